This design comes from an exercise in tuning for small area, a short achievable clock period and few clock cycles per item on the open sky130 flow, not from production work. At most, simulation tests tie the RTL to the original design; equivalence was not proved. The runs stand in the order in which they began. Some may have run side by side, so a run need not build on the results above it, and the first need not be the original design. The series may have gaps, and a smaller design here may also do less where the tests do not look. Function not checked in runs 3 to 8, 13, 25, 27, 33, 39 to 43, 50 and 53: the RTL went through the layout flow alone. Power figures rest on the tool's default switching activity, not on a simulated workload.

`design/flow/run.sh`:
```
#!/bin/bash
# synth_recipe.tcl (not shown) runs the flow's synth.tcl, then flattens the netlist and writes it again
# the make line also repeats each setting of config.mk as NAME=value (left out here)
make -C /OpenROAD-flow-scripts/flow DESIGN_CONFIG=/design/flow/config.mk WORK_HOME=/design/flow/orfs CLKGATE_MAP_FILE= SYNTH_SCRIPT=/design/flow/synth_recipe.tcl finish
```
`design/flow/config.mk`:
```
export PLATFORM = sky130hd
export DESIGN_NAME = unsigned_nonrestoring
export DESIGN_NICKNAME = unsigned_nonrestoring
export VERILOG_FILES = /design/flow/design.v
export SDC_FILE = /design/flow/constraint.sdc
export NUM_CORES = 4
export LEC_CHECK = 0
export CAP_MARGIN = 20
export CORE_MARGIN = 2
export CORE_UTILIZATION = 40
export SLEW_MARGIN = 20
```
`design/flow/constraint.sdc`:
```
create_clock -name core_clock -period 6.0 [get_ports {clk}]
set_input_delay 1.2000 -clock core_clock [delete_from_list [all_inputs] [get_ports {clk}]]
set_output_delay 1.2000 -clock core_clock [all_outputs]
set_load 0.01 [all_outputs]
```
`design/flow/design.v`:
```
module unsigned_nonrestoring #(
    parameter int WIDTH = 32
) (
    input logic go,
    input logic[WIDTH-1:0] divisor,
    input logic[WIDTH-1:0] dividend,
    input logic clk, rst,
    output logic done,
    output logic[WIDTH-1:0] quotient,
    output logic[WIDTH-1:0] remainder,
    output logic divide_by_zero
);
typedef enum logic [1:0] {
    WAIT,
    COMPUTE,
    DONE
} state_t;
state_t next_state, state_R;
logic[WIDTH-1:0] Q_R, next_Q, quotient_R, next_quotient, remainder_R, next_remainder;
logic[WIDTH:0] A_R, next_A, B_R, next_B, B_twos_comp_R, next_B_twos_comp;
logic[$clog2(WIDTH):0] Count_R, next_Count;
logic done_R, next_done;
logic divide_by_zero_R, next_divide_by_zero;
assign done = done_R;
assign divide_by_zero = divide_by_zero_R;
assign quotient = quotient_R;
assign remainder = remainder_R;
always_ff @(posedge clk or posedge rst) begin
    if(rst) begin
        state_R <= WAIT;
        Q_R <= '0;
        A_R <= '0;
        B_R <= '0;
        B_twos_comp_R <= '0;
        Count_R <= '0;
        quotient_R <= '0;
        remainder_R <= '0;
        done_R <= 1'b0;
        divide_by_zero_R <= 1'b0;
    end
    else begin
        state_R <= next_state;
        Q_R <= next_Q;
        A_R <= next_A;
        B_R <= next_B;
        B_twos_comp_R <= next_B_twos_comp;
        Count_R <= next_Count;
        quotient_R <= next_quotient;
        remainder_R <= next_remainder;
        done_R <= next_done;
        divide_by_zero_R <= next_divide_by_zero;
    end
end 
logic[WIDTH:0] A_temp;
always_comb begin
    logic[WIDTH:0] one;
    one = 1;
    A_temp = '0;
    next_Q = Q_R;
    next_A = A_R;
    next_B = B_R;
    next_B_twos_comp = B_twos_comp_R;
    next_Count = Count_R;
    next_remainder = remainder_R;
    next_quotient = quotient_R;
    next_state = state_R;
    next_divide_by_zero = divide_by_zero_R;
    next_done = done_R;
    case(state_R)
        WAIT: begin
            if (go) begin
                if(divisor == 0) begin
                    next_state = DONE;
                    next_done = 1'b1;
                    next_divide_by_zero = 1'b1;
                end
                else begin
                    next_A = '0;
                    next_B = {1'b0,divisor};
                    next_B_twos_comp = ~next_B + one;
                    next_Q = dividend;
                    next_Count = WIDTH;
                    next_state = COMPUTE;
                end
            end
        end
        COMPUTE: begin
            if(A_R[WIDTH]) begin
                A_temp = {A_R[WIDTH-1:0], Q_R[WIDTH-1]};
                next_A = A_temp + B_R;
            end else begin
                A_temp = {A_R[WIDTH-1:0], Q_R[WIDTH-1]};
                next_A = A_temp + B_twos_comp_R;
            end
            next_Q = {Q_R[WIDTH-2:0],~next_A[WIDTH]};
            next_Count = Count_R - 1;
            if(next_Count == 0) begin 
                next_state = DONE;
                if(next_A[WIDTH]) next_remainder = next_A[WIDTH-1:0] + B_R;
                else next_remainder = next_A[WIDTH-1:0];
                next_quotient = next_Q[WIDTH-1:0];
                next_done = 1;
            end
        end
        DONE: begin
            next_done = 0;
            next_divide_by_zero = 1'b0;
            next_state = WAIT;
        end
    endcase
end
endmodule
```
==> reports/summary.md, run 1 <==
### Outcome
* timing/DRC/antenna clean — status

### Clocking
* 0 — Post CTS Setup Buffer Count
* 0.55 ns — clock latency reported for the late side of the worst-skew pair
* 3 — Longest Clk Path Bufs
* 0 — quantity of hold-fixing buffers added after cts
* 1 — number of levels in the clock H-tree
* built — TritonCTS clock tree
* 203 — clock net sink count
* 25 — number of CTS-inserted buffers
* 0.06 ns — register clock-pin slew on the reported worst setup and hold paths
* clkbuf_16 — CTS Root Buffer Type
* 0 — # resized after CTS

### STA
* 0.928 — share of the clock period used by the worst path
* 0 ns — aggregate negative setup slack
* 0 — total setup violations reported at the end of the flow
* 5.57 ns — crit path time final
* 0.435 ns — worst setup slack after layout
* 0.471 ns — hold slack
* 0.0181 ns — setup clock skew after layout
* 180 MHz — achievable frequency
* 0 — number of pins with negative max-slew slack in the final report
* 1.13 ns — measured slew at the worst slew-check pin
* 0.244 — slew margin rel.
* 0 — Hold Violations, Final
* no — unrepaired setup endpoints after global routing

### Setup path
* 20 — crit path max fanout
* register to register — critical setup path kind
* 6.40 ns — data required time of the worst path
* register — Worst Setup End Kind
* register — startpoint types
* 5.97 ns — Worst EP arrival

### Finish
* 0.0954 — proportion of layout cells with a drive suffix above 1
* 1926 — final standard cell count with taps included and fillers excluded
* 20.6% — layout overhead on the synthesized area
* 1656 — fin nets
* 0 — antenna diode instance count

### GRT
* met2 — routing layer with the top usage in global route
* 0.331 — met2 layer usage reported by global route
* 0 — GR Overflow Total
* 0.0507 — GR Layer Usage met3
* 0.279 — met1 track demand over resource
* 10278 — vias in the first global route
* 0.207 — GRT Overall Usage
* 55.4 mm — global-route wire length before repair
* 0 — number of antenna violations at the first check in global routing
* 93 — maximum number of pins on one net before global-route repair

### Floorplan
* 0.0329 mm^2 — DIE AREA
* 0.409 — initial core utilization
* 182 um — height of the chip
* 133 — number of top-level pins
* 64 — Core Rows
* 182 um — die boundary width
* 0.0308 mm^2 — Std-Cell Core Area

### Route
* 0 — number of routed nets with antenna violations
* 5 — 1st-pass router iterations
* 5.36 — vias per cell
* 10322 — total vias in the final route
* 17.6 um — per-cell routed wire length
* 0 — post-route DRC violation count
* 478 — DRC marker count from the first detailed-route iteration
* 33.9 mm — detailed-route wire length

### Place
* 132 — count of input and output buffers
* 24.8 mm — final HPWL from detailed placement
* 1881 — cell count after placement
* 0.490 ns — Placement Setup Slack
* 0.883 — routability cong.

### Synthesis
* 1.00 — Synth async-reset ratio
* 64 — distinct cell type count of the synthesized netlist
* dfrtp_1, nand2_1, ha_1 — largest cells by area after synthesis
* dfrtp_1 — biggest area consumer among synthesized cells
* 1539 — synthesized net count
* 0 — number of synthesized flops with an enable pin
* dfrtp_1 — dominant synthesized flop cell
* 1 — synth warn
* nand2_1 — library cell with the highest instance count after synthesis
* 0.403 — area share of the largest cell type after synthesis
* 1395 — Post-Syn Instances
* 203 — number of synthesized register bits
* nand2_1, dfrtp_1, o21ai_0, ha_1, a21oi_1 — most frequent cells after synthesis
* 9.03 um^2 — mean post-synth cell area
* 0.0126 mm^2 — cell area after technology mapping
* 0.403 — proportion of synthesized chip area in sequential cells

### Hold path
* register to register — kind of path behind the tightest hold check

### Flow run
* 0 — Max-cap violations

[area by class of cell]
class	count	area, um^2
fillers	2916	15600
inverters	35	135
multi-input cells	1093	7140
repair buffers	154	1540
well taps	396	495
flip-flops and latches	203	5080
clock buffers	35	713
clock inverters	10	106
[worst max-delay path, stage by stage, from the launching register on]
cell and delay (ns):
dfrtp_1 0.47, buf_4 0.34, mux2_2 0.38, ha_1 0.36
a211oi_1 0.25, nor2_1 0.08, nor3_1 0.38, a21oi_1 0.13
nor2b_1 0.26, o21bai_1 0.14, a21o_1 0.19, a21oi_1 0.17
xor2_1 0.24, inv_1 0.08, ha_1 0.39, a21o_1 0.20
a21o_1 0.17, a21oi_1 0.22, nor4_1 0.07, a21oi_1 0.14
o211ai_1 0.15, o21ba_2 0.24, mux2i_1 0.11, o21ai_0 0.18
a31oi_1 0.10
[routing by layer]
metal  share of wire  routed length [um]
met3           0.067                2280
met1            0.46               15600
met5               0                   0
met2            0.44               15000
met4           0.030                1010
[final timing paths]
path | slack, ns | to | cells after the start | from
max in group asynchronous | 4.07 | B_R[24]$_DFFE_PP0P_ | 3 | rst
worst min-delay path | 0.47 | quotient_R[9]$_DFFE_PP0P_ | 2 | quotient_R[9]$_DFFE_PP0P_
worst max-delay path | 0.43 | remainder_R[29]$_DFFE_PP0P_ | 24 | A_R[32]$_DFFE_PP0P_
worst min register to register | 0.47 | quotient_R[9]$_DFFE_PP0P_ | 2 | quotient_R[9]$_DFFE_PP0P_
min in group asynchronous | 1.06 | quotient_R[8]$_DFFE_PP0P_ | 2 | rst
worst max register to register | 0.43 | remainder_R[29]$_DFFE_PP0P_ | 24 | A_R[32]$_DFFE_PP0P_
[registers in the layout, summed over array words and instances (netlist names)]
signal,count
A_R,33
B_R,31
B_twos_comp_R,33
Count_R,6
Q_R,32
divide_by_zero_R,1
done_R,1
quotient_R,32
remainder_R,32
state_R,2
[per-stage QoR]
stage / cell area, um^2 / utilization
after floorplan: 12600 / -
after global placement: 14400 / 0.467
after detailed placement: 14400 / 0.467
after CTS: 15200 / 0.493
after global routing: 15200 / 0.493
final: 15200 / 0.493
[layout by cell type (no fill, tap or decap), types with 25 or more instances in the layout]
cell | synthesis | routed
mux2_2 | 61 | 61
clkbuf_16 | 0 | 25
nand3_1 | 42 | 42
inv_1 | 35 | 34
a21oi_1 | 69 | 69
ha_1 | 75 | 74
o21ai_0 | 129 | 129
dfrtp_1 | 203 | 203
xor2_1 | 35 | 35
clkdlybuf4s50_1 | 0 | 132
nor2_1 | 53 | 53
nand2_1 | 306 | 305
xnor2_1 | 42 | 42
mux2i_1 | 57 | 57
a21o_1 | 28 | 28
[kinds of logic after synthesis]
| logic type | synth area share |
|---|---|
| xor+xnor | 0.0535 |
| fa+ha+maj | 0.0776 |
| flops | 0.403 |
| buf+inv | 0.0344 |
| mux | 0.0998 |
| compound gates | 0.157 |
| simple gates | 0.175 |
Testbench counts, summed over its fixed seeds: cycles 108,792, divisions 3,200.
Power of run 1 is not shown: the default activity estimate is doubtful for this run.
==> run 2: changes to the inputs <==
==> design/flow/design.v (replaced) <==
module unsigned_nonrestoring #(
    parameter int WIDTH = 32
) (
    input logic go,
    input logic[WIDTH-1:0] divisor,
    input logic[WIDTH-1:0] dividend,
    input logic clk, rst,
    output logic done,
    output logic[WIDTH-1:0] quotient,
    output logic[WIDTH-1:0] remainder,
    output logic divide_by_zero
);
logic align_R, iter_R, done_R, dbz_R;
logic [3:0] cnt_R;
logic [31:0] Q_R, A_R, B_R;
logic [33:0] B3_R;
assign done = done_R;
assign divide_by_zero = dbz_R;
assign quotient = Q_R;
assign remainder = A_R;
function automatic logic [5:0] lzc32(input logic [31:0] x);
    lzc32 = 6'd32;
    for (int i = 0; i < 32; i++)
        if (x[i]) lzc32 = 6'(31 - i);
endfunction
logic [5:0] lza, lzb;
logic [6:0] kdiff;       
logic [4:0] ndig;        
logic [5:0] sh;          
logic [63:0] shifted;
logic bzero;
always_comb begin
    lza = lzc32(Q_R);
    lzb = lzc32(B_R);
    bzero = (B_R == 32'd0);
    kdiff = {1'b0, lzb} - {1'b0, lza} + 7'd1;
    if (kdiff[6] || kdiff == 7'd0) ndig = 5'd0;
    else ndig = 5'((kdiff + 7'd1) >> 1);
    sh = 6'd32 - {ndig, 1'b0};
    shifted = {32'd0, Q_R} << sh;
end
logic [33:0] W;
logic [34:0] d1, d3;
logic [33:0] d2;
logic [1:0] qd;
logic [31:0] A_next;
always_comb begin
    W = {A_R, Q_R[31:30]};
    d1 = {1'b0, W} - {3'b0, B_R};
    d2 = {W[33:1] - {1'b0, B_R}, W[0]};
    d3 = {1'b0, W} - {1'b0, B3_R};
    if (!d3[34]) begin
        qd = 2'd3; A_next = d3[31:0];
    end else if (!d2[33]) begin
        qd = 2'd2; A_next = d2[31:0];
    end else if (!d1[34]) begin
        qd = 2'd1; A_next = d1[31:0];
    end else begin
        qd = 2'd0; A_next = W[31:0];
    end
end
always_ff @(posedge clk or posedge rst) begin
    if (rst) begin
        align_R <= 1'b0;
        iter_R <= 1'b0;
        done_R <= 1'b0;
        dbz_R <= 1'b0;
    end else begin
        done_R <= 1'b0;
        if (align_R) begin
            align_R <= 1'b0;
            dbz_R <= bzero;
            if (bzero || ndig == 5'd0) done_R <= 1'b1;
            else iter_R <= 1'b1;
        end else if (iter_R) begin
            if (cnt_R == 4'd0) begin
                iter_R <= 1'b0;
                done_R <= 1'b1;
            end
        end else if (go) begin
            align_R <= 1'b1;
        end
    end
end
always_ff @(posedge clk) begin
    if (align_R) begin
        {A_R, Q_R} <= shifted;
        B3_R <= {2'b0, B_R} + {1'b0, B_R, 1'b0};
        cnt_R <= 4'(ndig - 5'd1);
    end else if (iter_R) begin
        A_R <= A_next;
        Q_R <= {Q_R[29:0], qd};
        cnt_R <= cnt_R - 4'd1;
    end else begin
        Q_R <= dividend;
        B_R <= divisor;
    end
end
endmodule
==> reports/summary.md, run 2 <==
### Place
* 0.990 — routability cong.
* -0.660 ns — Placement Setup Slack
* 50.4 mm — final HPWL from detailed placement
* 0.0189 mm^2 — cell area reported after detailed placement
* 132 — count of input and output buffers
* 2659 — cell count after placement

### Synthesis
* edfxtp_1 — dominant synthesized flop cell
* 1853 — Post-Syn Instances
* a21oi_1, nand2_1, ha_1, nor2_1, inv_1 — most frequent cells after synthesis
* a21oi_1 — library cell with the highest instance count after synthesis
* 0.0290 — Synth async-reset ratio
* 8.36 um^2 — mean post-synth cell area
* 0.0155 mm^2 — cell area after technology mapping
* 2089 — synthesized net count
* 102 — number of synthesized flops with an enable pin
* 86 — distinct cell type count of the synthesized netlist
* edfxtp_1, ha_1, a21oi_1 — largest cells by area after synthesis
* 0.198 — area share of the largest cell type after synthesis
* 138 — number of synthesized register bits
* edfxtp_1 — biggest area consumer among synthesized cells
* 1 — synth warn
* 0.246 — proportion of synthesized chip area in sequential cells

### Setup path
* B_R[1]$_DFFE_PP_ — origin of the worst setup path
* register — startpoint types
* register to register — critical setup path kind
* fa_2 — Critical-path top delay cell
* register — Worst Setup End Kind
* -0.02 ns — minimum setup slack among reg-to-reg paths
* 0.38 ns — crit-path max cell delay
* 31 — worst reg2reg path depth
* 6 — crit path max fanout
* 6.21 ns — data required time of the worst path
* B_R[1]$_DFFE_PP_ — worst reg2reg startpoint
* A_R[27]$_DFFE_PN_ — terminus of the critical flop-to-flop path
* 6.23 ns — Worst EP arrival

### Floorplan
* 0.0385 mm^2 — Std-Cell Core Area
* 0.402 — initial core utilization
* 133 — number of top-level pins
* 72 — Core Rows
* 201 um — die boundary width
* 0.0403 mm^2 — DIE AREA
* 201 um — height of the chip

### STA
* 1.00 — share of the clock period used by the worst path
* 0 — Hold Violations, Final
* 166 MHz — achievable frequency
* yes — unrepaired setup endpoints after global routing
* 0.305 — slew margin rel.
* 0 — number of pins with negative max-slew slack in the final report
* 3 — total setup violations reported at the end of the flow
* 6.02 ns — crit path time final
* 1.04 ns — measured slew at the worst slew-check pin
* -0.0359 ns — aggregate negative setup slack
* 0.511 ns — hold slack
* 0.0109 ns — setup clock skew after layout
* -0.0186 ns — worst setup slack after layout

### Clocking
* 2 — Longest Clk Path Bufs
* 4 — number of levels in the clock H-tree
* 0 — quantity of hold-fixing buffers added after cts
* built — TritonCTS clock tree
* 0.06 ns — register clock-pin slew on the reported worst setup and hold paths
* 17 — number of CTS-inserted buffers
* 138 — clock net sink count
* clkbuf_16 — CTS Root Buffer Type
* 0.46 ns — clock latency reported for the late side of the worst-skew pair

### Route
* 5 — 1st-pass router iterations
* 1237 — DRC marker count from the first detailed-route iteration
* 16388 — total vias in the final route
* 0 — post-route DRC violation count
* 23.2 um — per-cell routed wire length
* 63.2 mm — detailed-route wire length
* 0 — number of routed nets with antenna violations
* 6.03 — vias per cell

### Finish
* 2720 — final standard cell count with taps included and fillers excluded
* B3_R — largest register by flop count
* 0.00381 mm^2 — area occupied by registers
* 0.541 — Final Util
* 0.0208 mm^2 — Layout Cell Area excl Fill
* 0.218 — proportion of layout cells with a drive suffix above 1
* 34 — number of flip-flops in the largest register
* buf_4, ha_1, nand2_1 — most frequent cells in the layout
* buf_4 — most frequent standard cell in the layout excluding fill and tap cells
* 0.0119 mm^2 — area used by multi-input combinational logic
* 3621 — number of fill cells in the layout
* 0 — antenna diode instance count
* 2425 — fin nets
* 34.4% — layout overhead on the synthesized area

### GRT
* 94.5 mm — global-route wire length before repair
* 54 — maximum number of pins on one net before global-route repair
* 0 — GR Overflow Total
* 0.306 — GRT Overall Usage
* 15880 — vias in the first global route
* 0 — number of antenna violations at the first check in global routing

### Flow run
* 0 — Max-cap violations

### Outcome
* negative setup slack — Layout Check Fail Reasons
* finished with violations — status

### Hold path
* 1 — count of cells along the worst hold path
* register to register — kind of path behind the tightest hold check
* dbz_R$_DFFE_PP0P_ — hold path startpoint
* dbz_R$_DFFE_PP0P_ — sink of the worst hold path

## run 2: cell count changes after synthesis, moves of 26 or more
cell      delta
nor2_1      +90
edfxtp_1   +102
nand2_1    -141
a21oi_1    +101
o21ai_0     -26
o22ai_1     +31
inv_1       +78
mux2_2      -56
xnor2_1     +32
dfrtp_1    -199
ha_1        +89
dfxtp_1     +32
## run 2: per-layer routing
| metal | global-route usage | up-vias | wire length [um] |
|---|---|---|---|
| met1 | 0.383 | 7961 | 27100 |
| met3 | 0.0378 | 133 | 3040 |
| met5 | 0 | - | 0 |
| met2 | 0.528 | 599 | 30300 |
| li1 | - | 7695 | - |
| met4 | 0.137 | 0 | 2760 |
## run 2: cell families (layout without fill, tap and decap cells)
| family | after synthesis | after routing | synth area share |
|---|---|---|---|
| AO/OA/AOI/OAI | 626 | 626 | 0.267 |
| flip-flops | 138 | 138 | 0.246 |
| multiplexers | 92 | 92 | 0.0765 |
| XOR/XNOR | 111 | 111 | 0.0628 |
| adder cells (fa/ha/maj) | 169 | 169 | 0.139 |
| AND/OR/NAND/NOR | 533 | 533 | 0.161 |
| buffers and inverters | 184 | 533 | 0.0487 |
## run 2: timing repair
action                     4_1_cts  5_1_grt
setup endpoints to repair       64       64
setup buffers                   19       19
resized for setup               91      149
pin swaps                       38       51
## run 2: area by class of cell
cell class / count / area share
clock buffers: 21 / 0.0247
repair buffers: 386 / 0.164
well taps: 518 / 0.0311
clock inverters: 11 / 0.00379
flip-flops and latches: 138 / 0.183
inverters: 115 / 0.0215
multi-input cells: 1531 / 0.572
## run 2: worst max-delay path by stage
stage | to | slack (ns)
after CTS | A_R[27]$_DFFE_PN_ | -0.14
final | A_R[27]$_DFFE_PN_ | -0.02
after global routing | A_R[29]$_DFFE_PN_ | -0.35
after floorplan | A_R[22]$_DFFE_PN_ | 0.01
after detailed placement | A_R[16]$_DFFE_PN_ | -0.66
after global placement | A_R[16]$_DFFE_PN_ | -0.66
## run 2: worst max-delay path, delay by kind of cell, from the launching register on
kind                     cells  cell delay, ns
buffers and inverters        8            0.89
adder cells (fa/ha/maj)      5            1.19
XOR/XNOR                     1            0.17
AO/OA/AOI/OAI                8            1.71
flip-flops                   1            0.37
multiplexers                 1            0.36
AND/OR/NAND/NOR              8            1.05
Testbench counts for the RTL of run 2, summed over its fixed seeds: cycles 20,152, divisions 3,200.
Power of run 2 is left out: the tool's default activity adds up to more than one toggle a clock period on the data nets, which glitch-free logic cannot reach.
==> run 3: changes to the inputs <==
--- a/design/flow/design.v
+++ b/design/flow/design.v
@@ -16,2 +16,3 @@
 logic [33:0] B3_R;
+logic [5:0] lza_R, lzb_R;
 assign done = done_R;
@@ -21,21 +22,41 @@
 function automatic logic [5:0] lzc32(input logic [31:0] x);
-    lzc32 = 6'd32;
-    for (int i = 0; i < 32; i++)
-        if (x[i]) lzc32 = 6'(31 - i);
+    logic [15:0] v1; logic [15:0] c1;
+    logic [7:0] v2; logic [1:0] c2 [8];
+    logic [3:0] v3; logic [2:0] c3 [4];
+    logic [1:0] v4; logic [3:0] c4 [2];
+    for (int i = 0; i < 16; i++) begin
+        v1[i] = x[2*i+1] | x[2*i];
+        c1[i] = ~x[2*i+1];
+    end
+    for (int i = 0; i < 8; i++) begin
+        v2[i] = v1[2*i+1] | v1[2*i];
+        c2[i] = v1[2*i+1] ? {1'b0, c1[2*i+1]} : {1'b1, c1[2*i]};
+    end
+    for (int i = 0; i < 4; i++) begin
+        v3[i] = v2[2*i+1] | v2[2*i];
+        c3[i] = v2[2*i+1] ? {1'b0, c2[2*i+1]} : {1'b1, c2[2*i]};
+    end
+    for (int i = 0; i < 2; i++) begin
+        v4[i] = v3[2*i+1] | v3[2*i];
+        c4[i] = v3[2*i+1] ? {1'b0, c3[2*i+1]} : {1'b1, c3[2*i]};
+    end
+    if (v4[1]) lzc32 = {2'b00, c4[1]};
+    else if (v4[0]) lzc32 = {2'b01, c4[0]};
+    else lzc32 = 6'd32;
 endfunction
-logic [5:0] lza, lzb;
-logic [6:0] kdiff;       
-logic [4:0] ndig;        
-logic [5:0] sh;          
-logic [63:0] shifted;
+logic [6:0] t;
+logic [4:0] ndig;
+logic [31:0] rot, amask;
 logic bzero;
 always_comb begin
-    lza = lzc32(Q_R);
-    lzb = lzc32(B_R);
-    bzero = (B_R == 32'd0);
-    kdiff = {1'b0, lzb} - {1'b0, lza} + 7'd1;
-    if (kdiff[6] || kdiff == 7'd0) ndig = 5'd0;
-    else ndig = 5'((kdiff + 7'd1) >> 1);
-    sh = 6'd32 - {ndig, 1'b0};
-    shifted = {32'd0, Q_R} << sh;
+    t = {1'b0, lzb_R} - {1'b0, lza_R} + 7'd2;
+    if (t[6] || t[5:1] == 5'd0) ndig = 5'd0;
+    else ndig = t[5:1];
+    bzero = lzb_R[5];
+    rot = Q_R;
+    if (ndig[0]) rot = {rot[1:0], rot[31:2]};
+    if (ndig[1]) rot = {rot[3:0], rot[31:4]};
+    if (ndig[2]) rot = {rot[7:0], rot[31:8]};
+    if (ndig[3]) rot = {rot[15:0], rot[31:16]};
+    for (int i = 0; i < 32; i++) amask[i] = (6'(i) < 6'd32 - {ndig, 1'b0});
 end
@@ -86,13 +107,16 @@
     if (align_R) begin
-        {A_R, Q_R} <= shifted;
-        B3_R <= {2'b0, B_R} + {1'b0, B_R, 1'b0};
+        A_R <= rot & amask;
+        Q_R <= rot & ~amask;
         cnt_R <= 4'(ndig - 5'd1);
-    end else if (iter_R) begin
+    end else begin
         A_R <= A_next;
-        Q_R <= {Q_R[29:0], qd};
+        Q_R <= iter_R ? {Q_R[29:0], qd} : dividend;
         cnt_R <= cnt_R - 4'd1;
-    end else begin
-        Q_R <= dividend;
+    end
+    if (!align_R && !iter_R) begin
         B_R <= divisor;
+        lza_R <= lzc32(dividend);
+        lzb_R <= lzc32(divisor);
     end
+    if (!iter_R) B3_R <= {2'b0, B_R} + {1'b0, B_R, 1'b0};
 end
==> reports/summary.md, run 3 <==
### Synthesis
* 1765 — Post-Syn Instances
* mux2i_1 — library cell with the highest instance count after synthesis
* 8.47 um^2 — mean post-synth cell area
* mux2i_1, ha_1, nand2_1, nor2_1, a21oi_1 — most frequent cells after synthesis
* 0.0149 mm^2 — cell area after technology mapping
* 0.254 — proportion of synthesized chip area in sequential cells
* 0.157 — area share of the largest cell type after synthesis
* edfxtp_1 — dominant synthesized flop cell
* 1981 — synthesized net count
* edfxtp_1 — biggest area consumer among synthesized cells
* edfxtp_1, ha_1, mux2i_1 — largest cells by area after synthesis
* 150 — number of synthesized register bits
* 78 — number of synthesized flops with an enable pin
* 7 — synth warn
* 0.0267 — Synth async-reset ratio
* 92 — distinct cell type count of the synthesized netlist

### Finish
* 0.0475 — proportion of layout cells with a drive suffix above 1
* mux2i_1 — most frequent standard cell in the layout excluding fill and tap cells
* 34 — number of flip-flops in the largest register
* mux2i_1, ha_1, nand2_1 — most frequent cells in the layout
* B3_R — largest register by flop count
* 0 — antenna diode instance count
* 15.8% — layout overhead on the synthesized area
* 2099 — fin nets

### STA
* 214 MHz — achievable frequency
* 0.523 ns — hold slack
* 0 — Hold Violations, Final
* 4.66 ns — crit path time final
* 0 ns — aggregate negative setup slack
* no — unrepaired setup endpoints after global routing
* 1.08 ns — measured slew at the worst slew-check pin
* 0.277 — slew margin rel.
* 0 — total setup violations reported at the end of the flow
* 0.0127 ns — setup clock skew after layout
* 0 — number of pins with negative max-slew slack in the final report
* 0.777 — share of the clock period used by the worst path

### Setup path
* lzb_R[1]$_DFFE_PP_ — origin of the worst setup path
* register to register — critical setup path kind
* 5.02 ns — Worst EP arrival
* 31 — crit path max fanout
* register — startpoint types
* lzb_R[1]$_DFFE_PP_ — worst reg2reg startpoint
* 6.35 ns — data required time of the worst path
* register — Worst Setup End Kind

### Floorplan
* 0.407 — initial core utilization
* 0.0389 mm^2 — DIE AREA
* 0.0367 mm^2 — Std-Cell Core Area
* 133 — number of top-level pins
* 197 um — die boundary width
* 70 — Core Rows
* 197 um — height of the chip

### Clocking
* 17 — number of CTS-inserted buffers
* 150 — clock net sink count
* built — TritonCTS clock tree
* 0 — Post CTS Setup Buffer Count
* 0 — # resized after CTS
* 0.46 ns — clock latency reported for the late side of the worst-skew pair
* clkbuf_16 — CTS Root Buffer Type
* 0 — quantity of hold-fixing buffers added after cts
* 4 — number of levels in the clock H-tree
* 0.08 ns — register clock-pin slew on the reported worst setup and hold paths
* 2 — Longest Clk Path Bufs

### Outcome
* timing/DRC/antenna clean — status

### Route
* 51.2 mm — detailed-route wire length
* 21.6 um — per-cell routed wire length
* 5 — 1st-pass router iterations
* 0 — number of routed nets with antenna violations
* 13975 — total vias in the final route
* 5.91 — vias per cell
* 900 — DRC marker count from the first detailed-route iteration
* 0 — post-route DRC violation count

### GRT
* 53 — maximum number of pins on one net before global-route repair
* 0 — GR Overflow Total
* 13706 — vias in the first global route
* 0.264 — GRT Overall Usage
* 78.3 mm — global-route wire length before repair
* 2 — number of antenna violations at the first check in global routing

### Place
* 42.3 mm — final HPWL from detailed placement
* 132 — count of input and output buffers
* 0.920 — routability cong.

### Hold path
* cnt_R[0]$_DFF_P_ — hold path startpoint
* register to register — kind of path behind the tightest hold check

### Flow run
* 0 — Max-cap violations

-- run 3: worst max-delay path, cell delays in order (launching register included) --
cell	delay, ns
edfxtp_1	0.46
inv_1	0.17
ha_1	0.31
inv_1	0.04
ha_1	0.23
a211oi_1	0.45
or4b_4	0.25
nand3_2	0.09
and2_1	0.23
inv_4	0.38
ha_1	0.35
nand2_1	0.07
nor2_1	0.10
ha_1	0.45
and2_1	0.26
nand2_1	0.11
a21oi_1	0.26
nor3_1	0.09
a221o_1	0.26
-- run 3: layout make-up --
| class | instances | area, um^2 |
|---|---|---|
| Multi-Input combinational cell | 1445 | 10400 |
| Sequential cell | 150 | 3810 |
| Inverter | 118 | 445 |
| Clock inverter | 15 | 131 |
| Clock buffer | 17 | 425 |
| Tap cell | 468 | 586 |
| Fill cell | 3594 | 19400 |
| Timing Repair Buffer | 151 | 1460 |
-- run 3: path summary, 6_finish.rpt --
kind / cells after the start / slack [ns] / to
worst min-delay path: 1 / 0.52 / cnt_R[0]$_DFF_P_
min in group asynchronous: 2 / 0.94 / dbz_R$_DFFE_PP0P_
worst max-delay path: 18 / 1.34 / A_R[5]$_DFF_P_
max in group asynchronous: 2 / 4.89 / iter_R$_DFFE_PP0P_
worst max register to register: 18 / 1.34 / A_R[5]$_DFF_P_
worst min register to register: 1 / 0.52 / cnt_R[0]$_DFF_P_
-- run 3: cells by family (layout without fill, tap and decap cells) --
logic type,count (synthesis),count (layout),share of synthesized area
flip-flops,150,150,0.254
AO/OA/AOI/OAI,551,551,0.248
buffers and inverters,170,301,0.0486
AND/OR/NAND/NOR,475,475,0.149
adder cells (fa/ha/maj),149,149,0.127
XOR/XNOR,119,119,0.0712
multiplexers,151,151,0.102
-- run 3: layer usage --
layer | GRT usage | wire [um] | vias to the layer above
met4 | 0.0916 | 1630 | 0
met2 | 0.450 | 24100 | 473
met3 | 0.0374 | 2740 | 74
li1 | - | - | 6804
met5 | 0 | 0 | -
met1 | 0.340 | 22700 | 6624
-- run 3: stage by stage --
| stage | setup WS, ns | utilization | cells | cell area [um^2] |
|---|---|---|---|---|
| floorplan | 2.20 | - | 1765 | 14900 |
| global placement | 1.39 | 0.456 | 2332 | 16700 |
| detailed placement | 1.32 | 0.456 | 2332 | 16700 |
| CTS | 1.33 | 0.472 | 2364 | 17300 |
| global route | 0.995 | 0.472 | 2364 | 17300 |
| finish | 1.34 | 0.472 | 2364 | 17300 |
Power of run 3 is left out for the same reason.
==> run 4: changes to the inputs <==
==> design/flow/design.v (replaced) <==
module unsigned_nonrestoring #(
    parameter int WIDTH = 32
) (
    input logic go,
    input logic[WIDTH-1:0] divisor,
    input logic[WIDTH-1:0] dividend,
    input logic clk, rst,
    output logic done,
    output logic[WIDTH-1:0] quotient,
    output logic[WIDTH-1:0] remainder,
    output logic divide_by_zero
);
logic align_R, iter_R, done_R, dbz_R;
logic [4:0] cnt_R;
logic [31:0] Q_R, R_R, B_R;
logic [5:0] lza_R, lzb_R;
assign done = done_R;
assign divide_by_zero = dbz_R;
assign quotient = Q_R;
assign remainder = R_R;
function automatic logic [5:0] lzc32(input logic [31:0] x);
    logic [15:0] v1; logic [15:0] c1;
    logic [7:0] v2; logic [1:0] c2 [8];
    logic [3:0] v3; logic [2:0] c3 [4];
    logic [1:0] v4; logic [3:0] c4 [2];
    for (int i = 0; i < 16; i++) begin
        v1[i] = x[2*i+1] | x[2*i];
        c1[i] = ~x[2*i+1];
    end
    for (int i = 0; i < 8; i++) begin
        v2[i] = v1[2*i+1] | v1[2*i];
        c2[i] = v1[2*i+1] ? {1'b0, c1[2*i+1]} : {1'b1, c1[2*i]};
    end
    for (int i = 0; i < 4; i++) begin
        v3[i] = v2[2*i+1] | v2[2*i];
        c3[i] = v2[2*i+1] ? {1'b0, c2[2*i+1]} : {1'b1, c2[2*i]};
    end
    for (int i = 0; i < 2; i++) begin
        v4[i] = v3[2*i+1] | v3[2*i];
        c4[i] = v3[2*i+1] ? {1'b0, c3[2*i+1]} : {1'b1, c3[2*i]};
    end
    if (v4[1]) lzc32 = {2'b00, c4[1]};
    else if (v4[0]) lzc32 = {2'b01, c4[0]};
    else lzc32 = 6'd32;
endfunction
logic [6:0] d;
logic [31:0] bsh;
logic bzero, qzero;
always_comb begin
    d = {1'b0, lzb_R} - {1'b0, lza_R};
    bzero = lzb_R[5];
    qzero = d[6];
    bsh = B_R << d[4:0];
end
logic [32:0] diff;
logic qd;
always_comb begin
    diff = {1'b0, R_R} - {1'b0, B_R};
    qd = !diff[32];
end
always_ff @(posedge clk or posedge rst) begin
    if (rst) begin
        align_R <= 1'b0;
        iter_R <= 1'b0;
        done_R <= 1'b0;
        dbz_R <= 1'b0;
    end else begin
        done_R <= 1'b0;
        if (align_R) begin
            align_R <= 1'b0;
            dbz_R <= bzero;
            if (bzero || qzero) done_R <= 1'b1;
            else iter_R <= 1'b1;
        end else if (iter_R) begin
            if (cnt_R == 5'd0) begin
                iter_R <= 1'b0;
                done_R <= 1'b1;
            end
        end else if (go) begin
            align_R <= 1'b1;
        end
    end
end
always_ff @(posedge clk) begin
    if (align_R) begin
        B_R <= bsh;
        Q_R <= '0;
        cnt_R <= d[4:0];
    end else if (iter_R) begin
        if (qd) R_R <= diff[31:0];
        B_R <= {1'b0, B_R[31:1]};
        Q_R <= {Q_R[30:0], qd};
        cnt_R <= cnt_R - 5'd1;
    end else begin
        R_R <= dividend;
        B_R <= divisor;
        lza_R <= lzc32(dividend);
        lzb_R <= lzc32(divisor);
    end
end
endmodule
==> reports/summary.md, run 4 <==
### Outcome
* timing/DRC/antenna clean — status

### Synthesis
* 0.334 — proportion of synthesized chip area in sequential cells
* 7 — synth warn
* 980 — Post-Syn Instances
* 0.00860 mm^2 — cell area after technology mapping
* 0.178 — area share of the largest cell type after synthesis
* nor2_1 — library cell with the highest instance count after synthesis
* 51 — number of synthesized flops with an enable pin
* 71 — distinct cell type count of the synthesized netlist
* edfxtp_1, dfxtp_1, mux2i_1 — largest cells by area after synthesis
* 0.0342 — Synth async-reset ratio
* 1089 — synthesized net count
* 8.77 um^2 — mean post-synth cell area
* 117 — number of synthesized register bits
* dfxtp_1 — dominant synthesized flop cell
* nor2_1, nand2_1, mux2i_1, a21oi_1, inv_1 — most frequent cells after synthesis
* edfxtp_1 — biggest area consumer among synthesized cells

### Setup path
* 3.61 ns — Worst EP arrival
* R_R[0]$_DFFE_PP_ — worst reg2reg startpoint
* 6.07 ns — data required time of the worst path
* 33 — crit path max fanout
* register — Worst Setup End Kind
* R_R[0]$_DFFE_PP_ — origin of the worst setup path
* register to register — critical setup path kind
* register — startpoint types

### Hold path
* register to register — kind of path behind the tightest hold check
* Q_R[0]$_SDFFE_PP0P_ — hold path startpoint

### Clocking
* 0.06 ns — register clock-pin slew on the reported worst setup and hold paths
* 2 — Longest Clk Path Bufs
* 117 — clock net sink count
* 0 — # resized after CTS
* clkbuf_16 — CTS Root Buffer Type
* 0 — quantity of hold-fixing buffers added after cts
* 0 — Post CTS Setup Buffer Count
* 4 — number of levels in the clock H-tree
* 0.43 ns — clock latency reported for the late side of the worst-skew pair
* built — TritonCTS clock tree
* 17 — number of CTS-inserted buffers

### Place
* 132 — count of input and output buffers
* 20.6 mm — final HPWL from detailed placement
* 0.906 — routability cong.

### Flow run
* 0 — Max-cap violations

### STA
* 282 MHz — achievable frequency
* 0 ns — aggregate negative setup slack
* 0 — Hold Violations, Final
* 0.0125 ns — setup clock skew after layout
* 0 — total setup violations reported at the end of the flow
* 0 — number of pins with negative max-slew slack in the final report
* 1.05 ns — measured slew at the worst slew-check pin
* 3.54 ns — crit path time final
* 0.591 — share of the clock period used by the worst path
* 0.293 — slew margin rel.
* no — unrepaired setup endpoints after global routing

### GRT
* 74 — maximum number of pins on one net before global-route repair
* 0.244 — GRT Overall Usage
* 0 — number of antenna violations at the first check in global routing
* 42.1 mm — global-route wire length before repair
* 0 — GR Overflow Total
* 7552 — vias in the first global route

### Route
* 27.4 mm — detailed-route wire length
* 0 — number of routed nets with antenna violations
* 5.75 — vias per cell
* 0 — post-route DRC violation count
* 7938 — total vias in the final route
* 5 — 1st-pass router iterations
* 19.8 um — per-cell routed wire length
* 937 — DRC marker count from the first detailed-route iteration

### Floorplan
* 0.0211 mm^2 — Std-Cell Core Area
* 133 — number of top-level pins
* 0.408 — initial core utilization
* 0.0227 mm^2 — DIE AREA
* 53 — Core Rows
* 151 um — height of the chip
* 151 um — die boundary width

### Finish
* clkdlybuf4s50_1, nor2_1, nand2_1 — most frequent cells in the layout
* clkdlybuf4s50_1 — most frequent standard cell in the layout excluding fill and tap cells
* 1994 — number of fill cells in the layout
* 0 — antenna diode instance count
* 0.0904 — proportion of layout cells with a drive suffix above 1
* 1202 — fin nets
* B_R (32), Q_R (32), R_R (32) — registers with the most flip-flops
* 25.5% — layout overhead on the synthesized area

==> run 4: worst paths after layout <==
| kind | endpoint | slack [ns] | cells past startpoint |
|---|---|---|---|
| worst max-delay path | R_R[0]$_DFFE_PP_ | 2.46 | 11 |
| worst min-delay path | Q_R[0]$_SDFFE_PP0P_ | 0.48 | 1 |
| worst max register to register | R_R[0]$_DFFE_PP_ | 2.46 | 11 |
| worst min register to register | Q_R[0]$_SDFFE_PP0P_ | 0.48 | 1 |
| max in group asynchronous | iter_R$_DFFE_PP0P_ | 4.88 | 2 |
| min in group asynchronous | iter_R$_DFFE_PP0P_ | 0.95 | 2 |
==> run 4: logic make-up after synthesis <==
logic type                 after synthesis  synth area share
AOI/OAI and AO/OA                      241             0.183
DFF                                    117             0.334
muxes                                  127             0.173
buffers and inverters                  118            0.0530
xor gates and xnor gates                32            0.0326
and+or+nand+nor                        303             0.161
adders and majority gates               42            0.0629
==> run 4: worst max-delay path, stage by stage, from the launching register on <==
cell	delay, ns
edfxtp_1	0.34
inv_1	0.05
ha_1	0.23
fa_1	0.38
nand2b_1	0.20
a21oi_1	0.24
o21ai_0	0.19
o21ai_0	0.42
a21oi_1	0.22
a21bo_2	0.28
o22ai_4	0.16
buf_4	0.43
==> run 4: per-layer routing <==
layer | share of wire | GRT usage | vias to the layer above
met5 | 0 | 0 | -
met4 | 0.017 | 0.0640 | 0
met3 | 0.077 | 0.0503 | 40
met2 | 0.45 | 0.375 | 338
met1 | 0.46 | 0.350 | 3735
li1 | - | - | 3825
==> run 4: metrics by stage <==
stage / area, um^2 / hold WS, ns / std cells / util / worst slack (ns)
2_1_floorplan: 8600 / 0.511 / 980 / - / 1.91
3_3_place_gp: 10200 / 0.472 / 1349 / 0.483 / 2.46
3_5_place_dp: 10200 / 0.472 / 1349 / 0.483 / 2.40
4_1_cts: 10800 / 0.486 / 1381 / 0.512 / 2.50
5_1_grt: 10800 / 0.507 / 1381 / 0.512 / 2.29
6_report: 10800 / 0.483 / 1381 / 0.512 / 2.46
==> run 4: layout make-up <==
| cell class | instances | area, um^2 | area share |
|---|---|---|---|
| well taps | 275 | 344 | 0.0319 |
| inverters | 68 | 255 | 0.0237 |
| flip-flops and latches | 117 | 2880 | 0.267 |
| multi-input cells | 745 | 5300 | 0.491 |
| repair buffers | 144 | 1410 | 0.131 |
| clock inverters | 12 | 101 | 0.00939 |
| clock buffers | 20 | 500 | 0.0464 |
Power of run 4 is not shown: the default activity estimate is doubtful for this run.
==> run 5: changes to the inputs <==
--- a/design/flow/config.mk
+++ b/design/flow/config.mk
@@ -10,2 +10,3 @@
 export CORE_UTILIZATION = 40
+export SETUP_SLACK_MARGIN = 2.5
 export SLEW_MARGIN = 20
==> reports/summary.md, run 5 <==
### Place
* 0.887 — routability cong.
* 2.34 ns — Placement Setup Slack
* 132 — count of input and output buffers
* 1350 — cell count after placement
* 21.0 mm — final HPWL from detailed placement

### Finish
* clkdlybuf4s50_1, nor2_1, nand2_1 — most frequent cells in the layout
* B_R (32), Q_R (32), R_R (32) — registers with the most flip-flops
* 0.511 — Final Util
* clkdlybuf4s50_1 — most frequent standard cell in the layout excluding fill and tap cells
* 25.4% — layout overhead on the synthesized area
* 1204 — fin nets
* 0 — antenna diode instance count
* 1383 — final standard cell count with taps included and fillers excluded
* 1985 — number of fill cells in the layout
* 0.0921 — proportion of layout cells with a drive suffix above 1

### STA
* 300 MHz — achievable frequency
* 0 ns — aggregate negative setup slack
* no — unrepaired setup endpoints after global routing
* 3.33 ns — crit path time final
* 0.0111 ns — setup clock skew after layout
* 0 — Hold Violations, Final
* 0.328 — slew margin rel.
* 2.67 ns — worst setup slack after layout
* 0 — number of pins with negative max-slew slack in the final report
* 0 — total setup violations reported at the end of the flow
* 0.556 — share of the clock period used by the worst path
* 1.01 ns — measured slew at the worst slew-check pin

### Synthesis
* 0.173 — post-synthesis mux area share
* 1089 — synthesized net count
* 71 — distinct cell type count of the synthesized netlist
* 51 — number of synthesized flops with an enable pin
* 0.0326 — XOR/XNOR Fraction of Synth Area
* compound AO/OA/AOI/OAI gates — largest family of logic cells by synthesized area
* 0.00860 mm^2 — cell area after technology mapping
* 8.77 um^2 — mean post-synth cell area
* edfxtp_1 — biggest area consumer among synthesized cells
* 0.0342 — Synth async-reset ratio
* 7 — synth warn
* 0.178 — area share of the largest cell type after synthesis
* dfxtp_1 — dominant synthesized flop cell
* 0.334 — proportion of synthesized chip area in sequential cells
* 117 — number of synthesized register bits
* 0.0629 — adder-cell share of the synthesized area
* 0.161 — post-synthesis simple-gate area fraction
* 980 — Post-Syn Instances
* nor2_1 — library cell with the highest instance count after synthesis
* edfxtp_1, dfxtp_1, mux2i_1 — largest cells by area after synthesis
* nor2_1, nand2_1, mux2i_1, a21oi_1, inv_1 — most frequent cells after synthesis
* 0.183 — post-synthesis compound-gate area fraction

### Route
* 5.71 — vias per cell
* 0 — post-route DRC violation count
* 0 — number of routed nets with antenna violations
* 729 — DRC marker count from the first detailed-route iteration
* 7892 — total vias in the final route
* 5 — 1st-pass router iterations
* 27.7 mm — detailed-route wire length
* 20.0 um — per-cell routed wire length

### Clocking
* 117 — clock net sink count
* 2 — Longest Clk Path Bufs
* 4 — number of levels in the clock H-tree
* 0.42 ns — clock latency reported for the late side of the worst-skew pair
* built — TritonCTS clock tree
* 17 — number of CTS-inserted buffers
* 0.06 ns — register clock-pin slew on the reported worst setup and hold paths
* clkbuf_16 — CTS Root Buffer Type
* 0 — quantity of hold-fixing buffers added after cts

### Setup path
* 3.48 ns — Worst EP arrival
* 13 — cell count along the critical path
* register to register — critical setup path kind
* 3 — Buffers & Inverters on Critical Path
* B_R[30]$_DFFE_PP_ — terminus of the critical flop-to-flop path
* lzb_R[0]$_DFFE_PP_ — worst reg2reg startpoint
* 0.56 ns — crit-path max cell delay
* register — startpoint types
* compound AO/OA/AOI/OAI gates — cell type group with the largest total delay on the critical path
* fa_2 — Critical-path top delay cell
* inv_1, ha_1, inv_1, fa_2, buf_12, mux2_2, a22oi_1, nand2_1, o21ai_1, nand2_1, o21ai_0, a21bo_2, a21oi_1 — CP cell instances
* 6.14 ns — data required time of the worst path
* 2.67 ns — minimum setup slack among reg-to-reg paths
* register — Worst Setup End Kind
* 37 — crit path max fanout
* 13 — worst reg2reg path depth

### GRT
* 0 — number of antenna violations at the first check in global routing
* 42.8 mm — global-route wire length before repair
* 74 — maximum number of pins on one net before global-route repair
* 0 — GR Overflow Total
* 0.248 — GRT Overall Usage
* 7775 — vias in the first global route

### Hold path
* Q_R[31]$_SDFFE_PP0P_ — hold path startpoint
* Q_R[31]$_SDFFE_PP0P_ — sink of the worst hold path
* 2 — count of cells along the worst hold path
* register to register — kind of path behind the tightest hold check

### Floorplan
* 151 um — die boundary width
* 53 — Core Rows
* 0.408 — initial core utilization
* 151 um — height of the chip
* 133 — number of top-level pins
* 0.0227 mm^2 — DIE AREA
* 0.0211 mm^2 — Std-Cell Core Area

### Flow run
* 0 — Max-cap violations

### Outcome
* timing/DRC/antenna clean — status

## run 5: cell counts after synthesis
No cell type changed its count.
## run 5: layout make-up
class                           count  area, um^2  area share
Clock buffer                       18         439      0.0407
Clock inverter                     14         126      0.0117
Inverter                           68         255      0.0237
Multi-Input combinational cell    745        5300       0.492
Sequential cell                   117        2880       0.267
Tap cell                          275         344      0.0319
Timing Repair Buffer              146        1440       0.133
## run 5: worst max-delay path by stage
stage / from / endpoint / slack [ns]
after floorplan: R_R[0]$_DFFE_PP_ / R_R[0]$_DFFE_PP_ / 2.59
after global placement: R_R[0]$_DFFE_PP_ / R_R[26]$_DFFE_PP_ / 2.46
after detailed placement: R_R[0]$_DFFE_PP_ / R_R[26]$_DFFE_PP_ / 2.34
after CTS: lzb_R[0]$_DFFE_PP_ / B_R[30]$_DFFE_PP_ / 2.59
after global routing: lzb_R[0]$_DFFE_PP_ / B_R[30]$_DFFE_PP_ / 2.53
final: lzb_R[0]$_DFFE_PP_ / B_R[30]$_DFFE_PP_ / 2.67
## run 5: cells by family (layout without fill, tap and decap cells)
logic type | Yosys count | after routing
and+or+nand+nor | 303 | 303
DFF | 117 | 117
muxes | 127 | 127
AOI/OAI and AO/OA | 241 | 241
adders and majority gates | 42 | 42
xor gates and xnor gates | 32 | 32
buffers and inverters | 118 | 246
## run 5: worst reg2reg max path, cell delays in order, from the launching register on
cell	delay, ns
edfxtp_1	0.36
inv_1	0.09
ha_1	0.15
inv_1	0.07
fa_2	0.56
buf_12	0.24
mux2_2	0.42
a22oi_1	0.32
nand2_1	0.09
o21ai_1	0.33
nand2_1	0.09
o21ai_0	0.13
a21bo_2	0.17
a21oi_1	0.05
## run 5: repair_timing
item,CTS,global route
endpoints found under the setup margin,21,2
resized for setup,1,4
buffers inserted,1,0
hold endpoints to repair,0,0
pin swaps,1,0
gates cloned,0,0
## run 5: layer usage
metal  GRT usage  vias to the layer above  share of wire
met1       0.348                     3745           0.45
met4      0.0790                        0          0.022
met5           0                        -              0
li1            -                     3816              -
met2       0.389                      284           0.46
met3      0.0403                       47          0.065
## run 5: per-stage QoR
step	instance area, um^2	hold WS (ns)
after global routing	10800	0.520
after CTS	10800	0.498
after global placement	10200	0.478
after detailed placement	10200	0.483
final	10800	0.497
after floorplan	8600	0.511
Power of run 5 is not shown: the default activity estimate is doubtful for this run.
==> run 6: changes to the inputs <==
--- a/design/flow/config.mk
+++ b/design/flow/config.mk
@@ -10,3 +10,3 @@
 export CORE_UTILIZATION = 40
-export SETUP_SLACK_MARGIN = 2.5
+export SETUP_SLACK_MARGIN = 3.5
 export SLEW_MARGIN = 20
==> reports/summary.md, run 6 <==
### Finish
* 0.00291 mm^2 — area occupied by registers
* 46.6% — layout overhead on the synthesized area
* dlygate4sd2_1, nor2_1, nand2_1 — most frequent cells in the layout
* 1793 — number of fill cells in the layout
* B_R (32), Q_R (32), R_R (32) — registers with the most flip-flops
* dlygate4sd2_1 — most frequent standard cell in the layout excluding fill and tap cells
* 0.294 — proportion of layout cells with a drive suffix above 1
* 1282 — fin nets
* 0.00634 mm^2 — area used by multi-input combinational logic

### Floorplan
* 133 — number of top-level pins
* 151 um — height of the chip
* 0.0227 mm^2 — DIE AREA
* 0.408 — initial core utilization
* 53 — Core Rows
* 0.0211 mm^2 — Std-Cell Core Area
* 151 um — die boundary width

### GRT
* 7788 — vias in the first global route
* 1 — number of antenna violations at the first check in global routing
* 0 — GR Overflow Total
* 43.8 mm — global-route wire length before repair
* 0.254 — GRT Overall Usage
* 74 — maximum number of pins on one net before global-route repair

### Synthesis
* 980 — Post-Syn Instances
* 8.77 um^2 — mean post-synth cell area
* edfxtp_1, dfxtp_1, mux2i_1 — largest cells by area after synthesis
* 117 — number of synthesized register bits
* 0.183 — post-synthesis compound-gate area fraction
* 0.161 — post-synthesis simple-gate area fraction
* edfxtp_1 — biggest area consumer among synthesized cells
* 0.00860 mm^2 — cell area after technology mapping
* 1089 — synthesized net count
* compound AO/OA/AOI/OAI gates — largest family of logic cells by synthesized area
* dfxtp_1 — dominant synthesized flop cell
* 7 — synth warn
* 71 — distinct cell type count of the synthesized netlist
* 0.0342 — Synth async-reset ratio
* 0.0326 — XOR/XNOR Fraction of Synth Area
* nor2_1 — library cell with the highest instance count after synthesis
* 0.0629 — adder-cell share of the synthesized area
* 0.178 — area share of the largest cell type after synthesis
* 0.334 — proportion of synthesized chip area in sequential cells
* nor2_1, nand2_1, mux2i_1, a21oi_1, inv_1 — most frequent cells after synthesis
* 51 — number of synthesized flops with an enable pin
* 0.173 — post-synthesis mux area share

### Setup path
* lzb_R[0]$_DFFE_PP_ — worst reg2reg startpoint
* B_R[24]$_DFF_P_ — terminus of the critical flop-to-flop path
* 3.29 ns — Worst EP arrival
* inv_1, ha_2, inv_2, fa_2, buf_12, buf_8, mux4_2, nand2_2, nand2_2, mux2i_2, nor2_1, a31oi_1, a21oi_1 — CP cell instances
* fa_2 — Critical-path top delay cell
* 4 — Buffers & Inverters on Critical Path
* 2.97 ns — minimum setup slack among reg-to-reg paths
* adder cells — cell type group with the largest total delay on the critical path
* 0.60 ns — crit-path max cell delay
* 5 — crit path max fanout
* register to register — critical setup path kind
* register — Worst Setup End Kind
* nand2_2 — most frequent cell on the critical path
* 13 — worst reg2reg path depth
* 6.27 ns — data required time of the worst path
* register — startpoint types

### Outcome
* timing/DRC/antenna clean — status

### Hold path
* Q_R[31]$_SDFFE_PP0P_ — hold path startpoint
* register to register — kind of path behind the tightest hold check
* Q_R[31]$_SDFFE_PP0P_ — sink of the worst hold path
* 2 — count of cells along the worst hold path

### Clocking
* 17 — number of CTS-inserted buffers
* 4 — number of levels in the clock H-tree
* 117 — clock net sink count
* built — TritonCTS clock tree
* 0.06 ns — register clock-pin slew on the reported worst setup and hold paths
* clkbuf_16 — CTS Root Buffer Type
* 0.44 ns — clock latency reported for the late side of the worst-skew pair
* 2 — Longest Clk Path Bufs
* 0 — quantity of hold-fixing buffers added after cts

### Route
* 0 — post-route DRC violation count
* 0 — number of routed nets with antenna violations
* 797 — DRC marker count from the first detailed-route iteration
* 8587 — total vias in the final route
* 6 — 1st-pass router iterations
* 5.87 — vias per cell
* 20.9 um — per-cell routed wire length
* 30.5 mm — detailed-route wire length

### Place
* 132 — count of input and output buffers
* 20.8 mm — final HPWL from detailed placement
* 0.959 — routability cong.

### STA
* yes — unrepaired setup endpoints after global routing
* 330 MHz — achievable frequency
* 0 — Hold Violations, Final
* 0.0139 ns — setup clock skew after layout
* 0.504 — share of the clock period used by the worst path
* 1.01 ns — measured slew at the worst slew-check pin
* 0.330 — slew margin rel.
* 0 — number of pins with negative max-slew slack in the final report
* 3.03 ns — crit path time final
* 0 ns — aggregate negative setup slack
* 0 — total setup violations reported at the end of the flow

### Flow run
* 0 — Max-cap violations

==> run 6: worst max-delay path by stage <==
stage,to,startpoint,cells after the start,slack (ns)
finish,B_R[24]$_DFF_P_,lzb_R[0]$_DFFE_PP_,13,2.97
global route,B_R[24]$_DFF_P_,lzb_R[0]$_DFFE_PP_,13,2.94
CTS,B_R[24]$_DFF_P_,lzb_R[0]$_DFFE_PP_,13,2.99
detailed placement,lzb_R[1]$_DFFE_PP_,divisor[15],8,2.48
global placement,lzb_R[1]$_DFFE_PP_,divisor[15],8,2.53
floorplan,lzb_R[1]$_DFFE_PP_,divisor[15],7,3.08
==> run 6: per-stage QoR <==
stage           util  hold slack [ns]  cell area, um^2  cells  setup WS (ns)
5_1_grt        0.598            0.517            12600   1461           2.94
3_3_place_gp   0.489            0.475            10300   1348           2.53
4_1_cts        0.546            0.497            11500   1412           2.99
2_1_floorplan      -            0.511             8780    980           3.08
6_report       0.598            0.490            12600   1462           2.97
3_5_place_dp   0.489            0.487            10300   1348           2.48
==> run 6: logic make-up (layout without fill, tap and decap cells) <==
kind of cell / Yosys count / count (layout)
adder cells (fa/ha/maj): 42 / 42
AND/OR/NAND/NOR: 303 / 303
AO/OA/AOI/OAI: 241 / 241
flip-flops: 117 / 117
buffers and inverters: 118 / 324
XOR/XNOR: 32 / 32
other: 0 / 1
multiplexers: 127 / 127
==> run 6: per-layer routing <==
layer | vias to the layer above | GRT usage | part of all wire
li1 | 3973 | - | -
met1 | 4137 | 0.357 | 0.44
met2 | 393 | 0.384 | 0.46
met3 | 84 | 0.0521 | 0.067
met4 | 0 | 0.0953 | 0.033
met5 | - | 0 | 0
==> run 6: area by class of cell <==
| cell class | count | share of cell area |
|---|---|---|
| multi-input cells | 745 | 0.503 |
| flip-flops and latches | 117 | 0.231 |
| repair buffers | 224 | 0.172 |
| clock buffers | 19 | 0.0377 |
| well taps | 275 | 0.0273 |
| inverters | 68 | 0.0209 |
| clock inverters | 13 | 0.00854 |
| diodes | 1 | 0.000199 |
==> run 6: repair_timing <==
action | CTS | global route
endpoints found under the hold margin | 0 | 0
setup buffers | 32 | 43
pin swaps | 27 | 76
setup endpoints to repair | 167 | 97
gates resized for setup | 227 | 146
gates cloned | 0 | 6
Power of run 6 is not shown: default switching activity piles up to over one toggle a cycle in this logic, so the estimate is an artifact.
==> run 7: changes to the inputs <==
--- a/design/flow/config.mk
+++ b/design/flow/config.mk
@@ -9,4 +9,4 @@
 export CORE_MARGIN = 2
-export CORE_UTILIZATION = 40
-export SETUP_SLACK_MARGIN = 3.5
+export CORE_UTILIZATION = 60
+export SETUP_SLACK_MARGIN = 3.0
 export SLEW_MARGIN = 20
==> reports/summary.md, run 7 <==
### Outcome
* timing/DRC/antenna clean — status

### Synthesis
* compound AO/OA/AOI/OAI gates — largest family of logic cells by synthesized area
* 0.173 — post-synthesis mux area share
* 0.0326 — XOR/XNOR Fraction of Synth Area
* edfxtp_1, dfxtp_1, mux2i_1 — largest cells by area after synthesis
* 980 — Post-Syn Instances
* edfxtp_1 — biggest area consumer among synthesized cells
* 117 — number of synthesized register bits
* 0.183 — post-synthesis compound-gate area fraction
* 0.178 — area share of the largest cell type after synthesis
* nor2_1, nand2_1, mux2i_1, a21oi_1, inv_1 — most frequent cells after synthesis
* 8.77 um^2 — mean post-synth cell area
* 51 — number of synthesized flops with an enable pin
* 7 — synth warn
* 71 — distinct cell type count of the synthesized netlist
* 1089 — synthesized net count
* 0.161 — post-synthesis simple-gate area fraction
* 0.00860 mm^2 — cell area after technology mapping
* 0.0629 — adder-cell share of the synthesized area
* nor2_1 — library cell with the highest instance count after synthesis
* 0.334 — proportion of synthesized chip area in sequential cells
* dfxtp_1 — dominant synthesized flop cell
* 0.0342 — Synth async-reset ratio

### Setup path
* 2.78 ns — minimum setup slack among reg-to-reg paths
* 11 — worst reg2reg path depth
* 8 — crit path max fanout
* register to register — critical setup path kind
* 6.32 ns — data required time of the worst path
* B_R[11]$_DFF_P_ — terminus of the critical flop-to-flop path
* lzb_R[0]$_DFFE_PP_ — worst reg2reg startpoint
* register — Worst Setup End Kind
* register — startpoint types
* 3.54 ns — Worst EP arrival

### Finish
* clkdlybuf4s50_1 — most frequent standard cell in the layout excluding fill and tap cells
* 0.187 — proportion of layout cells with a drive suffix above 1
* clkdlybuf4s50_1, nor2_1, nand2_1 — most frequent cells in the layout
* 1238 — fin nets
* 33.6% — layout overhead on the synthesized area
* 0.00571 mm^2 — area used by multi-input combinational logic
* 0.824 — Final Util
* B_R (32), Q_R (32), R_R (32) — registers with the most flip-flops
* 875 — number of fill cells in the layout
* 0.00289 mm^2 — area occupied by registers
* 0 — antenna diode instance count

### GRT
* 0 — GR Overflow Total
* 0 — number of antenna violations at the first check in global routing
* 0.372 — GRT Overall Usage
* 43.2 mm — global-route wire length before repair
* 8027 — vias in the first global route
* 73 — maximum number of pins on one net before global-route repair

### Floorplan
* 124 um — height of the chip
* 124 um — die boundary width
* 43 — Core Rows
* 0.617 — initial core utilization
* 133 — number of top-level pins
* 0.0153 mm^2 — DIE AREA
* 0.0139 mm^2 — Std-Cell Core Area

### Clocking
* 17 — number of CTS-inserted buffers
* 2 — Longest Clk Path Bufs
* 0.07 ns — register clock-pin slew on the reported worst setup and hold paths
* 0.44 ns — clock latency reported for the late side of the worst-skew pair
* built — TritonCTS clock tree
* 117 — clock net sink count
* clkbuf_16 — CTS Root Buffer Type
* 4 — number of levels in the clock H-tree

### STA
* 3.22 ns — crit path time final
* 0 — Hold Violations, Final
* 0.933 ns — measured slew at the worst slew-check pin
* 0 — number of pins with negative max-slew slack in the final report
* 0 ns — aggregate negative setup slack
* 0 — total setup violations reported at the end of the flow
* 0.0174 ns — setup clock skew after layout
* 0.378 — slew margin rel.
* yes — unrepaired setup endpoints after global routing
* 311 MHz — achievable frequency
* 0.536 — share of the clock period used by the worst path

### Place
* 0.959 — routability cong.
* 19.6 mm — final HPWL from detailed placement
* 132 — count of input and output buffers

### Route
* 29.9 mm — detailed-route wire length
* met4 — top layer in use
* 13.4 mm — met2 wire length
* 22.6 um — per-cell routed wire length
* 11.2 mm — sum of routed wire segments on met1
* 0 — number of routed nets with antenna violations
* 1196 — DRC marker count from the first detailed-route iteration
* 8 — 1st-pass router iterations
* 8963 — total vias in the final route
* 0 — post-route DRC violation count
* 3.63 mm — detailed-routed wire length on met3
* 6.78 — vias per cell

### Flow run
* 0 — Max-cap violations

### Hold path
* Q_R[31]$_SDFFE_PP0P_ — sink of the worst hold path
* Q_R[31]$_SDFFE_PP0P_ — hold path startpoint
* 2 — count of cells along the worst hold path
* register to register — kind of path behind the tightest hold check

-- run 7: critical path, stage by stage (launching register included) --
cell       delay [ns]
edfxtp_1         0.38
inv_2            0.08
ha_4             0.12
inv_2            0.04
fa_4             0.87
bufbuf_16        0.32
mux4_2           0.34
nor2_1           0.17
a21oi_1          0.12
a21oi_2          0.34
nand2_1          0.13
o21ai_0          0.17
-- run 7: logic make-up after synthesis --
| group | count (synthesis) |
|---|---|
| AND/OR/NAND/NOR | 303 |
| XOR/XNOR | 32 |
| buffers and inverters | 118 |
| AO/OA/AOI/OAI | 241 |
| adder cells (fa/ha/maj) | 42 |
| multiplexers | 127 |
| flip-flops | 117 |
-- run 7: worst max-delay path by stage --
| stage | from | end | slack, ns |
|---|---|---|---|
| after floorplan | R_R[0]$_DFFE_PP_ | R_R[0]$_DFFE_PP_ | 3.03 |
| after global placement | lzb_R[0]$_DFFE_PP_ | B_R[30]$_DFFE_PP_ | 2.44 |
| after detailed placement | divisor[15] | lzb_R[1]$_DFFE_PP_ | 2.33 |
| after CTS | lzb_R[0]$_DFFE_PP_ | B_R[30]$_DFFE_PP_ | 2.82 |
| after global routing | lzb_R[0]$_DFFE_PP_ | B_R[30]$_DFFE_PP_ | 2.74 |
| final | lzb_R[0]$_DFFE_PP_ | B_R[11]$_DFF_P_ | 2.78 |
-- run 7: metal layers --
layer / global-route usage / vias up
li1: - / 3900
met1: 0.473 / 4177
met2: 0.589 / 712
met3: 0.0897 / 174
met4: 0.189 / 0
met5: 0 / -
-- run 7: final cells by class --
class | count | area share
Multi-Input combinational cell | 745 | 0.497
Sequential cell | 117 | 0.252
Timing Repair Buffer | 180 | 0.158
Clock buffer | 22 | 0.0441
Inverter | 68 | 0.0225
Tap cell | 180 | 0.0196
Clock inverter | 10 | 0.00741
-- run 7: what timing repair did --
item,CTS,global route
pin swaps,17,21
setup buffers,21,13
setup endpoints to repair,73,75
cloned,2,2
resized for setup,59,62
hold buffers,0,0
hold endpoints to repair,0,0
-- run 7: metrics by stage --
stage	hold WS, ns	instances	cell area, um^2	setup WS [ns]
after floorplan	0.511	980	8610	3.03
after global placement	0.481	1251	10000	2.44
after detailed placement	0.497	1252	10100	2.33
after CTS	0.513	1307	11100	2.82
after global routing	0.554	1322	11500	2.74
final	0.510	1322	11500	2.78
Power of run 7 is left out for the same reason.
==> run 8: changes to the inputs <==
--- a/design/flow/design.v
+++ b/design/flow/design.v
@@ -13,4 +13,5 @@
 logic align_R, iter_R, done_R, dbz_R;
-logic [4:0] cnt_R;
-logic [31:0] Q_R, R_R, B_R;
+logic [3:0] cnt_R;
+logic [31:0] Q_R, A_R, B_R;
+logic [33:0] B3_R;
 logic [5:0] lza_R, lzb_R;
@@ -19,3 +20,3 @@
 assign quotient = Q_R;
-assign remainder = R_R;
+assign remainder = A_R;
 function automatic logic [5:0] lzc32(input logic [31:0] x);
@@ -45,16 +46,35 @@
 endfunction
-logic [6:0] d;
-logic [31:0] bsh;
+logic [6:0] t;
+logic [31:0] rot, amask;
 logic bzero, qzero;
 always_comb begin
-    d = {1'b0, lzb_R} - {1'b0, lza_R};
+    t = {1'b0, lzb_R} - {1'b0, lza_R} + 7'd2;
+    qzero = t[6] || t[5:1] == 5'd0;
     bzero = lzb_R[5];
-    qzero = d[6];
-    bsh = B_R << d[4:0];
+    rot = Q_R;
+    if (t[1]) rot = {rot[1:0], rot[31:2]};
+    if (t[2]) rot = {rot[3:0], rot[31:4]};
+    if (t[3]) rot = {rot[7:0], rot[31:8]};
+    if (t[4]) rot = {rot[15:0], rot[31:16]};
+    for (int i = 0; i < 32; i++) amask[i] = (6'(i) < 6'd32 - {t[5:1], 1'b0});
 end
-logic [32:0] diff;
-logic qd;
+logic [33:0] W;
+logic [34:0] d1, d3;
+logic [33:0] d2;
+logic [1:0] qd;
+logic [31:0] A_next;
 always_comb begin
-    diff = {1'b0, R_R} - {1'b0, B_R};
-    qd = !diff[32];
+    W = {A_R, Q_R[31:30]};
+    d1 = {1'b0, W} - {3'b0, B_R};
+    d2 = {W[33:1] - {1'b0, B_R}, W[0]};
+    d3 = {1'b0, W} - {1'b0, B3_R};
+    if (!d3[34]) begin
+        qd = 2'd3; A_next = d3[31:0];
+    end else if (!d2[33]) begin
+        qd = 2'd2; A_next = d2[31:0];
+    end else if (!d1[34]) begin
+        qd = 2'd1; A_next = d1[31:0];
+    end else begin
+        qd = 2'd0; A_next = W[31:0];
+    end
 end
@@ -74,3 +94,3 @@
         end else if (iter_R) begin
-            if (cnt_R == 5'd0) begin
+            if (cnt_R == 4'd0) begin
                 iter_R <= 1'b0;
@@ -85,12 +105,11 @@
     if (align_R) begin
-        B_R <= bsh;
-        Q_R <= '0;
-        cnt_R <= d[4:0];
-    end else if (iter_R) begin
-        if (qd) R_R <= diff[31:0];
-        B_R <= {1'b0, B_R[31:1]};
-        Q_R <= {Q_R[30:0], qd};
-        cnt_R <= cnt_R - 5'd1;
+        A_R <= qzero ? Q_R : rot & amask;
+        Q_R <= qzero ? 32'd0 : rot & ~amask;
+        cnt_R <= 4'(t[5:1] - 5'd1);
     end else begin
-        R_R <= dividend;
+        A_R <= A_next;
+        Q_R <= iter_R ? {Q_R[29:0], qd} : dividend;
+        cnt_R <= cnt_R - 4'd1;
+    end
+    if (!align_R && !iter_R) begin
         B_R <= divisor;
@@ -99,2 +118,3 @@
     end
+    if (!iter_R) B3_R <= {2'b0, B_R} + {1'b0, B_R, 1'b0};
 end
--- a/design/flow/config.mk
+++ b/design/flow/config.mk
@@ -9,4 +9,4 @@
 export CORE_MARGIN = 2
-export CORE_UTILIZATION = 60
-export SETUP_SLACK_MARGIN = 3.0
+export CORE_UTILIZATION = 40
+export SETUP_SLACK_MARGIN = 2.5
 export SLEW_MARGIN = 20
==> reports/summary.md, run 8 <==
### Outcome
* timing/DRC/antenna clean — status

### STA
* 281 MHz — achievable frequency
* 1.11 ns — measured slew at the worst slew-check pin
* 0 — Hold Violations, Final
* 0.504 ns — hold slack
* 0.594 — share of the clock period used by the worst path
* 0 ns — aggregate negative setup slack
* 0.0171 ns — setup clock skew after layout
* 3.56 ns — crit path time final
* 0 — total setup violations reported at the end of the flow
* 0.257 — slew margin rel.
* 0 — number of pins with negative max-slew slack in the final report
* yes — unrepaired setup endpoints after global routing

### Synthesis
* 2159 — synthesized net count
* edfxtp_1 — biggest area consumer among synthesized cells
* 0.243 — proportion of synthesized chip area in sequential cells
* 0.0267 — Synth async-reset ratio
* 0.149 — area share of the largest cell type after synthesis
* edfxtp_1, ha_1, dfxtp_1 — largest cells by area after synthesis
* nand2_1 — library cell with the highest instance count after synthesis
* edfxtp_1 — dominant synthesized flop cell
* 78 — number of synthesized flops with an enable pin
* 1943 — Post-Syn Instances
* 0.0157 mm^2 — cell area after technology mapping
* 7 — synth warn
* nand2_1, a21oi_1, nor2_1, ha_1, o21ai_0 — most frequent cells after synthesis
* 150 — number of synthesized register bits
* 8.06 um^2 — mean post-synth cell area
* 90 — distinct cell type count of the synthesized netlist

### Floorplan
* 133 — number of top-level pins
* 72 — Core Rows
* 202 um — height of the chip
* 0.405 — initial core utilization
* 202 um — die boundary width
* 0.0386 mm^2 — Std-Cell Core Area
* 0.0408 mm^2 — DIE AREA

### Route
* 0 — number of routed nets with antenna violations
* 27.1 mm — sum of routed wire segments on met1
* met4 — top layer in use
* 4.27 mm — detailed-routed wire length on met3
* 0 — post-route DRC violation count
* 5 — 1st-pass router iterations
* 62.1 mm — detailed-route wire length
* 6.07 — vias per cell
* 28.3 mm — met2 wire length
* 16087 — total vias in the final route
* 1596 — DRC marker count from the first detailed-route iteration
* 23.4 um — per-cell routed wire length

### Setup path
* Q_R[30]$_DFF_P_ — worst reg2reg startpoint
* 6.31 ns — data required time of the worst path
* 2.44 ns — minimum setup slack among reg-to-reg paths
* 7 — crit path max fanout
* A_R[3]$_DFF_P_ — terminus of the critical flop-to-flop path
* 14 — worst reg2reg path depth
* Q_R[30]$_DFF_P_ — origin of the worst setup path
* 3.87 ns — Worst EP arrival
* register — Worst Setup End Kind
* register — startpoint types
* register to register — critical setup path kind

### Place
* 132 — count of input and output buffers
* 0.0175 mm^2 — cell area reported after detailed placement
* 0.973 — routability cong.
* 45.6 mm — final HPWL from detailed placement

### Clocking
* built — TritonCTS clock tree
* 2 — Longest Clk Path Bufs
* 17 — number of CTS-inserted buffers
* 150 — clock net sink count
* 4 — number of levels in the clock H-tree
* 0.07 ns — register clock-pin slew on the reported worst setup and hold paths
* 0.46 ns — clock latency reported for the late side of the worst-skew pair
* clkbuf_16 — CTS Root Buffer Type

### Flow run
* 0 — Max-cap violations

### GRT
* 0.0392 — GR Layer Usage met3
* 0.462 — met2 layer usage reported by global route
* 0.394 — met1 track demand over resource
* 0 — GR Overflow Total
* 14849 — vias in the first global route
* 0.287 — GRT Overall Usage
* met2 — routing layer with the top usage in global route
* 59 — maximum number of pins on one net before global-route repair
* 1 — number of antenna violations at the first check in global routing
* 89.2 mm — global-route wire length before repair

### Hold path
* register to register — kind of path behind the tightest hold check
* cnt_R[0]$_DFF_P_ — sink of the worst hold path
* cnt_R[0]$_DFF_P_ — hold path startpoint
* 1 — count of cells along the worst hold path

### Finish
* 34 — number of flip-flops in the largest register
* nand2_1, a21oi_1, nor2_1 — most frequent cells in the layout
* 0.0198 mm^2 — Layout Cell Area excl Fill
* 0.156 — proportion of layout cells with a drive suffix above 1
* B3_R — largest register by flop count
* 2334 — fin nets
* nand2_1 — most frequent standard cell in the layout excluding fill and tap cells
* 26.1% — layout overhead on the synthesized area

[run 8: cell types whose count changed after synthesis, sizes merged, moves of 59 or more]
cell,delta
o21ai,+108
a21oi,+107
ha,+104
nand2,+95
inv,+61
nor2,+59
[run 8: kinds of logic (layout without fill, tap and decap cells)]
| group | Yosys count | in the layout | synth area share |
|---|---|---|---|
| other | 0 | 1 | 0 |
| AOI/OAI and AO/OA | 658 | 658 | 0.277 |
| adders and majority gates | 149 | 149 | 0.121 |
| xor gates and xnor gates | 106 | 107 | 0.0597 |
| buffers and inverters | 214 | 397 | 0.0558 |
| and+or+nand+nor | 581 | 585 | 0.175 |
| DFF | 150 | 150 | 0.243 |
| muxes | 85 | 85 | 0.0684 |
[run 8: stage by stage]
stage | util | setup slack [ns] | instances
detailed placement | 0.452 | 1.31 | 2528
finish | 0.511 | 2.44 | 2650
global route | 0.511 | 2.37 | 2649
global placement | 0.452 | 1.31 | 2528
floorplan | - | 2.51 | 1943
CTS | 0.481 | 2.44 | 2592
[run 8: area by class of cell]
cell class | instances | area, um^2
Clock buffer | 22 | 477
Inverter | 128 | 498
Clock inverter | 10 | 92.6
Timing Repair Buffer | 237 | 2370
Antenna cell | 1 | 2.50
Fill cell | 3656 | 18900
Tap cell | 518 | 648
Multi-Input combinational cell | 1584 | 11800
Sequential cell | 150 | 3840
[run 8: critical path, stage by stage (launching register included)]
cell	delay, ns
dfxtp_4	0.41
clkinvlp_4	0.18
ha_4	0.21
fa_2	0.35
nand2b_4	0.16
a21o_1	0.23
a211oi_4	0.34
a2111oi_4	0.18
nor3_4	0.27
nor3_4	0.13
buf_6	0.16
clkbuf_16	0.16
a211o_1	0.31
a311oi_2	0.24
a21oi_1	0.07
[run 8: how the worst max path moves through the flow]
| stage | endpoint | slack [ns] | cells past startpoint |
|---|---|---|---|
| final | A_R[3]$_DFF_P_ | 2.44 | 14 |
| after global routing | A_R[8]$_DFF_P_ | 2.37 | 13 |
| after CTS | Q_R[0]$_DFF_P_ | 2.44 | 14 |
| after detailed placement | A_R[12]$_DFF_P_ | 1.31 | 15 |
| after global placement | A_R[12]$_DFF_P_ | 1.31 | 15 |
| after floorplan | Q_R[0]$_DFF_P_ | 2.51 | 17 |
[run 8: timing repair]
| action | CTS | global route |
|---|---|---|
| gates resized for setup | 77 | 174 |
| cloned | 3 | 8 |
| buffers inserted | 29 | 49 |
| pin swaps | 20 | 56 |
| hold buffers | 0 | 0 |
| setup endpoints to repair | 69 | 48 |
Power of run 8 is left out for the same reason.
==> run 9: changes to the inputs <==
--- a/design/flow/design.v
+++ b/design/flow/design.v
@@ -13,5 +13,4 @@
 logic align_R, iter_R, done_R, dbz_R;
-logic [3:0] cnt_R;
-logic [31:0] Q_R, A_R, B_R;
-logic [33:0] B3_R;
+logic [4:0] cnt_R;
+logic [31:0] Q_R, R_R, B_R;
 logic [5:0] lza_R, lzb_R;
@@ -20,3 +19,3 @@
 assign quotient = Q_R;
-assign remainder = A_R;
+assign remainder = R_R;
 function automatic logic [5:0] lzc32(input logic [31:0] x);
@@ -46,35 +45,16 @@
 endfunction
-logic [6:0] t;
-logic [31:0] rot, amask;
+logic [6:0] d;
+logic [31:0] bsh;
 logic bzero, qzero;
 always_comb begin
-    t = {1'b0, lzb_R} - {1'b0, lza_R} + 7'd2;
-    qzero = t[6] || t[5:1] == 5'd0;
+    d = {1'b0, lzb_R} - {1'b0, lza_R};
     bzero = lzb_R[5];
-    rot = Q_R;
-    if (t[1]) rot = {rot[1:0], rot[31:2]};
-    if (t[2]) rot = {rot[3:0], rot[31:4]};
-    if (t[3]) rot = {rot[7:0], rot[31:8]};
-    if (t[4]) rot = {rot[15:0], rot[31:16]};
-    for (int i = 0; i < 32; i++) amask[i] = (6'(i) < 6'd32 - {t[5:1], 1'b0});
+    qzero = d[6];
+    bsh = divisor << d[4:0];
 end
-logic [33:0] W;
-logic [34:0] d1, d3;
-logic [33:0] d2;
-logic [1:0] qd;
-logic [31:0] A_next;
+logic [32:0] diff;
+logic qd;
 always_comb begin
-    W = {A_R, Q_R[31:30]};
-    d1 = {1'b0, W} - {3'b0, B_R};
-    d2 = {W[33:1] - {1'b0, B_R}, W[0]};
-    d3 = {1'b0, W} - {1'b0, B3_R};
-    if (!d3[34]) begin
-        qd = 2'd3; A_next = d3[31:0];
-    end else if (!d2[33]) begin
-        qd = 2'd2; A_next = d2[31:0];
-    end else if (!d1[34]) begin
-        qd = 2'd1; A_next = d1[31:0];
-    end else begin
-        qd = 2'd0; A_next = W[31:0];
-    end
+    diff = {1'b0, R_R} - {1'b0, B_R};
+    qd = !diff[32];
 end
@@ -94,3 +74,3 @@
         end else if (iter_R) begin
-            if (cnt_R == 4'd0) begin
+            if (cnt_R == 5'd0) begin
                 iter_R <= 1'b0;
@@ -104,17 +84,15 @@
 always_ff @(posedge clk) begin
+    lza_R <= lzc32(dividend);
+    lzb_R <= lzc32(divisor);
     if (align_R) begin
-        A_R <= qzero ? Q_R : rot & amask;
-        Q_R <= qzero ? 32'd0 : rot & ~amask;
-        cnt_R <= 4'(t[5:1] - 5'd1);
+        B_R <= bsh;
+        Q_R <= '0;
+        cnt_R <= d[4:0];
     end else begin
-        A_R <= A_next;
-        Q_R <= iter_R ? {Q_R[29:0], qd} : dividend;
-        cnt_R <= cnt_R - 4'd1;
+        B_R <= {1'b0, B_R[31:1]};
+        Q_R <= {Q_R[30:0], qd};
+        cnt_R <= cnt_R - 5'd1;
     end
-    if (!align_R && !iter_R) begin
-        B_R <= divisor;
-        lza_R <= lzc32(dividend);
-        lzb_R <= lzc32(divisor);
-    end
-    if (!iter_R) B3_R <= {2'b0, B_R} + {1'b0, B_R, 1'b0};
+    if (!align_R && !iter_R) R_R <= dividend;
+    else if (iter_R && qd) R_R <= diff[31:0];
 end
==> reports/summary.md, run 9 <==
### Finish
* 27.9% — layout overhead on the synthesized area
* clkdlybuf4s50_1 — most frequent standard cell in the layout excluding fill and tap cells
* 0.0733 — proportion of layout cells with a drive suffix above 1
* B_R (32), Q_R (32), R_R (32) — registers with the most flip-flops
* 0.00996 mm^2 — Layout Cell Area excl Fill
* 1188 — fin nets
* clkdlybuf4s50_1, a21oi_1, nor2_1 — most frequent cells in the layout
* 1357 — final standard cell count with taps included and fillers excluded
* 0.00268 mm^2 — area occupied by registers
* 1900 — number of fill cells in the layout
* 0.517 — Final Util
* 0 — antenna diode instance count
* 0.00470 mm^2 — area used by multi-input combinational logic

### Place
* 132 — count of input and output buffers
* 1324 — cell count after placement
* 0.00935 mm^2 — cell area reported after detailed placement
* 17.2 mm — final HPWL from detailed placement
* 2.14 ns — Placement Setup Slack
* 0.924 — routability cong.

### Clocking
* 0.06 ns — register clock-pin slew on the reported worst setup and hold paths
* 17 — number of CTS-inserted buffers
* 2 — Longest Clk Path Bufs
* 4 — number of levels in the clock H-tree
* 0 — quantity of hold-fixing buffers added after cts
* 117 — clock net sink count
* built — TritonCTS clock tree
* clkbuf_16 — CTS Root Buffer Type
* 0.42 ns — clock latency reported for the late side of the worst-skew pair

### Power and ir drop
* 3.99 nW — leakage power summed over all cells
* 0.000224 V — Max rail drop VDD
* 0.00623 W — overall power after layout
* 625 mW/mm^2 — pwr dens

### GRT
* 34.9 mm — global-route wire length before repair
* 0.218 — GRT Overall Usage
* 6638 — vias in the first global route
* 0 — GR Overflow Total
* 95 — maximum number of pins on one net before global-route repair
* 0 — number of antenna violations at the first check in global routing

### STA
* 0.546 — share of the clock period used by the worst path
* 0.887 ns — measured slew at the worst slew-check pin
* 0 — number of pins with negative max-slew slack in the final report
* 0 — total setup violations reported at the end of the flow
* 2.72 ns — worst setup slack after layout
* 0.456 ns — hold slack
* 0.0118 ns — setup clock skew after layout
* 3.28 ns — crit path time final
* 0 ns — aggregate negative setup slack
* 305 MHz — achievable frequency
* no — unrepaired setup endpoints after global routing
* 0.409 — slew margin rel.
* 0 — Hold Violations, Final

### Synthesis
* dfxtp_1, edfxtp_1, a21oi_1 — largest cells by area after synthesis
* 0.208 — area share of the largest cell type after synthesis
* 0.00779 mm^2 — cell area after technology mapping
* 0.344 — proportion of synthesized chip area in sequential cells
* 967 — Post-Syn Instances
* dfxtp_1 — dominant synthesized flop cell
* 8.06 um^2 — mean post-synth cell area
* 117 — number of synthesized register bits
* 32 — number of synthesized flops with an enable pin
* a21oi_1, nor2_1, nand2_1, dfxtp_1, inv_1 — most frequent cells after synthesis
* a21oi_1 — library cell with the highest instance count after synthesis
* 67 — distinct cell type count of the synthesized netlist
* 0.0342 — Synth async-reset ratio
* 7 — synth warn
* dfxtp_1 — biggest area consumer among synthesized cells
* 1076 — synthesized net count

### Floorplan
* 51 — Core Rows
* 133 — number of top-level pins
* 0.404 — initial core utilization
* 0.0206 mm^2 — DIE AREA
* 0.0193 mm^2 — Std-Cell Core Area
* 144 um — die boundary width
* 144 um — height of the chip

### Setup path
* 0.46 ns — crit-path max cell delay
* register to register — critical setup path kind
* inv_1, ha_2, fa_2, and2b_1, o2111ai_2, a21oi_2, nor2_2, a2111oi_2, nor3b_2, and3_4, o31ai_4, buf_6 — CP cell instances
* 21 — crit path max fanout
* register — Worst Setup End Kind
* 3.38 ns — Worst EP arrival
* 2 — Buffers & Inverters on Critical Path
* 6.10 ns — data required time of the worst path
* register — startpoint types
* compound AO/OA/AOI/OAI gates — cell type group with the largest total delay on the critical path
* 2.72 ns — minimum setup slack among reg-to-reg paths
* a2111oi_2 — Critical-path top delay cell

### Route
* 0 — number of routed nets with antenna violations
* 22.2 mm — detailed-route wire length
* 16.4 um — per-cell routed wire length
* 530 — DRC marker count from the first detailed-route iteration
* 0 — post-route DRC violation count
* 5.31 — vias per cell
* 7210 — total vias in the final route
* 5 — 1st-pass router iterations

### Hold path
* register to register — kind of path behind the tightest hold check

### Flow run
* 0 — Max-cap violations

### Outcome
* timing/DRC/antenna clean — status

-- run 9: changes by cell type after synthesis, sizes merged, moves of 42 or more --
cell	before	now
a21o	51	9
a21oi	183	112
edfxtp	78	32
ha	144	40
inv	128	64
nand2	189	83
nor2	158	103
o21ai	146	69
xnor2	61	19
-- run 9: kinds of logic (layout without fill, tap and decap cells) --
| kind of cell | count (synthesis) | in the layout | synth area share |
|---|---|---|---|
| and+or+nand+nor | 320 | 320 | 0.194 |
| AOI/OAI and AO/OA | 296 | 296 | 0.234 |
| DFF | 117 | 117 | 0.344 |
| buffers and inverters | 114 | 239 | 0.0588 |
| adders and majority gates | 42 | 42 | 0.0694 |
| muxes | 42 | 42 | 0.0585 |
| xor gates and xnor gates | 36 | 36 | 0.0414 |
-- run 9: repair_timing --
item,in CTS,in global routing
resized for setup,0,1
pin swaps,1,0
setup buffers,1,0
endpoints found under the hold margin,0,0
endpoints found under the setup margin,21,21
-- run 9: final timing paths --
path                                    start                  to  cells after the start
max                          R_R[0]$_DFFE_PP_   R_R[12]$_DFFE_PP_                     12
min                        Q_R[30]$_SDFF_PP0_  Q_R[31]$_SDFF_PP0_                      1
max reg2reg                  R_R[0]$_DFFE_PP_   R_R[12]$_DFFE_PP_                     12
min reg2reg                Q_R[30]$_SDFF_PP0_  Q_R[31]$_SDFF_PP0_                      1
max in group asynchronous                 rst   align_R$_DFF_PP0_                      2
min in group asynchronous                 rst   dbz_R$_DFFE_PP0P_                      2
-- run 9: power by group --
group	switching [W]	leakage [nW]	internal, W
Combinational	0.00210	2.66	0.00159
Clock	0.000411	0.293	0.000635
Sequential	0.000168	1.03	0.00133
-- run 9: routing by layer --
| metal | wire [um] | part of all wire | global-route usage |
|---|---|---|---|
| met1 | 10900 | 0.49 | 0.310 |
| met5 | 0 | 0 | 0 |
| met2 | 9930 | 0.45 | 0.341 |
| met3 | 1110 | 0.050 | 0.0360 |
| met4 | 236 | 0.011 | 0.0619 |
-- run 9: cell type report --
| type | count | share of cell area |
|---|---|---|
| tap | 265 | 0.0333 |
| clock buffer | 18 | 0.0441 |
| inverter | 64 | 0.0241 |
| timing repair buffer | 143 | 0.141 |
| multi-input combinational | 736 | 0.472 |
| clock inverter | 14 | 0.0163 |
| sequential | 117 | 0.269 |
Testbench counts for the RTL of run 9, summed over its fixed seeds: cycles 32,890, divisions 3,200.
==> run 10: changes to the inputs <==
--- a/design/flow/config.mk
+++ b/design/flow/config.mk
@@ -10,3 +10,3 @@
 export CORE_UTILIZATION = 40
-export SETUP_SLACK_MARGIN = 2.5
+export SETUP_SLACK_MARGIN = 3.0
 export SLEW_MARGIN = 20
==> reports/summary.md, run 10 <==
### Outcome
* timing/DRC/antenna clean — status

### Route
* 10.2 mm — met2 wire length
* 22.5 mm — detailed-route wire length
* 16.4 um — per-cell routed wire length
* 7291 — total vias in the final route
* 7 — 1st-pass router iterations
* 5.33 — vias per cell
* 0 — post-route DRC violation count
* 533 — DRC marker count from the first detailed-route iteration
* met4 — top layer in use
* 11.0 mm — sum of routed wire segments on met1
* 944 um — detailed-routed wire length on met3
* 0 — number of routed nets with antenna violations

### Clocking
* 0 — quantity of hold-fixing buffers added after cts
* 117 — clock net sink count
* built — TritonCTS clock tree
* clkbuf_16 — CTS Root Buffer Type
* 4 — number of levels in the clock H-tree
* 17 — number of CTS-inserted buffers
* 2 — Longest Clk Path Bufs
* 0.06 ns — register clock-pin slew on the reported worst setup and hold paths
* 0.42 ns — clock latency reported for the late side of the worst-skew pair

### Finish
* 1883 — number of fill cells in the layout
* 1200 — fin nets
* B_R (32), Q_R (32), R_R (32) — registers with the most flip-flops
* 0.0915 — proportion of layout cells with a drive suffix above 1
* 31.0% — layout overhead on the synthesized area
* clkdlybuf4s50_1, a21oi_1, nor2_1 — most frequent cells in the layout
* clkdlybuf4s50_1 — most frequent standard cell in the layout excluding fill and tap cells
* 0 — antenna diode instance count

### Floorplan
* 144 um — die boundary width
* 144 um — height of the chip
* 133 — number of top-level pins
* 0.0206 mm^2 — DIE AREA
* 0.404 — initial core utilization
* 0.0193 mm^2 — Std-Cell Core Area
* 51 — Core Rows

### STA
* 0 ns — aggregate negative setup slack
* 3.13 ns — crit path time final
* 0.457 ns — hold slack
* 0.402 — slew margin rel.
* yes — unrepaired setup endpoints after global routing
* 0 — Hold Violations, Final
* 0 — total setup violations reported at the end of the flow
* 319 MHz — achievable frequency
* 0.896 ns — measured slew at the worst slew-check pin
* 0.0114 ns — setup clock skew after layout
* 0 — number of pins with negative max-slew slack in the final report
* 0.522 — share of the clock period used by the worst path

### Synthesis
* 1076 — synthesized net count
* 8.06 um^2 — mean post-synth cell area
* 117 — number of synthesized register bits
* dfxtp_1 — biggest area consumer among synthesized cells
* dfxtp_1 — dominant synthesized flop cell
* 0.208 — area share of the largest cell type after synthesis
* 32 — number of synthesized flops with an enable pin
* 967 — Post-Syn Instances
* 67 — distinct cell type count of the synthesized netlist
* 0.00779 mm^2 — cell area after technology mapping
* 0.0342 — Synth async-reset ratio
* a21oi_1 — library cell with the highest instance count after synthesis
* a21oi_1, nor2_1, nand2_1, dfxtp_1, inv_1 — most frequent cells after synthesis
* 7 — synth warn
* 0.344 — proportion of synthesized chip area in sequential cells
* dfxtp_1, edfxtp_1, a21oi_1 — largest cells by area after synthesis

### Place
* 132 — count of input and output buffers
* 17.2 mm — final HPWL from detailed placement
* 0.924 — routability cong.

### GRT
* 0.220 — GRT Overall Usage
* 95 — maximum number of pins on one net before global-route repair
* 0 — GR Overflow Total
* 35.2 mm — global-route wire length before repair
* 0 — number of antenna violations at the first check in global routing
* 6679 — vias in the first global route

### Setup path
* 5 — crit path max fanout
* 0.37 ns — crit-path max cell delay
* compound AO/OA/AOI/OAI gates — cell type group with the largest total delay on the critical path
* register — Worst Setup End Kind
* 6.15 ns — data required time of the worst path
* 13 — cell count along the critical path
* 3.28 ns — Worst EP arrival
* inv_2, ha_4, fa_2, and2b_1, o2111ai_2, a21oi_2, nor2_4, a2111oi_4, nor3b_2, and3_4, o31ai_4, buf_6, clkbuf_16 — CP cell instances
* 3 — Buffers & Inverters on Critical Path
* 13 — worst reg2reg path depth
* register — startpoint types
* edfxtp_1 — Critical-path top delay cell
* register to register — critical setup path kind

### Flow run
* 0 — Max-cap violations

### Power and ir drop
* 4.08 nW — leakage power summed over all cells
* 0.000245 V — Max rail drop VDD
* 640 mW/mm^2 — pwr dens

### Hold path
* register to register — kind of path behind the tightest hold check
* 1 — count of cells along the worst hold path

## run 10: per-stage QoR
step	instances	total power (W)	util	instance area (um^2)	setup WS, ns
6_report	1369	0.00653	0.529	10200	2.87
5_1_grt	1369	0.00701	0.529	10200	2.73
4_1_cts	1362	0.00639	0.522	10100	2.90
3_5_place_dp	1324	0.00516	0.485	9350	2.14
3_3_place_gp	1324	0.00513	0.485	9350	2.17
2_1_floorplan	967	0.00404	-	7820	2.45
## run 10: cells by family (layout without fill, tap and decap cells)
| kind of cell | Yosys count | count (layout) | share of synthesized area |
|---|---|---|---|
| adders and majority gates | 42 | 42 | 0.0694 |
| xor gates and xnor gates | 36 | 36 | 0.0414 |
| DFF | 117 | 117 | 0.344 |
| and+or+nand+nor | 320 | 320 | 0.194 |
| buffers and inverters | 114 | 251 | 0.0588 |
| muxes | 42 | 42 | 0.0585 |
| AOI/OAI and AO/OA | 296 | 296 | 0.234 |
## run 10: layout make-up
class | count | area (um^2) | share of cell area
Sequential cell | 117 | 2680 | 0.263
Tap cell | 265 | 332 | 0.0325
Inverter | 64 | 243 | 0.0238
Timing Repair Buffer | 155 | 1560 | 0.153
Multi-Input combinational cell | 736 | 4780 | 0.469
Clock buffer | 18 | 439 | 0.0430
Clock inverter | 14 | 163 | 0.0159
## run 10: repair_timing
action                     4_1_cts  5_1_grt
gates resized for setup         10       15
pin swaps                        4        5
cloned                           1        1
setup endpoints to repair       46       56
buffers inserted                 5        6
## run 10: per-layer routing
layer  track usage  up-vias
met4        0.0660        0
met1         0.313     3337
met2         0.343      219
met3        0.0340       28
met5             0        -
li1              -     3707
## run 10: final timing paths
path / startpoint / to / slack (ns)
setup / recovery: R_R[0]$_DFFE_PP_ / R_R[30]$_DFFE_PP_ / 2.87
min in group asynchronous: rst / dbz_R$_DFFE_PP0P_ / 0.99
hold reg to reg: Q_R[30]$_SDFF_PP0_ / Q_R[31]$_SDFF_PP0_ / 0.46
hold / removal: Q_R[30]$_SDFF_PP0_ / Q_R[31]$_SDFF_PP0_ / 0.46
max in group asynchronous: rst / align_R$_DFF_PP0_ / 4.82
setup reg to reg: R_R[0]$_DFFE_PP_ / R_R[30]$_DFFE_PP_ / 2.87
## run 10: power by group
group	total, W	switching, W	internal (W)	leakage (nW)
Sequential	0.00150	0.000173	0.00133	1.03
Combinational	0.00398	0.00219	0.00179	2.76
Clock	0.00105	0.000412	0.000635	0.293
==> run 11: changes to the inputs <==
--- a/design/flow/config.mk
+++ b/design/flow/config.mk
@@ -10,3 +10,3 @@
 export CORE_UTILIZATION = 40
-export SETUP_SLACK_MARGIN = 3.0
+export SETUP_SLACK_MARGIN = 3.5
 export SLEW_MARGIN = 20
==> reports/summary.md, run 11 <==
### Outcome
* timing/DRC/antenna clean — status

### GRT
* 7023 — vias in the first global route
* met2 — routing layer with the top usage in global route
* 95 — maximum number of pins on one net before global-route repair
* 0 — GR Overflow Total
* 0.318 — met1 track demand over resource
* 0.0383 — GR Layer Usage met3
* 0.370 — met2 layer usage reported by global route
* 36.9 mm — global-route wire length before repair
* 0 — number of antenna violations at the first check in global routing
* 0.230 — GRT Overall Usage

### Finish
* 45.3% — layout overhead on the synthesized area
* 1750 — number of fill cells in the layout
* 0 — antenna diode instance count
* 0.244 — proportion of layout cells with a drive suffix above 1
* nor2_1 — most frequent standard cell in the layout excluding fill and tap cells
* B_R (32), Q_R (32), R_R (32) — registers with the most flip-flops
* nor2_1, a21oi_1, dfxtp_1, dlygate4sd2_1, nand2_1 — most frequent cells in the layout
* 1235 — fin nets

### STA
* 0 — Hold Violations, Final
* 0.507 — share of the clock period used by the worst path
* 0.00961 ns — setup clock skew after layout
* 0.358 — slew margin rel.
* yes — unrepaired setup endpoints after global routing
* 0 ns — aggregate negative setup slack
* 329 MHz — achievable frequency
* 0.963 ns — measured slew at the worst slew-check pin
* 0 — number of pins with negative max-slew slack in the final report
* 0 — total setup violations reported at the end of the flow
* 3.04 ns — crit path time final

### Route
* 0 — number of routed nets with antenna violations
* met4 — top layer in use
* 11.4 mm — sum of routed wire segments on met1
* 6 — 1st-pass router iterations
* 11.9 mm — met2 wire length
* 7668 — total vias in the final route
* 0 — post-route DRC violation count
* 1.04 mm — detailed-routed wire length on met3
* 17.6 um — per-cell routed wire length
* 24.7 mm — detailed-route wire length
* 5.46 — vias per cell
* 486 — DRC marker count from the first detailed-route iteration

### Power and ir drop
* 0.00377 W — Internal
* 0.00301 W — reported net switching power
* 0.000994 W — P_clk
* 0.222 — part of the total power dissipated in sequential elements
* 0.000298 V — Max rail drop VDD
* 599 mW/mm^2 — pwr dens
* 0.147 — proportion of power drawn by the clock network
* 0.632 — part of the power in combinational logic
* 0.00678 W — overall power after layout
* 0.00150 W — Sequential Power
* 4.97 nW — leakage power summed over all cells
* 0.444 — share of total power consumed by net switching
* combinational cells — dominant power group
* 0.00428 W — combinational group power

### Clocking
* clkbuf_16 — CTS Root Buffer Type
* 117 — clock net sink count
* 17 — number of CTS-inserted buffers
* 2 — Longest Clk Path Bufs
* 31 — Post CTS Setup Buffer Count
* 0.06 ns — register clock-pin slew on the reported worst setup and hold paths
* 0 — quantity of hold-fixing buffers added after cts
* 194 — # resized after CTS
* built — TritonCTS clock tree
* 0.43 ns — clock latency reported for the late side of the worst-skew pair
* 4 — number of levels in the clock H-tree

### Synthesis
* a21oi_1 — library cell with the highest instance count after synthesis
* 0.208 — area share of the largest cell type after synthesis
* 8.06 um^2 — mean post-synth cell area
* dfxtp_1, edfxtp_1, a21oi_1 — largest cells by area after synthesis
* a21oi_1, nor2_1, nand2_1, dfxtp_1, inv_1 — most frequent cells after synthesis
* 117 — number of synthesized register bits
* 32 — number of synthesized flops with an enable pin
* 67 — distinct cell type count of the synthesized netlist
* dfxtp_1 — biggest area consumer among synthesized cells
* 7 — synth warn
* 967 — Post-Syn Instances
* 0.0342 — Synth async-reset ratio
* 0.344 — proportion of synthesized chip area in sequential cells
* 1076 — synthesized net count
* dfxtp_1 — dominant synthesized flop cell
* 0.00779 mm^2 — cell area after technology mapping

### Setup path
* R_R[12]$_DFFE_PP_ — terminus of the critical flop-to-flop path
* register to register — critical setup path kind
* 16 — crit path max fanout
* R_R[0]$_DFFE_PP_ — worst reg2reg startpoint
* 2.96 ns — minimum setup slack among reg-to-reg paths
* 6.13 ns — data required time of the worst path
* register — Worst Setup End Kind
* 13 — worst reg2reg path depth
* register — startpoint types
* 3.17 ns — Worst EP arrival

### Floorplan
* 0.0193 mm^2 — Std-Cell Core Area
* 0.404 — initial core utilization
* 51 — Core Rows
* 0.0206 mm^2 — DIE AREA
* 144 um — height of the chip
* 144 um — die boundary width
* 133 — number of top-level pins

### Hold path
* register to register — kind of path behind the tightest hold check
* 1 — count of cells along the worst hold path
* Q_R[29]$_SDFF_PP0_ — hold path startpoint
* Q_R[30]$_SDFF_PP0_ — sink of the worst hold path

### Place
* 132 — count of input and output buffers
* 0.918 — routability cong.
* 17.2 mm — final HPWL from detailed placement

### Flow run
* 0 — Max-cap violations

## run 11: worst max-delay path, cell delays in order (launching register included)
cell and delay, ns:
edfxtp_1 0.34, inv_1 0.05, ha_2 0.19, fa_2 0.34, and2b_2 0.25, o2111ai_4 0.13
a21oi_4 0.21, nor2_4 0.06, a2111oi_4 0.34, nor3b_2 0.10, and3_4 0.17, o31ai_4 0.22
buf_4 0.16, buf_12 0.16
## run 11: area by class of cell
| type | instances | area, um^2 | share of cell area |
|---|---|---|---|
| clock buffers | 17 | 425 | 0.0376 |
| clock inverters | 15 | 141 | 0.0125 |
| repair buffers | 188 | 1850 | 0.164 |
| well taps | 265 | 332 | 0.0293 |
| multi-input cells | 736 | 5590 | 0.494 |
| repair inverters | 2 | 22.5 | 0.00199 |
| inverters | 64 | 269 | 0.0238 |
| flip-flops and latches | 117 | 2690 | 0.237 |
## run 11: stage by stage
| step | instances | worst slack [ns] | utilization | instance area, um^2 | hold slack (ns) |
|---|---|---|---|---|---|
| after floorplan | 967 | 2.45 | - | 7830 | 0.435 |
| after global placement | 1323 | 1.87 | 0.485 | 9350 | 0.442 |
| after detailed placement | 1323 | 2.01 | 0.485 | 9350 | 0.449 |
| after CTS | 1388 | 2.92 | 0.548 | 10600 | 0.462 |
| after global routing | 1404 | 2.83 | 0.587 | 11300 | 0.470 |
| final | 1404 | 2.96 | 0.587 | 11300 | 0.454 |
## run 11: logic make-up (layout without fill, tap and decap cells)
family | after synthesis | after routing | share of synthesized area
and+or+nand+nor | 320 | 320 | 0.194
AOI/OAI and AO/OA | 296 | 296 | 0.234
DFF | 117 | 117 | 0.344
buffers and inverters | 114 | 286 | 0.0588
adders and majority gates | 42 | 42 | 0.0694
muxes | 42 | 42 | 0.0585
xor gates and xnor gates | 36 | 36 | 0.0414
## run 11: worst max path at each step
stage | end | start | slack, ns
final | R_R[12]$_DFFE_PP_ | R_R[0]$_DFFE_PP_ | 2.96
after detailed placement | lza_R[5]$_SDFF_PN0_ | dividend[27] | 2.01
after global placement | lza_R[5]$_SDFF_PN0_ | dividend[27] | 1.87
after CTS | R_R[13]$_DFFE_PP_ | R_R[0]$_DFFE_PP_ | 2.92
after global routing | R_R[14]$_DFFE_PP_ | R_R[0]$_DFFE_PP_ | 2.83
after floorplan | R_R[0]$_DFFE_PP_ | R_R[0]$_DFFE_PP_ | 2.45
==> run 12: changes to the inputs <==
==> design/flow/flow/run.sh (new file) <==
#!/bin/bash
# The standard layout, with the port buffers made from the smallest plain buffer
# (buf_1) instead of the cell buffer_ports picks by itself.
set -euo pipefail
bash standard.sh 'BUFFER_PORTS_ARGS=-buffer_cell sky130_fd_sc_hd__buf_1' finish > make.log 2>&1
==> design/flow/standard.sh (new file) <==
#!/bin/bash
# synth_recipe.tcl (not shown) runs the flow's synth.tcl, then flattens the netlist and writes it again
# the make line also repeats each setting of config.mk as NAME=value (left out here)
make -C /OpenROAD-flow-scripts/flow DESIGN_CONFIG=/design/flow/config.mk WORK_HOME=/design/flow/orfs CLKGATE_MAP_FILE= SYNTH_SCRIPT=/design/flow/synth_recipe.tcl "${@:-finish}"
--- a/design/flow/config.mk
+++ b/design/flow/config.mk
@@ -10,3 +10,3 @@
 export CORE_UTILIZATION = 40
-export SETUP_SLACK_MARGIN = 3.5
+export SETUP_SLACK_MARGIN = 3.0
 export SLEW_MARGIN = 20
removed: design/flow/run.sh
==> reports/summary.md, run 12 <==
### Outcome
* timing/DRC/antenna clean — status

### Route
* 11.0 mm — sum of routed wire segments on met1
* 16.3 um — per-cell routed wire length
* 22.4 mm — detailed-route wire length
* met4 — top layer in use
* 1.02 mm — detailed-routed wire length on met3
* 461 — DRC marker count from the first detailed-route iteration
* 7327 — total vias in the final route
* 5 — 1st-pass router iterations
* 5.35 — vias per cell
* 10.0 mm — met2 wire length
* 0 — post-route DRC violation count
* 0 — number of routed nets with antenna violations

### Floorplan
* 0.0193 mm^2 — Std-Cell Core Area
* 144 um — die boundary width
* 51 — Core Rows
* 133 — number of top-level pins
* 144 um — height of the chip
* 0.0206 mm^2 — DIE AREA
* 0.404 — initial core utilization

### Synthesis
* 0.0342 — Synth async-reset ratio
* 8.06 um^2 — mean post-synth cell area
* 0.208 — area share of the largest cell type after synthesis
* 0.00779 mm^2 — cell area after technology mapping
* 117 — number of synthesized register bits
* 7 — synth warn
* a21oi_1 — library cell with the highest instance count after synthesis
* 32 — number of synthesized flops with an enable pin
* 967 — Post-Syn Instances
* 0.344 — proportion of synthesized chip area in sequential cells
* 67 — distinct cell type count of the synthesized netlist
* dfxtp_1, edfxtp_1, a21oi_1 — largest cells by area after synthesis
* dfxtp_1 — dominant synthesized flop cell
* 1076 — synthesized net count
* dfxtp_1 — biggest area consumer among synthesized cells
* a21oi_1, nor2_1, nand2_1, dfxtp_1, inv_1 — most frequent cells after synthesis

### Finish
* buf_1, a21oi_1, nor2_1 — most frequent cells in the layout
* 0.487 — Final Util
* 1921 — number of fill cells in the layout
* B_R (32), Q_R (32), R_R (32) — registers with the most flip-flops
* buf_1 — most frequent standard cell in the layout excluding fill and tap cells
* 20.4% — layout overhead on the synthesized area
* 1201 — fin nets
* 0 — antenna diode instance count
* 1370 — final standard cell count with taps included and fillers excluded
* 0.0878 — proportion of layout cells with a drive suffix above 1

### STA
* 0.00795 ns — setup clock skew after layout
* 3.19 ns — crit path time final
* 0 ns — aggregate negative setup slack
* 313 MHz — achievable frequency
* yes — unrepaired setup endpoints after global routing
* 0.404 — slew margin rel.
* 0 — number of pins with negative max-slew slack in the final report
* 0.532 — share of the clock period used by the worst path
* 0.894 ns — measured slew at the worst slew-check pin
* 0 — total setup violations reported at the end of the flow
* 0 — Hold Violations, Final

### Setup path
* compound AO/OA/AOI/OAI gates — cell type group with the largest total delay on the critical path
* a2111oi_4 — Critical-path top delay cell
* 2.81 ns — minimum setup slack among reg-to-reg paths
* R_R[0]$_DFFE_PP_ — worst reg2reg startpoint
* register — Worst Setup End Kind
* 4 — Buffers & Inverters on Critical Path
* R_R[3]$_DFFE_PP_ — terminus of the critical flop-to-flop path
* register to register — critical setup path kind
* inv_1, ha_2, fa_2, and2b_1, o2111ai_2, a21oi_2, nor2_4, a2111oi_4, nor3b_2, and3_4, o31ai_4, buf_6, buf_12, buf_16 — CP cell instances
* register — startpoint types
* 14 — worst reg2reg path depth
* 6.14 ns — data required time of the worst path
* 3.33 ns — Worst EP arrival
* 0.35 ns — crit-path max cell delay
* 8 — crit path max fanout

### Hold path
* Q_R[20]$_SDFF_PP0_ — sink of the worst hold path
* register to register — kind of path behind the tightest hold check
* 1 — count of cells along the worst hold path
* Q_R[19]$_SDFF_PP0_ — hold path startpoint

### GRT
* 0 — number of antenna violations at the first check in global routing
* 6691 — vias in the first global route
* 0.218 — GRT Overall Usage
* 35.2 mm — global-route wire length before repair
* 57 — maximum number of pins on one net before global-route repair
* 0 — GR Overflow Total

### Clocking
* 17 — number of CTS-inserted buffers
* clkbuf_16 — CTS Root Buffer Type
* 2 — Longest Clk Path Bufs
* 0.06 ns — register clock-pin slew on the reported worst setup and hold paths
* 4 — number of levels in the clock H-tree
* 117 — clock net sink count
* 0 — quantity of hold-fixing buffers added after cts
* 0.42 ns — clock latency reported for the late side of the worst-skew pair
* built — TritonCTS clock tree

### Flow run
* 0 — Max-cap violations

### Place
* 0.888 — routability cong.
* 1323 — cell count after placement
* 132 — count of input and output buffers
* 16.9 mm — final HPWL from detailed placement

[run 12: cell counts after synthesis]
Identical to the previous run, type by type.
[run 12: per-stage QoR]
step                      hold slack, ns  setup WS [ns]  area, um^2
after detailed placement           0.451           2.58        8520
final                              0.461           2.81        9380
after global placement             0.440           2.59        8520
after floorplan                    0.435           2.45        7820
after CTS                          0.461           2.85        9340
after global routing               0.471           2.69        9380
[run 12: final cells by class]
| cell class | count | area (um^2) | area share |
|---|---|---|---|
| multi-input combinational | 736 | 4730 | 0.504 |
| sequential | 117 | 2680 | 0.286 |
| timing repair buffer | 156 | 788 | 0.0840 |
| clock buffer | 20 | 489 | 0.0521 |
| tap | 265 | 332 | 0.0353 |
| inverter | 64 | 243 | 0.0259 |
| clock inverter | 12 | 114 | 0.0121 |
[run 12: worst max path at each step]
| stage | start | end | slack (ns) | cells past startpoint |
|---|---|---|---|---|
| 3_5_place_dp | R_R[0]$_DFFE_PP_ | R_R[4]$_DFFE_PP_ | 2.58 | 12 |
| 2_1_floorplan | R_R[0]$_DFFE_PP_ | R_R[0]$_DFFE_PP_ | 2.45 | 11 |
| 6_report | R_R[0]$_DFFE_PP_ | R_R[3]$_DFFE_PP_ | 2.81 | 14 |
| 3_3_place_gp | R_R[0]$_DFFE_PP_ | R_R[4]$_DFFE_PP_ | 2.59 | 12 |
| 5_1_grt | R_R[0]$_DFFE_PP_ | R_R[19]$_DFFE_PP_ | 2.69 | 14 |
| 4_1_cts | R_R[0]$_DFFE_PP_ | R_R[19]$_DFFE_PP_ | 2.85 | 14 |
[run 12: timing repair]
| action | 4_1_cts | 5_1_grt |
|---|---|---|
| buffers inserted | 9 | 3 |
| gates cloned | 3 | 0 |
| pin swaps | 4 | 2 |
| resized for setup | 13 | 5 |
| setup endpoints to repair | 35 | 36 |
[run 12: logic make-up after synthesis]
family	synth area share
AO/OA/AOI/OAI	0.234
XOR/XNOR	0.0414
adder cells (fa/ha/maj)	0.0694
buffers and inverters	0.0588
flip-flops	0.344
multiplexers	0.0585
AND/OR/NAND/NOR	0.194
[run 12: metal layers]
metal  global-route usage  vias to the layer above
met5                    0                        -
met2                0.340                      187
met1                0.307                     3403
met4               0.0676                        0
li1                     -                     3705
met3               0.0380                       32
Power of run 12 is not shown: the default activity estimate is doubtful for this run.
==> run 13: changes to the inputs <==
--- a/design/flow/design.v
+++ b/design/flow/design.v
@@ -12,5 +12,6 @@
 );
-logic align_R, iter_R, done_R, dbz_R;
+logic align_R, iter_R, fix_R, done_R, dbz_R;
 logic [4:0] cnt_R;
-logic [31:0] Q_R, R_R, B_R;
+logic [31:0] Q_R, B_R;
+logic [32:0] R_R;
 logic [5:0] lza_R, lzb_R;
@@ -19,3 +20,3 @@
 assign quotient = Q_R;
-assign remainder = R_R;
+assign remainder = R_R[31:0];
 function automatic logic [5:0] lzc32(input logic [31:0] x);
@@ -54,7 +55,7 @@
 end
-logic [32:0] diff;
-logic qd;
+logic [32:0] sum;
+logic last;
 always_comb begin
-    diff = {1'b0, R_R} - {1'b0, B_R};
-    qd = !diff[32];
+    sum = R_R[32] ? R_R + {1'b0, B_R} : R_R - {1'b0, B_R};
+    last = (cnt_R == 5'd0);
 end
@@ -64,2 +65,3 @@
         iter_R <= 1'b0;
+        fix_R <= 1'b0;
         done_R <= 1'b0;
@@ -74,6 +76,10 @@
         end else if (iter_R) begin
-            if (cnt_R == 5'd0) begin
+            if (last) begin
                 iter_R <= 1'b0;
-                done_R <= 1'b1;
+                if (sum[32]) fix_R <= 1'b1;
+                else done_R <= 1'b1;
             end
+        end else if (fix_R) begin
+            fix_R <= 1'b0;
+            done_R <= 1'b1;
         end else if (go) begin
@@ -91,8 +97,8 @@
     end else begin
-        B_R <= {1'b0, B_R[31:1]};
-        Q_R <= {Q_R[30:0], qd};
+        if (!last) B_R <= {1'b0, B_R[31:1]};
+        if (!fix_R) Q_R <= {Q_R[30:0], !sum[32]};
         cnt_R <= cnt_R - 5'd1;
     end
-    if (!align_R && !iter_R) R_R <= dividend;
-    else if (iter_R && qd) R_R <= diff[31:0];
+    if (!align_R && !iter_R && !fix_R) R_R <= {1'b0, dividend};
+    else if (!align_R) R_R <= sum;
 end
==> reports/summary.md, run 13 <==
### Place
* 132 — count of input and output buffers
* 0.874 — routability cong.
* 20.4 mm — final HPWL from detailed placement

### Setup path
* register — Worst Setup End Kind
* 3.97 ns — Worst EP arrival
* register to register — critical setup path kind
* 6.16 ns — data required time of the worst path
* 4 — crit path max fanout
* register — startpoint types

### STA
* 0.315 — slew margin rel.
* 1.03 ns — measured slew at the worst slew-check pin
* 0 ns — aggregate negative setup slack
* 0.00898 ns — setup clock skew after layout
* 3.81 ns — crit path time final
* 0.635 — share of the clock period used by the worst path
* 0 — number of pins with negative max-slew slack in the final report
* 0 — total setup violations reported at the end of the flow
* 0 — Hold Violations, Final
* 262 MHz — achievable frequency
* yes — unrepaired setup endpoints after global routing

### Hold path
* register to register — kind of path behind the tightest hold check

### Synthesis
* 7 — synth warn
* edfxtp_1, dfxtp_1, mux2i_1 — largest cells by area after synthesis
* edfxtp_1 — dominant synthesized flop cell
* nor2_1 — library cell with the highest instance count after synthesis
* 0.317 — proportion of synthesized chip area in sequential cells
* edfxtp_1 — biggest area consumer among synthesized cells
* 74 — distinct cell type count of the synthesized netlist
* 8.68 um^2 — mean post-synth cell area
* 0.0420 — Synth async-reset ratio
* 0.00961 mm^2 — cell area after technology mapping
* 1217 — synthesized net count
* 119 — number of synthesized register bits
* 1107 — Post-Syn Instances
* 0.200 — area share of the largest cell type after synthesis
* 64 — number of synthesized flops with an enable pin
* nor2_1, a21oi_1, nand2_1, edfxtp_1, mux2i_1 — most frequent cells after synthesis

### Route
* 18.4 um — per-cell routed wire length
* 0 — post-route DRC violation count
* 0 — number of routed nets with antenna violations
* 759 — DRC marker count from the first detailed-route iteration
* 9167 — total vias in the final route
* 29.7 mm — detailed-route wire length
* 5.67 — vias per cell
* 5 — 1st-pass router iterations

### Floorplan
* 56 — Core Rows
* 159 um — die boundary width
* 133 — number of top-level pins
* 0.0253 mm^2 — DIE AREA
* 159 um — height of the chip
* 0.0235 mm^2 — Std-Cell Core Area
* 0.408 — initial core utilization

### Finish
* R_R (33), B_R (32), Q_R (32) — registers with the most flip-flops
* 0 — antenna diode instance count
* buf_1 — most frequent standard cell in the layout excluding fill and tap cells
* R_R — largest register by flop count
* 0.00305 mm^2 — area occupied by registers
* 1395 — fin nets
* 0.307 — proportion of layout cells with a drive suffix above 1
* 0.00714 mm^2 — area used by multi-input combinational logic
* 33 — number of flip-flops in the largest register
* 35.0% — layout overhead on the synthesized area
* buf_1, nor2_1, buf_4 — most frequent cells in the layout
* 2136 — number of fill cells in the layout

### GRT
* 8758 — vias in the first global route
* 74 — maximum number of pins on one net before global-route repair
* 0 — GR Overflow Total
* 0.227 — GRT Overall Usage
* 46.6 mm — global-route wire length before repair
* 0 — number of antenna violations at the first check in global routing

### Clocking
* 0.42 ns — clock latency reported for the late side of the worst-skew pair
* clkbuf_16 — CTS Root Buffer Type
* 0 — quantity of hold-fixing buffers added after cts
* 0.06 ns — register clock-pin slew on the reported worst setup and hold paths
* built — TritonCTS clock tree
* 4 — number of levels in the clock H-tree
* 2 — Longest Clk Path Bufs
* 17 — number of CTS-inserted buffers
* 119 — clock net sink count

### Flow run
* 0 — Max-cap violations

### Outcome
* timing/DRC/antenna clean — status

## run 13: what timing repair did
item | in CTS | in global routing
cloned | 2 | 0
buffers inserted | 84 | 21
gates resized for setup | 185 | 94
pin swaps | 105 | 73
hold endpoints to repair | 0 | 0
setup endpoints to repair | 57 | 51
## run 13: routing by layer
metal	vias up	wire, um	GRT usage
met5	-	0	0
met4	0	517	0.0628
met3	35	1550	0.0302
met2	278	14300	0.375
met1	4436	13400	0.315
li1	4418	-	-
## run 13: through the flow
stage,hold slack (ns),instances,util,area [um^2],setup WS [ns]
2_1_floorplan,0.435,1107,-,9790,2.12
3_3_place_gp,0.457,1478,0.436,10300,1.89
3_5_place_dp,0.463,1478,0.436,10300,1.80
4_1_cts,0.477,1596,0.528,12400,2.19
5_1_grt,0.507,1617,0.551,13000,2.01
6_report,0.474,1617,0.551,13000,2.19
## run 13: critical path: stages (launching register included)
cell	delay, ns
edfxtp_1	0.39
or4_4	0.54
or4_4	0.47
nor3_4	0.23
a21oi_2	0.09
xor2_1	0.21
ha_2	0.34
buf_6	0.14
a21o_1	0.16
a21o_1	0.17
a21oi_2	0.20
o21ai_2	0.12
a211oi_2	0.21
xnor2_1	0.19
o21ai_1	0.10
## run 13: final timing paths
kind                                   startpoint                end  slack (ns)  cells past startpoint
worst min-delay path             cnt_R[0]$_DFF_P_   cnt_R[0]$_DFF_P_        0.47                      1
worst min register to register   cnt_R[0]$_DFF_P_   cnt_R[0]$_DFF_P_        0.47                      1
worst max-delay path            B_R[16]$_DFFE_PP_  R_R[28]$_DFFE_PP_        2.19                     14
max in group asynchronous                     rst  fix_R$_DFFE_PP0P_        5.15                      2
worst max register to register  B_R[16]$_DFFE_PP_  R_R[28]$_DFFE_PP_        2.19                     14
min in group asynchronous                     rst   done_R$_DFF_PP0_        0.65                      2
## run 13: cells by family (layout without fill, tap and decap cells)
family / count (synthesis) / after routing / share of synthesized area
AOI/OAI and AO/OA: 304 / 304 / 0.205
xor gates and xnor gates: 57 / 57 / 0.0519
adders and majority gates: 43 / 43 / 0.0575
buffers and inverters: 138 / 329 / 0.0690
DFF: 119 / 119 / 0.317
muxes: 91 / 91 / 0.126
and+or+nand+nor: 355 / 355 / 0.173
## run 13: area by class of cell
type	instances	area share
Clock inverter	13	0.0112
Tap cell	319	0.0308
Multi-Input combinational cell	850	0.550
Sequential cell	119	0.235
Inverter	48	0.0141
Clock buffer	19	0.0366
Timing Repair Buffer	249	0.122
Power of run 13 is not shown: the default activity estimate is doubtful for this run.
==> run 14: changes to the inputs <==
--- a/design/flow/design.v
+++ b/design/flow/design.v
@@ -12,6 +12,5 @@
 );
-logic align_R, iter_R, fix_R, done_R, dbz_R;
+logic align_R, iter_R, done_R, dbz_R;
 logic [4:0] cnt_R;
-logic [31:0] Q_R, B_R;
-logic [32:0] R_R;
+logic [31:0] Q_R, R_R, B_R;
 logic [5:0] lza_R, lzb_R;
@@ -20,3 +19,3 @@
 assign quotient = Q_R;
-assign remainder = R_R[31:0];
+assign remainder = R_R;
 function automatic logic [5:0] lzc32(input logic [31:0] x);
@@ -55,7 +54,7 @@
 end
-logic [32:0] sum;
-logic last;
+logic [32:0] diff;
+logic qd;
 always_comb begin
-    sum = R_R[32] ? R_R + {1'b0, B_R} : R_R - {1'b0, B_R};
-    last = (cnt_R == 5'd0);
+    diff = {1'b0, R_R} - {1'b0, B_R};
+    qd = R_R >= B_R;
 end
@@ -65,3 +64,2 @@
         iter_R <= 1'b0;
-        fix_R <= 1'b0;
         done_R <= 1'b0;
@@ -76,10 +74,6 @@
         end else if (iter_R) begin
-            if (last) begin
+            if (cnt_R == 5'd0) begin
                 iter_R <= 1'b0;
-                if (sum[32]) fix_R <= 1'b1;
-                else done_R <= 1'b1;
+                done_R <= 1'b1;
             end
-        end else if (fix_R) begin
-            fix_R <= 1'b0;
-            done_R <= 1'b1;
         end else if (go) begin
@@ -97,8 +91,8 @@
     end else begin
-        if (!last) B_R <= {1'b0, B_R[31:1]};
-        if (!fix_R) Q_R <= {Q_R[30:0], !sum[32]};
+        B_R <= {1'b0, B_R[31:1]};
+        Q_R <= {Q_R[30:0], qd};
         cnt_R <= cnt_R - 5'd1;
     end
-    if (!align_R && !iter_R && !fix_R) R_R <= {1'b0, dividend};
-    else if (!align_R) R_R <= sum;
+    if (!align_R && !iter_R) R_R <= dividend;
+    else if (iter_R && qd) R_R <= diff[31:0];
 end
--- a/design/flow/config.mk
+++ b/design/flow/config.mk
@@ -10,3 +10,3 @@
 export CORE_UTILIZATION = 40
-export SETUP_SLACK_MARGIN = 3.0
+export SETUP_SLACK_MARGIN = 3.25
 export SLEW_MARGIN = 20
==> reports/summary.md, run 14 <==
### GRT
* 0 — GR Overflow Total
* 36.6 mm — global-route wire length before repair
* 0 — number of antenna violations at the first check in global routing
* 62 — maximum number of pins on one net before global-route repair
* 0.231 — GRT Overall Usage
* 6824 — vias in the first global route

### Synthesis
* 1063 — synthesized net count
* 0.346 — proportion of synthesized chip area in sequential cells
* 32 — number of synthesized flops with an enable pin
* dfxtp_1 — dominant synthesized flop cell
* 117 — number of synthesized register bits
* 954 — Post-Syn Instances
* 8.12 um^2 — mean post-synth cell area
* 62 — distinct cell type count of the synthesized netlist
* 0.209 — area share of the largest cell type after synthesis
* dfxtp_1, edfxtp_1, a21oi_1 — largest cells by area after synthesis
* a21oi_1, nor2_1, nand2_1, dfxtp_1, inv_1 — most frequent cells after synthesis
* dfxtp_1 — biggest area consumer among synthesized cells
* 0.00775 mm^2 — cell area after technology mapping
* 7 — synth warn
* 0.0342 — Synth async-reset ratio

### Clocking
* built — TritonCTS clock tree
* 0 — quantity of hold-fixing buffers added after cts
* 0.43 ns — clock latency reported for the late side of the worst-skew pair
* 17 — number of CTS-inserted buffers
* 0.06 ns — register clock-pin slew on the reported worst setup and hold paths
* 117 — clock net sink count
* 2 — Longest Clk Path Bufs
* clkbuf_16 — CTS Root Buffer Type
* 4 — number of levels in the clock H-tree

### STA
* 0 ns — aggregate negative setup slack
* 0.517 — slew margin rel.
* 0 — number of pins with negative max-slew slack in the final report
* 0.722 ns — measured slew at the worst slew-check pin
* 0.482 — share of the clock period used by the worst path
* 2.89 ns — crit path time final
* 0 — Hold Violations, Final
* 0.0133 ns — setup clock skew after layout
* 0 — total setup violations reported at the end of the flow
* 346 MHz — achievable frequency
* yes — unrepaired setup endpoints after global routing

### Route
* 5.45 — vias per cell
* 7459 — total vias in the final route
* 5 — 1st-pass router iterations
* 534 — DRC marker count from the first detailed-route iteration
* 0 — number of routed nets with antenna violations
* 24.1 mm — detailed-route wire length
* 0 — post-route DRC violation count
* 17.6 um — per-cell routed wire length

### Floorplan
* 50 — Core Rows
* 143 um — die boundary width
* 133 — number of top-level pins
* 0.0205 mm^2 — DIE AREA
* 143 um — height of the chip
* 0.0188 mm^2 — Std-Cell Core Area
* 0.412 — initial core utilization

### Finish
* 27.0% — layout overhead on the synthesized area
* 0.00514 mm^2 — area used by multi-input combinational logic
* buf_1, nor2_1, a21oi_1 — most frequent cells in the layout
* 1873 — number of fill cells in the layout
* 0.00269 mm^2 — area occupied by registers
* B_R (32), Q_R (32), R_R (32) — registers with the most flip-flops
* 1205 — fin nets
* 0 — antenna diode instance count
* buf_1 — most frequent standard cell in the layout excluding fill and tap cells
* 0.156 — proportion of layout cells with a drive suffix above 1

### Place
* 132 — count of input and output buffers
* 0.901 — routability cong.
* 17.5 mm — final HPWL from detailed placement

### Setup path
* register — startpoint types
* register — Worst Setup End Kind
* 3.08 ns — Worst EP arrival
* register to register — critical setup path kind
* 12 — crit path max fanout
* 6.19 ns — data required time of the worst path
* 10 — worst reg2reg path depth

### Hold path
* 1 — count of cells along the worst hold path
* register to register — kind of path behind the tightest hold check

### Flow run
* 0 — Max-cap violations

### Outcome
* timing/DRC/antenna clean — status

==> run 14: kinds of logic after synthesis <==
logic type | Yosys count | synth area share
muxes | 42 | 0.0589
and+or+nand+nor | 317 | 0.194
AOI/OAI and AO/OA | 293 | 0.239
xor gates and xnor gates | 33 | 0.0373
buffers and inverters | 110 | 0.0550
adders and majority gates | 42 | 0.0697
DFF | 117 | 0.346
==> run 14: timing repair <==
item | 4_1_cts | 5_1_grt
buffers inserted | 17 | 8
endpoints found under the setup margin | 75 | 71
resized for setup | 49 | 62
gates cloned | 2 | 2
pin swaps | 16 | 25
==> run 14: area by class of cell <==
type	count	share of cell area
well taps	260	0.0330
repair inverters	2	0.00152
multi-input cells	727	0.522
flip-flops and latches	117	0.273
repair buffers	167	0.0868
inverters	64	0.0248
clock buffers	17	0.0432
clock inverters	15	0.0156
==> run 14: through the flow <==
stage / hold WS, ns / cells / instance area, um^2 / setup slack [ns] / utilization
floorplan: 0.435 / 954 / 7780 / 2.93 / -
finish: 0.460 / 1369 / 9850 / 3.11 / 0.523
detailed placement: 0.450 / 1308 / 8500 / 2.29 / 0.451
global placement: 0.441 / 1308 / 8500 / 2.32 / 0.451
global route: 0.472 / 1369 / 9850 / 3.01 / 0.523
CTS: 0.462 / 1359 / 9480 / 3.10 / 0.503
==> run 14: layer usage <==
layer	up-vias	routed length [um]	track usage
met5	-	0	0
li1	3721	-	-
met3	26	1390	0.0392
met2	256	10900	0.359
met4	0	406	0.0662
met1	3456	11400	0.330
==> run 14: final timing paths <==
check	endpoint	slack [ns]	startpoint
min in group asynchronous	done_R$_DFF_PP0_	0.62	rst
max in group asynchronous	align_R$_DFF_PP0_	5.21	rst
hold reg to reg	Q_R[28]$_SDFF_PP0_	0.46	Q_R[27]$_SDFF_PP0_
setup reg to reg	R_R[5]$_DFFE_PP_	3.11	R_R[4]$_DFFE_PP_
setup / recovery	R_R[5]$_DFFE_PP_	3.11	R_R[4]$_DFFE_PP_
hold / removal	Q_R[28]$_SDFF_PP0_	0.46	Q_R[27]$_SDFF_PP0_
==> run 14: worst max-delay path, stage by stage (launching register included) <==
cell       delay (ns)
edfxtp_1         0.40
ha_1             0.40
a21o_1           0.20
a221o_2          0.44
a31oi_4          0.22
o221ai_4         0.15
o2111ai_2        0.22
and3_4           0.22
mux2i_4          0.08
buf_12           0.17
buf_12           0.15
Testbench counts for the RTL of run 14, summed over its fixed seeds: cycles 32,890, divisions 3,200.
Power of run 14 is not shown: the default activity estimate is doubtful for this run.
==> run 15: changes to the inputs <==
--- a/design/flow/config.mk
+++ b/design/flow/config.mk
@@ -10,3 +10,3 @@
 export CORE_UTILIZATION = 40
-export SETUP_SLACK_MARGIN = 3.25
+export SETUP_SLACK_MARGIN = 3.5
 export SLEW_MARGIN = 20
==> reports/summary.md, run 15 <==
### GRT
* 2 — number of antenna violations at the first check in global routing
* 0.245 — GRT Overall Usage
* 79 — maximum number of pins on one net before global-route repair
* 7336 — vias in the first global route
* 38.8 mm — global-route wire length before repair
* 0 — GR Overflow Total

### Outcome
* timing/DRC/antenna clean — status

### STA
* 0.414 — slew margin rel.
* 0.498 — share of the clock period used by the worst path
* 2.99 ns — crit path time final
* 0 — total setup violations reported at the end of the flow
* 0.456 ns — hold slack
* 0 ns — aggregate negative setup slack
* 335 MHz — achievable frequency
* 0.0121 ns — setup clock skew after layout
* yes — unrepaired setup endpoints after global routing
* 0 — Hold Violations, Final
* 0.879 ns — measured slew at the worst slew-check pin
* 0 — number of pins with negative max-slew slack in the final report

### Synthesis
* 0.00775 mm^2 — cell area after technology mapping
* 0.346 — proportion of synthesized chip area in sequential cells
* a21oi_1, nor2_1, nand2_1, dfxtp_1, inv_1 — most frequent cells after synthesis
* 8.12 um^2 — mean post-synth cell area
* dfxtp_1 — biggest area consumer among synthesized cells
* 117 — number of synthesized register bits
* 0.194 — post-synthesis simple-gate area fraction
* compound AO/OA/AOI/OAI gates — largest family of logic cells by synthesized area
* 1063 — synthesized net count
* 32 — number of synthesized flops with an enable pin
* dfxtp_1, edfxtp_1, a21oi_1 — largest cells by area after synthesis
* 0.0589 — post-synthesis mux area share
* 0.239 — post-synthesis compound-gate area fraction
* 0.0697 — adder-cell share of the synthesized area
* 0.0342 — Synth async-reset ratio
* 0.209 — area share of the largest cell type after synthesis
* 7 — synth warn
* 954 — Post-Syn Instances
* 62 — distinct cell type count of the synthesized netlist
* 0.0373 — XOR/XNOR Fraction of Synth Area
* dfxtp_1 — dominant synthesized flop cell

### Power and ir drop
* 0.211 — part of the total power dissipated in sequential elements
* 4.31 nW — leakage power summed over all cells
* 0.445 — share of total power consumed by net switching
* 0.000276 V — Max rail drop VDD
* 0.140 — proportion of power drawn by the clock network
* 0.00318 W — reported net switching power
* 647 mW/mm^2 — pwr dens
* 0.649 — part of the power in combinational logic
* 0.00397 W — Internal

### Clocking
* 2 — Longest Clk Path Bufs
* 0.42 ns — clock latency reported for the late side of the worst-skew pair
* 0.06 ns — register clock-pin slew on the reported worst setup and hold paths
* 4 — number of levels in the clock H-tree
* built — TritonCTS clock tree
* clkbuf_16 — CTS Root Buffer Type
* 17 — number of CTS-inserted buffers
* 117 — clock net sink count
* 0 — quantity of hold-fixing buffers added after cts

### Hold path
* register to register — kind of path behind the tightest hold check
* Q_R[2]$_SDFF_PP0_ — hold path startpoint
* 1 — count of cells along the worst hold path
* Q_R[3]$_SDFF_PP0_ — sink of the worst hold path

### Setup path
* R_R[0]$_DFFE_PP_ — worst reg2reg startpoint
* edfxtp_1 — Critical-path top delay cell
* inv_2 — most frequent cell on the critical path
* register — Worst Setup End Kind
* register — startpoint types
* R_R[0]$_DFFE_PP_ — origin of the worst setup path
* inv_2, ha_4, fa_2, inv_2, a21o_1, a221o_1, buf_6, a211oi_4, o211ai_1, a21oi_2, mux2_4, a211oi_2 — CP cell instances
* 3.24 ns — Worst EP arrival
* R_R[30]$_DFFE_PP_ — terminus of the critical flop-to-flop path
* 12 — worst reg2reg path depth
* R_R[30]$_DFFE_PP_ — worst setup path endpoint
* 2 — crit path max fanout
* 6.25 ns — data required time of the worst path
* 3.01 ns — minimum setup slack among reg-to-reg paths
* register to register — critical setup path kind
* 0.40 ns — crit-path max cell delay

### Flow run
* 0 — Max-cap violations

### Floorplan
* 0.0205 mm^2 — DIE AREA
* 50 — Core Rows
* 143 um — height of the chip
* 143 um — die boundary width
* 0.412 — initial core utilization
* 0.0188 mm^2 — Std-Cell Core Area
* 133 — number of top-level pins

### Place
* 132 — count of input and output buffers
* 0.892 — routability cong.
* 1310 — cell count after placement
* 17.2 mm — final HPWL from detailed placement
* 0.00858 mm^2 — cell area reported after detailed placement

### Route
* 26.0 mm — detailed-route wire length
* 7933 — total vias in the final route
* 665 — DRC marker count from the first detailed-route iteration
* 6 — 1st-pass router iterations
* 5.58 — vias per cell
* 0 — number of routed nets with antenna violations
* 18.3 um — per-cell routed wire length
* 0 — post-route DRC violation count

### Finish
* buf_1, nor2_1, dfxtp_1 — most frequent cells in the layout
* 1421 — final standard cell count with taps included and fillers excluded
* buf_1 — most frequent standard cell in the layout excluding fill and tap cells
* 0.280 — proportion of layout cells with a drive suffix above 1
* B_R (32), Q_R (32), R_R (32) — registers with the most flip-flops
* 1637 — number of fill cells in the layout
* 0.0111 mm^2 — Layout Cell Area excl Fill
* 0 — antenna diode instance count
* 1257 — fin nets
* 42.6% — layout overhead on the synthesized area

run 15: power by group through the flow:
| stage | sequential (W) | clock [W] | combinational, W |
|---|---|---|---|
| 2_1_floorplan | 0.00154 | 0 | 0.00242 |
| 3_3_place_gp | 0.00150 | 0 | 0.00330 |
| 3_5_place_dp | 0.00151 | 0 | 0.00329 |
| 4_1_cts | 0.00151 | 0.00101 | 0.00406 |
| 5_1_grt | 0.00155 | 0.00105 | 0.00500 |
| 6_report | 0.00151 | 0.000998 | 0.00464 |
run 15: cells by family (layout without fill, tap and decap cells):
| kind of cell | count (synthesis) | in the layout |
|---|---|---|
| mux | 42 | 42 |
| xor+xnor | 33 | 34 |
| flops | 117 | 117 |
| buf+inv | 110 | 316 |
| simple gates | 317 | 317 |
| compound gates | 293 | 293 |
| fa+ha+maj | 42 | 42 |
run 15: layout make-up:
class                           instances  area (um^2)  share of cell area
Clock buffer                           20          478              0.0432
Timing Repair inverter                  2         15.0             0.00136
Multi-Input combinational cell        728         5810               0.526
Sequential cell                       117         2690               0.243
Inverter                               64          246              0.0223
Timing Repair Buffer                  218         1390               0.125
Clock inverter                         12          105             0.00951
Tap cell                              260          325              0.0294
run 15: repair_timing:
item,4_1_cts,5_1_grt
gates resized for setup,171,113
gates cloned,6,0
setup buffers,47,26
endpoints found under the setup margin,85,86
pin swaps,49,64
run 15: through the flow:
stage | total power [W] | utilization | setup slack [ns]
finish | 0.00715 | 0.587 | 3.01
global route | 0.00760 | 0.587 | 2.91
CTS | 0.00657 | 0.549 | 3.07
detailed placement | 0.00480 | 0.456 | 2.59
global placement | 0.00480 | 0.456 | 2.62
floorplan | 0.00396 | - | 2.93
run 15: per-layer routing:
layer / routed length (um) / track usage / share of wire / up-vias
li1: - / - / - / 3828
met1: 11500 / 0.336 / 0.44 / 3765
met2: 12000 / 0.391 / 0.46 / 287
met3: 1770 / 0.0402 / 0.068 / 53
met4: 748 / 0.0886 / 0.029 / 0
met5: 0 / 0 / 0 / -
run 15: critical path: cells and delay by family, from the launching register on:
family / cells / cell delay, ns
flops: 1 / 0.40
mux: 1 / 0.33
fa+ha+maj: 2 / 0.34
buf+inv: 3 / 0.27
compound gates: 6 / 1.48
==> run 16: changes to the inputs <==
--- a/design/flow/config.mk
+++ b/design/flow/config.mk
@@ -10,3 +10,4 @@
 export CORE_UTILIZATION = 40
-export SETUP_SLACK_MARGIN = 3.5
+export CTS_BUF_LIST = sky130_fd_sc_hd__clkbuf_8
+export SETUP_SLACK_MARGIN = 3.0
 export SLEW_MARGIN = 20
==> reports/summary.md, run 16 <==
### Power and ir drop
* 0.00312 W — Internal
* combinational cells — dominant power group
* 0.000317 V — Max rail drop VDD
* 0.00274 W — reported net switching power
* 0.468 — share of total power consumed by net switching
* 0.00150 W — Sequential Power
* 0.135 — proportion of power drawn by the clock network
* 3.70 nW — leakage power summed over all cells
* 636 mW/mm^2 — pwr dens
* 0.00357 W — combinational group power
* 0.000790 W — P_clk
* 0.609 — part of the power in combinational logic
* 0.256 — part of the total power dissipated in sequential elements

### Flow run
* 0 — Max-cap violations

### Place
* 1308 — cell count after placement
* 0.00850 mm^2 — cell area reported after detailed placement
* 0.910 — routability cong.
* 132 — count of input and output buffers
* 17.6 mm — final HPWL from detailed placement

### Synthesis
* 0.346 — proportion of synthesized chip area in sequential cells
* 32 — number of synthesized flops with an enable pin
* 1063 — synthesized net count
* 0.0589 — post-synthesis mux area share
* 954 — Post-Syn Instances
* dfxtp_1 — biggest area consumer among synthesized cells
* 0.00775 mm^2 — cell area after technology mapping
* a21oi_1, nor2_1, nand2_1, dfxtp_1, inv_1 — most frequent cells after synthesis
* compound AO/OA/AOI/OAI gates — largest family of logic cells by synthesized area
* dfxtp_1 — dominant synthesized flop cell
* 0.0697 — adder-cell share of the synthesized area
* 0.0373 — XOR/XNOR Fraction of Synth Area
* 0.0342 — Synth async-reset ratio
* 0.194 — post-synthesis simple-gate area fraction
* 62 — distinct cell type count of the synthesized netlist
* 0.239 — post-synthesis compound-gate area fraction
* 7 — synth warn
* 117 — number of synthesized register bits
* dfxtp_1, edfxtp_1, a21oi_1 — largest cells by area after synthesis
* 8.12 um^2 — mean post-synth cell area
* 0.209 — area share of the largest cell type after synthesis

### Floorplan
* 133 — number of top-level pins
* 0.0205 mm^2 — DIE AREA
* 50 — Core Rows
* 143 um — die boundary width
* 0.412 — initial core utilization
* 0.0188 mm^2 — Std-Cell Core Area
* 143 um — height of the chip

### Finish
* 18.8% — layout overhead on the synthesized area
* 0.00921 mm^2 — Layout Cell Area excl Fill
* B_R (32), Q_R (32), R_R (32) — registers with the most flip-flops
* buf_1, nor2_1, a21oi_1 — most frequent cells in the layout
* 0 — antenna diode instance count
* 1354 — final standard cell count with taps included and fillers excluded
* buf_1 — most frequent standard cell in the layout excluding fill and tap cells
* 0.489 — Final Util
* 1190 — fin nets
* 0.101 — proportion of layout cells with a drive suffix above 1

### Route
* 502 — DRC marker count from the first detailed-route iteration
* 0 — number of routed nets with antenna violations
* 7372 — total vias in the final route
* 5 — 1st-pass router iterations
* 0 — post-route DRC violation count
* 23.1 mm — detailed-route wire length
* 17.1 um — per-cell routed wire length
* 5.44 — vias per cell

### GRT
* 0 — number of antenna violations at the first check in global routing
* 35.9 mm — global-route wire length before repair
* 0.226 — GRT Overall Usage
* 0 — GR Overflow Total
* 66 — maximum number of pins on one net before global-route repair
* 6852 — vias in the first global route

### Hold path
* register to register — kind of path behind the tightest hold check

### Setup path
* inv_1 — most frequent cell on the critical path
* register — startpoint types
* register to register — critical setup path kind
* 6.18 ns — data required time of the worst path
* inv_1, ha_2, fa_2, inv_1, a21o_1, a221o_2, a31oi_4, o221ai_4, o2111ai_2, and3_4, mux2i_4, buf_12 — CP cell instances
* 0.43 ns — crit-path max cell delay
* 3.12 ns — Worst EP arrival
* register — Worst Setup End Kind
* a221o_2 — Critical-path top delay cell
* 25 — crit path max fanout

### STA
* 0 — number of pins with negative max-slew slack in the final report
* 0 — Hold Violations, Final
* 0 — total setup violations reported at the end of the flow
* 0.490 — share of the clock period used by the worst path
* 2.94 ns — crit path time final
* 0.319 — slew margin rel.
* 0.0191 ns — setup clock skew after layout
* 0 ns — aggregate negative setup slack
* 340 MHz — achievable frequency
* 0.460 ns — hold slack
* yes — unrepaired setup endpoints after global routing
* 1.01 ns — measured slew at the worst slew-check pin

### Clocking
* clkbuf_8 — CTS Root Buffer Type
* 0.09 ns — register clock-pin slew on the reported worst setup and hold paths
* 2 — Longest Clk Path Bufs
* 117 — clock net sink count
* 17 — number of CTS-inserted buffers
* built — TritonCTS clock tree
* 0.44 ns — clock latency reported for the late side of the worst-skew pair
* 4 — number of levels in the clock H-tree

### Outcome
* timing/DRC/antenna clean — status

run 16: cell counts after synthesis:
No cell type changed its count.
run 16: critical path, delay by kind of cell (launching register included):
kind / cells / cell delay (ns)
AND/OR/NAND/NOR: 1 / 0.23
AO/OA/AOI/OAI: 5 / 1.25
flip-flops: 1 / 0.38
adder cells (fa/ha/maj): 2 / 0.40
buffers and inverters: 3 / 0.33
multiplexers: 1 / 0.08
run 16: routing by layer:
| metal | track usage | part of all wire |
|---|---|---|
| met2 | 0.353 | 0.44 |
| met5 | 0 | 0 |
| met3 | 0.0386 | 0.060 |
| met4 | 0.0631 | 0.018 |
| met1 | 0.321 | 0.48 |
run 16: layout make-up:
cell class	instances	area [um^2]
Multi-Input combinational cell	727	4850
Fill cell	1904	9620
Clock buffer	17	234
Timing Repair inverter	1	7.51
Inverter	64	244
Timing Repair Buffer	153	682
Clock inverter	15	184
Tap cell	260	325
Sequential cell	117	2680
run 16: final timing paths:
kind | startpoint | end | slack, ns | depth (start not counted)
min | Q_R[6]$_SDFF_PP0_ | Q_R[7]$_SDFF_PP0_ | 0.46 | 1
max in group asynchronous | rst | align_R$_DFF_PP0_ | 5.24 | 2
max | R_R[0]$_DFFE_PP_ | R_R[13]$_DFFE_PP_ | 3.06 | 12
max reg2reg | R_R[0]$_DFFE_PP_ | R_R[13]$_DFFE_PP_ | 3.06 | 12
min reg2reg | Q_R[6]$_SDFF_PP0_ | Q_R[7]$_SDFF_PP0_ | 0.46 | 1
min in group asynchronous | rst | dbz_R$_DFFE_PP0P_ | 0.59 | 2
run 16: timing repair:
item	CTS	global route
pin swaps	4	10
gates resized for setup	13	22
setup buffers	4	9
cloned	1	0
setup endpoints to repair	53	65
hold buffers	0	0
run 16: kinds of logic (layout without fill, tap and decap cells):
logic type                 Yosys count  in the layout
and+or+nand+nor                    317            317
adders and majority gates           42             42
xor gates and xnor gates            33             33
AOI/OAI and AO/OA                  293            293
DFF                                117            117
muxes                               42             42
buffers and inverters              110            250
run 16: stage by stage:
step                      worst slack [ns]  total power (W)
after floorplan                       2.93          0.00392
after CTS                             2.90          0.00572
after global routing                  2.96          0.00632
after detailed placement              2.30          0.00478
final                                 3.06          0.00586
after global placement                2.34          0.00478
==> run 17: changes to the inputs <==
--- a/design/flow/config.mk
+++ b/design/flow/config.mk
@@ -10,3 +10,2 @@
 export CORE_UTILIZATION = 40
-export CTS_BUF_LIST = sky130_fd_sc_hd__clkbuf_8
 export SETUP_SLACK_MARGIN = 3.0
==> reports/summary.md, run 17 <==
### Route
* 0 — number of routed nets with antenna violations
* 17.3 um — per-cell routed wire length
* 0 — post-route DRC violation count
* 23.4 mm — detailed-route wire length
* 5.49 — vias per cell
* 562 — DRC marker count from the first detailed-route iteration
* 5 — 1st-pass router iterations
* 7417 — total vias in the final route

### GRT
* 66 — maximum number of pins on one net before global-route repair
* 0 — number of antenna violations at the first check in global routing
* 36.5 mm — global-route wire length before repair
* 0 — GR Overflow Total
* 0.231 — GRT Overall Usage
* 6949 — vias in the first global route

### Finish
* B_R (32), Q_R (32), R_R (32) — registers with the most flip-flops
* 20.9% — layout overhead on the synthesized area
* 1886 — number of fill cells in the layout
* 0.498 — Final Util
* 1187 — fin nets
* 0 — antenna diode instance count
* buf_1 — most frequent standard cell in the layout excluding fill and tap cells
* 0.0962 — proportion of layout cells with a drive suffix above 1
* buf_1, nor2_1, a21oi_1 — most frequent cells in the layout

### Synthesis
* 0.209 — area share of the largest cell type after synthesis
* 32 — number of synthesized flops with an enable pin
* 8.12 um^2 — mean post-synth cell area
* dfxtp_1 — dominant synthesized flop cell
* 0.239 — post-synthesis compound-gate area fraction
* 1063 — synthesized net count
* 62 — distinct cell type count of the synthesized netlist
* 0.0697 — adder-cell share of the synthesized area
* compound AO/OA/AOI/OAI gates — largest family of logic cells by synthesized area
* 0.00775 mm^2 — cell area after technology mapping
* 0.0589 — post-synthesis mux area share
* 954 — Post-Syn Instances
* dfxtp_1, edfxtp_1, a21oi_1 — largest cells by area after synthesis
* 0.194 — post-synthesis simple-gate area fraction
* 0.0373 — XOR/XNOR Fraction of Synth Area
* 7 — synth warn
* 0.0342 — Synth async-reset ratio
* 0.346 — proportion of synthesized chip area in sequential cells
* 117 — number of synthesized register bits
* dfxtp_1 — biggest area consumer among synthesized cells
* a21oi_1, nor2_1, nand2_1, dfxtp_1, inv_1 — most frequent cells after synthesis

### Floorplan
* 133 — number of top-level pins
* 143 um — die boundary width
* 0.0205 mm^2 — DIE AREA
* 143 um — height of the chip
* 50 — Core Rows
* 0.0188 mm^2 — Std-Cell Core Area
* 0.412 — initial core utilization

### Power and ir drop
* 0.00613 W — overall power after layout
* 0.000329 V — Max rail drop VDD
* 654 mW/mm^2 — pwr dens
* 3.77 nW — leakage power summed over all cells

### Flow run
* 0 — Max-cap violations

### Setup path
* 25 — crit path max fanout
* register — startpoint types
* register to register — critical setup path kind
* 6.16 ns — data required time of the worst path
* 3 — Buffers & Inverters on Critical Path
* R_R[13]$_DFFE_PP_ — terminus of the critical flop-to-flop path
* inv_1, ha_2, fa_2, inv_1, a21o_1, a221o_2, a31oi_4, o221ai_4, o2111ai_2, and3_4, mux2i_4, buf_12 — CP cell instances
* 3.10 ns — Worst EP arrival
* 0.41 ns — crit-path max cell delay
* R_R[0]$_DFFE_PP_ — worst reg2reg startpoint
* a221o_2 — Critical-path top delay cell
* compound AO/OA/AOI/OAI gates — cell type group with the largest total delay on the critical path
* register — Worst Setup End Kind
* R_R[0]$_DFFE_PP_ — origin of the worst setup path
* 3.06 ns — minimum setup slack among reg-to-reg paths
* 12 — worst reg2reg path depth
* inv_1 — most frequent cell on the critical path

### Clocking
* clkbuf_16 — CTS Root Buffer Type
* 17 — number of CTS-inserted buffers
* 117 — clock net sink count
* 0.42 ns — clock latency reported for the late side of the worst-skew pair
* 2 — Longest Clk Path Bufs
* 0 — quantity of hold-fixing buffers added after cts
* built — TritonCTS clock tree
* 4 — number of levels in the clock H-tree
* 0.06 ns — register clock-pin slew on the reported worst setup and hold paths

### Place
* 2.30 ns — Placement Setup Slack
* 17.6 mm — final HPWL from detailed placement
* 132 — count of input and output buffers
* 0.910 — routability cong.

### STA
* 0.0141 ns — setup clock skew after layout
* 3.06 ns — worst setup slack after layout
* yes — unrepaired setup endpoints after global routing
* 0 — number of pins with negative max-slew slack in the final report
* 0 ns — aggregate negative setup slack
* 0.350 — slew margin rel.
* 340 MHz — achievable frequency
* 0.966 ns — measured slew at the worst slew-check pin
* 0.490 — share of the clock period used by the worst path
* 2.94 ns — crit path time final
* 0 — Hold Violations, Final
* 0 — total setup violations reported at the end of the flow

### Outcome
* timing/DRC/antenna clean — status

### Hold path
* register to register — kind of path behind the tightest hold check
* Q_R[0]$_SDFF_PP0_ — hold path startpoint
* Q_R[1]$_SDFF_PP0_ — sink of the worst hold path
* 1 — count of cells along the worst hold path

[run 17: how the worst max path moves through the flow]
stage / endpoint / cells past startpoint / slack [ns]
final: R_R[13]$_DFFE_PP_ / 12 / 3.06
after detailed placement: R_R[9]$_DFFE_PP_ / 9 / 2.30
after global placement: R_R[9]$_DFFE_PP_ / 9 / 2.34
after CTS: R_R[16]$_DFFE_PP_ / 9 / 2.91
after global routing: R_R[13]$_DFFE_PP_ / 12 / 2.96
after floorplan: R_R[0]$_DFFE_PP_ / 11 / 2.93
[run 17: metrics by stage]
stage / std cells / cell area (um^2) / hold WS [ns]
floorplan: 954 / 7780 / 0.435
global placement: 1308 / 8500 / 0.440
detailed placement: 1308 / 8500 / 0.450
CTS: 1345 / 9220 / 0.463
global route: 1351 / 9370 / 0.470
finish: 1351 / 9370 / 0.461
[run 17: kinds of logic (layout without fill, tap and decap cells)]
logic type	Yosys count	count (layout)
XOR/XNOR	33	33
adder cells (fa/ha/maj)	42	42
multiplexers	42	42
AND/OR/NAND/NOR	317	317
AO/OA/AOI/OAI	293	293
flip-flops	117	117
buffers and inverters	110	247
[run 17: area by class of cell]
cell class	instances	area, um^2	share of cell area
timing repair buffer	150	659	0.0704
inverter	64	244	0.0260
tap	260	325	0.0347
clock inverter	15	184	0.0196
multi-input combinational	727	4840	0.517
sequential	117	2680	0.286
timing repair inverter	1	7.51	0.000801
clock buffer	17	425	0.0454
[run 17: repair_timing]
item                                   4_1_cts  5_1_grt
cloned                                       1        0
gates resized for setup                     14       19
pin swaps                                    4        9
endpoints found under the hold margin        0        0
setup endpoints to repair                   55       64
setup buffers                                4        6
[run 17: power breakdown]
| part | switching, W | total, W | leakage, nW | internal (W) |
|---|---|---|---|---|
| Sequential | 0.000193 | 0.00149 | 1.04 | 0.00130 |
| Combinational | 0.00215 | 0.00357 | 2.43 | 0.00142 |
| Clock | 0.000440 | 0.00107 | 0.301 | 0.000632 |
| Total | 0.00278 | 0.00613 | 3.77 | 0.00335 |
[run 17: per-layer routing]
metal  GRT usage  vias to the layer above  wire length (um)  part of all wire
li1            -                     3685                 -                 -
met1       0.324                     3443             11200              0.48
met2       0.363                      259             10400              0.44
met3      0.0416                       30              1390             0.059
met4      0.0646                        0               476             0.020
met5           0                        -                 0                 0
==> run 18: changes to the inputs <==
--- a/design/flow/config.mk
+++ b/design/flow/config.mk
@@ -10,3 +10,4 @@
 export CORE_UTILIZATION = 40
-export SETUP_SLACK_MARGIN = 3.0
+export CTS_BUF_LIST = sky130_fd_sc_hd__clkbuf_8
+export SETUP_SLACK_MARGIN = 2.75
 export SLEW_MARGIN = 20
==> reports/summary.md, run 18 <==
### GRT
* 35.4 mm — global-route wire length before repair
* 91 — maximum number of pins on one net before global-route repair
* 0 — number of antenna violations at the first check in global routing
* 6772 — vias in the first global route
* 0.222 — GRT Overall Usage
* 0 — GR Overflow Total

### Setup path
* register to register — critical setup path kind
* register — startpoint types
* R_R[13]$_DFFE_PP_ — terminus of the critical flop-to-flop path
* 2.88 ns — minimum setup slack among reg-to-reg paths
* 7 — crit path max fanout
* 3.27 ns — Worst EP arrival
* 6.15 ns — data required time of the worst path
* R_R[0]$_DFFE_PP_ — worst reg2reg startpoint
* 12 — worst reg2reg path depth
* register — Worst Setup End Kind

### Finish
* 17 — clk_buf instances
* 17.4% — layout overhead on the synthesized area
* 0 — antenna diode instance count
* 0.523 — proportion of cell area occupied by multi-input gates
* 65 — Non-clock inverters
* buf_1 — most frequent standard cell in the layout excluding fill and tap cells
* 117 — sequential cell count of the final layout
* 1192 — fin nets
* 0.483 — Final Util
* 728 — count of multi-input gates
* 1356 — final standard cell count with taps included and fillers excluded
* 0.295 — share of the final layout cell area in sequential cells
* B_R (32), Q_R (32), R_R (32) — registers with the most flip-flops
* multi-input combinational cells — dominant kind of cell by area
* 0.00476 mm^2 — area used by multi-input combinational logic
* 0.0743 — final-layout non-clock buffer area share
* 154 — number of ordinary and repair buffers in the finished layout
* 0.0443 — ClkCell Share
* buf_1, nor2_1, a21oi_1 — most frequent cells in the layout
* 1887 — number of fill cells in the layout
* 0.0885 — proportion of layout cells with a drive suffix above 1
* 0.00268 mm^2 — area occupied by registers

### Clocking
* clkbuf_8 — CTS Root Buffer Type
* 0 — quantity of hold-fixing buffers added after cts
* built — TritonCTS clock tree
* 117 — clock net sink count
* 2 — Longest Clk Path Bufs
* 17 — number of CTS-inserted buffers
* 0.44 ns — clock latency reported for the late side of the worst-skew pair
* 0.08 ns — register clock-pin slew on the reported worst setup and hold paths
* 4 — number of levels in the clock H-tree

### STA
* 0.414 — slew margin rel.
* 0.879 ns — measured slew at the worst slew-check pin
* 2.88 ns — worst setup slack after layout
* 3.12 ns — crit path time final
* 0 — number of pins with negative max-slew slack in the final report
* 320 MHz — achievable frequency
* no — unrepaired setup endpoints after global routing
* 0.00967 ns — setup clock skew after layout
* 0 — total setup violations reported at the end of the flow
* 0 — Hold Violations, Final
* 0 ns — aggregate negative setup slack
* 0.520 — share of the clock period used by the worst path

### Route
* 5.47 — vias per cell
* 5 — 1st-pass router iterations
* 475 — DRC marker count from the first detailed-route iteration
* 0 — number of routed nets with antenna violations
* 22.8 mm — detailed-route wire length
* 7423 — total vias in the final route
* 0 — post-route DRC violation count
* 16.8 um — per-cell routed wire length

### Synthesis
* 7 — synth warn
* dfxtp_1 — biggest area consumer among synthesized cells
* 0.0342 — Synth async-reset ratio
* dfxtp_1 — dominant synthesized flop cell
* dfxtp_1, edfxtp_1, a21oi_1 — largest cells by area after synthesis
* 32 — number of synthesized flops with an enable pin
* 1063 — synthesized net count
* a21oi_1, nor2_1, nand2_1, dfxtp_1, inv_1 — most frequent cells after synthesis
* 117 — number of synthesized register bits
* 0.209 — area share of the largest cell type after synthesis
* 8.12 um^2 — mean post-synth cell area
* 0.346 — proportion of synthesized chip area in sequential cells
* 954 — Post-Syn Instances
* 62 — distinct cell type count of the synthesized netlist
* 0.00775 mm^2 — cell area after technology mapping

### Flow run
* 0 — Max-cap violations

### Hold path
* Q_R[2]$_SDFF_PP0_ — hold path startpoint
* Q_R[3]$_SDFF_PP0_ — sink of the worst hold path
* register to register — kind of path behind the tightest hold check
* 1 — count of cells along the worst hold path

### Floorplan
* 50 — Core Rows
* 0.0188 mm^2 — Std-Cell Core Area
* 143 um — height of the chip
* 0.0205 mm^2 — DIE AREA
* 143 um — die boundary width
* 0.412 — initial core utilization
* 260 — well tap count
* 133 — number of top-level pins

### Place
* 2.16 ns — Placement Setup Slack
* 0.957 — routability cong.
* 17.3 mm — final HPWL from detailed placement
* 132 — count of input and output buffers
* 1310 — cell count after placement

### Power and ir drop
* 0.000341 V — Max rail drop VDD
* 3.67 nW — leakage power summed over all cells
* 635 mW/mm^2 — pwr dens

### Outcome
* timing/DRC/antenna clean — status

==> run 18: cell counts after synthesis <==
No cell type changed its count.
==> run 18: worst max-delay path by stage <==
stage,start,endpoint,slack (ns),depth (start not counted)
floorplan,R_R[0]$_DFFE_PP_,R_R[0]$_DFFE_PP_,2.79,11
global placement,R_R[0]$_DFFE_PP_,R_R[0]$_DFFE_PP_,2.23,12
detailed placement,R_R[0]$_DFFE_PP_,R_R[8]$_DFFE_PP_,2.16,12
CTS,R_R[0]$_DFFE_PP_,R_R[13]$_DFFE_PP_,2.75,12
global route,R_R[14]$_DFFE_PP_,R_R[13]$_DFFE_PP_,2.74,9
finish,R_R[0]$_DFFE_PP_,R_R[13]$_DFFE_PP_,2.88,12
==> run 18: per-stage QoR <==
stage	area [um^2]	total power [W]	hold slack (ns)
6_report	9100	0.00578	0.462
5_1_grt	9100	0.00625	0.470
4_1_cts	8980	0.00562	0.465
3_5_place_dp	8500	0.00475	0.450
3_3_place_gp	8500	0.00477	0.441
2_1_floorplan	7770	0.00391	0.435
==> run 18: report_power, final <==
part	switching (W)	total (W)	internal [W]
logic	0.00213	0.00355	0.00142
clock network	0.000370	0.000750	0.000381
registers	0.000182	0.00148	0.00130
==> run 18: timing repair <==
action                     in CTS  in global routing
pin swaps                       1                  6
setup buffers                   6                  6
resized for setup               2                 16
gates cloned                    2                  0
setup endpoints to repair      35                 45
==> run 18: routing by layer <==
| metal | share of wire | wire, um | vias up | GRT usage |
|---|---|---|---|---|
| met3 | 0.061 | 1400 | 37 | 0.0476 |
| met5 | 0 | 0 | - | 0 |
| li1 | - | - | 3689 | - |
| met1 | 0.47 | 10700 | 3452 | 0.301 |
| met4 | 0.021 | 490 | 0 | 0.0714 |
| met2 | 0.45 | 10200 | 245 | 0.353 |
==> run 18: cells by family (layout without fill, tap and decap cells) <==
group	Yosys count	after routing	synth area share
buffers and inverters	110	251	0.0550
AO/OA/AOI/OAI	293	293	0.239
AND/OR/NAND/NOR	317	317	0.194
multiplexers	42	43	0.0589
flip-flops	117	117	0.346
adder cells (fa/ha/maj)	42	42	0.0697
XOR/XNOR	33	33	0.0373
==> run 18: critical path, cell delays in order, from the launching register on <==
cell and delay [ns]:
edfxtp_1 0.35, inv_1 0.05, ha_1 0.22, fa_2 0.35, inv_1 0.06, a21o_1 0.13
a221o_1 0.27, a31oi_2 0.20, o221ai_4 0.29, o2111ai_2 0.17, and3_4 0.27, mux2i_4 0.28
buf_6 0.20
==> run 19: changes to the inputs <==
--- a/design/flow/design.v
+++ b/design/flow/design.v
@@ -54,2 +54,28 @@
 end
+function automatic logic ge32(input logic [31:0] x, input logic [31:0] y);
+    logic [31:0] g0, e0;
+    logic [15:0] g1, e1;
+    logic [7:0] g2, e2;
+    logic [3:0] g3, e3;
+    logic [1:0] g4, e4;
+    g0 = x & ~y;
+    e0 = ~(x ^ y);
+    for (int i = 0; i < 16; i++) begin
+        g1[i] = g0[2*i+1] | (e0[2*i+1] & g0[2*i]);
+        e1[i] = e0[2*i+1] & e0[2*i];
+    end
+    for (int i = 0; i < 8; i++) begin
+        g2[i] = g1[2*i+1] | (e1[2*i+1] & g1[2*i]);
+        e2[i] = e1[2*i+1] & e1[2*i];
+    end
+    for (int i = 0; i < 4; i++) begin
+        g3[i] = g2[2*i+1] | (e2[2*i+1] & g2[2*i]);
+        e3[i] = e2[2*i+1] & e2[2*i];
+    end
+    for (int i = 0; i < 2; i++) begin
+        g4[i] = g3[2*i+1] | (e3[2*i+1] & g3[2*i]);
+        e4[i] = e3[2*i+1] & e3[2*i];
+    end
+    ge32 = g4[1] | (e4[1] & (g4[0] | e4[0]));
+endfunction
 logic [32:0] diff;
@@ -58,3 +84,3 @@
     diff = {1'b0, R_R} - {1'b0, B_R};
-    qd = R_R >= B_R;
+    qd = ge32(R_R, B_R);
 end
--- a/design/flow/config.mk
+++ b/design/flow/config.mk
@@ -11,3 +11,3 @@
 export CTS_BUF_LIST = sky130_fd_sc_hd__clkbuf_8
-export SETUP_SLACK_MARGIN = 2.75
+export SETUP_SLACK_MARGIN = 3.0
 export SLEW_MARGIN = 20
==> reports/summary.md, run 19 <==
### STA
* no — unrepaired setup endpoints after global routing
* 0.359 — slew margin rel.
* 2.89 ns — crit path time final
* 0.0127 ns — setup clock skew after layout
* 0 — Hold Violations, Final
* 0 — total setup violations reported at the end of the flow
* 0 — number of pins with negative max-slew slack in the final report
* 346 MHz — achievable frequency
* 0.482 — share of the clock period used by the worst path
* 0.962 ns — measured slew at the worst slew-check pin
* 0 ns — aggregate negative setup slack

### GRT
* 0 — GR Overflow Total
* 7053 — vias in the first global route
* 94 — maximum number of pins on one net before global-route repair
* 0 — number of antenna violations at the first check in global routing
* 0.222 — GRT Overall Usage
* 38.0 mm — global-route wire length before repair

### Finish
* 16.2% — layout overhead on the synthesized area
* buf_1, nor2_1, nand2_1 — most frequent cells in the layout
* buf_1 — most frequent standard cell in the layout excluding fill and tap cells
* B_R (32), Q_R (32), R_R (32) — registers with the most flip-flops
* 1229 — fin nets
* 0.101 — proportion of layout cells with a drive suffix above 1
* 0 — antenna diode instance count

### Synthesis
* 0.00817 mm^2 — cell area after technology mapping
* dfxtp_1, edfxtp_1, ha_1 — largest cells by area after synthesis
* 0.0279 — XOR/XNOR Fraction of Synth Area
* dfxtp_1 — dominant synthesized flop cell
* 117 — number of synthesized register bits
* nor2_1, nand2_1, a21oi_1, dfxtp_1, inv_1 — most frequent cells after synthesis
* 995 — Post-Syn Instances
* 1105 — synthesized net count
* dfxtp_1 — biggest area consumer among synthesized cells
* 74 — distinct cell type count of the synthesized netlist
* nor2_1 — library cell with the highest instance count after synthesis
* 32 — number of synthesized flops with an enable pin
* compound AO/OA/AOI/OAI gates — largest family of logic cells by synthesized area
* 0.0677 — adder-cell share of the synthesized area
* 7 — synth warn
* 0.0342 — Synth async-reset ratio
* 0.0926 — post-synthesis mux area share
* 0.223 — post-synthesis compound-gate area fraction
* 0.198 — area share of the largest cell type after synthesis
* 0.206 — post-synthesis simple-gate area fraction
* 8.21 um^2 — mean post-synth cell area
* 0.328 — proportion of synthesized chip area in sequential cells

### Setup path
* register — startpoint types
* 2 — Buffers & Inverters on Critical Path
* register to register — critical setup path kind
* 0.59 ns — crit-path max cell delay
* fa_2 — Critical-path top delay cell
* ha_4, inv_1, fa_2, buf_4, mux4_2, nand2_1, o21ai_0, mux2i_2, nand2_1, a31o_2 — CP cell instances
* 6.35 ns — data required time of the worst path
* register — Worst Setup End Kind
* 3.24 ns — Worst EP arrival
* 5 — crit path max fanout
* nand2_1 — most frequent cell on the critical path
* multiplexers — cell type group with the largest total delay on the critical path

### Place
* 0.968 — routability cong.
* 132 — count of input and output buffers
* 18.6 mm — final HPWL from detailed placement

### Clocking
* 0.46 ns — clock latency reported for the late side of the worst-skew pair
* 117 — clock net sink count
* clkbuf_8 — CTS Root Buffer Type
* 0.08 ns — register clock-pin slew on the reported worst setup and hold paths
* built — TritonCTS clock tree
* 2 — Longest Clk Path Bufs
* 17 — number of CTS-inserted buffers
* 4 — number of levels in the clock H-tree

### Power and ir drop
* 0.000246 V — Max rail drop VDD
* 636 mW/mm^2 — pwr dens
* 3.81 nW — leakage power summed over all cells
* 0.00604 W — overall power after layout

### Floorplan
* 0.0216 mm^2 — DIE AREA
* 147 um — die boundary width
* 52 — Core Rows
* 0.0202 mm^2 — Std-Cell Core Area
* 0.405 — initial core utilization
* 147 um — height of the chip
* 133 — number of top-level pins

### Hold path
* register to register — kind of path behind the tightest hold check

### Outcome
* timing/DRC/antenna clean — status

### Route
* 528 — DRC marker count from the first detailed-route iteration
* 0 — number of routed nets with antenna violations
* 7759 — total vias in the final route
* 17.3 um — per-cell routed wire length
* 5.53 — vias per cell
* 5 — 1st-pass router iterations
* 24.2 mm — detailed-route wire length
* 0 — post-route DRC violation count

### Flow run
* 0 — Max-cap violations

## run 19: area by class of cell
cell class / instances / area [um^2]
clock buffers: 17 / 234
clock inverters: 15 / 158
fillers: 2100 / 10700
inverters: 62 / 236
multi-input cells: 769 / 5160
flip-flops and latches: 117 / 2680
well taps: 270 / 338
repair buffers: 151 / 676
repair inverters: 1 / 7.51
## run 19: layer usage
| layer | track usage | part of all wire |
|---|---|---|
| met5 | 0 | 0 |
| met4 | 0.0611 | 0.012 |
| met3 | 0.0320 | 0.048 |
| met2 | 0.351 | 0.46 |
| met1 | 0.319 | 0.48 |
## run 19: through the flow
stage / instances / hold WS [ns] / util / worst slack (ns) / area (um^2)
2_1_floorplan: 995 / 0.431 / - / 3.05 / 8180
3_3_place_gp: 1357 / 0.442 / 0.440 / 2.30 / 8880
3_5_place_dp: 1359 / 0.451 / 0.443 / 2.25 / 8930
4_1_cts: 1398 / 0.461 / 0.466 / 3.00 / 9400
5_1_grt: 1402 / 0.477 / 0.471 / 2.97 / 9500
6_report: 1402 / 0.462 / 0.471 / 3.11 / 9500
## run 19: final timing paths
path / start / endpoint / slack (ns) / cells past startpoint
min: Q_R[1]$_SDFF_PP0_ / Q_R[2]$_SDFF_PP0_ / 0.46 / 1
max in group asynchronous: rst / align_R$_DFF_PP0_ / 5.25 / 2
max reg2reg: lza_R[0]$_DFF_P_ / B_R[28]$_DFF_P_ / 3.11 / 10
min reg2reg: Q_R[1]$_SDFF_PP0_ / Q_R[2]$_SDFF_PP0_ / 0.46 / 1
max: lza_R[0]$_DFF_P_ / B_R[28]$_DFF_P_ / 3.11 / 10
min in group asynchronous: rst / done_R$_DFF_PP0_ / 0.59 / 2
## run 19: cell families after synthesis
family                     count (synthesis)
muxes                                     62
AOI/OAI and AO/OA                        286
buffers and inverters                    109
DFF                                      117
adders and majority gates                 43
and+or+nand+nor                          352
xor gates and xnor gates                  26
## run 19: timing repair
action,4_1_cts,5_1_grt
resized for setup,5,16
hold buffers,0,0
cloned,1,0
setup buffers,6,4
pin swaps,2,1
setup endpoints to repair,56,45
## run 19: power by group
group / switching, W / internal (W)
sequential: 0.000173 / 0.00131
combinational: 0.00230 / 0.00152
clock: 0.000363 / 0.000371
total: 0.00283 / 0.00321
Testbench counts for the RTL of run 19, summed over its fixed seeds: cycles 32,890, divisions 3,200.
==> run 20: changes to the inputs <==
--- a/design/flow/config.mk
+++ b/design/flow/config.mk
@@ -11,3 +11,3 @@
 export CTS_BUF_LIST = sky130_fd_sc_hd__clkbuf_8
-export SETUP_SLACK_MARGIN = 3.0
+export SETUP_SLACK_MARGIN = 3.25
 export SLEW_MARGIN = 20
==> reports/summary.md, run 20 <==
### Outcome
* timing/DRC/antenna clean — status

### Route
* 17.2 um — per-cell routed wire length
* 5.49 — vias per cell
* 24.3 mm — detailed-route wire length
* 0 — post-route DRC violation count
* 7768 — total vias in the final route
* 0 — number of routed nets with antenna violations
* 5 — 1st-pass router iterations
* 521 — DRC marker count from the first detailed-route iteration

### Place
* 0.951 — routability cong.
* 18.3 mm — final HPWL from detailed placement
* 132 — count of input and output buffers

### Floorplan
* 147 um — die boundary width
* 0.0216 mm^2 — DIE AREA
* 52 — Core Rows
* 133 — number of top-level pins
* 0.0202 mm^2 — Std-Cell Core Area
* 147 um — height of the chip
* 0.405 — initial core utilization

### Finish
* 19.8% — layout overhead on the synthesized area
* buf_1, nor2_1, nand2_1 — most frequent cells in the layout
* B_R (32), Q_R (32), R_R (32) — registers with the most flip-flops
* 0.139 — proportion of layout cells with a drive suffix above 1
* 0 — antenna diode instance count
* buf_1 — most frequent standard cell in the layout excluding fill and tap cells
* 1242 — fin nets

### STA
* 0.397 — slew margin rel.
* 0.461 — share of the clock period used by the worst path
* 0 — number of pins with negative max-slew slack in the final report
* 0.458 ns — hold slack
* yes — unrepaired setup endpoints after global routing
* 0 — Hold Violations, Final
* 361 MHz — achievable frequency
* 0 ns — aggregate negative setup slack
* 0 — total setup violations reported at the end of the flow
* 0.00767 ns — setup clock skew after layout
* 2.77 ns — crit path time final
* 0.904 ns — measured slew at the worst slew-check pin

### Synthesis
* 0.0342 — Synth async-reset ratio
* dfxtp_1, edfxtp_1, ha_1 — largest cells by area after synthesis
* 74 — distinct cell type count of the synthesized netlist
* 0.00817 mm^2 — cell area after technology mapping
* 117 — number of synthesized register bits
* dfxtp_1 — biggest area consumer among synthesized cells
* 8.21 um^2 — mean post-synth cell area
* 32 — number of synthesized flops with an enable pin
* 0.328 — proportion of synthesized chip area in sequential cells
* 995 — Post-Syn Instances
* dfxtp_1 — dominant synthesized flop cell
* 7 — synth warn
* 1105 — synthesized net count
* nor2_1 — library cell with the highest instance count after synthesis
* 0.198 — area share of the largest cell type after synthesis
* nor2_1, nand2_1, a21oi_1, dfxtp_1, inv_1 — most frequent cells after synthesis

### Clocking
* 0.45 ns — clock latency reported for the late side of the worst-skew pair
* 0.08 ns — register clock-pin slew on the reported worst setup and hold paths
* built — TritonCTS clock tree
* 17 — number of CTS-inserted buffers
* 4 — number of levels in the clock H-tree
* 117 — clock net sink count
* 0 — quantity of hold-fixing buffers added after cts
* 2 — Longest Clk Path Bufs
* clkbuf_8 — CTS Root Buffer Type

### Setup path
* 3.23 ns — minimum setup slack among reg-to-reg paths
* 6.17 ns — data required time of the worst path
* register to register — critical setup path kind
* register — startpoint types
* 2.94 ns — Worst EP arrival
* 6 — crit path max fanout
* register — Worst Setup End Kind

### Flow run
* 0 — Max-cap violations

### GRT
* 0 — GR Overflow Total
* 7053 — vias in the first global route
* 37.5 mm — global-route wire length before repair
* 0 — number of antenna violations at the first check in global routing
* 95 — maximum number of pins on one net before global-route repair
* 0.220 — GRT Overall Usage

### Hold path
* register to register — kind of path behind the tightest hold check

-- run 20: cell counts after synthesis --
No cell type changed its count.
-- run 20: cell families after synthesis --
kind of cell / after synthesis / share of synthesized area
and+or+nand+nor: 352 / 0.206
AOI/OAI and AO/OA: 286 / 0.223
DFF: 117 / 0.328
buffers and inverters: 109 / 0.0542
muxes: 62 / 0.0926
adders and majority gates: 43 / 0.0677
xor gates and xnor gates: 26 / 0.0279
-- run 20: path summary, 6_finish.rpt --
path                                    start                  to  cells past startpoint
max                         R_R[12]$_DFFE_PP_   R_R[31]$_DFFE_PP_                      8
min                        Q_R[27]$_SDFF_PP0_  Q_R[28]$_SDFF_PP0_                      1
max reg2reg                 R_R[12]$_DFFE_PP_   R_R[31]$_DFFE_PP_                      8
min reg2reg                Q_R[27]$_SDFF_PP0_  Q_R[28]$_SDFF_PP0_                      1
max in group asynchronous                 rst   align_R$_DFF_PP0_                      2
min in group asynchronous                 rst   dbz_R$_DFFE_PP0P_                      2
-- run 20: through the flow --
| step | setup slack, ns | instance area, um^2 | utilization | std cells |
|---|---|---|---|---|
| floorplan | 3.25 | 8220 | - | 995 |
| finish | 3.23 | 9780 | 0.485 | 1415 |
| detailed placement | 2.24 | 8920 | 0.442 | 1358 |
| global placement | 2.30 | 8890 | 0.441 | 1357 |
| CTS | 3.21 | 9500 | 0.471 | 1402 |
| global route | 3.20 | 9780 | 0.485 | 1415 |
-- run 20: metal layers --
metal  track usage  vias to the layer above  wire (um)
li1              -                     3872          -
met1         0.309                     3596      11200
met2         0.341                      259      11000
met3        0.0410                       41       1520
met4        0.0740                        0        511
met5             0                        -          0
-- run 20: worst max-delay path, stage by stage (launching register included) --
cell      delay [ns]
edfxtp_1        0.42
ha_1            0.43
a21oi_1         0.33
nor2_1          0.11
o41ai_2         0.41
a311oi_1        0.20
a221oi_2        0.25
mux2i_1         0.20
o311ai_0        0.14
-- run 20: timing repair --
action                                  CTS  global route
resized for setup                        24            48
buffers inserted                         11            11
cloned                                    1             2
endpoints found under the setup margin   71            65
hold endpoints to repair                  0             0
pin swaps                                 3            20
-- run 20: final cells by class --
class                      instances  area, um^2
multi-input combinational        769        5330
sequential                       117        2690
clock inverter                    15         131
timing repair inverter             1        7.51
clock buffer                      17         234
tap                              270         338
timing repair buffer             164         813
fill                            2011       10400
inverter                          62         236
Power of run 20 is not shown: the default activity estimate is doubtful for this run.
==> run 21: changes to the inputs <==
--- a/design/flow/config.mk
+++ b/design/flow/config.mk
@@ -9,5 +9,5 @@
 export CORE_MARGIN = 2
-export CORE_UTILIZATION = 40
+export CORE_UTILIZATION = 55
 export CTS_BUF_LIST = sky130_fd_sc_hd__clkbuf_8
-export SETUP_SLACK_MARGIN = 3.25
+export SETUP_SLACK_MARGIN = 3.0
 export SLEW_MARGIN = 20
==> reports/summary.md, run 21 <==
### Route
* 18.4 um — per-cell routed wire length
* 7909 — total vias in the final route
* 6.00 — vias per cell
* 24.2 mm — detailed-route wire length
* 6 — 1st-pass router iterations
* 0 — number of routed nets with antenna violations
* 0 — post-route DRC violation count
* 780 — DRC marker count from the first detailed-route iteration

### Setup path
* 6.33 ns — data required time of the worst path
* buf_1, nor4_1, nand3_1, nand2b_1, nor2_1, nand3_1, o22ai_1 — CP cell instances
* 4 — crit path max fanout
* nor4_1 — Critical-path top delay cell
* R_R[1]$_DFFE_PP_ — worst reg2reg startpoint
* primary input to register — critical setup path kind
* 0.61 ns — crit-path max cell delay
* nand3_1 — most frequent cell on the critical path
* simple AND/OR/NAND/NOR gates — cell type group with the largest total delay on the critical path
* R_R[29]$_DFFE_PP_ — terminus of the critical flop-to-flop path
* primary input — startpoint types
* 3.07 ns — minimum setup slack among reg-to-reg paths
* 3.29 ns — Worst EP arrival
* register — Worst Setup End Kind
* 8 — worst reg2reg path depth
* 1 — Buffers & Inverters on Critical Path

### GRT
* 94 — maximum number of pins on one net before global-route repair
* 0.303 — GRT Overall Usage
* 7218 — vias in the first global route
* 0 — GR Overflow Total
* 1 — number of antenna violations at the first check in global routing
* 37.9 mm — global-route wire length before repair

### Clocking
* 4 — number of levels in the clock H-tree
* clkbuf_8 — CTS Root Buffer Type
* 117 — clock net sink count
* 0.46 ns — clock latency reported for the late side of the worst-skew pair
* built — TritonCTS clock tree
* 17 — number of CTS-inserted buffers
* 2 — Longest Clk Path Bufs
* 0.09 ns — register clock-pin slew on the reported worst setup and hold paths
* 0 — quantity of hold-fixing buffers added after cts

### STA
* 2.96 ns — crit path time final
* 0 — total setup violations reported at the end of the flow
* 0.362 — slew margin rel.
* 338 MHz — achievable frequency
* 0.0130 ns — setup clock skew after layout
* 0 — Hold Violations, Final
* yes — unrepaired setup endpoints after global routing
* 0 — number of pins with negative max-slew slack in the final report
* 0.957 ns — measured slew at the worst slew-check pin
* 0.494 — share of the clock period used by the worst path
* 0 ns — aggregate negative setup slack

### Place
* 0.945 — routability cong.
* 1270 — cell count after placement
* 132 — count of input and output buffers
* 18.0 mm — final HPWL from detailed placement

### Finish
* buf_1 — most frequent standard cell in the layout excluding fill and tap cells
* 0.0980 — proportion of layout cells with a drive suffix above 1
* 0.644 — Final Util
* 1318 — final standard cell count with taps included and fillers excluded
* 0.00268 mm^2 — area occupied by registers
* 1352 — number of fill cells in the layout
* 14.6% — layout overhead on the synthesized area
* 0.00516 mm^2 — area used by multi-input combinational logic
* 1230 — fin nets
* B_R (32), Q_R (32), R_R (32) — registers with the most flip-flops
* buf_1, nor2_1, nand2_1 — most frequent cells in the layout

### Synthesis
* 0.0677 — adder-cell share of the synthesized area
* 0.0342 — Synth async-reset ratio
* 74 — distinct cell type count of the synthesized netlist
* 0.0926 — post-synthesis mux area share
* dfxtp_1 — biggest area consumer among synthesized cells
* 32 — number of synthesized flops with an enable pin
* 0.206 — post-synthesis simple-gate area fraction
* 8.21 um^2 — mean post-synth cell area
* dfxtp_1 — dominant synthesized flop cell
* compound AO/OA/AOI/OAI gates — largest family of logic cells by synthesized area
* nor2_1 — library cell with the highest instance count after synthesis
* 0.198 — area share of the largest cell type after synthesis
* 117 — number of synthesized register bits
* 0.00817 mm^2 — cell area after technology mapping
* 995 — Post-Syn Instances
* dfxtp_1, edfxtp_1, ha_1 — largest cells by area after synthesis
* 0.0279 — XOR/XNOR Fraction of Synth Area
* 1105 — synthesized net count
* 0.223 — post-synthesis compound-gate area fraction
* nor2_1, nand2_1, a21oi_1, dfxtp_1, inv_1 — most frequent cells after synthesis
* 7 — synth warn
* 0.328 — proportion of synthesized chip area in sequential cells

### Floorplan
* 0.0158 mm^2 — DIE AREA
* 133 — number of top-level pins
* 126 um — height of the chip
* 0.562 — initial core utilization
* 0.0145 mm^2 — Std-Cell Core Area
* 126 um — die boundary width
* 44 — Core Rows

### Hold path
* register to register — kind of path behind the tightest hold check
* 1 — count of cells along the worst hold path
* Q_R[1]$_SDFF_PP0_ — sink of the worst hold path
* Q_R[0]$_SDFF_PP0_ — hold path startpoint

### Flow run
* 0 — Max-cap violations

### Outcome
* timing/DRC/antenna clean — status

run 21: cell types whose count changed in the layout (fill, tap and decap cells not counted), sizes merged:
cell,before,now
buf,163,151
o21ai,63,64
clkinv,4,2
bufinv,1,0
inv,67,72
diode,0,1
clkinvlp,6,4
clkbuf,18,17
run 21: repair_timing:
action	in CTS	in global routing
pin swaps	3	1
resized for setup	7	8
cloned	2	0
endpoints found under the setup margin	60	43
setup buffers	12	1
run 21: kinds of logic after synthesis:
family,count (synthesis)
AND/OR/NAND/NOR,352
AO/OA/AOI/OAI,286
flip-flops,117
buffers and inverters,109
multiplexers,62
adder cells (fa/ha/maj),43
XOR/XNOR,26
run 21: final cells by class:
type	count	area share
sequential	117	0.287
multi-input combinational	770	0.551
timing repair buffer	151	0.0708
tap	184	0.0246
clock buffer	17	0.0250
antenna	1	0.000267
inverter	62	0.0253
clock inverter	15	0.0159
timing repair inverter	1	0.000802
run 21: through the flow:
| step | cell area (um^2) | hold WS, ns | worst slack [ns] |
|---|---|---|---|
| 2_1_floorplan | 8180 | 0.431 | 3.05 |
| 3_3_place_gp | 8760 | 0.439 | 2.25 |
| 3_5_place_dp | 8760 | 0.450 | 2.19 |
| 4_1_cts | 9300 | 0.451 | 3.07 |
| 5_1_grt | 9360 | 0.468 | 2.99 |
| 6_report | 9360 | 0.453 | 3.04 |
run 21: worst max-delay path by stage:
stage	end	slack, ns	from	depth (start not counted)
2_1_floorplan	R_R[0]$_DFFE_PP_	3.05	R_R[18]$_DFFE_PP_	9
3_3_place_gp	B_R[21]$_DFF_P_	2.25	lzb_R[0]$_DFF_P_	11
3_5_place_dp	B_R[21]$_DFF_P_	2.19	lzb_R[0]$_DFF_P_	11
4_1_cts	B_R[21]$_DFF_P_	3.07	lzb_R[0]$_DFF_P_	12
5_1_grt	R_R[29]$_DFFE_PP_	2.99	R_R[1]$_DFFE_PP_	8
6_report	lza_R[0]$_DFF_P_	3.04	dividend[27]	7
run 21: routing by layer:
layer,vias up,global-route usage,share of wire
li1,3836,-,-
met1,3662,0.423,0.44
met2,350,0.453,0.45
met3,61,0.0616,0.076
met4,0,0.137,0.033
met5,-,0,0
Power of run 21 is not shown: the default activity estimate is doubtful for this run.
==> run 22: changes to the inputs <==
--- a/design/flow/config.mk
+++ b/design/flow/config.mk
@@ -9,4 +9,5 @@
 export CORE_MARGIN = 2
-export CORE_UTILIZATION = 55
+export CORE_UTILIZATION = 40
 export CTS_BUF_LIST = sky130_fd_sc_hd__clkbuf_8
+export PLACE_DENSITY = 0.75
 export SETUP_SLACK_MARGIN = 3.0
==> reports/summary.md, run 22 <==
### Finish
* buf_1, nor2_1, nand2_1 — most frequent cells in the layout
* 0 — antenna diode instance count
* 17.5% — layout overhead on the synthesized area
* 1233 — fin nets
* 1406 — final standard cell count with taps included and fillers excluded
* buf_1 — most frequent standard cell in the layout excluding fill and tap cells
* 0.100 — proportion of layout cells with a drive suffix above 1
* B_R (32), Q_R (32), R_R (32) — registers with the most flip-flops

### Place
* 2.26 ns — Placement Setup Slack
* 18.4 mm — final HPWL from detailed placement
* 1356 — cell count after placement
* 0.969 — routability cong.
* 132 — count of input and output buffers

### GRT
* 0.0373 — GR Layer Usage met3
* 0.350 — met2 layer usage reported by global route
* 0.311 — met1 track demand over resource
* met2 — routing layer with the top usage in global route
* 1 — number of antenna violations at the first check in global routing
* 7130 — vias in the first global route
* 95 — maximum number of pins on one net before global-route repair
* 0.222 — GRT Overall Usage
* 38.0 mm — global-route wire length before repair
* 0 — GR Overflow Total

### Route
* 5.66 — vias per cell
* 24.3 mm — detailed-route wire length
* 7958 — total vias in the final route
* 0 — post-route DRC violation count
* 675 — DRC marker count from the first detailed-route iteration
* 17.3 um — per-cell routed wire length
* 0 — number of routed nets with antenna violations
* 5 — 1st-pass router iterations

### Setup path
* 3.21 ns — Worst EP arrival
* o41ai_1 — Critical-path top delay cell
* ha_1, a21oi_1, nor2_1, o41ai_1, a311oi_1, a221oi_1, mux2i_1, o311ai_0 — CP cell instances
* 0.56 ns — crit-path max cell delay
* 6.18 ns — data required time of the worst path
* register to register — critical setup path kind
* register — Worst Setup End Kind
* 6 — crit path max fanout
* compound AO/OA/AOI/OAI gates — cell type group with the largest total delay on the critical path
* 2.97 ns — minimum setup slack among reg-to-reg paths
* R_R[31]$_DFFE_PP_ — terminus of the critical flop-to-flop path
* 8 — worst reg2reg path depth
* 0 — Buffers & Inverters on Critical Path
* R_R[12]$_DFFE_PP_ — worst reg2reg startpoint
* register — startpoint types

### Clocking
* 0 — quantity of hold-fixing buffers added after cts
* 0.46 ns — clock latency reported for the late side of the worst-skew pair
* clkbuf_8 — CTS Root Buffer Type
* built — TritonCTS clock tree
* 4 — number of levels in the clock H-tree
* 0.08 ns — register clock-pin slew on the reported worst setup and hold paths
* 117 — clock net sink count
* 2 — Longest Clk Path Bufs
* 17 — number of CTS-inserted buffers

### Hold path
* register to register — kind of path behind the tightest hold check
* Q_R[31]$_SDFF_PP0_ — sink of the worst hold path
* Q_R[30]$_SDFF_PP0_ — hold path startpoint
* 1 — count of cells along the worst hold path

### Floorplan
* 0.0216 mm^2 — DIE AREA
* 52 — Core Rows
* 147 um — height of the chip
* 133 — number of top-level pins
* 0.0202 mm^2 — Std-Cell Core Area
* 0.405 — initial core utilization
* 147 um — die boundary width

### STA
* 0.0158 ns — setup clock skew after layout
* yes — unrepaired setup endpoints after global routing
* 0 — total setup violations reported at the end of the flow
* 0 — number of pins with negative max-slew slack in the final report
* 0 — Hold Violations, Final
* 3.03 ns — crit path time final
* 0 ns — aggregate negative setup slack
* 0.954 ns — measured slew at the worst slew-check pin
* 0.505 — share of the clock period used by the worst path
* 330 MHz — achievable frequency
* 0.364 — slew margin rel.
* 2.97 ns — worst setup slack after layout

### Synthesis
* 995 — Post-Syn Instances
* 0.00817 mm^2 — cell area after technology mapping
* dfxtp_1, edfxtp_1, ha_1 — largest cells by area after synthesis
* nor2_1, nand2_1, a21oi_1, dfxtp_1, inv_1 — most frequent cells after synthesis
* dfxtp_1 — biggest area consumer among synthesized cells
* 32 — number of synthesized flops with an enable pin
* 0.198 — area share of the largest cell type after synthesis
* dfxtp_1 — dominant synthesized flop cell
* 0.0342 — Synth async-reset ratio
* 74 — distinct cell type count of the synthesized netlist
* nor2_1 — library cell with the highest instance count after synthesis
* 7 — synth warn
* 8.21 um^2 — mean post-synth cell area
* 117 — number of synthesized register bits
* 1105 — synthesized net count
* 0.328 — proportion of synthesized chip area in sequential cells

### Outcome
* timing/DRC/antenna clean — status

### Flow run
* 0 — Max-cap violations

[run 22: cell counts after synthesis]
Identical to the previous run, type by type.
[run 22: logic make-up after synthesis]
| family | Yosys count | synth area share |
|---|---|---|
| DFF | 117 | 0.328 |
| adders and majority gates | 43 | 0.0677 |
| buffers and inverters | 109 | 0.0542 |
| AOI/OAI and AO/OA | 286 | 0.223 |
| muxes | 62 | 0.0926 |
| and+or+nand+nor | 352 | 0.206 |
| xor gates and xnor gates | 26 | 0.0279 |
[run 22: worst max-delay path by stage]
stage                   endpoint               from  depth (start not counted)  slack, ns
2_1_floorplan   R_R[0]$_DFFE_PP_  R_R[18]$_DFFE_PP_                          9       3.05
3_3_place_gp     B_R[28]$_DFF_P_   lza_R[0]$_DFF_P_                          9       2.33
3_5_place_dp     B_R[30]$_DFF_P_   lza_R[0]$_DFF_P_                         10       2.26
4_1_cts          B_R[30]$_DFF_P_   lza_R[0]$_DFF_P_                          9       2.94
5_1_grt        R_R[31]$_DFFE_PP_  R_R[12]$_DFFE_PP_                          8       2.94
6_report       R_R[31]$_DFFE_PP_  R_R[12]$_DFFE_PP_                          8       2.97
[run 22: through the flow]
stage | hold slack (ns) | cell area [um^2] | util
final | 0.461 | 9600 | 0.476
after floorplan | 0.431 | 8180 | -
after CTS | 0.463 | 9500 | 0.471
after detailed placement | 0.449 | 8870 | 0.440
after global routing | 0.476 | 9600 | 0.476
after global placement | 0.445 | 8870 | 0.440
[run 22: final cells by class]
class,instances,area [um^2]
repair inverters,1,5.00
multi-input cells,770,5160
flip-flops and latches,117,2690
well taps,270,338
repair buffers,154,683
inverters,62,236
clock inverters,13,229
fillers,2036,10600
clock buffers,19,262
[run 22: worst reg2reg max path, cell delays in order (launching register included)]
cell,delay (ns)
edfxtp_1,0.43
ha_1,0.42
a21oi_1,0.33
nor2_1,0.10
o41ai_1,0.56
a311oi_1,0.19
a221oi_1,0.34
mux2i_1,0.24
o311ai_0,0.16
[run 22: what timing repair did]
action / CTS / global route
gates cloned: 2 / 0
endpoints found under the setup margin: 61 / 68
pin swaps: 3 / 1
setup buffers: 12 / 4
gates resized for setup: 4 / 12
[run 22: layer usage]
metal | part of all wire | up-vias
met5 | 0 | -
met4 | 0.026 | 0
met3 | 0.079 | 47
met2 | 0.45 | 327
met1 | 0.44 | 3734
li1 | - | 3850
Power of run 22 is not shown: the default activity estimate is doubtful for this run.
==> run 23: changes to the inputs <==
--- a/design/flow/config.mk
+++ b/design/flow/config.mk
@@ -7,2 +7,3 @@
 export LEC_CHECK = 0
+export ABC_AREA = 1
 export CAP_MARGIN = 20
@@ -11,3 +12,2 @@
 export CTS_BUF_LIST = sky130_fd_sc_hd__clkbuf_8
-export PLACE_DENSITY = 0.75
 export SETUP_SLACK_MARGIN = 3.0
==> reports/summary.md, run 23 <==
### Setup path
* B_R[13]$_DFF_P_ — worst setup path endpoint
* lzb_R[0]$_DFF_P_ — worst reg2reg startpoint
* 34 — crit path max fanout
* register — Worst Setup End Kind
* 3.10 ns — Worst EP arrival
* B_R[13]$_DFF_P_ — terminus of the critical flop-to-flop path
* 6.36 ns — data required time of the worst path
* lzb_R[0]$_DFF_P_ — origin of the worst setup path
* 11 — worst reg2reg path depth
* 3.26 ns — minimum setup slack among reg-to-reg paths
* register — startpoint types
* register to register — critical setup path kind

### Clocking
* 0.45 ns — clock latency reported for the late side of the worst-skew pair
* 0 — quantity of hold-fixing buffers added after cts
* 117 — clock net sink count
* 0 — Post CTS Setup Buffer Count
* 0.08 ns — register clock-pin slew on the reported worst setup and hold paths
* clkbuf_8 — CTS Root Buffer Type
* built — TritonCTS clock tree
* 17 — number of CTS-inserted buffers
* 4 — number of levels in the clock H-tree
* 0 — # resized after CTS
* 2 — Longest Clk Path Bufs

### Route
* 4.99 — vias per cell
* 0 — post-route DRC violation count
* 27.1 mm — detailed-route wire length
* 687 — DRC marker count from the first detailed-route iteration
* 9224 — total vias in the final route
* 14.6 um — per-cell routed wire length
* 6 — 1st-pass router iterations
* 0 — number of routed nets with antenna violations

### STA
* 2.74 ns — crit path time final
* 0.456 — share of the clock period used by the worst path
* 365 MHz — achievable frequency
* 0.0172 ns — setup clock skew after layout
* 0 — Hold Violations, Final
* 0 — number of pins with negative max-slew slack in the final report
* 0 — total setup violations reported at the end of the flow
* 1.06 ns — measured slew at the worst slew-check pin
* 0 ns — aggregate negative setup slack
* no — unrepaired setup endpoints after global routing
* 0.290 — slew margin rel.

### Finish
* 1667 — fin nets
* 0.00993 mm^2 — Layout Cell Area excl Fill
* 12.5% — layout overhead on the synthesized area
* 0.456 — Final Util
* 2411 — number of fill cells in the layout
* B_R (32), Q_R (32), R_R (32) — registers with the most flip-flops
* nand2_1 — most frequent standard cell in the layout excluding fill and tap cells
* nand2_1, inv_1, nand3_1 — most frequent cells in the layout
* 0 — antenna diode instance count
* 1850 — final standard cell count with taps included and fillers excluded
* 0.0427 — proportion of layout cells with a drive suffix above 1

### Synthesis
* nand2_1 — biggest area consumer among synthesized cells
* nand2_1 — library cell with the highest instance count after synthesis
* dfxtp_1 — dominant synthesized flop cell
* 0.196 — area share of the largest cell type after synthesis
* 117 — number of synthesized register bits
* nand2_1, dfxtp_1, inv_1 — largest cells by area after synthesis
* 32 — number of synthesized flops with an enable pin
* 0.00882 mm^2 — cell area after technology mapping
* nand2_1, inv_1, nand3_1, nor2_1, dfxtp_1 — most frequent cells after synthesis
* 1549 — synthesized net count
* 7 — synth warn
* 0.0342 — Synth async-reset ratio
* 41 — distinct cell type count of the synthesized netlist
* 0.304 — proportion of synthesized chip area in sequential cells
* 6.13 um^2 — mean post-synth cell area
* 1439 — Post-Syn Instances

### Power and ir drop
* 0.00374 W — combinational group power
* 0.000187 V — Max rail drop VDD
* 0.00284 W — Internal
* 595 mW/mm^2 — pwr dens
* combinational cells — dominant power group
* 0.00306 W — reported net switching power
* 0.518 — share of total power consumed by net switching
* 0.117 — proportion of power drawn by the clock network
* 0.250 — part of the total power dissipated in sequential elements
* 0.634 — part of the power in combinational logic
* 0.000690 W — P_clk
* 0.00147 W — Sequential Power
* 4.98 nW — leakage power summed over all cells

### Place
* 0.00954 mm^2 — cell area reported after detailed placement
* 1817 — cell count after placement
* 0.915 — routability cong.
* 21.9 mm — final HPWL from detailed placement
* 132 — count of input and output buffers

### GRT
* 8546 — vias in the first global route
* 62 — maximum number of pins on one net before global-route repair
* 0 — GR Overflow Total
* 43.1 mm — global-route wire length before repair
* 0.231 — GRT Overall Usage
* 0 — number of antenna violations at the first check in global routing

### Floorplan
* 153 um — height of the chip
* 153 um — die boundary width
* 0.0218 mm^2 — Std-Cell Core Area
* 133 — number of top-level pins
* 54 — Core Rows
* 0.0233 mm^2 — DIE AREA
* 0.406 — initial core utilization

### Outcome
* timing/DRC/antenna clean — status

### Hold path
* register to register — kind of path behind the tightest hold check

### Flow run
* 0 — Max-cap violations

==> run 23: changes by cell type after synthesis, sizes merged, moves of 20 or more <==
cell and delta:
inv +199, a21oi -46, nand2 +362, nor2b -42, mux2i -38, nand3 +143, o211ai +20
==> run 23: cells by family (layout without fill, tap and decap cells) <==
logic type                 count (synthesis)  after routing  share of synthesized area
buffers and inverters                    303            434                      0.132
adders and majority gates                 43             43                     0.0627
xor gates and xnor gates                  12             12                     0.0136
AOI/OAI and AO/OA                        175            175                      0.113
and+or+nand+nor                          784            784                      0.368
muxes                                      5              5                    0.00567
DFF                                      117            117                      0.304
==> run 23: layout make-up <==
class                           instances  area (um^2)  area share
Timing Repair inverter                  1         5.00    0.000504
Tap cell                              280          350      0.0353
Clock inverter                         15          133      0.0134
Inverter                              261          983      0.0991
Sequential cell                       117         2680       0.270
Clock buffer                           17          234      0.0236
Timing Repair Buffer                  140          559      0.0563
Multi-Input combinational cell       1019         4980       0.501
==> run 23: through the flow <==
stage	total power, W	setup slack (ns)	hold WS (ns)
6_report	0.00591	3.26	0.422
4_1_cts	0.00588	3.00	0.426
2_1_floorplan	0.00417	3.40	0.431
3_3_place_gp	0.00514	3.09	0.407
3_5_place_dp	0.00518	3.02	0.413
5_1_grt	0.00651	3.02	0.443
==> run 23: worst min-delay path by stage <==
stage / cells after the start / slack [ns] / from / endpoint
2_1_floorplan: 2 / 0.43 / B_R[22]$_DFF_P_ / B_R[21]$_DFF_P_
3_3_place_gp: 2 / 0.41 / Q_R[8]$_SDFF_PP0_ / Q_R[9]$_SDFF_PP0_
3_5_place_dp: 2 / 0.41 / Q_R[4]$_SDFF_PP0_ / Q_R[5]$_SDFF_PP0_
4_1_cts: 2 / 0.43 / Q_R[23]$_SDFF_PP0_ / Q_R[24]$_SDFF_PP0_
5_1_grt: 2 / 0.44 / Q_R[8]$_SDFF_PP0_ / Q_R[9]$_SDFF_PP0_
6_report: 2 / 0.42 / Q_R[10]$_SDFF_PP0_ / Q_R[11]$_SDFF_PP0_
==> run 23: worst max-delay path, stage by stage (launching register included) <==
cell and delay [ns]:
dfxtp_1 0.30, inv_1 0.05, ha_1 0.13, inv_1 0.06, fa_1 0.47, buf_4 0.33
clkinvlp_2 0.55, nand2_1 0.24, nand3_1 0.12, o211ai_1 0.19, nand3_1 0.11, o21ai_0 0.10
==> run 23: metal layers <==
layer,global-route usage,wire length (um)
met1,0.303,12400
met2,0.396,12800
met3,0.0321,1160
met4,0.0758,642
met5,0,0
==> run 24: changes to the inputs <==
--- a/design/flow/config.mk
+++ b/design/flow/config.mk
@@ -12,3 +12,3 @@
 export CTS_BUF_LIST = sky130_fd_sc_hd__clkbuf_8
-export SETUP_SLACK_MARGIN = 3.0
+export SETUP_SLACK_MARGIN = 3.25
 export SLEW_MARGIN = 20
==> reports/summary.md, run 24 <==
### Outcome
* timing/DRC/antenna clean — status

### Route
* 702 — DRC marker count from the first detailed-route iteration
* 14.6 um — per-cell routed wire length
* 9227 — total vias in the final route
* 0 — number of routed nets with antenna violations
* 0 — post-route DRC violation count
* 4.98 — vias per cell
* 27.0 mm — detailed-route wire length
* 5 — 1st-pass router iterations

### Finish
* 0.0445 — proportion of layout cells with a drive suffix above 1
* B_R (32), Q_R (32), R_R (32) — registers with the most flip-flops
* 0.00498 mm^2 — area used by multi-input combinational logic
* 12.9% — layout overhead on the synthesized area
* 1669 — fin nets
* 1852 — final standard cell count with taps included and fillers excluded
* 0.00269 mm^2 — area occupied by registers
* 2405 — number of fill cells in the layout
* nand2_1 — most frequent standard cell in the layout excluding fill and tap cells
* 0 — antenna diode instance count
* nand2_1, inv_1, nand3_1 — most frequent cells in the layout

### Setup path
* 34 — crit path max fanout
* 0.47 ns — crit-path max cell delay
* 2.89 ns — Worst EP arrival
* fa_1 — Critical-path top delay cell
* inv_1, ha_1, inv_1, fa_1, buf_4, clkinvlp_4, buf_4, or2_1, nand3_1, inv_1, nand2_1, nor2_1, a21oi_1, nand2_1 — CP cell instances
* register — startpoint types
* lzb_R[0]$_DFF_P_ — origin of the worst setup path
* register to register — critical setup path kind
* lzb_R[0]$_DFF_P_ — worst reg2reg startpoint
* 6.34 ns — data required time of the worst path
* buffers and inverters — cell type group with the largest total delay on the critical path
* register — Worst Setup End Kind
* 6 — Buffers & Inverters on Critical Path
* inv_1 — most frequent cell on the critical path
* 3.45 ns — minimum setup slack among reg-to-reg paths

### STA
* 0.0154 ns — setup clock skew after layout
* 0 — Hold Violations, Final
* 0 ns — aggregate negative setup slack
* no — unrepaired setup endpoints after global routing
* 3.45 ns — worst setup slack after layout
* 392 MHz — achievable frequency
* 0.554 — slew margin rel.
* 0.425 — share of the clock period used by the worst path
* 0 — number of pins with negative max-slew slack in the final report
* 0.661 ns — measured slew at the worst slew-check pin
* 2.55 ns — crit path time final
* 0 — total setup violations reported at the end of the flow

### Synthesis
* 0.00882 mm^2 — cell area after technology mapping
* 6.13 um^2 — mean post-synth cell area
* nand2_1 — library cell with the highest instance count after synthesis
* 0.304 — proportion of synthesized chip area in sequential cells
* 0.0342 — Synth async-reset ratio
* 1549 — synthesized net count
* dfxtp_1 — dominant synthesized flop cell
* nand2_1 — biggest area consumer among synthesized cells
* 0.196 — area share of the largest cell type after synthesis
* 1439 — Post-Syn Instances
* nand2_1, inv_1, nand3_1, nor2_1, dfxtp_1 — most frequent cells after synthesis
* 7 — synth warn
* 117 — number of synthesized register bits
* 32 — number of synthesized flops with an enable pin
* nand2_1, dfxtp_1, inv_1 — largest cells by area after synthesis
* 41 — distinct cell type count of the synthesized netlist

### Power and ir drop
* 0.000198 V — Max rail drop VDD
* 5.00 nW — leakage power summed over all cells
* 594 mW/mm^2 — pwr dens
* 0.00592 W — overall power after layout

### Clocking
* 0.08 ns — register clock-pin slew on the reported worst setup and hold paths
* 117 — clock net sink count
* 2 — Longest Clk Path Bufs
* built — TritonCTS clock tree
* clkbuf_8 — CTS Root Buffer Type
* 17 — number of CTS-inserted buffers
* 4 — number of levels in the clock H-tree
* 0.45 ns — clock latency reported for the late side of the worst-skew pair

### Place
* 0.915 — routability cong.
* 1817 — cell count after placement
* 132 — count of input and output buffers
* 3.02 ns — Placement Setup Slack
* 21.9 mm — final HPWL from detailed placement

### Hold path
* register to register — kind of path behind the tightest hold check
* Q_R[10]$_SDFF_PP0_ — hold path startpoint

### Floorplan
* 153 um — height of the chip
* 153 um — die boundary width
* 0.406 — initial core utilization
* 133 — number of top-level pins
* 0.0233 mm^2 — DIE AREA
* 54 — Core Rows
* 0.0218 mm^2 — Std-Cell Core Area

### GRT
* 62 — maximum number of pins on one net before global-route repair
* 8568 — vias in the first global route
* 0 — number of antenna violations at the first check in global routing
* 0.233 — GRT Overall Usage
* 43.3 mm — global-route wire length before repair
* 0 — GR Overflow Total

### Flow run
* 0 — Max-cap violations

==> run 24: worst paths after layout <==
path | endpoint | depth (start not counted)
worst max-delay path | B_R[19]$_DFF_P_ | 14
worst min-delay path | Q_R[11]$_SDFF_PP0_ | 2
worst max register to register | B_R[19]$_DFF_P_ | 14
worst min register to register | Q_R[11]$_SDFF_PP0_ | 2
max in group asynchronous | align_R$_DFF_PP0_ | 2
min in group asynchronous | done_R$_DFF_PP0_ | 2
==> run 24: tightest hold or removal path, stage by stage (launching register included) <==
cell and delay (ns):
dfxtp_1 0.31, inv_1 0.05, nor2_1 0.03
==> run 24: layout make-up <==
class | count | area share
clock buffers | 17 | 0.0235
clock inverters | 15 | 0.0133
inverters | 261 | 0.0990
multi-input cells | 1019 | 0.500
flip-flops and latches | 117 | 0.270
well taps | 280 | 0.0352
repair buffers | 142 | 0.0585
repair inverters | 1 | 0.000754
==> run 24: cells by family after synthesis <==
family,count (synthesis),synth area share
compound gates,175,0.113
fa+ha+maj,43,0.0627
mux,5,0.00567
simple gates,784,0.368
buf+inv,303,0.132
flops,117,0.304
xor+xnor,12,0.0136
==> run 24: power by group <==
group          switching [W]  internal [W]  total (W)
logic                0.00249       0.00127    0.00376
registers           0.000207       0.00127    0.00147
clock network       0.000357      0.000329   0.000686
total                0.00305       0.00286    0.00592
==> run 24: metrics by stage <==
step / cell area, um^2 / utilization / hold slack [ns]
2_1_floorplan: 8820 / - / 0.431
3_3_place_gp: 9540 / 0.439 / 0.407
3_5_place_dp: 9540 / 0.439 / 0.413
4_1_cts: 9930 / 0.456 / 0.426
5_1_grt: 9960 / 0.458 / 0.443
6_report: 9960 / 0.458 / 0.423
==> run 24: layer usage <==
| metal | wire length [um] | global-route usage |
|---|---|---|
| met5 | 0 | 0 |
| met3 | 1140 | 0.0321 |
| met2 | 12800 | 0.397 |
| met1 | 12400 | 0.304 |
| met4 | 703 | 0.0758 |
==> run 24: timing repair <==
item,4_1_cts,5_1_grt
gates resized for setup,3,7
cloned,1,0
setup buffers,0,2
hold endpoints to repair,0,0
hold buffers,0,0
endpoints found under the setup margin,25,53
==> run 25: changes to the inputs <==
--- a/design/flow/design.v
+++ b/design/flow/design.v
@@ -13,3 +13,3 @@
 logic align_R, iter_R, done_R, dbz_R;
-logic [4:0] cnt_R;
+logic [3:0] cnt_R;
 logic [31:0] Q_R, R_R, B_R;
@@ -52,35 +52,26 @@
     qzero = d[6];
-    bsh = divisor << d[4:0];
+    bsh = divisor << {d[4:1], 1'b0};
 end
-function automatic logic ge32(input logic [31:0] x, input logic [31:0] y);
-    logic [31:0] g0, e0;
-    logic [15:0] g1, e1;
-    logic [7:0] g2, e2;
-    logic [3:0] g3, e3;
-    logic [1:0] g4, e4;
-    g0 = x & ~y;
-    e0 = ~(x ^ y);
-    for (int i = 0; i < 16; i++) begin
-        g1[i] = g0[2*i+1] | (e0[2*i+1] & g0[2*i]);
-        e1[i] = e0[2*i+1] & e0[2*i];
+logic [32:0] d1;
+logic [33:0] d2;
+logic [34:0] d3;
+logic ge1, ge2, ge3;
+logic [1:0] qd;
+logic [31:0] R_next;
+always_comb begin
+    d1 = {1'b0, R_R} - {1'b0, B_R};
+    d2 = {2'b0, R_R} - {1'b0, B_R, 1'b0};
+    d3 = {3'b0, R_R} - {3'b0, B_R} - {2'b0, B_R, 1'b0};
+    ge1 = R_R >= B_R;
+    ge2 = {1'b0, R_R} >= {B_R, 1'b0};
+    ge3 = !d3[34];
+    if (ge3) begin
+        qd = 2'd3; R_next = d3[31:0];
+    end else if (ge2) begin
+        qd = 2'd2; R_next = d2[31:0];
+    end else if (ge1) begin
+        qd = 2'd1; R_next = d1[31:0];
+    end else begin
+        qd = 2'd0; R_next = R_R;
     end
-    for (int i = 0; i < 8; i++) begin
-        g2[i] = g1[2*i+1] | (e1[2*i+1] & g1[2*i]);
-        e2[i] = e1[2*i+1] & e1[2*i];
-    end
-    for (int i = 0; i < 4; i++) begin
-        g3[i] = g2[2*i+1] | (e2[2*i+1] & g2[2*i]);
-        e3[i] = e2[2*i+1] & e2[2*i];
-    end
-    for (int i = 0; i < 2; i++) begin
-        g4[i] = g3[2*i+1] | (e3[2*i+1] & g3[2*i]);
-        e4[i] = e3[2*i+1] & e3[2*i];
-    end
-    ge32 = g4[1] | (e4[1] & (g4[0] | e4[0]));
-endfunction
-logic [32:0] diff;
-logic qd;
-always_comb begin
-    diff = {1'b0, R_R} - {1'b0, B_R};
-    qd = ge32(R_R, B_R);
 end
@@ -100,3 +91,3 @@
         end else if (iter_R) begin
-            if (cnt_R == 5'd0) begin
+            if (cnt_R == 4'd0) begin
                 iter_R <= 1'b0;
@@ -115,10 +106,10 @@
         Q_R <= '0;
-        cnt_R <= d[4:0];
+        cnt_R <= d[4:1];
     end else begin
-        B_R <= {1'b0, B_R[31:1]};
-        Q_R <= {Q_R[30:0], qd};
-        cnt_R <= cnt_R - 5'd1;
+        B_R <= {2'b0, B_R[31:2]};
+        Q_R <= {Q_R[29:0], qd};
+        cnt_R <= cnt_R - 4'd1;
     end
     if (!align_R && !iter_R) R_R <= dividend;
-    else if (iter_R && qd) R_R <= diff[31:0];
+    else if (iter_R) R_R <= R_next;
 end
--- a/design/flow/config.mk
+++ b/design/flow/config.mk
@@ -12,3 +12,3 @@
 export CTS_BUF_LIST = sky130_fd_sc_hd__clkbuf_8
-export SETUP_SLACK_MARGIN = 3.25
+export SETUP_SLACK_MARGIN = 2.75
 export SLEW_MARGIN = 20
==> reports/summary.md, run 25 <==
### Outcome
* timing/DRC/antenna clean — status

### Route
* 20.0 um — per-cell routed wire length
* 5.33 — vias per cell
* 16693 — total vias in the final route
* 62.8 mm — detailed-route wire length
* 0 — post-route DRC violation count
* 1430 — DRC marker count from the first detailed-route iteration
* 6 — 1st-pass router iterations
* 0 — number of routed nets with antenna violations

### Finish
* nand2_1, inv_1, nor2_1 — most frequent cells in the layout
* 26.9% — layout overhead on the synthesized area
* 0.159 — proportion of layout cells with a drive suffix above 1
* B_R (32), Q_R (32), R_R (32) — registers with the most flip-flops
* 3134 — final standard cell count with taps included and fillers excluded
* 0 — antenna diode instance count
* nand2_1 — most frequent standard cell in the layout excluding fill and tap cells
* 2837 — fin nets

### STA
* 2.04 ns — worst setup slack after layout
* 0.660 — share of the clock period used by the worst path
* 0.412 ns — hold slack
* 0.780 ns — measured slew at the worst slew-check pin
* 0 — total setup violations reported at the end of the flow
* 0 ns — aggregate negative setup slack
* 0.0143 ns — setup clock skew after layout
* 0.479 — slew margin rel.
* 3.96 ns — crit path time final
* 252 MHz — achievable frequency
* 0 — Hold Violations, Final
* yes — unrepaired setup endpoints after global routing
* 0 — number of pins with negative max-slew slack in the final report

### Floorplan
* 133 — number of top-level pins
* 190 um — die boundary width
* 190 um — height of the chip
* 68 — Core Rows
* 0.0343 mm^2 — Std-Cell Core Area
* 0.404 — initial core utilization
* 0.0361 mm^2 — DIE AREA

### Synthesis
* 0.192 — proportion of synthesized chip area in sequential cells
* 7 — synth warn
* 49 — distinct cell type count of the synthesized netlist
* nand2_1 — library cell with the highest instance count after synthesis
* nand2_1, inv_1, nor2_1, nand3_1, ha_1 — most frequent cells after synthesis
* 2631 — synthesized net count
* 116 — number of synthesized register bits
* 2460 — Post-Syn Instances
* nand2_1, inv_1, dfxtp_1 — largest cells by area after synthesis
* 0.0345 — Synth async-reset ratio
* 5.62 um^2 — mean post-synth cell area
* 32 — number of synthesized flops with an enable pin
* 0.241 — area share of the largest cell type after synthesis
* 0.0138 mm^2 — cell area after technology mapping
* nand2_1 — biggest area consumer among synthesized cells
* dfxtp_1 — dominant synthesized flop cell

### Setup path
* 8 — Buffers & Inverters on Critical Path
* simple AND/OR/NAND/NOR gates — cell type group with the largest total delay on the critical path
* register — Worst Setup End Kind
* 4.19 ns — Worst EP arrival
* 6.23 ns — data required time of the worst path
* 5 — crit path max fanout
* 0.49 ns — crit-path max cell delay
* R_R[8]$_DFFE_PP_ — origin of the worst setup path
* register — startpoint types
* edfxtp_1 — Critical-path top delay cell
* R_R[8]$_DFFE_PP_ — worst reg2reg startpoint
* nand2_2 — most frequent cell on the critical path
* register to register — critical setup path kind

### Hold path
* register to register — kind of path behind the tightest hold check
* Q_R[11]$_SDFF_PP0_ — hold path startpoint

### GRT
* 76 — maximum number of pins on one net before global-route repair
* 0 — GR Overflow Total
* 0 — number of antenna violations at the first check in global routing
* 15509 — vias in the first global route
* 91.4 mm — global-route wire length before repair
* 0.340 — GRT Overall Usage

### Place
* 1.02 — routability cong.
* 3005 — cell count after placement
* 49.9 mm — final HPWL from detailed placement
* 132 — count of input and output buffers
* 1.32 ns — Placement Setup Slack

### Clocking
* clkbuf_8 — CTS Root Buffer Type
* built — TritonCTS clock tree
* 116 — clock net sink count
* 0 — quantity of hold-fixing buffers added after cts
* 2 — Longest Clk Path Bufs
* 17 — number of CTS-inserted buffers
* 0.08 ns — register clock-pin slew on the reported worst setup and hold paths
* 0.47 ns — clock latency reported for the late side of the worst-skew pair
* 4 — number of levels in the clock H-tree

### Flow run
* 0 — Max-cap violations

[run 25: cell types whose count changed after synthesis, sizes merged, moves of 16 or more]
cell	previous run	this run
nor2	120	208
nand3b	2	18
ha	41	100
and2	1	17
nand4	6	27
o211ai	26	7
nand3	164	195
inv	261	486
nand2	460	905
xnor2	6	28
a21oi	43	89
[run 25: kinds of logic (layout without fill, tap and decap cells)]
kind of cell	after synthesis	after routing	share of synthesized area
simple gates	1406	1407	0.424
buf+inv	537	755	0.152
compound gates	243	243	0.101
flops	116	116	0.192
fa+ha+maj	104	104	0.0962
xor+xnor	47	47	0.0298
mux	7	7	0.00506
[run 25: final timing paths]
| path | slack (ns) | end | depth (start not counted) |
|---|---|---|---|
| setup / recovery | 2.04 | R_R[19]$_DFFE_PP_ | 29 |
| hold / removal | 0.41 | Q_R[13]$_SDFF_PP0_ | 2 |
| setup reg to reg | 2.04 | R_R[19]$_DFFE_PP_ | 29 |
| hold reg to reg | 0.41 | Q_R[13]$_SDFF_PP0_ | 2 |
| max in group asynchronous | 5.26 | align_R$_DFF_PP0_ | 2 |
| min in group asynchronous | 0.58 | dbz_R$_DFFE_PP0P_ | 2 |
[run 25: layer usage]
layer / wire (um) / global-route usage / share of wire
met2: 28000 / 0.550 / 0.45
met3: 5110 / 0.0483 / 0.081
met1: 27000 / 0.458 / 0.43
met5: 0 / 0 / 0
met4: 2610 / 0.134 / 0.042
[run 25: final cells by class]
| type | instances | area [um^2] |
|---|---|---|
| fill | 3592 | 16700 |
| multi-input combinational | 1808 | 10500 |
| inverter | 486 | 1840 |
| clock inverter | 15 | 194 |
| clock buffer | 17 | 234 |
| tap | 455 | 569 |
| sequential | 116 | 2670 |
| timing repair buffer | 237 | 1590 |
[run 25: repair_timing]
item,in CTS,in global routing
gates resized for setup,212,86
cloned,8,3
endpoints found under the setup margin,66,74
buffers inserted,69,17
pin swaps,38,58
[run 25: through the flow]
stage | utilization | instance area (um^2)
after floorplan | - | 13900
after global placement | 0.431 | 14800
after detailed placement | 0.431 | 14800
after CTS | 0.496 | 17000
after global routing | 0.512 | 17600
final | 0.512 | 17600
[run 25: tightest hold or removal path: cells and delay by family, from the launching register on]
kind	cells	cell delay [ns]
DFF	1	0.31
and+or+nand+nor	1	0.03
buffers and inverters	1	0.05
Power of run 25 is left out: the tool's default activity adds up to more than one toggle a clock period on the data nets, which glitch-free logic cannot reach.
==> run 26: changes to the inputs <==
--- a/design/flow/design.v
+++ b/design/flow/design.v
@@ -13,3 +13,3 @@
 logic align_R, iter_R, done_R, dbz_R;
-logic [3:0] cnt_R;
+logic [4:0] cnt_R;
 logic [31:0] Q_R, R_R, B_R;
@@ -52,26 +52,35 @@
     qzero = d[6];
-    bsh = divisor << {d[4:1], 1'b0};
+    bsh = divisor << d[4:0];
 end
-logic [32:0] d1;
-logic [33:0] d2;
-logic [34:0] d3;
-logic ge1, ge2, ge3;
-logic [1:0] qd;
-logic [31:0] R_next;
+function automatic logic ge32(input logic [31:0] x, input logic [31:0] y);
+    logic [31:0] g0, e0;
+    logic [15:0] g1, e1;
+    logic [7:0] g2, e2;
+    logic [3:0] g3, e3;
+    logic [1:0] g4, e4;
+    g0 = x & ~y;
+    e0 = ~(x ^ y);
+    for (int i = 0; i < 16; i++) begin
+        g1[i] = g0[2*i+1] | (e0[2*i+1] & g0[2*i]);
+        e1[i] = e0[2*i+1] & e0[2*i];
+    end
+    for (int i = 0; i < 8; i++) begin
+        g2[i] = g1[2*i+1] | (e1[2*i+1] & g1[2*i]);
+        e2[i] = e1[2*i+1] & e1[2*i];
+    end
+    for (int i = 0; i < 4; i++) begin
+        g3[i] = g2[2*i+1] | (e2[2*i+1] & g2[2*i]);
+        e3[i] = e2[2*i+1] & e2[2*i];
+    end
+    for (int i = 0; i < 2; i++) begin
+        g4[i] = g3[2*i+1] | (e3[2*i+1] & g3[2*i]);
+        e4[i] = e3[2*i+1] & e3[2*i];
+    end
+    ge32 = g4[1] | (e4[1] & (g4[0] | e4[0]));
+endfunction
+logic [32:0] diff;
+logic qd;
 always_comb begin
-    d1 = {1'b0, R_R} - {1'b0, B_R};
-    d2 = {2'b0, R_R} - {1'b0, B_R, 1'b0};
-    d3 = {3'b0, R_R} - {3'b0, B_R} - {2'b0, B_R, 1'b0};
-    ge1 = R_R >= B_R;
-    ge2 = {1'b0, R_R} >= {B_R, 1'b0};
-    ge3 = !d3[34];
-    if (ge3) begin
-        qd = 2'd3; R_next = d3[31:0];
-    end else if (ge2) begin
-        qd = 2'd2; R_next = d2[31:0];
-    end else if (ge1) begin
-        qd = 2'd1; R_next = d1[31:0];
-    end else begin
-        qd = 2'd0; R_next = R_R;
-    end
+    diff = {1'b0, R_R} - {1'b0, B_R};
+    qd = ge32(R_R, B_R);
 end
@@ -91,3 +100,3 @@
         end else if (iter_R) begin
-            if (cnt_R == 4'd0) begin
+            if (cnt_R == 5'd0) begin
                 iter_R <= 1'b0;
@@ -106,10 +115,10 @@
         Q_R <= '0;
-        cnt_R <= d[4:1];
+        cnt_R <= d[4:0];
     end else begin
-        B_R <= {2'b0, B_R[31:2]};
-        Q_R <= {Q_R[29:0], qd};
-        cnt_R <= cnt_R - 4'd1;
+        B_R <= {1'b0, B_R[31:1]};
+        Q_R <= {Q_R[30:0], qd};
+        cnt_R <= cnt_R - 5'd1;
     end
     if (!align_R && !iter_R) R_R <= dividend;
-    else if (iter_R) R_R <= R_next;
+    else if (iter_R && qd) R_R <= diff[31:0];
 end
--- a/design/flow/config.mk
+++ b/design/flow/config.mk
@@ -12,3 +12,3 @@
 export CTS_BUF_LIST = sky130_fd_sc_hd__clkbuf_8
-export SETUP_SLACK_MARGIN = 2.75
+export SETUP_SLACK_MARGIN = 3.75
 export SLEW_MARGIN = 20
==> reports/summary.md, run 26 <==
### Synthesis
* 41 — distinct cell type count of the synthesized netlist
* 117 — number of synthesized register bits
* dfxtp_1 — dominant synthesized flop cell
* 0.304 — proportion of synthesized chip area in sequential cells
* 1439 — Post-Syn Instances
* 0.00882 mm^2 — cell area after technology mapping
* nand2_1, inv_1, nand3_1, nor2_1, dfxtp_1 — most frequent cells after synthesis
* nand2_1, dfxtp_1, inv_1 — largest cells by area after synthesis
* 7 — synth warn
* nand2_1 — library cell with the highest instance count after synthesis
* nand2_1 — biggest area consumer among synthesized cells
* 0.196 — area share of the largest cell type after synthesis
* 32 — number of synthesized flops with an enable pin
* 0.0342 — Synth async-reset ratio
* 1549 — synthesized net count
* 6.13 um^2 — mean post-synth cell area

### Finish
* 0.00269 mm^2 — area occupied by registers
* 0 — antenna diode instance count
* B_R (32), Q_R (32), R_R (32) — registers with the most flip-flops
* 17 — clk_buf instances
* 0.159 — proportion of layout cells with a drive suffix above 1
* 0.0381 — ClkCell Share
* nand2_1, inv_1, nand3_1 — most frequent cells in the layout
* 0.513 — proportion of cell area occupied by multi-input gates
* 0.238 — share of the final layout cell area in sequential cells
* 117 — sequential cell count of the final layout
* multi-input combinational cells — dominant kind of cell by area
* 0.0883 — final-layout non-clock buffer area share
* 1895 — final standard cell count with taps included and fillers excluded
* 263 — Non-clock inverters
* 0.520 — Final Util
* 179 — number of ordinary and repair buffers in the finished layout
* 28.1% — layout overhead on the synthesized area
* 0.0113 mm^2 — Layout Cell Area excl Fill
* 0.00580 mm^2 — area used by multi-input combinational logic
* 1024 — count of multi-input gates
* 2186 — number of fill cells in the layout
* nand2_1 — most frequent standard cell in the layout excluding fill and tap cells
* 1712 — fin nets

### Setup path
* register — startpoint types
* 1.14 ns — Worst EP arrival
* 4.80 ns — data required time of the worst path
* register to output pin — critical setup path kind
* 2 — crit path max fanout
* output pin — Worst Setup End Kind

### Hold path
* register to register — kind of path behind the tightest hold check

### GRT
* 0.247 — GRT Overall Usage
* 54 — maximum number of pins on one net before global-route repair
* 8825 — vias in the first global route
* 0 — GR Overflow Total
* 45.6 mm — global-route wire length before repair
* 0 — number of antenna violations at the first check in global routing

### STA
* 428 MHz — achievable frequency
* 0 — total setup violations reported at the end of the flow
* 0.0156 ns — setup clock skew after layout
* 2.34 ns — crit path time final
* 0.771 ns — measured slew at the worst slew-check pin
* 0 ns — aggregate negative setup slack
* 0.389 — share of the clock period used by the worst path
* yes — unrepaired setup endpoints after global routing
* 0.486 — slew margin rel.
* 0 — number of pins with negative max-slew slack in the final report
* 0 — Hold Violations, Final

### Route
* 793 — DRC marker count from the first detailed-route iteration
* 5.10 — vias per cell
* 0 — post-route DRC violation count
* 9667 — total vias in the final route
* 5 — 1st-pass router iterations
* 15.8 um — per-cell routed wire length
* 0 — number of routed nets with antenna violations
* 29.9 mm — detailed-route wire length

### Clocking
* built — TritonCTS clock tree
* 0.46 ns — clock latency reported for the late side of the worst-skew pair
* 0.09 ns — register clock-pin slew on the reported worst setup and hold paths
* 4 — number of levels in the clock H-tree
* 17 — number of CTS-inserted buffers
* 0 — quantity of hold-fixing buffers added after cts
* clkbuf_8 — CTS Root Buffer Type
* 2 — Longest Clk Path Bufs
* 117 — clock net sink count

### Place
* 1815 — cell count after placement
* 0.944 — routability cong.
* 22.2 mm — final HPWL from detailed placement
* 0.00956 mm^2 — cell area reported after detailed placement
* 132 — count of input and output buffers

### Floorplan
* 153 um — height of the chip
* 153 um — die boundary width
* 0.0233 mm^2 — DIE AREA
* 280 — well tap count
* 133 — number of top-level pins
* 0.406 — initial core utilization
* 0.0218 mm^2 — Std-Cell Core Area
* 54 — Core Rows

### Power and ir drop
* 5.43 nW — leakage power summed over all cells
* 615 mW/mm^2 — pwr dens
* 0.000206 V — Max rail drop VDD

### Flow run
* 0 — Max-cap violations

### Outcome
* timing/DRC/antenna clean — status

==> run 26: cell count changes after synthesis, sizes merged, moves of 16 or more <==
cell / previous run / this run
a21oi: 89 / 43
and2: 17 / 1
ha: 100 / 41
inv: 486 / 261
nand2: 905 / 460
nand3: 195 / 164
nand3b: 18 / 2
nand4: 27 / 6
nor2: 208 / 120
o211ai: 7 / 26
xnor2: 28 / 6
==> run 26: kinds of logic after synthesis <==
group	Yosys count	synth area share
simple gates	784	0.368
buf+inv	303	0.132
compound gates	175	0.113
flops	117	0.304
fa+ha+maj	43	0.0627
xor+xnor	12	0.0136
mux	5	0.00567
==> run 26: per-stage QoR <==
stage	worst slack, ns	hold WS, ns	power [W]
after CTS	3.64	0.418	0.00630
after floorplan	3.76	0.431	0.00417
after global routing	3.62	0.439	0.00756
after global placement	3.20	0.406	0.00516
after detailed placement	3.11	0.407	0.00518
final	3.66	0.418	0.00695
==> run 26: repair_timing <==
item / in CTS / in global routing
setup endpoints to repair: 108 / 108
hold endpoints to repair: 0 / 0
setup buffers: 14 / 25
gates cloned: 7 / 2
pin swaps: 11 / 52
resized for setup: 43 / 164
==> run 26: report_power, final <==
group / switching (W) / total [W] / leakage (nW) / internal (W)
clock: 0.000393 / 0.000816 / 0.218 / 0.000424
sequential: 0.000230 / 0.00150 / 1.04 / 0.00127
combinational: 0.00287 / 0.00463 / 4.17 / 0.00176
total: 0.00349 / 0.00695 / 5.43 / 0.00346
==> run 26: final timing paths <==
kind | from | depth (start not counted) | slack (ns) | endpoint
max in group asynchronous | rst | 2 | 5.25 | align_R$_DFF_PP0_
worst min register to register | Q_R[18]$_SDFF_PP0_ | 2 | 0.42 | Q_R[19]$_SDFF_PP0_
worst min-delay path | Q_R[18]$_SDFF_PP0_ | 2 | 0.42 | Q_R[19]$_SDFF_PP0_
min in group asynchronous | rst | 2 | 0.59 | align_R$_DFF_PP0_
worst max register to register | lzb_R[0]$_DFF_P_ | 14 | 3.72 | B_R[19]$_DFF_P_
worst max-delay path | R_R[14]$_DFFE_PP_ | 2 | 3.66 | remainder[14]
==> run 26: worst max-delay path, stage by stage (launching register included) <==
cell and delay [ns]:
edfxtp_1 0.43, buf_6 0.15, buf_6 0.11
==> run 26: layer usage <==
layer	wire length, um	track usage
met5	0	0
met4	739	0.0833
met3	1570	0.0338
met2	14500	0.425
met1	13100	0.320
Testbench counts for the RTL of run 26, summed over its fixed seeds: cycles 32,890, divisions 3,200.
==> run 27: changes to the inputs <==
--- a/design/flow/design.v
+++ b/design/flow/design.v
@@ -15,3 +15,5 @@
 logic [31:0] Q_R, R_R, B_R;
-logic [5:0] lza_R, lzb_R;
+logic [3:0] lzah_R, lzbh_R;    
+logic [1:0] dl_R;              
+logic bl_R;                    
 assign done = done_R;
@@ -45,2 +47,5 @@
 endfunction
+logic [5:0] lza, lzb;
+logic [2:0] dl;
+logic [4:0] dh;
 logic [6:0] d;
@@ -49,5 +54,9 @@
 always_comb begin
-    d = {1'b0, lzb_R} - {1'b0, lza_R};
-    bzero = lzb_R[5];
-    qzero = d[6];
+    lza = lzc32(dividend);
+    lzb = lzc32(divisor);
+    dl = {1'b0, lzb[1:0]} - {1'b0, lza[1:0]};
+    dh = {1'b0, lzbh_R} - {1'b0, lzah_R} - {4'b0, bl_R};
+    d = {dh, dl_R};
+    bzero = lzbh_R[3];
+    qzero = dh[4];
     bsh = divisor << d[4:0];
@@ -110,4 +119,6 @@
 always_ff @(posedge clk) begin
-    lza_R <= lzc32(dividend);
-    lzb_R <= lzc32(divisor);
+    lzah_R <= lza[5:2];
+    lzbh_R <= lzb[5:2];
+    dl_R <= dl[1:0];
+    bl_R <= dl[2];
     if (align_R) begin
--- a/design/flow/config.mk
+++ b/design/flow/config.mk
@@ -12,3 +12,3 @@
 export CTS_BUF_LIST = sky130_fd_sc_hd__clkbuf_8
-export SETUP_SLACK_MARGIN = 3.75
+export SETUP_SLACK_MARGIN = 3.5
 export SLEW_MARGIN = 20
==> reports/summary.md, run 27 <==
### Outcome
* timing/DRC/antenna clean — status

### Setup path
* 11 — worst reg2reg path depth
* 2.98 ns — Worst EP arrival
* B_R[24]$_DFF_P_ — worst setup path endpoint
* 7 — crit path max fanout
* 0.62 ns — crit-path max cell delay
* register to register — critical setup path kind
* adder cells — cell type group with the largest total delay on the critical path
* register — startpoint types
* fa_2 — Critical-path top delay cell
* B_R[24]$_DFF_P_ — terminus of the critical flop-to-flop path
* 11 — cell count along the critical path
* register — Worst Setup End Kind
* nand3_1 — most frequent cell on the critical path
* bl_R$_DFF_P_ — origin of the worst setup path
* inv_2, fa_1, inv_1, ha_2, nor2_4, fa_2, buf_12, buf_6, o211ai_1, nand3_1, nand3_1 — CP cell instances
* 4 — Buffers & Inverters on Critical Path
* bl_R$_DFF_P_ — worst reg2reg startpoint
* 3.38 ns — minimum setup slack among reg-to-reg paths
* 6.36 ns — data required time of the worst path

### Flow run
* 0 — Max-cap violations

### Route
* 13.3 mm — met2 wire length
* 30.3 mm — detailed-route wire length
* 16.5 um — per-cell routed wire length
* 9570 — total vias in the final route
* 5.20 — vias per cell
* 0 — post-route DRC violation count
* 0 — number of routed nets with antenna violations
* met4 — top layer in use
* 13.9 mm — sum of routed wire segments on met1
* 882 — DRC marker count from the first detailed-route iteration
* 7 — 1st-pass router iterations
* 2.52 mm — detailed-routed wire length on met3

### Power and ir drop
* 5.17 nW — leakage power summed over all cells
* 0.119 — proportion of power drawn by the clock network
* 0.00331 W — reported net switching power
* 0.00286 W — Internal
* 0.228 — part of the total power dissipated in sequential elements
* 0.654 — part of the power in combinational logic
* 0.537 — share of total power consumed by net switching
* 0.000281 V — Max rail drop VDD
* 571 mW/mm^2 — pwr dens

### Finish
* 0.124 — proportion of layout cells with a drive suffix above 1
* B_R (32), Q_R (32), R_R (32) — registers with the most flip-flops
* 0.495 — Final Util
* 0.00543 mm^2 — area used by multi-input combinational logic
* nand2_1, inv_1, buf_1 — most frequent cells in the layout
* 1659 — fin nets
* nand2_1 — most frequent standard cell in the layout excluding fill and tap cells
* 21.7% — layout overhead on the synthesized area
* 2264 — number of fill cells in the layout
* 0 — antenna diode instance count
* 0.00267 mm^2 — area occupied by registers

### GRT
* 0.0454 — GR Layer Usage met3
* 8379 — vias in the first global route
* 0.245 — GRT Overall Usage
* 0 — GR Overflow Total
* 62 — maximum number of pins on one net before global-route repair
* 0.348 — met1 track demand over resource
* 0.383 — met2 layer usage reported by global route
* met2 — routing layer with the top usage in global route
* 0 — number of antenna violations at the first check in global routing
* 45.2 mm — global-route wire length before repair

### Synthesis
* 0.300 — proportion of synthesized chip area in sequential cells
* 7 — synth warn
* 0.183 — area share of the largest cell type after synthesis
* nand2_1 — library cell with the highest instance count after synthesis
* nand2_1, inv_1, nand3_1, nor2_1, dfxtp_1 — most frequent cells after synthesis
* nand2_1 — biggest area consumer among synthesized cells
* 50 — distinct cell type count of the synthesized netlist
* 0.00889 mm^2 — cell area after technology mapping
* 1405 — Post-Syn Instances
* 0.0345 — Synth async-reset ratio
* nand2_1, dfxtp_1, edfxtp_1 — largest cells by area after synthesis
* 116 — number of synthesized register bits
* 32 — number of synthesized flops with an enable pin
* dfxtp_1 — dominant synthesized flop cell
* 1517 — synthesized net count
* 6.32 um^2 — mean post-synth cell area

### Floorplan
* 153 um — die boundary width
* 54 — Core Rows
* 0.407 — initial core utilization
* 0.0234 mm^2 — DIE AREA
* 153 um — height of the chip
* 0.0218 mm^2 — Std-Cell Core Area
* 133 — number of top-level pins

### STA
* 0.975 ns — measured slew at the worst slew-check pin
* 0 — Hold Violations, Final
* 0.350 — slew margin rel.
* 0 — total setup violations reported at the end of the flow
* yes — unrepaired setup endpoints after global routing
* 2.62 ns — crit path time final
* 382 MHz — achievable frequency
* 0.437 — share of the clock period used by the worst path
* 0 — number of pins with negative max-slew slack in the final report
* 0.0141 ns — setup clock skew after layout
* 0 ns — aggregate negative setup slack

### Clocking
* 17 — number of CTS-inserted buffers
* clkbuf_8 — CTS Root Buffer Type
* built — TritonCTS clock tree
* 0.09 ns — register clock-pin slew on the reported worst setup and hold paths
* 4 — number of levels in the clock H-tree
* 116 — clock net sink count
* 2 — Longest Clk Path Bufs
* 0.47 ns — clock latency reported for the late side of the worst-skew pair

### Hold path
* register to register — kind of path behind the tightest hold check

### Place
* 22.2 mm — final HPWL from detailed placement
* 0.945 — routability cong.
* 132 — count of input and output buffers

[run 27: worst min path at each step]
stage	start	end	slack [ns]	cells after the start
after floorplan	B_R[12]$_DFF_P_	B_R[11]$_DFF_P_	0.43	2
after global placement	Q_R[0]$_SDFF_PP0_	Q_R[1]$_SDFF_PP0_	0.41	2
after detailed placement	Q_R[5]$_SDFF_PP0_	Q_R[6]$_SDFF_PP0_	0.41	2
after CTS	Q_R[5]$_SDFF_PP0_	Q_R[6]$_SDFF_PP0_	0.42	2
after global routing	Q_R[12]$_SDFF_PP0_	Q_R[13]$_SDFF_PP0_	0.44	2
final	Q_R[1]$_SDFF_PP0_	Q_R[2]$_SDFF_PP0_	0.42	2
[run 27: kinds of logic (layout without fill, tap and decap cells)]
family                     after synthesis  count (layout)  share of synthesized area
muxes                                    5               5                    0.00563
xor gates and xnor gates                10              10                     0.0120
and+or+nand+nor                        765             766                      0.366
adders and majority gates               45              45                     0.0667
DFF                                    116             116                      0.300
buffers and inverters                  291             445                      0.133
AOI/OAI and AO/OA                      173             173                      0.116
[run 27: timing repair]
item	in CTS	in global routing
pin swaps	14	34
gates resized for setup	33	85
gates cloned	4	7
setup endpoints to repair	77	80
hold buffers	0	0
endpoints found under the hold margin	0	0
buffers inserted	9	9
[run 27: through the flow]
stage	cell area, um^2	total power [W]	worst slack, ns	hold slack [ns]	cells
6_report	10800	0.00618	3.38	0.420	1840
5_1_grt	10800	0.00675	3.31	0.443	1840
4_1_cts	10300	0.00598	3.48	0.424	1824
3_5_place_dp	9570	0.00515	2.63	0.410	1779
3_3_place_gp	9570	0.00511	2.68	0.408	1779
2_1_floorplan	8940	0.00412	3.36	0.431	1405
[run 27: cell type report]
class,count,share of cell area
Clock buffer,17,0.0216
Clock inverter,15,0.0139
Inverter,246,0.0892
Multi-Input combinational cell,999,0.502
Sequential cell,116,0.247
Tap cell,280,0.0324
Timing Repair Buffer,165,0.0914
Timing Repair inverter,2,0.00255
[run 27: power by group through the flow]
stage / clock network (W) / registers (W) / logic, W
after global placement: 0 / 0.00142 / 0.00369
final: 0.000733 / 0.00141 / 0.00404
after global routing: 0.000781 / 0.00143 / 0.00453
after detailed placement: 0 / 0.00141 / 0.00373
after CTS: 0.000744 / 0.00140 / 0.00384
after floorplan: 0 / 0.00142 / 0.00270
==> run 28: changes to the inputs <==
--- a/design/flow/design.v
+++ b/design/flow/design.v
@@ -15,5 +15,3 @@
 logic [31:0] Q_R, R_R, B_R;
-logic [3:0] lzah_R, lzbh_R;    
-logic [1:0] dl_R;              
-logic bl_R;                    
+logic [5:0] lza_R, lzb_R;
 assign done = done_R;
@@ -47,5 +45,2 @@
 endfunction
-logic [5:0] lza, lzb;
-logic [2:0] dl;
-logic [4:0] dh;
 logic [6:0] d;
@@ -54,9 +49,5 @@
 always_comb begin
-    lza = lzc32(dividend);
-    lzb = lzc32(divisor);
-    dl = {1'b0, lzb[1:0]} - {1'b0, lza[1:0]};
-    dh = {1'b0, lzbh_R} - {1'b0, lzah_R} - {4'b0, bl_R};
-    d = {dh, dl_R};
-    bzero = lzbh_R[3];
-    qzero = dh[4];
+    d = {1'b0, lzb_R} - {1'b0, lza_R};
+    bzero = lzb_R[5];
+    qzero = d[6];
     bsh = divisor << d[4:0];
@@ -119,6 +110,4 @@
 always_ff @(posedge clk) begin
-    lzah_R <= lza[5:2];
-    lzbh_R <= lzb[5:2];
-    dl_R <= dl[1:0];
-    bl_R <= dl[2];
+    lza_R <= lzc32(dividend);
+    lzb_R <= lzc32(divisor);
     if (align_R) begin
==> reports/summary.md, run 28 <==
### Clocking
* 0 — quantity of hold-fixing buffers added after cts
* clkbuf_8 — CTS Root Buffer Type
* 0.09 ns — register clock-pin slew on the reported worst setup and hold paths
* 0.46 ns — clock latency reported for the late side of the worst-skew pair
* 4 — number of levels in the clock H-tree
* 117 — clock net sink count
* 17 — number of CTS-inserted buffers
* 2 — Longest Clk Path Bufs
* built — TritonCTS clock tree

### STA
* 0.599 — slew margin rel.
* 0.600 ns — measured slew at the worst slew-check pin
* 0.393 — share of the clock period used by the worst path
* 3.64 ns — worst setup slack after layout
* yes — unrepaired setup endpoints after global routing
* 424 MHz — achievable frequency
* 0 — number of pins with negative max-slew slack in the final report
* 0 — total setup violations reported at the end of the flow
* 2.36 ns — crit path time final
* 0 ns — aggregate negative setup slack
* 0 — Hold Violations, Final
* 0.0161 ns — setup clock skew after layout

### Synthesis
* 1549 — synthesized net count
* 1439 — Post-Syn Instances
* 41 — distinct cell type count of the synthesized netlist
* 0.0342 — Synth async-reset ratio
* 32 — number of synthesized flops with an enable pin
* 7 — synth warn
* 0.00882 mm^2 — cell area after technology mapping
* 0.196 — area share of the largest cell type after synthesis
* nand2_1 — biggest area consumer among synthesized cells
* nand2_1, inv_1, nand3_1, nor2_1, dfxtp_1 — most frequent cells after synthesis
* 6.13 um^2 — mean post-synth cell area
* dfxtp_1 — dominant synthesized flop cell
* nand2_1, dfxtp_1, inv_1 — largest cells by area after synthesis
* 117 — number of synthesized register bits
* nand2_1 — library cell with the highest instance count after synthesis
* 0.304 — proportion of synthesized chip area in sequential cells

### Route
* 688 — DRC marker count from the first detailed-route iteration
* met4 — top layer in use
* 0 — post-route DRC violation count
* 1.75 mm — detailed-routed wire length on met3
* 0 — number of routed nets with antenna violations
* 15.2 um — per-cell routed wire length
* 5.05 — vias per cell
* 28.3 mm — detailed-route wire length
* 13.5 mm — met2 wire length
* 9419 — total vias in the final route
* 7 — 1st-pass router iterations
* 12.1 mm — sum of routed wire segments on met1

### Floorplan
* 0.0233 mm^2 — DIE AREA
* 153 um — height of the chip
* 54 — Core Rows
* 0.406 — initial core utilization
* 0.0218 mm^2 — Std-Cell Core Area
* 153 um — die boundary width
* 133 — number of top-level pins

### Power and ir drop
* 601 mW/mm^2 — pwr dens
* 0.000222 V — Max rail drop VDD
* 5.11 nW — leakage power summed over all cells

### GRT
* 43.2 mm — global-route wire length before repair
* 0 — number of antenna violations at the first check in global routing
* 0.234 — GRT Overall Usage
* 62 — maximum number of pins on one net before global-route repair
* 8574 — vias in the first global route
* 0 — GR Overflow Total

### Setup path
* 0.61 ns — crit-path max cell delay
* register — Worst Setup End Kind
* inv_1, ha_2, inv_2, fa_2, buf_12, clkinvlp_4, buf_12, nand2_2, nand2_2, o211ai_1, nand3_1, nand3_1 — CP cell instances
* register to register — critical setup path kind
* 2.75 ns — Worst EP arrival
* 8 — crit path max fanout
* 6.39 ns — data required time of the worst path
* fa_2 — Critical-path top delay cell
* 5 — Buffers & Inverters on Critical Path
* register — startpoint types
* adder cells — cell type group with the largest total delay on the critical path

### Flow run
* 0 — Max-cap violations

### Place
* 22.0 mm — final HPWL from detailed placement
* 0.925 — routability cong.
* 132 — count of input and output buffers
* 2.88 ns — Placement Setup Slack

### Finish
* nand2_1 — most frequent standard cell in the layout excluding fill and tap cells
* 0.0631 — proportion of layout cells with a drive suffix above 1
* 1683 — fin nets
* 0 — antenna diode instance count
* 16.1% — layout overhead on the synthesized area
* nand2_1, inv_1, nand3_1 — most frequent cells in the layout
* B_R (32), Q_R (32), R_R (32) — registers with the most flip-flops

### Hold path
* register to register — kind of path behind the tightest hold check

### Outcome
* timing/DRC/antenna clean — status

run 28: changes by cell type in the layout (fill, tap and decap cells not counted), sizes merged, moves of 5 or more:
cell / previous run / this run
inv: 254 / 268
o21ai: 85 / 80
nand2: 442 / 462
buf: 160 / 150
run 28: what timing repair did:
| action | in CTS | in global routing |
|---|---|---|
| setup buffers | 2 | 10 |
| gates resized for setup | 8 | 24 |
| gates cloned | 1 | 6 |
| endpoints found under the setup margin | 86 | 67 |
| pin swaps | 0 | 15 |
run 28: cell type report:
cell class / count / area [um^2]
Sequential cell: 117 / 2690
Timing Repair inverter: 2 / 12.5
Inverter: 261 / 993
Clock inverter: 15 / 160
Fill cell: 2352 / 11500
Multi-Input combinational cell: 1022 / 5080
Clock buffer: 17 / 234
Tap cell: 280 / 350
Timing Repair Buffer: 152 / 722
run 28: path summary, 6_finish.rpt:
path                                    startpoint            endpoint  slack, ns  cells after the start
worst max-delay path              lzb_R[0]$_DFF_P_     B_R[24]$_DFF_P_       3.64                     12
worst min-delay path            Q_R[24]$_SDFF_PP0_  Q_R[25]$_SDFF_PP0_       0.42                      2
worst max register to register    lzb_R[0]$_DFF_P_     B_R[24]$_DFF_P_       3.64                     12
worst min register to register  Q_R[24]$_SDFF_PP0_  Q_R[25]$_SDFF_PP0_       0.42                      2
max in group asynchronous                      rst   align_R$_DFF_PP0_       5.25                      2
min in group asynchronous                      rst    done_R$_DFF_PP0_       0.58                      2
run 28: report_power, final:
part	leakage, nW	total (W)	switching [W]	internal (W)
Clock	0.207	0.000748	0.000400	0.000348
Sequential	1.04	0.00147	0.000204	0.00127
Combinational	3.86	0.00393	0.00261	0.00132
run 28: kinds of logic after synthesis:
family,after synthesis,synth area share
AO/OA/AOI/OAI,175,0.113
AND/OR/NAND/NOR,784,0.368
multiplexers,5,0.00567
buffers and inverters,303,0.132
adder cells (fa/ha/maj),43,0.0627
flip-flops,117,0.304
XOR/XNOR,12,0.0136
run 28: per-stage QoR:
stage	std cells	util	area [um^2]	hold slack (ns)	power, W
6_report	1866	0.471	10200	0.418	0.00615
3_3_place_gp	1815	0.438	9530	0.406	0.00516
4_1_cts	1850	0.459	9990	0.421	0.00598
2_1_floorplan	1439	-	8830	0.431	0.00417
5_1_grt	1866	0.471	10200	0.443	0.00675
3_5_place_dp	1815	0.438	9530	0.410	0.00519
run 28: metal layers:
metal	vias up	GRT usage
li1	4820	-
met2	316	0.405
met4	0	0.0825
met1	4232	0.293
met3	51	0.0435
met5	-	0
Testbench counts for the RTL of run 28, summed over its fixed seeds: cycles 32,890, divisions 3,200.
==> run 29: changes to the inputs <==
--- a/design/flow/config.mk
+++ b/design/flow/config.mk
@@ -8,2 +8,3 @@
 export ABC_AREA = 1
+export ABC_CLOCK_PERIOD_IN_PS = 2000
 export CAP_MARGIN = 20
==> reports/summary.md, run 29 <==
### Outcome
* timing/DRC/antenna clean — status

### Setup path
* 2.75 ns — Worst EP arrival
* B_R[24]$_DFF_P_ — terminus of the critical flop-to-flop path
* 6.39 ns — data required time of the worst path
* lzb_R[0]$_DFF_P_ — origin of the worst setup path
* register — startpoint types
* 8 — crit path max fanout
* lzb_R[0]$_DFF_P_ — worst reg2reg startpoint
* register to register — critical setup path kind
* register — Worst Setup End Kind
* 12 — worst reg2reg path depth
* 3.64 ns — minimum setup slack among reg-to-reg paths

### Synthesis
* nand2_1 — library cell with the highest instance count after synthesis
* 0.0342 — Synth async-reset ratio
* 0.196 — area share of the largest cell type after synthesis
* 32 — number of synthesized flops with an enable pin
* 0.00567 — post-synthesis mux area share
* 1439 — Post-Syn Instances
* 0.00882 mm^2 — cell area after technology mapping
* 0.0627 — adder-cell share of the synthesized area
* dfxtp_1 — dominant synthesized flop cell
* nand2_1, dfxtp_1, inv_1 — largest cells by area after synthesis
* 0.368 — post-synthesis simple-gate area fraction
* 117 — number of synthesized register bits
* 41 — distinct cell type count of the synthesized netlist
* 0.0136 — XOR/XNOR Fraction of Synth Area
* nand2_1 — biggest area consumer among synthesized cells
* nand2_1, inv_1, nand3_1, nor2_1, dfxtp_1 — most frequent cells after synthesis
* 0.113 — post-synthesis compound-gate area fraction
* 6.13 um^2 — mean post-synth cell area
* 7 — synth warn
* 1549 — synthesized net count
* 0.304 — proportion of synthesized chip area in sequential cells
* simple AND/OR/NAND/NOR gates — largest family of logic cells by synthesized area

### Finish
* 2352 — number of fill cells in the layout
* 1683 — fin nets
* 0 — antenna diode instance count
* 16.1% — layout overhead on the synthesized area
* nand2_1 — most frequent standard cell in the layout excluding fill and tap cells
* B_R (32), Q_R (32), R_R (32) — registers with the most flip-flops
* 0.0631 — proportion of layout cells with a drive suffix above 1
* nand2_1, inv_1, nand3_1 — most frequent cells in the layout
* 1866 — final standard cell count with taps included and fillers excluded
* 0.471 — Final Util

### STA
* 2.36 ns — crit path time final
* yes — unrepaired setup endpoints after global routing
* 0.599 — slew margin rel.
* 0 — total setup violations reported at the end of the flow
* 0.393 — share of the clock period used by the worst path
* 424 MHz — achievable frequency
* 0 ns — aggregate negative setup slack
* 0.600 ns — measured slew at the worst slew-check pin
* 0.0161 ns — setup clock skew after layout
* 0 — number of pins with negative max-slew slack in the final report
* 0 — Hold Violations, Final
* 3.64 ns — worst setup slack after layout

### Clocking
* 117 — clock net sink count
* built — TritonCTS clock tree
* 17 — number of CTS-inserted buffers
* 0.09 ns — register clock-pin slew on the reported worst setup and hold paths
* 2 — Longest Clk Path Bufs
* 4 — number of levels in the clock H-tree
* clkbuf_8 — CTS Root Buffer Type
* 0.46 ns — clock latency reported for the late side of the worst-skew pair

### Floorplan
* 0.406 — initial core utilization
* 153 um — die boundary width
* 0.0233 mm^2 — DIE AREA
* 153 um — height of the chip
* 133 — number of top-level pins
* 0.0218 mm^2 — Std-Cell Core Area
* 54 — Core Rows

### Place
* 132 — count of input and output buffers
* 2.88 ns — Placement Setup Slack
* 0.925 — routability cong.
* 22.0 mm — final HPWL from detailed placement
* 1815 — cell count after placement

### Route
* 7 — 1st-pass router iterations
* 9419 — total vias in the final route
* 15.2 um — per-cell routed wire length
* 5.05 — vias per cell
* 0 — number of routed nets with antenna violations
* 688 — DRC marker count from the first detailed-route iteration
* 0 — post-route DRC violation count
* 28.3 mm — detailed-route wire length

### Hold path
* 2 — count of cells along the worst hold path
* Q_R[25]$_SDFF_PP0_ — sink of the worst hold path
* register to register — kind of path behind the tightest hold check
* Q_R[24]$_SDFF_PP0_ — hold path startpoint

### GRT
* 43.2 mm — global-route wire length before repair
* 0.234 — GRT Overall Usage
* 0 — GR Overflow Total
* 62 — maximum number of pins on one net before global-route repair
* 8574 — vias in the first global route
* 0 — number of antenna violations at the first check in global routing

### Power and ir drop
* 601 mW/mm^2 — pwr dens
* 5.11 nW — leakage power summed over all cells
* 0.000222 V — Max rail drop VDD

### Flow run
* 0 — Max-cap violations

## run 29: cell counts in the layout (fill, tap and decap cells not counted)
No cell type changed its count.
## run 29: how the worst max path moves through the flow
stage / endpoint / slack [ns] / cells after the start
floorplan: R_R[0]$_DFFE_PP_ / 3.70 / 11
global placement: R_R[5]$_DFFE_PP_ / 2.92 / 4
detailed placement: R_R[5]$_DFFE_PP_ / 2.88 / 4
CTS: B_R[5]$_DFF_P_ / 3.55 / 4
global route: R_R[12]$_DFFE_PP_ / 3.47 / 11
finish: B_R[24]$_DFF_P_ / 3.64 / 12
## run 29: critical path: stages (launching register included)
cell and delay [ns]:
dfxtp_1 0.31, inv_1 0.05, ha_2 0.16, inv_2 0.04
fa_2 0.61, buf_12 0.14, clkinvlp_4 0.15, buf_12 0.17
nand2_2 0.07, nand2_2 0.06, o211ai_1 0.23, nand3_1 0.17
nand3_1 0.11
## run 29: through the flow
step	total power (W)	hold slack (ns)	area, um^2
finish	0.00615	0.418	10200
global route	0.00675	0.443	10200
detailed placement	0.00519	0.410	9530
CTS	0.00598	0.421	9990
global placement	0.00516	0.406	9530
floorplan	0.00417	0.431	8830
## run 29: metal layers
layer / GRT usage / part of all wire / vias to the layer above
met4: 0.0825 / 0.032 / 0
met3: 0.0435 / 0.062 / 51
met1: 0.293 / 0.43 / 4232
met5: 0 / 0 / -
met2: 0.405 / 0.48 / 316
li1: - / - / 4820
## run 29: power by group
group,internal [W],switching (W),leakage [nW]
Clock,0.000348,0.000400,0.207
Sequential,0.00127,0.000204,1.04
Combinational,0.00132,0.00261,3.86
## run 29: repair_timing
item | in CTS | in global routing
hold buffers | 0 | 0
endpoints found under the hold margin | 0 | 0
gates cloned | 1 | 6
endpoints found under the setup margin | 86 | 67
resized for setup | 8 | 24
setup buffers | 2 | 10
pin swaps | 0 | 15
## run 29: area by class of cell
| type | count | area [um^2] | area share |
|---|---|---|---|
| Clock buffer | 17 | 234 | 0.0228 |
| Tap cell | 280 | 350 | 0.0342 |
| Sequential cell | 117 | 2690 | 0.262 |
| Inverter | 261 | 993 | 0.0970 |
| Multi-Input combinational cell | 1022 | 5080 | 0.496 |
| Timing Repair Buffer | 152 | 722 | 0.0705 |
| Clock inverter | 15 | 160 | 0.0156 |
| Timing Repair inverter | 2 | 12.5 | 0.00122 |
==> run 30: changes to the inputs <==
--- a/design/flow/config.mk
+++ b/design/flow/config.mk
@@ -8,3 +8,3 @@
 export ABC_AREA = 1
-export ABC_CLOCK_PERIOD_IN_PS = 2000
+export ABC_CLOCK_PERIOD_IN_PS = 3000
 export CAP_MARGIN = 20
==> reports/summary.md, run 30 <==
### Finish
* 0 — antenna diode instance count
* nand2_1 — most frequent standard cell in the layout excluding fill and tap cells
* 0.0102 mm^2 — Layout Cell Area excl Fill
* 0.0631 — proportion of layout cells with a drive suffix above 1
* 1683 — fin nets
* nand2_1, inv_1, nand3_1 — most frequent cells in the layout
* B_R (32), Q_R (32), R_R (32) — registers with the most flip-flops
* 16.1% — layout overhead on the synthesized area

### Power and ir drop
* 0.000222 V — Max rail drop VDD
* 0.00615 W — overall power after layout
* 5.11 nW — leakage power summed over all cells
* 601 mW/mm^2 — pwr dens

### Place
* 132 — count of input and output buffers
* 2.88 ns — Placement Setup Slack
* 22.0 mm — final HPWL from detailed placement
* 0.00953 mm^2 — cell area reported after detailed placement
* 0.925 — routability cong.

### GRT
* 8574 — vias in the first global route
* 0 — GR Overflow Total
* 0 — number of antenna violations at the first check in global routing
* 62 — maximum number of pins on one net before global-route repair
* 0.234 — GRT Overall Usage
* 43.2 mm — global-route wire length before repair

### STA
* 0.600 ns — measured slew at the worst slew-check pin
* 3.64 ns — worst setup slack after layout
* 0.599 — slew margin rel.
* 0.0161 ns — setup clock skew after layout
* 0 — total setup violations reported at the end of the flow
* 0 — number of pins with negative max-slew slack in the final report
* 0.418 ns — hold slack
* 0.393 — share of the clock period used by the worst path
* 0 — Hold Violations, Final
* 0 ns — aggregate negative setup slack
* 2.36 ns — crit path time final
* 424 MHz — achievable frequency
* yes — unrepaired setup endpoints after global routing

### Route
* 0 — number of routed nets with antenna violations
* 7 — 1st-pass router iterations
* 15.2 um — per-cell routed wire length
* 9419 — total vias in the final route
* 28.3 mm — detailed-route wire length
* 0 — post-route DRC violation count
* 688 — DRC marker count from the first detailed-route iteration
* 5.05 — vias per cell

### Synthesis
* nand2_1, dfxtp_1, inv_1 — largest cells by area after synthesis
* 0.196 — area share of the largest cell type after synthesis
* dfxtp_1 — dominant synthesized flop cell
* 1439 — Post-Syn Instances
* 41 — distinct cell type count of the synthesized netlist
* 117 — number of synthesized register bits
* 7 — synth warn
* nand2_1 — library cell with the highest instance count after synthesis
* 32 — number of synthesized flops with an enable pin
* 0.0342 — Synth async-reset ratio
* nand2_1 — biggest area consumer among synthesized cells
* 1549 — synthesized net count
* 0.304 — proportion of synthesized chip area in sequential cells
* nand2_1, inv_1, nand3_1, nor2_1, dfxtp_1 — most frequent cells after synthesis
* 6.13 um^2 — mean post-synth cell area
* 0.00882 mm^2 — cell area after technology mapping

### Floorplan
* 54 — Core Rows
* 0.406 — initial core utilization
* 0.0218 mm^2 — Std-Cell Core Area
* 153 um — die boundary width
* 133 — number of top-level pins
* 153 um — height of the chip
* 0.0233 mm^2 — DIE AREA

### Clocking
* 117 — clock net sink count
* 0.46 ns — clock latency reported for the late side of the worst-skew pair
* 0.09 ns — register clock-pin slew on the reported worst setup and hold paths
* 17 — number of CTS-inserted buffers
* clkbuf_8 — CTS Root Buffer Type
* built — TritonCTS clock tree
* 0 — quantity of hold-fixing buffers added after cts
* 2 — Longest Clk Path Bufs
* 4 — number of levels in the clock H-tree

### Setup path
* 5 — Buffers & Inverters on Critical Path
* inv_1, ha_2, inv_2, fa_2, buf_12, clkinvlp_4, buf_12, nand2_2, nand2_2, o211ai_1, nand3_1, nand3_1 — CP cell instances
* register — Worst Setup End Kind
* adder cells — cell type group with the largest total delay on the critical path
* 2.75 ns — Worst EP arrival
* 0.61 ns — crit-path max cell delay
* register — startpoint types
* 8 — crit path max fanout
* fa_2 — Critical-path top delay cell
* register to register — critical setup path kind
* 6.39 ns — data required time of the worst path

### Hold path
* register to register — kind of path behind the tightest hold check

### Outcome
* timing/DRC/antenna clean — status

### Flow run
* 0 — Max-cap violations

run 30: cell counts in the layout (fill, tap and decap cells not counted):
Identical to the previous run, type by type.
run 30: kinds of logic (layout without fill, tap and decap cells):
logic type | count (synthesis) | in the layout | synth area share
simple gates | 784 | 787 | 0.368
buf+inv | 303 | 447 | 0.132
xor+xnor | 12 | 12 | 0.0136
compound gates | 175 | 175 | 0.113
flops | 117 | 117 | 0.304
fa+ha+maj | 43 | 43 | 0.0627
mux | 5 | 5 | 0.00567
run 30: area by class of cell:
cell class	instances	area [um^2]
repair buffers	152	722
inverters	261	993
well taps	280	350
fillers	2352	11500
clock inverters	15	160
multi-input cells	1022	5080
clock buffers	17	234
repair inverters	2	12.5
flip-flops and latches	117	2690
run 30: worst min-delay path, cell delays in order, from the launching register on:
cell     delay, ns
dfxtp_1       0.31
inv_1         0.04
nor2_1        0.03
run 30: stage by stage:
stage               utilization  cells
floorplan                     -   1439
global placement          0.438   1815
detailed placement        0.438   1815
CTS                       0.459   1850
global route              0.471   1866
finish                    0.471   1866
run 30: path summary, 6_finish.rpt:
check	startpoint	slack, ns	endpoint	depth (start not counted)
min in group asynchronous	rst	0.58	done_R$_DFF_PP0_	2
hold reg to reg	Q_R[24]$_SDFF_PP0_	0.42	Q_R[25]$_SDFF_PP0_	2
setup reg to reg	lzb_R[0]$_DFF_P_	3.64	B_R[24]$_DFF_P_	12
hold / removal	Q_R[24]$_SDFF_PP0_	0.42	Q_R[25]$_SDFF_PP0_	2
max in group asynchronous	rst	5.25	align_R$_DFF_PP0_	2
setup / recovery	lzb_R[0]$_DFF_P_	3.64	B_R[24]$_DFF_P_	12
run 30: repair_timing:
item / 4_1_cts / 5_1_grt
endpoints found under the hold margin: 0 / 0
setup buffers: 2 / 10
cloned: 1 / 6
resized for setup: 8 / 24
pin swaps: 0 / 15
endpoints found under the setup margin: 86 / 67
run 30: metal layers:
layer / vias to the layer above / wire, um / GRT usage
met1: 4232 / 12100 / 0.293
met5: - / 0 / 0
met3: 51 / 1750 / 0.0435
met2: 316 / 13500 / 0.405
met4: 0 / 912 / 0.0825
li1: 4820 / - / -
run 30: power breakdown:
part / switching [W] / leakage [nW] / total [W] / internal, W
sequential: 0.000204 / 1.04 / 0.00147 / 0.00127
combinational: 0.00261 / 3.86 / 0.00393 / 0.00132
clock: 0.000400 / 0.207 / 0.000748 / 0.000348
total: 0.00322 / 5.11 / 0.00615 / 0.00293
==> run 31: changes to the inputs <==
--- a/design/flow/design.v
+++ b/design/flow/design.v
@@ -54,28 +54,2 @@
 end
-function automatic logic ge32(input logic [31:0] x, input logic [31:0] y);
-    logic [31:0] g0, e0;
-    logic [15:0] g1, e1;
-    logic [7:0] g2, e2;
-    logic [3:0] g3, e3;
-    logic [1:0] g4, e4;
-    g0 = x & ~y;
-    e0 = ~(x ^ y);
-    for (int i = 0; i < 16; i++) begin
-        g1[i] = g0[2*i+1] | (e0[2*i+1] & g0[2*i]);
-        e1[i] = e0[2*i+1] & e0[2*i];
-    end
-    for (int i = 0; i < 8; i++) begin
-        g2[i] = g1[2*i+1] | (e1[2*i+1] & g1[2*i]);
-        e2[i] = e1[2*i+1] & e1[2*i];
-    end
-    for (int i = 0; i < 4; i++) begin
-        g3[i] = g2[2*i+1] | (e2[2*i+1] & g2[2*i]);
-        e3[i] = e2[2*i+1] & e2[2*i];
-    end
-    for (int i = 0; i < 2; i++) begin
-        g4[i] = g3[2*i+1] | (e3[2*i+1] & g3[2*i]);
-        e4[i] = e3[2*i+1] & e3[2*i];
-    end
-    ge32 = g4[1] | (e4[1] & (g4[0] | e4[0]));
-endfunction
 logic [32:0] diff;
@@ -84,3 +58,3 @@
     diff = {1'b0, R_R} - {1'b0, B_R};
-    qd = ge32(R_R, B_R);
+    qd = !diff[32];
 end
--- a/design/flow/config.mk
+++ b/design/flow/config.mk
@@ -8,3 +8,2 @@
 export ABC_AREA = 1
-export ABC_CLOCK_PERIOD_IN_PS = 3000
 export CAP_MARGIN = 20
==> reports/summary.md, run 31 <==
### Setup path
* 6.16 ns — data required time of the worst path
* register to register — critical setup path kind
* register — startpoint types
* R_R[0]$_DFFE_PP_ — origin of the worst setup path
* 8 — crit path max fanout
* fa_1 — Critical-path top delay cell
* inv_1, ha_1, fa_1, inv_2, nand3_1, nand3_2, nand2_1, nand2_2, nand2_1, nand2_2, nand2_2, nand2_4, nand2_8, nand2_8 — CP cell instances
* 0.38 ns — crit-path max cell delay
* nand2_2 — most frequent cell on the critical path
* register — Worst Setup End Kind
* 2.57 ns — Worst EP arrival
* R_R[0]$_DFFE_PP_ — worst reg2reg startpoint

### Route
* 12.7 mm — sum of routed wire segments on met1
* 13.4 mm — met2 wire length
* 733 — DRC marker count from the first detailed-route iteration
* met4 — top layer in use
* 15.5 um — per-cell routed wire length
* 5 — 1st-pass router iterations
* 5.10 — vias per cell
* 0 — post-route DRC violation count
* 1.74 mm — detailed-routed wire length on met3
* 28.5 mm — detailed-route wire length
* 9402 — total vias in the final route
* 0 — number of routed nets with antenna violations

### Synthesis
* nand2_1 — library cell with the highest instance count after synthesis
* 0.0342 — Synth async-reset ratio
* 0.194 — area share of the largest cell type after synthesis
* 0.00574 — post-synthesis mux area share
* 32 — number of synthesized flops with an enable pin
* 6.15 um^2 — mean post-synth cell area
* 39 — distinct cell type count of the synthesized netlist
* 117 — number of synthesized register bits
* 0.364 — post-synthesis simple-gate area fraction
* 0.0620 — adder-cell share of the synthesized area
* 1417 — Post-Syn Instances
* 0.308 — proportion of synthesized chip area in sequential cells
* 1526 — synthesized net count
* 7 — synth warn
* 0.115 — post-synthesis compound-gate area fraction
* nand2_1 — biggest area consumer among synthesized cells
* nand2_1, dfxtp_1, edfxtp_1 — largest cells by area after synthesis
* 0.00871 mm^2 — cell area after technology mapping
* dfxtp_1 — dominant synthesized flop cell
* nand2_1, inv_1, nand3_1, nor2_1, dfxtp_1 — most frequent cells after synthesis
* simple AND/OR/NAND/NOR gates — largest family of logic cells by synthesized area
* 0.0128 — XOR/XNOR Fraction of Synth Area

### STA
* 0 — Hold Violations, Final
* 3.58 ns — worst setup slack after layout
* 0 ns — aggregate negative setup slack
* 0.403 — share of the clock period used by the worst path
* 0.505 — slew margin rel.
* 0 — number of pins with negative max-slew slack in the final report
* 0 — total setup violations reported at the end of the flow
* 0.0117 ns — setup clock skew after layout
* no — unrepaired setup endpoints after global routing
* 0.740 ns — measured slew at the worst slew-check pin
* 2.42 ns — crit path time final
* 414 MHz — achievable frequency

### Clocking
* built — TritonCTS clock tree
* 4 — number of levels in the clock H-tree
* 0.07 ns — register clock-pin slew on the reported worst setup and hold paths
* 17 — number of CTS-inserted buffers
* 117 — clock net sink count
* clkbuf_8 — CTS Root Buffer Type
* 0 — quantity of hold-fixing buffers added after cts
* 0.46 ns — clock latency reported for the late side of the worst-skew pair
* 2 — Longest Clk Path Bufs

### GRT
* 0.0386 — GR Layer Usage met3
* 0.250 — GRT Overall Usage
* met2 — routing layer with the top usage in global route
* 0 — GR Overflow Total
* 0.410 — met2 layer usage reported by global route
* 8397 — vias in the first global route
* 43.8 mm — global-route wire length before repair
* 0 — number of antenna violations at the first check in global routing
* 63 — maximum number of pins on one net before global-route repair
* 0.333 — met1 track demand over resource

### Power and ir drop
* 607 mW/mm^2 — pwr dens
* 0.00321 W — reported net switching power
* 0.239 — part of the total power dissipated in sequential elements
* 0.634 — part of the power in combinational logic
* 0.127 — proportion of power drawn by the clock network
* 5.01 nW — leakage power summed over all cells
* 0.516 — share of total power consumed by net switching
* 0.000209 V — Max rail drop VDD
* 0.00301 W — Internal

### Finish
* 0 — antenna diode instance count
* 0.0657 — proportion of layout cells with a drive suffix above 1
* B_R (32), Q_R (32), R_R (32) — registers with the most flip-flops
* 1664 — fin nets
* 17.6% — layout overhead on the synthesized area
* nand2_1 — most frequent standard cell in the layout excluding fill and tap cells
* 1843 — final standard cell count with taps included and fillers excluded
* nand2_1, inv_1, nand3_1 — most frequent cells in the layout

### Floorplan
* 53 — Core Rows
* 152 um — height of the chip
* 152 um — die boundary width
* 0.0230 mm^2 — DIE AREA
* 0.411 — initial core utilization
* 133 — number of top-level pins
* 0.0212 mm^2 — Std-Cell Core Area

### Place
* 21.5 mm — final HPWL from detailed placement
* 132 — count of input and output buffers
* 0.924 — routability cong.
* 1787 — cell count after placement
* 2.42 ns — Placement Setup Slack

### Flow run
* 0 — Max-cap violations

### Hold path
* register to register — kind of path behind the tightest hold check
* Q_R[2]$_SDFF_PP0_ — hold path startpoint

### Outcome
* timing/DRC/antenna clean — status

-- run 31: cell count changes in the layout (fill, tap and decap cells not counted), moves of 4 or more --
cell and delta:
or2_2 -4, nand2_1 -8, a21oi_1 +4, inv_8 -5
o21ai_0 -6, buf_4 +4
-- run 31: critical path: cells and delay by family (launching register included) --
kind                     cells  cell delay [ns]
adder cells (fa/ha/maj)      2             0.60
buffers and inverters        2             0.14
flip-flops                   1             0.34
AND/OR/NAND/NOR             10             1.03
-- run 31: path summary, 6_finish.rpt --
check	slack (ns)	cells past startpoint	end
hold / removal	0.42	2	Q_R[3]$_SDFF_PP0_
hold reg to reg	0.42	2	Q_R[3]$_SDFF_PP0_
setup / recovery	3.58	14	R_R[1]$_DFFE_PP_
max in group asynchronous	5.24	2	align_R$_DFF_PP0_
setup reg to reg	3.58	14	R_R[1]$_DFFE_PP_
min in group asynchronous	0.58	2	done_R$_DFF_PP0_
-- run 31: kinds of logic after synthesis --
group / Yosys count
buffers and inverters: 300
and+or+nand+nor: 767
AOI/OAI and AO/OA: 175
xor gates and xnor gates: 11
adders and majority gates: 42
muxes: 5
DFF: 117
-- run 31: cell type report --
type                            count  area [um^2]
Inverter                          258          985
Sequential cell                   117         2690
Fill cell                        2273        11000
Timing Repair Buffer              154          693
Clock inverter                     15          179
Tap cell                          275          344
Timing Repair inverter              1         7.51
Clock buffer                       17          234
Multi-Input combinational cell   1006         5110
-- run 31: power groups by stage --
stage | clock network (W) | registers, W | logic (W)
2_1_floorplan | 0 | 0.00150 | 0.00261
3_3_place_gp | 0 | 0.00151 | 0.00357
3_5_place_dp | 0 | 0.00152 | 0.00360
4_1_cts | 0.000798 | 0.00150 | 0.00379
5_1_grt | 0.000830 | 0.00152 | 0.00448
6_report | 0.000786 | 0.00149 | 0.00394
-- run 31: stage by stage --
| step | area [um^2] | utilization | hold WS [ns] | power (W) |
|---|---|---|---|---|
| after floorplan | 8720 | - | 0.431 | 0.00411 |
| after global placement | 9430 | 0.445 | 0.404 | 0.00508 |
| after detailed placement | 9430 | 0.445 | 0.408 | 0.00512 |
| after CTS | 10000 | 0.473 | 0.419 | 0.00609 |
| after global routing | 10200 | 0.483 | 0.431 | 0.00683 |
| final | 10200 | 0.483 | 0.418 | 0.00621 |
-- run 31: timing repair --
action	CTS	global route
resized for setup	20	20
endpoints found under the hold margin	0	0
pin swaps	7	6
cloned	6	1
setup buffers	6	11
endpoints found under the setup margin	64	79
Testbench counts for the RTL of run 31, summed over its fixed seeds: cycles 32,890, divisions 3,200.
==> run 32: changes to the inputs <==
--- a/design/flow/design.v
+++ b/design/flow/design.v
@@ -58,3 +58,3 @@
     diff = {1'b0, R_R} - {1'b0, B_R};
-    qd = !diff[32];
+    qd = R_R >= B_R;
 end
==> reports/summary.md, run 32 <==
### Outcome
* timing/DRC/antenna clean — status

### Synthesis
* 51 — distinct cell type count of the synthesized netlist
* 1529 — synthesized net count
* 0.0342 — Synth async-reset ratio
* nand2_1, dfxtp_1, edfxtp_1 — largest cells by area after synthesis
* 0.298 — proportion of synthesized chip area in sequential cells
* dfxtp_1 — dominant synthesized flop cell
* nand2_1 — library cell with the highest instance count after synthesis
* 6.34 um^2 — mean post-synth cell area
* 7 — synth warn
* nand2_1 — biggest area consumer among synthesized cells
* 32 — number of synthesized flops with an enable pin
* 117 — number of synthesized register bits
* 1420 — Post-Syn Instances
* nand2_1, inv_1, nand3_1, nor2_1, dfxtp_1 — most frequent cells after synthesis
* 0.187 — area share of the largest cell type after synthesis
* 0.00900 mm^2 — cell area after technology mapping

### Power and ir drop
* 5.14 nW — leakage power summed over all cells
* 593 mW/mm^2 — pwr dens
* 0.650 — part of the power in combinational logic
* 0.000199 V — Max rail drop VDD
* 0.00621 W — overall power after layout
* 0.227 — part of the total power dissipated in sequential elements
* 0.00292 W — Internal
* 0.124 — proportion of power drawn by the clock network
* 0.529 — share of total power consumed by net switching
* 0.00329 W — reported net switching power

### Route
* 5.06 — vias per cell
* 7 — 1st-pass router iterations
* 787 — DRC marker count from the first detailed-route iteration
* 15.6 um — per-cell routed wire length
* 0 — post-route DRC violation count
* 29.0 mm — detailed-route wire length
* 0 — number of routed nets with antenna violations
* 9379 — total vias in the final route

### Finish
* 0 — antenna diode instance count
* 0.0105 mm^2 — Layout Cell Area excl Fill
* nand2_1, inv_1, nand3_1 — most frequent cells in the layout
* nand2_1 — most frequent standard cell in the layout excluding fill and tap cells
* 0.0863 — proportion of layout cells with a drive suffix above 1
* 2316 — number of fill cells in the layout
* 16.4% — layout overhead on the synthesized area
* 1671 — fin nets
* B_R (32), Q_R (32), R_R (32) — registers with the most flip-flops
* 0.477 — Final Util

### Flow run
* 0 — Max-cap violations

### Hold path
* 2 — count of cells along the worst hold path
* Q_R[27]$_SDFF_PP0_ — sink of the worst hold path
* register to register — kind of path behind the tightest hold check
* Q_R[26]$_SDFF_PP0_ — hold path startpoint

### Setup path
* 3.59 ns — minimum setup slack among reg-to-reg paths
* R_R[28]$_DFFE_PP_ — worst setup path endpoint
* R_R[28]$_DFFE_PP_ — worst reg2reg startpoint
* register — Worst Setup End Kind
* R_R[28]$_DFFE_PP_ — terminus of the critical flop-to-flop path
* 6.16 ns — data required time of the worst path
* R_R[28]$_DFFE_PP_ — origin of the worst setup path
* 9 — worst reg2reg path depth
* 8 — crit path max fanout
* register — startpoint types
* register to register — critical setup path kind
* 2.56 ns — Worst EP arrival

### GRT
* 0.241 — GRT Overall Usage
* 0 — number of antenna violations at the first check in global routing
* 63 — maximum number of pins on one net before global-route repair
* 44.7 mm — global-route wire length before repair
* 8397 — vias in the first global route
* 0 — GR Overflow Total

### Clocking
* 2 — Longest Clk Path Bufs
* 0.09 ns — register clock-pin slew on the reported worst setup and hold paths
* 17 — number of CTS-inserted buffers
* 4 — number of levels in the clock H-tree
* 117 — clock net sink count
* clkbuf_8 — CTS Root Buffer Type
* built — TritonCTS clock tree
* 0.46 ns — clock latency reported for the late side of the worst-skew pair

### STA
* 0 — total setup violations reported at the end of the flow
* 415 MHz — achievable frequency
* 0 — number of pins with negative max-slew slack in the final report
* 0.402 — share of the clock period used by the worst path
* 0.959 ns — measured slew at the worst slew-check pin
* 0.353 — slew margin rel.
* no — unrepaired setup endpoints after global routing
* 0 — Hold Violations, Final
* 0 ns — aggregate negative setup slack
* 2.41 ns — crit path time final
* 0.0134 ns — setup clock skew after layout

### Place
* 0.924 — routability cong.
* 132 — count of input and output buffers
* 0.00965 mm^2 — cell area reported after detailed placement
* 22.1 mm — final HPWL from detailed placement

### Floorplan
* 0.0220 mm^2 — Std-Cell Core Area
* 133 — number of top-level pins
* 0.410 — initial core utilization
* 154 um — height of the chip
* 0.0237 mm^2 — DIE AREA
* 54 — Core Rows
* 154 um — die boundary width

==> run 32: cell count changes after synthesis, moves of 3 or more <==
| cell | delta |
|---|---|
| clkbuf_1 | -13 |
| a21oi_1 | -7 |
| nand2_2 | +3 |
| nand3_1 | -9 |
| nor2_1 | -7 |
| o311ai_0 | +3 |
| inv_1 | +3 |
| o21ai_2 | +7 |
| buf_6 | +5 |
| nand3_2 | +18 |
==> run 32: final cells by class <==
class	instances	area (um^2)	area share
Tap cell	280	350	0.0334
Inverter	260	1000	0.0958
Timing Repair Buffer	157	733	0.0700
Multi-Input combinational cell	1008	5280	0.504
Sequential cell	117	2680	0.256
Clock inverter	15	184	0.0176
Timing Repair inverter	1	7.51	0.000716
Clock buffer	17	234	0.0223
==> run 32: kinds of logic after synthesis <==
group | share of synthesized area
AOI/OAI and AO/OA | 0.117
xor gates and xnor gates | 0.0145
adders and majority gates | 0.0600
buffers and inverters | 0.138
DFF | 0.298
muxes | 0.00445
and+or+nand+nor | 0.368
==> run 32: routing by layer <==
metal	GRT usage	wire length (um)	up-vias
met2	0.411	13900	312
met5	0	0	-
met1	0.317	12900	4213
li1	-	-	4810
met4	0.0601	584	0
met3	0.0409	1630	44
==> run 32: what timing repair did <==
item | 4_1_cts | 5_1_grt
setup endpoints to repair | 64 | 64
hold buffers | 0 | 0
pin swaps | 5 | 7
gates resized for setup | 15 | 21
hold endpoints to repair | 0 | 0
buffers inserted | 3 | 15
gates cloned | 5 | 2
==> run 32: power by group through the flow <==
| stage | Clock [W] | Sequential (W) | Combinational [W] |
|---|---|---|---|
| 2_1_floorplan | 0 | 0.00143 | 0.00272 |
| 6_report | 0.000768 | 0.00141 | 0.00404 |
| 4_1_cts | 0.000781 | 0.00141 | 0.00388 |
| 3_5_place_dp | 0 | 0.00143 | 0.00372 |
| 3_3_place_gp | 0 | 0.00142 | 0.00368 |
| 5_1_grt | 0.000818 | 0.00144 | 0.00453 |
==> run 32: through the flow <==
stage	setup slack (ns)	hold slack, ns	instances
6_report	3.59	0.422	1855
5_1_grt	3.49	0.443	1855
4_1_cts	3.51	0.425	1838
3_5_place_dp	3.17	0.410	1798
3_3_place_gp	3.19	0.407	1798
2_1_floorplan	3.64	0.431	1420
==> run 32: worst max-delay path, stage by stage (launching register included) <==
cell      delay [ns]
edfxtp_1        0.43
ha_1            0.41
nand2_1         0.12
nor3_1          0.31
nand2_1         0.17
nor2_1          0.14
nand2_1         0.11
nand2_2         0.13
nand2_8         0.12
nand2_8         0.17
Testbench counts for the RTL of run 32, summed over its fixed seeds: cycles 32,890, divisions 3,200.
==> run 33: changes to the inputs <==
--- a/design/flow/design.v
+++ b/design/flow/design.v
@@ -15,3 +15,4 @@
 logic [31:0] Q_R, R_R, B_R;
-logic [5:0] lza_R, lzb_R;
+logic [4:0] lza_R;
+logic [5:0] lzb_R;
 assign done = done_R;
@@ -48,5 +49,7 @@
 logic bzero, qzero;
+logic [5:0] lza6;
 always_comb begin
-    d = {1'b0, lzb_R} - {1'b0, lza_R};
+    d = {1'b0, lzb_R} - {2'b0, lza_R};
     bzero = lzb_R[5];
+    lza6 = lzc32(dividend);
     qzero = d[6];
@@ -54,2 +57,28 @@
 end
+function automatic logic ge32(input logic [31:0] x, input logic [31:0] y);
+    logic [31:0] g0, e0;
+    logic [15:0] g1, e1;
+    logic [7:0] g2, e2;
+    logic [3:0] g3, e3;
+    logic [1:0] g4, e4;
+    g0 = x & ~y;
+    e0 = ~(x ^ y);
+    for (int i = 0; i < 16; i++) begin
+        g1[i] = g0[2*i+1] | (e0[2*i+1] & g0[2*i]);
+        e1[i] = e0[2*i+1] & e0[2*i];
+    end
+    for (int i = 0; i < 8; i++) begin
+        g2[i] = g1[2*i+1] | (e1[2*i+1] & g1[2*i]);
+        e2[i] = e1[2*i+1] & e1[2*i];
+    end
+    for (int i = 0; i < 4; i++) begin
+        g3[i] = g2[2*i+1] | (e2[2*i+1] & g2[2*i]);
+        e3[i] = e2[2*i+1] & e2[2*i];
+    end
+    for (int i = 0; i < 2; i++) begin
+        g4[i] = g3[2*i+1] | (e3[2*i+1] & g3[2*i]);
+        e4[i] = e3[2*i+1] & e3[2*i];
+    end
+    ge32 = g4[1] | (e4[1] & (g4[0] | e4[0]));
+endfunction
 logic [32:0] diff;
@@ -58,3 +87,3 @@
     diff = {1'b0, R_R} - {1'b0, B_R};
-    qd = R_R >= B_R;
+    qd = ge32(R_R, B_R);
 end
@@ -84,3 +113,3 @@
 always_ff @(posedge clk) begin
-    lza_R <= lzc32(dividend);
+    lza_R <= lza6[4:0] | {5{lza6[5]}};
     lzb_R <= lzc32(divisor);
==> reports/summary.md, run 33 <==
### Outcome
* timing/DRC/antenna clean — status

### GRT
* 0.238 — GRT Overall Usage
* 0 — GR Overflow Total
* 42.1 mm — global-route wire length before repair
* 0 — number of antenna violations at the first check in global routing
* 63 — maximum number of pins on one net before global-route repair
* 8264 — vias in the first global route

### Finish
* 0.00508 mm^2 — area used by multi-input combinational logic
* 0.469 — Final Util
* 0.0101 mm^2 — Layout Cell Area excl Fill
* nand2_1 — most frequent standard cell in the layout excluding fill and tap cells
* 2344 — number of fill cells in the layout
* 0.00267 mm^2 — area occupied by registers
* nand2_1, inv_1, nand3_1 — most frequent cells in the layout
* 16.0% — layout overhead on the synthesized area
* 0 — antenna diode instance count
* B_R (32), Q_R (32), R_R (32) — registers with the most flip-flops
* 1669 — fin nets
* 0.0655 — proportion of layout cells with a drive suffix above 1
* 1853 — final standard cell count with taps included and fillers excluded

### Synthesis
* dfxtp_1 — dominant synthesized flop cell
* 7 — synth warn
* 116 — number of synthesized register bits
* nand2_1 — library cell with the highest instance count after synthesis
* 37 — distinct cell type count of the synthesized netlist
* 32 — number of synthesized flops with an enable pin
* 0.00873 mm^2 — cell area after technology mapping
* 1535 — synthesized net count
* nand2_1, dfxtp_1, edfxtp_1 — largest cells by area after synthesis
* nand2_1, inv_1, nand3_1, nor2_1, dfxtp_1 — most frequent cells after synthesis
* 0.0345 — Synth async-reset ratio
* 0.198 — area share of the largest cell type after synthesis
* nand2_1 — biggest area consumer among synthesized cells
* 0.305 — proportion of synthesized chip area in sequential cells
* 1426 — Post-Syn Instances
* 6.12 um^2 — mean post-synth cell area

### Power and ir drop
* 591 mW/mm^2 — pwr dens
* 5.02 nW — leakage power summed over all cells
* 0.000182 V — Max rail drop VDD

### Route
* 28.2 mm — detailed-route wire length
* 5.04 — vias per cell
* 0 — number of routed nets with antenna violations
* 15.2 um — per-cell routed wire length
* 6 — 1st-pass router iterations
* 613 — DRC marker count from the first detailed-route iteration
* 9343 — total vias in the final route
* 0 — post-route DRC violation count

### Setup path
* 2.59 ns — Worst EP arrival
* 11 — worst reg2reg path depth
* register — Worst Setup End Kind
* nand2_1 — most frequent cell on the critical path
* ha_1, nand2_1, inv_1, nand2_1, nand2_1, a21oi_1, nor2_1, nor2_1, nand2_1, nand2_4, nand2_8 — CP cell instances
* 6.17 ns — data required time of the worst path
* register — startpoint types
* register to register — critical setup path kind
* 0.45 ns — crit-path max cell delay
* 16 — crit path max fanout
* edfxtp_1 — Critical-path top delay cell

### STA
* 0 — total setup violations reported at the end of the flow
* 2.42 ns — crit path time final
* 0 ns — aggregate negative setup slack
* 0 — Hold Violations, Final
* yes — unrepaired setup endpoints after global routing
* 413 MHz — achievable frequency
* 0.0157 ns — setup clock skew after layout
* 0.689 ns — measured slew at the worst slew-check pin
* 0.540 — slew margin rel.
* 0.403 — share of the clock period used by the worst path
* 0 — number of pins with negative max-slew slack in the final report

### Floorplan
* 152 um — height of the chip
* 133 — number of top-level pins
* 54 — Core Rows
* 152 um — die boundary width
* 0.404 — initial core utilization
* 0.0216 mm^2 — Std-Cell Core Area
* 0.0230 mm^2 — DIE AREA

### Flow run
* 0 — Max-cap violations

### Clocking
* 0.47 ns — clock latency reported for the late side of the worst-skew pair
* 2 — Longest Clk Path Bufs
* 17 — number of CTS-inserted buffers
* built — TritonCTS clock tree
* clkbuf_8 — CTS Root Buffer Type
* 0.08 ns — register clock-pin slew on the reported worst setup and hold paths
* 4 — number of levels in the clock H-tree
* 116 — clock net sink count

### Place
* 132 — count of input and output buffers
* 21.6 mm — final HPWL from detailed placement
* 1802 — cell count after placement
* 0.901 — routability cong.
* 0.00945 mm^2 — cell area reported after detailed placement

### Hold path
* 2 — count of cells along the worst hold path
* register to register — kind of path behind the tightest hold check

==> run 33: layout make-up <==
class | count | area share
well taps | 280 | 0.0346
repair inverters | 1 | 0.000741
clock buffers | 17 | 0.0231
clock inverters | 15 | 0.0102
multi-input cells | 1018 | 0.501
inverters | 253 | 0.0947
flip-flops and latches | 116 | 0.263
repair buffers | 153 | 0.0723
==> run 33: cell families after synthesis <==
group	Yosys count	synth area share
buffers and inverters	295	0.130
AO/OA/AOI/OAI	171	0.111
XOR/XNOR	13	0.0148
AND/OR/NAND/NOR	785	0.372
flip-flops	116	0.305
adder cells (fa/ha/maj)	42	0.0619
multiplexers	4	0.00458
==> run 33: per-stage QoR <==
stage	worst slack [ns]	power, W	hold slack [ns]
2_1_floorplan	3.70	0.00409	0.412
3_3_place_gp	3.10	0.00508	0.406
3_5_place_dp	3.08	0.00511	0.410
4_1_cts	3.51	0.00581	0.423
5_1_grt	3.44	0.00659	0.440
6_report	3.58	0.00599	0.422
==> run 33: power by group <==
group          switching, W  leakage (nW)  total [W]  internal (W)
sequential         0.000212          1.03    0.00143       0.00122
combinational       0.00260          3.81    0.00391       0.00131
clock              0.000371         0.179   0.000656      0.000286
total               0.00318          5.02    0.00599       0.00281
==> run 33: worst paths after layout <==
check | startpoint | to | slack (ns)
min in group asynchronous | rst | iter_R$_DFFE_PP0P_ | 0.58
min reg2reg | Q_R[7]$_SDFF_PP0_ | Q_R[8]$_SDFF_PP0_ | 0.42
min | Q_R[7]$_SDFF_PP0_ | Q_R[8]$_SDFF_PP0_ | 0.42
max in group asynchronous | rst | align_R$_DFF_PP0_ | 5.24
max reg2reg | R_R[23]$_DFFE_PP_ | R_R[8]$_DFFE_PP_ | 3.58
max | R_R[23]$_DFFE_PP_ | R_R[8]$_DFFE_PP_ | 3.58
==> run 33: layer usage <==
metal	GRT usage	routed length (um)
met1	0.316	12900
met2	0.397	13200
met3	0.0317	1380
met4	0.0852	670
met5	0	0
==> run 33: repair_timing <==
item | 4_1_cts | 5_1_grt
hold buffers | 0 | 0
cloned | 2 | 4
resized for setup | 10 | 21
pin swaps | 1 | 8
setup endpoints to repair | 65 | 63
setup buffers | 2 | 11
==> run 33: critical path: cells and delay by family, from the launching register on <==
family          cells  cell delay (ns)
fa+ha+maj           1             0.40
compound gates      1             0.26
buf+inv             1             0.05
flops               1             0.45
simple gates        8             0.96
==> run 34: changes to the inputs <==
--- a/design/flow/design.v
+++ b/design/flow/design.v
@@ -15,4 +15,3 @@
 logic [31:0] Q_R, R_R, B_R;
-logic [4:0] lza_R;
-logic [5:0] lzb_R;
+logic [5:0] lza_R, lzb_R;
 assign done = done_R;
@@ -49,7 +48,5 @@
 logic bzero, qzero;
-logic [5:0] lza6;
 always_comb begin
-    d = {1'b0, lzb_R} - {2'b0, lza_R};
+    d = {1'b0, lzb_R} - {1'b0, lza_R};
     bzero = lzb_R[5];
-    lza6 = lzc32(dividend);
     qzero = d[6];
@@ -113,3 +110,3 @@
 always_ff @(posedge clk) begin
-    lza_R <= lza6[4:0] | {5{lza6[5]}};
+    lza_R <= lzc32(dividend);
     lzb_R <= lzc32(divisor);
--- a/design/flow/config.mk
+++ b/design/flow/config.mk
@@ -12,3 +12,3 @@
 export CTS_BUF_LIST = sky130_fd_sc_hd__clkbuf_8
-export SETUP_SLACK_MARGIN = 3.5
+export SETUP_SLACK_MARGIN = 3.4
 export SLEW_MARGIN = 20
==> reports/summary.md, run 34 <==
### Outcome
* timing/DRC/antenna clean — status

### Clocking
* 0.08 ns — register clock-pin slew on the reported worst setup and hold paths
* clkbuf_8 — CTS Root Buffer Type
* 4 — number of levels in the clock H-tree
* 117 — clock net sink count
* 0 — quantity of hold-fixing buffers added after cts
* 0.46 ns — clock latency reported for the late side of the worst-skew pair
* 2 — Longest Clk Path Bufs
* 17 — number of CTS-inserted buffers
* built — TritonCTS clock tree

### Setup path
* 53 — crit path max fanout
* B_R[24]$_DFF_P_ — terminus of the critical flop-to-flop path
* nand3_1 — most frequent cell on the critical path
* fa_1 — Critical-path top delay cell
* 11 — worst reg2reg path depth
* buffers and inverters — cell type group with the largest total delay on the critical path
* register — Worst Setup End Kind
* 6.39 ns — data required time of the worst path
* B_R[24]$_DFF_P_ — worst setup path endpoint
* register to register — critical setup path kind
* 11 — cell count along the critical path
* 2.82 ns — Worst EP arrival
* 3.57 ns — minimum setup slack among reg-to-reg paths
* lzb_R[0]$_DFF_P_ — worst reg2reg startpoint
* lzb_R[0]$_DFF_P_ — origin of the worst setup path
* inv_1, ha_1, inv_1, fa_1, xor2_1, buf_4, inv_4, nand3_1, o211ai_1, nand3_1, nand3_1 — CP cell instances
* register — startpoint types
* 0.41 ns — crit-path max cell delay
* 4 — Buffers & Inverters on Critical Path

### Place
* 0.00954 mm^2 — cell area reported after detailed placement
* 3.02 ns — Placement Setup Slack
* 21.9 mm — final HPWL from detailed placement
* 132 — count of input and output buffers
* 0.915 — routability cong.
* 1817 — cell count after placement

### GRT
* 0 — GR Overflow Total
* 43.4 mm — global-route wire length before repair
* 62 — maximum number of pins on one net before global-route repair
* 0 — number of antenna violations at the first check in global routing
* 0.233 — GRT Overall Usage
* 8604 — vias in the first global route

### STA
* 0.423 ns — hold slack
* 412 MHz — achievable frequency
* 0.540 — slew margin rel.
* no — unrepaired setup endpoints after global routing
* 0 — number of pins with negative max-slew slack in the final report
* 0 ns — aggregate negative setup slack
* 0.681 ns — measured slew at the worst slew-check pin
* 0 — Hold Violations, Final
* 0 — total setup violations reported at the end of the flow
* 0.0167 ns — setup clock skew after layout
* 0.405 — share of the clock period used by the worst path
* 3.57 ns — worst setup slack after layout
* 2.43 ns — crit path time final

### Route
* 14.7 um — per-cell routed wire length
* 0 — number of routed nets with antenna violations
* 4.99 — vias per cell
* 5 — 1st-pass router iterations
* 0 — post-route DRC violation count
* 27.2 mm — detailed-route wire length
* 9250 — total vias in the final route
* 651 — DRC marker count from the first detailed-route iteration

### Synthesis
* simple AND/OR/NAND/NOR gates — largest family of logic cells by synthesized area
* 32 — number of synthesized flops with an enable pin
* 1549 — synthesized net count
* 0.0342 — Synth async-reset ratio
* 0.196 — area share of the largest cell type after synthesis
* 0.113 — post-synthesis compound-gate area fraction
* dfxtp_1 — dominant synthesized flop cell
* 1439 — Post-Syn Instances
* nand2_1, inv_1, nand3_1, nor2_1, dfxtp_1 — most frequent cells after synthesis
* 7 — synth warn
* 0.304 — proportion of synthesized chip area in sequential cells
* 117 — number of synthesized register bits
* nand2_1, dfxtp_1, inv_1 — largest cells by area after synthesis
* 0.00882 mm^2 — cell area after technology mapping
* 0.368 — post-synthesis simple-gate area fraction
* nand2_1 — library cell with the highest instance count after synthesis
* 0.0627 — adder-cell share of the synthesized area
* 0.00567 — post-synthesis mux area share
* 0.0136 — XOR/XNOR Fraction of Synth Area
* nand2_1 — biggest area consumer among synthesized cells
* 41 — distinct cell type count of the synthesized netlist
* 6.13 um^2 — mean post-synth cell area

### Finish
* 0.0100 mm^2 — Layout Cell Area excl Fill
* B_R (32), Q_R (32), R_R (32) — registers with the most flip-flops
* 1672 — fin nets
* 0.460 — Final Util
* 1855 — final standard cell count with taps included and fillers excluded
* 2407 — number of fill cells in the layout
* nand2_1, inv_1, nand3_1 — most frequent cells in the layout
* 0.0476 — proportion of layout cells with a drive suffix above 1
* nand2_1 — most frequent standard cell in the layout excluding fill and tap cells
* 0 — antenna diode instance count
* 13.4% — layout overhead on the synthesized area

### Floorplan
* 0.0233 mm^2 — DIE AREA
* 153 um — height of the chip
* 153 um — die boundary width
* 54 — Core Rows
* 0.0218 mm^2 — Std-Cell Core Area
* 133 — number of top-level pins
* 0.406 — initial core utilization

### Power and ir drop
* 0.00308 W — reported net switching power
* 5.01 nW — leakage power summed over all cells
* 0.00288 W — Internal
* 0.000200 V — Max rail drop VDD
* 0.116 — proportion of power drawn by the clock network
* 0.248 — part of the total power dissipated in sequential elements
* 596 mW/mm^2 — pwr dens
* 0.637 — part of the power in combinational logic
* 0.517 — share of total power consumed by net switching
* 0.00596 W — overall power after layout

### Hold path
* register to register — kind of path behind the tightest hold check

### Flow run
* 0 — Max-cap violations

[run 34: changes by cell type in the layout (fill, tap and decap cells not counted), sizes merged, moves of 2 or more]
cell and delta:
inv +7, o31ai +2, nand4 +2, buf -7
clkbuf -2, nand3 +3, a21boi +2, nand2 -4
nor2 -6
[run 34: worst min path at each step]
stage                            start            endpoint  slack (ns)  cells after the start
finish              Q_R[10]$_SDFF_PP0_  Q_R[11]$_SDFF_PP0_        0.42                      2
global route         Q_R[8]$_SDFF_PP0_   Q_R[9]$_SDFF_PP0_        0.44                      2
CTS                 Q_R[23]$_SDFF_PP0_  Q_R[24]$_SDFF_PP0_        0.43                      2
detailed placement   Q_R[4]$_SDFF_PP0_   Q_R[5]$_SDFF_PP0_        0.41                      2
global placement     Q_R[8]$_SDFF_PP0_   Q_R[9]$_SDFF_PP0_        0.41                      2
floorplan              B_R[22]$_DFF_P_     B_R[21]$_DFF_P_        0.43                      2
[run 34: worst min-delay path: cells and delay by family (launching register included)]
family                 cells  cell delay (ns)
and+or+nand+nor            1             0.03
DFF                        1             0.31
buffers and inverters      1             0.05
[run 34: logic make-up after synthesis]
kind of cell,Yosys count
mux,5
xor+xnor,12
flops,117
fa+ha+maj,43
simple gates,784
buf+inv,303
compound gates,175
[run 34: layout make-up]
type,instances,area (um^2),share of cell area
repair buffers,144,602,0.0602
inverters,261,986,0.0985
flip-flops and latches,117,2690,0.269
multi-input cells,1020,5010,0.500
clock buffers,17,234,0.0234
well taps,280,350,0.0350
repair inverters,1,7.51,0.000750
clock inverters,15,133,0.0133
[run 34: what timing repair did]
action / in CTS / in global routing
setup buffers: 4 / 0
pin swaps: 0 / 1
setup endpoints to repair: 72 / 46
gates cloned: 1 / 1
resized for setup: 6 / 7
endpoints found under the hold margin: 0 / 0
[run 34: per-layer routing]
layer  track usage  wire (um)  vias to the layer above  share of wire
li1              -          -                     4800              -
met1         0.303      12400                     4169           0.45
met2         0.400      13000                      242           0.48
met3        0.0321       1210                       39          0.044
met4        0.0758        672                        0          0.025
met5             0          0                        -              0
[run 34: power by group through the flow]
stage,combinational [W],sequential (W),clock (W)
2_1_floorplan,0.00267,0.00150,0
3_3_place_gp,0.00365,0.00148,0
3_5_place_dp,0.00369,0.00149,0
4_1_cts,0.00373,0.00148,0.000695
5_1_grt,0.00431,0.00151,0.000735
6_report,0.00380,0.00148,0.000690
Testbench counts for the RTL of run 34, summed over its fixed seeds: cycles 32,890, divisions 3,200.
==> run 35: changes to the inputs <==
--- a/design/flow/config.mk
+++ b/design/flow/config.mk
@@ -10,5 +10,5 @@
 export CORE_MARGIN = 2
-export CORE_UTILIZATION = 40
+export CORE_UTILIZATION = 50
 export CTS_BUF_LIST = sky130_fd_sc_hd__clkbuf_8
-export SETUP_SLACK_MARGIN = 3.4
+export SETUP_SLACK_MARGIN = 3.5
 export SLEW_MARGIN = 20
==> reports/summary.md, run 35 <==
### Setup path
* R_R[1]$_DFFE_PP_ — terminus of the critical flop-to-flop path
* register — Worst Setup End Kind
* 16 — crit path max fanout
* simple AND/OR/NAND/NOR gates — cell type group with the largest total delay on the critical path
* register — startpoint types
* B_R[31]$_SDFF_PN0_ — worst reg2reg startpoint
* 2 — Buffers & Inverters on Critical Path
* 3.50 ns — minimum setup slack among reg-to-reg paths
* inv_1 — most frequent cell on the critical path
* dfxtp_1 — Critical-path top delay cell
* 2.65 ns — Worst EP arrival
* register to register — critical setup path kind
* 6.15 ns — data required time of the worst path
* 0.39 ns — crit-path max cell delay
* 10 — worst reg2reg path depth
* inv_1, ha_1, inv_1, nor3_1, o21ai_0, nand3_1, nor2_1, nand2_1, nand2_2, nand2_4 — CP cell instances

### Synthesis
* 117 — number of synthesized register bits
* 41 — distinct cell type count of the synthesized netlist
* 0.304 — proportion of synthesized chip area in sequential cells
* dfxtp_1 — dominant synthesized flop cell
* 6.13 um^2 — mean post-synth cell area
* 0.196 — area share of the largest cell type after synthesis
* 0.0342 — Synth async-reset ratio
* 1439 — Post-Syn Instances
* 7 — synth warn
* nand2_1, dfxtp_1, inv_1 — largest cells by area after synthesis
* nand2_1, inv_1, nand3_1, nor2_1, dfxtp_1 — most frequent cells after synthesis
* nand2_1 — biggest area consumer among synthesized cells
* 0.00882 mm^2 — cell area after technology mapping
* nand2_1 — library cell with the highest instance count after synthesis
* 32 — number of synthesized flops with an enable pin
* 1549 — synthesized net count

### STA
* 0 — Hold Violations, Final
* 0.571 ns — measured slew at the worst slew-check pin
* 0 — number of pins with negative max-slew slack in the final report
* 0.619 — slew margin rel.
* 0.417 — share of the clock period used by the worst path
* 0 ns — aggregate negative setup slack
* 400 MHz — achievable frequency
* 0 — total setup violations reported at the end of the flow
* 0.0110 ns — setup clock skew after layout
* 2.50 ns — crit path time final
* yes — unrepaired setup endpoints after global routing

### Route
* 0 — post-route DRC violation count
* 726 — DRC marker count from the first detailed-route iteration
* 9459 — total vias in the final route
* 7 — 1st-pass router iterations
* 15.6 um — per-cell routed wire length
* 0 — number of routed nets with antenna violations
* 5.23 — vias per cell
* 28.2 mm — detailed-route wire length

### Clocking
* 0.09 ns — register clock-pin slew on the reported worst setup and hold paths
* 117 — clock net sink count
* built — TritonCTS clock tree
* 0.47 ns — clock latency reported for the late side of the worst-skew pair
* clkbuf_8 — CTS Root Buffer Type
* 4 — number of levels in the clock H-tree
* 2 — Longest Clk Path Bufs
* 0 — quantity of hold-fixing buffers added after cts
* 17 — number of CTS-inserted buffers

### GRT
* 8284 — vias in the first global route
* 41.9 mm — global-route wire length before repair
* 0.292 — GRT Overall Usage
* 0 — GR Overflow Total
* 62 — maximum number of pins on one net before global-route repair
* 0 — number of antenna violations at the first check in global routing

### Hold path
* register to register — kind of path behind the tightest hold check
* Q_R[22]$_SDFF_PP0_ — hold path startpoint
* Q_R[23]$_SDFF_PP0_ — sink of the worst hold path
* 2 — count of cells along the worst hold path

### Finish
* 1681 — fin nets
* 15.1% — layout overhead on the synthesized area
* 1808 — number of fill cells in the layout
* 0 — antenna diode instance count
* 0.00269 mm^2 — area occupied by registers
* 1809 — final standard cell count with taps included and fillers excluded
* 0.0102 mm^2 — Layout Cell Area excl Fill
* B_R (32), Q_R (32), R_R (32) — registers with the most flip-flops
* nand2_1, inv_1, nand3_1 — most frequent cells in the layout
* 0.0574 — proportion of layout cells with a drive suffix above 1
* 0.00510 mm^2 — area used by multi-input combinational logic
* nand2_1 — most frequent standard cell in the layout excluding fill and tap cells

### Floorplan
* 133 — number of top-level pins
* 137 um — die boundary width
* 0.0173 mm^2 — Std-Cell Core Area
* 0.510 — initial core utilization
* 137 um — height of the chip
* 0.0187 mm^2 — DIE AREA
* 48 — Core Rows

### Flow run
* 0 — Max-cap violations

### Place
* 0.950 — routability cong.
* 132 — count of input and output buffers
* 1760 — cell count after placement
* 0.00947 mm^2 — cell area reported after detailed placement
* 21.8 mm — final HPWL from detailed placement

### Power and ir drop
* 5.09 nW — leakage power summed over all cells
* 0.000277 V — Max rail drop VDD
* 606 mW/mm^2 — pwr dens

### Outcome
* timing/DRC/antenna clean — status

[run 35: cell counts after synthesis]
Identical to the previous run, type by type.
[run 35: cells by family after synthesis]
group,count (synthesis),synth area share
simple gates,784,0.368
compound gates,175,0.113
mux,5,0.00567
xor+xnor,12,0.0136
fa+ha+maj,43,0.0627
flops,117,0.304
buf+inv,303,0.132
[run 35: metal layers]
metal | global-route usage | share of wire
met1 | 0.384 | 0.44
met2 | 0.503 | 0.49
met3 | 0.0415 | 0.056
met4 | 0.0785 | 0.020
met5 | 0 | 0
[run 35: worst max path at each step]
stage                             startpoint               end  slack, ns  cells past startpoint
after detailed placement    lzb_R[0]$_DFF_P_   B_R[13]$_DFF_P_       3.11                     12
after CTS                   lzb_R[0]$_DFF_P_   B_R[19]$_DFF_P_       3.51                     13
after global placement      lzb_R[0]$_DFF_P_   B_R[29]$_DFF_P_       3.14                     12
after floorplan            R_R[14]$_DFFE_PP_  R_R[0]$_DFFE_PP_       3.70                     11
final                     B_R[31]$_SDFF_PN0_  R_R[1]$_DFFE_PP_       3.50                     10
after global routing       R_R[14]$_DFFE_PP_  R_R[1]$_DFFE_PP_       3.35                     11
[run 35: worst reg2reg max path: cells and delay by family (launching register included)]
kind / cells / cell delay, ns
AOI/OAI and AO/OA: 1 / 0.17
buffers and inverters: 2 / 0.18
and+or+nand+nor: 6 / 1.10
DFF: 1 / 0.39
adders and majority gates: 1 / 0.35
[run 35: report_power, final]
group	total [W]	internal, W	switching (W)
clock network	0.000752	0.000321	0.000431
logic	0.00392	0.00131	0.00261
registers	0.00148	0.00127	0.000215
total	0.00615	0.00290	0.00326
[run 35: final cells by class]
cell class	count	area share
flip-flops and latches	117	0.264
clock inverters	15	0.0179
repair inverters	3	0.00197
repair buffers	148	0.0652
well taps	225	0.0277
inverters	261	0.0977
multi-input cells	1023	0.502
clock buffers	17	0.0230
[run 35: what timing repair did]
| action | 4_1_cts | 5_1_grt |
|---|---|---|
| gates cloned | 1 | 7 |
| setup buffers | 2 | 7 |
| endpoints found under the setup margin | 65 | 68 |
| pin swaps | 0 | 4 |
| resized for setup | 9 | 17 |
[run 35: stage by stage]
step	power, W	worst slack [ns]	util	hold WS [ns]
after floorplan	0.00417	3.70	-	0.431
after global placement	0.00518	3.14	0.548	0.405
after detailed placement	0.00521	3.11	0.548	0.409
after CTS	0.00600	3.51	0.575	0.422
after global routing	0.00673	3.35	0.587	0.434
final	0.00615	3.50	0.587	0.421
==> run 36: changes to the inputs <==
--- a/design/flow/config.mk
+++ b/design/flow/config.mk
@@ -10,3 +10,3 @@
 export CORE_MARGIN = 2
-export CORE_UTILIZATION = 50
+export CORE_UTILIZATION = 30
 export CTS_BUF_LIST = sky130_fd_sc_hd__clkbuf_8
==> reports/summary.md, run 36 <==
### Synthesis
* 117 — number of synthesized register bits
* 0.0342 — Synth async-reset ratio
* 0.304 — proportion of synthesized chip area in sequential cells
* nand2_1 — biggest area consumer among synthesized cells
* 1439 — Post-Syn Instances
* nand2_1, dfxtp_1, inv_1 — largest cells by area after synthesis
* nand2_1 — library cell with the highest instance count after synthesis
* 32 — number of synthesized flops with an enable pin
* 0.196 — area share of the largest cell type after synthesis
* dfxtp_1 — dominant synthesized flop cell
* 6.13 um^2 — mean post-synth cell area
* 0.00882 mm^2 — cell area after technology mapping
* 7 — synth warn
* 1549 — synthesized net count
* 41 — distinct cell type count of the synthesized netlist
* nand2_1, inv_1, nand3_1, nor2_1, dfxtp_1 — most frequent cells after synthesis

### Clocking
* 17 — number of CTS-inserted buffers
* 0.46 ns — clock latency reported for the late side of the worst-skew pair
* 117 — clock net sink count
* 2 — Longest Clk Path Bufs
* built — TritonCTS clock tree
* clkbuf_8 — CTS Root Buffer Type
* 0.09 ns — register clock-pin slew on the reported worst setup and hold paths
* 4 — number of levels in the clock H-tree

### Setup path
* 0.38 ns — crit-path max cell delay
* 32 — crit path max fanout
* inv_1, ha_1, nand2_1, nor3_1, o21ai_0, nand3_1, nor2_1, nand2_1, nand2_1, nand2_8 — CP cell instances
* 1 — Buffers & Inverters on Critical Path
* 2.53 ns — Worst EP arrival
* register — Worst Setup End Kind
* register — startpoint types
* 6.13 ns — data required time of the worst path
* dfxtp_1 — Critical-path top delay cell
* simple AND/OR/NAND/NOR gates — cell type group with the largest total delay on the critical path
* register to register — critical setup path kind
* nand2_1 — most frequent cell on the critical path

### STA
* 0 — Hold Violations, Final
* 2.40 ns — crit path time final
* 416 MHz — achievable frequency
* yes — unrepaired setup endpoints after global routing
* 0.400 — share of the clock period used by the worst path
* 0 ns — aggregate negative setup slack
* 0 — number of pins with negative max-slew slack in the final report
* 0 — total setup violations reported at the end of the flow
* 0.0151 ns — setup clock skew after layout
* 0.505 — slew margin rel.
* 0.736 ns — measured slew at the worst slew-check pin
* 3.60 ns — worst setup slack after layout

### Floorplan
* 62 — Core Rows
* 133 — number of top-level pins
* 0.0289 mm^2 — Std-Cell Core Area
* 0.306 — initial core utilization
* 175 um — height of the chip
* 175 um — die boundary width
* 0.0308 mm^2 — DIE AREA

### Finish
* nand2_1 — most frequent standard cell in the layout excluding fill and tap cells
* 0.00508 mm^2 — area used by multi-input combinational logic
* nand2_1, inv_1, nand3_1 — most frequent cells in the layout
* 0.00269 mm^2 — area occupied by registers
* 17.0% — layout overhead on the synthesized area
* B_R (32), Q_R (32), R_R (32) — registers with the most flip-flops
* 3236 — number of fill cells in the layout
* 0.0544 — proportion of layout cells with a drive suffix above 1
* 0 — antenna diode instance count
* 1678 — fin nets
* 1965 — final standard cell count with taps included and fillers excluded

### Route
* 14.7 um — per-cell routed wire length
* 0 — number of routed nets with antenna violations
* 0 — post-route DRC violation count
* 4.77 — vias per cell
* 5 — 1st-pass router iterations
* 29.0 mm — detailed-route wire length
* 687 — DRC marker count from the first detailed-route iteration
* 9374 — total vias in the final route

### Place
* 1918 — cell count after placement
* 22.9 mm — final HPWL from detailed placement
* 3.15 ns — Placement Setup Slack
* 0.910 — routability cong.
* 132 — count of input and output buffers

### Power and ir drop
* 0.00610 W — overall power after layout
* 5.07 nW — leakage power summed over all cells
* 591 mW/mm^2 — pwr dens
* 0.000195 V — Max rail drop VDD

### Outcome
* timing/DRC/antenna clean — status

### GRT
* 0.185 — GRT Overall Usage
* 44.4 mm — global-route wire length before repair
* 8544 — vias in the first global route
* 0 — number of antenna violations at the first check in global routing
* 62 — maximum number of pins on one net before global-route repair
* 0 — GR Overflow Total

### Hold path
* register to register — kind of path behind the tightest hold check

### Flow run
* 0 — Max-cap violations

## run 36: cell counts after synthesis
No cell type changed its count.
## run 36: cell type report
type / instances / share of cell area
multi-input cells: 1022 / 0.492
well taps: 384 / 0.0466
clock buffers: 17 / 0.0227
inverters: 261 / 0.0965
repair inverters: 3 / 0.00194
repair buffers: 146 / 0.0643
clock inverters: 15 / 0.0153
flip-flops and latches: 117 / 0.260
## run 36: cell families after synthesis
family | synth area share
and+or+nand+nor | 0.368
buffers and inverters | 0.132
AOI/OAI and AO/OA | 0.113
DFF | 0.304
adders and majority gates | 0.0627
xor gates and xnor gates | 0.0136
muxes | 0.00567
## run 36: routing by layer
layer / global-route usage / wire, um / vias up
met5: 0 / 0 / -
met4: 0.0689 / 825 / 0
met2: 0.304 / 13600 / 254
li1: - / - / 4819
met1: 0.246 / 13200 / 4265
met3: 0.0258 / 1360 / 36
## run 36: final timing paths
path                                    from                 end  slack [ns]  cells after the start
max                          B_R[29]$_DFF_P_    R_R[2]$_DFFE_PP_        3.60                     10
min                        Q_R[7]$_SDFF_PP0_   Q_R[8]$_SDFF_PP0_        0.42                      2
max reg2reg                  B_R[29]$_DFF_P_    R_R[2]$_DFFE_PP_        3.60                     10
min reg2reg                Q_R[7]$_SDFF_PP0_   Q_R[8]$_SDFF_PP0_        0.42                      2
max in group asynchronous                rst   align_R$_DFF_PP0_        5.24                      2
min in group asynchronous                rst  iter_R$_DFFE_PP0P_        0.58                      2
## run 36: timing repair
action | 4_1_cts | 5_1_grt
endpoints found under the setup margin | 66 | 67
pin swaps | 0 | 4
hold buffers | 0 | 0
setup buffers | 2 | 6
resized for setup | 10 | 12
cloned | 1 | 6
## run 36: where the power goes
group	internal (W)	switching (W)
registers	0.00127	0.000207
clock network	0.000348	0.000410
logic	0.00128	0.00258
total	0.00290	0.00320
## run 36: stage by stage
stage / instance area (um^2) / hold WS (ns) / util
after floorplan: 8830 / 0.431 / -
after global routing: 10300 / 0.441 / 0.358
after CTS: 10100 / 0.419 / 0.351
final: 10300 / 0.422 / 0.358
after detailed placement: 9670 / 0.411 / 0.335
after global placement: 9670 / 0.405 / 0.335
## run 36: worst min-delay path, delay by kind of cell (launching register included)
family | cells | cell delay (ns)
buffers and inverters | 1 | 0.04
and+or+nand+nor | 1 | 0.03
DFF | 1 | 0.32
==> run 37: changes to the inputs <==
--- a/design/flow/config.mk
+++ b/design/flow/config.mk
@@ -10,3 +10,3 @@
 export CORE_MARGIN = 2
-export CORE_UTILIZATION = 30
+export CORE_UTILIZATION = 40
 export CTS_BUF_LIST = sky130_fd_sc_hd__clkbuf_8
@@ -14 +14,2 @@
 export SLEW_MARGIN = 20
+export TNS_END_PERCENT = 20
==> reports/summary.md, run 37 <==
### Setup path
* 2.59 ns — Worst EP arrival
* register — Worst Setup End Kind
* register — startpoint types
* 1 — Buffers & Inverters on Critical Path
* ha_1, nand2_1, nor2_1, inv_1, nor2_1, nand3_1, nand3_1, nand2_1, nand2_1, nand2_2, nand2_8 — CP cell instances
* edfxtp_1 — Critical-path top delay cell
* 0.43 ns — crit-path max cell delay
* nand2_1 — most frequent cell on the critical path
* 16 — crit path max fanout
* simple AND/OR/NAND/NOR gates — cell type group with the largest total delay on the critical path
* register to register — critical setup path kind
* 6.15 ns — data required time of the worst path

### Finish
* 15.9% — layout overhead on the synthesized area
* B_R (32), Q_R (32), R_R (32) — registers with the most flip-flops
* 2356 — number of fill cells in the layout
* nand2_1 — most frequent standard cell in the layout excluding fill and tap cells
* 1683 — fin nets
* 1866 — final standard cell count with taps included and fillers excluded
* nand2_1, inv_1, nand3_1 — most frequent cells in the layout
* 0.0624 — proportion of layout cells with a drive suffix above 1
* 0 — antenna diode instance count

### STA
* 0.0182 ns — setup clock skew after layout
* 410 MHz — achievable frequency
* 0 — number of pins with negative max-slew slack in the final report
* 0.407 — share of the clock period used by the worst path
* 0 — Hold Violations, Final
* 0 ns — aggregate negative setup slack
* yes — unrepaired setup endpoints after global routing
* 0.598 — slew margin rel.
* 0.602 ns — measured slew at the worst slew-check pin
* 2.44 ns — crit path time final
* 0 — total setup violations reported at the end of the flow

### Place
* 22.0 mm — final HPWL from detailed placement
* 132 — count of input and output buffers
* 1815 — cell count after placement
* 0.925 — routability cong.

### Synthesis
* dfxtp_1 — dominant synthesized flop cell
* 6.13 um^2 — mean post-synth cell area
* 7 — synth warn
* 0.0342 — Synth async-reset ratio
* 0.196 — area share of the largest cell type after synthesis
* nand2_1, inv_1, nand3_1, nor2_1, dfxtp_1 — most frequent cells after synthesis
* 1549 — synthesized net count
* nand2_1 — biggest area consumer among synthesized cells
* nand2_1, dfxtp_1, inv_1 — largest cells by area after synthesis
* 41 — distinct cell type count of the synthesized netlist
* 32 — number of synthesized flops with an enable pin
* nand2_1 — library cell with the highest instance count after synthesis
* 0.00882 mm^2 — cell area after technology mapping
* 0.304 — proportion of synthesized chip area in sequential cells
* 1439 — Post-Syn Instances
* 117 — number of synthesized register bits

### Clocking
* 2 — Post CTS Setup Buffer Count
* 117 — clock net sink count
* 0.08 ns — register clock-pin slew on the reported worst setup and hold paths
* 4 — number of levels in the clock H-tree
* built — TritonCTS clock tree
* 0.46 ns — clock latency reported for the late side of the worst-skew pair
* clkbuf_8 — CTS Root Buffer Type
* 8 — # resized after CTS
* 2 — Longest Clk Path Bufs
* 17 — number of CTS-inserted buffers
* 0 — quantity of hold-fixing buffers added after cts

### Route
* 5.04 — vias per cell
* 7 — 1st-pass router iterations
* 12.2 mm — sum of routed wire segments on met1
* 9399 — total vias in the final route
* 28.3 mm — detailed-route wire length
* 13.5 mm — met2 wire length
* 0 — post-route DRC violation count
* 15.2 um — per-cell routed wire length
* 1.62 mm — detailed-routed wire length on met3
* 644 — DRC marker count from the first detailed-route iteration
* met4 — top layer in use
* 0 — number of routed nets with antenna violations

### Floorplan
* 0.406 — initial core utilization
* 133 — number of top-level pins
* 0.0233 mm^2 — DIE AREA
* 0.0218 mm^2 — Std-Cell Core Area
* 153 um — height of the chip
* 54 — Core Rows
* 153 um — die boundary width

### Power and ir drop
* 601 mW/mm^2 — pwr dens
* 0.000222 V — Max rail drop VDD
* 5.10 nW — leakage power summed over all cells

### GRT
* 0 — GR Overflow Total
* met2 — routing layer with the top usage in global route
* 0.0435 — GR Layer Usage met3
* 0.293 — met1 track demand over resource
* 62 — maximum number of pins on one net before global-route repair
* 8574 — vias in the first global route
* 0.234 — GRT Overall Usage
* 43.2 mm — global-route wire length before repair
* 0.405 — met2 layer usage reported by global route
* 0 — number of antenna violations at the first check in global routing

### Outcome
* timing/DRC/antenna clean — status

### Flow run
* 0 — Max-cap violations

### Hold path
* register to register — kind of path behind the tightest hold check

## run 37: stage by stage
| stage | hold slack (ns) | utilization | power, W | worst slack, ns | instance area (um^2) |
|---|---|---|---|---|---|
| after floorplan | 0.431 | - | 0.00417 | 3.70 | 8830 |
| after global placement | 0.406 | 0.438 | 0.00516 | 2.92 | 9530 |
| final | 0.419 | 0.470 | 0.00614 | 3.56 | 10200 |
| after detailed placement | 0.410 | 0.438 | 0.00519 | 2.88 | 9530 |
| after CTS | 0.421 | 0.459 | 0.00598 | 3.55 | 9990 |
| after global routing | 0.443 | 0.470 | 0.00673 | 3.38 | 10200 |
## run 37: final cells by class
| cell class | instances | area [um^2] | area share |
|---|---|---|---|
| multi-input cells | 1022 | 5060 | 0.495 |
| flip-flops and latches | 117 | 2690 | 0.263 |
| inverters | 261 | 993 | 0.0972 |
| repair buffers | 152 | 722 | 0.0706 |
| well taps | 280 | 350 | 0.0343 |
| clock buffers | 17 | 234 | 0.0229 |
| clock inverters | 15 | 160 | 0.0157 |
| repair inverters | 2 | 12.5 | 0.00122 |
## run 37: power by group
part	internal [W]	switching (W)
Clock	0.000348	0.000400
Sequential	0.00127	0.000203
Combinational	0.00131	0.00261
Total	0.00292	0.00322
## run 37: logic make-up (layout without fill, tap and decap cells)
logic type,Yosys count,in the layout,synth area share
AND/OR/NAND/NOR,784,787,0.368
buffers and inverters,303,447,0.132
AO/OA/AOI/OAI,175,175,0.113
flip-flops,117,117,0.304
adder cells (fa/ha/maj),43,43,0.0627
XOR/XNOR,12,12,0.0136
multiplexers,5,5,0.00567
## run 37: path summary, 6_finish.rpt
path	from	to	slack [ns]	depth (start not counted)
max	R_R[13]$_DFFE_PP_	R_R[23]$_DFFE_PP_	3.56	11
min	Q_R[30]$_SDFF_PP0_	Q_R[31]$_SDFF_PP0_	0.42	2
max reg2reg	R_R[13]$_DFFE_PP_	R_R[23]$_DFFE_PP_	3.56	11
min reg2reg	Q_R[30]$_SDFF_PP0_	Q_R[31]$_SDFF_PP0_	0.42	2
max in group asynchronous	rst	align_R$_DFF_PP0_	5.25	2
min in group asynchronous	rst	done_R$_DFF_PP0_	0.59	2
## run 37: worst reg2reg max path, cell delays in order (launching register included)
cell and delay (ns):
edfxtp_1 0.43, ha_1 0.38, nand2_1 0.09, nor2_1 0.19, inv_1 0.11, nor2_1 0.16, nand3_1 0.09, nand3_1 0.09
nand2_1 0.10, nand2_1 0.09, nand2_2 0.18, nand2_8 0.24
==> run 38: changes to the inputs <==
--- a/design/flow/config.mk
+++ b/design/flow/config.mk
@@ -12,3 +12,3 @@
 export CTS_BUF_LIST = sky130_fd_sc_hd__clkbuf_8
-export SETUP_SLACK_MARGIN = 3.5
+export SETUP_SLACK_MARGIN = 3.75
 export SLEW_MARGIN = 20
==> reports/summary.md, run 38 <==
### Outcome
* timing/DRC/antenna clean — status

### STA
* 0.673 — slew margin rel.
* 0 — Hold Violations, Final
* 0 ns — aggregate negative setup slack
* 0.399 — share of the clock period used by the worst path
* 0 — number of pins with negative max-slew slack in the final report
* yes — unrepaired setup endpoints after global routing
* 0.485 ns — measured slew at the worst slew-check pin
* 418 MHz — achievable frequency
* 2.39 ns — crit path time final
* 0.0145 ns — setup clock skew after layout
* 0 — total setup violations reported at the end of the flow

### Clocking
* clkbuf_8 — CTS Root Buffer Type
* 2 — Longest Clk Path Bufs
* 17 — number of CTS-inserted buffers
* built — TritonCTS clock tree
* 0.08 ns — register clock-pin slew on the reported worst setup and hold paths
* 4 — number of levels in the clock H-tree
* 117 — clock net sink count
* 0.46 ns — clock latency reported for the late side of the worst-skew pair

### Synthesis
* nand2_1 — library cell with the highest instance count after synthesis
* 0.304 — proportion of synthesized chip area in sequential cells
* 7 — synth warn
* nand2_1 — biggest area consumer among synthesized cells
* 0.00882 mm^2 — cell area after technology mapping
* dfxtp_1 — dominant synthesized flop cell
* 32 — number of synthesized flops with an enable pin
* 0.0342 — Synth async-reset ratio
* 0.196 — area share of the largest cell type after synthesis
* 0.00567 — post-synthesis mux area share
* nand2_1, inv_1, nand3_1, nor2_1, dfxtp_1 — most frequent cells after synthesis
* 0.113 — post-synthesis compound-gate area fraction
* nand2_1, dfxtp_1, inv_1 — largest cells by area after synthesis
* 0.368 — post-synthesis simple-gate area fraction
* simple AND/OR/NAND/NOR gates — largest family of logic cells by synthesized area
* 0.0136 — XOR/XNOR Fraction of Synth Area
* 0.0627 — adder-cell share of the synthesized area
* 117 — number of synthesized register bits
* 41 — distinct cell type count of the synthesized netlist
* 1549 — synthesized net count
* 6.13 um^2 — mean post-synth cell area
* 1439 — Post-Syn Instances

### Route
* 0 — number of routed nets with antenna violations
* 15.5 um — per-cell routed wire length
* 9506 — total vias in the final route
* 713 — DRC marker count from the first detailed-route iteration
* 5.06 — vias per cell
* 29.2 mm — detailed-route wire length
* 8 — 1st-pass router iterations
* 0 — post-route DRC violation count

### Hold path
* Q_R[12]$_SDFF_PP0_ — hold path startpoint
* 2 — count of cells along the worst hold path
* register to register — kind of path behind the tightest hold check
* Q_R[13]$_SDFF_PP0_ — sink of the worst hold path

### GRT
* 0.249 — GRT Overall Usage
* 45.6 mm — global-route wire length before repair
* 1 — number of antenna violations at the first check in global routing
* 0 — GR Overflow Total
* 8873 — vias in the first global route
* 63 — maximum number of pins on one net before global-route repair

### Finish
* 1879 — final standard cell count with taps included and fillers excluded
* nand2_1 — most frequent standard cell in the layout excluding fill and tap cells
* 0.114 — proportion of layout cells with a drive suffix above 1
* 1695 — fin nets
* 22.6% — layout overhead on the synthesized area
* nand2_1, inv_1, nand3_1 — most frequent cells in the layout
* B_R (32), Q_R (32), R_R (32) — registers with the most flip-flops

### Setup path
* lzb_R[0]$_DFF_P_ — worst reg2reg startpoint
* register — startpoint types
* 3.73 ns — minimum setup slack among reg-to-reg paths
* B_R[15]$_DFF_P_ — terminus of the critical flop-to-flop path
* output pin — Worst Setup End Kind
* 1.19 ns — Worst EP arrival
* 4.80 ns — data required time of the worst path
* 13 — worst reg2reg path depth
* 2 — crit path max fanout
* register to output pin — critical setup path kind

### Floorplan
* 54 — Core Rows
* 153 um — die boundary width
* 0.0218 mm^2 — Std-Cell Core Area
* 0.406 — initial core utilization
* 133 — number of top-level pins
* 0.0233 mm^2 — DIE AREA
* 153 um — height of the chip

### Place
* 132 — count of input and output buffers
* 22.3 mm — final HPWL from detailed placement
* 1816 — cell count after placement
* 0.933 — routability cong.

### Flow run
* 0 — Max-cap violations

[run 38: changes by cell type in the layout (fill, tap and decap cells not counted), moves of 4 or more]
cell     previous run  this run
inv_8               6         0
nand2_2             7        11
ha_4                0        25
ha_2                1         5
nor2_1            116       104
buf_4              14        23
nor2_2              3        13
a21oi_1            43        38
nand2_1           451       446
inv_2               3         7
nand3_1           164       160
a21oi_2             0         5
ha_1               40        11
inv_1             254       250
[run 38: worst max-delay path, stage by stage, from the launching register on]
cell and delay [ns]:
edfxtp_1 0.44, buf_4 0.18, buf_1 0.12
[run 38: through the flow]
| step | hold WS (ns) | setup WS, ns | cell area [um^2] | utilization |
|---|---|---|---|---|
| after floorplan | 0.431 | 3.71 | 8830 | - |
| after global placement | 0.406 | 3.20 | 9540 | 0.439 |
| after detailed placement | 0.409 | 3.13 | 9540 | 0.439 |
| after CTS | 0.423 | 3.69 | 10300 | 0.473 |
| after global routing | 0.442 | 3.58 | 10800 | 0.497 |
| final | 0.421 | 3.61 | 10800 | 0.497 |
[run 38: routing by layer]
metal	GRT usage	wire, um
met4	0.0851	741
met2	0.423	13900
met1	0.319	12900
met3	0.0447	1630
met5	0	0
[run 38: how the worst max path moves through the flow]
stage / from / end / slack [ns] / cells after the start
6_report: R_R[14]$_DFFE_PP_ / remainder[14] / 3.61 / 2
5_1_grt: R_R[12]$_DFFE_PP_ / remainder[12] / 3.58 / 2
4_1_cts: R_R[14]$_DFFE_PP_ / remainder[14] / 3.69 / 1
3_5_place_dp: lzb_R[0]$_DFF_P_ / B_R[13]$_DFF_P_ / 3.13 / 12
3_3_place_gp: lzb_R[0]$_DFF_P_ / B_R[13]$_DFF_P_ / 3.20 / 12
2_1_floorplan: dividend[30] / lza_R[1]$_DFF_P_ / 3.71 / 8
[run 38: final cells by class]
type | count | area, um^2
fillers | 2299 | 10900
multi-input cells | 1023 | 5570
flip-flops and latches | 117 | 2690
inverters | 261 | 1000
repair buffers | 163 | 833
well taps | 280 | 350
clock buffers | 17 | 234
clock inverters | 15 | 129
repair inverters | 2 | 12.5
diodes | 1 | 2.50
[run 38: timing repair]
action,in CTS,in global routing
resized for setup,41,86
gates cloned,7,0
pin swaps,8,21
hold buffers,0,0
endpoints found under the setup margin,111,129
buffers inserted,10,13
hold endpoints to repair,0,0
Power of run 38 is not shown: the default activity estimate is doubtful for this run.
==> run 39: changes to the inputs <==
--- a/design/flow/design.v
+++ b/design/flow/design.v
@@ -82,4 +82,67 @@
 logic qd;
+logic [32:0] sx, sz, sg, sp, G, P;
 always_comb begin
-    diff = {1'b0, R_R} - {1'b0, B_R};
+    sx = {1'b0, R_R}; sz = ~{1'b0, B_R};
+    sg = sx & sz; sp = sx ^ sz;
+    G = {sg[32:1], sg[0] | sp[0]}; P = sp;
+    G[1] = G[1] | (P[1] & G[0]); P[1] = P[1] & P[0];
+    G[3] = G[3] | (P[3] & G[2]); P[3] = P[3] & P[2];
+    G[5] = G[5] | (P[5] & G[4]); P[5] = P[5] & P[4];
+    G[7] = G[7] | (P[7] & G[6]); P[7] = P[7] & P[6];
+    G[9] = G[9] | (P[9] & G[8]); P[9] = P[9] & P[8];
+    G[11] = G[11] | (P[11] & G[10]); P[11] = P[11] & P[10];
+    G[13] = G[13] | (P[13] & G[12]); P[13] = P[13] & P[12];
+    G[15] = G[15] | (P[15] & G[14]); P[15] = P[15] & P[14];
+    G[17] = G[17] | (P[17] & G[16]); P[17] = P[17] & P[16];
+    G[19] = G[19] | (P[19] & G[18]); P[19] = P[19] & P[18];
+    G[21] = G[21] | (P[21] & G[20]); P[21] = P[21] & P[20];
+    G[23] = G[23] | (P[23] & G[22]); P[23] = P[23] & P[22];
+    G[25] = G[25] | (P[25] & G[24]); P[25] = P[25] & P[24];
+    G[27] = G[27] | (P[27] & G[26]); P[27] = P[27] & P[26];
+    G[29] = G[29] | (P[29] & G[28]); P[29] = P[29] & P[28];
+    G[31] = G[31] | (P[31] & G[30]); P[31] = P[31] & P[30];
+    G[3] = G[3] | (P[3] & G[1]); P[3] = P[3] & P[1];
+    G[7] = G[7] | (P[7] & G[5]); P[7] = P[7] & P[5];
+    G[11] = G[11] | (P[11] & G[9]); P[11] = P[11] & P[9];
+    G[15] = G[15] | (P[15] & G[13]); P[15] = P[15] & P[13];
+    G[19] = G[19] | (P[19] & G[17]); P[19] = P[19] & P[17];
+    G[23] = G[23] | (P[23] & G[21]); P[23] = P[23] & P[21];
+    G[27] = G[27] | (P[27] & G[25]); P[27] = P[27] & P[25];
+    G[31] = G[31] | (P[31] & G[29]); P[31] = P[31] & P[29];
+    G[7] = G[7] | (P[7] & G[3]); P[7] = P[7] & P[3];
+    G[15] = G[15] | (P[15] & G[11]); P[15] = P[15] & P[11];
+    G[23] = G[23] | (P[23] & G[19]); P[23] = P[23] & P[19];
+    G[31] = G[31] | (P[31] & G[27]); P[31] = P[31] & P[27];
+    G[15] = G[15] | (P[15] & G[7]); P[15] = P[15] & P[7];
+    G[31] = G[31] | (P[31] & G[23]); P[31] = P[31] & P[23];
+    G[31] = G[31] | (P[31] & G[15]); P[31] = P[31] & P[15];
+    G[23] = G[23] | (P[23] & G[15]); P[23] = P[23] & P[15];
+    G[11] = G[11] | (P[11] & G[7]); P[11] = P[11] & P[7];
+    G[19] = G[19] | (P[19] & G[15]); P[19] = P[19] & P[15];
+    G[27] = G[27] | (P[27] & G[23]); P[27] = P[27] & P[23];
+    G[5] = G[5] | (P[5] & G[3]); P[5] = P[5] & P[3];
+    G[9] = G[9] | (P[9] & G[7]); P[9] = P[9] & P[7];
+    G[13] = G[13] | (P[13] & G[11]); P[13] = P[13] & P[11];
+    G[17] = G[17] | (P[17] & G[15]); P[17] = P[17] & P[15];
+    G[21] = G[21] | (P[21] & G[19]); P[21] = P[21] & P[19];
+    G[25] = G[25] | (P[25] & G[23]); P[25] = P[25] & P[23];
+    G[29] = G[29] | (P[29] & G[27]); P[29] = P[29] & P[27];
+    G[2] = G[2] | (P[2] & G[1]); P[2] = P[2] & P[1];
+    G[4] = G[4] | (P[4] & G[3]); P[4] = P[4] & P[3];
+    G[6] = G[6] | (P[6] & G[5]); P[6] = P[6] & P[5];
+    G[8] = G[8] | (P[8] & G[7]); P[8] = P[8] & P[7];
+    G[10] = G[10] | (P[10] & G[9]); P[10] = P[10] & P[9];
+    G[12] = G[12] | (P[12] & G[11]); P[12] = P[12] & P[11];
+    G[14] = G[14] | (P[14] & G[13]); P[14] = P[14] & P[13];
+    G[16] = G[16] | (P[16] & G[15]); P[16] = P[16] & P[15];
+    G[18] = G[18] | (P[18] & G[17]); P[18] = P[18] & P[17];
+    G[20] = G[20] | (P[20] & G[19]); P[20] = P[20] & P[19];
+    G[22] = G[22] | (P[22] & G[21]); P[22] = P[22] & P[21];
+    G[24] = G[24] | (P[24] & G[23]); P[24] = P[24] & P[23];
+    G[26] = G[26] | (P[26] & G[25]); P[26] = P[26] & P[25];
+    G[28] = G[28] | (P[28] & G[27]); P[28] = P[28] & P[27];
+    G[30] = G[30] | (P[30] & G[29]); P[30] = P[30] & P[29];
+    G[32] = G[32] | (P[32] & G[31]); P[32] = P[32] & P[31];
+    diff[0] = ~sp[0];
+    for (int i = 1; i < 33; i++) diff[i] = sp[i] ^ G[i-1];
     qd = ge32(R_R, B_R);
--- a/design/flow/config.mk
+++ b/design/flow/config.mk
@@ -12,4 +12,3 @@
 export CTS_BUF_LIST = sky130_fd_sc_hd__clkbuf_8
-export SETUP_SLACK_MARGIN = 3.75
+export SETUP_SLACK_MARGIN = 3.5
 export SLEW_MARGIN = 20
-export TNS_END_PERCENT = 20
==> reports/summary.md, run 39 <==
### Finish
* nand2_1 — most frequent standard cell in the layout excluding fill and tap cells
* 0.00269 mm^2 — area occupied by registers
* 0.00444 mm^2 — area used by multi-input combinational logic
* 1345 — fin nets
* nand2_1, inv_1, buf_1 — most frequent cells in the layout
* B_R (32), Q_R (32), R_R (32) — registers with the most flip-flops
* 1892 — number of fill cells in the layout
* 22.9% — layout overhead on the synthesized area
* 0 — antenna diode instance count
* 0.502 — Final Util
* 0.120 — proportion of layout cells with a drive suffix above 1
* 0.00939 mm^2 — Layout Cell Area excl Fill

### STA
* 0.570 ns — measured slew at the worst slew-check pin
* 2.56 ns — crit path time final
* 0 — total setup violations reported at the end of the flow
* 390 MHz — achievable frequency
* 0.427 — share of the clock period used by the worst path
* 0 ns — aggregate negative setup slack
* 0.620 — slew margin rel.
* 0 — Hold Violations, Final
* 0 — number of pins with negative max-slew slack in the final report
* 0.0124 ns — setup clock skew after layout
* yes — unrepaired setup endpoints after global routing

### Flow run
* 0 — Max-cap violations

### Setup path
* 6.19 ns — data required time of the worst path
* edfxtp_1 — Critical-path top delay cell
* register — Worst Setup End Kind
* 0.37 ns — crit-path max cell delay
* 4 — crit path max fanout
* inv_1, ha_2, fa_2, inv_2, nand3_2, nand2_2, nand2_2, nand2_2, nand2_2, nand2_4, nand2_2, nand2_4, nand2_2, nand2_2, inv_2, fa_2, xor2_1, o21ai_1 — CP cell instances
* register to register — critical setup path kind
* nand2_2 — most frequent cell on the critical path
* register — startpoint types
* 2.75 ns — Worst EP arrival

### Clocking
* 17 — number of CTS-inserted buffers
* 0 — quantity of hold-fixing buffers added after cts
* 0.45 ns — clock latency reported for the late side of the worst-skew pair
* 4 — number of levels in the clock H-tree
* built — TritonCTS clock tree
* 0.07 ns — register clock-pin slew on the reported worst setup and hold paths
* clkbuf_8 — CTS Root Buffer Type
* 2 — Longest Clk Path Bufs
* 117 — clock net sink count

### Synthesis
* nand2_1, inv_1, nand3_1, nor2_1, o21ai_0 — most frequent cells after synthesis
* 0.00763 mm^2 — cell area after technology mapping
* dfxtp_1 — dominant synthesized flop cell
* 0.0342 — Synth async-reset ratio
* nand2_1 — library cell with the highest instance count after synthesis
* 7 — synth warn
* 117 — number of synthesized register bits
* 7.16 um^2 — mean post-synth cell area
* dfxtp_1, edfxtp_1, nand2_1 — largest cells by area after synthesis
* 32 — number of synthesized flops with an enable pin
* 41 — distinct cell type count of the synthesized netlist
* 1067 — Post-Syn Instances
* 0.212 — area share of the largest cell type after synthesis
* 1192 — synthesized net count
* dfxtp_1 — biggest area consumer among synthesized cells
* 0.351 — proportion of synthesized chip area in sequential cells

### Route
* 5.03 — vias per cell
* 5 — 1st-pass router iterations
* 21.8 mm — detailed-route wire length
* 545 — DRC marker count from the first detailed-route iteration
* 0 — number of routed nets with antenna violations
* 14.8 um — per-cell routed wire length
* 0 — post-route DRC violation count
* 7386 — total vias in the final route

### Floorplan
* 50 — Core Rows
* 133 — number of top-level pins
* 0.408 — initial core utilization
* 142 um — height of the chip
* 142 um — die boundary width
* 0.0187 mm^2 — Std-Cell Core Area
* 0.0202 mm^2 — DIE AREA

### GRT
* 33.6 mm — global-route wire length before repair
* 0.0434 — GR Layer Usage met3
* met2 — routing layer with the top usage in global route
* 57 — maximum number of pins on one net before global-route repair
* 0 — GR Overflow Total
* 0 — number of antenna violations at the first check in global routing
* 6660 — vias in the first global route
* 0.305 — met1 track demand over resource
* 0.212 — GRT Overall Usage
* 0.323 — met2 layer usage reported by global route

### Place
* 15.8 mm — final HPWL from detailed placement
* 0.897 — routability cong.
* 132 — count of input and output buffers
* 0.00829 mm^2 — cell area reported after detailed placement

### Power and ir drop
* 0.00523 W — overall power after layout
* 0.000208 V — Max rail drop VDD
* 4.03 nW — leakage power summed over all cells
* 557 mW/mm^2 — pwr dens

### Hold path
* register to register — kind of path behind the tightest hold check

### Outcome
* timing/DRC/antenna clean — status

run 39: power breakdown:
group	leakage, nW	switching, W	internal (W)
sequential	1.04	0.000254	0.00123
clock	0.223	0.000342	0.000432
combinational	2.76	0.00174	0.00123
total	4.03	0.00233	0.00290
run 39: stage by stage:
| stage | hold WS, ns | std cells | worst slack [ns] |
|---|---|---|---|
| global placement | 0.405 | 1395 | 3.04 |
| detailed placement | 0.412 | 1395 | 3.03 |
| finish | 0.415 | 1467 | 3.44 |
| floorplan | 0.427 | 1067 | 3.40 |
| global route | 0.428 | 1467 | 3.32 |
| CTS | 0.416 | 1442 | 3.45 |
run 39: cells by family (layout without fill, tap and decap cells):
logic type | count (synthesis) | after routing | synth area share
DFF | 117 | 117 | 0.351
muxes | 1 | 1 | 0.00131
adders and majority gates | 58 | 58 | 0.112
AOI/OAI and AO/OA | 195 | 195 | 0.147
and+or+nand+nor | 474 | 474 | 0.259
buffers and inverters | 203 | 369 | 0.107
xor gates and xnor gates | 19 | 19 | 0.0228
run 39: worst paths after layout:
check	from	endpoint	slack, ns	depth (start not counted)
worst min-delay path	Q_R[1]$_SDFF_PP0_	Q_R[2]$_SDFF_PP0_	0.42	2
worst min register to register	Q_R[1]$_SDFF_PP0_	Q_R[2]$_SDFF_PP0_	0.42	2
worst max register to register	R_R[0]$_DFFE_PP_	R_R[29]$_DFFE_PP_	3.44	18
max in group asynchronous	rst	align_R$_DFF_PP0_	5.22	2
min in group asynchronous	rst	align_R$_DFF_PP0_	0.61	2
worst max-delay path	R_R[0]$_DFFE_PP_	R_R[29]$_DFFE_PP_	3.44	18
run 39: final cells by class:
class,instances,share of cell area
Clock buffer,19,0.0279
Clock inverter,13,0.0165
Inverter,159,0.0652
Multi-Input combinational cell,747,0.473
Sequential cell,117,0.286
Tap cell,234,0.0312
Timing Repair Buffer,170,0.0940
Timing Repair inverter,8,0.00613
run 39: critical path, delay by kind of cell, from the launching register on:
kind	cells	cell delay, ns
fa+ha+maj	3	0.87
flops	1	0.37
xor+xnor	1	0.16
compound gates	1	0.08
buf+inv	3	0.17
simple gates	10	0.66
run 39: layer usage:
layer | wire length (um) | vias up
li1 | - | 3792
met1 | 10500 | 3357
met2 | 9740 | 215
met3 | 1140 | 22
met4 | 361 | 0
met5 | 0 | -
run 39: timing repair:
item | CTS | global route
pin swaps | 3 | 13
cloned | 3 | 8
setup buffers | 12 | 17
endpoints found under the hold margin | 0 | 0
resized for setup | 29 | 42
setup endpoints to repair | 79 | 84
==> run 40: changes to the inputs <==
--- a/design/flow/design.v
+++ b/design/flow/design.v
@@ -54,28 +54,2 @@
 end
-function automatic logic ge32(input logic [31:0] x, input logic [31:0] y);
-    logic [31:0] g0, e0;
-    logic [15:0] g1, e1;
-    logic [7:0] g2, e2;
-    logic [3:0] g3, e3;
-    logic [1:0] g4, e4;
-    g0 = x & ~y;
-    e0 = ~(x ^ y);
-    for (int i = 0; i < 16; i++) begin
-        g1[i] = g0[2*i+1] | (e0[2*i+1] & g0[2*i]);
-        e1[i] = e0[2*i+1] & e0[2*i];
-    end
-    for (int i = 0; i < 8; i++) begin
-        g2[i] = g1[2*i+1] | (e1[2*i+1] & g1[2*i]);
-        e2[i] = e1[2*i+1] & e1[2*i];
-    end
-    for (int i = 0; i < 4; i++) begin
-        g3[i] = g2[2*i+1] | (e2[2*i+1] & g2[2*i]);
-        e3[i] = e2[2*i+1] & e2[2*i];
-    end
-    for (int i = 0; i < 2; i++) begin
-        g4[i] = g3[2*i+1] | (e3[2*i+1] & g3[2*i]);
-        e4[i] = e3[2*i+1] & e3[2*i];
-    end
-    ge32 = g4[1] | (e4[1] & (g4[0] | e4[0]));
-endfunction
 logic [32:0] diff;
@@ -147,3 +121,3 @@
     for (int i = 1; i < 33; i++) diff[i] = sp[i] ^ G[i-1];
-    qd = ge32(R_R, B_R);
+    qd = !diff[32];
 end
==> reports/summary.md, run 40 <==
### Clocking
* 0.08 ns — register clock-pin slew on the reported worst setup and hold paths
* 0.46 ns — clock latency reported for the late side of the worst-skew pair
* 117 — clock net sink count
* 2 — Longest Clk Path Bufs
* 4 — number of levels in the clock H-tree
* 17 — number of CTS-inserted buffers
* built — TritonCTS clock tree
* clkbuf_8 — CTS Root Buffer Type

### Setup path
* 6.20 ns — data required time of the worst path
* register — Worst Setup End Kind
* 2.83 ns — Worst EP arrival
* 4 — crit path max fanout
* register to register — critical setup path kind
* register — startpoint types

### GRT
* 0 — number of antenna violations at the first check in global routing
* 56 — maximum number of pins on one net before global-route repair
* 6436 — vias in the first global route
* 0.209 — GRT Overall Usage
* 0 — GR Overflow Total
* 32.9 mm — global-route wire length before repair

### Finish
* 0 — antenna diode instance count
* 19.5% — layout overhead on the synthesized area
* 0.00905 mm^2 — Layout Cell Area excl Fill
* nand2_1 — most frequent standard cell in the layout excluding fill and tap cells
* B_R (32), Q_R (32), R_R (32) — registers with the most flip-flops
* 1309 — fin nets
* nand2_1, inv_1, buf_1 — most frequent cells in the layout
* 0.0976 — proportion of layout cells with a drive suffix above 1
* 1433 — final standard cell count with taps included and fillers excluded
* 0.486 — Final Util

### STA
* 0 — number of pins with negative max-slew slack in the final report
* 0 — total setup violations reported at the end of the flow
* 1.05 ns — measured slew at the worst slew-check pin
* yes — unrepaired setup endpoints after global routing
* 0 ns — aggregate negative setup slack
* 3.38 ns — worst setup slack after layout
* 2.62 ns — crit path time final
* 381 MHz — achievable frequency
* 0.411 ns — hold slack
* 0.437 — share of the clock period used by the worst path
* 0.0175 ns — setup clock skew after layout
* 0.297 — slew margin rel.
* 0 — Hold Violations, Final

### Route
* 21.2 mm — detailed-route wire length
* 0 — number of routed nets with antenna violations
* 527 — DRC marker count from the first detailed-route iteration
* 5 — 1st-pass router iterations
* 0 — post-route DRC violation count
* 7318 — total vias in the final route
* 5.11 — vias per cell
* 14.8 um — per-cell routed wire length

### Synthesis
* dfxtp_1 — dominant synthesized flop cell
* 45 — distinct cell type count of the synthesized netlist
* 0.354 — proportion of synthesized chip area in sequential cells
* 1051 — Post-Syn Instances
* 0.0342 — Synth async-reset ratio
* 117 — number of synthesized register bits
* 32 — number of synthesized flops with an enable pin
* 7.20 um^2 — mean post-synth cell area
* 7 — synth warn
* 1174 — synthesized net count
* dfxtp_1, nand2_1, edfxtp_1 — largest cells by area after synthesis
* 0.214 — area share of the largest cell type after synthesis
* nand2_1, inv_1, nand3_1, dfxtp_1, nor2_1 — most frequent cells after synthesis
* nand2_1 — library cell with the highest instance count after synthesis
* dfxtp_1 — biggest area consumer among synthesized cells
* 0.00757 mm^2 — cell area after technology mapping

### Outcome
* timing/DRC/antenna clean — status

### Floorplan
* 50 — Core Rows
* 142 um — height of the chip
* 0.0186 mm^2 — Std-Cell Core Area
* 142 um — die boundary width
* 0.0200 mm^2 — DIE AREA
* 133 — number of top-level pins
* 0.406 — initial core utilization

### Power and ir drop
* 0.00144 W — Sequential Power
* 0.449 — share of total power consumed by net switching
* 0.00510 W — overall power after layout
* 0.00286 W — combinational group power
* 0.000231 V — Max rail drop VDD
* 0.283 — part of the total power dissipated in sequential elements
* 0.560 — part of the power in combinational logic
* 563 mW/mm^2 — pwr dens
* 0.00229 W — reported net switching power
* 3.94 nW — leakage power summed over all cells
* 0.157 — proportion of power drawn by the clock network
* combinational cells — dominant power group
* 0.000798 W — P_clk
* 0.00281 W — Internal

### Place
* 2.89 ns — Placement Setup Slack
* 132 — count of input and output buffers
* 0.00821 mm^2 — cell area reported after detailed placement
* 1380 — cell count after placement
* 0.880 — routability cong.
* 15.7 mm — final HPWL from detailed placement

### Hold path
* register to register — kind of path behind the tightest hold check

### Flow run
* 0 — Max-cap violations

==> run 40: changes by cell type after synthesis, sizes merged, moves of 3 or more <==
cell / delta
inv: -8
nor2: -7
nand3: -4
o21ai: -4
a31oi: -3
nand2: +11
a21oi: -3
==> run 40: critical path, cell delays in order (launching register included) <==
cell      delay [ns]
edfxtp_1        0.35
inv_1           0.06
ha_2            0.17
fa_2            0.33
inv_2           0.07
nand3_2         0.06
nand2_2         0.08
nand2_2         0.07
nand2_4         0.08
nand2_2         0.07
nand2_4         0.11
nand2_4         0.06
nand2_4         0.08
nand2_2         0.05
nand2_2         0.09
a21oi_2         0.07
fa_2            0.52
o21ai_2         0.06
==> run 40: path summary, 6_finish.rpt <==
kind                       slack, ns  depth (start not counted)            endpoint                from
max                             3.38                         17   R_R[30]$_DFFE_PP_    R_R[0]$_DFFE_PP_
min                             0.41                          2  Q_R[30]$_SDFF_PP0_  Q_R[29]$_SDFF_PP0_
max reg2reg                     3.38                         17   R_R[30]$_DFFE_PP_    R_R[0]$_DFFE_PP_
min reg2reg                     0.41                          2  Q_R[30]$_SDFF_PP0_  Q_R[29]$_SDFF_PP0_
max in group asynchronous       5.26                          2   dbz_R$_DFFE_PP0P_                 rst
min in group asynchronous       0.58                          2    done_R$_DFF_PP0_                 rst
==> run 40: cell families after synthesis <==
kind of cell,Yosys count,share of synthesized area
AO/OA/AOI/OAI,187,0.143
AND/OR/NAND/NOR,477,0.264
multiplexers,1,0.00132
adder cells (fa/ha/maj),56,0.109
flip-flops,117,0.354
buffers and inverters,194,0.106
XOR/XNOR,19,0.0230
==> run 40: cell type report <==
cell class,instances,area [um^2]
repair buffers,155,679
multi-input cells,743,4390
flip-flops and latches,117,2680
clock buffers,17,234
clock inverters,15,188
fillers,1897,9590
repair inverters,1,7.51
inverters,151,576
well taps,234,293
==> run 40: repair_timing <==
| item | in CTS | in global routing |
|---|---|---|
| hold buffers | 0 | 0 |
| pin swaps | 7 | 12 |
| cloned | 0 | 4 |
| resized for setup | 24 | 40 |
| buffers inserted | 6 | 11 |
| endpoints found under the setup margin | 77 | 82 |
==> run 40: layer usage <==
| metal | GRT usage | part of all wire |
|---|---|---|
| met2 | 0.318 | 0.44 |
| met5 | 0 | 0 |
| met4 | 0.0458 | 0.012 |
| met3 | 0.0391 | 0.064 |
| met1 | 0.307 | 0.48 |
==> run 41: changes to the inputs <==
--- a/design/flow/config.mk
+++ b/design/flow/config.mk
@@ -12,3 +12,3 @@
 export CTS_BUF_LIST = sky130_fd_sc_hd__clkbuf_8
-export SETUP_SLACK_MARGIN = 3.5
+export SETUP_SLACK_MARGIN = 3.75
 export SLEW_MARGIN = 20
==> reports/summary.md, run 41 <==
### Synthesis
* nand2_1, inv_1, nand3_1, dfxtp_1, nor2_1 — most frequent cells after synthesis
* dfxtp_1, nand2_1, edfxtp_1 — largest cells by area after synthesis
* 0.354 — proportion of synthesized chip area in sequential cells
* 0.00757 mm^2 — cell area after technology mapping
* 0.214 — area share of the largest cell type after synthesis
* 7.20 um^2 — mean post-synth cell area
* dfxtp_1 — dominant synthesized flop cell
* 117 — number of synthesized register bits
* 1174 — synthesized net count
* 1051 — Post-Syn Instances
* dfxtp_1 — biggest area consumer among synthesized cells
* 45 — distinct cell type count of the synthesized netlist
* 32 — number of synthesized flops with an enable pin
* nand2_1 — library cell with the highest instance count after synthesis
* 0.0342 — Synth async-reset ratio
* 7 — synth warn

### Finish
* 1335 — fin nets
* nand2_1 — most frequent standard cell in the layout excluding fill and tap cells
* B_R (32), Q_R (32), R_R (32) — registers with the most flip-flops
* 1459 — final standard cell count with taps included and fillers excluded
* 0.00955 mm^2 — Layout Cell Area excl Fill
* 0 — antenna diode instance count
* 26.1% — layout overhead on the synthesized area
* nand2_1, inv_1, buf_1 — most frequent cells in the layout
* 0.153 — proportion of layout cells with a drive suffix above 1

### Power and ir drop
* 0.000189 V — Max rail drop VDD
* 553 mW/mm^2 — pwr dens
* 4.19 nW — leakage power summed over all cells
* 0.00528 W — overall power after layout

### STA
* 2.60 ns — crit path time final
* 0.418 ns — hold slack
* 0 — total setup violations reported at the end of the flow
* 0.434 — share of the clock period used by the worst path
* 0.0126 ns — setup clock skew after layout
* yes — unrepaired setup endpoints after global routing
* 0 — Hold Violations, Final
* 1.16 ns — measured slew at the worst slew-check pin
* 0 — number of pins with negative max-slew slack in the final report
* 0 ns — aggregate negative setup slack
* 0.225 — slew margin rel.
* 384 MHz — achievable frequency

### Route
* 0 — number of routed nets with antenna violations
* 7583 — total vias in the final route
* 5.20 — vias per cell
* 22.3 mm — detailed-route wire length
* 15.3 um — per-cell routed wire length
* met4 — top layer in use
* 5 — 1st-pass router iterations
* 9.82 mm — met2 wire length
* 1.60 mm — detailed-routed wire length on met3
* 657 — DRC marker count from the first detailed-route iteration
* 0 — post-route DRC violation count
* 10.4 mm — sum of routed wire segments on met1

### GRT
* 0 — number of antenna violations at the first check in global routing
* 0.217 — GRT Overall Usage
* 0 — GR Overflow Total
* 6676 — vias in the first global route
* 56 — maximum number of pins on one net before global-route repair
* 34.2 mm — global-route wire length before repair

### Place
* 15.7 mm — final HPWL from detailed placement
* 0.00826 mm^2 — cell area reported after detailed placement
* 132 — count of input and output buffers
* 0.838 — routability cong.
* 1380 — cell count after placement

### Flow run
* 0 — Max-cap violations

### Setup path
* 0.51 ns — crit-path max cell delay
* adder cells — cell type group with the largest total delay on the critical path
* 2.80 ns — Worst EP arrival
* 6.20 ns — data required time of the worst path
* nand2_4 — most frequent cell on the critical path
* 3 — Buffers & Inverters on Critical Path
* register — startpoint types
* inv_1, ha_2, fa_2, inv_2, nand3_2, nand2_4, nand2_4, nand2_4, nand2_2, nand2_4, nand2_4, nand2_4, nand2_2, nand2_2, inv_1, fa_2, o21ai_1 — CP cell instances
* register — Worst Setup End Kind
* 4 — crit path max fanout
* register to register — critical setup path kind
* fa_2 — Critical-path top delay cell

### Floorplan
* 133 — number of top-level pins
* 142 um — die boundary width
* 50 — Core Rows
* 0.406 — initial core utilization
* 0.0186 mm^2 — Std-Cell Core Area
* 142 um — height of the chip
* 0.0200 mm^2 — DIE AREA

### Outcome
* timing/DRC/antenna clean — status

### Clocking
* 4 — number of levels in the clock H-tree
* 0 — quantity of hold-fixing buffers added after cts
* 17 — number of CTS-inserted buffers
* 0.46 ns — clock latency reported for the late side of the worst-skew pair
* clkbuf_8 — CTS Root Buffer Type
* built — TritonCTS clock tree
* 117 — clock net sink count
* 0.08 ns — register clock-pin slew on the reported worst setup and hold paths
* 2 — Longest Clk Path Bufs

### Hold path
* register to register — kind of path behind the tightest hold check

## run 41: cell counts after synthesis
Identical to the previous run, type by type.
## run 41: per-layer routing
layer,global-route usage,vias to the layer above
met2,0.325,280
met1,0.316,3472
met3,0.0415,44
met5,0,-
li1,-,3787
met4,0.0668,0
## run 41: layout make-up
| type | instances | area [um^2] |
|---|---|---|
| Fill cell | 1829 | 9090 |
| Clock inverter | 15 | 144 |
| Timing Repair Buffer | 178 | 1050 |
| Tap cell | 234 | 293 |
| Sequential cell | 117 | 2680 |
| Timing Repair inverter | 4 | 33.8 |
| Inverter | 151 | 588 |
| Multi-Input combinational cell | 743 | 4520 |
| Clock buffer | 17 | 234 |
## run 41: metrics by stage
stage                     setup slack [ns]   util
after floorplan                       3.44      -
after global placement                2.94  0.443
after detailed placement              2.90  0.443
after CTS                             3.43  0.484
after global routing                  3.31  0.512
final                                 3.40  0.512
## run 41: path summary, 6_finish.rpt
check                                        start  slack, ns  cells past startpoint                  to
worst max register to register    R_R[0]$_DFFE_PP_       3.40                     17   R_R[28]$_DFFE_PP_
worst max-delay path              R_R[0]$_DFFE_PP_       3.40                     17   R_R[28]$_DFFE_PP_
worst min-delay path            Q_R[11]$_SDFF_PP0_       0.42                      2  Q_R[12]$_SDFF_PP0_
min in group asynchronous                      rst       0.58                      2    done_R$_DFF_PP0_
max in group asynchronous                      rst       5.28                      2   align_R$_DFF_PP0_
worst min register to register  Q_R[11]$_SDFF_PP0_       0.42                      2  Q_R[12]$_SDFF_PP0_
## run 41: logic make-up (layout without fill, tap and decap cells)
group / Yosys count / count (layout) / share of synthesized area
simple gates: 477 / 480 / 0.264
buf+inv: 194 / 365 / 0.106
compound gates: 187 / 187 / 0.143
flops: 117 / 117 / 0.354
fa+ha+maj: 56 / 56 / 0.109
xor+xnor: 19 / 19 / 0.0230
mux: 1 / 1 / 0.00132
## run 41: timing repair
| action | in CTS | in global routing |
|---|---|---|
| pin swaps | 13 | 23 |
| gates resized for setup | 44 | 86 |
| setup buffers | 18 | 19 |
| cloned | 4 | 6 |
| setup endpoints to repair | 112 | 123 |
## run 41: where the power goes
| part | switching, W | total [W] | internal [W] |
|---|---|---|---|
| registers | 0.000211 | 0.00144 | 0.00123 |
| clock network | 0.000381 | 0.000718 | 0.000337 |
| logic | 0.00181 | 0.00312 | 0.00132 |
| total | 0.00240 | 0.00528 | 0.00288 |
==> run 42: changes to the inputs <==
--- a/design/flow/config.mk
+++ b/design/flow/config.mk
@@ -12,3 +12,3 @@
 export CTS_BUF_LIST = sky130_fd_sc_hd__clkbuf_8
-export SETUP_SLACK_MARGIN = 3.75
+export SETUP_SLACK_MARGIN = 3.25
 export SLEW_MARGIN = 20
==> reports/summary.md, run 42 <==
### Clocking
* 4 — number of levels in the clock H-tree
* 17 — number of CTS-inserted buffers
* 2 — Longest Clk Path Bufs
* built — TritonCTS clock tree
* 0.08 ns — register clock-pin slew on the reported worst setup and hold paths
* 117 — clock net sink count
* clkbuf_8 — CTS Root Buffer Type
* 0 — quantity of hold-fixing buffers added after cts
* 0.45 ns — clock latency reported for the late side of the worst-skew pair

### Synthesis
* 0.0342 — Synth async-reset ratio
* dfxtp_1, nand2_1, edfxtp_1 — largest cells by area after synthesis
* 117 — number of synthesized register bits
* 7 — synth warn
* 7.20 um^2 — mean post-synth cell area
* 32 — number of synthesized flops with an enable pin
* 0.214 — area share of the largest cell type after synthesis
* 0.00757 mm^2 — cell area after technology mapping
* 45 — distinct cell type count of the synthesized netlist
* nand2_1, inv_1, nand3_1, dfxtp_1, nor2_1 — most frequent cells after synthesis
* dfxtp_1 — biggest area consumer among synthesized cells
* nand2_1 — library cell with the highest instance count after synthesis
* dfxtp_1 — dominant synthesized flop cell
* 1051 — Post-Syn Instances
* 1174 — synthesized net count
* 0.354 — proportion of synthesized chip area in sequential cells

### STA
* 2.67 ns — crit path time final
* 0.446 — share of the clock period used by the worst path
* 0.980 ns — measured slew at the worst slew-check pin
* 0.344 — slew margin rel.
* 0.0122 ns — setup clock skew after layout
* 0 — Hold Violations, Final
* 374 MHz — achievable frequency
* 0 ns — aggregate negative setup slack
* 3.33 ns — worst setup slack after layout
* yes — unrepaired setup endpoints after global routing
* 0 — total setup violations reported at the end of the flow
* 0 — number of pins with negative max-slew slack in the final report

### Floorplan
* 142 um — height of the chip
* 0.406 — initial core utilization
* 0.0200 mm^2 — DIE AREA
* 50 — Core Rows
* 133 — number of top-level pins
* 142 um — die boundary width
* 0.0186 mm^2 — Std-Cell Core Area

### Finish
* 0.469 — Final Util
* 0.0673 — proportion of layout cells with a drive suffix above 1
* 0 — antenna diode instance count
* 1422 — final standard cell count with taps included and fillers excluded
* nand2_1, inv_1, buf_1 — most frequent cells in the layout
* 0.00269 mm^2 — area occupied by registers
* nand2_1 — most frequent standard cell in the layout excluding fill and tap cells
* 0.00420 mm^2 — area used by multi-input combinational logic
* B_R (32), Q_R (32), R_R (32) — registers with the most flip-flops
* 1985 — number of fill cells in the layout
* 15.6% — layout overhead on the synthesized area
* 1298 — fin nets

### Hold path
* 2 — count of cells along the worst hold path
* Q_R[28]$_SDFF_PP0_ — hold path startpoint
* register to register — kind of path behind the tightest hold check
* Q_R[29]$_SDFF_PP0_ — sink of the worst hold path

### Power and ir drop
* 3.85 nW — leakage power summed over all cells
* 0.00147 W — Sequential Power
* 0.306 — part of the total power dissipated in sequential elements
* 0.159 — proportion of power drawn by the clock network
* 0.459 — share of total power consumed by net switching
* 0.00259 W — Internal
* 0.000180 V — Max rail drop VDD
* 0.000760 W — P_clk
* 0.536 — part of the power in combinational logic
* 0.00220 W — reported net switching power
* combinational cells — dominant power group
* 0.00257 W — combinational group power
* 548 mW/mm^2 — pwr dens

### Flow run
* 0 — Max-cap violations

### Route
* 5 — 1st-pass router iterations
* 0 — post-route DRC violation count
* 5.14 — vias per cell
* 593 — DRC marker count from the first detailed-route iteration
* 14.8 um — per-cell routed wire length
* 0 — number of routed nets with antenna violations
* 7312 — total vias in the final route
* 21.1 mm — detailed-route wire length

### GRT
* 0.213 — GRT Overall Usage
* 33.5 mm — global-route wire length before repair
* 0 — GR Overflow Total
* 2 — number of antenna violations at the first check in global routing
* 57 — maximum number of pins on one net before global-route repair
* 6534 — vias in the first global route

### Place
* 132 — count of input and output buffers
* 2.88 ns — Placement Setup Slack
* 15.8 mm — final HPWL from detailed placement
* 1379 — cell count after placement
* 0.877 — routability cong.

### Setup path
* B_R[26]$_DFF_P_ — terminus of the critical flop-to-flop path
* 0.77 ns — crit-path max cell delay
* 6.37 ns — data required time of the worst path
* inv_1, ha_1, inv_1, fa_2, nand3_1, nand2_1, nand2_1, nand2_1, nor2_1, nand3_1, nand3_1 — CP cell instances
* 15 — crit path max fanout
* 11 — worst reg2reg path depth
* register to register — critical setup path kind
* 3.33 ns — minimum setup slack among reg-to-reg paths
* lzb_R[0]$_DFF_P_ — worst reg2reg startpoint
* register — Worst Setup End Kind
* nor2_1 — Critical-path top delay cell
* register — startpoint types
* 3.05 ns — Worst EP arrival

### Outcome
* timing/DRC/antenna clean — status

run 42: per-stage QoR:
step | total power (W) | hold WS (ns) | area [um^2]
final | 0.00479 | 0.414 | 8750
after global routing | 0.00524 | 0.427 | 8750
after CTS | 0.00474 | 0.416 | 8680
after detailed placement | 0.00383 | 0.410 | 8170
after global placement | 0.00380 | 0.405 | 8170
after floorplan | 0.00318 | 0.427 | 7570
run 42: worst max-delay path by stage:
stage	start	slack (ns)	to	cells past startpoint
6_report	lzb_R[0]$_DFF_P_	3.33	B_R[26]$_DFF_P_	11
5_1_grt	R_R[0]$_DFFE_PP_	3.22	R_R[30]$_DFFE_PP_	17
4_1_cts	R_R[0]$_DFFE_PP_	3.24	R_R[31]$_DFFE_PP_	18
3_5_place_dp	R_R[0]$_DFFE_PP_	2.88	R_R[8]$_DFFE_PP_	16
3_3_place_gp	R_R[0]$_DFFE_PP_	2.95	R_R[12]$_DFFE_PP_	16
2_1_floorplan	R_R[0]$_DFFE_PP_	3.29	R_R[31]$_DFFE_PP_	18
run 42: kinds of logic (layout without fill, tap and decap cells):
group                      Yosys count  count (layout)  share of synthesized area
and+or+nand+nor                    477             480                      0.264
adders and majority gates           56              56                      0.109
xor gates and xnor gates            19              19                     0.0230
buffers and inverters              194             328                      0.106
DFF                                117             117                      0.354
AOI/OAI and AO/OA                  187             187                      0.143
muxes                                1               1                    0.00132
run 42: timing repair:
action                                  CTS  global route
setup buffers                             3             5
pin swaps                                 1             2
resized for setup                        11            15
endpoints found under the setup margin   72            40
endpoints found under the hold margin     0             0
gates cloned                              3             0
run 42: per-layer routing:
metal	GRT usage	vias up	wire length, um
li1	-	3703	-
met3	0.0348	24	1490
met4	0.0600	0	293
met5	0	-	0
met1	0.312	3303	10000
met2	0.325	282	9290
run 42: critical path: cells and delay by family, from the launching register on:
| family | cells | cell delay (ns) |
|---|---|---|
| flops | 1 | 0.30 |
| simple gates | 7 | 1.65 |
| buf+inv | 2 | 0.11 |
| fa+ha+maj | 2 | 0.54 |
run 42: cell type report:
cell class / instances / share of cell area
Clock buffer: 17 / 0.0267
Clock inverter: 15 / 0.0194
Inverter: 151 / 0.0651
Multi-Input combinational cell: 743 / 0.480
Sequential cell: 117 / 0.307
Tap cell: 234 / 0.0335
Timing Repair Buffer: 145 / 0.0686
==> run 43: changes to the inputs <==
==> design/flow/design.v (replaced) <==
module unsigned_nonrestoring #(
    parameter int WIDTH = 32
) (
    input logic go,
    input logic[WIDTH-1:0] divisor,
    input logic[WIDTH-1:0] dividend,
    input logic clk, rst,
    output logic done,
    output logic[WIDTH-1:0] quotient,
    output logic[WIDTH-1:0] remainder,
    output logic divide_by_zero
);
logic align_R, iter_R, done_R, dbz_R;
logic [4:0] cnt_R;
logic [31:0] Q_R, R_R, B_R;
logic [5:0] lza_R, lzb_R;
assign done = done_R;
assign divide_by_zero = dbz_R;
assign quotient = Q_R;
assign remainder = R_R;
function automatic logic [5:0] lzc32(input logic [31:0] x);
    logic [15:0] v1; logic [15:0] c1;
    logic [7:0] v2; logic [1:0] c2 [8];
    logic [3:0] v3; logic [2:0] c3 [4];
    logic [1:0] v4; logic [3:0] c4 [2];
    for (int i = 0; i < 16; i++) begin
        v1[i] = x[2*i+1] | x[2*i];
        c1[i] = ~x[2*i+1];
    end
    for (int i = 0; i < 8; i++) begin
        v2[i] = v1[2*i+1] | v1[2*i];
        c2[i] = v1[2*i+1] ? {1'b0, c1[2*i+1]} : {1'b1, c1[2*i]};
    end
    for (int i = 0; i < 4; i++) begin
        v3[i] = v2[2*i+1] | v2[2*i];
        c3[i] = v2[2*i+1] ? {1'b0, c2[2*i+1]} : {1'b1, c2[2*i]};
    end
    for (int i = 0; i < 2; i++) begin
        v4[i] = v3[2*i+1] | v3[2*i];
        c4[i] = v3[2*i+1] ? {1'b0, c3[2*i+1]} : {1'b1, c3[2*i]};
    end
    if (v4[1]) lzc32 = {2'b00, c4[1]};
    else if (v4[0]) lzc32 = {2'b01, c4[0]};
    else lzc32 = 6'd32;
endfunction
logic [6:0] d;
logic [31:0] bsh;
logic bzero, qzero;
always_comb begin
    d = {1'b0, lzb_R} - {1'b0, lza_R};
    bzero = lzb_R[5];
    qzero = d[6];
    bsh = divisor << d[4:0];
end
logic [32:0] diff;
logic qd;
logic [32:0] sx, sz, sg, sp, G, P;
always_comb begin
    sx = {1'b0, R_R}; sz = ~{1'b0, B_R};
    sg = sx & sz; sp = sx ^ sz;
    G = {sg[32:1], sg[0] | sp[0]}; P = sp;
    G[31] = G[31] | (P[31] & G[30]); P[31] = P[31] & P[30];
    G[29] = G[29] | (P[29] & G[28]); P[29] = P[29] & P[28];
    G[27] = G[27] | (P[27] & G[26]); P[27] = P[27] & P[26];
    G[25] = G[25] | (P[25] & G[24]); P[25] = P[25] & P[24];
    G[23] = G[23] | (P[23] & G[22]); P[23] = P[23] & P[22];
    G[21] = G[21] | (P[21] & G[20]); P[21] = P[21] & P[20];
    G[19] = G[19] | (P[19] & G[18]); P[19] = P[19] & P[18];
    G[17] = G[17] | (P[17] & G[16]); P[17] = P[17] & P[16];
    G[15] = G[15] | (P[15] & G[14]); P[15] = P[15] & P[14];
    G[13] = G[13] | (P[13] & G[12]); P[13] = P[13] & P[12];
    G[11] = G[11] | (P[11] & G[10]); P[11] = P[11] & P[10];
    G[9] = G[9] | (P[9] & G[8]); P[9] = P[9] & P[8];
    G[7] = G[7] | (P[7] & G[6]); P[7] = P[7] & P[6];
    G[5] = G[5] | (P[5] & G[4]); P[5] = P[5] & P[4];
    G[3] = G[3] | (P[3] & G[2]); P[3] = P[3] & P[2];
    G[1] = G[1] | (P[1] & G[0]); P[1] = P[1] & P[0];
    G[31] = G[31] | (P[31] & G[29]); P[31] = P[31] & P[29];
    G[29] = G[29] | (P[29] & G[27]); P[29] = P[29] & P[27];
    G[27] = G[27] | (P[27] & G[25]); P[27] = P[27] & P[25];
    G[25] = G[25] | (P[25] & G[23]); P[25] = P[25] & P[23];
    G[23] = G[23] | (P[23] & G[21]); P[23] = P[23] & P[21];
    G[21] = G[21] | (P[21] & G[19]); P[21] = P[21] & P[19];
    G[19] = G[19] | (P[19] & G[17]); P[19] = P[19] & P[17];
    G[17] = G[17] | (P[17] & G[15]); P[17] = P[17] & P[15];
    G[15] = G[15] | (P[15] & G[13]); P[15] = P[15] & P[13];
    G[13] = G[13] | (P[13] & G[11]); P[13] = P[13] & P[11];
    G[11] = G[11] | (P[11] & G[9]); P[11] = P[11] & P[9];
    G[9] = G[9] | (P[9] & G[7]); P[9] = P[9] & P[7];
    G[7] = G[7] | (P[7] & G[5]); P[7] = P[7] & P[5];
    G[5] = G[5] | (P[5] & G[3]); P[5] = P[5] & P[3];
    G[3] = G[3] | (P[3] & G[1]); P[3] = P[3] & P[1];
    G[31] = G[31] | (P[31] & G[27]); P[31] = P[31] & P[27];
    G[29] = G[29] | (P[29] & G[25]); P[29] = P[29] & P[25];
    G[27] = G[27] | (P[27] & G[23]); P[27] = P[27] & P[23];
    G[25] = G[25] | (P[25] & G[21]); P[25] = P[25] & P[21];
    G[23] = G[23] | (P[23] & G[19]); P[23] = P[23] & P[19];
    G[21] = G[21] | (P[21] & G[17]); P[21] = P[21] & P[17];
    G[19] = G[19] | (P[19] & G[15]); P[19] = P[19] & P[15];
    G[17] = G[17] | (P[17] & G[13]); P[17] = P[17] & P[13];
    G[15] = G[15] | (P[15] & G[11]); P[15] = P[15] & P[11];
    G[13] = G[13] | (P[13] & G[9]); P[13] = P[13] & P[9];
    G[11] = G[11] | (P[11] & G[7]); P[11] = P[11] & P[7];
    G[9] = G[9] | (P[9] & G[5]); P[9] = P[9] & P[5];
    G[7] = G[7] | (P[7] & G[3]); P[7] = P[7] & P[3];
    G[5] = G[5] | (P[5] & G[1]); P[5] = P[5] & P[1];
    G[31] = G[31] | (P[31] & G[23]); P[31] = P[31] & P[23];
    G[29] = G[29] | (P[29] & G[21]); P[29] = P[29] & P[21];
    G[27] = G[27] | (P[27] & G[19]); P[27] = P[27] & P[19];
    G[25] = G[25] | (P[25] & G[17]); P[25] = P[25] & P[17];
    G[23] = G[23] | (P[23] & G[15]); P[23] = P[23] & P[15];
    G[21] = G[21] | (P[21] & G[13]); P[21] = P[21] & P[13];
    G[19] = G[19] | (P[19] & G[11]); P[19] = P[19] & P[11];
    G[17] = G[17] | (P[17] & G[9]); P[17] = P[17] & P[9];
    G[15] = G[15] | (P[15] & G[7]); P[15] = P[15] & P[7];
    G[13] = G[13] | (P[13] & G[5]); P[13] = P[13] & P[5];
    G[11] = G[11] | (P[11] & G[3]); P[11] = P[11] & P[3];
    G[9] = G[9] | (P[9] & G[1]); P[9] = P[9] & P[1];
    G[31] = G[31] | (P[31] & G[15]); P[31] = P[31] & P[15];
    G[29] = G[29] | (P[29] & G[13]); P[29] = P[29] & P[13];
    G[27] = G[27] | (P[27] & G[11]); P[27] = P[27] & P[11];
    G[25] = G[25] | (P[25] & G[9]); P[25] = P[25] & P[9];
    G[23] = G[23] | (P[23] & G[7]); P[23] = P[23] & P[7];
    G[21] = G[21] | (P[21] & G[5]); P[21] = P[21] & P[5];
    G[19] = G[19] | (P[19] & G[3]); P[19] = P[19] & P[3];
    G[17] = G[17] | (P[17] & G[1]); P[17] = P[17] & P[1];
    G[32] = G[32] | (P[32] & G[31]); P[32] = P[32] & P[31];
    G[30] = G[30] | (P[30] & G[29]); P[30] = P[30] & P[29];
    G[28] = G[28] | (P[28] & G[27]); P[28] = P[28] & P[27];
    G[26] = G[26] | (P[26] & G[25]); P[26] = P[26] & P[25];
    G[24] = G[24] | (P[24] & G[23]); P[24] = P[24] & P[23];
    G[22] = G[22] | (P[22] & G[21]); P[22] = P[22] & P[21];
    G[20] = G[20] | (P[20] & G[19]); P[20] = P[20] & P[19];
    G[18] = G[18] | (P[18] & G[17]); P[18] = P[18] & P[17];
    G[16] = G[16] | (P[16] & G[15]); P[16] = P[16] & P[15];
    G[14] = G[14] | (P[14] & G[13]); P[14] = P[14] & P[13];
    G[12] = G[12] | (P[12] & G[11]); P[12] = P[12] & P[11];
    G[10] = G[10] | (P[10] & G[9]); P[10] = P[10] & P[9];
    G[8] = G[8] | (P[8] & G[7]); P[8] = P[8] & P[7];
    G[6] = G[6] | (P[6] & G[5]); P[6] = P[6] & P[5];
    G[4] = G[4] | (P[4] & G[3]); P[4] = P[4] & P[3];
    G[2] = G[2] | (P[2] & G[1]); P[2] = P[2] & P[1];
    diff[0] = ~sp[0];
    for (int i = 1; i < 33; i++) diff[i] = sp[i] ^ G[i-1];
    qd = !diff[32];
end
always_ff @(posedge clk or posedge rst) begin
    if (rst) begin
        align_R <= 1'b0;
        iter_R <= 1'b0;
        done_R <= 1'b0;
        dbz_R <= 1'b0;
    end else begin
        done_R <= 1'b0;
        if (align_R) begin
            align_R <= 1'b0;
            dbz_R <= bzero;
            if (bzero || qzero) done_R <= 1'b1;
            else iter_R <= 1'b1;
        end else if (iter_R) begin
            if (cnt_R == 5'd0) begin
                iter_R <= 1'b0;
                done_R <= 1'b1;
            end
        end else if (go) begin
            align_R <= 1'b1;
        end
    end
end
always_ff @(posedge clk) begin
    lza_R <= lzc32(dividend);
    lzb_R <= lzc32(divisor);
    if (align_R) begin
        B_R <= bsh;
        Q_R <= '0;
        cnt_R <= d[4:0];
    end else begin
        B_R <= {1'b0, B_R[31:1]};
        Q_R <= {Q_R[30:0], qd};
        cnt_R <= cnt_R - 5'd1;
    end
    if (!align_R && !iter_R) R_R <= dividend;
    else if (iter_R && qd) R_R <= diff[31:0];
end
endmodule
--- a/design/flow/config.mk
+++ b/design/flow/config.mk
@@ -12,3 +12,3 @@
 export CTS_BUF_LIST = sky130_fd_sc_hd__clkbuf_8
-export SETUP_SLACK_MARGIN = 3.25
+export SETUP_SLACK_MARGIN = 3.5
 export SLEW_MARGIN = 20
==> reports/summary.md, run 43 <==
### Outcome
* timing/DRC/antenna clean — status

### Setup path
* 6.16 ns — data required time of the worst path
* R_R[31]$_DFFE_PP_ — terminus of the critical flop-to-flop path
* 0.47 ns — crit-path max cell delay
* register — startpoint types
* 3.43 ns — minimum setup slack among reg-to-reg paths
* edfxtp_1 — Critical-path top delay cell
* R_R[13]$_DFFE_PP_ — worst reg2reg startpoint
* 11 — worst reg2reg path depth
* 1 — Buffers & Inverters on Critical Path
* 2.73 ns — Worst EP arrival
* 3 — crit path max fanout
* ha_4, nand2_1, nor2_2, inv_1, nor2_1, nor2_1, o21ai_4, a21oi_2, fa_1, xor2_1, o21ai_0 — CP cell instances
* nor2_1 — most frequent cell on the critical path
* R_R[13]$_DFFE_PP_ — origin of the worst setup path
* register to register — critical setup path kind
* adder cells — cell type group with the largest total delay on the critical path
* register — Worst Setup End Kind

### Synthesis
* 0.00775 mm^2 — cell area after technology mapping
* 0.0342 — Synth async-reset ratio
* 0.209 — area share of the largest cell type after synthesis
* nand2_1 — library cell with the highest instance count after synthesis
* dfxtp_1, nand3_1, edfxtp_1 — largest cells by area after synthesis
* 0.346 — proportion of synthesized chip area in sequential cells
* 6.93 um^2 — mean post-synth cell area
* 39 — distinct cell type count of the synthesized netlist
* 7 — synth warn
* dfxtp_1 — dominant synthesized flop cell
* 32 — number of synthesized flops with an enable pin
* 1119 — Post-Syn Instances
* 117 — number of synthesized register bits
* nand2_1, nand3_1, inv_1, nor2_1, dfxtp_1 — most frequent cells after synthesis
* dfxtp_1 — biggest area consumer among synthesized cells
* 1242 — synthesized net count

### STA
* 0.428 — share of the clock period used by the worst path
* 0 — number of pins with negative max-slew slack in the final report
* 0.280 — slew margin rel.
* 2.57 ns — crit path time final
* 0 ns — aggregate negative setup slack
* 0.0144 ns — setup clock skew after layout
* 0 — Hold Violations, Final
* 1.08 ns — measured slew at the worst slew-check pin
* yes — unrepaired setup endpoints after global routing
* 0 — total setup violations reported at the end of the flow
* 389 MHz — achievable frequency

### Clocking
* built — TritonCTS clock tree
* 117 — clock net sink count
* 4 — number of levels in the clock H-tree
* 2 — Longest Clk Path Bufs
* 0.08 ns — register clock-pin slew on the reported worst setup and hold paths
* 17 — number of CTS-inserted buffers
* clkbuf_8 — CTS Root Buffer Type
* 0.43 ns — clock latency reported for the late side of the worst-skew pair
* 0 — quantity of hold-fixing buffers added after cts

### Power and ir drop
* 0.260 — part of the total power dissipated in sequential elements
* 0.136 — proportion of power drawn by the clock network
* 0.458 — share of total power consumed by net switching
* 0.000220 V — Max rail drop VDD
* 4.24 nW — leakage power summed over all cells
* 0.604 — part of the power in combinational logic
* 0.00270 W — reported net switching power
* 605 mW/mm^2 — pwr dens
* 0.00319 W — Internal
* 0.00588 W — overall power after layout

### Floorplan
* 0.0205 mm^2 — DIE AREA
* 0.0188 mm^2 — Std-Cell Core Area
* 50 — Core Rows
* 133 — number of top-level pins
* 143 um — height of the chip
* 0.412 — initial core utilization
* 143 um — die boundary width

### GRT
* 36.8 mm — global-route wire length before repair
* 7191 — vias in the first global route
* 63 — maximum number of pins on one net before global-route repair
* 1 — number of antenna violations at the first check in global routing
* 0 — GR Overflow Total
* 0.231 — GRT Overall Usage

### Place
* 0.00845 mm^2 — cell area reported after detailed placement
* 17.5 mm — final HPWL from detailed placement
* 0.898 — routability cong.
* 132 — count of input and output buffers

### Hold path
* Q_R[5]$_SDFF_PP0_ — sink of the worst hold path
* Q_R[4]$_SDFF_PP0_ — hold path startpoint
* register to register — kind of path behind the tightest hold check
* 2 — count of cells along the worst hold path

### Finish
* nand2_1, nand3_1, inv_1 — most frequent cells in the layout
* 1401 — fin nets
* B_R (32), Q_R (32), R_R (32) — registers with the most flip-flops
* 0.00973 mm^2 — Layout Cell Area excl Fill
* 0 — antenna diode instance count
* 0.129 — proportion of layout cells with a drive suffix above 1
* 25.5% — layout overhead on the synthesized area
* nand2_1 — most frequent standard cell in the layout excluding fill and tap cells
* 0.517 — Final Util

### Route
* 8055 — total vias in the final route
* 7 — 1st-pass router iterations
* 590 — DRC marker count from the first detailed-route iteration
* 15.7 um — per-cell routed wire length
* 0 — number of routed nets with antenna violations
* 24.3 mm — detailed-route wire length
* 0 — post-route DRC violation count
* 5.19 — vias per cell

### Flow run
* 0 — Max-cap violations

## run 43: cell count changes after synthesis, sizes merged, moves of 6 or more
cell,before,now
buf,34,14
clkbuf,9,27
nor2,82,116
o22ai,0,10
nand3,108,218
o21ai,102,61
a21oi,33,44
o211ai,23,7
or2,10,1
nor3,10,4
## run 43: how the worst max path moves through the flow
stage | end | cells after the start | slack, ns
finish | R_R[31]$_DFFE_PP_ | 11 | 3.43
global route | R_R[23]$_DFFE_PP_ | 14 | 3.26
CTS | R_R[23]$_DFFE_PP_ | 14 | 3.42
detailed placement | R_R[5]$_DFFE_PP_ | 4 | 2.73
global placement | R_R[5]$_DFFE_PP_ | 4 | 2.77
floorplan | R_R[23]$_DFFE_PP_ | 14 | 3.52
## run 43: worst min-delay path: stages, from the launching register on
cell and delay (ns):
dfxtp_1 0.31, inv_1 0.04, nor2_1 0.03
## run 43: power by group through the flow
stage / clock, W / sequential [W] / combinational (W)
global route: 0.000850 / 0.00157 / 0.00395
floorplan: 0 / 0.00155 / 0.00189
detailed placement: 0 / 0.00153 / 0.00269
finish: 0.000800 / 0.00153 / 0.00356
CTS: 0.000816 / 0.00152 / 0.00298
global placement: 0 / 0.00153 / 0.00265
## run 43: area by class of cell
type	count	area (um^2)
Clock buffer	17	234
Clock inverter	15	205
Fill cell	1897	9100
Inverter	147	566
Multi-Input combinational cell	819	4830
Sequential cell	117	2690
Tap cell	260	325
Timing Repair Buffer	174	870
Timing Repair inverter	2	15.0
## run 43: cells by family after synthesis
family,share of synthesized area
compound gates,0.0959
xor+xnor,0.0245
fa+ha+maj,0.107
buf+inv,0.0943
flops,0.346
simple gates,0.332
## run 43: repair_timing
item | 4_1_cts | 5_1_grt
endpoints found under the setup margin | 84 | 84
cloned | 5 | 3
pin swaps | 16 | 27
buffers inserted | 12 | 25
gates resized for setup | 41 | 62
## run 43: per-layer routing
layer  GRT usage  part of all wire  vias to the layer above
li1            -                 -                     3997
met1       0.320              0.44                     3728
met2       0.368              0.46                      295
met3      0.0419             0.069                       35
met4      0.0697             0.021                        0
met5           0                 0                        -
## run 43: stage by stage
| step | worst slack [ns] | hold WS (ns) | cells |
|---|---|---|---|
| after detailed placement | 2.73 | 0.412 | 1474 |
| after floorplan | 3.52 | 0.431 | 1119 |
| after global placement | 2.77 | 0.405 | 1474 |
| final | 3.43 | 0.421 | 1551 |
| after CTS | 3.42 | 0.419 | 1523 |
| after global routing | 3.26 | 0.433 | 1551 |
==> run 44: changes to the inputs <==
--- a/design/flow/design.v
+++ b/design/flow/design.v
@@ -78,66 +78,66 @@
     G[31] = G[31] | (P[31] & G[29]); P[31] = P[31] & P[29];
+    G[30] = G[30] | (P[30] & G[29]); P[30] = P[30] & P[29];
+    G[27] = G[27] | (P[27] & G[25]); P[27] = P[27] & P[25];
+    G[26] = G[26] | (P[26] & G[25]); P[26] = P[26] & P[25];
+    G[23] = G[23] | (P[23] & G[21]); P[23] = P[23] & P[21];
+    G[22] = G[22] | (P[22] & G[21]); P[22] = P[22] & P[21];
+    G[19] = G[19] | (P[19] & G[17]); P[19] = P[19] & P[17];
+    G[18] = G[18] | (P[18] & G[17]); P[18] = P[18] & P[17];
+    G[15] = G[15] | (P[15] & G[13]); P[15] = P[15] & P[13];
+    G[14] = G[14] | (P[14] & G[13]); P[14] = P[14] & P[13];
+    G[11] = G[11] | (P[11] & G[9]); P[11] = P[11] & P[9];
+    G[10] = G[10] | (P[10] & G[9]); P[10] = P[10] & P[9];
+    G[7] = G[7] | (P[7] & G[5]); P[7] = P[7] & P[5];
+    G[6] = G[6] | (P[6] & G[5]); P[6] = P[6] & P[5];
+    G[3] = G[3] | (P[3] & G[1]); P[3] = P[3] & P[1];
+    G[2] = G[2] | (P[2] & G[1]); P[2] = P[2] & P[1];
+    G[31] = G[31] | (P[31] & G[27]); P[31] = P[31] & P[27];
+    G[30] = G[30] | (P[30] & G[27]); P[30] = P[30] & P[27];
     G[29] = G[29] | (P[29] & G[27]); P[29] = P[29] & P[27];
-    G[27] = G[27] | (P[27] & G[25]); P[27] = P[27] & P[25];
+    G[28] = G[28] | (P[28] & G[27]); P[28] = P[28] & P[27];
+    G[23] = G[23] | (P[23] & G[19]); P[23] = P[23] & P[19];
+    G[22] = G[22] | (P[22] & G[19]); P[22] = P[22] & P[19];
+    G[21] = G[21] | (P[21] & G[19]); P[21] = P[21] & P[19];
+    G[20] = G[20] | (P[20] & G[19]); P[20] = P[20] & P[19];
+    G[15] = G[15] | (P[15] & G[11]); P[15] = P[15] & P[11];
+    G[14] = G[14] | (P[14] & G[11]); P[14] = P[14] & P[11];
+    G[13] = G[13] | (P[13] & G[11]); P[13] = P[13] & P[11];
+    G[12] = G[12] | (P[12] & G[11]); P[12] = P[12] & P[11];
+    G[7] = G[7] | (P[7] & G[3]); P[7] = P[7] & P[3];
+    G[6] = G[6] | (P[6] & G[3]); P[6] = P[6] & P[3];
+    G[5] = G[5] | (P[5] & G[3]); P[5] = P[5] & P[3];
+    G[4] = G[4] | (P[4] & G[3]); P[4] = P[4] & P[3];
+    G[31] = G[31] | (P[31] & G[23]); P[31] = P[31] & P[23];
+    G[30] = G[30] | (P[30] & G[23]); P[30] = P[30] & P[23];
+    G[29] = G[29] | (P[29] & G[23]); P[29] = P[29] & P[23];
+    G[28] = G[28] | (P[28] & G[23]); P[28] = P[28] & P[23];
+    G[27] = G[27] | (P[27] & G[23]); P[27] = P[27] & P[23];
+    G[26] = G[26] | (P[26] & G[23]); P[26] = P[26] & P[23];
     G[25] = G[25] | (P[25] & G[23]); P[25] = P[25] & P[23];
-    G[23] = G[23] | (P[23] & G[21]); P[23] = P[23] & P[21];
-    G[21] = G[21] | (P[21] & G[19]); P[21] = P[21] & P[19];
-    G[19] = G[19] | (P[19] & G[17]); P[19] = P[19] & P[17];
+    G[24] = G[24] | (P[24] & G[23]); P[24] = P[24] & P[23];
+    G[15] = G[15] | (P[15] & G[7]); P[15] = P[15] & P[7];
+    G[14] = G[14] | (P[14] & G[7]); P[14] = P[14] & P[7];
+    G[13] = G[13] | (P[13] & G[7]); P[13] = P[13] & P[7];
+    G[12] = G[12] | (P[12] & G[7]); P[12] = P[12] & P[7];
+    G[11] = G[11] | (P[11] & G[7]); P[11] = P[11] & P[7];
+    G[10] = G[10] | (P[10] & G[7]); P[10] = P[10] & P[7];
+    G[9] = G[9] | (P[9] & G[7]); P[9] = P[9] & P[7];
+    G[8] = G[8] | (P[8] & G[7]); P[8] = P[8] & P[7];
+    G[31] = G[31] | (P[31] & G[15]); P[31] = P[31] & P[15];
+    G[30] = G[30] | (P[30] & G[15]); P[30] = P[30] & P[15];
+    G[29] = G[29] | (P[29] & G[15]); P[29] = P[29] & P[15];
+    G[28] = G[28] | (P[28] & G[15]); P[28] = P[28] & P[15];
+    G[27] = G[27] | (P[27] & G[15]); P[27] = P[27] & P[15];
+    G[26] = G[26] | (P[26] & G[15]); P[26] = P[26] & P[15];
+    G[25] = G[25] | (P[25] & G[15]); P[25] = P[25] & P[15];
+    G[24] = G[24] | (P[24] & G[15]); P[24] = P[24] & P[15];
+    G[23] = G[23] | (P[23] & G[15]); P[23] = P[23] & P[15];
+    G[22] = G[22] | (P[22] & G[15]); P[22] = P[22] & P[15];
+    G[21] = G[21] | (P[21] & G[15]); P[21] = P[21] & P[15];
+    G[20] = G[20] | (P[20] & G[15]); P[20] = P[20] & P[15];
+    G[19] = G[19] | (P[19] & G[15]); P[19] = P[19] & P[15];
+    G[18] = G[18] | (P[18] & G[15]); P[18] = P[18] & P[15];
     G[17] = G[17] | (P[17] & G[15]); P[17] = P[17] & P[15];
-    G[15] = G[15] | (P[15] & G[13]); P[15] = P[15] & P[13];
-    G[13] = G[13] | (P[13] & G[11]); P[13] = P[13] & P[11];
-    G[11] = G[11] | (P[11] & G[9]); P[11] = P[11] & P[9];
-    G[9] = G[9] | (P[9] & G[7]); P[9] = P[9] & P[7];
-    G[7] = G[7] | (P[7] & G[5]); P[7] = P[7] & P[5];
-    G[5] = G[5] | (P[5] & G[3]); P[5] = P[5] & P[3];
-    G[3] = G[3] | (P[3] & G[1]); P[3] = P[3] & P[1];
-    G[31] = G[31] | (P[31] & G[27]); P[31] = P[31] & P[27];
-    G[29] = G[29] | (P[29] & G[25]); P[29] = P[29] & P[25];
-    G[27] = G[27] | (P[27] & G[23]); P[27] = P[27] & P[23];
-    G[25] = G[25] | (P[25] & G[21]); P[25] = P[25] & P[21];
-    G[23] = G[23] | (P[23] & G[19]); P[23] = P[23] & P[19];
-    G[21] = G[21] | (P[21] & G[17]); P[21] = P[21] & P[17];
-    G[19] = G[19] | (P[19] & G[15]); P[19] = P[19] & P[15];
-    G[17] = G[17] | (P[17] & G[13]); P[17] = P[17] & P[13];
-    G[15] = G[15] | (P[15] & G[11]); P[15] = P[15] & P[11];
-    G[13] = G[13] | (P[13] & G[9]); P[13] = P[13] & P[9];
-    G[11] = G[11] | (P[11] & G[7]); P[11] = P[11] & P[7];
-    G[9] = G[9] | (P[9] & G[5]); P[9] = P[9] & P[5];
-    G[7] = G[7] | (P[7] & G[3]); P[7] = P[7] & P[3];
-    G[5] = G[5] | (P[5] & G[1]); P[5] = P[5] & P[1];
-    G[31] = G[31] | (P[31] & G[23]); P[31] = P[31] & P[23];
-    G[29] = G[29] | (P[29] & G[21]); P[29] = P[29] & P[21];
-    G[27] = G[27] | (P[27] & G[19]); P[27] = P[27] & P[19];
-    G[25] = G[25] | (P[25] & G[17]); P[25] = P[25] & P[17];
-    G[23] = G[23] | (P[23] & G[15]); P[23] = P[23] & P[15];
-    G[21] = G[21] | (P[21] & G[13]); P[21] = P[21] & P[13];
-    G[19] = G[19] | (P[19] & G[11]); P[19] = P[19] & P[11];
-    G[17] = G[17] | (P[17] & G[9]); P[17] = P[17] & P[9];
-    G[15] = G[15] | (P[15] & G[7]); P[15] = P[15] & P[7];
-    G[13] = G[13] | (P[13] & G[5]); P[13] = P[13] & P[5];
-    G[11] = G[11] | (P[11] & G[3]); P[11] = P[11] & P[3];
-    G[9] = G[9] | (P[9] & G[1]); P[9] = P[9] & P[1];
-    G[31] = G[31] | (P[31] & G[15]); P[31] = P[31] & P[15];
-    G[29] = G[29] | (P[29] & G[13]); P[29] = P[29] & P[13];
-    G[27] = G[27] | (P[27] & G[11]); P[27] = P[27] & P[11];
-    G[25] = G[25] | (P[25] & G[9]); P[25] = P[25] & P[9];
-    G[23] = G[23] | (P[23] & G[7]); P[23] = P[23] & P[7];
-    G[21] = G[21] | (P[21] & G[5]); P[21] = P[21] & P[5];
-    G[19] = G[19] | (P[19] & G[3]); P[19] = P[19] & P[3];
-    G[17] = G[17] | (P[17] & G[1]); P[17] = P[17] & P[1];
+    G[16] = G[16] | (P[16] & G[15]); P[16] = P[16] & P[15];
     G[32] = G[32] | (P[32] & G[31]); P[32] = P[32] & P[31];
-    G[30] = G[30] | (P[30] & G[29]); P[30] = P[30] & P[29];
-    G[28] = G[28] | (P[28] & G[27]); P[28] = P[28] & P[27];
-    G[26] = G[26] | (P[26] & G[25]); P[26] = P[26] & P[25];
-    G[24] = G[24] | (P[24] & G[23]); P[24] = P[24] & P[23];
-    G[22] = G[22] | (P[22] & G[21]); P[22] = P[22] & P[21];
-    G[20] = G[20] | (P[20] & G[19]); P[20] = P[20] & P[19];
-    G[18] = G[18] | (P[18] & G[17]); P[18] = P[18] & P[17];
-    G[16] = G[16] | (P[16] & G[15]); P[16] = P[16] & P[15];
-    G[14] = G[14] | (P[14] & G[13]); P[14] = P[14] & P[13];
-    G[12] = G[12] | (P[12] & G[11]); P[12] = P[12] & P[11];
-    G[10] = G[10] | (P[10] & G[9]); P[10] = P[10] & P[9];
-    G[8] = G[8] | (P[8] & G[7]); P[8] = P[8] & P[7];
-    G[6] = G[6] | (P[6] & G[5]); P[6] = P[6] & P[5];
-    G[4] = G[4] | (P[4] & G[3]); P[4] = P[4] & P[3];
-    G[2] = G[2] | (P[2] & G[1]); P[2] = P[2] & P[1];
     diff[0] = ~sp[0];
--- a/design/flow/config.mk
+++ b/design/flow/config.mk
@@ -12,3 +12,3 @@
 export CTS_BUF_LIST = sky130_fd_sc_hd__clkbuf_8
-export SETUP_SLACK_MARGIN = 3.5
+export SETUP_SLACK_MARGIN = 3.75
 export SLEW_MARGIN = 20
==> reports/summary.md, run 44 <==
### Synthesis
* 7 — synth warn
* dfxtp_1, nand2_1, edfxtp_1 — largest cells by area after synthesis
* 0.321 — post-synthesis simple-gate area fraction
* 0.00380 — post-synthesis mux area share
* 0.0342 — Synth async-reset ratio
* 1317 — synthesized net count
* simple AND/OR/NAND/NOR gates — largest family of logic cells by synthesized area
* 0.130 — post-synthesis compound-gate area fraction
* 0.0152 — XOR/XNOR Fraction of Synth Area
* 6.57 um^2 — mean post-synth cell area
* dfxtp_1 — biggest area consumer among synthesized cells
* 117 — number of synthesized register bits
* nand2_1 — library cell with the highest instance count after synthesis
* nand2_1, inv_1, nand3_1, nor2_1, dfxtp_1 — most frequent cells after synthesis
* 0.00791 mm^2 — cell area after technology mapping
* dfxtp_1 — dominant synthesized flop cell
* 0.205 — area share of the largest cell type after synthesis
* 44 — distinct cell type count of the synthesized netlist
* 0.339 — proportion of synthesized chip area in sequential cells
* 0.0769 — adder-cell share of the synthesized area
* 1205 — Post-Syn Instances
* 32 — number of synthesized flops with an enable pin

### Finish
* 0.195 — proportion of layout cells with a drive suffix above 1
* 0.0104 mm^2 — Layout Cell Area excl Fill
* 31.2% — layout overhead on the synthesized area
* 0 — antenna diode instance count
* nand2_1, inv_1, nand3_1 — most frequent cells in the layout
* 1482 — fin nets
* B_R (32), Q_R (32), R_R (32) — registers with the most flip-flops
* nand2_1 — most frequent standard cell in the layout excluding fill and tap cells

### Route
* 14.6 um — per-cell routed wire length
* 24.1 mm — detailed-route wire length
* 0 — number of routed nets with antenna violations
* 0 — post-route DRC violation count
* 5 — 1st-pass router iterations
* 623 — DRC marker count from the first detailed-route iteration
* 8317 — total vias in the final route
* 5.05 — vias per cell

### Place
* 0.00866 mm^2 — cell area reported after detailed placement
* 0.878 — routability cong.
* 132 — count of input and output buffers
* 17.1 mm — final HPWL from detailed placement

### GRT
* 54 — maximum number of pins on one net before global-route repair
* 0.0397 — GR Layer Usage met3
* 0.365 — met2 layer usage reported by global route
* met2 — routing layer with the top usage in global route
* 0.315 — met1 track demand over resource
* 0.227 — GRT Overall Usage
* 0 — number of antenna violations at the first check in global routing
* 36.6 mm — global-route wire length before repair
* 7337 — vias in the first global route
* 0 — GR Overflow Total

### Power and ir drop
* 4.73 nW — leakage power summed over all cells
* 568 mW/mm^2 — pwr dens
* 0.244 — part of the total power dissipated in sequential elements
* 0.476 — share of total power consumed by net switching
* 0.00281 W — reported net switching power
* 0.000189 V — Max rail drop VDD
* 0.00309 W — Internal
* 0.116 — proportion of power drawn by the clock network
* 0.639 — part of the power in combinational logic

### STA
* 0 — Hold Violations, Final
* 0.397 — share of the clock period used by the worst path
* 0 — total setup violations reported at the end of the flow
* 2.38 ns — crit path time final
* 0 — number of pins with negative max-slew slack in the final report
* 0.722 ns — measured slew at the worst slew-check pin
* 0.0100 ns — setup clock skew after layout
* yes — unrepaired setup endpoints after global routing
* 420 MHz — achievable frequency
* 0.518 — slew margin rel.
* 0 ns — aggregate negative setup slack

### Setup path
* 2.76 ns — Worst EP arrival
* register — Worst Setup End Kind
* register to register — critical setup path kind
* fa_2 — Critical-path top delay cell
* 5 — Buffers & Inverters on Critical Path
* lzb_R[0]$_DFF_P_ — worst reg2reg startpoint
* 12 — cell count along the critical path
* lzb_R[0]$_DFF_P_ — origin of the worst setup path
* inv_2, ha_4, inv_2, fa_2, buf_12, clkinvlp_4, buf_12, nand2_4, nand2_2, o211ai_1, nand3_1, nand3_1 — CP cell instances
* 12 — worst reg2reg path depth
* 3.62 ns — minimum setup slack among reg-to-reg paths
* adder cells — cell type group with the largest total delay on the critical path
* 6.38 ns — data required time of the worst path
* 0.57 ns — crit-path max cell delay
* B_R[24]$_DFF_P_ — worst setup path endpoint
* 6 — crit path max fanout
* B_R[24]$_DFF_P_ — terminus of the critical flop-to-flop path
* register — startpoint types

### Clocking
* 17 — number of CTS-inserted buffers
* 2 — Longest Clk Path Bufs
* 0 — quantity of hold-fixing buffers added after cts
* clkbuf_8 — CTS Root Buffer Type
* 0.45 ns — clock latency reported for the late side of the worst-skew pair
* built — TritonCTS clock tree
* 4 — number of levels in the clock H-tree
* 0.08 ns — register clock-pin slew on the reported worst setup and hold paths
* 117 — clock net sink count

### Outcome
* timing/DRC/antenna clean — status

### Floorplan
* 145 um — die boundary width
* 145 um — height of the chip
* 133 — number of top-level pins
* 0.0195 mm^2 — Std-Cell Core Area
* 0.407 — initial core utilization
* 0.0209 mm^2 — DIE AREA
* 51 — Core Rows

### Hold path
* Q_R[4]$_SDFF_PP0_ — sink of the worst hold path
* 2 — count of cells along the worst hold path
* Q_R[3]$_SDFF_PP0_ — hold path startpoint
* register to register — kind of path behind the tightest hold check

### Flow run
* 0 — Max-cap violations

==> run 44: cell count changes after synthesis, moves of 12 or more <==
cell	change
nand2_1	+82
nand3_1	-76
inv_1	+41
o21ai_0	+25
o211ai_1	+19
a21oi_1	+12
==> run 44: worst register-to-register path, cell delays in order (launching register included) <==
cell and delay, ns:
dfxtp_2 0.32, inv_2 0.05, ha_4 0.12, inv_2 0.04, fa_2 0.57, buf_12 0.14, clkinvlp_4 0.19, buf_12 0.20
nand2_4 0.07, nand2_2 0.06, o211ai_1 0.32, nand3_1 0.15, nand3_1 0.09
==> run 44: through the flow <==
step / power (W) / worst slack (ns) / hold slack, ns / std cells / util
floorplan: 0.00349 / 3.63 / 0.431 / 1205 / -
global placement: 0.00416 / 3.19 / 0.405 / 1565 / 0.445
detailed placement: 0.00418 / 3.11 / 0.410 / 1565 / 0.445
CTS: 0.00530 / 3.66 / 0.414 / 1625 / 0.493
global route: 0.00641 / 3.53 / 0.432 / 1648 / 0.534
finish: 0.00590 / 3.62 / 0.414 / 1648 / 0.534
==> run 44: metal layers <==
layer  routed length (um)  up-vias
li1                     -     4233
met1                11400     3794
met2                11100      258
met3                 1210       32
met4                  334        0
met5                    0        -
==> run 44: repair_timing <==
action,in CTS,in global routing
setup endpoints to repair,104,113
pin swaps,23,62
resized for setup,55,173
cloned,7,4
setup buffers,21,19
==> run 44: cell families after synthesis <==
group / count (synthesis)
XOR/XNOR: 12
buffers and inverters: 233
multiplexers: 3
flip-flops: 117
AND/OR/NAND/NOR: 613
adder cells (fa/ha/maj): 45
AO/OA/AOI/OAI: 182
==> run 44: layout make-up <==
class	instances	area (um^2)
fill	1985	9080
clock buffer	19	262
clock inverter	13	106
sequential	117	2690
inverter	190	731
timing repair buffer	182	1090
multi-input combinational	860	5150
tap	265	332
timing repair inverter	2	15.0
==> run 44: power by group through the flow <==
stage	Clock (W)	Combinational, W	Sequential (W)
after global routing	0.000735	0.00420	0.00147
final	0.000685	0.00377	0.00144
after CTS	0.000699	0.00317	0.00144
after detailed placement	0	0.00272	0.00146
after floorplan	0	0.00206	0.00143
after global placement	0	0.00271	0.00145
Testbench counts for the RTL of run 44, summed over its fixed seeds: cycles 32,890, divisions 3,200.
==> run 45: changes to the inputs <==
--- a/design/flow/config.mk
+++ b/design/flow/config.mk
@@ -12,3 +12,3 @@
 export CTS_BUF_LIST = sky130_fd_sc_hd__clkbuf_8
-export SETUP_SLACK_MARGIN = 3.75
+export SETUP_SLACK_MARGIN = 3.5
 export SLEW_MARGIN = 20
==> reports/summary.md, run 45 <==
### Route
* 23.1 mm — detailed-route wire length
* 0 — post-route DRC violation count
* 14.3 um — per-cell routed wire length
* 591 — DRC marker count from the first detailed-route iteration
* 6 — 1st-pass router iterations
* 0 — number of routed nets with antenna violations
* 4.99 — vias per cell
* 8083 — total vias in the final route

### GRT
* 61 — maximum number of pins on one net before global-route repair
* 0.220 — GRT Overall Usage
* 0 — GR Overflow Total
* 36.0 mm — global-route wire length before repair
* 0 — number of antenna violations at the first check in global routing
* 7074 — vias in the first global route

### STA
* 0 — total setup violations reported at the end of the flow
* 419 MHz — achievable frequency
* 0.498 — slew margin rel.
* 0 ns — aggregate negative setup slack
* 0.411 ns — hold slack
* 0.752 ns — measured slew at the worst slew-check pin
* 0 — number of pins with negative max-slew slack in the final report
* yes — unrepaired setup endpoints after global routing
* 0.398 — share of the clock period used by the worst path
* 2.39 ns — crit path time final
* 3.61 ns — worst setup slack after layout
* 0 — Hold Violations, Final
* 0.0141 ns — setup clock skew after layout

### Synthesis
* 0.205 — area share of the largest cell type after synthesis
* 0.00791 mm^2 — cell area after technology mapping
* 1317 — synthesized net count
* nand2_1, inv_1, nand3_1, nor2_1, dfxtp_1 — most frequent cells after synthesis
* 0.0342 — Synth async-reset ratio
* 7 — synth warn
* dfxtp_1 — biggest area consumer among synthesized cells
* 1205 — Post-Syn Instances
* nand2_1 — library cell with the highest instance count after synthesis
* dfxtp_1 — dominant synthesized flop cell
* 44 — distinct cell type count of the synthesized netlist
* 6.57 um^2 — mean post-synth cell area
* 117 — number of synthesized register bits
* 32 — number of synthesized flops with an enable pin
* 0.339 — proportion of synthesized chip area in sequential cells
* dfxtp_1, nand2_1, edfxtp_1 — largest cells by area after synthesis

### Setup path
* 6.17 ns — data required time of the worst path
* inv_1, ha_2, fa_2, inv_2, nand3_2, nand2_2, nand2_2, nand2_4, nand2_4, nand2_4, buf_6, fa_1, nand2_1, o21ai_1 — CP cell instances
* register — startpoint types
* 2.56 ns — Worst EP arrival
* fa_1 — Critical-path top delay cell
* 5 — crit path max fanout
* nand2_4 — most frequent cell on the critical path
* register to register — critical setup path kind
* 0.41 ns — crit-path max cell delay
* register — Worst Setup End Kind
* 3 — Buffers & Inverters on Critical Path
* adder cells — cell type group with the largest total delay on the critical path

### Place
* 132 — count of input and output buffers
* 3.09 ns — Placement Setup Slack
* 0.911 — routability cong.
* 0.00862 mm^2 — cell area reported after detailed placement
* 17.2 mm — final HPWL from detailed placement

### Finish
* 2033 — number of fill cells in the layout
* 20.6% — layout overhead on the synthesized area
* 0.0783 — proportion of layout cells with a drive suffix above 1
* B_R (32), Q_R (32), R_R (32) — registers with the most flip-flops
* 0.00954 mm^2 — Layout Cell Area excl Fill
* 1453 — fin nets
* nand2_1, inv_1, nand3_1 — most frequent cells in the layout
* nand2_1 — most frequent standard cell in the layout excluding fill and tap cells
* 0 — antenna diode instance count

### Clocking
* 4 — number of levels in the clock H-tree
* 2 — Longest Clk Path Bufs
* 117 — clock net sink count
* clkbuf_8 — CTS Root Buffer Type
* 17 — number of CTS-inserted buffers
* 0.07 ns — register clock-pin slew on the reported worst setup and hold paths
* 0.44 ns — clock latency reported for the late side of the worst-skew pair
* built — TritonCTS clock tree

### Flow run
* 0 — Max-cap violations

### Floorplan
* 145 um — die boundary width
* 51 — Core Rows
* 0.0209 mm^2 — DIE AREA
* 133 — number of top-level pins
* 0.0195 mm^2 — Std-Cell Core Area
* 0.407 — initial core utilization
* 145 um — height of the chip

### Outcome
* timing/DRC/antenna clean — status

### Power and ir drop
* 0.000188 V — Max rail drop VDD
* 569 mW/mm^2 — pwr dens
* 4.36 nW — leakage power summed over all cells

### Hold path
* register to register — kind of path behind the tightest hold check

==> run 45: cell counts after synthesis <==
No cell type changed its count.
==> run 45: power breakdown <==
group	leakage [nW]	switching [W]	internal, W	total [W]
combinational	3.09	0.00202	0.00122	0.00324
clock	0.225	0.000330	0.000426	0.000756
sequential	1.04	0.000212	0.00122	0.00143
==> run 45: logic make-up (layout without fill, tap and decap cells) <==
kind of cell,count (synthesis),in the layout,synth area share
multiplexers,3,3,0.00380
AND/OR/NAND/NOR,613,617,0.321
AO/OA/AOI/OAI,182,182,0.130
XOR/XNOR,12,12,0.0152
buffers and inverters,233,378,0.115
flip-flops,117,117,0.339
adder cells (fa/ha/maj),45,45,0.0769
==> run 45: cell type report <==
type                       instances  area [um^2]  share of cell area
multi-input combinational        859         4630               0.485
sequential                       117         2690               0.281
timing repair buffer             155          758              0.0794
inverter                         190          727              0.0762
tap                              265          332              0.0347
clock buffer                      19          262              0.0274
clock inverter                    13          141              0.0148
timing repair inverter             1         7.51            0.000787
==> run 45: repair_timing <==
item	CTS	global route
pin swaps	2	13
hold buffers	0	0
gates cloned	3	3
resized for setup	16	41
buffers inserted	7	9
setup endpoints to repair	80	76
==> run 45: stage by stage <==
step / utilization / instances / total power [W]
floorplan: - / 1205 / 0.00346
global placement: 0.443 / 1565 / 0.00413
detailed placement: 0.443 / 1565 / 0.00416
CTS: 0.472 / 1607 / 0.00512
global route: 0.490 / 1619 / 0.00594
finish: 0.490 / 1619 / 0.00543
==> run 45: path summary, 6_finish.rpt <==
kind	start	end	slack (ns)	cells after the start
max	R_R[0]$_DFFE_PP_	R_R[16]$_DFFE_PP_	3.61	14
max in group asynchronous	rst	align_R$_DFF_PP0_	5.24	2
min reg2reg	Q_R[24]$_SDFF_PP0_	Q_R[25]$_SDFF_PP0_	0.41	2
min	Q_R[24]$_SDFF_PP0_	Q_R[25]$_SDFF_PP0_	0.41	2
min in group asynchronous	rst	align_R$_DFF_PP0_	0.60	2
max reg2reg	R_R[0]$_DFFE_PP_	R_R[16]$_DFFE_PP_	3.61	14
==> run 45: metal layers <==
layer,global-route usage,wire (um)
met3,0.0377,1380
met4,0.0731,436
met1,0.309,11100
met2,0.343,10200
met5,0,0
==> run 45: worst reg2reg max path: cells and delay by family, from the launching register on <==
kind                     cells  cell delay, ns
adder cells (fa/ha/maj)      3            0.97
buffers and inverters        3            0.26
flip-flops                   1            0.34
AO/OA/AOI/OAI                1            0.06
AND/OR/NAND/NOR              7            0.51
==> run 46: changes to the inputs <==
--- a/design/flow/config.mk
+++ b/design/flow/config.mk
@@ -11,3 +11,3 @@
 export CORE_UTILIZATION = 40
-export CTS_BUF_LIST = sky130_fd_sc_hd__clkbuf_8
+export CTS_BUF_LIST = sky130_fd_sc_hd__clkbuf_4 sky130_fd_sc_hd__clkbuf_8
 export SETUP_SLACK_MARGIN = 3.5
==> reports/summary.md, run 46 <==
### Synthesis
* dfxtp_1 — dominant synthesized flop cell
* 32 — number of synthesized flops with an enable pin
* 0.00791 mm^2 — cell area after technology mapping
* 0.205 — area share of the largest cell type after synthesis
* dfxtp_1, nand2_1, edfxtp_1 — largest cells by area after synthesis
* nand2_1 — library cell with the highest instance count after synthesis
* 0.00380 — post-synthesis mux area share
* 1205 — Post-Syn Instances
* dfxtp_1 — biggest area consumer among synthesized cells
* 0.130 — post-synthesis compound-gate area fraction
* 0.339 — proportion of synthesized chip area in sequential cells
* 44 — distinct cell type count of the synthesized netlist
* 7 — synth warn
* 0.0769 — adder-cell share of the synthesized area
* 0.0152 — XOR/XNOR Fraction of Synth Area
* 0.321 — post-synthesis simple-gate area fraction
* 117 — number of synthesized register bits
* simple AND/OR/NAND/NOR gates — largest family of logic cells by synthesized area
* 0.0342 — Synth async-reset ratio
* 1317 — synthesized net count
* nand2_1, inv_1, nand3_1, nor2_1, dfxtp_1 — most frequent cells after synthesis
* 6.57 um^2 — mean post-synth cell area

### Floorplan
* 0.0195 mm^2 — Std-Cell Core Area
* 133 — number of top-level pins
* 51 — Core Rows
* 145 um — die boundary width
* 145 um — height of the chip
* 0.407 — initial core utilization
* 0.0209 mm^2 — DIE AREA

### STA
* 3.61 ns — worst setup slack after layout
* 2.39 ns — crit path time final
* 0 ns — aggregate negative setup slack
* 0.734 ns — measured slew at the worst slew-check pin
* yes — unrepaired setup endpoints after global routing
* 0 — total setup violations reported at the end of the flow
* 418 MHz — achievable frequency
* 0 — number of pins with negative max-slew slack in the final report
* 0.399 — share of the clock period used by the worst path
* 0.510 — slew margin rel.
* 0.0141 ns — setup clock skew after layout
* 0.412 ns — hold slack
* 0 — Hold Violations, Final

### GRT
* 0 — GR Overflow Total
* 7093 — vias in the first global route
* 36.0 mm — global-route wire length before repair
* 0.220 — GRT Overall Usage
* 0 — number of antenna violations at the first check in global routing
* 61 — maximum number of pins on one net before global-route repair

### Route
* 6 — 1st-pass router iterations
* 14.3 um — per-cell routed wire length
* 563 — DRC marker count from the first detailed-route iteration
* 8089 — total vias in the final route
* 23.1 mm — detailed-route wire length
* 0 — number of routed nets with antenna violations
* 0 — post-route DRC violation count
* 5.00 — vias per cell

### Power and ir drop
* 4.35 nW — leakage power summed over all cells
* 571 mW/mm^2 — pwr dens
* 0.000189 V — Max rail drop VDD

### Setup path
* 6.38 ns — data required time of the worst path
* register to register — critical setup path kind
* 17 — crit path max fanout
* fa_2 — Critical-path top delay cell
* inv_1, fa_2, buf_12, clkinvlp_4, buf_4, nand2_1, nand2_1, o211ai_1, nand3_1, nand3_1 — CP cell instances
* 4 — Buffers & Inverters on Critical Path
* register — Worst Setup End Kind
* 0.65 ns — crit-path max cell delay
* adder cells — cell type group with the largest total delay on the critical path
* register — startpoint types
* 2.77 ns — Worst EP arrival

### Hold path
* register to register — kind of path behind the tightest hold check

### Finish
* nand2_1 — most frequent standard cell in the layout excluding fill and tap cells
* nand2_1, inv_1, nand3_1 — most frequent cells in the layout
* 1619 — final standard cell count with taps included and fillers excluded
* 0 — antenna diode instance count
* 20.8% — layout overhead on the synthesized area
* 1453 — fin nets
* B_R (32), Q_R (32), R_R (32) — registers with the most flip-flops
* 0.0812 — proportion of layout cells with a drive suffix above 1
* 0.00956 mm^2 — Layout Cell Area excl Fill

### Clocking
* built — TritonCTS clock tree
* 4 — number of levels in the clock H-tree
* 117 — clock net sink count
* 2 — Longest Clk Path Bufs
* 0.08 ns — register clock-pin slew on the reported worst setup and hold paths
* 17 — number of CTS-inserted buffers
* clkbuf_8 — CTS Root Buffer Type
* 0.44 ns — clock latency reported for the late side of the worst-skew pair

### Place
* 0.00862 mm^2 — cell area reported after detailed placement
* 3.09 ns — Placement Setup Slack
* 132 — count of input and output buffers
* 1565 — cell count after placement
* 17.2 mm — final HPWL from detailed placement
* 0.911 — routability cong.

### Flow run
* 0 — Max-cap violations

### Outcome
* timing/DRC/antenna clean — status

[run 46: worst min-delay path, stage by stage, from the launching register on]
cell,delay (ns)
dfxtp_1,0.31
inv_1,0.05
nor2_1,0.03
[run 46: cell type report]
class | count | area [um^2]
Clock buffer | 23 | 292
Clock inverter | 9 | 126
Fill cell | 2029 | 9900
Inverter | 190 | 727
Multi-Input combinational cell | 859 | 4630
Sequential cell | 117 | 2690
Tap cell | 265 | 332
Timing Repair Buffer | 155 | 758
Timing Repair inverter | 1 | 7.51
[run 46: worst paths after layout]
kind                                      end  depth (start not counted)  slack, ns          startpoint
setup / recovery              B_R[28]$_DFF_P_                         10       3.61    lza_R[1]$_DFF_P_
min in group asynchronous   align_R$_DFF_PP0_                          2       0.60                 rst
max in group asynchronous   align_R$_DFF_PP0_                          2       5.23                 rst
hold / removal             Q_R[25]$_SDFF_PP0_                          2       0.41  Q_R[24]$_SDFF_PP0_
hold reg to reg            Q_R[25]$_SDFF_PP0_                          2       0.41  Q_R[24]$_SDFF_PP0_
setup reg to reg              B_R[28]$_DFF_P_                         10       3.61    lza_R[1]$_DFF_P_
[run 46: metrics by stage]
stage	total power, W	utilization
final	0.00545	0.491
after global routing	0.00597	0.491
after CTS	0.00514	0.473
after detailed placement	0.00416	0.443
after global placement	0.00413	0.443
after floorplan	0.00346	-
[run 46: report_power, final]
part | switching, W | internal, W
clock | 0.000329 | 0.000451
sequential | 0.000213 | 0.00122
combinational | 0.00203 | 0.00122
total | 0.00257 | 0.00289
[run 46: repair_timing]
| item | in CTS | in global routing |
|---|---|---|
| buffers inserted | 7 | 9 |
| endpoints found under the setup margin | 80 | 76 |
| cloned | 3 | 3 |
| pin swaps | 2 | 14 |
| hold buffers | 0 | 0 |
| gates resized for setup | 16 | 41 |
[run 46: logic make-up after synthesis]
kind of cell / count (synthesis)
and+or+nand+nor: 613
buffers and inverters: 233
AOI/OAI and AO/OA: 182
DFF: 117
adders and majority gates: 45
xor gates and xnor gates: 12
muxes: 3
[run 46: per-layer routing]
| layer | wire [um] | vias up | track usage |
|---|---|---|---|
| met4 | 421 | 0 | 0.0731 |
| met3 | 1220 | 30 | 0.0377 |
| met2 | 10300 | 241 | 0.343 |
| met1 | 11200 | 3647 | 0.309 |
| met5 | 0 | - | 0 |
| li1 | - | 4171 | - |
==> run 47: changes to the inputs <==
--- a/design/flow/design.v
+++ b/design/flow/design.v
@@ -15,3 +15,4 @@
 logic [31:0] Q_R, R_R, B_R;
-logic [5:0] lza_R, lzb_R;
+logic [4:0] lza_R;
+logic [5:0] lzb_R;
 assign done = done_R;
@@ -48,5 +49,7 @@
 logic bzero, qzero;
+logic [5:0] lza6;
 always_comb begin
-    d = {1'b0, lzb_R} - {1'b0, lza_R};
+    d = {1'b0, lzb_R} - {2'b0, lza_R};
     bzero = lzb_R[5];
+    lza6 = lzc32(dividend);
     qzero = d[6];
@@ -170,3 +173,3 @@
 always_ff @(posedge clk) begin
-    lza_R <= lzc32(dividend);
+    lza_R <= lza6[4:0] | {5{lza6[5]}};
     lzb_R <= lzc32(divisor);
--- a/design/flow/config.mk
+++ b/design/flow/config.mk
@@ -11,3 +11,3 @@
 export CORE_UTILIZATION = 40
-export CTS_BUF_LIST = sky130_fd_sc_hd__clkbuf_4 sky130_fd_sc_hd__clkbuf_8
+export CTS_BUF_LIST = sky130_fd_sc_hd__clkbuf_8
 export SETUP_SLACK_MARGIN = 3.5
==> reports/summary.md, run 47 <==
### Synthesis
* 1291 — synthesized net count
* nand2_1 — library cell with the highest instance count after synthesis
* 32 — number of synthesized flops with an enable pin
* 0.0345 — Synth async-reset ratio
* dfxtp_1, nand2_1, edfxtp_1 — largest cells by area after synthesis
* dfxtp_1 — dominant synthesized flop cell
* 116 — number of synthesized register bits
* 41 — distinct cell type count of the synthesized netlist
* dfxtp_1 — biggest area consumer among synthesized cells
* 6.62 um^2 — mean post-synth cell area
* nand2_1, inv_1, nand3_1, nor2_1, dfxtp_1 — most frequent cells after synthesis
* 7 — synth warn
* 1180 — Post-Syn Instances
* 0.205 — area share of the largest cell type after synthesis
* 0.00781 mm^2 — cell area after technology mapping
* 0.341 — proportion of synthesized chip area in sequential cells

### Setup path
* register — startpoint types
* 2.56 ns — Worst EP arrival
* R_R[17]$_DFFE_PP_ — terminus of the critical flop-to-flop path
* register to register — critical setup path kind
* 5 — crit path max fanout
* 6.18 ns — data required time of the worst path
* R_R[10]$_DFFE_PP_ — worst reg2reg startpoint
* register — Worst Setup End Kind
* 11 — worst reg2reg path depth
* 3.62 ns — minimum setup slack among reg-to-reg paths
* R_R[17]$_DFFE_PP_ — worst setup path endpoint
* R_R[10]$_DFFE_PP_ — origin of the worst setup path

### Clocking
* 2 — Longest Clk Path Bufs
* clkbuf_8 — CTS Root Buffer Type
* 4 — number of levels in the clock H-tree
* built — TritonCTS clock tree
* 0.45 ns — clock latency reported for the late side of the worst-skew pair
* 17 — number of CTS-inserted buffers
* 0 — quantity of hold-fixing buffers added after cts
* 0.07 ns — register clock-pin slew on the reported worst setup and hold paths
* 116 — clock net sink count

### Finish
* 19.2% — layout overhead on the synthesized area
* nand2_1, inv_1, nand3_1 — most frequent cells in the layout
* 1592 — final standard cell count with taps included and fillers excluded
* B_R (32), Q_R (32), R_R (32) — registers with the most flip-flops
* 1425 — fin nets
* 0 — antenna diode instance count
* 0.0746 — proportion of layout cells with a drive suffix above 1
* 0.00267 mm^2 — area occupied by registers
* 0.00446 mm^2 — area used by multi-input combinational logic
* 2013 — number of fill cells in the layout
* nand2_1 — most frequent standard cell in the layout excluding fill and tap cells

### Route
* 0 — number of routed nets with antenna violations
* 4.96 — vias per cell
* 14.1 um — per-cell routed wire length
* 9.68 mm — met2 wire length
* 22.5 mm — detailed-route wire length
* 0 — post-route DRC violation count
* met4 — top layer in use
* 1.32 mm — detailed-routed wire length on met3
* 627 — DRC marker count from the first detailed-route iteration
* 7896 — total vias in the final route
* 6 — 1st-pass router iterations
* 11.0 mm — sum of routed wire segments on met1

### GRT
* 0 — GR Overflow Total
* 0.0403 — GR Layer Usage met3
* 6957 — vias in the first global route
* 0.324 — met2 layer usage reported by global route
* 0.314 — met1 track demand over resource
* 0 — number of antenna violations at the first check in global routing
* 60 — maximum number of pins on one net before global-route repair
* 0.217 — GRT Overall Usage
* 35.1 mm — global-route wire length before repair
* met2 — routing layer with the top usage in global route

### Power and ir drop
* 4.33 nW — leakage power summed over all cells
* 0.000190 V — Max rail drop VDD
* 565 mW/mm^2 — pwr dens

### Place
* 132 — count of input and output buffers
* 16.6 mm — final HPWL from detailed placement
* 1541 — cell count after placement
* 0.866 — routability cong.

### Floorplan
* 0.0207 mm^2 — DIE AREA
* 51 — Core Rows
* 133 — number of top-level pins
* 144 um — height of the chip
* 0.404 — initial core utilization
* 0.0193 mm^2 — Std-Cell Core Area
* 144 um — die boundary width

### STA
* yes — unrepaired setup endpoints after global routing
* 0.638 ns — measured slew at the worst slew-check pin
* 419 MHz — achievable frequency
* 0.574 — slew margin rel.
* 0 — Hold Violations, Final
* 0 — total setup violations reported at the end of the flow
* 0 — number of pins with negative max-slew slack in the final report
* 0 ns — aggregate negative setup slack
* 2.38 ns — crit path time final
* 0.397 — share of the clock period used by the worst path
* 0.0128 ns — setup clock skew after layout

### Hold path
* register to register — kind of path behind the tightest hold check

### Outcome
* timing/DRC/antenna clean — status

### Flow run
* 0 — Max-cap violations

## run 47: where the power goes
part	leakage [nW]	internal (W)	total (W)	switching, W
logic	3.07	0.00107	0.00304	0.00196
clock network	0.228	0.000474	0.000809	0.000335
registers	1.03	0.00121	0.00142	0.000202
## run 47: timing repair
action | in CTS | in global routing
endpoints found under the setup margin | 72 | 86
gates cloned | 4 | 3
pin swaps | 3 | 9
setup buffers | 7 | 5
gates resized for setup | 12 | 27
## run 47: worst min-delay path by stage
stage	startpoint	slack (ns)	endpoint	depth (start not counted)
global placement	Q_R[25]$_SDFF_PP0_	0.40	Q_R[26]$_SDFF_PP0_	2
global route	Q_R[22]$_SDFF_PP0_	0.43	Q_R[23]$_SDFF_PP0_	2
CTS	Q_R[30]$_SDFF_PP0_	0.41	Q_R[31]$_SDFF_PP0_	2
finish	Q_R[30]$_SDFF_PP0_	0.41	Q_R[31]$_SDFF_PP0_	2
floorplan	B_R[22]$_DFF_P_	0.43	B_R[21]$_DFF_P_	2
detailed placement	Q_R[13]$_SDFF_PP0_	0.41	Q_R[14]$_SDFF_PP0_	2
## run 47: worst max-delay path: stages (launching register included)
cell and delay, ns:
edfxtp_1 0.42, ha_1 0.36, nand2_1 0.09, inv_1 0.05
nand2_1 0.07, nand2_2 0.10, a21oi_2 0.20, nand2_4 0.10
buf_6 0.14, fa_1 0.37, xnor2_1 0.15, o21ai_0 0.08
## run 47: per-stage QoR
step | hold WS (ns) | total power [W] | util | cell area, um^2 | setup WS, ns
after global placement | 0.405 | 0.00411 | 0.441 | 8520 | 3.16
final | 0.413 | 0.00526 | 0.481 | 9310 | 3.62
after detailed placement | 0.410 | 0.00415 | 0.441 | 8520 | 3.12
after floorplan | 0.431 | 0.00346 | - | 7830 | 3.52
after global routing | 0.433 | 0.00578 | 0.481 | 9310 | 3.48
after CTS | 0.414 | 0.00514 | 0.471 | 9110 | 3.46
## run 47: final cells by class
class	count	area share
Sequential cell	116	0.287
Timing Repair Buffer	151	0.0748
Tap cell	265	0.0356
Timing Repair inverter	2	0.00134
Inverter	180	0.0750
Multi-Input combinational cell	846	0.479
Clock buffer	19	0.0281
Clock inverter	13	0.0194
## run 47: cell families after synthesis
group           after synthesis  synth area share
flops                       116             0.341
simple gates                601             0.320
xor+xnor                     12            0.0154
mux                           4           0.00513
fa+ha+maj                    44            0.0763
buf+inv                     222             0.111
compound gates              181             0.131
Testbench counts for the RTL of run 47, summed over its fixed seeds: cycles 32,895, divisions 3,200.
==> run 48: changes to the inputs <==
--- a/design/flow/config.mk
+++ b/design/flow/config.mk
@@ -12,3 +12,3 @@
 export CTS_BUF_LIST = sky130_fd_sc_hd__clkbuf_8
-export SETUP_SLACK_MARGIN = 3.5
+export SETUP_SLACK_MARGIN = 3.6
 export SLEW_MARGIN = 20
==> reports/summary.md, run 48 <==
### Place
* 0.00853 mm^2 — cell area reported after detailed placement
* 16.8 mm — final HPWL from detailed placement
* 0.854 — routability cong.
* 3.11 ns — Placement Setup Slack
* 1541 — cell count after placement
* 132 — count of input and output buffers

### Power and ir drop
* 0.00288 W — Internal
* 0.147 — proportion of power drawn by the clock network
* 0.00547 W — overall power after layout
* 572 mW/mm^2 — pwr dens
* 0.264 — part of the total power dissipated in sequential elements
* 0.00259 W — reported net switching power
* 0.589 — part of the power in combinational logic
* 0.473 — share of total power consumed by net switching
* 0.000199 V — Max rail drop VDD
* 4.40 nW — leakage power summed over all cells

### Floorplan
* 51 — Core Rows
* 133 — number of top-level pins
* 0.0193 mm^2 — Std-Cell Core Area
* 144 um — height of the chip
* 144 um — die boundary width
* 0.404 — initial core utilization
* 0.0207 mm^2 — DIE AREA

### Synthesis
* 1180 — Post-Syn Instances
* 7 — synth warn
* 41 — distinct cell type count of the synthesized netlist
* nand2_1, inv_1, nand3_1, nor2_1, dfxtp_1 — most frequent cells after synthesis
* 116 — number of synthesized register bits
* dfxtp_1 — biggest area consumer among synthesized cells
* nand2_1 — library cell with the highest instance count after synthesis
* 0.00781 mm^2 — cell area after technology mapping
* 6.62 um^2 — mean post-synth cell area
* 0.341 — proportion of synthesized chip area in sequential cells
* 0.0345 — Synth async-reset ratio
* 32 — number of synthesized flops with an enable pin
* 0.205 — area share of the largest cell type after synthesis
* 1291 — synthesized net count
* dfxtp_1, nand2_1, edfxtp_1 — largest cells by area after synthesis
* dfxtp_1 — dominant synthesized flop cell

### Finish
* 0.0914 — proportion of layout cells with a drive suffix above 1
* 0 — antenna diode instance count
* 1600 — final standard cell count with taps included and fillers excluded
* 0.00956 mm^2 — Layout Cell Area excl Fill
* nand2_1, inv_1, nand3_1 — most frequent cells in the layout
* 0.495 — Final Util
* nand2_1 — most frequent standard cell in the layout excluding fill and tap cells
* B_R (32), Q_R (32), R_R (32) — registers with the most flip-flops
* 22.5% — layout overhead on the synthesized area
* 1433 — fin nets

### STA
* 0 — Hold Violations, Final
* 3.64 ns — worst setup slack after layout
* 423 MHz — achievable frequency
* 0.584 — slew margin rel.
* 0.407 ns — hold slack
* 2.36 ns — crit path time final
* 0 ns — aggregate negative setup slack
* yes — unrepaired setup endpoints after global routing
* 0 — number of pins with negative max-slew slack in the final report
* 0.394 — share of the clock period used by the worst path
* 0.622 ns — measured slew at the worst slew-check pin
* 0.0139 ns — setup clock skew after layout
* 0 — total setup violations reported at the end of the flow

### GRT
* 0 — GR Overflow Total
* 0 — number of antenna violations at the first check in global routing
* 7052 — vias in the first global route
* 35.8 mm — global-route wire length before repair
* 60 — maximum number of pins on one net before global-route repair
* 0.222 — GRT Overall Usage

### Route
* 0 — number of routed nets with antenna violations
* 14.4 um — per-cell routed wire length
* 6 — 1st-pass router iterations
* 5.00 — vias per cell
* 8004 — total vias in the final route
* 23.0 mm — detailed-route wire length
* 514 — DRC marker count from the first detailed-route iteration
* 0 — post-route DRC violation count

### Hold path
* Q_R[3]$_SDFF_PP0_ — sink of the worst hold path
* Q_R[2]$_SDFF_PP0_ — hold path startpoint
* register to register — kind of path behind the tightest hold check
* 2 — count of cells along the worst hold path

### Setup path
* fa_2 — Critical-path top delay cell
* R_R[16]$_DFFE_PP_ — terminus of the critical flop-to-flop path
* R_R[0]$_DFFE_PP_ — worst reg2reg startpoint
* 3.64 ns — minimum setup slack among reg-to-reg paths
* 2.57 ns — Worst EP arrival
* 2 — Buffers & Inverters on Critical Path
* inv_1, ha_2, fa_2, inv_2, nand3_2, nand2_2, nand2_2, nand2_4, nand2_4, nand2_8, fa_2, nand2_1, nand2_1 — CP cell instances
* 6.20 ns — data required time of the worst path
* 0.43 ns — crit-path max cell delay
* register to register — critical setup path kind
* 6 — crit path max fanout
* adder cells — cell type group with the largest total delay on the critical path
* register — Worst Setup End Kind
* register — startpoint types
* 13 — cell count along the critical path
* 13 — worst reg2reg path depth

### Clocking
* 0.45 ns — clock latency reported for the late side of the worst-skew pair
* 0.08 ns — register clock-pin slew on the reported worst setup and hold paths
* 17 — number of CTS-inserted buffers
* 4 — number of levels in the clock H-tree
* 0 — quantity of hold-fixing buffers added after cts
* 2 — Longest Clk Path Bufs
* built — TritonCTS clock tree
* 116 — clock net sink count
* clkbuf_8 — CTS Root Buffer Type

### Flow run
* 0 — Max-cap violations

### Outcome
* timing/DRC/antenna clean — status

-- run 48: final cells by class --
cell class / count / area (um^2)
fillers: 1975 / 9770
multi-input cells: 846 / 4640
flip-flops and latches: 116 / 2670
repair buffers: 158 / 772
inverters: 180 / 696
well taps: 265 / 332
clock buffers: 20 / 275
clock inverters: 12 / 163
repair inverters: 3 / 20.0
-- run 48: timing repair --
action / 4_1_cts / 5_1_grt
setup buffers: 4 / 15
gates resized for setup: 28 / 38
pin swaps: 8 / 14
gates cloned: 5 / 3
endpoints found under the setup margin: 84 / 82
-- run 48: worst max path at each step --
stage,start,slack [ns],end
floorplan,R_R[0]$_DFFE_PP_,3.62,R_R[16]$_DFFE_PP_
global placement,lza_R[0]$_DFF_P_,3.14,B_R[19]$_DFF_P_
global route,R_R[0]$_DFFE_PP_,3.54,R_R[16]$_DFFE_PP_
finish,R_R[0]$_DFFE_PP_,3.64,R_R[16]$_DFFE_PP_
detailed placement,lza_R[0]$_DFF_P_,3.11,B_R[13]$_DFF_P_
CTS,R_R[0]$_DFFE_PP_,3.59,R_R[16]$_DFFE_PP_
-- run 48: kinds of logic (layout without fill, tap and decap cells) --
group / after synthesis / after routing / synth area share
AOI/OAI and AO/OA: 181 / 181 / 0.131
xor gates and xnor gates: 12 / 12 / 0.0154
buffers and inverters: 222 / 373 / 0.111
muxes: 4 / 4 / 0.00513
and+or+nand+nor: 601 / 605 / 0.320
adders and majority gates: 44 / 44 / 0.0763
DFF: 116 / 116 / 0.341
-- run 48: power groups by stage --
| stage | logic [W] | clock network, W | registers [W] |
|---|---|---|---|
| 6_report | 0.00322 | 0.000806 | 0.00144 |
| 5_1_grt | 0.00366 | 0.000851 | 0.00148 |
| 4_1_cts | 0.00294 | 0.000819 | 0.00144 |
| 3_5_place_dp | 0.00271 | 0 | 0.00145 |
| 3_3_place_gp | 0.00268 | 0 | 0.00145 |
| 2_1_floorplan | 0.00205 | 0 | 0.00143 |
-- run 48: worst register-to-register path, cell delays in order, from the launching register on --
cell      delay, ns
edfxtp_1       0.35
inv_1          0.05
ha_2           0.18
fa_2           0.40
inv_2          0.08
nand3_2        0.06
nand2_2        0.10
nand2_2        0.07
nand2_4        0.10
nand2_4        0.08
nand2_8        0.12
fa_2           0.43
nand2_1        0.07
nand2_1        0.05
-- run 48: routing by layer --
metal,routed length [um],global-route usage
met5,0,0
met4,383,0.0619
met3,1100,0.0353
met2,10200,0.341
met1,11300,0.321
==> run 49: changes to the inputs <==
--- a/design/flow/config.mk
+++ b/design/flow/config.mk
@@ -12,3 +12,5 @@
 export CTS_BUF_LIST = sky130_fd_sc_hd__clkbuf_8
-export SETUP_SLACK_MARGIN = 3.6
+export CTS_CLUSTER_DIAMETER = 150
+export CTS_CLUSTER_SIZE = 30
+export SETUP_SLACK_MARGIN = 3.5
 export SLEW_MARGIN = 20
==> reports/summary.md, run 49 <==
### STA
* 0 — number of pins with negative max-slew slack in the final report
* 0 — Hold Violations, Final
* 2.38 ns — crit path time final
* 0 ns — aggregate negative setup slack
* 0.638 ns — measured slew at the worst slew-check pin
* 0.397 — share of the clock period used by the worst path
* 0 — total setup violations reported at the end of the flow
* 419 MHz — achievable frequency
* yes — unrepaired setup endpoints after global routing
* 0.574 — slew margin rel.
* 0.0128 ns — setup clock skew after layout

### Clocking
* 0.07 ns — register clock-pin slew on the reported worst setup and hold paths
* clkbuf_8 — CTS Root Buffer Type
* 116 — clock net sink count
* 4 — number of levels in the clock H-tree
* 2 — Longest Clk Path Bufs
* 0 — quantity of hold-fixing buffers added after cts
* built — TritonCTS clock tree
* 0.45 ns — clock latency reported for the late side of the worst-skew pair
* 17 — number of CTS-inserted buffers

### Finish
* 1592 — final standard cell count with taps included and fillers excluded
* 0.0746 — proportion of layout cells with a drive suffix above 1
* 0 — antenna diode instance count
* 0.481 — Final Util
* 2013 — number of fill cells in the layout
* 1425 — fin nets
* nand2_1, inv_1, nand3_1 — most frequent cells in the layout
* 0.00931 mm^2 — Layout Cell Area excl Fill
* nand2_1 — most frequent standard cell in the layout excluding fill and tap cells
* B_R (32), Q_R (32), R_R (32) — registers with the most flip-flops
* 19.2% — layout overhead on the synthesized area

### Power and ir drop
* 4.33 nW — leakage power summed over all cells
* 565 mW/mm^2 — pwr dens
* 0.00276 W — Internal
* 0.269 — part of the total power dissipated in sequential elements
* 0.577 — part of the power in combinational logic
* 0.000190 V — Max rail drop VDD
* 0.00526 W — overall power after layout
* 0.154 — proportion of power drawn by the clock network
* 0.476 — share of total power consumed by net switching
* 0.00250 W — reported net switching power

### Setup path
* 5 — crit path max fanout
* 2.56 ns — Worst EP arrival
* 6.18 ns — data required time of the worst path
* register — startpoint types
* register to register — critical setup path kind
* register — Worst Setup End Kind

### Floorplan
* 133 — number of top-level pins
* 51 — Core Rows
* 0.0193 mm^2 — Std-Cell Core Area
* 0.0207 mm^2 — DIE AREA
* 144 um — die boundary width
* 144 um — height of the chip
* 0.404 — initial core utilization

### Route
* 22.5 mm — detailed-route wire length
* 627 — DRC marker count from the first detailed-route iteration
* 4.96 — vias per cell
* 6 — 1st-pass router iterations
* 0 — number of routed nets with antenna violations
* 7896 — total vias in the final route
* 0 — post-route DRC violation count
* 14.1 um — per-cell routed wire length

### Place
* 0.866 — routability cong.
* 1541 — cell count after placement
* 0.00852 mm^2 — cell area reported after detailed placement
* 16.6 mm — final HPWL from detailed placement
* 132 — count of input and output buffers

### GRT
* 60 — maximum number of pins on one net before global-route repair
* 6957 — vias in the first global route
* 0 — GR Overflow Total
* 0 — number of antenna violations at the first check in global routing
* 35.1 mm — global-route wire length before repair
* 0.217 — GRT Overall Usage

### Synthesis
* 41 — distinct cell type count of the synthesized netlist
* 0.0345 — Synth async-reset ratio
* 6.62 um^2 — mean post-synth cell area
* 0.0154 — XOR/XNOR Fraction of Synth Area
* 1291 — synthesized net count
* 0.131 — post-synthesis compound-gate area fraction
* nand2_1 — library cell with the highest instance count after synthesis
* dfxtp_1 — dominant synthesized flop cell
* 0.341 — proportion of synthesized chip area in sequential cells
* 116 — number of synthesized register bits
* 0.0763 — adder-cell share of the synthesized area
* 0.00513 — post-synthesis mux area share
* simple AND/OR/NAND/NOR gates — largest family of logic cells by synthesized area
* 7 — synth warn
* 32 — number of synthesized flops with an enable pin
* 1180 — Post-Syn Instances
* 0.205 — area share of the largest cell type after synthesis
* 0.320 — post-synthesis simple-gate area fraction
* nand2_1, inv_1, nand3_1, nor2_1, dfxtp_1 — most frequent cells after synthesis
* dfxtp_1, nand2_1, edfxtp_1 — largest cells by area after synthesis
* dfxtp_1 — biggest area consumer among synthesized cells
* 0.00781 mm^2 — cell area after technology mapping

### Outcome
* timing/DRC/antenna clean — status

### Flow run
* 0 — Max-cap violations

### Hold path
* register to register — kind of path behind the tightest hold check

run 49: cell counts after synthesis:
Identical to the previous run, type by type.
run 49: routing by layer:
| metal | share of wire | wire [um] | global-route usage |
|---|---|---|---|
| met1 | 0.49 | 11000 | 0.314 |
| met2 | 0.43 | 9680 | 0.324 |
| met3 | 0.059 | 1320 | 0.0403 |
| met4 | 0.019 | 425 | 0.0722 |
| met5 | 0 | 0 | 0 |
run 49: what timing repair did:
item,CTS,global route
setup buffers,7,5
gates cloned,4,3
gates resized for setup,12,27
pin swaps,3,9
endpoints found under the setup margin,72,86
run 49: worst max-delay path, stage by stage (launching register included):
cell,delay [ns]
edfxtp_1,0.42
ha_1,0.36
nand2_1,0.09
inv_1,0.05
nand2_1,0.07
nand2_2,0.10
a21oi_2,0.20
nand2_4,0.10
buf_6,0.14
fa_1,0.37
xnor2_1,0.15
o21ai_0,0.08
run 49: power groups by stage:
stage	clock (W)	sequential (W)	combinational (W)
2_1_floorplan	0	0.00143	0.00204
3_3_place_gp	0	0.00144	0.00267
3_5_place_dp	0	0.00144	0.00271
4_1_cts	0.000824	0.00143	0.00289
5_1_grt	0.000856	0.00145	0.00347
6_report	0.000809	0.00142	0.00304
run 49: through the flow:
| stage | worst slack (ns) | hold slack, ns |
|---|---|---|
| floorplan | 3.52 | 0.431 |
| global placement | 3.16 | 0.405 |
| CTS | 3.46 | 0.414 |
| detailed placement | 3.12 | 0.410 |
| finish | 3.62 | 0.413 |
| global route | 3.48 | 0.433 |
run 49: path summary, 6_finish.rpt:
path | startpoint | end | slack (ns) | cells past startpoint
max | R_R[10]$_DFFE_PP_ | R_R[17]$_DFFE_PP_ | 3.62 | 11
max reg2reg | R_R[10]$_DFFE_PP_ | R_R[17]$_DFFE_PP_ | 3.62 | 11
min | Q_R[30]$_SDFF_PP0_ | Q_R[31]$_SDFF_PP0_ | 0.41 | 2
min in group asynchronous | rst | dbz_R$_DFFE_PP0P_ | 0.59 | 2
max in group asynchronous | rst | align_R$_DFF_PP0_ | 5.23 | 2
min reg2reg | Q_R[30]$_SDFF_PP0_ | Q_R[31]$_SDFF_PP0_ | 0.41 | 2
run 49: final cells by class:
class	count	area, um^2	share of cell area
Multi-Input combinational cell	846	4460	0.479
Timing Repair inverter	2	12.5	0.00134
Tap cell	265	332	0.0356
Sequential cell	116	2670	0.287
Clock inverter	13	180	0.0194
Clock buffer	19	262	0.0281
Inverter	180	698	0.0750
Timing Repair Buffer	151	696	0.0748
==> run 50: changes to the inputs <==
--- a/design/flow/design.v
+++ b/design/flow/design.v
@@ -184,4 +184,4 @@
     end
-    if (!align_R && !iter_R) R_R <= dividend;
-    else if (iter_R && qd) R_R <= diff[31:0];
+    if (!iter_R) R_R <= dividend;
+    else if (qd) R_R <= diff[31:0];
 end
--- a/design/flow/config.mk
+++ b/design/flow/config.mk
@@ -12,4 +12,2 @@
 export CTS_BUF_LIST = sky130_fd_sc_hd__clkbuf_8
-export CTS_CLUSTER_DIAMETER = 150
-export CTS_CLUSTER_SIZE = 30
 export SETUP_SLACK_MARGIN = 3.5
==> reports/summary.md, run 50 <==
### Outcome
* timing/DRC/antenna clean — status

### Floorplan
* 143 um — height of the chip
* 0.0206 mm^2 — DIE AREA
* 50 — Core Rows
* 133 — number of top-level pins
* 0.0189 mm^2 — Std-Cell Core Area
* 143 um — die boundary width
* 0.411 — initial core utilization

### Power and ir drop
* 0.486 — share of total power consumed by net switching
* 0.00247 W — reported net switching power
* 0.00294 W — combinational group power
* 541 mW/mm^2 — pwr dens
* 0.000743 W — P_clk
* 0.146 — proportion of power drawn by the clock network
* 0.00261 W — Internal
* 0.00140 W — Sequential Power
* 4.41 nW — leakage power summed over all cells
* 0.579 — part of the power in combinational logic
* 0.275 — part of the total power dissipated in sequential elements
* combinational cells — dominant power group
* 0.000207 V — Max rail drop VDD

### Synthesis
* 0.343 — proportion of synthesized chip area in sequential cells
* 0.00777 mm^2 — cell area after technology mapping
* nand2_1, inv_1, nand3_1, nor2_1, dfxtp_1 — most frequent cells after synthesis
* 1289 — synthesized net count
* 37 — distinct cell type count of the synthesized netlist
* 116 — number of synthesized register bits
* 1178 — Post-Syn Instances
* 7 — synth warn
* 0.206 — area share of the largest cell type after synthesis
* dfxtp_1, nand2_1, edfxtp_1 — largest cells by area after synthesis
* dfxtp_1 — dominant synthesized flop cell
* nand2_1 — library cell with the highest instance count after synthesis
* 32 — number of synthesized flops with an enable pin
* 6.60 um^2 — mean post-synth cell area
* 0.0345 — Synth async-reset ratio
* dfxtp_1 — biggest area consumer among synthesized cells

### STA
* 0 — Hold Violations, Final
* yes — unrepaired setup endpoints after global routing
* 0.399 — share of the clock period used by the worst path
* 418 MHz — achievable frequency
* 2.39 ns — crit path time final
* 0.582 ns — measured slew at the worst slew-check pin
* 0 — total setup violations reported at the end of the flow
* 0 — number of pins with negative max-slew slack in the final report
* 0 ns — aggregate negative setup slack
* 0.610 — slew margin rel.
* 0.0150 ns — setup clock skew after layout
* 3.61 ns — worst setup slack after layout

### Setup path
* register to register — critical setup path kind
* nand3_1 — most frequent cell on the critical path
* register — startpoint types
* buffers and inverters — cell type group with the largest total delay on the critical path
* inv_2, ha_4, inv_1, fa_2, buf_12, clkinvlp_4, buf_6, nand2_1, nand3_1, o211ai_1, buf_4, nand3_1, o21ai_1 — CP cell instances
* 6.39 ns — data required time of the worst path
* fa_2 — Critical-path top delay cell
* 7 — crit path max fanout
* 0.57 ns — crit-path max cell delay
* 2.78 ns — Worst EP arrival
* register — Worst Setup End Kind
* 6 — Buffers & Inverters on Critical Path

### GRT
* 59 — maximum number of pins on one net before global-route repair
* 0.237 — GRT Overall Usage
* 7364 — vias in the first global route
* 37.8 mm — global-route wire length before repair
* 0 — GR Overflow Total
* 0 — number of antenna violations at the first check in global routing

### Clocking
* clkbuf_8 — CTS Root Buffer Type
* built — TritonCTS clock tree
* 0.08 ns — register clock-pin slew on the reported worst setup and hold paths
* 2 — Longest Clk Path Bufs
* 17 — number of CTS-inserted buffers
* 116 — clock net sink count
* 0.47 ns — clock latency reported for the late side of the worst-skew pair
* 4 — number of levels in the clock H-tree

### Place
* 17.5 mm — final HPWL from detailed placement
* 0.872 — routability cong.
* 132 — count of input and output buffers
* 2.97 ns — Placement Setup Slack

### Finish
* 1434 — fin nets
* 0.0786 — proportion of layout cells with a drive suffix above 1
* nand2_1 — most frequent standard cell in the layout excluding fill and tap cells
* 21.0% — layout overhead on the synthesized area
* 0 — antenna diode instance count
* nand2_1, inv_1, nand3_1 — most frequent cells in the layout
* B_R (32), Q_R (32), R_R (32) — registers with the most flip-flops
* 0.498 — Final Util

### Route
* 5.05 — vias per cell
* 15.1 um — per-cell routed wire length
* 0 — post-route DRC violation count
* 5 — 1st-pass router iterations
* 510 — DRC marker count from the first detailed-route iteration
* 8054 — total vias in the final route
* 0 — number of routed nets with antenna violations
* 24.1 mm — detailed-route wire length

### Hold path
* register to register — kind of path behind the tightest hold check

### Flow run
* 0 — Max-cap violations

run 50: changes by cell type in the layout (fill, tap and decap cells not counted), moves of 4 or more:
| cell | delta |
|---|---|
| inv_6 | +11 |
| buf_4 | +4 |
| nand2_8 | -5 |
| buf_12 | +5 |
| o21ai_1 | +4 |
| nand2_1 | -7 |
| clkinvlp_4 | -4 |
run 50: final timing paths:
path | start | to | slack [ns] | cells past startpoint
max | lzb_R[0]$_DFF_P_ | B_R[13]$_DFF_P_ | 3.61 | 13
min | Q_R[18]$_SDFF_PP0_ | Q_R[19]$_SDFF_PP0_ | 0.42 | 2
max reg2reg | lzb_R[0]$_DFF_P_ | B_R[13]$_DFF_P_ | 3.61 | 13
min reg2reg | Q_R[18]$_SDFF_PP0_ | Q_R[19]$_SDFF_PP0_ | 0.42 | 2
max in group asynchronous | rst | align_R$_DFF_PP0_ | 5.23 | 2
min in group asynchronous | rst | align_R$_DFF_PP0_ | 0.59 | 2
run 50: per-layer routing:
metal,GRT usage,part of all wire
met5,0,0
met4,0.106,0.033
met3,0.0463,0.065
met2,0.380,0.46
met1,0.309,0.44
run 50: kinds of logic (layout without fill, tap and decap cells):
family,Yosys count,count (layout),share of synthesized area
AND/OR/NAND/NOR,596,599,0.318
buffers and inverters,225,378,0.112
AO/OA/AOI/OAI,179,179,0.129
flip-flops,116,116,0.343
adder cells (fa/ha/maj),44,44,0.0766
XOR/XNOR,14,16,0.0167
multiplexers,4,4,0.00515
run 50: layout make-up:
type,instances,area [um^2]
timing repair inverter,2,12.5
timing repair buffer,162,840
clock inverter,15,155
tap,260,325
clock buffer,17,234
inverter,182,692
multi-input combinational,842,4480
sequential,116,2670
fill,1994,9490
run 50: repair_timing:
action | in CTS | in global routing
hold buffers | 0 | 0
resized for setup | 19 | 31
endpoints found under the hold margin | 0 | 0
gates cloned | 6 | 2
endpoints found under the setup margin | 81 | 79
pin swaps | 5 | 13
setup buffers | 10 | 14
run 50: per-stage QoR:
| stage | hold slack [ns] | instances | cell area [um^2] | power [W] |
|---|---|---|---|---|
| 2_1_floorplan | 0.431 | 1178 | 7790 | 0.00336 |
| 3_3_place_gp | 0.407 | 1532 | 8480 | 0.00401 |
| 3_5_place_dp | 0.411 | 1532 | 8480 | 0.00404 |
| 4_1_cts | 0.424 | 1580 | 9150 | 0.00498 |
| 5_1_grt | 0.442 | 1596 | 9400 | 0.00560 |
| 6_report | 0.422 | 1596 | 9400 | 0.00508 |
==> run 51: changes to the inputs <==
--- a/design/flow/design.v
+++ b/design/flow/design.v
@@ -184,4 +184,4 @@
     end
-    if (!iter_R) R_R <= dividend;
-    else if (qd) R_R <= diff[31:0];
+    if (!align_R && !iter_R) R_R <= dividend;
+    else if (iter_R && qd) R_R <= diff[31:0];
 end
==> design/flow/flow/run.sh (replaced) <==
#!/bin/bash
# The standard layout, with the port buffers made from the smallest plain buffer
# (buf_1) instead of the cell buffer_ports picks by itself, and no gate cloning in
# timing repair.
set -euo pipefail
bash standard.sh 'BUFFER_PORTS_ARGS=-buffer_cell sky130_fd_sc_hd__buf_1' 'SKIP_GATE_CLONING=1' finish > make.log 2>&1
==> reports/summary.md, run 51 <==
### Setup path
* 14 — crit path max fanout
* register — startpoint types
* 2.73 ns — Worst EP arrival
* 3.60 ns — minimum setup slack among reg-to-reg paths
* B_R[25]$_DFF_P_ — terminus of the critical flop-to-flop path
* register to register — critical setup path kind
* lza_R[0]$_DFF_P_ — worst reg2reg startpoint
* ha_1, inv_1, fa_1, buf_12, clkinvlp_4, dlymetal6s2s_1, buf_4, nand2_1, nand3_1, o211ai_1, nand3_1, nand3_1 — CP cell instances
* register — Worst Setup End Kind
* 0.46 ns — crit-path max cell delay
* fa_1 — Critical-path top delay cell
* 12 — worst reg2reg path depth
* nand3_1 — most frequent cell on the critical path
* 6.32 ns — data required time of the worst path

### Floorplan
* 0.0193 mm^2 — Std-Cell Core Area
* 51 — Core Rows
* 133 — number of top-level pins
* 144 um — height of the chip
* 144 um — die boundary width
* 0.0207 mm^2 — DIE AREA
* 0.404 — initial core utilization

### STA
* 0.401 — share of the clock period used by the worst path
* 2.40 ns — crit path time final
* 3.60 ns — worst setup slack after layout
* 416 MHz — achievable frequency
* 0 ns — aggregate negative setup slack
* 0.0116 ns — setup clock skew after layout
* 0.657 ns — measured slew at the worst slew-check pin
* 0.414 ns — hold slack
* 0.562 — slew margin rel.
* 0 — number of pins with negative max-slew slack in the final report
* 0 — Hold Violations, Final
* yes — unrepaired setup endpoints after global routing
* 0 — total setup violations reported at the end of the flow

### Synthesis
* 32 — number of synthesized flops with an enable pin
* 6.62 um^2 — mean post-synth cell area
* 0.205 — area share of the largest cell type after synthesis
* 116 — number of synthesized register bits
* dfxtp_1 — dominant synthesized flop cell
* 1291 — synthesized net count
* 7 — synth warn
* 0.0345 — Synth async-reset ratio
* dfxtp_1, nand2_1, edfxtp_1 — largest cells by area after synthesis
* 0.00781 mm^2 — cell area after technology mapping
* 41 — distinct cell type count of the synthesized netlist
* dfxtp_1 — biggest area consumer among synthesized cells
* 1180 — Post-Syn Instances
* 0.341 — proportion of synthesized chip area in sequential cells
* nand2_1, inv_1, nand3_1, nor2_1, dfxtp_1 — most frequent cells after synthesis
* nand2_1 — library cell with the highest instance count after synthesis

### GRT
* 60 — maximum number of pins on one net before global-route repair
* 34.8 mm — global-route wire length before repair
* 0 — number of antenna violations at the first check in global routing
* 0 — GR Overflow Total
* met2 — routing layer with the top usage in global route
* 0.0387 — GR Layer Usage met3
* 6921 — vias in the first global route
* 0.321 — met2 layer usage reported by global route
* 0.215 — GRT Overall Usage
* 0.314 — met1 track demand over resource

### Finish
* 0.0796 — proportion of layout cells with a drive suffix above 1
* B_R (32), Q_R (32), R_R (32) — registers with the most flip-flops
* 1430 — fin nets
* 19.5% — layout overhead on the synthesized area
* 0 — antenna diode instance count
* nand2_1, inv_1, nand3_1 — most frequent cells in the layout
* 1597 — final standard cell count with taps included and fillers excluded
* 0.483 — Final Util
* 0.00933 mm^2 — Layout Cell Area excl Fill
* nand2_1 — most frequent standard cell in the layout excluding fill and tap cells

### Place
* 132 — count of input and output buffers
* 0.866 — routability cong.
* 3.12 ns — Placement Setup Slack
* 0.00852 mm^2 — cell area reported after detailed placement
* 16.6 mm — final HPWL from detailed placement
* 1541 — cell count after placement

### Clocking
* 0.08 ns — register clock-pin slew on the reported worst setup and hold paths
* 0 — quantity of hold-fixing buffers added after cts
* 4 — number of levels in the clock H-tree
* 2 — Longest Clk Path Bufs
* 0.44 ns — clock latency reported for the late side of the worst-skew pair
* 17 — number of CTS-inserted buffers
* clkbuf_8 — CTS Root Buffer Type
* 116 — clock net sink count
* built — TritonCTS clock tree

### Power and ir drop
* 4.37 nW — leakage power summed over all cells
* 565 mW/mm^2 — pwr dens
* 0.00280 W — Internal
* 0.154 — proportion of power drawn by the clock network
* 0.270 — part of the total power dissipated in sequential elements
* 0.000194 V — Max rail drop VDD
* 0.00247 W — reported net switching power
* 0.00527 W — overall power after layout
* 0.576 — part of the power in combinational logic
* 0.469 — share of total power consumed by net switching

### Hold path
* 2 — count of cells along the worst hold path
* register to register — kind of path behind the tightest hold check
* Q_R[31]$_SDFF_PP0_ — sink of the worst hold path
* Q_R[30]$_SDFF_PP0_ — hold path startpoint

### Flow run
* 0 — Max-cap violations

### Route
* 14.0 um — per-cell routed wire length
* 0 — number of routed nets with antenna violations
* 4.95 — vias per cell
* 6 — 1st-pass router iterations
* 22.3 mm — detailed-route wire length
* 608 — DRC marker count from the first detailed-route iteration
* 0 — post-route DRC violation count
* 7906 — total vias in the final route

### Outcome
* timing/DRC/antenna clean — status

-- run 51: worst max-delay path by stage --
stage	to	cells past startpoint	startpoint	slack (ns)
after floorplan	R_R[0]$_DFFE_PP_	15	R_R[0]$_DFFE_PP_	3.52
after global placement	B_R[19]$_DFF_P_	12	lza_R[0]$_DFF_P_	3.16
after detailed placement	B_R[13]$_DFF_P_	11	lza_R[0]$_DFF_P_	3.12
after CTS	B_R[20]$_DFF_P_	12	lza_R[0]$_DFF_P_	3.51
after global routing	B_R[12]$_DFF_P_	11	lza_R[0]$_DFF_P_	3.49
final	B_R[25]$_DFF_P_	12	lza_R[0]$_DFF_P_	3.60
-- run 51: cell type report --
class                           count  area (um^2)
Fill cell                        1999        10000
Multi-Input combinational cell    842         4400
Sequential cell                   116         2670
Timing Repair Buffer              162          798
Inverter                          180          696
Tap cell                          265          332
Clock buffer                       19          262
Clock inverter                     13          180
-- run 51: repair_timing --
item                                    CTS  global route
endpoints found under the setup margin   72            81
buffers inserted                         11            13
gates resized for setup                   9            30
pin swaps                                 2             5
-- run 51: kinds of logic after synthesis --
kind of cell,count (synthesis),share of synthesized area
buf+inv,222,0.111
flops,116,0.341
simple gates,601,0.320
compound gates,181,0.131
mux,4,0.00513
fa+ha+maj,44,0.0763
xor+xnor,12,0.0154
-- run 51: routing by layer --
layer	up-vias	routed length [um]
li1	4099	-
met1	3533	11100
met2	255	9690
met3	19	1250
met4	0	281
met5	-	0
-- run 51: power by group through the flow --
stage	logic (W)	clock network [W]	registers (W)
4_1_cts	0.00289	0.000824	0.00142
6_report	0.00304	0.000811	0.00142
2_1_floorplan	0.00204	0	0.00143
5_1_grt	0.00346	0.000856	0.00146
3_5_place_dp	0.00271	0	0.00144
3_3_place_gp	0.00267	0	0.00144
-- run 51: critical path: cells and delay by family (launching register included) --
kind	cells	cell delay, ns
adder cells (fa/ha/maj)	2	0.64
AND/OR/NAND/NOR	4	0.45
buffers and inverters	5	0.74
flip-flops	1	0.33
AO/OA/AOI/OAI	1	0.12
Testbench counts for the RTL of run 51, summed over its fixed seeds: cycles 32,895, divisions 3,200.
==> run 52: changes to the inputs <==
==> design/flow/flow/run.sh (replaced) <==
#!/bin/bash
# The standard layout, with the port buffers made from the smallest plain buffer
# (buf_1) instead of the cell buffer_ports picks by itself.
set -euo pipefail
bash standard.sh 'BUFFER_PORTS_ARGS=-buffer_cell sky130_fd_sc_hd__buf_1' finish > make.log 2>&1
--- a/design/flow/config.mk
+++ b/design/flow/config.mk
@@ -12,2 +12,3 @@
 export CTS_BUF_LIST = sky130_fd_sc_hd__clkbuf_8
+export GPL_ROUTABILITY_DRIVEN = 0
 export SETUP_SLACK_MARGIN = 3.5
==> reports/summary.md, run 52 <==
### Setup path
* ha_1, nand2_1, inv_1, nand2_1, nand2_2, a21oi_2, nand2_4, buf_6, fa_1, xnor2_1, o21ai_0 — CP cell instances
* R_R[10]$_DFFE_PP_ — origin of the worst setup path
* R_R[17]$_DFFE_PP_ — terminus of the critical flop-to-flop path
* 0.42 ns — crit-path max cell delay
* 5 — crit path max fanout
* 3.62 ns — minimum setup slack among reg-to-reg paths
* register to register — critical setup path kind
* register — startpoint types
* 6.18 ns — data required time of the worst path
* edfxtp_1 — Critical-path top delay cell
* register — Worst Setup End Kind
* 11 — worst reg2reg path depth
* nand2_1 — most frequent cell on the critical path
* 2.56 ns — Worst EP arrival
* R_R[10]$_DFFE_PP_ — worst reg2reg startpoint
* R_R[17]$_DFFE_PP_ — worst setup path endpoint

### STA
* 0 — number of pins with negative max-slew slack in the final report
* 0.397 — share of the clock period used by the worst path
* 2.38 ns — crit path time final
* 0 — Hold Violations, Final
* 0.574 — slew margin rel.
* 0.638 ns — measured slew at the worst slew-check pin
* 0 ns — aggregate negative setup slack
* 3.62 ns — worst setup slack after layout
* 0 — total setup violations reported at the end of the flow
* yes — unrepaired setup endpoints after global routing
* 419 MHz — achievable frequency
* 0.0128 ns — setup clock skew after layout
* 0.413 ns — hold slack

### Clocking
* 2 — Longest Clk Path Bufs
* 17 — number of CTS-inserted buffers
* built — TritonCTS clock tree
* 0.45 ns — clock latency reported for the late side of the worst-skew pair
* 116 — clock net sink count
* 0.07 ns — register clock-pin slew on the reported worst setup and hold paths
* clkbuf_8 — CTS Root Buffer Type
* 4 — number of levels in the clock H-tree

### Synthesis
* 116 — number of synthesized register bits
* 0.341 — proportion of synthesized chip area in sequential cells
* dfxtp_1 — dominant synthesized flop cell
* 0.00781 mm^2 — cell area after technology mapping
* 1291 — synthesized net count
* 41 — distinct cell type count of the synthesized netlist
* 0.205 — area share of the largest cell type after synthesis
* nand2_1, inv_1, nand3_1, nor2_1, dfxtp_1 — most frequent cells after synthesis
* 1180 — Post-Syn Instances
* dfxtp_1 — biggest area consumer among synthesized cells
* 6.62 um^2 — mean post-synth cell area
* 0.0345 — Synth async-reset ratio
* dfxtp_1, nand2_1, edfxtp_1 — largest cells by area after synthesis
* nand2_1 — library cell with the highest instance count after synthesis
* 32 — number of synthesized flops with an enable pin
* 7 — synth warn

### Finish
* 1425 — fin nets
* 0.00267 mm^2 — area occupied by registers
* 0 — antenna diode instance count
* 0.481 — Final Util
* B_R (32), Q_R (32), R_R (32) — registers with the most flip-flops
* 0.00931 mm^2 — Layout Cell Area excl Fill
* 0.00446 mm^2 — area used by multi-input combinational logic
* 1592 — final standard cell count with taps included and fillers excluded
* 19.2% — layout overhead on the synthesized area
* 2013 — number of fill cells in the layout
* nand2_1, inv_1, nand3_1 — most frequent cells in the layout
* nand2_1 — most frequent standard cell in the layout excluding fill and tap cells
* 0.0746 — proportion of layout cells with a drive suffix above 1

### Floorplan
* 144 um — die boundary width
* 144 um — height of the chip
* 133 — number of top-level pins
* 0.0193 mm^2 — Std-Cell Core Area
* 0.404 — initial core utilization
* 0.0207 mm^2 — DIE AREA
* 51 — Core Rows

### Power and ir drop
* 565 mW/mm^2 — pwr dens
* 0.000190 V — Max rail drop VDD
* 0.00526 W — overall power after layout
* 4.33 nW — leakage power summed over all cells

### GRT
* 0 — number of antenna violations at the first check in global routing
* 0 — GR Overflow Total
* 6957 — vias in the first global route
* 35.1 mm — global-route wire length before repair
* 60 — maximum number of pins on one net before global-route repair
* 0.217 — GRT Overall Usage

### Outcome
* timing/DRC/antenna clean — status

### Hold path
* register to register — kind of path behind the tightest hold check

### Route
* 4.96 — vias per cell
* 627 — DRC marker count from the first detailed-route iteration
* 22.5 mm — detailed-route wire length
* 7896 — total vias in the final route
* 0 — number of routed nets with antenna violations
* 0 — post-route DRC violation count
* 14.1 um — per-cell routed wire length
* 6 — 1st-pass router iterations

### Place
* 16.6 mm — final HPWL from detailed placement
* 3.12 ns — Placement Setup Slack
* 132 — count of input and output buffers
* 0.00852 mm^2 — cell area reported after detailed placement
* 1541 — cell count after placement

### Flow run
* 0 — Max-cap violations

-- run 52: final cells by class --
type / instances / area share
clock buffers: 19 / 0.0281
clock inverters: 13 / 0.0194
inverters: 180 / 0.0750
multi-input cells: 846 / 0.479
flip-flops and latches: 116 / 0.287
well taps: 265 / 0.0356
repair buffers: 151 / 0.0748
repair inverters: 2 / 0.00134
-- run 52: metal layers --
| metal | global-route usage | part of all wire |
|---|---|---|
| met1 | 0.314 | 0.49 |
| met2 | 0.324 | 0.43 |
| met3 | 0.0403 | 0.059 |
| met4 | 0.0722 | 0.019 |
| met5 | 0 | 0 |
-- run 52: critical path: cells and delay by family (launching register included) --
kind	cells	cell delay, ns
AO/OA/AOI/OAI	2	0.28
AND/OR/NAND/NOR	4	0.36
buffers and inverters	2	0.19
XOR/XNOR	1	0.15
adder cells (fa/ha/maj)	2	0.73
flip-flops	1	0.42
-- run 52: what timing repair did --
item                                    in CTS  in global routing
cloned                                       4                  3
hold buffers                                 0                  0
endpoints found under the setup margin      72                 86
pin swaps                                    3                  9
gates resized for setup                     12                 27
buffers inserted                             7                  5
-- run 52: where the power goes --
group / switching [W] / internal, W / leakage (nW)
Sequential: 0.000202 / 0.00121 / 1.03
Clock: 0.000335 / 0.000474 / 0.228
Combinational: 0.00196 / 0.00107 / 3.07
-- run 52: cell families after synthesis --
| family | share of synthesized area |
|---|---|
| compound gates | 0.131 |
| simple gates | 0.320 |
| buf+inv | 0.111 |
| flops | 0.341 |
| mux | 0.00513 |
| xor+xnor | 0.0154 |
| fa+ha+maj | 0.0763 |
-- run 52: worst min-delay path by stage --
stage | start | end | slack [ns] | cells after the start
floorplan | B_R[22]$_DFF_P_ | B_R[21]$_DFF_P_ | 0.43 | 2
global route | Q_R[22]$_SDFF_PP0_ | Q_R[23]$_SDFF_PP0_ | 0.43 | 2
finish | Q_R[30]$_SDFF_PP0_ | Q_R[31]$_SDFF_PP0_ | 0.41 | 2
detailed placement | Q_R[13]$_SDFF_PP0_ | Q_R[14]$_SDFF_PP0_ | 0.41 | 2
CTS | Q_R[30]$_SDFF_PP0_ | Q_R[31]$_SDFF_PP0_ | 0.41 | 2
global placement | Q_R[25]$_SDFF_PP0_ | Q_R[26]$_SDFF_PP0_ | 0.40 | 2
==> run 53: changes to the inputs <==
--- a/design/flow/design.v
+++ b/design/flow/design.v
@@ -15,4 +15,6 @@
 logic [31:0] Q_R, R_R, B_R;
-logic [4:0] lza_R;
-logic [5:0] lzb_R;
+logic [2:0] lzah_R;            
+logic [3:0] lzbh_R;            
+logic [1:0] dl_R;              
+logic bl_R;                    
 assign done = done_R;
@@ -47,10 +49,17 @@
 logic [6:0] d;
+logic [4:0] dh;
 logic [31:0] bsh;
 logic bzero, qzero;
-logic [5:0] lza6;
+logic [5:0] lza6, lzb6;
+logic [4:0] lza5;
+logic [2:0] dl;
 always_comb begin
-    d = {1'b0, lzb_R} - {2'b0, lza_R};
-    bzero = lzb_R[5];
     lza6 = lzc32(dividend);
-    qzero = d[6];
+    lza5 = lza6[4:0] | {5{lza6[5]}};
+    lzb6 = lzc32(divisor);
+    dl = {1'b0, lzb6[1:0]} - {1'b0, lza5[1:0]};
+    dh = {1'b0, lzbh_R} - {2'b0, lzah_R} - {4'b0, bl_R};
+    d = {dh, dl_R};
+    bzero = lzbh_R[3];
+    qzero = dh[4];
     bsh = divisor << d[4:0];
@@ -173,4 +182,6 @@
 always_ff @(posedge clk) begin
-    lza_R <= lza6[4:0] | {5{lza6[5]}};
-    lzb_R <= lzc32(divisor);
+    lzah_R <= lza5[4:2];
+    lzbh_R <= lzb6[5:2];
+    dl_R <= dl[1:0];
+    bl_R <= dl[2];
     if (align_R) begin
--- a/design/flow/config.mk
+++ b/design/flow/config.mk
@@ -12,3 +12,2 @@
 export CTS_BUF_LIST = sky130_fd_sc_hd__clkbuf_8
-export GPL_ROUTABILITY_DRIVEN = 0
 export SETUP_SLACK_MARGIN = 3.5
==> reports/summary.md, run 53 <==
### Finish
* 1434 — fin nets
* B_R (32), Q_R (32), R_R (32) — registers with the most flip-flops
* 2002 — number of fill cells in the layout
* 1599 — final standard cell count with taps included and fillers excluded
* 0 — antenna diode instance count
* 0.144 — proportion of layout cells with a drive suffix above 1
* nand2_1, inv_1, nand3_1, buf_1, nor2_1 — most frequent cells in the layout
* 24.8% — layout overhead on the synthesized area
* nand2_1 — most frequent standard cell in the layout excluding fill and tap cells

### Floorplan
* 133 — number of top-level pins
* 0.0210 mm^2 — DIE AREA
* 0.408 — initial core utilization
* 0.0195 mm^2 — Std-Cell Core Area
* 51 — Core Rows
* 145 um — die boundary width
* 145 um — height of the chip

### Clocking
* 2 — Longest Clk Path Bufs
* 0 — quantity of hold-fixing buffers added after cts
* 4 — number of levels in the clock H-tree
* 115 — clock net sink count
* built — TritonCTS clock tree
* 17 — number of CTS-inserted buffers
* clkbuf_8 — CTS Root Buffer Type
* 0.46 ns — clock latency reported for the late side of the worst-skew pair
* 0.08 ns — register clock-pin slew on the reported worst setup and hold paths

### GRT
* 37.3 mm — global-route wire length before repair
* 0 — number of antenna violations at the first check in global routing
* 0 — GR Overflow Total
* 0.230 — GRT Overall Usage
* 7415 — vias in the first global route
* 62 — maximum number of pins on one net before global-route repair

### STA
* yes — unrepaired setup endpoints after global routing
* 0.822 ns — measured slew at the worst slew-check pin
* 0 — number of pins with negative max-slew slack in the final report
* 0.428 — share of the clock period used by the worst path
* 0.451 — slew margin rel.
* 0 ns — aggregate negative setup slack
* 0 — total setup violations reported at the end of the flow
* 2.57 ns — crit path time final
* 390 MHz — achievable frequency
* 0 — Hold Violations, Final
* 0.0109 ns — setup clock skew after layout
* 3.43 ns — worst setup slack after layout

### Synthesis
* 1173 — Post-Syn Instances
* 0.333 — proportion of synthesized chip area in sequential cells
* simple AND/OR/NAND/NOR gates — largest family of logic cells by synthesized area
* 1286 — synthesized net count
* 53 — distinct cell type count of the synthesized netlist
* 0.0120 — XOR/XNOR Fraction of Synth Area
* 0.00793 mm^2 — cell area after technology mapping
* 0.0348 — Synth async-reset ratio
* 0.0801 — adder-cell share of the synthesized area
* 0.00252 — post-synthesis mux area share
* 7 — synth warn
* nand2_1 — library cell with the highest instance count after synthesis
* dfxtp_1 — dominant synthesized flop cell
* dfxtp_1, nand2_1, edfxtp_1 — largest cells by area after synthesis
* 6.76 um^2 — mean post-synth cell area
* 0.199 — area share of the largest cell type after synthesis
* 32 — number of synthesized flops with an enable pin
* 0.137 — post-synthesis compound-gate area fraction
* nand2_1, inv_1, nand3_1, nor2_1, dfxtp_1 — most frequent cells after synthesis
* dfxtp_1 — biggest area consumer among synthesized cells
* 0.318 — post-synthesis simple-gate area fraction
* 115 — number of synthesized register bits

### Setup path
* 4 — crit path max fanout
* 0.41 ns — crit-path max cell delay
* fa_2 — Critical-path top delay cell
* 2.91 ns — Worst EP arrival
* clkbuf_2, nor2_4, nand2_4, nor2_4, inv_4, nor3_4, o21ai_2, nand3b_1, nand2_1, inv_1, ha_2, inv_2, fa_2 — CP cell instances
* primary input to register — critical setup path kind
* 6.34 ns — data required time of the worst path
* nor2_4 — most frequent cell on the critical path
* primary input — startpoint types
* register — Worst Setup End Kind

### Route
* 0 — number of routed nets with antenna violations
* 5.11 — vias per cell
* 0 — post-route DRC violation count
* 6 — 1st-pass router iterations
* 598 — DRC marker count from the first detailed-route iteration
* 15.3 um — per-cell routed wire length
* 8163 — total vias in the final route
* 24.4 mm — detailed-route wire length

### Outcome
* timing/DRC/antenna clean — status

### Power and ir drop
* 0.00530 W — overall power after layout
* 535 mW/mm^2 — pwr dens
* 0.000285 V — Max rail drop VDD
* 4.47 nW — leakage power summed over all cells

### Place
* 132 — count of input and output buffers
* 1531 — cell count after placement
* 2.65 ns — Placement Setup Slack
* 0.907 — routability cong.
* 17.2 mm — final HPWL from detailed placement

### Flow run
* 0 — Max-cap violations

### Hold path
* register to register — kind of path behind the tightest hold check

## run 53: repair_timing
item	in CTS	in global routing
endpoints found under the setup margin	68	88
cloned	4	5
pin swaps	32	28
setup buffers	19	8
gates resized for setup	64	65
## run 53: worst paths after layout
kind | start | to | slack, ns | depth (start not counted)
setup / recovery | dividend[29] | dl_R[1]$_DFF_P_ | 3.43 | 13
hold / removal | Q_R[17]$_SDFF_PP0_ | Q_R[18]$_SDFF_PP0_ | 0.42 | 2
setup reg to reg | bl_R$_DFF_P_ | B_R[26]$_DFF_P_ | 3.45 | 12
hold reg to reg | Q_R[17]$_SDFF_PP0_ | Q_R[18]$_SDFF_PP0_ | 0.42 | 2
max in group asynchronous | rst | align_R$_DFF_PP0_ | 5.24 | 2
min in group asynchronous | rst | dbz_R$_DFFE_PP0P_ | 0.59 | 2
## run 53: cells by family (layout without fill, tap and decap cells)
family / count (synthesis) / count (layout)
simple gates: 587 / 590
buf+inv: 228 / 386
compound gates: 185 / 185
flops: 115 / 115
fa+ha+maj: 46 / 46
xor+xnor: 10 / 10
mux: 2 / 2
## run 53: power by group
part	internal, W	total [W]	switching, W
clock	0.000342	0.000707	0.000365
combinational	0.00113	0.00320	0.00207
sequential	0.00120	0.00140	0.000194
## run 53: metal layers
metal | up-vias | GRT usage | wire [um]
met5 | - | 0 | 0
met4 | 0 | 0.0884 | 863
met3 | 64 | 0.0372 | 1330
met2 | 251 | 0.394 | 11800
met1 | 3727 | 0.290 | 10400
li1 | 4121 | - | -
## run 53: worst max-delay path: cells and delay by family
kind	cells	cell delay (ns)
fa+ha+maj	2	0.57
simple gates	6	0.76
buf+inv	4	0.29
compound gates	1	0.09
## run 53: final cells by class
cell class,instances,area [um^2],share of cell area
sequential,115,2650,0.267
multi-input combinational,833,4840,0.489
clock buffer,18,248,0.0250
inverter,182,714,0.0722
tap,265,332,0.0335
timing repair buffer,171,980,0.0990
timing repair inverter,1,11.3,0.00114
clock inverter,14,125,0.0126
## run 53: through the flow
stage | instance area (um^2) | hold WS [ns] | utilization
global route | 9900 | 0.436 | 0.509
global placement | 8600 | 0.407 | 0.442
finish | 9900 | 0.421 | 0.509
CTS | 9480 | 0.425 | 0.487
detailed placement | 8600 | 0.413 | 0.442
floorplan | 7950 | 0.430 | -

-- static timing again, ports no longer ideal --
In the flow no input, the clock included, has a driving cell. The finished layouts below were timed again as built, in two steps.
Step 1 assumes that a clkbuf_16 drives the clock port and a buf_2 every other input.
Step 2 moves the port delays by t, midway between the first and last clock arrival at a register: inputs arrive t later, outputs are due t later. That takes back most of the time a late clock gives input paths.
a / b / c = ideal / step 1 / step 2; a / b = the first two.
| run | shift t [ns] | setup WS [ns] | worst setup path at the end | worst slew at a driven data input, ns |
|---|---|---|---|---|
| run 1 | 0.585 | 0.435 / 0.435 / 0.435 | register to register | 0.06 |
| run 2 | 0.517 | -0.019 / -0.019 / -0.019 | register to register | 0.06 |
| run 3 | 0.507 | 1.336 / 1.336 / 1.336 | register to register | 0.04 |
| run 4 | 0.473 | 2.456 / 2.456 / 2.373 | input to register | 0.07 |
| run 5 | 0.465 | 2.665 / 2.665 / 2.400 | input to register | 0.05 |
| run 6 | 0.476 | 2.973 / 2.973 / 2.882 | input to register | 0.07 |
| run 7 | 0.471 | 2.781 / 2.781 / 2.472 | input to register | 0.06 |
| run 8 | 0.514 | 2.435 / 2.435 / 2.147 | input to register | 0.05 |
| run 9 | 0.465 | 2.722 / 2.722 / 2.443 | input to register | 0.05 |
| run 10 | 0.463 | 2.869 / 2.869 / 2.664 | input to register | 0.05 |
| run 11 | 0.468 | 2.958 / 2.958 / 2.958 | register to register | 0.04 |
| run 12 | 0.466 | 2.809 / 2.809 / 2.809 | register to register | 0.05 |
| run 13 | 0.466 | 2.190 / 2.190 / 2.190 | register to register | 0.04 |
| run 14 | 0.466 | 3.109 / 3.109 / 2.833 | input to register | 0.04 |
| run 15 | 0.464 | 3.015 / 3.015 / 3.015 | register to register | 0.04 |
| run 16 | 0.475 | 3.062 / 3.062 / 2.633 | input to register | 0.04 |
| run 17 | 0.456 | 3.060 / 3.060 / 2.669 | input to register | 0.04 |
| run 18 | 0.471 | 2.878 / 2.878 / 2.738 | input to register | 0.04 |
| run 19 | 0.492 | 3.106 / 3.106 / 2.859 | input to register | 0.04 |
| run 20 | 0.488 | 3.232 / 3.232 / 2.933 | input to register | 0.04 |
| run 21 | 0.491 | 3.037 / 3.054 / 2.563 | input to register | 0.04 |
| run 22 | 0.487 | 2.970 / 2.970 / 2.806 | input to register | 0.04 |
| run 23 | 0.484 | 3.261 / 3.261 / 3.250 | input to register | 0.06 |
| run 24 | 0.483 | 3.448 / 3.448 / 3.244 | input to register | 0.06 |
| run 25 | 0.516 | 2.038 / 2.038 / 2.038 | register to register | 0.05 |
| run 26 | 0.493 | 3.663 / 3.619 / 3.346 | input to register | 0.07 |
| run 27 | 0.504 | 3.379 / 3.379 / 2.982 | input to register | 0.05 |
| run 28 | 0.494 | 3.642 / 3.642 / 3.167 | input to register | 0.07 |
| run 29 | 0.494 | 3.642 / 3.642 / 3.167 | input to register | 0.07 |
| run 30 | 0.494 | 3.642 / 3.642 / 3.167 | input to register | 0.07 |
| run 31 | 0.494 | 3.584 / 3.584 / 3.125 | input to register | 0.06 |
| run 32 | 0.494 | 3.591 / 3.591 / 3.254 | input to register | 0.04 |
| run 33 | 0.501 | 3.580 / 3.580 / 3.252 | input to register | 0.06 |
| run 34 | 0.495 | 3.571 / 3.571 / 3.251 | input to register | 0.06 |
| run 35 | 0.510 | 3.498 / 3.498 / 3.126 | input to register | 0.05 |
| run 36 | 0.492 | 3.599 / 3.599 / 3.170 | input to register | 0.06 |
| run 37 | 0.492 | 3.561 / 3.561 / 3.175 | input to register | 0.07 |
| run 38 | 0.502 | 3.606 / 3.561 / 3.256 | input to register | 0.08 |
| run 39 | 0.484 | 3.438 / 3.438 / 3.235 | input to register | 0.04 |
| run 40 | 0.488 | 3.378 / 3.378 / 3.183 | input to register | 0.04 |
| run 41 | 0.493 | 3.399 / 3.399 / 3.397 | input to register | 0.04 |
| run 42 | 0.479 | 3.325 / 3.325 / 3.030 | input to register | 0.04 |
| run 43 | 0.465 | 3.431 / 3.431 / 3.228 | input to register | 0.06 |
| run 44 | 0.477 | 3.620 / 3.620 / 3.359 | input to register | 0.04 |
| run 45 | 0.471 | 3.613 / 3.613 / 3.196 | input to register | 0.04 |
| run 46 | 0.469 | 3.607 / 3.607 / 3.197 | input to register | 0.04 |
| run 47 | 0.482 | 3.616 / 3.616 / 3.335 | input to register | 0.04 |
| run 48 | 0.483 | 3.636 / 3.636 / 3.308 | input to register | 0.04 |
| run 49 | 0.482 | 3.616 / 3.616 / 3.335 | input to register | 0.04 |
| run 50 | 0.504 | 3.609 / 3.609 / 3.221 | input to register | 0.04 |
| run 51 | 0.477 | 3.596 / 3.596 / 3.343 | input to register | 0.04 |
| run 52 | 0.482 | 3.616 / 3.616 / 3.335 | input to register | 0.04 |
| run 53 | 0.491 | 3.433 / 3.443 / 2.952 | input to register | 0.05 |
The setup slack of run 53, which loses most, moves by +0.010 ns with the drivers and by -0.481 ns with both steps.
